What follows belongs to an exercise in optimizing a design on an open flow for small area and a short achievable clock period; a production flow would make more cautious choices. Where RTL was checked, it was by simulation tests only, not by an equivalence proof against the original. Runs are listed by start time; runs that overlapped did not see each other's results, and the first one shown may already differ from the original design. Not every run is shown, and edits may drop behaviour that the tests do not exercise. No functional check of the RTL was part of runs 2 to 5, 7, 13, 14, 21 and 22. Power and IR drop assume default switching activity.

==> flow/design.v <==
module cla32(input [31:0]a, input [31:0]b,output [32:0]out);
wire [1:0]w[0:32], L1[0:31], L2[0:31], L3[0:31], L4[0:31],L5[0:31];
wire L6[31:0];
genvar q;
generate    for(q=0; q<=31; q=q+1) begin
                  current_status s(.a(a[q]),.b(b[q]),.t(w[q+1]));
            end
endgenerate
assign w[0] = 0;
generate    for(q=0;q<=30;q=q+1) begin
                  look_ahead l(.s(w[31-q]),.f(w[30-q]),.o(L1[q]));
            end
endgenerate
assign L1[31] = w[0];
generate    for(q=0;q<=29;q=q+1) begin
                  look_ahead l(.s(L1[q]),.f(L1[q+2]),.o(L2[q]));
            end
endgenerate
assign L2[30] = L1[30];
assign L2[31] = L1[31];
generate    for(q=0;q<=27;q=q+1) begin
                  look_ahead l(.s(L2[q]),.f(L2[q+4]),.o(L3[q]));
            end
endgenerate
assign {L3[28], L3[29], L3[30], L3[31]} = {L2[28], L2[29], L2[30], L2[31]};
generate    for(q=0;q<=23;q=q+1) begin
                  look_ahead l(.s(L3[q]),.f(L3[q+8]),.o(L4[q]));
            end
endgenerate
generate    for(q=24;q<=31;q=q+1) begin
                  assign L4[q] = L3[q];
            end
endgenerate
generate    for(q=0;q<=15;q=q+1) begin
                  look_ahead l(.s(L4[q]),.f(L4[q+16]),.o(L5[q]));
            end
endgenerate
generate    for(q=16;q<=31;q=q+1) begin
                  assign L5[q] = L4[q];
            end
endgenerate
generate    for(q=0;q<=31;q=q+1) begin
                  assign L6[q] = a[q] ^ b[q] ^ L5[31-q][0];
            end
endgenerate
generate    for(q=0;q<=31;q=q+1) begin
                  assign out[q] = L6[q];
            end
            assign out[32] = w[0];
endgenerate
endmodule
module current_status(input a,input b,output [1:0]t);
      assign {t[0],t[1]} = {a || b , a && b};
endmodule
module look_ahead(input [1:0]s, input [1:0]f,output [1:0]o);
      assign o[1] = (s[1] & s[0] & !f[1]) | (s[0] & f[1] & f[0]);
      assign o[0] = (s[1] & s[0] & !f[1] & !f[0]) | (f[0] & s[0]);
endmodule
module wallace_mul(input [15:0] a, input [15:0] b, output [32:0] out, input clk);
wire [30:0] m[0:15];
reg [30:0] m15_1,m15_2,m15_3;
reg [30:0] u[14:0];
reg [31:0] v[14:0];
reg [31:0] v10_1,v12_2,v12_1;
reg [31:0] temp;
reg [31:0] temp_v;
genvar q,k,i,j;
assign m[0] = b[0] == 0 ? 31'b0 : {15'b0,a};
assign m[1] = b[1] == 0 ? 31'b0 : {14'b0,a,1'b0};
assign m[2] = b[2] == 0 ? 31'b0 : {13'b0,a,2'b0};
assign m[3] = b[3] == 0 ? 31'b0 : {12'b0,a,3'b0};
assign m[4] = b[4] == 0 ? 31'b0 : {11'b0,a,4'b0};
assign m[5] = b[5] == 0 ? 31'b0 : {10'b0,a,5'b0};
assign m[6] = b[6] == 0 ? 31'b0 : {9'b0,a,6'b0};
assign m[7] = b[7] == 0 ? 31'b0 : {8'b0,a,7'b0};
assign m[8] = b[8] == 0 ? 31'b0 : {7'b0,a,8'b0};
assign m[9] = b[9] == 0 ? 31'b0 : {6'b0,a,9'b0};
assign m[10] = b[10] == 0 ? 31'b0 : {5'b0,a,10'b0};
assign m[11] = b[11] == 0 ? 31'b0 : {4'b0,a,11'b0};
assign m[12] = b[12] == 0 ? 31'b0 : {3'b0,a,12'b0};
assign m[13] = b[13] == 0 ? 31'b0 : {2'b0,a,13'b0};
assign m[14] = b[14] == 0 ? 31'b0 : {1'b0,a,14'b0};
assign m[15] = b[15] == 0 ? 31'b0 : {a,15'b0};
generate    for(q=0; q<=14; q=q+1) begin
                  always @ ( posedge clk )
                        v[q][0] <= 0;
            end
endgenerate
generate    for(k=0; k<=12; k=k+3) begin
                  for(q=0; q<=30; q=q+1) begin
                  always @ ( posedge clk ) begin
                        u[k][q] <= m[k][q] ^ m[k+1][q] ^ m[k+2][q];
                        v[k][q+1] <= m[k][q] && m[k+1][q] || m[k+2][q] && ( m[k][q] || m[k+1][q] );
                  end
                  end
            end
            always @ ( posedge clk )
                  m15_1 <= m[15];
            for(q=0; q<=30; q=q+1) begin
            always @ ( posedge clk ) begin
                        u[1][q] <= u[0][q] ^ v[0][q] ^ u[3][q];
                        v[1][q+1] <= u[0][q] && v[0][q] || u[3][q] && ( u[0][q] || v[0][q] );
            end
            end
            for(q=0; q<=30; q=q+1) begin
            always @ ( posedge clk ) begin
                        u[2][q] <= u[6][q] ^ v[6][q] ^ v[3][q];
                        v[2][q+1] <= u[6][q] && v[6][q] || v[3][q] && ( u[6][q] || v[6][q] );
            end
            end
            for(q=0; q<=30; q=q+1) begin
            always @ ( posedge clk ) begin
                  u[4][q] <= u[9][q] ^ v[9][q] ^ u[12][q];
                  v[4][q+1] <= u[9][q] && v[9][q] || u[12][q] && ( u[9][q] || v[9][q] );
            end
            end
            always @ ( posedge clk ) begin
                  m15_2 <= m15_1;
                  v12_1 <= v[12];
            end
            for(q=0; q<=30; q=q+1) begin
            always @ ( posedge clk ) begin
                  u[5][q] <= u[1][q] ^ v[1][q] ^ u[2][q];
                  v[5][q+1] <= u[1][q] && v[1][q] || u[2][q] && ( u[1][q] || v[1][q] );
            end
            end
            for(q=0; q<=30; q=q+1) begin
            always @ ( posedge clk ) begin
                  u[7][q] <= u[4][q] ^ v[4][q] ^ v[2][q];
                  v[7][q+1] <= u[4][q] && v[4][q] || v[2][q] && ( u[4][q] || v[4][q] );
            end
            end
            always @ ( posedge clk ) begin
                  m15_3 <= m15_2;
                  v12_2 <= v12_1;
            end
            for(q=0; q<=30; q=q+1) begin
            always @ ( posedge clk ) begin
                  u[8][q] <= u[5][q] ^ v[5][q] ^ u[7][q];
                  v[8][q+1] <= u[5][q] && v[5][q] || u[7][q] && ( u[5][q] || v[5][q] );
            end
            end
            for(q=0; q<=30; q=q+1) begin
            always @ ( posedge clk ) begin
                  u[10][q] <= m15_3[q] ^ v12_2[q] ^ v[7][q];
                  v[10][q+1] <= m15_3[q] && v12_2[q] || v[7][q] && ( m15_3[q] || v12_2[q] );
            end
            end
            for(q=0; q<=30; q=q+1) begin
            always @ ( posedge clk ) begin
                  u[11][q] <= u[8][q] ^ v[8][q] ^ u[10][q];
                  v[11][q+1] <= u[8][q] && v[8][q] || u[10][q] && ( u[8][q] || v[8][q] );
            end
            end
            always @ ( posedge clk )
                  v10_1 <= v[10];
            for(q=0; q<=30; q=q+1) begin
            always @ ( posedge clk ) begin
                  u[13][q] <= u[11][q] ^ v[11][q] ^ v10_1[q];
                  v[13][q+1] <= u[11][q] && v[11][q] || v10_1[q] && ( u[11][q] || v[11][q] );
            end
            end
endgenerate
always @ ( posedge clk ) begin
      temp <= {1'b0,u[13]};
      temp_v <= v[13];
end
cla32 object(.a(temp),.b(temp_v),.out(out));
endmodule
==> flow/run.sh <==
#!/bin/bash
# synth_recipe.tcl (not shown) runs the flow's synth.tcl, then flattens the netlist and writes it again
# the make line also repeats each setting of config.mk as NAME=value (left out here)
make -C /OpenROAD-flow-scripts/flow DESIGN_CONFIG=/design/flow/config.mk WORK_HOME=/design/flow/orfs CLKGATE_MAP_FILE= SYNTH_SCRIPT=/design/flow/synth_recipe.tcl finish
==> flow/config.mk <==
export PLATFORM = sky130hd
export DESIGN_NAME = wallace_mul
export DESIGN_NICKNAME = wallace_mul
export VERILOG_FILES = /design/flow/design.v
export SDC_FILE = /design/flow/constraint.sdc
export NUM_CORES = 4
export LEC_CHECK = 0
export CAP_MARGIN = 20
export CORE_MARGIN = 2
export CORE_UTILIZATION = 40
export PLACE_DENSITY = 0.6
export SLEW_MARGIN = 20
==> flow/constraint.sdc <==
create_clock -name core_clock -period 4.4 [get_ports {clk}]
set_input_delay 0.8800 -clock core_clock [delete_from_list [all_inputs] [get_ports {clk}]]
set_output_delay 0.8800 -clock core_clock [all_outputs]
set_load 0.01 [all_outputs]
==> impl_metrics.csv, run 1 <==
group,metric,value,unit
power_and_ir_drop,leakage,0.0117,uW
yosys,yosysWarnings,4,
global_route,grt_pass1_vias,12500,
power_and_ir_drop,sequential_power_share,46.2,%
final_layout,n_antenna_cell,0,
sta,post-route-worst-setup-slack,106,ps
run_status,status,"timing/DRC/antenna clean",
power_and_ir_drop,p_per_area,688,mW/mm2
detailed_routing,routed_wl,40900,um
critical_path,worstPathMaxFanout,6,
clock_tree,worst_skew_pair.late_latency,590,ps
critical_path,critical_path.cell_chain,"inv_1, ha_1, or2_0, a221o_1, a221oi_4, o21ai_0, xnor2_1, clkdlybuf4s50_1",
place,routability_congestion_estimate_from_global_placement,0.892,
yosys,synth_sequential_area_ratio,59.8,%
place,hpwlAfterDp,30300,um
clock_tree,cts_tree,"done",
yosys,synthDominantCellAreaShare,59.8,%
final_layout,finish.net_count,2125,
global_route,grt_max_degree,17,
clock_tree,ctsRootBufferMaster,"clkbuf_16",
power_and_ir_drop,irDropWorstVdd,0.000281,V
critical_path,required,3520,ps
floorplanning,placementRows,89,
sta,worst_slew_margin_rel,42.6,%
detailed_routing,drcViolationCount,0,
sta,totalNegativeSetupSlack,0,ps
yosys,async_s_r_ff_share_synth,0,%
yosys,dominantRegCellSynth,"dfxtp_1",
yosys,ys_top_cells_by_area,"dfxtp_1 60%, fa_1 17%, and2_1 6.8%, ha_1 5.8%, buf_4 1.0%",
clock_tree,clock_path_buffers,3,
place,placed_cell_area,0.0252,mm2
critical_path,cp-end-kind,"output port",
yosys,synthesized_area_per_cell,14.0,um2
critical_path,max_stage_delay,620,ps
detailed_routing,dr.pass1.iters,4,
sta,period_share,97.6,%
critical_path,timing_worst_setup_path_type,"reg -> out",
job,max_cap_violations,0,
critical_path,crit_path_top_delay_cell,"clkdlybuf4s50_1",
yosys,synthTopCellsByCount,"716 x dfxtp_1, 261 x and2_1, 200 x fa_1",
final_layout,post_route_cells_drive_above_1_share,9.01,%
clock_tree,cts.sink_count,716,
sta,setup_viol_count_final,0,
critical_path,crit_arrival,3410,ps
critical_path,timing.critical_path.max_delay_family,"compound AO/OA/AOI/OAI gates",
clock_tree,htreeDepth,3,
sta,timing.fmax,0.233,GHz
global_route,grt_usage,13.7,%
sta,tightest_slew,859,ps
sta,finalClockSkew,19.6,ps
detailed_routing,postRouteAntennaNets,0,
sta,grt_setup_unrepaired,"yes",
sta,finalWorstPathRequiredPeriod,4290,ps
yosys,yosys.area.top_type,"dfxtp_1",
place,port-buffer-count,64,
power_and_ir_drop,swShare,28.7,%
detailed_routing,vias,11500,
final_layout,areaGrowthSynthToFinish,15.3,%
critical_path,cp.buffers_inverters,2,
global_route,globalRoute.totalOverflow,0,
final_layout,instances_no_fill,2605,
floorplanning,core_area,0.0591,mm2
floorplanning,initial_utilization,40.5,%
place,place_inst,2480,
yosys,synthesis.instances,1714,
floorplanning,floorplan.io_pins,66,
clock_tree,number_of_cts_inserted_buffers,68,
floorplanning,die-height,249,um
floorplanning,area_enclosed_by_the_die_boundary,0.0619,mm2
global_route,grt_pass1_wl,67300,um
detailed_routing,post_drt_via_cell_ratio,4.41,
final_layout,finish.instance_area,0.0276,mm2
power_and_ir_drop,p_int,13600,uW
hold_path,timing.hold.worst.class,"reg -> reg",
global_route,grt_antenna_before_repair,0,
power_and_ir_drop,comb_power_share,23.5,%
critical_path,cp-start-kind,"flip-flop",
sta,finalHoldWorstSlack,312,ps
floorplanning,die_width,249,um
clock_tree,clk_pin_slew_worst_paths,60,ps
power_and_ir_drop,clkPwrFrac,30.3,%
detailed_routing,drt-initial-drc-count,448,
sta,timing_hold_violations_final,0,
yosys,ys_seq_elements,716,
yosys,count_of_flip_flops_with_a_built_in_enable_after_synthesis,0,
place,place_ws,390,ps
yosys,synth.distinct_cells,69,
clock_tree,hold_buffers,0,
power_and_ir_drop,net_switching_component_of_the_power,5450,uW
yosys,yosysMostFrequentCell,"dfxtp_1",
yosys,synth.cell_area,0.0240,mm2
sta,slew_violations,0,
detailed_routing,wl_per_cell,15.7,um
## flip-flops by register name, indices dropped and copies added, names as in the netlist
| register | cells |
|---|---|
| v12_1 | 16 |
| m15_1 | 16 |
| v12_2 | 16 |
| temp | 31 |
| v | 253 |
| v10_1 | 16 |
| m15_3 | 16 |
| m15_2 | 16 |
| temp_v | 25 |
| u | 311 |
## kinds of logic after synthesis
family | synth area share (%)
AOI/OAI and AO/OA | 3.75
xor gates and xnor gates | 0.840
adders and majority gates | 22.6
buffers and inverters | 2.56
DFF | 59.8
muxes | 0.392
other | 0.0156
and+or+nand+nor | 10.1
## what timing repair did
| item | 4_1_cts | 5_1_grt |
|---|---|---|
| setup buffers | 0 | 3 |
| pin swaps | 2 | 5 |
| setup endpoints to repair | 7 | 8 |
| hold endpoints to repair | 0 | 0 |
| resized for setup | 14 | 27 |
## layout by cell type (no fill, tap or decap), types with 14 or more instances in the layout
cell             synthesis  final
and2_1                 261    261
a21oi_1                 28     26
o21ai_0                 16     16
nor2b_1                 22     20
ha_1                   112    104
inv_1                   55     55
nor2_1                  35     33
dfxtp_1                716    716
clkdlybuf4s50_1          0     59
clkbuf_16                0     70
nand2b_1                29     29
fa_1                   200    200
xnor2_1                 14     14
clkbuf_8                 0     16
clkinv_2                 0     14
## cell type report
class	instances	area [um2]
Clock buffer	98	2020
Clock inverter	24	264
Fill cell	5124	31500
Inverter	55	206
Multi-Input combinational cell	872	9180
Sequential cell	716	14300
Tap cell	773	967
Timing Repair Buffer	67	672
## final timing paths
kind / cells past startpoint / startpoint / slack (ps) / endpoint
max: 8 / temp[12]$_DFF_P_ / 110 / out[13]
min: 0 / v[12][21]$_DFF_P_ / 310 / v12_1[21]$_DFF_P_
max reg2reg: 1 / v[1][12]$_DFF_P_ / 3400 / u[5][12]$_DFF_P_
min reg2reg: 0 / v[12][21]$_DFF_P_ / 310 / v12_1[21]$_DFF_P_
## power groups by stage
stage	registers (uW)	clock network, uW	logic [uW]
after floorplan	8740	0	2970
after global placement	8910	0	4350
after detailed placement	8960	0	4400
after CTS	8820	5910	4480
after global routing	8960	6190	5090
final	8780	5760	4470
## stage by stage
step	total power, uW	util [%]
floorplan	11700	-
global route	20200	46.7
CTS	19200	46.5
finish	19000	46.7
global placement	13300	42.6
detailed placement	13400	42.6
## per-layer routing
| layer | GRT usage (%) | vias up | part of all wire, % |
|---|---|---|---|
| met5 | 0 | - | 0 |
| li1 | - | 5582 | - |
| met1 | 18.4 | 5680 | 48 |
| met2 | 22.3 | 164 | 46 |
| met4 | 5.21 | 0 | 2.7 |
| met3 | 2.49 | 74 | 3.3 |
==> inputs of run 2 (changes only) <==
==> flow/design.v (replaced) <==
module cla32(input [31:0] a, input [31:0] b, output [32:0] out);
  assign out = a + b;
endmodule
module wallace_mul(input [15:0] a, input [15:0] b, output [32:0] out, input clk);
  reg [15:0] ra1, rb1;
  wire pp_0_0 = ra1[0] & rb1[0];
  wire pp_0_1 = ra1[0] & rb1[1];
  wire pp_0_2 = ra1[0] & rb1[2];
  wire pp_0_3 = ra1[0] & rb1[3];
  wire pp_0_4 = ra1[0] & rb1[4];
  wire pp_0_5 = ra1[0] & rb1[5];
  wire pp_0_6 = ra1[0] & rb1[6];
  wire pp_0_7 = ra1[0] & rb1[7];
  wire pp_0_8 = ra1[0] & rb1[8];
  wire pp_0_9 = ra1[0] & rb1[9];
  wire pp_0_10 = ra1[0] & rb1[10];
  wire pp_0_11 = ra1[0] & rb1[11];
  wire pp_0_12 = ra1[0] & rb1[12];
  wire pp_0_13 = ra1[0] & rb1[13];
  wire pp_0_14 = ra1[0] & rb1[14];
  wire pp_0_15 = ra1[0] & rb1[15];
  wire pp_1_0 = ra1[1] & rb1[0];
  wire pp_1_1 = ra1[1] & rb1[1];
  wire pp_1_2 = ra1[1] & rb1[2];
  wire pp_1_3 = ra1[1] & rb1[3];
  wire pp_1_4 = ra1[1] & rb1[4];
  wire pp_1_5 = ra1[1] & rb1[5];
  wire pp_1_6 = ra1[1] & rb1[6];
  wire pp_1_7 = ra1[1] & rb1[7];
  wire pp_1_8 = ra1[1] & rb1[8];
  wire pp_1_9 = ra1[1] & rb1[9];
  wire pp_1_10 = ra1[1] & rb1[10];
  wire pp_1_11 = ra1[1] & rb1[11];
  wire pp_1_12 = ra1[1] & rb1[12];
  wire pp_1_13 = ra1[1] & rb1[13];
  wire pp_1_14 = ra1[1] & rb1[14];
  wire pp_1_15 = ra1[1] & rb1[15];
  wire pp_2_0 = ra1[2] & rb1[0];
  wire pp_2_1 = ra1[2] & rb1[1];
  wire pp_2_2 = ra1[2] & rb1[2];
  wire pp_2_3 = ra1[2] & rb1[3];
  wire pp_2_4 = ra1[2] & rb1[4];
  wire pp_2_5 = ra1[2] & rb1[5];
  wire pp_2_6 = ra1[2] & rb1[6];
  wire pp_2_7 = ra1[2] & rb1[7];
  wire pp_2_8 = ra1[2] & rb1[8];
  wire pp_2_9 = ra1[2] & rb1[9];
  wire pp_2_10 = ra1[2] & rb1[10];
  wire pp_2_11 = ra1[2] & rb1[11];
  wire pp_2_12 = ra1[2] & rb1[12];
  wire pp_2_13 = ra1[2] & rb1[13];
  wire pp_2_14 = ra1[2] & rb1[14];
  wire pp_2_15 = ra1[2] & rb1[15];
  wire pp_3_0 = ra1[3] & rb1[0];
  wire pp_3_1 = ra1[3] & rb1[1];
  wire pp_3_2 = ra1[3] & rb1[2];
  wire pp_3_3 = ra1[3] & rb1[3];
  wire pp_3_4 = ra1[3] & rb1[4];
  wire pp_3_5 = ra1[3] & rb1[5];
  wire pp_3_6 = ra1[3] & rb1[6];
  wire pp_3_7 = ra1[3] & rb1[7];
  wire pp_3_8 = ra1[3] & rb1[8];
  wire pp_3_9 = ra1[3] & rb1[9];
  wire pp_3_10 = ra1[3] & rb1[10];
  wire pp_3_11 = ra1[3] & rb1[11];
  wire pp_3_12 = ra1[3] & rb1[12];
  wire pp_3_13 = ra1[3] & rb1[13];
  wire pp_3_14 = ra1[3] & rb1[14];
  wire pp_3_15 = ra1[3] & rb1[15];
  wire pp_4_0 = ra1[4] & rb1[0];
  wire pp_4_1 = ra1[4] & rb1[1];
  wire pp_4_2 = ra1[4] & rb1[2];
  wire pp_4_3 = ra1[4] & rb1[3];
  wire pp_4_4 = ra1[4] & rb1[4];
  wire pp_4_5 = ra1[4] & rb1[5];
  wire pp_4_6 = ra1[4] & rb1[6];
  wire pp_4_7 = ra1[4] & rb1[7];
  wire pp_4_8 = ra1[4] & rb1[8];
  wire pp_4_9 = ra1[4] & rb1[9];
  wire pp_4_10 = ra1[4] & rb1[10];
  wire pp_4_11 = ra1[4] & rb1[11];
  wire pp_4_12 = ra1[4] & rb1[12];
  wire pp_4_13 = ra1[4] & rb1[13];
  wire pp_4_14 = ra1[4] & rb1[14];
  wire pp_4_15 = ra1[4] & rb1[15];
  wire pp_5_0 = ra1[5] & rb1[0];
  wire pp_5_1 = ra1[5] & rb1[1];
  wire pp_5_2 = ra1[5] & rb1[2];
  wire pp_5_3 = ra1[5] & rb1[3];
  wire pp_5_4 = ra1[5] & rb1[4];
  wire pp_5_5 = ra1[5] & rb1[5];
  wire pp_5_6 = ra1[5] & rb1[6];
  wire pp_5_7 = ra1[5] & rb1[7];
  wire pp_5_8 = ra1[5] & rb1[8];
  wire pp_5_9 = ra1[5] & rb1[9];
  wire pp_5_10 = ra1[5] & rb1[10];
  wire pp_5_11 = ra1[5] & rb1[11];
  wire pp_5_12 = ra1[5] & rb1[12];
  wire pp_5_13 = ra1[5] & rb1[13];
  wire pp_5_14 = ra1[5] & rb1[14];
  wire pp_5_15 = ra1[5] & rb1[15];
  wire pp_6_0 = ra1[6] & rb1[0];
  wire pp_6_1 = ra1[6] & rb1[1];
  wire pp_6_2 = ra1[6] & rb1[2];
  wire pp_6_3 = ra1[6] & rb1[3];
  wire pp_6_4 = ra1[6] & rb1[4];
  wire pp_6_5 = ra1[6] & rb1[5];
  wire pp_6_6 = ra1[6] & rb1[6];
  wire pp_6_7 = ra1[6] & rb1[7];
  wire pp_6_8 = ra1[6] & rb1[8];
  wire pp_6_9 = ra1[6] & rb1[9];
  wire pp_6_10 = ra1[6] & rb1[10];
  wire pp_6_11 = ra1[6] & rb1[11];
  wire pp_6_12 = ra1[6] & rb1[12];
  wire pp_6_13 = ra1[6] & rb1[13];
  wire pp_6_14 = ra1[6] & rb1[14];
  wire pp_6_15 = ra1[6] & rb1[15];
  wire pp_7_0 = ra1[7] & rb1[0];
  wire pp_7_1 = ra1[7] & rb1[1];
  wire pp_7_2 = ra1[7] & rb1[2];
  wire pp_7_3 = ra1[7] & rb1[3];
  wire pp_7_4 = ra1[7] & rb1[4];
  wire pp_7_5 = ra1[7] & rb1[5];
  wire pp_7_6 = ra1[7] & rb1[6];
  wire pp_7_7 = ra1[7] & rb1[7];
  wire pp_7_8 = ra1[7] & rb1[8];
  wire pp_7_9 = ra1[7] & rb1[9];
  wire pp_7_10 = ra1[7] & rb1[10];
  wire pp_7_11 = ra1[7] & rb1[11];
  wire pp_7_12 = ra1[7] & rb1[12];
  wire pp_7_13 = ra1[7] & rb1[13];
  wire pp_7_14 = ra1[7] & rb1[14];
  wire pp_7_15 = ra1[7] & rb1[15];
  wire pp_8_0 = ra1[8] & rb1[0];
  wire pp_8_1 = ra1[8] & rb1[1];
  wire pp_8_2 = ra1[8] & rb1[2];
  wire pp_8_3 = ra1[8] & rb1[3];
  wire pp_8_4 = ra1[8] & rb1[4];
  wire pp_8_5 = ra1[8] & rb1[5];
  wire pp_8_6 = ra1[8] & rb1[6];
  wire pp_8_7 = ra1[8] & rb1[7];
  wire pp_8_8 = ra1[8] & rb1[8];
  wire pp_8_9 = ra1[8] & rb1[9];
  wire pp_8_10 = ra1[8] & rb1[10];
  wire pp_8_11 = ra1[8] & rb1[11];
  wire pp_8_12 = ra1[8] & rb1[12];
  wire pp_8_13 = ra1[8] & rb1[13];
  wire pp_8_14 = ra1[8] & rb1[14];
  wire pp_8_15 = ra1[8] & rb1[15];
  wire pp_9_0 = ra1[9] & rb1[0];
  wire pp_9_1 = ra1[9] & rb1[1];
  wire pp_9_2 = ra1[9] & rb1[2];
  wire pp_9_3 = ra1[9] & rb1[3];
  wire pp_9_4 = ra1[9] & rb1[4];
  wire pp_9_5 = ra1[9] & rb1[5];
  wire pp_9_6 = ra1[9] & rb1[6];
  wire pp_9_7 = ra1[9] & rb1[7];
  wire pp_9_8 = ra1[9] & rb1[8];
  wire pp_9_9 = ra1[9] & rb1[9];
  wire pp_9_10 = ra1[9] & rb1[10];
  wire pp_9_11 = ra1[9] & rb1[11];
  wire pp_9_12 = ra1[9] & rb1[12];
  wire pp_9_13 = ra1[9] & rb1[13];
  wire pp_9_14 = ra1[9] & rb1[14];
  wire pp_9_15 = ra1[9] & rb1[15];
  wire pp_10_0 = ra1[10] & rb1[0];
  wire pp_10_1 = ra1[10] & rb1[1];
  wire pp_10_2 = ra1[10] & rb1[2];
  wire pp_10_3 = ra1[10] & rb1[3];
  wire pp_10_4 = ra1[10] & rb1[4];
  wire pp_10_5 = ra1[10] & rb1[5];
  wire pp_10_6 = ra1[10] & rb1[6];
  wire pp_10_7 = ra1[10] & rb1[7];
  wire pp_10_8 = ra1[10] & rb1[8];
  wire pp_10_9 = ra1[10] & rb1[9];
  wire pp_10_10 = ra1[10] & rb1[10];
  wire pp_10_11 = ra1[10] & rb1[11];
  wire pp_10_12 = ra1[10] & rb1[12];
  wire pp_10_13 = ra1[10] & rb1[13];
  wire pp_10_14 = ra1[10] & rb1[14];
  wire pp_10_15 = ra1[10] & rb1[15];
  wire pp_11_0 = ra1[11] & rb1[0];
  wire pp_11_1 = ra1[11] & rb1[1];
  wire pp_11_2 = ra1[11] & rb1[2];
  wire pp_11_3 = ra1[11] & rb1[3];
  wire pp_11_4 = ra1[11] & rb1[4];
  wire pp_11_5 = ra1[11] & rb1[5];
  wire pp_11_6 = ra1[11] & rb1[6];
  wire pp_11_7 = ra1[11] & rb1[7];
  wire pp_11_8 = ra1[11] & rb1[8];
  wire pp_11_9 = ra1[11] & rb1[9];
  wire pp_11_10 = ra1[11] & rb1[10];
  wire pp_11_11 = ra1[11] & rb1[11];
  wire pp_11_12 = ra1[11] & rb1[12];
  wire pp_11_13 = ra1[11] & rb1[13];
  wire pp_11_14 = ra1[11] & rb1[14];
  wire pp_11_15 = ra1[11] & rb1[15];
  wire pp_12_0 = ra1[12] & rb1[0];
  wire pp_12_1 = ra1[12] & rb1[1];
  wire pp_12_2 = ra1[12] & rb1[2];
  wire pp_12_3 = ra1[12] & rb1[3];
  wire pp_12_4 = ra1[12] & rb1[4];
  wire pp_12_5 = ra1[12] & rb1[5];
  wire pp_12_6 = ra1[12] & rb1[6];
  wire pp_12_7 = ra1[12] & rb1[7];
  wire pp_12_8 = ra1[12] & rb1[8];
  wire pp_12_9 = ra1[12] & rb1[9];
  wire pp_12_10 = ra1[12] & rb1[10];
  wire pp_12_11 = ra1[12] & rb1[11];
  wire pp_12_12 = ra1[12] & rb1[12];
  wire pp_12_13 = ra1[12] & rb1[13];
  wire pp_12_14 = ra1[12] & rb1[14];
  wire pp_12_15 = ra1[12] & rb1[15];
  wire pp_13_0 = ra1[13] & rb1[0];
  wire pp_13_1 = ra1[13] & rb1[1];
  wire pp_13_2 = ra1[13] & rb1[2];
  wire pp_13_3 = ra1[13] & rb1[3];
  wire pp_13_4 = ra1[13] & rb1[4];
  wire pp_13_5 = ra1[13] & rb1[5];
  wire pp_13_6 = ra1[13] & rb1[6];
  wire pp_13_7 = ra1[13] & rb1[7];
  wire pp_13_8 = ra1[13] & rb1[8];
  wire pp_13_9 = ra1[13] & rb1[9];
  wire pp_13_10 = ra1[13] & rb1[10];
  wire pp_13_11 = ra1[13] & rb1[11];
  wire pp_13_12 = ra1[13] & rb1[12];
  wire pp_13_13 = ra1[13] & rb1[13];
  wire pp_13_14 = ra1[13] & rb1[14];
  wire pp_13_15 = ra1[13] & rb1[15];
  wire pp_14_0 = ra1[14] & rb1[0];
  wire pp_14_1 = ra1[14] & rb1[1];
  wire pp_14_2 = ra1[14] & rb1[2];
  wire pp_14_3 = ra1[14] & rb1[3];
  wire pp_14_4 = ra1[14] & rb1[4];
  wire pp_14_5 = ra1[14] & rb1[5];
  wire pp_14_6 = ra1[14] & rb1[6];
  wire pp_14_7 = ra1[14] & rb1[7];
  wire pp_14_8 = ra1[14] & rb1[8];
  wire pp_14_9 = ra1[14] & rb1[9];
  wire pp_14_10 = ra1[14] & rb1[10];
  wire pp_14_11 = ra1[14] & rb1[11];
  wire pp_14_12 = ra1[14] & rb1[12];
  wire pp_14_13 = ra1[14] & rb1[13];
  wire pp_14_14 = ra1[14] & rb1[14];
  wire pp_14_15 = ra1[14] & rb1[15];
  wire pp_15_0 = ra1[15] & rb1[0];
  wire pp_15_1 = ra1[15] & rb1[1];
  wire pp_15_2 = ra1[15] & rb1[2];
  wire pp_15_3 = ra1[15] & rb1[3];
  wire pp_15_4 = ra1[15] & rb1[4];
  wire pp_15_5 = ra1[15] & rb1[5];
  wire pp_15_6 = ra1[15] & rb1[6];
  wire pp_15_7 = ra1[15] & rb1[7];
  wire pp_15_8 = ra1[15] & rb1[8];
  wire pp_15_9 = ra1[15] & rb1[9];
  wire pp_15_10 = ra1[15] & rb1[10];
  wire pp_15_11 = ra1[15] & rb1[11];
  wire pp_15_12 = ra1[15] & rb1[12];
  wire pp_15_13 = ra1[15] & rb1[13];
  wire pp_15_14 = ra1[15] & rb1[14];
  wire pp_15_15 = ra1[15] & rb1[15];
  wire s1, c2;
  wire s3, c4;
  wire s5, c6;
  wire s7, c8;
  wire s9, c10;
  wire s11, c12;
  wire s13, c14;
  wire s15, c16;
  wire s17, c18;
  wire s19, c20;
  wire s21, c22;
  wire s23, c24;
  wire s25, c26;
  wire s27, c28;
  wire s29, c30;
  wire s31, c32;
  wire s33, c34;
  wire s35, c36;
  wire s37, c38;
  wire s39, c40;
  wire s41, c42;
  wire s43, c44;
  wire s45, c46;
  wire s47, c48;
  wire s49, c50;
  wire s51, c52;
  wire s53, c54;
  wire s55, c56;
  wire s57, c58;
  wire s59, c60;
  wire s61, c62;
  wire s63, c64;
  wire s65, c66;
  wire s67, c68;
  wire s69, c70;
  wire s71, c72;
  wire s73, c74;
  wire s75, c76;
  wire s77, c78;
  wire s79, c80;
  wire s81, c82;
  wire s83, c84;
  wire s85, c86;
  wire s87, c88;
  wire s89, c90;
  wire s91, c92;
  wire s93, c94;
  wire s95, c96;
  wire s97, c98;
  wire s99, c100;
  wire s101, c102;
  wire s103, c104;
  wire s105, c106;
  wire s107, c108;
  wire s109, c110;
  wire s111, c112;
  wire s113, c114;
  wire s115, c116;
  wire s117, c118;
  wire s119, c120;
  wire s121, c122;
  wire s123, c124;
  wire s125, c126;
  wire s127, c128;
  wire s129, c130;
  wire s131, c132;
  wire s133, c134;
  wire s135, c136;
  wire s137, c138;
  wire s139, c140;
  wire s141, c142;
  wire s143, c144;
  wire s145, c146;
  wire s147, c148;
  wire s149, c150;
  wire s151, c152;
  wire s153, c154;
  wire s155, c156;
  wire s157, c158;
  wire s159, c160;
  wire s161, c162;
  wire s163, c164;
  wire s165, c166;
  wire s167, c168;
  wire s169, c170;
  wire s171, c172;
  wire s173, c174;
  wire s175, c176;
  wire s177, c178;
  wire s179, c180;
  wire s181, c182;
  wire s183, c184;
  wire s185, c186;
  wire s187, c188;
  wire s189, c190;
  wire s191, c192;
  wire s193, c194;
  wire s195, c196;
  wire s197, c198;
  wire s199, c200;
  wire s201, c202;
  wire s203, c204;
  wire s205, c206;
  wire s207, c208;
  wire s209, c210;
  wire s211, c212;
  wire s213, c214;
  wire s215, c216;
  wire s217, c218;
  wire s219, c220;
  wire s221, c222;
  wire s223, c224;
  wire s225, c226;
  wire s227, c228;
  wire s229, c230;
  wire s231, c232;
  wire s233, c234;
  wire s235, c236;
  wire s237, c238;
  wire s239, c240;
  wire s241, c242;
  wire s243, c244;
  wire s245, c246;
  wire s247, c248;
  wire s249, c250;
  wire s251, c252;
  wire s253, c254;
  wire s255, c256;
  wire s257, c258;
  wire s259, c260;
  wire s261, c262;
  wire s263, c264;
  wire s265, c266;
  wire s267, c268;
  wire s269, c270;
  wire s271, c272;
  wire s273, c274;
  wire s275, c276;
  wire s277, c278;
  wire s279, c280;
  wire s281, c282;
  wire s283, c284;
  wire s285, c286;
  wire s287, c288;
  wire s289, c290;
  wire s291, c292;
  wire s293, c294;
  wire s295, c296;
  wire s297, c298;
  wire s299, c300;
  wire s301, c302;
  wire s303, c304;
  wire s305, c306;
  wire s307, c308;
  wire s309, c310;
  wire s311, c312;
  wire s313, c314;
  reg q2_pp_0_0;
  reg q2_pp_0_1;
  reg q2_pp_1_0;
  reg q2_s1;
  reg q2_s151;
  reg q2_s251;
  reg q2_c252;
  reg q2_c154;
  reg q2_s155;
  reg q2_s253;
  reg q2_pp_6_0;
  reg q2_c254;
  reg q2_s255;
  reg q2_c256;
  reg q2_s257;
  reg q2_s21;
  reg q2_s23;
  reg q2_c258;
  reg q2_s259;
  reg q2_pp_9_0;
  reg q2_c260;
  reg q2_s261;
  reg q2_s263;
  reg q2_c262;
  reg q2_c264;
  reg q2_s265;
  reg q2_s175;
  reg q2_s43;
  reg q2_c266;
  reg q2_s267;
  reg q2_s179;
  reg q2_s181;
  reg q2_c268;
  reg q2_s269;
  reg q2_s271;
  reg q2_pp_13_0;
  reg q2_c270;
  reg q2_c272;
  reg q2_s273;
  reg q2_s275;
  reg q2_c274;
  reg q2_c276;
  reg q2_s277;
  reg q2_s279;
  reg q2_s79;
  reg q2_pp_15_0;
  reg q2_c278;
  reg q2_c280;
  reg q2_s281;
  reg q2_s283;
  reg q2_s89;
  reg q2_c282;
  reg q2_c284;
  reg q2_s285;
  reg q2_s287;
  reg q2_pp_14_3;
  reg q2_pp_15_2;
  reg q2_c286;
  reg q2_c288;
  reg q2_s289;
  reg q2_s291;
  reg q2_c290;
  reg q2_c292;
  reg q2_s293;
  reg q2_s295;
  reg q2_s113;
  reg q2_c294;
  reg q2_c296;
  reg q2_s297;
  reg q2_s225;
  reg q2_s227;
  reg q2_c298;
  reg q2_s299;
  reg q2_s301;
  reg q2_c300;
  reg q2_c302;
  reg q2_s303;
  reg q2_s235;
  reg q2_c304;
  reg q2_s305;
  reg q2_s239;
  reg q2_pp_15_8;
  reg q2_c306;
  reg q2_s307;
  reg q2_s139;
  reg q2_pp_15_9;
  reg q2_c308;
  reg q2_s309;
  reg q2_c310;
  reg q2_s311;
  reg q2_pp_15_11;
  reg q2_c312;
  reg q2_c246;
  reg q2_s247;
  reg q2_s313;
  reg q2_c314;
  reg q2_s249;
  reg q2_c250;
  reg q2_pp_15_15;
  wire s315, c316;
  wire s317, c318;
  wire s319, c320;
  wire s321, c322;
  wire s323, c324;
  wire s325, c326;
  wire s327, c328;
  wire s329, c330;
  wire s331, c332;
  wire s333, c334;
  wire s335, c336;
  wire s337, c338;
  wire s339, c340;
  wire s341, c342;
  wire s343, c344;
  wire s345, c346;
  wire s347, c348;
  wire s349, c350;
  wire s351, c352;
  wire s353, c354;
  wire s355, c356;
  wire s357, c358;
  wire s359, c360;
  wire s361, c362;
  wire s363, c364;
  wire s365, c366;
  wire s367, c368;
  wire s369, c370;
  wire s371, c372;
  wire s373, c374;
  wire s375, c376;
  wire s377, c378;
  wire s379, c380;
  wire s381, c382;
  wire s383, c384;
  wire s385, c386;
  wire s387, c388;
  wire s389, c390;
  wire s391, c392;
  wire s393, c394;
  wire s395, c396;
  wire s397, c398;
  wire s399, c400;
  wire s401, c402;
  wire s403, c404;
  wire s405, c406;
  wire s407, c408;
  wire s409, c410;
  wire s411, c412;
  wire s413, c414;
  wire s415, c416;
  wire s417, c418;
  wire s419, c420;
  reg q3_q2_pp_0_0;
  reg q3_q2_pp_0_1;
  reg q3_q2_pp_1_0;
  reg q3_q2_s1;
  reg q3_q2_s151;
  reg q3_q2_s251;
  reg q3_s315;
  reg q3_s361;
  reg q3_s391;
  reg q3_c392;
  reg q3_s393;
  reg q3_c394;
  reg q3_s395;
  reg q3_c396;
  reg q3_s397;
  reg q3_c398;
  reg q3_s399;
  reg q3_c400;
  reg q3_s401;
  reg q3_c402;
  reg q3_s403;
  reg q3_c404;
  reg q3_s405;
  reg q3_c406;
  reg q3_s407;
  reg q3_c408;
  reg q3_s409;
  reg q3_c410;
  reg q3_s411;
  reg q3_c412;
  reg q3_s413;
  reg q3_c414;
  reg q3_s415;
  reg q3_c416;
  reg q3_s417;
  reg q3_c418;
  reg q3_s419;
  reg q3_c420;
  reg q3_s383;
  reg q3_c384;
  reg q3_s385;
  reg q3_c386;
  reg q3_s387;
  reg q3_c388;
  reg q3_s389;
  reg q3_c390;
  reg q3_s357;
  reg q3_c358;
  reg q3_s359;
  reg q3_c360;
  reg q3_q2_s313;
  reg q3_q2_c314;
  reg q3_q2_s249;
  reg q3_q2_c250;
  reg q3_q2_pp_15_15;
  wire [31:0] fx = {1'b0, q3_q2_c250, q3_q2_c314, q3_c360, q3_c358, q3_c390, q3_c388, q3_c386, q3_c384, q3_c420, q3_c418, q3_c416, q3_c414, q3_c412, q3_c410, q3_c408, q3_c406, q3_c404, q3_c402, q3_c400, q3_c398, q3_c396, q3_c394, q3_c392, q3_s391, q3_s361, q3_s315, q3_q2_s251, q3_q2_s151, q3_q2_s1, q3_q2_pp_0_1, q3_q2_pp_0_0};
  wire [31:0] fy = {1'b0, q3_q2_pp_15_15, q3_q2_s249, q3_q2_s313, q3_s359, q3_s357, q3_s389, q3_s387, q3_s385, q3_s383, q3_s419, q3_s417, q3_s415, q3_s413, q3_s411, q3_s409, q3_s407, q3_s405, q3_s403, q3_s401, q3_s399, q3_s397, q3_s395, q3_s393, 1'b0, 1'b0, 1'b0, 1'b0, 1'b0, 1'b0, q3_q2_pp_1_0, 1'b0};
  wire [32:0] fs;
  reg [31:0] p4;
  reg [31:0] p5;
  reg [31:0] p6;
  reg [31:0] p7;
  always @(posedge clk) begin ra1 <= a; rb1 <= b; end
  assign s1 = pp_0_2 ^ pp_1_1 ^ pp_2_0;
  assign c2 = (pp_0_2 & pp_1_1) | (pp_0_2 & pp_2_0) | (pp_1_1 & pp_2_0);
  assign s3 = pp_0_3 ^ pp_1_2 ^ pp_2_1;
  assign c4 = (pp_0_3 & pp_1_2) | (pp_0_3 & pp_2_1) | (pp_1_2 & pp_2_1);
  assign s5 = pp_0_4 ^ pp_1_3 ^ pp_2_2;
  assign c6 = (pp_0_4 & pp_1_3) | (pp_0_4 & pp_2_2) | (pp_1_3 & pp_2_2);
  assign s7 = pp_0_5 ^ pp_1_4 ^ pp_2_3;
  assign c8 = (pp_0_5 & pp_1_4) | (pp_0_5 & pp_2_3) | (pp_1_4 & pp_2_3);
  assign s9 = pp_3_2 ^ pp_4_1 ^ pp_5_0;
  assign c10 = (pp_3_2 & pp_4_1) | (pp_3_2 & pp_5_0) | (pp_4_1 & pp_5_0);
  assign s11 = pp_0_6 ^ pp_1_5 ^ pp_2_4;
  assign c12 = (pp_0_6 & pp_1_5) | (pp_0_6 & pp_2_4) | (pp_1_5 & pp_2_4);
  assign s13 = pp_3_3 ^ pp_4_2 ^ pp_5_1;
  assign c14 = (pp_3_3 & pp_4_2) | (pp_3_3 & pp_5_1) | (pp_4_2 & pp_5_1);
  assign s15 = pp_0_7 ^ pp_1_6 ^ pp_2_5;
  assign c16 = (pp_0_7 & pp_1_6) | (pp_0_7 & pp_2_5) | (pp_1_6 & pp_2_5);
  assign s17 = pp_3_4 ^ pp_4_3 ^ pp_5_2;
  assign c18 = (pp_3_4 & pp_4_3) | (pp_3_4 & pp_5_2) | (pp_4_3 & pp_5_2);
  assign s19 = pp_0_8 ^ pp_1_7 ^ pp_2_6;
  assign c20 = (pp_0_8 & pp_1_7) | (pp_0_8 & pp_2_6) | (pp_1_7 & pp_2_6);
  assign s21 = pp_3_5 ^ pp_4_4 ^ pp_5_3;
  assign c22 = (pp_3_5 & pp_4_4) | (pp_3_5 & pp_5_3) | (pp_4_4 & pp_5_3);
  assign s23 = pp_6_2 ^ pp_7_1 ^ pp_8_0;
  assign c24 = (pp_6_2 & pp_7_1) | (pp_6_2 & pp_8_0) | (pp_7_1 & pp_8_0);
  assign s25 = pp_0_9 ^ pp_1_8 ^ pp_2_7;
  assign c26 = (pp_0_9 & pp_1_8) | (pp_0_9 & pp_2_7) | (pp_1_8 & pp_2_7);
  assign s27 = pp_3_6 ^ pp_4_5 ^ pp_5_4;
  assign c28 = (pp_3_6 & pp_4_5) | (pp_3_6 & pp_5_4) | (pp_4_5 & pp_5_4);
  assign s29 = pp_6_3 ^ pp_7_2 ^ pp_8_1;
  assign c30 = (pp_6_3 & pp_7_2) | (pp_6_3 & pp_8_1) | (pp_7_2 & pp_8_1);
  assign s31 = pp_0_10 ^ pp_1_9 ^ pp_2_8;
  assign c32 = (pp_0_10 & pp_1_9) | (pp_0_10 & pp_2_8) | (pp_1_9 & pp_2_8);
  assign s33 = pp_3_7 ^ pp_4_6 ^ pp_5_5;
  assign c34 = (pp_3_7 & pp_4_6) | (pp_3_7 & pp_5_5) | (pp_4_6 & pp_5_5);
  assign s35 = pp_6_4 ^ pp_7_3 ^ pp_8_2;
  assign c36 = (pp_6_4 & pp_7_3) | (pp_6_4 & pp_8_2) | (pp_7_3 & pp_8_2);
  assign s37 = pp_0_11 ^ pp_1_10 ^ pp_2_9;
  assign c38 = (pp_0_11 & pp_1_10) | (pp_0_11 & pp_2_9) | (pp_1_10 & pp_2_9);
  assign s39 = pp_3_8 ^ pp_4_7 ^ pp_5_6;
  assign c40 = (pp_3_8 & pp_4_7) | (pp_3_8 & pp_5_6) | (pp_4_7 & pp_5_6);
  assign s41 = pp_6_5 ^ pp_7_4 ^ pp_8_3;
  assign c42 = (pp_6_5 & pp_7_4) | (pp_6_5 & pp_8_3) | (pp_7_4 & pp_8_3);
  assign s43 = pp_9_2 ^ pp_10_1 ^ pp_11_0;
  assign c44 = (pp_9_2 & pp_10_1) | (pp_9_2 & pp_11_0) | (pp_10_1 & pp_11_0);
  assign s45 = pp_0_12 ^ pp_1_11 ^ pp_2_10;
  assign c46 = (pp_0_12 & pp_1_11) | (pp_0_12 & pp_2_10) | (pp_1_11 & pp_2_10);
  assign s47 = pp_3_9 ^ pp_4_8 ^ pp_5_7;
  assign c48 = (pp_3_9 & pp_4_8) | (pp_3_9 & pp_5_7) | (pp_4_8 & pp_5_7);
  assign s49 = pp_6_6 ^ pp_7_5 ^ pp_8_4;
  assign c50 = (pp_6_6 & pp_7_5) | (pp_6_6 & pp_8_4) | (pp_7_5 & pp_8_4);
  assign s51 = pp_9_3 ^ pp_10_2 ^ pp_11_1;
  assign c52 = (pp_9_3 & pp_10_2) | (pp_9_3 & pp_11_1) | (pp_10_2 & pp_11_1);
  assign s53 = pp_0_13 ^ pp_1_12 ^ pp_2_11;
  assign c54 = (pp_0_13 & pp_1_12) | (pp_0_13 & pp_2_11) | (pp_1_12 & pp_2_11);
  assign s55 = pp_3_10 ^ pp_4_9 ^ pp_5_8;
  assign c56 = (pp_3_10 & pp_4_9) | (pp_3_10 & pp_5_8) | (pp_4_9 & pp_5_8);
  assign s57 = pp_6_7 ^ pp_7_6 ^ pp_8_5;
  assign c58 = (pp_6_7 & pp_7_6) | (pp_6_7 & pp_8_5) | (pp_7_6 & pp_8_5);
  assign s59 = pp_9_4 ^ pp_10_3 ^ pp_11_2;
  assign c60 = (pp_9_4 & pp_10_3) | (pp_9_4 & pp_11_2) | (pp_10_3 & pp_11_2);
  assign s61 = pp_0_14 ^ pp_1_13 ^ pp_2_12;
  assign c62 = (pp_0_14 & pp_1_13) | (pp_0_14 & pp_2_12) | (pp_1_13 & pp_2_12);
  assign s63 = pp_3_11 ^ pp_4_10 ^ pp_5_9;
  assign c64 = (pp_3_11 & pp_4_10) | (pp_3_11 & pp_5_9) | (pp_4_10 & pp_5_9);
  assign s65 = pp_6_8 ^ pp_7_7 ^ pp_8_6;
  assign c66 = (pp_6_8 & pp_7_7) | (pp_6_8 & pp_8_6) | (pp_7_7 & pp_8_6);
  assign s67 = pp_9_5 ^ pp_10_4 ^ pp_11_3;
  assign c68 = (pp_9_5 & pp_10_4) | (pp_9_5 & pp_11_3) | (pp_10_4 & pp_11_3);
  assign s69 = pp_12_2 ^ pp_13_1 ^ pp_14_0;
  assign c70 = (pp_12_2 & pp_13_1) | (pp_12_2 & pp_14_0) | (pp_13_1 & pp_14_0);
  assign s71 = pp_0_15 ^ pp_1_14 ^ pp_2_13;
  assign c72 = (pp_0_15 & pp_1_14) | (pp_0_15 & pp_2_13) | (pp_1_14 & pp_2_13);
  assign s73 = pp_3_12 ^ pp_4_11 ^ pp_5_10;
  assign c74 = (pp_3_12 & pp_4_11) | (pp_3_12 & pp_5_10) | (pp_4_11 & pp_5_10);
  assign s75 = pp_6_9 ^ pp_7_8 ^ pp_8_7;
  assign c76 = (pp_6_9 & pp_7_8) | (pp_6_9 & pp_8_7) | (pp_7_8 & pp_8_7);
  assign s77 = pp_9_6 ^ pp_10_5 ^ pp_11_4;
  assign c78 = (pp_9_6 & pp_10_5) | (pp_9_6 & pp_11_4) | (pp_10_5 & pp_11_4);
  assign s79 = pp_12_3 ^ pp_13_2 ^ pp_14_1;
  assign c80 = (pp_12_3 & pp_13_2) | (pp_12_3 & pp_14_1) | (pp_13_2 & pp_14_1);
  assign s81 = pp_1_15 ^ pp_2_14 ^ pp_3_13;
  assign c82 = (pp_1_15 & pp_2_14) | (pp_1_15 & pp_3_13) | (pp_2_14 & pp_3_13);
  assign s83 = pp_4_12 ^ pp_5_11 ^ pp_6_10;
  assign c84 = (pp_4_12 & pp_5_11) | (pp_4_12 & pp_6_10) | (pp_5_11 & pp_6_10);
  assign s85 = pp_7_9 ^ pp_8_8 ^ pp_9_7;
  assign c86 = (pp_7_9 & pp_8_8) | (pp_7_9 & pp_9_7) | (pp_8_8 & pp_9_7);
  assign s87 = pp_10_6 ^ pp_11_5 ^ pp_12_4;
  assign c88 = (pp_10_6 & pp_11_5) | (pp_10_6 & pp_12_4) | (pp_11_5 & pp_12_4);
  assign s89 = pp_13_3 ^ pp_14_2 ^ pp_15_1;
  assign c90 = (pp_13_3 & pp_14_2) | (pp_13_3 & pp_15_1) | (pp_14_2 & pp_15_1);
  assign s91 = pp_2_15 ^ pp_3_14 ^ pp_4_13;
  assign c92 = (pp_2_15 & pp_3_14) | (pp_2_15 & pp_4_13) | (pp_3_14 & pp_4_13);
  assign s93 = pp_5_12 ^ pp_6_11 ^ pp_7_10;
  assign c94 = (pp_5_12 & pp_6_11) | (pp_5_12 & pp_7_10) | (pp_6_11 & pp_7_10);
  assign s95 = pp_8_9 ^ pp_9_8 ^ pp_10_7;
  assign c96 = (pp_8_9 & pp_9_8) | (pp_8_9 & pp_10_7) | (pp_9_8 & pp_10_7);
  assign s97 = pp_11_6 ^ pp_12_5 ^ pp_13_4;
  assign c98 = (pp_11_6 & pp_12_5) | (pp_11_6 & pp_13_4) | (pp_12_5 & pp_13_4);
  assign s99 = pp_3_15 ^ pp_4_14 ^ pp_5_13;
  assign c100 = (pp_3_15 & pp_4_14) | (pp_3_15 & pp_5_13) | (pp_4_14 & pp_5_13);
  assign s101 = pp_6_12 ^ pp_7_11 ^ pp_8_10;
  assign c102 = (pp_6_12 & pp_7_11) | (pp_6_12 & pp_8_10) | (pp_7_11 & pp_8_10);
  assign s103 = pp_9_9 ^ pp_10_8 ^ pp_11_7;
  assign c104 = (pp_9_9 & pp_10_8) | (pp_9_9 & pp_11_7) | (pp_10_8 & pp_11_7);
  assign s105 = pp_12_6 ^ pp_13_5 ^ pp_14_4;
  assign c106 = (pp_12_6 & pp_13_5) | (pp_12_6 & pp_14_4) | (pp_13_5 & pp_14_4);
  assign s107 = pp_4_15 ^ pp_5_14 ^ pp_6_13;
  assign c108 = (pp_4_15 & pp_5_14) | (pp_4_15 & pp_6_13) | (pp_5_14 & pp_6_13);
  assign s109 = pp_7_12 ^ pp_8_11 ^ pp_9_10;
  assign c110 = (pp_7_12 & pp_8_11) | (pp_7_12 & pp_9_10) | (pp_8_11 & pp_9_10);
  assign s111 = pp_10_9 ^ pp_11_8 ^ pp_12_7;
  assign c112 = (pp_10_9 & pp_11_8) | (pp_10_9 & pp_12_7) | (pp_11_8 & pp_12_7);
  assign s113 = pp_13_6 ^ pp_14_5 ^ pp_15_4;
  assign c114 = (pp_13_6 & pp_14_5) | (pp_13_6 & pp_15_4) | (pp_14_5 & pp_15_4);
  assign s115 = pp_5_15 ^ pp_6_14 ^ pp_7_13;
  assign c116 = (pp_5_15 & pp_6_14) | (pp_5_15 & pp_7_13) | (pp_6_14 & pp_7_13);
  assign s117 = pp_8_12 ^ pp_9_11 ^ pp_10_10;
  assign c118 = (pp_8_12 & pp_9_11) | (pp_8_12 & pp_10_10) | (pp_9_11 & pp_10_10);
  assign s119 = pp_11_9 ^ pp_12_8 ^ pp_13_7;
  assign c120 = (pp_11_9 & pp_12_8) | (pp_11_9 & pp_13_7) | (pp_12_8 & pp_13_7);
  assign s121 = pp_6_15 ^ pp_7_14 ^ pp_8_13;
  assign c122 = (pp_6_15 & pp_7_14) | (pp_6_15 & pp_8_13) | (pp_7_14 & pp_8_13);
  assign s123 = pp_9_12 ^ pp_10_11 ^ pp_11_10;
  assign c124 = (pp_9_12 & pp_10_11) | (pp_9_12 & pp_11_10) | (pp_10_11 & pp_11_10);
  assign s125 = pp_12_9 ^ pp_13_8 ^ pp_14_7;
  assign c126 = (pp_12_9 & pp_13_8) | (pp_12_9 & pp_14_7) | (pp_13_8 & pp_14_7);
  assign s127 = pp_7_15 ^ pp_8_14 ^ pp_9_13;
  assign c128 = (pp_7_15 & pp_8_14) | (pp_7_15 & pp_9_13) | (pp_8_14 & pp_9_13);
  assign s129 = pp_10_12 ^ pp_11_11 ^ pp_12_10;
  assign c130 = (pp_10_12 & pp_11_11) | (pp_10_12 & pp_12_10) | (pp_11_11 & pp_12_10);
  assign s131 = pp_13_9 ^ pp_14_8 ^ pp_15_7;
  assign c132 = (pp_13_9 & pp_14_8) | (pp_13_9 & pp_15_7) | (pp_14_8 & pp_15_7);
  assign s133 = pp_8_15 ^ pp_9_14 ^ pp_10_13;
  assign c134 = (pp_8_15 & pp_9_14) | (pp_8_15 & pp_10_13) | (pp_9_14 & pp_10_13);
  assign s135 = pp_11_12 ^ pp_12_11 ^ pp_13_10;
  assign c136 = (pp_11_12 & pp_12_11) | (pp_11_12 & pp_13_10) | (pp_12_11 & pp_13_10);
  assign s137 = pp_9_15 ^ pp_10_14 ^ pp_11_13;
  assign c138 = (pp_9_15 & pp_10_14) | (pp_9_15 & pp_11_13) | (pp_10_14 & pp_11_13);
  assign s139 = pp_12_12 ^ pp_13_11 ^ pp_14_10;
  assign c140 = (pp_12_12 & pp_13_11) | (pp_12_12 & pp_14_10) | (pp_13_11 & pp_14_10);
  assign s141 = pp_10_15 ^ pp_11_14 ^ pp_12_13;
  assign c142 = (pp_10_15 & pp_11_14) | (pp_10_15 & pp_12_13) | (pp_11_14 & pp_12_13);
  assign s143 = pp_13_12 ^ pp_14_11 ^ pp_15_10;
  assign c144 = (pp_13_12 & pp_14_11) | (pp_13_12 & pp_15_10) | (pp_14_11 & pp_15_10);
  assign s145 = pp_11_15 ^ pp_12_14 ^ pp_13_13;
  assign c146 = (pp_11_15 & pp_12_14) | (pp_11_15 & pp_13_13) | (pp_12_14 & pp_13_13);
  assign s147 = pp_12_15 ^ pp_13_14 ^ pp_14_13;
  assign c148 = (pp_12_15 & pp_13_14) | (pp_12_15 & pp_14_13) | (pp_13_14 & pp_14_13);
  assign s149 = pp_13_15 ^ pp_14_14 ^ pp_15_13;
  assign c150 = (pp_13_15 & pp_14_14) | (pp_13_15 & pp_15_13) | (pp_14_14 & pp_15_13);
  assign s151 = c2 ^ s3 ^ pp_3_0;
  assign c152 = (c2 & s3) | (c2 & pp_3_0) | (s3 & pp_3_0);
  assign s153 = c4 ^ s5 ^ pp_3_1;
  assign c154 = (c4 & s5) | (c4 & pp_3_1) | (s5 & pp_3_1);
  assign s155 = c6 ^ s7 ^ s9;
  assign c156 = (c6 & s7) | (c6 & s9) | (s7 & s9);
  assign s157 = c8 ^ c10 ^ s11;
  assign c158 = (c8 & c10) | (c8 & s11) | (c10 & s11);
  assign s159 = c12 ^ c14 ^ s15;
  assign c160 = (c12 & c14) | (c12 & s15) | (c14 & s15);
  assign s161 = s17 ^ pp_6_1 ^ pp_7_0;
  assign c162 = (s17 & pp_6_1) | (s17 & pp_7_0) | (pp_6_1 & pp_7_0);
  assign s163 = c16 ^ c18 ^ s19;
  assign c164 = (c16 & c18) | (c16 & s19) | (c18 & s19);
  assign s165 = c20 ^ c22 ^ c24;
  assign c166 = (c20 & c22) | (c20 & c24) | (c22 & c24);
  assign s167 = s25 ^ s27 ^ s29;
  assign c168 = (s25 & s27) | (s25 & s29) | (s27 & s29);
  assign s169 = c26 ^ c28 ^ c30;
  assign c170 = (c26 & c28) | (c26 & c30) | (c28 & c30);
  assign s171 = s31 ^ s33 ^ s35;
  assign c172 = (s31 & s33) | (s31 & s35) | (s33 & s35);
  assign s173 = c32 ^ c34 ^ c36;
  assign c174 = (c32 & c34) | (c32 & c36) | (c34 & c36);
  assign s175 = s37 ^ s39 ^ s41;
  assign c176 = (s37 & s39) | (s37 & s41) | (s39 & s41);
  assign s177 = c38 ^ c40 ^ c42;
  assign c178 = (c38 & c40) | (c38 & c42) | (c40 & c42);
  assign s179 = c44 ^ s45 ^ s47;
  assign c180 = (c44 & s45) | (c44 & s47) | (s45 & s47);
  assign s181 = s49 ^ s51 ^ pp_12_0;
  assign c182 = (s49 & s51) | (s49 & pp_12_0) | (s51 & pp_12_0);
  assign s183 = c46 ^ c48 ^ c50;
  assign c184 = (c46 & c48) | (c46 & c50) | (c48 & c50);
  assign s185 = c52 ^ s53 ^ s55;
  assign c186 = (c52 & s53) | (c52 & s55) | (s53 & s55);
  assign s187 = s57 ^ s59 ^ pp_12_1;
  assign c188 = (s57 & s59) | (s57 & pp_12_1) | (s59 & pp_12_1);
  assign s189 = c54 ^ c56 ^ c58;
  assign c190 = (c54 & c56) | (c54 & c58) | (c56 & c58);
  assign s191 = c60 ^ s61 ^ s63;
  assign c192 = (c60 & s61) | (c60 & s63) | (s61 & s63);
  assign s193 = s65 ^ s67 ^ s69;
  assign c194 = (s65 & s67) | (s65 & s69) | (s67 & s69);
  assign s195 = c62 ^ c64 ^ c66;
  assign c196 = (c62 & c64) | (c62 & c66) | (c64 & c66);
  assign s197 = c68 ^ c70 ^ s71;
  assign c198 = (c68 & c70) | (c68 & s71) | (c70 & s71);
  assign s199 = s73 ^ s75 ^ s77;
  assign c200 = (s73 & s75) | (s73 & s77) | (s75 & s77);
  assign s201 = c72 ^ c74 ^ c76;
  assign c202 = (c72 & c74) | (c72 & c76) | (c74 & c76);
  assign s203 = c78 ^ c80 ^ s81;
  assign c204 = (c78 & c80) | (c78 & s81) | (c80 & s81);
  assign s205 = s83 ^ s85 ^ s87;
  assign c206 = (s83 & s85) | (s83 & s87) | (s85 & s87);
  assign s207 = c82 ^ c84 ^ c86;
  assign c208 = (c82 & c84) | (c82 & c86) | (c84 & c86);
  assign s209 = c88 ^ c90 ^ s91;
  assign c210 = (c88 & c90) | (c88 & s91) | (c90 & s91);
  assign s211 = s93 ^ s95 ^ s97;
  assign c212 = (s93 & s95) | (s93 & s97) | (s95 & s97);
  assign s213 = c92 ^ c94 ^ c96;
  assign c214 = (c92 & c94) | (c92 & c96) | (c94 & c96);
  assign s215 = c98 ^ s99 ^ s101;
  assign c216 = (c98 & s99) | (c98 & s101) | (s99 & s101);
  assign s217 = s103 ^ s105 ^ pp_15_3;
  assign c218 = (s103 & s105) | (s103 & pp_15_3) | (s105 & pp_15_3);
  assign s219 = c100 ^ c102 ^ c104;
  assign c220 = (c100 & c102) | (c100 & c104) | (c102 & c104);
  assign s221 = c106 ^ s107 ^ s109;
  assign c222 = (c106 & s107) | (c106 & s109) | (s107 & s109);
  assign s223 = c108 ^ c110 ^ c112;
  assign c224 = (c108 & c110) | (c108 & c112) | (c110 & c112);
  assign s225 = c114 ^ s115 ^ s117;
  assign c226 = (c114 & s115) | (c114 & s117) | (s115 & s117);
  assign s227 = s119 ^ pp_14_6 ^ pp_15_5;
  assign c228 = (s119 & pp_14_6) | (s119 & pp_15_5) | (pp_14_6 & pp_15_5);
  assign s229 = c116 ^ c118 ^ c120;
  assign c230 = (c116 & c118) | (c116 & c120) | (c118 & c120);
  assign s231 = s121 ^ s123 ^ s125;
  assign c232 = (s121 & s123) | (s121 & s125) | (s123 & s125);
  assign s233 = c122 ^ c124 ^ c126;
  assign c234 = (c122 & c124) | (c122 & c126) | (c124 & c126);
  assign s235 = s127 ^ s129 ^ s131;
  assign c236 = (s127 & s129) | (s127 & s131) | (s129 & s131);
  assign s237 = c128 ^ c130 ^ c132;
  assign c238 = (c128 & c130) | (c128 & c132) | (c130 & c132);
  assign s239 = s133 ^ s135 ^ pp_14_9;
  assign c240 = (s133 & s135) | (s133 & pp_14_9) | (s135 & pp_14_9);
  assign s241 = c134 ^ c136 ^ s137;
  assign c242 = (c134 & c136) | (c134 & s137) | (c136 & s137);
  assign s243 = c138 ^ c140 ^ s141;
  assign c244 = (c138 & c140) | (c138 & s141) | (c140 & s141);
  assign s245 = c142 ^ c144 ^ s145;
  assign c246 = (c142 & c144) | (c142 & s145) | (c144 & s145);
  assign s247 = c146 ^ s147 ^ pp_15_12;
  assign c248 = (c146 & s147) | (c146 & pp_15_12) | (s147 & pp_15_12);
  assign s249 = c150 ^ pp_14_15 ^ pp_15_14;
  assign c250 = (c150 & pp_14_15) | (c150 & pp_15_14) | (pp_14_15 & pp_15_14);
  assign s251 = c152 ^ s153 ^ pp_4_0;
  assign c252 = (c152 & s153) | (c152 & pp_4_0) | (s153 & pp_4_0);
  assign s253 = c156 ^ s157 ^ s13;
  assign c254 = (c156 & s157) | (c156 & s13) | (s157 & s13);
  assign s255 = c158 ^ s159 ^ s161;
  assign c256 = (c158 & s159) | (c158 & s161) | (s159 & s161);
  assign s257 = c160 ^ c162 ^ s163;
  assign c258 = (c160 & c162) | (c160 & s163) | (c162 & s163);
  assign s259 = c164 ^ s165 ^ s167;
  assign c260 = (c164 & s165) | (c164 & s167) | (s165 & s167);
  assign s261 = c166 ^ c168 ^ s169;
  assign c262 = (c166 & c168) | (c166 & s169) | (c168 & s169);
  assign s263 = s171 ^ pp_9_1 ^ pp_10_0;
  assign c264 = (s171 & pp_9_1) | (s171 & pp_10_0) | (pp_9_1 & pp_10_0);
  assign s265 = c170 ^ c172 ^ s173;
  assign c266 = (c170 & c172) | (c170 & s173) | (c172 & s173);
  assign s267 = c174 ^ c176 ^ s177;
  assign c268 = (c174 & c176) | (c174 & s177) | (c176 & s177);
  assign s269 = c178 ^ c180 ^ c182;
  assign c270 = (c178 & c180) | (c178 & c182) | (c180 & c182);
  assign s271 = s183 ^ s185 ^ s187;
  assign c272 = (s183 & s185) | (s183 & s187) | (s185 & s187);
  assign s273 = c184 ^ c186 ^ c188;
  assign c274 = (c184 & c186) | (c184 & c188) | (c186 & c188);
  assign s275 = s189 ^ s191 ^ s193;
  assign c276 = (s189 & s191) | (s189 & s193) | (s191 & s193);
  assign s277 = c190 ^ c192 ^ c194;
  assign c278 = (c190 & c192) | (c190 & c194) | (c192 & c194);
  assign s279 = s195 ^ s197 ^ s199;
  assign c280 = (s195 & s197) | (s195 & s199) | (s197 & s199);
  assign s281 = c196 ^ c198 ^ c200;
  assign c282 = (c196 & c198) | (c196 & c200) | (c198 & c200);
  assign s283 = s201 ^ s203 ^ s205;
  assign c284 = (s201 & s203) | (s201 & s205) | (s203 & s205);
  assign s285 = c202 ^ c204 ^ c206;
  assign c286 = (c202 & c204) | (c202 & c206) | (c204 & c206);
  assign s287 = s207 ^ s209 ^ s211;
  assign c288 = (s207 & s209) | (s207 & s211) | (s209 & s211);
  assign s289 = c208 ^ c210 ^ c212;
  assign c290 = (c208 & c210) | (c208 & c212) | (c210 & c212);
  assign s291 = s213 ^ s215 ^ s217;
  assign c292 = (s213 & s215) | (s213 & s217) | (s215 & s217);
  assign s293 = c214 ^ c216 ^ c218;
  assign c294 = (c214 & c216) | (c214 & c218) | (c216 & c218);
  assign s295 = s219 ^ s221 ^ s111;
  assign c296 = (s219 & s221) | (s219 & s111) | (s221 & s111);
  assign s297 = c220 ^ c222 ^ s223;
  assign c298 = (c220 & c222) | (c220 & s223) | (c222 & s223);
  assign s299 = c224 ^ c226 ^ c228;
  assign c300 = (c224 & c226) | (c224 & c228) | (c226 & c228);
  assign s301 = s229 ^ s231 ^ pp_15_6;
  assign c302 = (s229 & s231) | (s229 & pp_15_6) | (s231 & pp_15_6);
  assign s303 = c230 ^ c232 ^ s233;
  assign c304 = (c230 & c232) | (c230 & s233) | (c232 & s233);
  assign s305 = c234 ^ c236 ^ s237;
  assign c306 = (c234 & c236) | (c234 & s237) | (c236 & s237);
  assign s307 = c238 ^ c240 ^ s241;
  assign c308 = (c238 & c240) | (c238 & s241) | (c240 & s241);
  assign s309 = c242 ^ s243 ^ s143;
  assign c310 = (c242 & s243) | (c242 & s143) | (s243 & s143);
  assign s311 = c244 ^ s245 ^ pp_14_12;
  assign c312 = (c244 & s245) | (c244 & pp_14_12) | (s245 & pp_14_12);
  assign s313 = c248 ^ c148 ^ s149;
  assign c314 = (c248 & c148) | (c248 & s149) | (c148 & s149);
  always @(posedge clk) q2_pp_0_0 <= pp_0_0;
  always @(posedge clk) q2_pp_0_1 <= pp_0_1;
  always @(posedge clk) q2_pp_1_0 <= pp_1_0;
  always @(posedge clk) q2_s1 <= s1;
  always @(posedge clk) q2_s151 <= s151;
  always @(posedge clk) q2_s251 <= s251;
  always @(posedge clk) q2_c252 <= c252;
  always @(posedge clk) q2_c154 <= c154;
  always @(posedge clk) q2_s155 <= s155;
  always @(posedge clk) q2_s253 <= s253;
  always @(posedge clk) q2_pp_6_0 <= pp_6_0;
  always @(posedge clk) q2_c254 <= c254;
  always @(posedge clk) q2_s255 <= s255;
  always @(posedge clk) q2_c256 <= c256;
  always @(posedge clk) q2_s257 <= s257;
  always @(posedge clk) q2_s21 <= s21;
  always @(posedge clk) q2_s23 <= s23;
  always @(posedge clk) q2_c258 <= c258;
  always @(posedge clk) q2_s259 <= s259;
  always @(posedge clk) q2_pp_9_0 <= pp_9_0;
  always @(posedge clk) q2_c260 <= c260;
  always @(posedge clk) q2_s261 <= s261;
  always @(posedge clk) q2_s263 <= s263;
  always @(posedge clk) q2_c262 <= c262;
  always @(posedge clk) q2_c264 <= c264;
  always @(posedge clk) q2_s265 <= s265;
  always @(posedge clk) q2_s175 <= s175;
  always @(posedge clk) q2_s43 <= s43;
  always @(posedge clk) q2_c266 <= c266;
  always @(posedge clk) q2_s267 <= s267;
  always @(posedge clk) q2_s179 <= s179;
  always @(posedge clk) q2_s181 <= s181;
  always @(posedge clk) q2_c268 <= c268;
  always @(posedge clk) q2_s269 <= s269;
  always @(posedge clk) q2_s271 <= s271;
  always @(posedge clk) q2_pp_13_0 <= pp_13_0;
  always @(posedge clk) q2_c270 <= c270;
  always @(posedge clk) q2_c272 <= c272;
  always @(posedge clk) q2_s273 <= s273;
  always @(posedge clk) q2_s275 <= s275;
  always @(posedge clk) q2_c274 <= c274;
  always @(posedge clk) q2_c276 <= c276;
  always @(posedge clk) q2_s277 <= s277;
  always @(posedge clk) q2_s279 <= s279;
  always @(posedge clk) q2_s79 <= s79;
  always @(posedge clk) q2_pp_15_0 <= pp_15_0;
  always @(posedge clk) q2_c278 <= c278;
  always @(posedge clk) q2_c280 <= c280;
  always @(posedge clk) q2_s281 <= s281;
  always @(posedge clk) q2_s283 <= s283;
  always @(posedge clk) q2_s89 <= s89;
  always @(posedge clk) q2_c282 <= c282;
  always @(posedge clk) q2_c284 <= c284;
  always @(posedge clk) q2_s285 <= s285;
  always @(posedge clk) q2_s287 <= s287;
  always @(posedge clk) q2_pp_14_3 <= pp_14_3;
  always @(posedge clk) q2_pp_15_2 <= pp_15_2;
  always @(posedge clk) q2_c286 <= c286;
  always @(posedge clk) q2_c288 <= c288;
  always @(posedge clk) q2_s289 <= s289;
  always @(posedge clk) q2_s291 <= s291;
  always @(posedge clk) q2_c290 <= c290;
  always @(posedge clk) q2_c292 <= c292;
  always @(posedge clk) q2_s293 <= s293;
  always @(posedge clk) q2_s295 <= s295;
  always @(posedge clk) q2_s113 <= s113;
  always @(posedge clk) q2_c294 <= c294;
  always @(posedge clk) q2_c296 <= c296;
  always @(posedge clk) q2_s297 <= s297;
  always @(posedge clk) q2_s225 <= s225;
  always @(posedge clk) q2_s227 <= s227;
  always @(posedge clk) q2_c298 <= c298;
  always @(posedge clk) q2_s299 <= s299;
  always @(posedge clk) q2_s301 <= s301;
  always @(posedge clk) q2_c300 <= c300;
  always @(posedge clk) q2_c302 <= c302;
  always @(posedge clk) q2_s303 <= s303;
  always @(posedge clk) q2_s235 <= s235;
  always @(posedge clk) q2_c304 <= c304;
  always @(posedge clk) q2_s305 <= s305;
  always @(posedge clk) q2_s239 <= s239;
  always @(posedge clk) q2_pp_15_8 <= pp_15_8;
  always @(posedge clk) q2_c306 <= c306;
  always @(posedge clk) q2_s307 <= s307;
  always @(posedge clk) q2_s139 <= s139;
  always @(posedge clk) q2_pp_15_9 <= pp_15_9;
  always @(posedge clk) q2_c308 <= c308;
  always @(posedge clk) q2_s309 <= s309;
  always @(posedge clk) q2_c310 <= c310;
  always @(posedge clk) q2_s311 <= s311;
  always @(posedge clk) q2_pp_15_11 <= pp_15_11;
  always @(posedge clk) q2_c312 <= c312;
  always @(posedge clk) q2_c246 <= c246;
  always @(posedge clk) q2_s247 <= s247;
  always @(posedge clk) q2_s313 <= s313;
  always @(posedge clk) q2_c314 <= c314;
  always @(posedge clk) q2_s249 <= s249;
  always @(posedge clk) q2_c250 <= c250;
  always @(posedge clk) q2_pp_15_15 <= pp_15_15;
  assign s315 = q2_c252 ^ q2_c154 ^ q2_s155;
  assign c316 = (q2_c252 & q2_c154) | (q2_c252 & q2_s155) | (q2_c154 & q2_s155);
  assign s317 = q2_c256 ^ q2_s257 ^ q2_s21;
  assign c318 = (q2_c256 & q2_s257) | (q2_c256 & q2_s21) | (q2_s257 & q2_s21);
  assign s319 = q2_c258 ^ q2_s259 ^ q2_pp_9_0;
  assign c320 = (q2_c258 & q2_s259) | (q2_c258 & q2_pp_9_0) | (q2_s259 & q2_pp_9_0);
  assign s321 = q2_c260 ^ q2_s261 ^ q2_s263;
  assign c322 = (q2_c260 & q2_s261) | (q2_c260 & q2_s263) | (q2_s261 & q2_s263);
  assign s323 = q2_c262 ^ q2_c264 ^ q2_s265;
  assign c324 = (q2_c262 & q2_c264) | (q2_c262 & q2_s265) | (q2_c264 & q2_s265);
  assign s325 = q2_c266 ^ q2_s267 ^ q2_s179;
  assign c326 = (q2_c266 & q2_s267) | (q2_c266 & q2_s179) | (q2_s267 & q2_s179);
  assign s327 = q2_c268 ^ q2_s269 ^ q2_s271;
  assign c328 = (q2_c268 & q2_s269) | (q2_c268 & q2_s271) | (q2_s269 & q2_s271);
  assign s329 = q2_c270 ^ q2_c272 ^ q2_s273;
  assign c330 = (q2_c270 & q2_c272) | (q2_c270 & q2_s273) | (q2_c272 & q2_s273);
  assign s331 = q2_c274 ^ q2_c276 ^ q2_s277;
  assign c332 = (q2_c274 & q2_c276) | (q2_c274 & q2_s277) | (q2_c276 & q2_s277);
  assign s333 = q2_s279 ^ q2_s79 ^ q2_pp_15_0;
  assign c334 = (q2_s279 & q2_s79) | (q2_s279 & q2_pp_15_0) | (q2_s79 & q2_pp_15_0);
  assign s335 = q2_c278 ^ q2_c280 ^ q2_s281;
  assign c336 = (q2_c278 & q2_c280) | (q2_c278 & q2_s281) | (q2_c280 & q2_s281);
  assign s337 = q2_s283 ^ q2_s89;
  assign c338 = q2_s283 & q2_s89;
  assign s339 = q2_c282 ^ q2_c284 ^ q2_s285;
  assign c340 = (q2_c282 & q2_c284) | (q2_c282 & q2_s285) | (q2_c284 & q2_s285);
  assign s341 = q2_s287 ^ q2_pp_14_3 ^ q2_pp_15_2;
  assign c342 = (q2_s287 & q2_pp_14_3) | (q2_s287 & q2_pp_15_2) | (q2_pp_14_3 & q2_pp_15_2);
  assign s343 = q2_c286 ^ q2_c288 ^ q2_s289;
  assign c344 = (q2_c286 & q2_c288) | (q2_c286 & q2_s289) | (q2_c288 & q2_s289);
  assign s345 = q2_c290 ^ q2_c292 ^ q2_s293;
  assign c346 = (q2_c290 & q2_c292) | (q2_c290 & q2_s293) | (q2_c292 & q2_s293);
  assign s347 = q2_c294 ^ q2_c296 ^ q2_s297;
  assign c348 = (q2_c294 & q2_c296) | (q2_c294 & q2_s297) | (q2_c296 & q2_s297);
  assign s349 = q2_c298 ^ q2_s299 ^ q2_s301;
  assign c350 = (q2_c298 & q2_s299) | (q2_c298 & q2_s301) | (q2_s299 & q2_s301);
  assign s351 = q2_c300 ^ q2_c302 ^ q2_s303;
  assign c352 = (q2_c300 & q2_c302) | (q2_c300 & q2_s303) | (q2_c302 & q2_s303);
  assign s353 = q2_c304 ^ q2_s305 ^ q2_s239;
  assign c354 = (q2_c304 & q2_s305) | (q2_c304 & q2_s239) | (q2_s305 & q2_s239);
  assign s355 = q2_c306 ^ q2_s307 ^ q2_s139;
  assign c356 = (q2_c306 & q2_s307) | (q2_c306 & q2_s139) | (q2_s307 & q2_s139);
  assign s357 = q2_c310 ^ q2_s311 ^ q2_pp_15_11;
  assign c358 = (q2_c310 & q2_s311) | (q2_c310 & q2_pp_15_11) | (q2_s311 & q2_pp_15_11);
  assign s359 = q2_c312 ^ q2_c246 ^ q2_s247;
  assign c360 = (q2_c312 & q2_c246) | (q2_c312 & q2_s247) | (q2_c246 & q2_s247);
  assign s361 = c316 ^ q2_s253 ^ q2_pp_6_0;
  assign c362 = (c316 & q2_s253) | (c316 & q2_pp_6_0) | (q2_s253 & q2_pp_6_0);
  assign s363 = c322 ^ s323 ^ q2_s175;
  assign c364 = (c322 & s323) | (c322 & q2_s175) | (s323 & q2_s175);
  assign s365 = c324 ^ s325 ^ q2_s181;
  assign c366 = (c324 & s325) | (c324 & q2_s181) | (s325 & q2_s181);
  assign s367 = c326 ^ s327 ^ q2_pp_13_0;
  assign c368 = (c326 & s327) | (c326 & q2_pp_13_0) | (s327 & q2_pp_13_0);
  assign s369 = c328 ^ s329 ^ q2_s275;
  assign c370 = (c328 & s329) | (c328 & q2_s275) | (s329 & q2_s275);
  assign s371 = c330 ^ s331 ^ s333;
  assign c372 = (c330 & s331) | (c330 & s333) | (s331 & s333);
  assign s373 = c332 ^ c334 ^ s335;
  assign c374 = (c332 & c334) | (c332 & s335) | (c334 & s335);
  assign s375 = c336 ^ c338 ^ s339;
  assign c376 = (c336 & c338) | (c336 & s339) | (c338 & s339);
  assign s377 = c340 ^ c342 ^ s343;
  assign c378 = (c340 & c342) | (c340 & s343) | (c342 & s343);
  assign s379 = c344 ^ s345 ^ q2_s295;
  assign c380 = (c344 & s345) | (c344 & q2_s295) | (s345 & q2_s295);
  assign s381 = c346 ^ s347 ^ q2_s225;
  assign c382 = (c346 & s347) | (c346 & q2_s225) | (s347 & q2_s225);
  assign s383 = c350 ^ s351 ^ q2_s235;
  assign c384 = (c350 & s351) | (c350 & q2_s235) | (s351 & q2_s235);
  assign s385 = c352 ^ s353 ^ q2_pp_15_8;
  assign c386 = (c352 & s353) | (c352 & q2_pp_15_8) | (s353 & q2_pp_15_8);
  assign s387 = c354 ^ s355 ^ q2_pp_15_9;
  assign c388 = (c354 & s355) | (c354 & q2_pp_15_9) | (s355 & q2_pp_15_9);
  assign s389 = c356 ^ q2_c308 ^ q2_s309;
  assign c390 = (c356 & q2_c308) | (c356 & q2_s309) | (q2_c308 & q2_s309);
  assign s391 = c362 ^ q2_c254 ^ q2_s255;
  assign c392 = (c362 & q2_c254) | (c362 & q2_s255) | (q2_c254 & q2_s255);
  assign s393 = s317 ^ q2_s23;
  assign c394 = s317 & q2_s23;
  assign s395 = c318 ^ s319;
  assign c396 = c318 & s319;
  assign s397 = c320 ^ s321;
  assign c398 = c320 & s321;
  assign s399 = s363 ^ q2_s43;
  assign c400 = s363 & q2_s43;
  assign s401 = c364 ^ s365;
  assign c402 = c364 & s365;
  assign s403 = c366 ^ s367;
  assign c404 = c366 & s367;
  assign s405 = c368 ^ s369;
  assign c406 = c368 & s369;
  assign s407 = c370 ^ s371;
  assign c408 = c370 & s371;
  assign s409 = c372 ^ s373 ^ s337;
  assign c410 = (c372 & s373) | (c372 & s337) | (s373 & s337);
  assign s411 = c374 ^ s375 ^ s341;
  assign c412 = (c374 & s375) | (c374 & s341) | (s375 & s341);
  assign s413 = c376 ^ s377 ^ q2_s291;
  assign c414 = (c376 & s377) | (c376 & q2_s291) | (s377 & q2_s291);
  assign s415 = c378 ^ s379 ^ q2_s113;
  assign c416 = (c378 & s379) | (c378 & q2_s113) | (s379 & q2_s113);
  assign s417 = c380 ^ s381 ^ q2_s227;
  assign c418 = (c380 & s381) | (c380 & q2_s227) | (s381 & q2_s227);
  assign s419 = c382 ^ c348 ^ s349;
  assign c420 = (c382 & c348) | (c382 & s349) | (c348 & s349);
  always @(posedge clk) q3_q2_pp_0_0 <= q2_pp_0_0;
  always @(posedge clk) q3_q2_pp_0_1 <= q2_pp_0_1;
  always @(posedge clk) q3_q2_pp_1_0 <= q2_pp_1_0;
  always @(posedge clk) q3_q2_s1 <= q2_s1;
  always @(posedge clk) q3_q2_s151 <= q2_s151;
  always @(posedge clk) q3_q2_s251 <= q2_s251;
  always @(posedge clk) q3_s315 <= s315;
  always @(posedge clk) q3_s361 <= s361;
  always @(posedge clk) q3_s391 <= s391;
  always @(posedge clk) q3_c392 <= c392;
  always @(posedge clk) q3_s393 <= s393;
  always @(posedge clk) q3_c394 <= c394;
  always @(posedge clk) q3_s395 <= s395;
  always @(posedge clk) q3_c396 <= c396;
  always @(posedge clk) q3_s397 <= s397;
  always @(posedge clk) q3_c398 <= c398;
  always @(posedge clk) q3_s399 <= s399;
  always @(posedge clk) q3_c400 <= c400;
  always @(posedge clk) q3_s401 <= s401;
  always @(posedge clk) q3_c402 <= c402;
  always @(posedge clk) q3_s403 <= s403;
  always @(posedge clk) q3_c404 <= c404;
  always @(posedge clk) q3_s405 <= s405;
  always @(posedge clk) q3_c406 <= c406;
  always @(posedge clk) q3_s407 <= s407;
  always @(posedge clk) q3_c408 <= c408;
  always @(posedge clk) q3_s409 <= s409;
  always @(posedge clk) q3_c410 <= c410;
  always @(posedge clk) q3_s411 <= s411;
  always @(posedge clk) q3_c412 <= c412;
  always @(posedge clk) q3_s413 <= s413;
  always @(posedge clk) q3_c414 <= c414;
  always @(posedge clk) q3_s415 <= s415;
  always @(posedge clk) q3_c416 <= c416;
  always @(posedge clk) q3_s417 <= s417;
  always @(posedge clk) q3_c418 <= c418;
  always @(posedge clk) q3_s419 <= s419;
  always @(posedge clk) q3_c420 <= c420;
  always @(posedge clk) q3_s383 <= s383;
  always @(posedge clk) q3_c384 <= c384;
  always @(posedge clk) q3_s385 <= s385;
  always @(posedge clk) q3_c386 <= c386;
  always @(posedge clk) q3_s387 <= s387;
  always @(posedge clk) q3_c388 <= c388;
  always @(posedge clk) q3_s389 <= s389;
  always @(posedge clk) q3_c390 <= c390;
  always @(posedge clk) q3_s357 <= s357;
  always @(posedge clk) q3_c358 <= c358;
  always @(posedge clk) q3_s359 <= s359;
  always @(posedge clk) q3_c360 <= c360;
  always @(posedge clk) q3_q2_s313 <= q2_s313;
  always @(posedge clk) q3_q2_c314 <= q2_c314;
  always @(posedge clk) q3_q2_s249 <= q2_s249;
  always @(posedge clk) q3_q2_c250 <= q2_c250;
  always @(posedge clk) q3_q2_pp_15_15 <= q2_pp_15_15;
  cla32 u_cla(.a(fx), .b(fy), .out(fs));
  always @(posedge clk) p4 <= fs[31:0];
  always @(posedge clk) p5 <= p4;
  always @(posedge clk) p6 <= p5;
  always @(posedge clk) p7 <= p6;
  assign out = {1'b0, p7};
endmodule
==> run 2 against run 1 <==
- clock power decreased by 49%
- area after synthesis fell by 43%
- maximum frequency rose by 59%
- sequential power is about 50% lower
- sequential cell count decreased by 402
- clock-buffer cell count fell by 50
- combinational power is 26% lower
- die area is 42% lower
- cell count down 35%
- setup slack gained 1600 ps
- register-to-register slack got worse by 1700 ps
- non-clock buffer count shrank 3
- critical path type is now reg -> reg
==> impl_metrics.csv, run 2 <==
group,metric,value,unit
detailed_routing,routed_wl,25500,um
floorplanning,initial_utilization,40.8,%
sta,post-route-worst-setup-slack,1710,ps
critical_path,cp-start-kind,"flip-flop",
yosys,yosys.area.top_type,"dfxtp_1",
critical_path,worst_r2r_endpoint,"q2_s279$_DFF_P_",
yosys,synthesis.instances,1155,
final_layout,n_antenna_cell,0,
clock_tree,post_cts_resized,0,
critical_path,crit_arrival,3080,ps
yosys,synth_sequential_area_ratio,45.7,%
detailed_routing,wl_per_cell,15.1,um
detailed_routing,vias,7396,
yosys,count_of_flip_flops_with_a_built_in_enable_after_synthesis,0,
clock_tree,ctsRootBufferMaster,"clkbuf_16",
sta,totalNegativeSetupSlack,0,ps
clock_tree,clock_path_buffers,3,
global_route,grt_pass1_vias,7998,
power_and_ir_drop,p_int,7310,uW
critical_path,cp-end-kind,"flip-flop",
critical_path,timing.critical_path.max_delay_family,"adder cells",
clock_tree,hold_buffers,0,
final_layout,layout.cells.most_common,"dfxtp_1",
yosys,yosysMostFrequentCell,"dfxtp_1",
critical_path,max_stage_delay,870,ps
clock_tree,cts.sink_count,314,
final_layout,areaGrowthSynthToFinish,16.3,%
critical_path,required,4780,ps
final_layout,ff_latch_area,0.00629,mm2
power_and_ir_drop,comb_power_share,31.2,%
critical_path,timing.critical_path.mode_cell,"fa_1",
critical_path,ff2ff_path_depth,6,
global_route,grt_usage,14.8,%
detailed_routing,dr.pass1.iters,4,
clock_tree,number_of_cts_inserted_buffers,35,
place,place_ws,1670,ps
critical_path,worstSetupStartpoint,"ra1[8]$_DFF_P_",
critical_path,critical_path.cell_chain,"and2_1, fa_1, inv_1, fa_1, inv_1, fa_1",
floorplanning,placementRows,67,
place,hpwlAfterDp,17700,um
power_and_ir_drop,p_per_area,663,mW/mm2
sta,timing_hold_violations_final,0,
global_route,grt_pass1_wl,41700,um
power_and_ir_drop,irDropWorstVdd,0.000288,V
clock_tree,htreeDepth,2,
critical_path,rr_startpoint,"ra1[8]$_DFF_P_",
power_and_ir_drop,leakage,0.00733,uW
detailed_routing,drcViolationCount,0,
sta,tightest_slew,856,ps
global_route,grt_max_degree,17,
power_and_ir_drop,swShare,31.1,%
yosys,async_s_r_ff_share_synth,0,%
floorplanning,floorplan.io_pins,66,
final_layout,post_route_cells_drive_above_1_share,5.53,%
detailed_routing,drt-initial-drc-count,308,
final_layout,multiInputGateArea,0.00673,mm2
sta,finalWorstPathRequiredPeriod,2690,ps
critical_path,total_stage_count_of_the_critical_path,6,
global_route,globalRoute.totalOverflow,0,
place,port-buffer-count,64,
critical_path,reg2reg_slack,1710,ps
critical_path,cp.buffers_inverters,2,
run_status,status,"timing/DRC/antenna clean",
detailed_routing,postRouteAntennaNets,0,
floorplanning,die_width,189,um
power_and_ir_drop,clkPwrFrac,27.6,%
floorplanning,area_enclosed_by_the_die_boundary,0.0359,mm2
yosys,yosysWarnings,1,
yosys,synthesized_area_per_cell,11.9,um2
sta,slew_violations,0,
floorplanning,core_area,0.0337,mm2
power_and_ir_drop,net_switching_component_of_the_power,3300,uW
sta,grt_setup_unrepaired,"no",
final_layout,mostFrequentLayoutCells,"314 x dfxtp_1, 201 x fa_1, 159 x inv_1",
job,max_cap_violations,0,
sta,worst_slew_margin_rel,42.9,%
power_and_ir_drop,sequential_power_share,41.2,%
yosys,synth.cell_area,0.0137,mm2
final_layout,nFillCells,3061,
sta,setup_viol_count_final,0,
clock_tree,cts_setup_buffers,0,
critical_path,setup.worst_path.end,"q2_s279$_DFF_P_",
sta,timing.fmax,0.371,GHz
yosys,synthDominantCellAreaShare,45.7,%
hold_path,timing.hold.worst.class,"reg -> reg",
clock_tree,cts_tree,"done",
yosys,synth.distinct_cells,45,
floorplanning,die-height,189,um
final_layout,finish.net_count,1488,
global_route,grt_antenna_before_repair,1,
detailed_routing,post_drt_via_cell_ratio,4.36,
clock_tree,worst_skew_pair.late_latency,510,ps
yosys,ys_top_cells_by_area,"dfxtp_1 46%, fa_1 29%, and2_1 5.9%, inv_1 4.3%, nand2_1 4.1%",
critical_path,worstPathMaxFanout,16,
yosys,dominantRegCellSynth,"dfxtp_1",
critical_path,crit_path_top_delay_cell,"dfxtp_1",
yosys,ys_seq_elements,314,
clock_tree,clk_pin_slew_worst_paths,60,ps
yosys,synthTopCellsByCount,"314 x dfxtp_1, 201 x fa_1, 159 x inv_1",
sta,period_share,61.2,%
sta,finalClockSkew,13.4,ps
place,routability_congestion_estimate_from_global_placement,0.812,
critical_path,timing_worst_setup_path_type,"reg -> reg",
==> run 2: cell types whose count changed after synthesis, sizes merged, moves of 29 or more <==
cell    change
inv       +104
and2      -131
nand2b     -29
buf        -34
dfxtp     -402
nand2     +143
ha         -78
==> run 2: worst register-to-register path, delay by kind of cell, from the launching register on <==
kind | cells | cell delay, ps
simple gates | 1 | 250
flops | 1 | 870
fa+ha+maj | 3 | 1270
buf+inv | 2 | 190
==> run 2: area by class of cell <==
class | instances | share of cell area (%)
Tap cell | 448 | 3.50
Clock buffer | 48 | 6.23
Sequential cell | 314 | 39.3
Clock inverter | 16 | 1.17
Inverter | 159 | 3.73
Multi-Input combinational cell | 646 | 42.1
Timing Repair Buffer | 64 | 4.01
==> run 2: worst min path at each step <==
| stage | slack [ps] | from | cells past startpoint | endpoint |
|---|---|---|---|---|
| after floorplan | 310 | q3_q2_pp_0_0$_DFF_P_ | 0 | p4[0]$_DFF_P_ |
| after global placement | 310 | p6[1]$_DFF_P_ | 0 | p7[1]$_DFF_P_ |
| after detailed placement | 310 | p4[12]$_DFF_P_ | 0 | p5[12]$_DFF_P_ |
| after CTS | 300 | q2_pp_15_15$_DFF_P_ | 0 | q3_q2_pp_15_15$_DFF_P_ |
| after global routing | 320 | q2_s313$_DFF_P_ | 0 | q3_q2_s313$_DFF_P_ |
| final | 310 | q2_pp_15_15$_DFF_P_ | 0 | q3_q2_pp_15_15$_DFF_P_ |
==> run 2: logic make-up (layout without fill, tap and decap cells) <==
| group | after synthesis | count (layout) | share of synthesized area (%) |
|---|---|---|---|
| flip-flops | 314 | 314 | 45.7 |
| other | 1 | 1 | 0.0273 |
| buffers and inverters | 195 | 287 | 5.35 |
| AO/OA/AOI/OAI | 66 | 66 | 3.29 |
| AND/OR/NAND/NOR | 319 | 319 | 11.6 |
| multiplexers | 1 | 1 | 0.0819 |
| adder cells (fa/ha/maj) | 235 | 235 | 32.4 |
| XOR/XNOR | 24 | 24 | 1.53 |
==> run 2: per-stage QoR <==
stage | power, uW | util, % | instance area, um2 | cells | hold slack [ps]
after floorplan | 6670 | - | 13700 | 1155 | 310
after global placement | 7710 | 44.0 | 14800 | 1631 | 310
after detailed placement | 7800 | 44.0 | 14800 | 1631 | 312
after CTS | 10800 | 47.5 | 16000 | 1695 | 303
after global routing | 11500 | 47.5 | 16000 | 1695 | 319
final | 10600 | 47.5 | 16000 | 1695 | 315
==> run 2: metal layers <==
metal	up-vias	track usage (%)	share of wire, %
met5	-	0	0
met4	0	5.28	2.7
met3	55	2.58	5.8
met2	201	23.4	44
met1	3550	20.6	48
li1	3590	-	-
==> run 2: power by group through the flow <==
stage | registers [uW] | logic [uW] | clock network, uW
3_5_place_dp | 4440 | 3360 | 0
5_1_grt | 4470 | 3850 | 3140
2_1_floorplan | 4350 | 2320 | 0
4_1_cts | 4380 | 3370 | 3020
3_3_place_gp | 4430 | 3280 | 0
6_report | 4370 | 3310 | 2930
==> inputs of run 3 (changes only) <==
==> flow/design.v (replaced) <==
module cla32(input [31:0] a, input [31:0] b, output [32:0] out);
  assign out = a + b;
endmodule
module wallace_mul(input [15:0] a, input [15:0] b, output [32:0] out, input clk);
  reg [15:0] ra1;
  wire [17:0] bx = {2'b00, b};
  wire [16:0] bl = {b, 1'b0};
  wire [7:0] e_neg, e_one, e_two;
  reg [7:0] rneg1;
  reg [7:0] rone1;
  reg [7:0] rtwo1;
  reg rb15_1;
  wire [17:0] ax = {1'b0, ra1, 1'b0};
  wire pp_0_0 = ((rone1[0] & ax[1]) | (rtwo1[0] & ax[0])) ^ rneg1[0];
  wire pp_0_1 = ((rone1[0] & ax[2]) | (rtwo1[0] & ax[1])) ^ rneg1[0];
  wire pp_0_2 = ((rone1[0] & ax[3]) | (rtwo1[0] & ax[2])) ^ rneg1[0];
  wire pp_0_3 = ((rone1[0] & ax[4]) | (rtwo1[0] & ax[3])) ^ rneg1[0];
  wire pp_0_4 = ((rone1[0] & ax[5]) | (rtwo1[0] & ax[4])) ^ rneg1[0];
  wire pp_0_5 = ((rone1[0] & ax[6]) | (rtwo1[0] & ax[5])) ^ rneg1[0];
  wire pp_0_6 = ((rone1[0] & ax[7]) | (rtwo1[0] & ax[6])) ^ rneg1[0];
  wire pp_0_7 = ((rone1[0] & ax[8]) | (rtwo1[0] & ax[7])) ^ rneg1[0];
  wire pp_0_8 = ((rone1[0] & ax[9]) | (rtwo1[0] & ax[8])) ^ rneg1[0];
  wire pp_0_9 = ((rone1[0] & ax[10]) | (rtwo1[0] & ax[9])) ^ rneg1[0];
  wire pp_0_10 = ((rone1[0] & ax[11]) | (rtwo1[0] & ax[10])) ^ rneg1[0];
  wire pp_0_11 = ((rone1[0] & ax[12]) | (rtwo1[0] & ax[11])) ^ rneg1[0];
  wire pp_0_12 = ((rone1[0] & ax[13]) | (rtwo1[0] & ax[12])) ^ rneg1[0];
  wire pp_0_13 = ((rone1[0] & ax[14]) | (rtwo1[0] & ax[13])) ^ rneg1[0];
  wire pp_0_14 = ((rone1[0] & ax[15]) | (rtwo1[0] & ax[14])) ^ rneg1[0];
  wire pp_0_15 = ((rone1[0] & ax[16]) | (rtwo1[0] & ax[15])) ^ rneg1[0];
  wire pp_0_16 = ((rone1[0] & ax[17]) | (rtwo1[0] & ax[16])) ^ rneg1[0];
  wire pp_1_0 = ((rone1[1] & ax[1]) | (rtwo1[1] & ax[0])) ^ rneg1[1];
  wire pp_1_1 = ((rone1[1] & ax[2]) | (rtwo1[1] & ax[1])) ^ rneg1[1];
  wire pp_1_2 = ((rone1[1] & ax[3]) | (rtwo1[1] & ax[2])) ^ rneg1[1];
  wire pp_1_3 = ((rone1[1] & ax[4]) | (rtwo1[1] & ax[3])) ^ rneg1[1];
  wire pp_1_4 = ((rone1[1] & ax[5]) | (rtwo1[1] & ax[4])) ^ rneg1[1];
  wire pp_1_5 = ((rone1[1] & ax[6]) | (rtwo1[1] & ax[5])) ^ rneg1[1];
  wire pp_1_6 = ((rone1[1] & ax[7]) | (rtwo1[1] & ax[6])) ^ rneg1[1];
  wire pp_1_7 = ((rone1[1] & ax[8]) | (rtwo1[1] & ax[7])) ^ rneg1[1];
  wire pp_1_8 = ((rone1[1] & ax[9]) | (rtwo1[1] & ax[8])) ^ rneg1[1];
  wire pp_1_9 = ((rone1[1] & ax[10]) | (rtwo1[1] & ax[9])) ^ rneg1[1];
  wire pp_1_10 = ((rone1[1] & ax[11]) | (rtwo1[1] & ax[10])) ^ rneg1[1];
  wire pp_1_11 = ((rone1[1] & ax[12]) | (rtwo1[1] & ax[11])) ^ rneg1[1];
  wire pp_1_12 = ((rone1[1] & ax[13]) | (rtwo1[1] & ax[12])) ^ rneg1[1];
  wire pp_1_13 = ((rone1[1] & ax[14]) | (rtwo1[1] & ax[13])) ^ rneg1[1];
  wire pp_1_14 = ((rone1[1] & ax[15]) | (rtwo1[1] & ax[14])) ^ rneg1[1];
  wire pp_1_15 = ((rone1[1] & ax[16]) | (rtwo1[1] & ax[15])) ^ rneg1[1];
  wire pp_1_16 = ((rone1[1] & ax[17]) | (rtwo1[1] & ax[16])) ^ rneg1[1];
  wire pp_2_0 = ((rone1[2] & ax[1]) | (rtwo1[2] & ax[0])) ^ rneg1[2];
  wire pp_2_1 = ((rone1[2] & ax[2]) | (rtwo1[2] & ax[1])) ^ rneg1[2];
  wire pp_2_2 = ((rone1[2] & ax[3]) | (rtwo1[2] & ax[2])) ^ rneg1[2];
  wire pp_2_3 = ((rone1[2] & ax[4]) | (rtwo1[2] & ax[3])) ^ rneg1[2];
  wire pp_2_4 = ((rone1[2] & ax[5]) | (rtwo1[2] & ax[4])) ^ rneg1[2];
  wire pp_2_5 = ((rone1[2] & ax[6]) | (rtwo1[2] & ax[5])) ^ rneg1[2];
  wire pp_2_6 = ((rone1[2] & ax[7]) | (rtwo1[2] & ax[6])) ^ rneg1[2];
  wire pp_2_7 = ((rone1[2] & ax[8]) | (rtwo1[2] & ax[7])) ^ rneg1[2];
  wire pp_2_8 = ((rone1[2] & ax[9]) | (rtwo1[2] & ax[8])) ^ rneg1[2];
  wire pp_2_9 = ((rone1[2] & ax[10]) | (rtwo1[2] & ax[9])) ^ rneg1[2];
  wire pp_2_10 = ((rone1[2] & ax[11]) | (rtwo1[2] & ax[10])) ^ rneg1[2];
  wire pp_2_11 = ((rone1[2] & ax[12]) | (rtwo1[2] & ax[11])) ^ rneg1[2];
  wire pp_2_12 = ((rone1[2] & ax[13]) | (rtwo1[2] & ax[12])) ^ rneg1[2];
  wire pp_2_13 = ((rone1[2] & ax[14]) | (rtwo1[2] & ax[13])) ^ rneg1[2];
  wire pp_2_14 = ((rone1[2] & ax[15]) | (rtwo1[2] & ax[14])) ^ rneg1[2];
  wire pp_2_15 = ((rone1[2] & ax[16]) | (rtwo1[2] & ax[15])) ^ rneg1[2];
  wire pp_2_16 = ((rone1[2] & ax[17]) | (rtwo1[2] & ax[16])) ^ rneg1[2];
  wire pp_3_0 = ((rone1[3] & ax[1]) | (rtwo1[3] & ax[0])) ^ rneg1[3];
  wire pp_3_1 = ((rone1[3] & ax[2]) | (rtwo1[3] & ax[1])) ^ rneg1[3];
  wire pp_3_2 = ((rone1[3] & ax[3]) | (rtwo1[3] & ax[2])) ^ rneg1[3];
  wire pp_3_3 = ((rone1[3] & ax[4]) | (rtwo1[3] & ax[3])) ^ rneg1[3];
  wire pp_3_4 = ((rone1[3] & ax[5]) | (rtwo1[3] & ax[4])) ^ rneg1[3];
  wire pp_3_5 = ((rone1[3] & ax[6]) | (rtwo1[3] & ax[5])) ^ rneg1[3];
  wire pp_3_6 = ((rone1[3] & ax[7]) | (rtwo1[3] & ax[6])) ^ rneg1[3];
  wire pp_3_7 = ((rone1[3] & ax[8]) | (rtwo1[3] & ax[7])) ^ rneg1[3];
  wire pp_3_8 = ((rone1[3] & ax[9]) | (rtwo1[3] & ax[8])) ^ rneg1[3];
  wire pp_3_9 = ((rone1[3] & ax[10]) | (rtwo1[3] & ax[9])) ^ rneg1[3];
  wire pp_3_10 = ((rone1[3] & ax[11]) | (rtwo1[3] & ax[10])) ^ rneg1[3];
  wire pp_3_11 = ((rone1[3] & ax[12]) | (rtwo1[3] & ax[11])) ^ rneg1[3];
  wire pp_3_12 = ((rone1[3] & ax[13]) | (rtwo1[3] & ax[12])) ^ rneg1[3];
  wire pp_3_13 = ((rone1[3] & ax[14]) | (rtwo1[3] & ax[13])) ^ rneg1[3];
  wire pp_3_14 = ((rone1[3] & ax[15]) | (rtwo1[3] & ax[14])) ^ rneg1[3];
  wire pp_3_15 = ((rone1[3] & ax[16]) | (rtwo1[3] & ax[15])) ^ rneg1[3];
  wire pp_3_16 = ((rone1[3] & ax[17]) | (rtwo1[3] & ax[16])) ^ rneg1[3];
  wire pp_4_0 = ((rone1[4] & ax[1]) | (rtwo1[4] & ax[0])) ^ rneg1[4];
  wire pp_4_1 = ((rone1[4] & ax[2]) | (rtwo1[4] & ax[1])) ^ rneg1[4];
  wire pp_4_2 = ((rone1[4] & ax[3]) | (rtwo1[4] & ax[2])) ^ rneg1[4];
  wire pp_4_3 = ((rone1[4] & ax[4]) | (rtwo1[4] & ax[3])) ^ rneg1[4];
  wire pp_4_4 = ((rone1[4] & ax[5]) | (rtwo1[4] & ax[4])) ^ rneg1[4];
  wire pp_4_5 = ((rone1[4] & ax[6]) | (rtwo1[4] & ax[5])) ^ rneg1[4];
  wire pp_4_6 = ((rone1[4] & ax[7]) | (rtwo1[4] & ax[6])) ^ rneg1[4];
  wire pp_4_7 = ((rone1[4] & ax[8]) | (rtwo1[4] & ax[7])) ^ rneg1[4];
  wire pp_4_8 = ((rone1[4] & ax[9]) | (rtwo1[4] & ax[8])) ^ rneg1[4];
  wire pp_4_9 = ((rone1[4] & ax[10]) | (rtwo1[4] & ax[9])) ^ rneg1[4];
  wire pp_4_10 = ((rone1[4] & ax[11]) | (rtwo1[4] & ax[10])) ^ rneg1[4];
  wire pp_4_11 = ((rone1[4] & ax[12]) | (rtwo1[4] & ax[11])) ^ rneg1[4];
  wire pp_4_12 = ((rone1[4] & ax[13]) | (rtwo1[4] & ax[12])) ^ rneg1[4];
  wire pp_4_13 = ((rone1[4] & ax[14]) | (rtwo1[4] & ax[13])) ^ rneg1[4];
  wire pp_4_14 = ((rone1[4] & ax[15]) | (rtwo1[4] & ax[14])) ^ rneg1[4];
  wire pp_4_15 = ((rone1[4] & ax[16]) | (rtwo1[4] & ax[15])) ^ rneg1[4];
  wire pp_4_16 = ((rone1[4] & ax[17]) | (rtwo1[4] & ax[16])) ^ rneg1[4];
  wire pp_5_0 = ((rone1[5] & ax[1]) | (rtwo1[5] & ax[0])) ^ rneg1[5];
  wire pp_5_1 = ((rone1[5] & ax[2]) | (rtwo1[5] & ax[1])) ^ rneg1[5];
  wire pp_5_2 = ((rone1[5] & ax[3]) | (rtwo1[5] & ax[2])) ^ rneg1[5];
  wire pp_5_3 = ((rone1[5] & ax[4]) | (rtwo1[5] & ax[3])) ^ rneg1[5];
  wire pp_5_4 = ((rone1[5] & ax[5]) | (rtwo1[5] & ax[4])) ^ rneg1[5];
  wire pp_5_5 = ((rone1[5] & ax[6]) | (rtwo1[5] & ax[5])) ^ rneg1[5];
  wire pp_5_6 = ((rone1[5] & ax[7]) | (rtwo1[5] & ax[6])) ^ rneg1[5];
  wire pp_5_7 = ((rone1[5] & ax[8]) | (rtwo1[5] & ax[7])) ^ rneg1[5];
  wire pp_5_8 = ((rone1[5] & ax[9]) | (rtwo1[5] & ax[8])) ^ rneg1[5];
  wire pp_5_9 = ((rone1[5] & ax[10]) | (rtwo1[5] & ax[9])) ^ rneg1[5];
  wire pp_5_10 = ((rone1[5] & ax[11]) | (rtwo1[5] & ax[10])) ^ rneg1[5];
  wire pp_5_11 = ((rone1[5] & ax[12]) | (rtwo1[5] & ax[11])) ^ rneg1[5];
  wire pp_5_12 = ((rone1[5] & ax[13]) | (rtwo1[5] & ax[12])) ^ rneg1[5];
  wire pp_5_13 = ((rone1[5] & ax[14]) | (rtwo1[5] & ax[13])) ^ rneg1[5];
  wire pp_5_14 = ((rone1[5] & ax[15]) | (rtwo1[5] & ax[14])) ^ rneg1[5];
  wire pp_5_15 = ((rone1[5] & ax[16]) | (rtwo1[5] & ax[15])) ^ rneg1[5];
  wire pp_5_16 = ((rone1[5] & ax[17]) | (rtwo1[5] & ax[16])) ^ rneg1[5];
  wire pp_6_0 = ((rone1[6] & ax[1]) | (rtwo1[6] & ax[0])) ^ rneg1[6];
  wire pp_6_1 = ((rone1[6] & ax[2]) | (rtwo1[6] & ax[1])) ^ rneg1[6];
  wire pp_6_2 = ((rone1[6] & ax[3]) | (rtwo1[6] & ax[2])) ^ rneg1[6];
  wire pp_6_3 = ((rone1[6] & ax[4]) | (rtwo1[6] & ax[3])) ^ rneg1[6];
  wire pp_6_4 = ((rone1[6] & ax[5]) | (rtwo1[6] & ax[4])) ^ rneg1[6];
  wire pp_6_5 = ((rone1[6] & ax[6]) | (rtwo1[6] & ax[5])) ^ rneg1[6];
  wire pp_6_6 = ((rone1[6] & ax[7]) | (rtwo1[6] & ax[6])) ^ rneg1[6];
  wire pp_6_7 = ((rone1[6] & ax[8]) | (rtwo1[6] & ax[7])) ^ rneg1[6];
  wire pp_6_8 = ((rone1[6] & ax[9]) | (rtwo1[6] & ax[8])) ^ rneg1[6];
  wire pp_6_9 = ((rone1[6] & ax[10]) | (rtwo1[6] & ax[9])) ^ rneg1[6];
  wire pp_6_10 = ((rone1[6] & ax[11]) | (rtwo1[6] & ax[10])) ^ rneg1[6];
  wire pp_6_11 = ((rone1[6] & ax[12]) | (rtwo1[6] & ax[11])) ^ rneg1[6];
  wire pp_6_12 = ((rone1[6] & ax[13]) | (rtwo1[6] & ax[12])) ^ rneg1[6];
  wire pp_6_13 = ((rone1[6] & ax[14]) | (rtwo1[6] & ax[13])) ^ rneg1[6];
  wire pp_6_14 = ((rone1[6] & ax[15]) | (rtwo1[6] & ax[14])) ^ rneg1[6];
  wire pp_6_15 = ((rone1[6] & ax[16]) | (rtwo1[6] & ax[15])) ^ rneg1[6];
  wire pp_6_16 = ((rone1[6] & ax[17]) | (rtwo1[6] & ax[16])) ^ rneg1[6];
  wire pp_7_0 = ((rone1[7] & ax[1]) | (rtwo1[7] & ax[0])) ^ rneg1[7];
  wire pp_7_1 = ((rone1[7] & ax[2]) | (rtwo1[7] & ax[1])) ^ rneg1[7];
  wire pp_7_2 = ((rone1[7] & ax[3]) | (rtwo1[7] & ax[2])) ^ rneg1[7];
  wire pp_7_3 = ((rone1[7] & ax[4]) | (rtwo1[7] & ax[3])) ^ rneg1[7];
  wire pp_7_4 = ((rone1[7] & ax[5]) | (rtwo1[7] & ax[4])) ^ rneg1[7];
  wire pp_7_5 = ((rone1[7] & ax[6]) | (rtwo1[7] & ax[5])) ^ rneg1[7];
  wire pp_7_6 = ((rone1[7] & ax[7]) | (rtwo1[7] & ax[6])) ^ rneg1[7];
  wire pp_7_7 = ((rone1[7] & ax[8]) | (rtwo1[7] & ax[7])) ^ rneg1[7];
  wire pp_7_8 = ((rone1[7] & ax[9]) | (rtwo1[7] & ax[8])) ^ rneg1[7];
  wire pp_7_9 = ((rone1[7] & ax[10]) | (rtwo1[7] & ax[9])) ^ rneg1[7];
  wire pp_7_10 = ((rone1[7] & ax[11]) | (rtwo1[7] & ax[10])) ^ rneg1[7];
  wire pp_7_11 = ((rone1[7] & ax[12]) | (rtwo1[7] & ax[11])) ^ rneg1[7];
  wire pp_7_12 = ((rone1[7] & ax[13]) | (rtwo1[7] & ax[12])) ^ rneg1[7];
  wire pp_7_13 = ((rone1[7] & ax[14]) | (rtwo1[7] & ax[13])) ^ rneg1[7];
  wire pp_7_14 = ((rone1[7] & ax[15]) | (rtwo1[7] & ax[14])) ^ rneg1[7];
  wire pp_7_15 = ((rone1[7] & ax[16]) | (rtwo1[7] & ax[15])) ^ rneg1[7];
  wire pp_7_16 = ((rone1[7] & ax[17]) | (rtwo1[7] & ax[16])) ^ rneg1[7];
  wire pp_8_0 = ra1[0] & rb15_1;
  wire pp_8_1 = ra1[1] & rb15_1;
  wire pp_8_2 = ra1[2] & rb15_1;
  wire pp_8_3 = ra1[3] & rb15_1;
  wire pp_8_4 = ra1[4] & rb15_1;
  wire pp_8_5 = ra1[5] & rb15_1;
  wire pp_8_6 = ra1[6] & rb15_1;
  wire pp_8_7 = ra1[7] & rb15_1;
  wire pp_8_8 = ra1[8] & rb15_1;
  wire pp_8_9 = ra1[9] & rb15_1;
  wire pp_8_10 = ra1[10] & rb15_1;
  wire pp_8_11 = ra1[11] & rb15_1;
  wire pp_8_12 = ra1[12] & rb15_1;
  wire pp_8_13 = ra1[13] & rb15_1;
  wire pp_8_14 = ra1[14] & rb15_1;
  wire pp_8_15 = ra1[15] & rb15_1;
  wire s1, c1;
  wire s2, c2;
  wire s3, c3;
  wire s4, c4;
  wire s5, c5;
  wire s6, c6;
  wire s7, c7;
  wire s8, c8;
  wire s9, c9;
  wire s10, c10;
  wire s11, c11;
  wire s12, c12;
  wire s13, c13;
  wire s14, c14;
  wire s15, c15;
  wire s16, c16;
  wire s17, c17;
  wire s18, c18;
  wire s19, c19;
  wire s20, c20;
  wire s21, c21;
  wire s22, c22;
  wire s23, c23;
  wire s24, c24;
  wire s25, c25;
  wire s26, c26;
  wire s27, c27;
  wire s28, c28;
  wire s29, c29;
  wire s30, c30;
  wire s31, c31;
  wire s32, c32;
  wire s33, c33;
  wire s34, c34;
  wire s35, c35;
  wire s36, c36;
  wire s37, c37;
  wire s38, c38;
  wire s39, c39;
  wire s40, c40;
  wire s41, c41;
  wire s42, c42;
  wire s43, c43;
  wire s44, c44;
  wire s45, c45;
  wire s46, c46;
  wire s47, c47;
  wire s48, c48;
  wire s49, c49;
  wire s50, c50;
  wire s51, c51;
  wire s52, c52;
  wire s53, c53;
  wire s54, c54;
  wire s55, c55;
  wire s56, c56;
  wire s57, c57;
  wire s58, c58;
  wire s59, c59;
  wire s60, c60;
  wire s61, c61;
  wire s62, c62;
  wire s63, c63;
  wire s64, c64;
  wire s65, c65;
  wire s66, c66;
  wire s67, c67;
  wire s68, c68;
  wire s69, c69;
  wire s70, c70;
  wire s71, c71;
  wire s72, c72;
  wire s73, c73;
  wire s74, c74;
  wire s75, c75;
  wire s76, c76;
  wire s77, c77;
  wire s78, c78;
  wire s79, c79;
  wire s80, c80;
  wire s81, c81;
  wire s82, c82;
  wire s83, c83;
  wire s84, c84;
  wire s85, c85;
  wire s86, c86;
  wire s87, c87;
  reg q2_pp_0_0;
  reg q2_rneg1_0;
  reg q2_pp_0_1;
  reg q2_s1;
  reg q2_s52;
  reg q2_c52;
  reg q2_s2;
  reg q2_rneg1_2;
  reg q2_c2;
  reg q2_s3;
  reg q2_s53;
  reg q2_rneg1_3;
  reg q2_c53;
  reg q2_s54;
  reg q2_c54;
  reg q2_s55;
  reg q2_c55;
  reg q2_s56;
  reg q2_pp_3_3;
  reg q2_pp_4_1;
  reg q2_c56;
  reg q2_s57;
  reg q2_rneg1_5;
  reg q2_c57;
  reg q2_s58;
  reg q2_s12;
  reg q2_c58;
  reg q2_s59;
  reg q2_s60;
  reg q2_c59;
  reg q2_c60;
  reg q2_s61;
  reg q2_s62;
  reg q2_c61;
  reg q2_c62;
  reg q2_s63;
  reg q2_s64;
  reg q2_c63;
  reg q2_c64;
  reg q2_s65;
  reg q2_s66;
  reg q2_c65;
  reg q2_c66;
  reg q2_s67;
  reg q2_s68;
  reg q2_c67;
  reg q2_c68;
  reg q2_s69;
  reg q2_s70;
  reg q2_c69;
  reg q2_c70;
  reg q2_s71;
  reg q2_s72;
  reg q2_c71;
  reg q2_c72;
  reg q2_s73;
  reg q2_s74;
  reg q2_c73;
  reg q2_c74;
  reg q2_s75;
  reg q2_s76;
  reg q2_c75;
  reg q2_c76;
  reg q2_s77;
  reg q2_s78;
  reg q2_c77;
  reg q2_c78;
  reg q2_s79;
  reg q2_s80;
  reg q2_c79;
  reg q2_c80;
  reg q2_s81;
  reg q2_s43;
  reg q2_c81;
  reg q2_s82;
  reg q2_s45;
  reg q2_c82;
  reg q2_s83;
  reg q2_pp_7_11;
  reg q2_pp_8_9;
  reg q2_c83;
  reg q2_s84;
  reg q2_pp_8_10;
  reg q2_c84;
  reg q2_s85;
  reg q2_c85;
  reg q2_s86;
  reg q2_c86;
  reg q2_c49;
  reg q2_s50;
  reg q2_c50;
  reg q2_s51;
  reg q2_s87;
  wire s88, c88;
  wire s89, c89;
  wire s90, c90;
  wire s91, c91;
  wire s92, c92;
  wire s93, c93;
  wire s94, c94;
  wire s95, c95;
  wire s96, c96;
  wire s97, c97;
  wire s98, c98;
  wire s99, c99;
  wire s100, c100;
  wire s101, c101;
  wire s102, c102;
  wire s103, c103;
  wire s104, c104;
  wire s105, c105;
  wire s106, c106;
  wire s107, c107;
  wire s108, c108;
  wire s109, c109;
  wire s110, c110;
  wire s111, c111;
  wire s112, c112;
  wire s113, c113;
  wire s114, c114;
  wire s115, c115;
  wire s116, c116;
  wire s117, c117;
  wire s118, c118;
  wire s119, c119;
  wire s120, c120;
  wire s121, c121;
  wire s122, c122;
  wire s123, c123;
  wire s124, c124;
  wire s125, c125;
  wire s126, c126;
  wire s127, c127;
  wire s128, c128;
  wire s129, c129;
  wire s130, c130;
  wire s131, c131;
  wire s132, c132;
  reg q3_q2_pp_0_0;
  reg q3_q2_rneg1_0;
  reg q3_q2_pp_0_1;
  reg q3_q2_s1;
  reg q3_q2_s52;
  reg q3_s88;
  reg q3_s108;
  reg q3_c108;
  reg q3_s109;
  reg q3_c109;
  reg q3_s110;
  reg q3_c110;
  reg q3_s111;
  reg q3_c111;
  reg q3_s112;
  reg q3_c112;
  reg q3_s113;
  reg q3_c113;
  reg q3_s114;
  reg q3_c114;
  reg q3_s115;
  reg q3_c115;
  reg q3_s116;
  reg q3_c116;
  reg q3_s117;
  reg q3_c117;
  reg q3_s118;
  reg q3_c118;
  reg q3_s119;
  reg q3_c119;
  reg q3_s120;
  reg q3_c120;
  reg q3_s121;
  reg q3_c121;
  reg q3_s122;
  reg q3_c122;
  reg q3_s123;
  reg q3_c123;
  reg q3_s124;
  reg q3_c124;
  reg q3_s125;
  reg q3_c125;
  reg q3_s126;
  reg q3_c126;
  reg q3_s127;
  reg q3_c127;
  reg q3_s128;
  reg q3_c128;
  reg q3_s129;
  reg q3_c129;
  reg q3_s130;
  reg q3_c130;
  reg q3_s131;
  reg q3_c131;
  reg q3_s107;
  reg q3_s132;
  reg q3_c132;
  reg q3_q2_s87;
  wire [31:0] fx = {q3_c132, q3_s132, q3_c131, q3_c130, q3_c129, q3_c128, q3_c127, q3_c126, q3_c125, q3_c124, q3_c123, q3_c122, q3_c121, q3_c120, q3_c119, q3_c118, q3_c117, q3_c116, q3_c115, q3_c114, q3_c113, q3_c112, q3_c111, q3_c110, q3_c109, q3_c108, q3_s108, q3_s88, q3_q2_s52, q3_q2_s1, q3_q2_pp_0_1, q3_q2_pp_0_0};
  wire [31:0] fy = {q3_q2_s87, 1'b0, q3_s107, q3_s131, q3_s130, q3_s129, q3_s128, q3_s127, q3_s126, q3_s125, q3_s124, q3_s123, q3_s122, q3_s121, q3_s120, q3_s119, q3_s118, q3_s117, q3_s116, q3_s115, q3_s114, q3_s113, q3_s112, q3_s111, q3_s110, q3_s109, 1'b0, 1'b0, 1'b0, 1'b0, 1'b0, q3_q2_rneg1_0};
  wire [32:0] fs;
  reg [31:0] p4;
  reg [31:0] p5;
  reg [31:0] p6;
  reg [31:0] p7;
  always @(posedge clk) ra1 <= a;
  assign e_neg[0] = bx[1];
  assign e_one[0] = bx[0] ^ bl[0];
  assign e_two[0] = (bx[1] & ~bx[0] & ~bl[0]) | (~bx[1] & bx[0] & bl[0]);
  assign e_neg[1] = bx[3];
  assign e_one[1] = bx[2] ^ bl[2];
  assign e_two[1] = (bx[3] & ~bx[2] & ~bl[2]) | (~bx[3] & bx[2] & bl[2]);
  assign e_neg[2] = bx[5];
  assign e_one[2] = bx[4] ^ bl[4];
  assign e_two[2] = (bx[5] & ~bx[4] & ~bl[4]) | (~bx[5] & bx[4] & bl[4]);
  assign e_neg[3] = bx[7];
  assign e_one[3] = bx[6] ^ bl[6];
  assign e_two[3] = (bx[7] & ~bx[6] & ~bl[6]) | (~bx[7] & bx[6] & bl[6]);
  assign e_neg[4] = bx[9];
  assign e_one[4] = bx[8] ^ bl[8];
  assign e_two[4] = (bx[9] & ~bx[8] & ~bl[8]) | (~bx[9] & bx[8] & bl[8]);
  assign e_neg[5] = bx[11];
  assign e_one[5] = bx[10] ^ bl[10];
  assign e_two[5] = (bx[11] & ~bx[10] & ~bl[10]) | (~bx[11] & bx[10] & bl[10]);
  assign e_neg[6] = bx[13];
  assign e_one[6] = bx[12] ^ bl[12];
  assign e_two[6] = (bx[13] & ~bx[12] & ~bl[12]) | (~bx[13] & bx[12] & bl[12]);
  assign e_neg[7] = bx[15];
  assign e_one[7] = bx[14] ^ bl[14];
  assign e_two[7] = (bx[15] & ~bx[14] & ~bl[14]) | (~bx[15] & bx[14] & bl[14]);
  always @(posedge clk) rneg1 <= e_neg;
  always @(posedge clk) rone1 <= e_one;
  always @(posedge clk) rtwo1 <= e_two;
  always @(posedge clk) rb15_1 <= b[15];
  csa_fa u_s1(.x(pp_0_2), .y(pp_1_0), .z(rneg1[1]), .s(s1), .c(c1));
  csa_fa u_s2(.x(pp_0_4), .y(pp_1_2), .z(pp_2_0), .s(s2), .c(c2));
  csa_fa u_s3(.x(pp_0_5), .y(pp_1_3), .z(pp_2_1), .s(s3), .c(c3));
  csa_fa u_s4(.x(pp_0_6), .y(pp_1_4), .z(pp_2_2), .s(s4), .c(c4));
  csa_fa u_s5(.x(pp_0_7), .y(pp_1_5), .z(pp_2_3), .s(s5), .c(c5));
  csa_fa u_s6(.x(pp_0_8), .y(pp_1_6), .z(pp_2_4), .s(s6), .c(c6));
  csa_fa u_s7(.x(pp_3_2), .y(pp_4_0), .z(rneg1[4]), .s(s7), .c(c7));
  csa_fa u_s8(.x(pp_0_9), .y(pp_1_7), .z(pp_2_5), .s(s8), .c(c8));
  csa_fa u_s9(.x(pp_0_10), .y(pp_1_8), .z(pp_2_6), .s(s9), .c(c9));
  csa_fa u_s10(.x(pp_3_4), .y(pp_4_2), .z(pp_5_0), .s(s10), .c(c10));
  csa_fa u_s11(.x(pp_0_11), .y(pp_1_9), .z(pp_2_7), .s(s11), .c(c11));
  csa_fa u_s12(.x(pp_3_5), .y(pp_4_3), .z(pp_5_1), .s(s12), .c(c12));
  csa_fa u_s13(.x(pp_0_12), .y(pp_1_10), .z(pp_2_8), .s(s13), .c(c13));
  csa_fa u_s14(.x(pp_3_6), .y(pp_4_4), .z(pp_5_2), .s(s14), .c(c14));
  csa_fa u_s15(.x(pp_0_13), .y(pp_1_11), .z(pp_2_9), .s(s15), .c(c15));
  csa_fa u_s16(.x(pp_3_7), .y(pp_4_5), .z(pp_5_3), .s(s16), .c(c16));
  csa_fa u_s17(.x(pp_0_14), .y(pp_1_12), .z(pp_2_10), .s(s17), .c(c17));
  csa_fa u_s18(.x(pp_3_8), .y(pp_4_6), .z(pp_5_4), .s(s18), .c(c18));
  csa_fa u_s19(.x(pp_6_2), .y(pp_7_0), .z(rneg1[7]), .s(s19), .c(c19));
  csa_fa u_s20(.x(pp_0_15), .y(pp_1_13), .z(pp_2_11), .s(s20), .c(c20));
  csa_fa u_s21(.x(pp_3_9), .y(pp_4_7), .z(pp_5_5), .s(s21), .c(c21));
  csa_ha u_s22(.x(pp_6_3), .y(pp_7_1), .s(s22), .c(c22));
  csa_fa u_s23(.x(pp_0_16), .y(pp_1_14), .z(pp_2_12), .s(s23), .c(c23));
  csa_fa u_s24(.x(pp_3_10), .y(pp_4_8), .z(pp_5_6), .s(s24), .c(c24));
  csa_fa u_s25(.x(pp_6_4), .y(pp_7_2), .z(pp_8_0), .s(s25), .c(c25));
  csa_fa u_s26(.x(rneg1[0]), .y(pp_1_15), .z(pp_2_13), .s(s26), .c(c26));
  csa_fa u_s27(.x(pp_3_11), .y(pp_4_9), .z(pp_5_7), .s(s27), .c(c27));
  csa_fa u_s28(.x(pp_6_5), .y(pp_7_3), .z(pp_8_1), .s(s28), .c(c28));
  csa_fa u_s29(.x(rneg1[0]), .y(pp_1_16), .z(pp_2_14), .s(s29), .c(c29));
  csa_fa u_s30(.x(pp_3_12), .y(pp_4_10), .z(pp_5_8), .s(s30), .c(c30));
  csa_fa u_s31(.x(pp_6_6), .y(pp_7_4), .z(pp_8_2), .s(s31), .c(c31));
  csa_fa u_s32(.x(~rneg1[0]), .y(~rneg1[1]), .z(pp_2_15), .s(s32), .c(c32));
  csa_fa u_s33(.x(pp_3_13), .y(pp_4_11), .z(pp_5_9), .s(s33), .c(c33));
  csa_fa u_s34(.x(pp_6_7), .y(pp_7_5), .z(pp_8_3), .s(s34), .c(c34));
  assign s35 = ~(pp_2_16 ^ pp_3_14);
  assign c35 = pp_2_16 | pp_3_14;
  csa_fa u_s36(.x(pp_4_12), .y(pp_5_10), .z(pp_6_8), .s(s36), .c(c36));
  csa_ha u_s37(.x(pp_7_6), .y(pp_8_4), .s(s37), .c(c37));
  csa_fa u_s38(.x(~rneg1[2]), .y(pp_3_15), .z(pp_4_13), .s(s38), .c(c38));
  csa_fa u_s39(.x(pp_5_11), .y(pp_6_9), .z(pp_7_7), .s(s39), .c(c39));
  assign s40 = ~(pp_3_16 ^ pp_4_14);
  assign c40 = pp_3_16 | pp_4_14;
  csa_fa u_s41(.x(pp_5_12), .y(pp_6_10), .z(pp_7_8), .s(s41), .c(c41));
  csa_fa u_s42(.x(~rneg1[3]), .y(pp_4_15), .z(pp_5_13), .s(s42), .c(c42));
  csa_fa u_s43(.x(pp_6_11), .y(pp_7_9), .z(pp_8_7), .s(s43), .c(c43));
  assign s44 = ~(pp_4_16 ^ pp_5_14);
  assign c44 = pp_4_16 | pp_5_14;
  csa_fa u_s45(.x(pp_6_12), .y(pp_7_10), .z(pp_8_8), .s(s45), .c(c45));
  csa_fa u_s46(.x(~rneg1[4]), .y(pp_5_15), .z(pp_6_13), .s(s46), .c(c46));
  assign s47 = ~(pp_5_16 ^ pp_6_14);
  assign c47 = pp_5_16 | pp_6_14;
  csa_fa u_s48(.x(~rneg1[5]), .y(pp_6_15), .z(pp_7_13), .s(s48), .c(c48));
  assign s49 = ~(pp_6_16 ^ pp_7_14);
  assign c49 = pp_6_16 | pp_7_14;
  csa_fa u_s50(.x(~rneg1[6]), .y(pp_7_15), .z(pp_8_13), .s(s50), .c(c50));
  assign s51 = ~(pp_7_16 ^ pp_8_14);
  assign c51 = pp_7_16 | pp_8_14;
  csa_fa u_s52(.x(c1), .y(pp_0_3), .z(pp_1_1), .s(s52), .c(c52));
  csa_fa u_s53(.x(c3), .y(s4), .z(pp_3_0), .s(s53), .c(c53));
  csa_fa u_s54(.x(c4), .y(s5), .z(pp_3_1), .s(s54), .c(c54));
  csa_fa u_s55(.x(c5), .y(s6), .z(s7), .s(s55), .c(c55));
  csa_fa u_s56(.x(c6), .y(c7), .z(s8), .s(s56), .c(c56));
  csa_fa u_s57(.x(c8), .y(s9), .z(s10), .s(s57), .c(c57));
  csa_fa u_s58(.x(c9), .y(c10), .z(s11), .s(s58), .c(c58));
  csa_fa u_s59(.x(c11), .y(c12), .z(s13), .s(s59), .c(c59));
  csa_fa u_s60(.x(s14), .y(pp_6_0), .z(rneg1[6]), .s(s60), .c(c60));
  csa_fa u_s61(.x(c13), .y(c14), .z(s15), .s(s61), .c(c61));
  csa_ha u_s62(.x(s16), .y(pp_6_1), .s(s62), .c(c62));
  csa_fa u_s63(.x(c15), .y(c16), .z(s17), .s(s63), .c(c63));
  csa_ha u_s64(.x(s18), .y(s19), .s(s64), .c(c64));
  csa_fa u_s65(.x(c17), .y(c18), .z(c19), .s(s65), .c(c65));
  csa_fa u_s66(.x(s20), .y(s21), .z(s22), .s(s66), .c(c66));
  csa_fa u_s67(.x(c20), .y(c21), .z(c22), .s(s67), .c(c67));
  csa_fa u_s68(.x(s23), .y(s24), .z(s25), .s(s68), .c(c68));
  csa_fa u_s69(.x(c23), .y(c24), .z(c25), .s(s69), .c(c69));
  csa_fa u_s70(.x(s26), .y(s27), .z(s28), .s(s70), .c(c70));
  csa_fa u_s71(.x(c26), .y(c27), .z(c28), .s(s71), .c(c71));
  csa_fa u_s72(.x(s29), .y(s30), .z(s31), .s(s72), .c(c72));
  csa_fa u_s73(.x(c29), .y(c30), .z(c31), .s(s73), .c(c73));
  csa_fa u_s74(.x(s32), .y(s33), .z(s34), .s(s74), .c(c74));
  csa_fa u_s75(.x(c32), .y(c33), .z(c34), .s(s75), .c(c75));
  csa_fa u_s76(.x(s35), .y(s36), .z(s37), .s(s76), .c(c76));
  csa_fa u_s77(.x(c35), .y(c36), .z(c37), .s(s77), .c(c77));
  csa_fa u_s78(.x(s38), .y(s39), .z(pp_8_5), .s(s78), .c(c78));
  csa_fa u_s79(.x(c38), .y(c39), .z(s40), .s(s79), .c(c79));
  csa_ha u_s80(.x(s41), .y(pp_8_6), .s(s80), .c(c80));
  csa_fa u_s81(.x(c40), .y(c41), .z(s42), .s(s81), .c(c81));
  csa_fa u_s82(.x(c42), .y(c43), .z(s44), .s(s82), .c(c82));
  csa_fa u_s83(.x(c44), .y(c45), .z(s46), .s(s83), .c(c83));
  csa_fa u_s84(.x(c46), .y(s47), .z(pp_7_12), .s(s84), .c(c84));
  csa_fa u_s85(.x(c47), .y(s48), .z(pp_8_11), .s(s85), .c(c85));
  csa_fa u_s86(.x(c48), .y(s49), .z(pp_8_12), .s(s86), .c(c86));
  csa_fa u_s87(.x(c51), .y(~rneg1[7]), .z(pp_8_15), .s(s87), .c(c87));
  always @(posedge clk) q2_pp_0_0 <= pp_0_0;
  always @(posedge clk) q2_rneg1_0 <= rneg1[0];
  always @(posedge clk) q2_pp_0_1 <= pp_0_1;
  always @(posedge clk) q2_s1 <= s1;
  always @(posedge clk) q2_s52 <= s52;
  always @(posedge clk) q2_c52 <= c52;
  always @(posedge clk) q2_s2 <= s2;
  always @(posedge clk) q2_rneg1_2 <= rneg1[2];
  always @(posedge clk) q2_c2 <= c2;
  always @(posedge clk) q2_s3 <= s3;
  always @(posedge clk) q2_s53 <= s53;
  always @(posedge clk) q2_rneg1_3 <= rneg1[3];
  always @(posedge clk) q2_c53 <= c53;
  always @(posedge clk) q2_s54 <= s54;
  always @(posedge clk) q2_c54 <= c54;
  always @(posedge clk) q2_s55 <= s55;
  always @(posedge clk) q2_c55 <= c55;
  always @(posedge clk) q2_s56 <= s56;
  always @(posedge clk) q2_pp_3_3 <= pp_3_3;
  always @(posedge clk) q2_pp_4_1 <= pp_4_1;
  always @(posedge clk) q2_c56 <= c56;
  always @(posedge clk) q2_s57 <= s57;
  always @(posedge clk) q2_rneg1_5 <= rneg1[5];
  always @(posedge clk) q2_c57 <= c57;
  always @(posedge clk) q2_s58 <= s58;
  always @(posedge clk) q2_s12 <= s12;
  always @(posedge clk) q2_c58 <= c58;
  always @(posedge clk) q2_s59 <= s59;
  always @(posedge clk) q2_s60 <= s60;
  always @(posedge clk) q2_c59 <= c59;
  always @(posedge clk) q2_c60 <= c60;
  always @(posedge clk) q2_s61 <= s61;
  always @(posedge clk) q2_s62 <= s62;
  always @(posedge clk) q2_c61 <= c61;
  always @(posedge clk) q2_c62 <= c62;
  always @(posedge clk) q2_s63 <= s63;
  always @(posedge clk) q2_s64 <= s64;
  always @(posedge clk) q2_c63 <= c63;
  always @(posedge clk) q2_c64 <= c64;
  always @(posedge clk) q2_s65 <= s65;
  always @(posedge clk) q2_s66 <= s66;
  always @(posedge clk) q2_c65 <= c65;
  always @(posedge clk) q2_c66 <= c66;
  always @(posedge clk) q2_s67 <= s67;
  always @(posedge clk) q2_s68 <= s68;
  always @(posedge clk) q2_c67 <= c67;
  always @(posedge clk) q2_c68 <= c68;
  always @(posedge clk) q2_s69 <= s69;
  always @(posedge clk) q2_s70 <= s70;
  always @(posedge clk) q2_c69 <= c69;
  always @(posedge clk) q2_c70 <= c70;
  always @(posedge clk) q2_s71 <= s71;
  always @(posedge clk) q2_s72 <= s72;
  always @(posedge clk) q2_c71 <= c71;
  always @(posedge clk) q2_c72 <= c72;
  always @(posedge clk) q2_s73 <= s73;
  always @(posedge clk) q2_s74 <= s74;
  always @(posedge clk) q2_c73 <= c73;
  always @(posedge clk) q2_c74 <= c74;
  always @(posedge clk) q2_s75 <= s75;
  always @(posedge clk) q2_s76 <= s76;
  always @(posedge clk) q2_c75 <= c75;
  always @(posedge clk) q2_c76 <= c76;
  always @(posedge clk) q2_s77 <= s77;
  always @(posedge clk) q2_s78 <= s78;
  always @(posedge clk) q2_c77 <= c77;
  always @(posedge clk) q2_c78 <= c78;
  always @(posedge clk) q2_s79 <= s79;
  always @(posedge clk) q2_s80 <= s80;
  always @(posedge clk) q2_c79 <= c79;
  always @(posedge clk) q2_c80 <= c80;
  always @(posedge clk) q2_s81 <= s81;
  always @(posedge clk) q2_s43 <= s43;
  always @(posedge clk) q2_c81 <= c81;
  always @(posedge clk) q2_s82 <= s82;
  always @(posedge clk) q2_s45 <= s45;
  always @(posedge clk) q2_c82 <= c82;
  always @(posedge clk) q2_s83 <= s83;
  always @(posedge clk) q2_pp_7_11 <= pp_7_11;
  always @(posedge clk) q2_pp_8_9 <= pp_8_9;
  always @(posedge clk) q2_c83 <= c83;
  always @(posedge clk) q2_s84 <= s84;
  always @(posedge clk) q2_pp_8_10 <= pp_8_10;
  always @(posedge clk) q2_c84 <= c84;
  always @(posedge clk) q2_s85 <= s85;
  always @(posedge clk) q2_c85 <= c85;
  always @(posedge clk) q2_s86 <= s86;
  always @(posedge clk) q2_c86 <= c86;
  always @(posedge clk) q2_c49 <= c49;
  always @(posedge clk) q2_s50 <= s50;
  always @(posedge clk) q2_c50 <= c50;
  always @(posedge clk) q2_s51 <= s51;
  always @(posedge clk) q2_s87 <= s87;
  csa_fa u_s88(.x(q2_c52), .y(q2_s2), .z(q2_rneg1_2), .s(s88), .c(c88));
  csa_fa u_s89(.x(q2_c55), .y(q2_s56), .z(q2_pp_3_3), .s(s89), .c(c89));
  csa_fa u_s90(.x(q2_c56), .y(q2_s57), .z(q2_rneg1_5), .s(s90), .c(c90));
  csa_fa u_s91(.x(q2_c57), .y(q2_s58), .z(q2_s12), .s(s91), .c(c91));
  csa_fa u_s92(.x(q2_c58), .y(q2_s59), .z(q2_s60), .s(s92), .c(c92));
  csa_fa u_s93(.x(q2_c59), .y(q2_c60), .z(q2_s61), .s(s93), .c(c93));
  csa_fa u_s94(.x(q2_c61), .y(q2_c62), .z(q2_s63), .s(s94), .c(c94));
  csa_fa u_s95(.x(q2_c63), .y(q2_c64), .z(q2_s65), .s(s95), .c(c95));
  csa_fa u_s96(.x(q2_c65), .y(q2_c66), .z(q2_s67), .s(s96), .c(c96));
  csa_fa u_s97(.x(q2_c67), .y(q2_c68), .z(q2_s69), .s(s97), .c(c97));
  csa_fa u_s98(.x(q2_c69), .y(q2_c70), .z(q2_s71), .s(s98), .c(c98));
  csa_fa u_s99(.x(q2_c71), .y(q2_c72), .z(q2_s73), .s(s99), .c(c99));
  csa_fa u_s100(.x(q2_c73), .y(q2_c74), .z(q2_s75), .s(s100), .c(c100));
  csa_fa u_s101(.x(q2_c75), .y(q2_c76), .z(q2_s77), .s(s101), .c(c101));
  csa_fa u_s102(.x(q2_c77), .y(q2_c78), .z(q2_s79), .s(s102), .c(c102));
  csa_fa u_s103(.x(q2_c79), .y(q2_c80), .z(q2_s81), .s(s103), .c(c103));
  csa_fa u_s104(.x(q2_c81), .y(q2_s82), .z(q2_s45), .s(s104), .c(c104));
  csa_fa u_s105(.x(q2_c82), .y(q2_s83), .z(q2_pp_7_11), .s(s105), .c(c105));
  csa_fa u_s106(.x(q2_c83), .y(q2_s84), .z(q2_pp_8_10), .s(s106), .c(c106));
  csa_fa u_s107(.x(q2_c86), .y(q2_c49), .z(q2_s50), .s(s107), .c(c107));
  csa_fa u_s108(.x(c88), .y(q2_c2), .z(q2_s3), .s(s108), .c(c108));
  csa_ha u_s109(.x(q2_s53), .y(q2_rneg1_3), .s(s109), .c(c109));
  csa_ha u_s110(.x(q2_c53), .y(q2_s54), .s(s110), .c(c110));
  csa_ha u_s111(.x(q2_c54), .y(q2_s55), .s(s111), .c(c111));
  csa_ha u_s112(.x(s89), .y(q2_pp_4_1), .s(s112), .c(c112));
  csa_ha u_s113(.x(c89), .y(s90), .s(s113), .c(c113));
  csa_ha u_s114(.x(c90), .y(s91), .s(s114), .c(c114));
  csa_ha u_s115(.x(c91), .y(s92), .s(s115), .c(c115));
  csa_fa u_s116(.x(c92), .y(s93), .z(q2_s62), .s(s116), .c(c116));
  csa_fa u_s117(.x(c93), .y(s94), .z(q2_s64), .s(s117), .c(c117));
  csa_fa u_s118(.x(c94), .y(s95), .z(q2_s66), .s(s118), .c(c118));
  csa_fa u_s119(.x(c95), .y(s96), .z(q2_s68), .s(s119), .c(c119));
  csa_fa u_s120(.x(c96), .y(s97), .z(q2_s70), .s(s120), .c(c120));
  csa_fa u_s121(.x(c97), .y(s98), .z(q2_s72), .s(s121), .c(c121));
  csa_fa u_s122(.x(c98), .y(s99), .z(q2_s74), .s(s122), .c(c122));
  csa_fa u_s123(.x(c99), .y(s100), .z(q2_s76), .s(s123), .c(c123));
  csa_fa u_s124(.x(c100), .y(s101), .z(q2_s78), .s(s124), .c(c124));
  csa_fa u_s125(.x(c101), .y(s102), .z(q2_s80), .s(s125), .c(c125));
  csa_fa u_s126(.x(c102), .y(s103), .z(q2_s43), .s(s126), .c(c126));
  csa_ha u_s127(.x(c103), .y(s104), .s(s127), .c(c127));
  csa_fa u_s128(.x(c104), .y(s105), .z(q2_pp_8_9), .s(s128), .c(c128));
  csa_ha u_s129(.x(c105), .y(s106), .s(s129), .c(c129));
  csa_fa u_s130(.x(c106), .y(q2_c84), .z(q2_s85), .s(s130), .c(c130));
  csa_ha u_s131(.x(q2_c85), .y(q2_s86), .s(s131), .c(c131));
  csa_fa u_s132(.x(c107), .y(q2_c50), .z(q2_s51), .s(s132), .c(c132));
  always @(posedge clk) q3_q2_pp_0_0 <= q2_pp_0_0;
  always @(posedge clk) q3_q2_rneg1_0 <= q2_rneg1_0;
  always @(posedge clk) q3_q2_pp_0_1 <= q2_pp_0_1;
  always @(posedge clk) q3_q2_s1 <= q2_s1;
  always @(posedge clk) q3_q2_s52 <= q2_s52;
  always @(posedge clk) q3_s88 <= s88;
  always @(posedge clk) q3_s108 <= s108;
  always @(posedge clk) q3_c108 <= c108;
  always @(posedge clk) q3_s109 <= s109;
  always @(posedge clk) q3_c109 <= c109;
  always @(posedge clk) q3_s110 <= s110;
  always @(posedge clk) q3_c110 <= c110;
  always @(posedge clk) q3_s111 <= s111;
  always @(posedge clk) q3_c111 <= c111;
  always @(posedge clk) q3_s112 <= s112;
  always @(posedge clk) q3_c112 <= c112;
  always @(posedge clk) q3_s113 <= s113;
  always @(posedge clk) q3_c113 <= c113;
  always @(posedge clk) q3_s114 <= s114;
  always @(posedge clk) q3_c114 <= c114;
  always @(posedge clk) q3_s115 <= s115;
  always @(posedge clk) q3_c115 <= c115;
  always @(posedge clk) q3_s116 <= s116;
  always @(posedge clk) q3_c116 <= c116;
  always @(posedge clk) q3_s117 <= s117;
  always @(posedge clk) q3_c117 <= c117;
  always @(posedge clk) q3_s118 <= s118;
  always @(posedge clk) q3_c118 <= c118;
  always @(posedge clk) q3_s119 <= s119;
  always @(posedge clk) q3_c119 <= c119;
  always @(posedge clk) q3_s120 <= s120;
  always @(posedge clk) q3_c120 <= c120;
  always @(posedge clk) q3_s121 <= s121;
  always @(posedge clk) q3_c121 <= c121;
  always @(posedge clk) q3_s122 <= s122;
  always @(posedge clk) q3_c122 <= c122;
  always @(posedge clk) q3_s123 <= s123;
  always @(posedge clk) q3_c123 <= c123;
  always @(posedge clk) q3_s124 <= s124;
  always @(posedge clk) q3_c124 <= c124;
  always @(posedge clk) q3_s125 <= s125;
  always @(posedge clk) q3_c125 <= c125;
  always @(posedge clk) q3_s126 <= s126;
  always @(posedge clk) q3_c126 <= c126;
  always @(posedge clk) q3_s127 <= s127;
  always @(posedge clk) q3_c127 <= c127;
  always @(posedge clk) q3_s128 <= s128;
  always @(posedge clk) q3_c128 <= c128;
  always @(posedge clk) q3_s129 <= s129;
  always @(posedge clk) q3_c129 <= c129;
  always @(posedge clk) q3_s130 <= s130;
  always @(posedge clk) q3_c130 <= c130;
  always @(posedge clk) q3_s131 <= s131;
  always @(posedge clk) q3_c131 <= c131;
  always @(posedge clk) q3_s107 <= s107;
  always @(posedge clk) q3_s132 <= s132;
  always @(posedge clk) q3_c132 <= c132;
  always @(posedge clk) q3_q2_s87 <= q2_s87;
  cla32 u_cla(.a(fx), .b(fy), .out(fs));
  always @(posedge clk) p4 <= fs[31:0];
  always @(posedge clk) p5 <= p4;
  always @(posedge clk) p6 <= p5;
  always @(posedge clk) p7 <= p6;
  assign out = {1'b0, p7};
endmodule
module csa_fa(input x, input y, input z, output s, output c);
  assign s = x ^ y ^ z;
  assign c = (x & y) | (x & z) | (y & z);
endmodule
module csa_ha(input x, input y, output s, output c);
  assign s = x ^ y;
  assign c = x & y;
endmodule
--- a/flow/config.mk
+++ b/flow/config.mk
@@ -10,3 +10,5 @@
 export CORE_UTILIZATION = 40
 export PLACE_DENSITY = 0.6
 export SLEW_MARGIN = 20
+export SYNTH_HIERARCHICAL = 1
+export SYNTH_MINIMUM_KEEP_SIZE = 0
==> run 3 against run 2 <==
- still clean
- die area increased by 6.2%
- combinational power increased by 27%
- clock-buffer cell count decreased by 2
- area after synthesis increased by 6.3%
- sequential cell count increased by 5
- cell count decreased by 3.7%
- synthesized cell count decreased by 2.9%
- wire length increased by 12%
- critical path type unchanged
==> impl_metrics.csv, run 3 <==
group,metric,value,unit
run_status,status,"timing/DRC/antenna clean",
final_layout,layout.cells.most_common,"dfxtp_1",
critical_path,required,4790,ps
critical_path,cp-start-kind,"flip-flop",
final_layout,finish.instance_area,0.0162,mm2
place,routability_congestion_estimate_from_global_placement,0.858,
final_layout,mostFrequentLayoutCells,"314 x dfxtp_1, 150 x xnor2_1, 120 x a22oi_2",
sta,slew_violations,0,
clock_tree,worst_skew_pair.late_latency,520,ps
sta,finalClockSkew,14.5,ps
power_and_ir_drop,comb_power_share,34.7,%
detailed_routing,post_drt_via_cell_ratio,4.80,
critical_path,crit_path_top_delay_cell,"dfxtp_1",
floorplanning,floorplan.io_pins,66,
clock_tree,post_cts_resized,0,
critical_path,max_stage_delay,1070,ps
clock_tree,hold_buffers,0,
power_and_ir_drop,swShare,32.6,%
power_and_ir_drop,net_switching_component_of_the_power,3940,uW
clock_tree,ctsRootBufferMaster,"clkbuf_16",
final_layout,n_antenna_cell,0,
yosys,synthesis.instances,1122,
power_and_ir_drop,p_per_area,744,mW/mm2
yosys,synth.cell_area,0.0146,mm2
floorplanning,die_width,195,um
power_and_ir_drop,p_int,8130,uW
sta,finalWorstPathRequiredPeriod,2730,ps
clock_tree,clock_path_buffers,3,
final_layout,finish.net_count,1340,
global_route,grt_pass1_wl,46100,um
clock_tree,cts.sink_count,319,
critical_path,cp-end-kind,"flip-flop",
detailed_routing,postRouteAntennaNets,0,
detailed_routing,dr.pass1.iters,5,
yosys,yosysWarnings,7,
global_route,grt_usage,15.3,%
sta,timing.fmax,0.366,GHz
sta,tightest_slew,1190,ps
power_and_ir_drop,leakage,0.00622,uW
sta,grt_setup_unrepaired,"no",
critical_path,crit_arrival,3120,ps
sta,setup_viol_count_final,0,
place,port-buffer-count,64,
final_layout,areaGrowthSynthToFinish,11.0,%
place,hpwlAfterDp,19600,um
place,place_ws,1720,ps
final_layout,post_route_cells_drive_above_1_share,16.7,%
clock_tree,number_of_cts_inserted_buffers,35,
global_route,grt_antenna_before_repair,0,
clock_tree,cts_tree,"done",
detailed_routing,drcViolationCount,0,
power_and_ir_drop,clkPwrFrac,25.5,%
floorplanning,area_enclosed_by_the_die_boundary,0.0381,mm2
floorplanning,initial_utilization,40.3,%
critical_path,worstPathMaxFanout,16,
detailed_routing,wl_per_cell,17.5,um
hold_path,timing.hold.worst.class,"reg -> reg",
clock_tree,clk_pin_slew_worst_paths,60,ps
hold_path,min_delay_path_depth,0,
critical_path,critical_path.cell_chain,"a22oi_2, xnor2_1, fa_1, fa_1",
clock_tree,htreeDepth,2,
critical_path,timing_worst_setup_path_type,"reg -> reg",
global_route,grt_pass1_vias,8256,
job,max_cap_violations,0,
power_and_ir_drop,sequential_power_share,39.8,%
floorplanning,die-height,195,um
detailed_routing,drt-initial-drc-count,483,
floorplanning,placementRows,70,
critical_path,ff2ff_path_depth,4,
sta,post-route-worst-setup-slack,1670,ps
place,placed_cell_area,0.0150,mm2
sta,period_share,62.1,%
global_route,grt_max_degree,34,
critical_path,timing.critical_path.mode_cell,"fa_1",
floorplanning,core_area,0.0363,mm2
power_and_ir_drop,irDropWorstVdd,0.000283,V
sta,worst_slew_margin_rel,20.8,%
global_route,globalRoute.totalOverflow,0,
sta,totalNegativeSetupSlack,0,ps
yosys,synthesized_area_per_cell,13.0,um2
sta,timing_hold_violations_final,0,
clock_tree,cts_setup_buffers,0,
detailed_routing,vias,7839,
detailed_routing,routed_wl,28500,um
==> run 3: changes by cell type in the layout (fill, tap and decap cells not counted), moves of 11 or more <==
cell / change
nand2_1: -110
fa_1: -89
inv_1: -130
a22oi_2: +120
and2_1: -113
xor2_1: +11
o21ai_0: +11
a21oi_1: +16
xnor2_1: +133
ha_1: +19
==> run 3: worst max-delay path, delay by kind of cell (launching register included) <==
kind	cells	cell delay, ps
AOI/OAI and AO/OA	1	190
adders and majority gates	2	1000
xor gates and xnor gates	1	340
DFF	1	1070
==> run 3: cell type report <==
class | instances | area (um2)
inverters | 29 | 109
clock buffers | 46 | 1020
repair buffers | 66 | 656
flip-flops and latches | 319 | 6390
well taps | 468 | 586
fillers | 3340 | 20000
multi-input cells | 691 | 7250
clock inverters | 14 | 211
==> run 3: per-stage QoR <==
step                utilization [%]  cells  hold slack (ps)  total power (uW)
detailed placement             41.3   1573              312              9090
CTS                            44.7   1633              313             12200
floorplan                         -   1129              310              7770
global placement               41.3   1573              310              8970
finish                         44.8   1633              323             12100
global route                   44.8   1633              328             13100
==> run 3: final timing paths <==
path | to | from | slack, ps
setup / recovery | q2_s72$_DFF_P_ | rone1[3]$_DFF_P_ | 1670
hold / removal | p6[25]$_DFF_P_ | p5[25]$_DFF_P_ | 320
setup reg to reg | q2_s72$_DFF_P_ | rone1[3]$_DFF_P_ | 1670
hold reg to reg | p6[25]$_DFF_P_ | p5[25]$_DFF_P_ | 320
==> run 3: power by group through the flow <==
stage / clock [uW] / sequential, uW / combinational (uW)
2_1_floorplan: 0 / 4640 / 3130
3_3_place_gp: 0 / 4870 / 4110
3_5_place_dp: 0 / 4880 / 4210
4_1_cts: 3170 / 4830 / 4230
5_1_grt: 3310 / 4940 / 4820
6_report: 3080 / 4810 / 4190
==> run 3: routing by layer <==
layer / part of all wire [%] / GRT usage [%] / routed length, um
met1: 48 / 21.6 / 13600
met2: 43 / 22.9 / 12400
met3: 6.2 / 3.66 / 1770
met4: 2.8 / 5.57 / 806
met5: 0 / 0 / 0
==> inputs of run 4 (changes only) <==
--- a/flow/config.mk
+++ b/flow/config.mk
@@ -9,6 +9,7 @@
 export CORE_MARGIN = 2
 export CORE_UTILIZATION = 40
 export PLACE_DENSITY = 0.6
+export SETUP_SLACK_MARGIN = 2.5
 export SLEW_MARGIN = 20
 export SYNTH_HIERARCHICAL = 1
 export SYNTH_MINIMUM_KEEP_SIZE = 0
==> run 4 against run 3 <==
- critical path type unchanged
- still clean on timing, DRC and antenna
- global-route usage increased by 1.6 points
- die area unchanged
- highest routed layer unchanged
- largest power group is now combinational cells
- cell count increased by 10%
- clock skew decreased by 4.7 ps
==> impl_metrics.csv, run 4 <==
group,metric,value,unit
run_status,status,"timing/DRC/antenna clean",
detailed_routing,met3WireLength,1770,um
final_layout,nFillCells,3034,
critical_path,crit_arrival,2720,ps
clock_tree,cts_tree,"done",
detailed_routing,wl_per_cell,18.0,um
global_route,grt_antenna_before_repair,0,
yosys,synthesized_area_per_cell,13.0,um2
global_route,grt_max_degree,34,
sta,finalWorstPathRequiredPeriod,2330,ps
place,placed_cell_area,0.0150,mm2
critical_path,total_stage_count_of_the_critical_path,9,
critical_path,worst_r2r_endpoint,"p4[26]$_DFF_P_",
sta,worst_slew_margin_rel,63.3,%
final_layout,finish.instance_area,0.0191,mm2
global_route,grt_usage,17.0,%
sta,finalClockSkew,9.77,ps
critical_path,ff2ff_path_depth,9,
critical_path,critical_path.cell_chain,"ha_4, fa_2, a211oi_2, o211ai_1, nand4_1, a21oi_2, o32a_1, buf_4, xor2_1",
critical_path,cp-start-kind,"flip-flop",
final_layout,areaGrowthSynthToFinish,30.7,%
detailed_routing,wl_met1,14500,um
detailed_routing,drt-initial-drc-count,428,
sta,setup_viol_count_final,0,
critical_path,reg2reg_slack,2070,ps
power_and_ir_drop,comb_power_share,40.9,%
clock_tree,ctsRootBufferMaster,"clkbuf_16",
final_layout,finish.net_count,1506,
power_and_ir_drop,swShare,33.2,%
power_and_ir_drop,leakage,0.00762,uW
critical_path,worstSetupStartpoint,"q3_q2_pp_0_0$_DFF_P_",
clock_tree,hold_buffers,0,
floorplanning,core_area,0.0363,mm2
global_route,globalRoute.totalOverflow,0,
sta,slew_violations,0,
critical_path,rr_startpoint,"q3_q2_pp_0_0$_DFF_P_",
detailed_routing,routed.top_layer,"met4",
detailed_routing,routed_wl,32300,um
critical_path,max_stage_delay,350,ps
floorplanning,die_width,195,um
sta,period_share,53.0,%
final_layout,mostFrequentLayoutCells,"278 x dfxtp_1, 120 x a22oi_2, 100 x xnor2_1",
clock_tree,worst_skew_pair.late_latency,510,ps
sta,timing_hold_violations_final,0,
hold_path,timing.hold.worst.class,"reg -> reg",
floorplanning,initial_utilization,40.3,%
place,routability_congestion_estimate_from_global_placement,0.853,
detailed_routing,dr.pass1.iters,5,
clock_tree,number_of_cts_inserted_buffers,35,
critical_path,setup.worst_path.end,"p4[26]$_DFF_P_",
power_and_ir_drop,clkPwrFrac,23.4,%
clock_tree,clock_path_buffers,3,
sta,timing.fmax,0.429,GHz
sta,tightest_slew,551,ps
critical_path,timing_worst_setup_path_type,"reg -> reg",
critical_path,cp-end-kind,"flip-flop",
floorplanning,placementRows,70,
final_layout,layout.cells.most_common,"dfxtp_1",
clock_tree,cts.sink_count,319,
detailed_routing,vias,8681,
floorplanning,floorplan.io_pins,66,
floorplanning,die-height,195,um
final_layout,post_route_cells_drive_above_1_share,43.4,%
power_and_ir_drop,p_per_area,691,mW/mm2
detailed_routing,postRouteAntennaNets,0,
power_and_ir_drop,net_switching_component_of_the_power,4380,uW
power_and_ir_drop,sequential_power_share,35.7,%
detailed_routing,wl_met2,14900,um
global_route,grt_pass1_wl,50500,um
power_and_ir_drop,p_int,8820,uW
power_and_ir_drop,irDropWorstVdd,0.000316,V
yosys,synthesis.instances,1122,
sta,totalNegativeSetupSlack,0,ps
floorplanning,area_enclosed_by_the_die_boundary,0.0381,mm2
place,hpwlAfterDp,19200,um
place,port-buffer-count,64,
detailed_routing,post_drt_via_cell_ratio,4.83,
critical_path,required,4780,ps
critical_path,crit_path_top_delay_cell,"fa_2",
job,max_cap_violations,0,
yosys,synth.cell_area,0.0146,mm2
critical_path,timing.critical_path.max_delay_family,"compound AO/OA/AOI/OAI gates",
sta,grt_setup_unrepaired,"yes",
clock_tree,clk_pin_slew_worst_paths,60,ps
critical_path,cp.buffers_inverters,1,
final_layout,n_antenna_cell,0,
global_route,grt_pass1_vias,9210,
yosys,yosysWarnings,7,
clock_tree,htreeDepth,2,
detailed_routing,drcViolationCount,0,
critical_path,worstPathMaxFanout,2,
==> run 4: cell count changes in the layout (fill, tap and decap cells not counted), moves of 36 or more <==
cell     delta
fa_1       -44
buf_4      +93
dfxtp_1    -36
xnor2_2    +50
buf_12     +49
dfxtp_4    +39
xnor2_1    -50
fa_2       +44
==> run 4: per-layer routing <==
| metal | up-vias | global-route usage [%] |
|---|---|---|
| met4 | 0 | 7.46 |
| met1 | 4197 | 22.0 |
| li1 | 4143 | - |
| met2 | 272 | 27.6 |
| met5 | - | 0 |
| met3 | 69 | 3.23 |
==> run 4: final cells by class <==
type | count | area, um2 | area share, %
Sequential cell | 319 | 6540 | 34.2
Clock inverter | 15 | 249 | 1.30
Multi-Input combinational cell | 691 | 8170 | 42.7
Tap cell | 468 | 586 | 3.06
Inverter | 29 | 109 | 0.570
Timing Repair Buffer | 232 | 2480 | 13.0
Clock buffer | 43 | 987 | 5.17
==> run 4: how the worst min path moves through the flow <==
stage,from,end,slack (ps),cells past startpoint
CTS,p5[19]$_DFF_P_,p6[19]$_DFF_P_,320,0
finish,p5[11]$_DFF_P_,p6[11]$_DFF_P_,320,0
floorplan,p4[0]$_DFF_P_,p5[0]$_DFF_P_,310,0
global route,p5[19]$_DFF_P_,p6[19]$_DFF_P_,320,0
detailed placement,p4[2]$_DFF_P_,p5[2]$_DFF_P_,310,0
global placement,q2_rneg1_0$_DFF_P_,q3_q2_rneg1_0$_DFF_P_,310,0
==> run 4: metrics by stage <==
| stage | power, uW | instances | hold WS [ps] | util, % | setup WS, ps |
|---|---|---|---|---|---|
| after floorplan | 7820 | 1129 | 310 | - | 2480 |
| after global placement | 9000 | 1573 | 310 | 41.4 | 1670 |
| after detailed placement | 9100 | 1573 | 312 | 41.4 | 1710 |
| after CTS | 13100 | 1773 | 321 | 50.8 | 2010 |
| after global routing | 14200 | 1797 | 323 | 52.7 | 2010 |
| final | 13200 | 1797 | 322 | 52.7 | 2070 |
==> run 4: worst reg2reg max path, cell delays in order, from the launching register on <==
cell,delay [ps]
dfxtp_2,330
ha_4,160
fa_2,350
a211oi_2,250
o211ai_1,190
nand4_1,240
a21oi_2,90
o32a_1,320
buf_4,140
xor2_1,130
==> run 4: power groups by stage <==
stage	clock network (uW)	registers, uW	logic [uW]
after CTS	3180	4740	5130
final	3090	4710	5400
after detailed placement	0	4880	4220
after global placement	0	4870	4130
after global routing	3300	4840	6040
after floorplan	0	4640	3170
==> run 4: what timing repair did <==
| action | 4_1_cts | 5_1_grt |
|---|---|---|
| gates cloned | 1 | 0 |
| pin swaps | 83 | 96 |
| endpoints found under the setup margin | 133 | 80 |
| buffers inserted | 141 | 24 |
| resized for setup | 314 | 93 |
==> inputs of run 5 (changes only) <==
--- a/flow/design.v
+++ b/flow/design.v
@@ -388,33 +388,10 @@
   wire s130, c130;
   wire s131, c131;
   wire s132, c132;
-  reg q3_q2_pp_0_0;
-  reg q3_q2_rneg1_0;
-  reg q3_q2_pp_0_1;
-  reg q3_q2_s1;
-  reg q3_q2_s52;
-  reg q3_s88;
-  reg q3_s108;
-  reg q3_c108;
-  reg q3_s109;
-  reg q3_c109;
-  reg q3_s110;
-  reg q3_c110;
-  reg q3_s111;
-  reg q3_c111;
-  reg q3_s112;
-  reg q3_c112;
-  reg q3_s113;
-  reg q3_c113;
-  reg q3_s114;
-  reg q3_c114;
-  reg q3_s115;
-  reg q3_c115;
-  reg q3_s116;
-  reg q3_c116;
-  reg q3_s117;
-  reg q3_c117;
-  reg q3_s118;
+  wire [15:0] lx = {c117, c116, c115, c114, c113, c112, c111, c110, c109, c108, s108, s88, q2_s52, q2_s1, q2_pp_0_1, q2_pp_0_0};
+  wire [15:0] ly = {s118, s117, s116, s115, s114, s113, s112, s111, s110, s109, 1'b0, 1'b0, 1'b0, 1'b0, 1'b0, q2_rneg1_0};
+  wire [16:0] lsum = lx + ly;
+  reg [16:0] lo3;
   reg q3_c118;
   reg q3_s119;
   reg q3_c119;
@@ -446,9 +423,10 @@
   reg q3_s132;
   reg q3_c132;
   reg q3_q2_s87;
-  wire [31:0] fx = {q3_c132, q3_s132, q3_c131, q3_c130, q3_c129, q3_c128, q3_c127, q3_c126, q3_c125, q3_c124, q3_c123, q3_c122, q3_c121, q3_c120, q3_c119, q3_c118, q3_c117, q3_c116, q3_c115, q3_c114, q3_c113, q3_c112, q3_c111, q3_c110, q3_c109, q3_c108, q3_s108, q3_s88, q3_q2_s52, q3_q2_s1, q3_q2_pp_0_1, q3_q2_pp_0_0};
-  wire [31:0] fy = {q3_q2_s87, 1'b0, q3_s107, q3_s131, q3_s130, q3_s129, q3_s128, q3_s127, q3_s126, q3_s125, q3_s124, q3_s123, q3_s122, q3_s121, q3_s120, q3_s119, q3_s118, q3_s117, q3_s116, q3_s115, q3_s114, q3_s113, q3_s112, q3_s111, q3_s110, q3_s109, 1'b0, 1'b0, 1'b0, 1'b0, 1'b0, q3_q2_rneg1_0};
-  wire [32:0] fs;
+  wire [15:0] hx = {q3_c132, q3_s132, q3_c131, q3_c130, q3_c129, q3_c128, q3_c127, q3_c126, q3_c125, q3_c124, q3_c123, q3_c122, q3_c121, q3_c120, q3_c119, q3_c118};
+  wire [15:0] hy = {q3_q2_s87, 1'b0, q3_s107, q3_s131, q3_s130, q3_s129, q3_s128, q3_s127, q3_s126, q3_s125, q3_s124, q3_s123, q3_s122, q3_s121, q3_s120, q3_s119};
+  wire [15:0] hsum = hx + hy + lo3[16];
+  wire [32:0] fs = {1'b0, hsum, lo3[15:0]};
   reg [31:0] p4;
   reg [31:0] p5;
   reg [31:0] p6;
@@ -713,33 +691,7 @@
   csa_fa u_s130(.x(c106), .y(q2_c84), .z(q2_s85), .s(s130), .c(c130));
   csa_ha u_s131(.x(q2_c85), .y(q2_s86), .s(s131), .c(c131));
   csa_fa u_s132(.x(c107), .y(q2_c50), .z(q2_s51), .s(s132), .c(c132));
-  always @(posedge clk) q3_q2_pp_0_0 <= q2_pp_0_0;
-  always @(posedge clk) q3_q2_rneg1_0 <= q2_rneg1_0;
-  always @(posedge clk) q3_q2_pp_0_1 <= q2_pp_0_1;
-  always @(posedge clk) q3_q2_s1 <= q2_s1;
-  always @(posedge clk) q3_q2_s52 <= q2_s52;
-  always @(posedge clk) q3_s88 <= s88;
-  always @(posedge clk) q3_s108 <= s108;
-  always @(posedge clk) q3_c108 <= c108;
-  always @(posedge clk) q3_s109 <= s109;
-  always @(posedge clk) q3_c109 <= c109;
-  always @(posedge clk) q3_s110 <= s110;
-  always @(posedge clk) q3_c110 <= c110;
-  always @(posedge clk) q3_s111 <= s111;
-  always @(posedge clk) q3_c111 <= c111;
-  always @(posedge clk) q3_s112 <= s112;
-  always @(posedge clk) q3_c112 <= c112;
-  always @(posedge clk) q3_s113 <= s113;
-  always @(posedge clk) q3_c113 <= c113;
-  always @(posedge clk) q3_s114 <= s114;
-  always @(posedge clk) q3_c114 <= c114;
-  always @(posedge clk) q3_s115 <= s115;
-  always @(posedge clk) q3_c115 <= c115;
-  always @(posedge clk) q3_s116 <= s116;
-  always @(posedge clk) q3_c116 <= c116;
-  always @(posedge clk) q3_s117 <= s117;
-  always @(posedge clk) q3_c117 <= c117;
-  always @(posedge clk) q3_s118 <= s118;
+  always @(posedge clk) lo3 <= lsum;
   always @(posedge clk) q3_c118 <= c118;
   always @(posedge clk) q3_s119 <= s119;
   always @(posedge clk) q3_c119 <= c119;
@@ -771,7 +723,6 @@
   always @(posedge clk) q3_s132 <= s132;
   always @(posedge clk) q3_c132 <= c132;
   always @(posedge clk) q3_q2_s87 <= q2_s87;
-  cla32 u_cla(.a(fx), .b(fy), .out(fs));
   always @(posedge clk) p4 <= fs[31:0];
   always @(posedge clk) p5 <= p4;
   always @(posedge clk) p6 <= p5;
--- a/flow/config.mk
+++ b/flow/config.mk
@@ -9,7 +9,7 @@
 export CORE_MARGIN = 2
 export CORE_UTILIZATION = 40
 export PLACE_DENSITY = 0.6
-export SETUP_SLACK_MARGIN = 2.5
+export SETUP_SLACK_MARGIN = 2.3
 export SLEW_MARGIN = 20
 export SYNTH_HIERARCHICAL = 1
 export SYNTH_MINIMUM_KEEP_SIZE = 0
==> run 5 against run 4 <==
- still clean
- cell count fell by 17%
- combinational power decreased by 0.7%
- sequential power shrank 2%
- wire length fell by 26%
- setup slack worse by 270 ps
- clock-buffer cell count up 7
- worst hold slack worse by 2.5 ps
- area after synthesis is 12% lower
- via count fell by 15%
- highest routed layer unchanged
==> impl_metrics.csv, run 5 <==
group,metric,value,unit
yosys,dominantRegCellSynth,"dfxtp_1",
sta,grt_setup_unrepaired,"yes",
critical_path,crit_arrival,3000,ps
sta,timing_hold_violations_final,0,
final_layout,mostFrequentLayoutCells,"266 x dfxtp_1, 152 x xnor2_1, 120 x a22oi_1",
global_route,grt_usage,14.9,%
sta,slew_violations,0,
clock_tree,number_of_cts_inserted_buffers,34,
power_and_ir_drop,p_per_area,832,mW/mm2
power_and_ir_drop,p_int,8440,uW
global_route,globalRoute.totalOverflow,0,
yosys,synthesis.instances,1041,
final_layout,nFillCells,2794,
floorplanning,die_width,183,um
clock_tree,htreeDepth,2,
final_layout,layout.cells.most_common,"dfxtp_1",
detailed_routing,drt-initial-drc-count,574,
global_route,grt_max_degree,22,
sta,finalClockSkew,14.2,ps
power_and_ir_drop,comb_power_share,42.3,%
sta,period_share,59.1,%
clock_tree,hold_buffers,0,
yosys,async_s_r_ff_share_synth,0,%
run_status,status,"timing/DRC/antenna clean",
hold_path,timing.hold.worst.class,"reg -> reg",
power_and_ir_drop,swShare,33.5,%
final_layout,post_route_cells_drive_above_1_share,13.9,%
place,hpwlAfterDp,16300,um
floorplanning,floorplan.io_pins,66,
critical_path,worstSetupStartpoint,"q2_c55$_DFF_P_",
clock_tree,worst_skew_pair.late_latency,500,ps
critical_path,timing.critical_path.max_delay_family,"compound AO/OA/AOI/OAI gates",
final_layout,final_core_util,48.2,%
yosys,synthTopCellsByCount,"309 x dfxtp_1, 154 x xnor2_1, 120 x a22oi_1",
detailed_routing,dr.pass1.iters,5,
detailed_routing,post_drt_via_cell_ratio,4.93,
place,routability_congestion_estimate_from_global_placement,0.831,
final_layout,areaGrowthSynthToFinish,18.6,%
yosys,synth.cell_area,0.0129,mm2
sta,totalNegativeSetupSlack,0,ps
yosys,count_of_flip_flops_with_a_built_in_enable_after_synthesis,0,
critical_path,cp-start-kind,"flip-flop",
power_and_ir_drop,sequential_power_share,36.2,%
power_and_ir_drop,irDropWorstVdd,0.000552,V
detailed_routing,routed_wl,24100,um
critical_path,max_stage_delay,580,ps
global_route,grt_antenna_before_repair,0,
floorplanning,die-height,183,um
yosys,synthDominantCellAreaShare,48.1,%
floorplanning,area_enclosed_by_the_die_boundary,0.0336,mm2
hold_path,worstHoldStart,"p4[24]$_DFF_P_",
critical_path,cp.buffers_inverters,0,
floorplanning,initial_utilization,40.7,%
job,max_cap_violations,0,
detailed_routing,wl_met2,10100,um
yosys,synth_sequential_area_ratio,48.1,%
power_and_ir_drop,clkPwrFrac,21.5,%
floorplanning,core_area,0.0316,mm2
clock_tree,cts_tree,"done",
yosys,ys_seq_elements,309,
sta,finalWorstPathRequiredPeriod,2600,ps
power_and_ir_drop,net_switching_component_of_the_power,4250,uW
critical_path,worstPathMaxFanout,4,
clock_tree,ctsRootBufferMaster,"clkbuf_16",
yosys,yosys.area.top_type,"dfxtp_1",
detailed_routing,met3WireLength,1730,um
detailed_routing,wl_per_cell,16.1,um
yosys,ys_top_cells_by_area,"dfxtp_1 48%, fa_1 18%, xnor2_1 10%, a22oi_1 7.0%, ha_1 4.5%",
final_layout,ff_latch_area,0.00633,mm2
final_layout,finish.net_count,1262,
detailed_routing,vias,7369,
detailed_routing,postRouteAntennaNets,0,
final_layout,multiInputGateArea,0.00650,mm2
critical_path,rr_startpoint,"q2_c55$_DFF_P_",
final_layout,n_antenna_cell,0,
power_and_ir_drop,leakage,0.00595,uW
global_route,grt_pass1_vias,7392,
clock_tree,clock_path_buffers,3,
clock_tree,clk_pin_slew_worst_paths,60,ps
detailed_routing,drcViolationCount,0,
detailed_routing,routed.top_layer,"met4",
place,port-buffer-count,64,
critical_path,required,4800,ps
critical_path,cp-end-kind,"flip-flop",
sta,timing.fmax,0.385,GHz
critical_path,critical_path.cell_chain,"fa_1, ha_4, ha_4, a2111oi_4, o21ai_2, a221oi_2, o21ai_1, a21o_1",
critical_path,timing_worst_setup_path_type,"reg -> reg",
yosys,yosysWarnings,7,
clock_tree,cts.sink_count,309,
sta,setup_viol_count_final,0,
critical_path,timing.critical_path.mode_cell,"ha_4",
yosys,synth.distinct_cells,46,
yosys,yosysMostFrequentCell,"dfxtp_1",
floorplanning,placementRows,65,
detailed_routing,wl_met1,11700,um
yosys,synthesized_area_per_cell,12.4,um2
global_route,grt_pass1_wl,39900,um
critical_path,crit_path_top_delay_cell,"fa_1",
## run 5: timing repair
action                     in CTS  in global routing
setup endpoints to repair     112                 54
setup buffers                   9                  2
resized for setup             106                 47
pin swaps                      17                 10
## run 5: cells by family after synthesis
kind of cell	Yosys count	synth area share, %
AND/OR/NAND/NOR	101	4.16
XOR/XNOR	168	11.4
buffers and inverters	111	3.33
flip-flops	309	48.1
adder cells (fa/ha/maj)	159	22.1
other	1	0.0292
AO/OA/AOI/OAI	190	10.7
multiplexers	2	0.156
## run 5: path summary, 6_finish.rpt
check             cells past startpoint  slack [ps]         endpoint
setup / recovery                      8        1800  lo3[16]$_DFF_P_
hold / removal                        0         320   p5[24]$_DFF_P_
setup reg to reg                      8        1800  lo3[16]$_DFF_P_
hold reg to reg                       0         320   p5[24]$_DFF_P_
## run 5: Yosys stat by module (local to each module, per instance)
module / copies in the design / flip-flops and latches / area (um2) / cells
wallace_mul: 1 / 309 / 10500 / 915
csa_fa: 111 / 0 / 20.0 / 1
csa_ha: 15 / 0 / 12.5 / 1
## run 5: layout make-up
class	instances	share of cell area, %
clock buffer	50	6.62
inverter	27	0.664
sequential	309	41.5
timing repair buffer	77	4.67
clock inverter	9	0.648
tap	402	3.30
multi-input combinational	621	42.6
## run 5: worst register-to-register path, cell delays in order (launching register included)
cell and delay (ps):
dfxtp_2 320, fa_1 580, ha_4 230, ha_4 270
a2111oi_4 330, o21ai_2 140, a221oi_2 340, o21ai_1 140
a21o_1 170
## run 5: power by group through the flow
stage / Sequential [uW] / Clock, uW / Combinational [uW]
6_report: 4600 / 2730 / 5360
5_1_grt: 4740 / 2940 / 6000
4_1_cts: 4620 / 2830 / 5020
3_5_place_dp: 4670 / 0 / 4550
3_3_place_gp: 4650 / 0 / 4480
2_1_floorplan: 4510 / 0 / 3420
## run 5: per-layer routing
layer / up-vias / global-route usage [%]
li1: 3534 / -
met1: 3524 / 22.1
met2: 271 / 21.8
met3: 40 / 2.90
met4: 0 / 4.54
met5: - / 0
## run 5: per-stage QoR
step	total power, uW	instance area (um2)	hold WS, ps	cells	setup slack, ps
6_report	12700	15300	320	1495	1800
4_1_cts	12500	15100	319	1493	1970
3_5_place_dp	9220	13800	312	1425	1850
3_3_place_gp	9130	13800	311	1425	1860
5_1_grt	13700	15300	330	1495	1740
2_1_floorplan	7930	13000	310	1041	1990
==> inputs of run 6 (changes only) <==
--- a/flow/design.v
+++ b/flow/design.v
@@ -214,6 +214,133 @@
   wire s49, c49;
   wire s50, c50;
   wire s51, c51;
+  reg q2_pp_0_0;
+  reg q2_rneg1_0;
+  reg q2_pp_0_1;
+  reg q2_s1;
+  reg q2_c1;
+  reg q2_pp_0_3;
+  reg q2_pp_1_1;
+  reg q2_s2;
+  reg q2_rneg1_2;
+  reg q2_c2;
+  reg q2_s3;
+  reg q2_c3;
+  reg q2_s4;
+  reg q2_pp_3_0;
+  reg q2_rneg1_3;
+  reg q2_c4;
+  reg q2_s5;
+  reg q2_pp_3_1;
+  reg q2_c5;
+  reg q2_s6;
+  reg q2_s7;
+  reg q2_c6;
+  reg q2_c7;
+  reg q2_s8;
+  reg q2_pp_3_3;
+  reg q2_pp_4_1;
+  reg q2_c8;
+  reg q2_s9;
+  reg q2_s10;
+  reg q2_rneg1_5;
+  reg q2_c9;
+  reg q2_c10;
+  reg q2_s11;
+  reg q2_s12;
+  reg q2_c11;
+  reg q2_c12;
+  reg q2_s13;
+  reg q2_s14;
+  reg q2_pp_6_0;
+  reg q2_rneg1_6;
+  reg q2_c13;
+  reg q2_c14;
+  reg q2_s15;
+  reg q2_s16;
+  reg q2_pp_6_1;
+  reg q2_c15;
+  reg q2_c16;
+  reg q2_s17;
+  reg q2_s18;
+  reg q2_s19;
+  reg q2_c17;
+  reg q2_c18;
+  reg q2_c19;
+  reg q2_s20;
+  reg q2_s21;
+  reg q2_s22;
+  reg q2_c20;
+  reg q2_c21;
+  reg q2_c22;
+  reg q2_s23;
+  reg q2_s24;
+  reg q2_s25;
+  reg q2_c23;
+  reg q2_c24;
+  reg q2_c25;
+  reg q2_s26;
+  reg q2_s27;
+  reg q2_s28;
+  reg q2_c26;
+  reg q2_c27;
+  reg q2_c28;
+  reg q2_s29;
+  reg q2_s30;
+  reg q2_s31;
+  reg q2_c29;
+  reg q2_c30;
+  reg q2_c31;
+  reg q2_s32;
+  reg q2_s33;
+  reg q2_s34;
+  reg q2_c32;
+  reg q2_c33;
+  reg q2_c34;
+  reg q2_s35;
+  reg q2_s36;
+  reg q2_s37;
+  reg q2_c35;
+  reg q2_c36;
+  reg q2_c37;
+  reg q2_s38;
+  reg q2_s39;
+  reg q2_pp_8_5;
+  reg q2_c38;
+  reg q2_c39;
+  reg q2_s40;
+  reg q2_s41;
+  reg q2_pp_8_6;
+  reg q2_c40;
+  reg q2_c41;
+  reg q2_s42;
+  reg q2_s43;
+  reg q2_c42;
+  reg q2_c43;
+  reg q2_s44;
+  reg q2_s45;
+  reg q2_c44;
+  reg q2_c45;
+  reg q2_s46;
+  reg q2_pp_7_11;
+  reg q2_pp_8_9;
+  reg q2_c46;
+  reg q2_s47;
+  reg q2_pp_7_12;
+  reg q2_pp_8_10;
+  reg q2_c47;
+  reg q2_s48;
+  reg q2_pp_8_11;
+  reg q2_c48;
+  reg q2_s49;
+  reg q2_pp_8_12;
+  reg q2_c49;
+  reg q2_s50;
+  reg q2_c50;
+  reg q2_s51;
+  reg q2_c51;
+  reg q2_nrneg1_7;
+  reg q2_pp_8_15;
   wire s52, c52;
   wire s53, c53;
   wire s54, c54;
@@ -250,99 +377,6 @@
   wire s85, c85;
   wire s86, c86;
   wire s87, c87;
-  reg q2_pp_0_0;
-  reg q2_rneg1_0;
-  reg q2_pp_0_1;
-  reg q2_s1;
-  reg q2_s52;
-  reg q2_c52;
-  reg q2_s2;
-  reg q2_rneg1_2;
-  reg q2_c2;
-  reg q2_s3;
-  reg q2_s53;
-  reg q2_rneg1_3;
-  reg q2_c53;
-  reg q2_s54;
-  reg q2_c54;
-  reg q2_s55;
-  reg q2_c55;
-  reg q2_s56;
-  reg q2_pp_3_3;
-  reg q2_pp_4_1;
-  reg q2_c56;
-  reg q2_s57;
-  reg q2_rneg1_5;
-  reg q2_c57;
-  reg q2_s58;
-  reg q2_s12;
-  reg q2_c58;
-  reg q2_s59;
-  reg q2_s60;
-  reg q2_c59;
-  reg q2_c60;
-  reg q2_s61;
-  reg q2_s62;
-  reg q2_c61;
-  reg q2_c62;
-  reg q2_s63;
-  reg q2_s64;
-  reg q2_c63;
-  reg q2_c64;
-  reg q2_s65;
-  reg q2_s66;
-  reg q2_c65;
-  reg q2_c66;
-  reg q2_s67;
-  reg q2_s68;
-  reg q2_c67;
-  reg q2_c68;
-  reg q2_s69;
-  reg q2_s70;
-  reg q2_c69;
-  reg q2_c70;
-  reg q2_s71;
-  reg q2_s72;
-  reg q2_c71;
-  reg q2_c72;
-  reg q2_s73;
-  reg q2_s74;
-  reg q2_c73;
-  reg q2_c74;
-  reg q2_s75;
-  reg q2_s76;
-  reg q2_c75;
-  reg q2_c76;
-  reg q2_s77;
-  reg q2_s78;
-  reg q2_c77;
-  reg q2_c78;
-  reg q2_s79;
-  reg q2_s80;
-  reg q2_c79;
-  reg q2_c80;
-  reg q2_s81;
-  reg q2_s43;
-  reg q2_c81;
-  reg q2_s82;
-  reg q2_s45;
-  reg q2_c82;
-  reg q2_s83;
-  reg q2_pp_7_11;
-  reg q2_pp_8_9;
-  reg q2_c83;
-  reg q2_s84;
-  reg q2_pp_8_10;
-  reg q2_c84;
-  reg q2_s85;
-  reg q2_c85;
-  reg q2_s86;
-  reg q2_c86;
-  reg q2_c49;
-  reg q2_s50;
-  reg q2_c50;
-  reg q2_s51;
-  reg q2_s87;
   wire s88, c88;
   wire s89, c89;
   wire s90, c90;
@@ -363,6 +397,79 @@
   wire s105, c105;
   wire s106, c106;
   wire s107, c107;
+  reg q3_q2_pp_0_0;
+  reg q3_q2_rneg1_0;
+  reg q3_q2_pp_0_1;
+  reg q3_q2_s1;
+  reg q3_s52;
+  reg q3_s88;
+  reg q3_c88;
+  reg q3_q2_c2;
+  reg q3_q2_s3;
+  reg q3_s53;
+  reg q3_q2_rneg1_3;
+  reg q3_c53;
+  reg q3_s54;
+  reg q3_c54;
+  reg q3_s55;
+  reg q3_s89;
+  reg q3_q2_pp_4_1;
+  reg q3_c89;
+  reg q3_s90;
+  reg q3_c90;
+  reg q3_s91;
+  reg q3_c91;
+  reg q3_s92;
+  reg q3_c92;
+  reg q3_s93;
+  reg q3_s62;
+  reg q3_c93;
+  reg q3_s94;
+  reg q3_s64;
+  reg q3_c94;
+  reg q3_s95;
+  reg q3_s66;
+  reg q3_c95;
+  reg q3_s96;
+  reg q3_s68;
+  reg q3_c96;
+  reg q3_s97;
+  reg q3_s70;
+  reg q3_c97;
+  reg q3_s98;
+  reg q3_s72;
+  reg q3_c98;
+  reg q3_s99;
+  reg q3_s74;
+  reg q3_c99;
+  reg q3_s100;
+  reg q3_s76;
+  reg q3_c100;
+  reg q3_s101;
+  reg q3_s78;
+  reg q3_c101;
+  reg q3_s102;
+  reg q3_s80;
+  reg q3_c102;
+  reg q3_s103;
+  reg q3_q2_s43;
+  reg q3_c103;
+  reg q3_s104;
+  reg q3_c104;
+  reg q3_s105;
+  reg q3_q2_pp_8_9;
+  reg q3_c105;
+  reg q3_s106;
+  reg q3_c106;
+  reg q3_c84;
+  reg q3_s85;
+  reg q3_c85;
+  reg q3_s86;
+  reg q3_s107;
+  reg q3_c107;
+  reg q3_q2_c50;
+  reg q3_q2_s51;
+  reg q3_s87;
   wire s108, c108;
   wire s109, c109;
   wire s110, c110;
@@ -388,46 +495,53 @@
   wire s130, c130;
   wire s131, c131;
   wire s132, c132;
-  wire [15:0] lx = {c117, c116, c115, c114, c113, c112, c111, c110, c109, c108, s108, s88, q2_s52, q2_s1, q2_pp_0_1, q2_pp_0_0};
-  wire [15:0] ly = {s118, s117, s116, s115, s114, s113, s112, s111, s110, s109, 1'b0, 1'b0, 1'b0, 1'b0, 1'b0, q2_rneg1_0};
-  wire [16:0] lsum = lx + ly;
-  reg [16:0] lo3;
-  reg q3_c118;
-  reg q3_s119;
-  reg q3_c119;
-  reg q3_s120;
-  reg q3_c120;
-  reg q3_s121;
-  reg q3_c121;
-  reg q3_s122;
-  reg q3_c122;
-  reg q3_s123;
-  reg q3_c123;
-  reg q3_s124;
-  reg q3_c124;
-  reg q3_s125;
-  reg q3_c125;
-  reg q3_s126;
-  reg q3_c126;
-  reg q3_s127;
-  reg q3_c127;
-  reg q3_s128;
-  reg q3_c128;
-  reg q3_s129;
-  reg q3_c129;
-  reg q3_s130;
-  reg q3_c130;
-  reg q3_s131;
-  reg q3_c131;
-  reg q3_s107;
-  reg q3_s132;
-  reg q3_c132;
-  reg q3_q2_s87;
-  wire [15:0] hx = {q3_c132, q3_s132, q3_c131, q3_c130, q3_c129, q3_c128, q3_c127, q3_c126, q3_c125, q3_c124, q3_c123, q3_c122, q3_c121, q3_c120, q3_c119, q3_c118};
-  wire [15:0] hy = {q3_q2_s87, 1'b0, q3_s107, q3_s131, q3_s130, q3_s129, q3_s128, q3_s127, q3_s126, q3_s125, q3_s124, q3_s123, q3_s122, q3_s121, q3_s120, q3_s119};
-  wire [15:0] hsum = hx + hy + lo3[16];
-  wire [32:0] fs = {1'b0, hsum, lo3[15:0]};
-  reg [31:0] p4;
+  wire [11:0] lx = {c113, c112, c111, c110, c109, c108, s108, q3_s88, q3_s52, q3_q2_s1, q3_q2_pp_0_1, q3_q2_pp_0_0};
+  wire [11:0] ly = {s114, s113, s112, s111, s110, s109, 1'b0, 1'b0, 1'b0, 1'b0, 1'b0, q3_q2_rneg1_0};
+  wire [12:0] lsum = lx + ly;
+  reg [12:0] lo4;
+  reg q4_c114;
+  reg q4_s115;
+  reg q4_c115;
+  reg q4_s116;
+  reg q4_c116;
+  reg q4_s117;
+  reg q4_c117;
+  reg q4_s118;
+  reg q4_c118;
+  reg q4_s119;
+  reg q4_c119;
+  reg q4_s120;
+  reg q4_c120;
+  reg q4_s121;
+  reg q4_c121;
+  reg q4_s122;
+  reg q4_c122;
+  reg q4_s123;
+  reg q4_c123;
+  reg q4_s124;
+  reg q4_c124;
+  reg q4_s125;
+  reg q4_c125;
+  reg q4_s126;
+  reg q4_c126;
+  reg q4_s127;
+  reg q4_c127;
+  reg q4_s128;
+  reg q4_c128;
+  reg q4_s129;
+  reg q4_c129;
+  reg q4_s130;
+  reg q4_c130;
+  reg q4_s131;
+  reg q4_c131;
+  reg q4_q3_s107;
+  reg q4_s132;
+  reg q4_c132;
+  reg q4_q3_s87;
+  wire [19:0] hx = {q4_c132, q4_s132, q4_c131, q4_c130, q4_c129, q4_c128, q4_c127, q4_c126, q4_c125, q4_c124, q4_c123, q4_c122, q4_c121, q4_c120, q4_c119, q4_c118, q4_c117, q4_c116, q4_c115, q4_c114};
+  wire [19:0] hy = {q4_q3_s87, 1'b0, q4_q3_s107, q4_s131, q4_s130, q4_s129, q4_s128, q4_s127, q4_s126, q4_s125, q4_s124, q4_s123, q4_s122, q4_s121, q4_s120, q4_s119, q4_s118, q4_s117, q4_s116, q4_s115};
+  wire [20:0] hsum = {hx, lo4[12]} + {hy, lo4[12]};
+  wire [32:0] fs = {1'b0, hsum[20:1], lo4[11:0]};
   reg [31:0] p5;
   reg [31:0] p6;
   reg [31:0] p7;
@@ -517,214 +631,328 @@
   csa_fa u_s50(.x(~rneg1[6]), .y(pp_7_15), .z(pp_8_13), .s(s50), .c(c50));
   assign s51 = ~(pp_7_16 ^ pp_8_14);
   assign c51 = pp_7_16 | pp_8_14;
-  csa_fa u_s52(.x(c1), .y(pp_0_3), .z(pp_1_1), .s(s52), .c(c52));
-  csa_fa u_s53(.x(c3), .y(s4), .z(pp_3_0), .s(s53), .c(c53));
-  csa_fa u_s54(.x(c4), .y(s5), .z(pp_3_1), .s(s54), .c(c54));
-  csa_fa u_s55(.x(c5), .y(s6), .z(s7), .s(s55), .c(c55));
-  csa_fa u_s56(.x(c6), .y(c7), .z(s8), .s(s56), .c(c56));
-  csa_fa u_s57(.x(c8), .y(s9), .z(s10), .s(s57), .c(c57));
-  csa_fa u_s58(.x(c9), .y(c10), .z(s11), .s(s58), .c(c58));
-  csa_fa u_s59(.x(c11), .y(c12), .z(s13), .s(s59), .c(c59));
-  csa_fa u_s60(.x(s14), .y(pp_6_0), .z(rneg1[6]), .s(s60), .c(c60));
-  csa_fa u_s61(.x(c13), .y(c14), .z(s15), .s(s61), .c(c61));
-  csa_ha u_s62(.x(s16), .y(pp_6_1), .s(s62), .c(c62));
-  csa_fa u_s63(.x(c15), .y(c16), .z(s17), .s(s63), .c(c63));
-  csa_ha u_s64(.x(s18), .y(s19), .s(s64), .c(c64));
-  csa_fa u_s65(.x(c17), .y(c18), .z(c19), .s(s65), .c(c65));
-  csa_fa u_s66(.x(s20), .y(s21), .z(s22), .s(s66), .c(c66));
-  csa_fa u_s67(.x(c20), .y(c21), .z(c22), .s(s67), .c(c67));
-  csa_fa u_s68(.x(s23), .y(s24), .z(s25), .s(s68), .c(c68));
-  csa_fa u_s69(.x(c23), .y(c24), .z(c25), .s(s69), .c(c69));
-  csa_fa u_s70(.x(s26), .y(s27), .z(s28), .s(s70), .c(c70));
-  csa_fa u_s71(.x(c26), .y(c27), .z(c28), .s(s71), .c(c71));
-  csa_fa u_s72(.x(s29), .y(s30), .z(s31), .s(s72), .c(c72));
-  csa_fa u_s73(.x(c29), .y(c30), .z(c31), .s(s73), .c(c73));
-  csa_fa u_s74(.x(s32), .y(s33), .z(s34), .s(s74), .c(c74));
-  csa_fa u_s75(.x(c32), .y(c33), .z(c34), .s(s75), .c(c75));
-  csa_fa u_s76(.x(s35), .y(s36), .z(s37), .s(s76), .c(c76));
-  csa_fa u_s77(.x(c35), .y(c36), .z(c37), .s(s77), .c(c77));
-  csa_fa u_s78(.x(s38), .y(s39), .z(pp_8_5), .s(s78), .c(c78));
-  csa_fa u_s79(.x(c38), .y(c39), .z(s40), .s(s79), .c(c79));
-  csa_ha u_s80(.x(s41), .y(pp_8_6), .s(s80), .c(c80));
-  csa_fa u_s81(.x(c40), .y(c41), .z(s42), .s(s81), .c(c81));
-  csa_fa u_s82(.x(c42), .y(c43), .z(s44), .s(s82), .c(c82));
-  csa_fa u_s83(.x(c44), .y(c45), .z(s46), .s(s83), .c(c83));
-  csa_fa u_s84(.x(c46), .y(s47), .z(pp_7_12), .s(s84), .c(c84));
-  csa_fa u_s85(.x(c47), .y(s48), .z(pp_8_11), .s(s85), .c(c85));
-  csa_fa u_s86(.x(c48), .y(s49), .z(pp_8_12), .s(s86), .c(c86));
-  csa_fa u_s87(.x(c51), .y(~rneg1[7]), .z(pp_8_15), .s(s87), .c(c87));
   always @(posedge clk) q2_pp_0_0 <= pp_0_0;
   always @(posedge clk) q2_rneg1_0 <= rneg1[0];
   always @(posedge clk) q2_pp_0_1 <= pp_0_1;
   always @(posedge clk) q2_s1 <= s1;
-  always @(posedge clk) q2_s52 <= s52;
-  always @(posedge clk) q2_c52 <= c52;
+  always @(posedge clk) q2_c1 <= c1;
+  always @(posedge clk) q2_pp_0_3 <= pp_0_3;
+  always @(posedge clk) q2_pp_1_1 <= pp_1_1;
   always @(posedge clk) q2_s2 <= s2;
   always @(posedge clk) q2_rneg1_2 <= rneg1[2];
   always @(posedge clk) q2_c2 <= c2;
   always @(posedge clk) q2_s3 <= s3;
-  always @(posedge clk) q2_s53 <= s53;
+  always @(posedge clk) q2_c3 <= c3;
+  always @(posedge clk) q2_s4 <= s4;
+  always @(posedge clk) q2_pp_3_0 <= pp_3_0;
   always @(posedge clk) q2_rneg1_3 <= rneg1[3];
-  always @(posedge clk) q2_c53 <= c53;
-  always @(posedge clk) q2_s54 <= s54;
-  always @(posedge clk) q2_c54 <= c54;
-  always @(posedge clk) q2_s55 <= s55;
-  always @(posedge clk) q2_c55 <= c55;
-  always @(posedge clk) q2_s56 <= s56;
+  always @(posedge clk) q2_c4 <= c4;
+  always @(posedge clk) q2_s5 <= s5;
+  always @(posedge clk) q2_pp_3_1 <= pp_3_1;
+  always @(posedge clk) q2_c5 <= c5;
+  always @(posedge clk) q2_s6 <= s6;
+  always @(posedge clk) q2_s7 <= s7;
+  always @(posedge clk) q2_c6 <= c6;
+  always @(posedge clk) q2_c7 <= c7;
+  always @(posedge clk) q2_s8 <= s8;
   always @(posedge clk) q2_pp_3_3 <= pp_3_3;
   always @(posedge clk) q2_pp_4_1 <= pp_4_1;
-  always @(posedge clk) q2_c56 <= c56;
-  always @(posedge clk) q2_s57 <= s57;
+  always @(posedge clk) q2_c8 <= c8;
+  always @(posedge clk) q2_s9 <= s9;
+  always @(posedge clk) q2_s10 <= s10;
   always @(posedge clk) q2_rneg1_5 <= rneg1[5];
-  always @(posedge clk) q2_c57 <= c57;
-  always @(posedge clk) q2_s58 <= s58;
+  always @(posedge clk) q2_c9 <= c9;
+  always @(posedge clk) q2_c10 <= c10;
+  always @(posedge clk) q2_s11 <= s11;
   always @(posedge clk) q2_s12 <= s12;
-  always @(posedge clk) q2_c58 <= c58;
-  always @(posedge clk) q2_s59 <= s59;
-  always @(posedge clk) q2_s60 <= s60;
-  always @(posedge clk) q2_c59 <= c59;
-  always @(posedge clk) q2_c60 <= c60;
-  always @(posedge clk) q2_s61 <= s61;
-  always @(posedge clk) q2_s62 <= s62;
-  always @(posedge clk) q2_c61 <= c61;
-  always @(posedge clk) q2_c62 <= c62;
-  always @(posedge clk) q2_s63 <= s63;
-  always @(posedge clk) q2_s64 <= s64;
-  always @(posedge clk) q2_c63 <= c63;
-  always @(posedge clk) q2_c64 <= c64;
-  always @(posedge clk) q2_s65 <= s65;
-  always @(posedge clk) q2_s66 <= s66;
-  always @(posedge clk) q2_c65 <= c65;
-  always @(posedge clk) q2_c66 <= c66;
-  always @(posedge clk) q2_s67 <= s67;
-  always @(posedge clk) q2_s68 <= s68;
-  always @(posedge clk) q2_c67 <= c67;
-  always @(posedge clk) q2_c68 <= c68;
-  always @(posedge clk) q2_s69 <= s69;
-  always @(posedge clk) q2_s70 <= s70;
-  always @(posedge clk) q2_c69 <= c69;
-  always @(posedge clk) q2_c70 <= c70;
-  always @(posedge clk) q2_s71 <= s71;
-  always @(posedge clk) q2_s72 <= s72;
-  always @(posedge clk) q2_c71 <= c71;
-  always @(posedge clk) q2_c72 <= c72;
-  always @(posedge clk) q2_s73 <= s73;
-  always @(posedge clk) q2_s74 <= s74;
-  always @(posedge clk) q2_c73 <= c73;
-  always @(posedge clk) q2_c74 <= c74;
-  always @(posedge clk) q2_s75 <= s75;
-  always @(posedge clk) q2_s76 <= s76;
-  always @(posedge clk) q2_c75 <= c75;
-  always @(posedge clk) q2_c76 <= c76;
-  always @(posedge clk) q2_s77 <= s77;
-  always @(posedge clk) q2_s78 <= s78;
-  always @(posedge clk) q2_c77 <= c77;
-  always @(posedge clk) q2_c78 <= c78;
-  always @(posedge clk) q2_s79 <= s79;
-  always @(posedge clk) q2_s80 <= s80;
-  always @(posedge clk) q2_c79 <= c79;
-  always @(posedge clk) q2_c80 <= c80;
-  always @(posedge clk) q2_s81 <= s81;
+  always @(posedge clk) q2_c11 <= c11;
+  always @(posedge clk) q2_c12 <= c12;
+  always @(posedge clk) q2_s13 <= s13;
+  always @(posedge clk) q2_s14 <= s14;
+  always @(posedge clk) q2_pp_6_0 <= pp_6_0;
+  always @(posedge clk) q2_rneg1_6 <= rneg1[6];
+  always @(posedge clk) q2_c13 <= c13;
+  always @(posedge clk) q2_c14 <= c14;
+  always @(posedge clk) q2_s15 <= s15;
+  always @(posedge clk) q2_s16 <= s16;
+  always @(posedge clk) q2_pp_6_1 <= pp_6_1;
+  always @(posedge clk) q2_c15 <= c15;
+  always @(posedge clk) q2_c16 <= c16;
+  always @(posedge clk) q2_s17 <= s17;
+  always @(posedge clk) q2_s18 <= s18;
+  always @(posedge clk) q2_s19 <= s19;
+  always @(posedge clk) q2_c17 <= c17;
+  always @(posedge clk) q2_c18 <= c18;
+  always @(posedge clk) q2_c19 <= c19;
+  always @(posedge clk) q2_s20 <= s20;
+  always @(posedge clk) q2_s21 <= s21;
+  always @(posedge clk) q2_s22 <= s22;
+  always @(posedge clk) q2_c20 <= c20;
+  always @(posedge clk) q2_c21 <= c21;
+  always @(posedge clk) q2_c22 <= c22;
+  always @(posedge clk) q2_s23 <= s23;
+  always @(posedge clk) q2_s24 <= s24;
+  always @(posedge clk) q2_s25 <= s25;
+  always @(posedge clk) q2_c23 <= c23;
+  always @(posedge clk) q2_c24 <= c24;
+  always @(posedge clk) q2_c25 <= c25;
+  always @(posedge clk) q2_s26 <= s26;
+  always @(posedge clk) q2_s27 <= s27;
+  always @(posedge clk) q2_s28 <= s28;
+  always @(posedge clk) q2_c26 <= c26;
+  always @(posedge clk) q2_c27 <= c27;
+  always @(posedge clk) q2_c28 <= c28;
+  always @(posedge clk) q2_s29 <= s29;
+  always @(posedge clk) q2_s30 <= s30;
+  always @(posedge clk) q2_s31 <= s31;
+  always @(posedge clk) q2_c29 <= c29;
+  always @(posedge clk) q2_c30 <= c30;
+  always @(posedge clk) q2_c31 <= c31;
+  always @(posedge clk) q2_s32 <= s32;
+  always @(posedge clk) q2_s33 <= s33;
+  always @(posedge clk) q2_s34 <= s34;
+  always @(posedge clk) q2_c32 <= c32;
+  always @(posedge clk) q2_c33 <= c33;
+  always @(posedge clk) q2_c34 <= c34;
+  always @(posedge clk) q2_s35 <= s35;
+  always @(posedge clk) q2_s36 <= s36;
+  always @(posedge clk) q2_s37 <= s37;
+  always @(posedge clk) q2_c35 <= c35;
+  always @(posedge clk) q2_c36 <= c36;
+  always @(posedge clk) q2_c37 <= c37;
+  always @(posedge clk) q2_s38 <= s38;
+  always @(posedge clk) q2_s39 <= s39;
+  always @(posedge clk) q2_pp_8_5 <= pp_8_5;
+  always @(posedge clk) q2_c38 <= c38;
+  always @(posedge clk) q2_c39 <= c39;
+  always @(posedge clk) q2_s40 <= s40;
+  always @(posedge clk) q2_s41 <= s41;
+  always @(posedge clk) q2_pp_8_6 <= pp_8_6;
+  always @(posedge clk) q2_c40 <= c40;
+  always @(posedge clk) q2_c41 <= c41;
+  always @(posedge clk) q2_s42 <= s42;
   always @(posedge clk) q2_s43 <= s43;
-  always @(posedge clk) q2_c81 <= c81;
-  always @(posedge clk) q2_s82 <= s82;
+  always @(posedge clk) q2_c42 <= c42;
+  always @(posedge clk) q2_c43 <= c43;
+  always @(posedge clk) q2_s44 <= s44;
   always @(posedge clk) q2_s45 <= s45;
-  always @(posedge clk) q2_c82 <= c82;
-  always @(posedge clk) q2_s83 <= s83;
+  always @(posedge clk) q2_c44 <= c44;
+  always @(posedge clk) q2_c45 <= c45;
+  always @(posedge clk) q2_s46 <= s46;
   always @(posedge clk) q2_pp_7_11 <= pp_7_11;
   always @(posedge clk) q2_pp_8_9 <= pp_8_9;
-  always @(posedge clk) q2_c83 <= c83;
-  always @(posedge clk) q2_s84 <= s84;
+  always @(posedge clk) q2_c46 <= c46;
+  always @(posedge clk) q2_s47 <= s47;
+  always @(posedge clk) q2_pp_7_12 <= pp_7_12;
   always @(posedge clk) q2_pp_8_10 <= pp_8_10;
-  always @(posedge clk) q2_c84 <= c84;
-  always @(posedge clk) q2_s85 <= s85;
-  always @(posedge clk) q2_c85 <= c85;
-  always @(posedge clk) q2_s86 <= s86;
-  always @(posedge clk) q2_c86 <= c86;
+  always @(posedge clk) q2_c47 <= c47;
+  always @(posedge clk) q2_s48 <= s48;
+  always @(posedge clk) q2_pp_8_11 <= pp_8_11;
+  always @(posedge clk) q2_c48 <= c48;
+  always @(posedge clk) q2_s49 <= s49;
+  always @(posedge clk) q2_pp_8_12 <= pp_8_12;
   always @(posedge clk) q2_c49 <= c49;
   always @(posedge clk) q2_s50 <= s50;
   always @(posedge clk) q2_c50 <= c50;
   always @(posedge clk) q2_s51 <= s51;
-  always @(posedge clk) q2_s87 <= s87;
-  csa_fa u_s88(.x(q2_c52), .y(q2_s2), .z(q2_rneg1_2), .s(s88), .c(c88));
-  csa_fa u_s89(.x(q2_c55), .y(q2_s56), .z(q2_pp_3_3), .s(s89), .c(c89));
-  csa_fa u_s90(.x(q2_c56), .y(q2_s57), .z(q2_rneg1_5), .s(s90), .c(c90));
-  csa_fa u_s91(.x(q2_c57), .y(q2_s58), .z(q2_s12), .s(s91), .c(c91));
-  csa_fa u_s92(.x(q2_c58), .y(q2_s59), .z(q2_s60), .s(s92), .c(c92));
-  csa_fa u_s93(.x(q2_c59), .y(q2_c60), .z(q2_s61), .s(s93), .c(c93));
-  csa_fa u_s94(.x(q2_c61), .y(q2_c62), .z(q2_s63), .s(s94), .c(c94));
-  csa_fa u_s95(.x(q2_c63), .y(q2_c64), .z(q2_s65), .s(s95), .c(c95));
-  csa_fa u_s96(.x(q2_c65), .y(q2_c66), .z(q2_s67), .s(s96), .c(c96));
-  csa_fa u_s97(.x(q2_c67), .y(q2_c68), .z(q2_s69), .s(s97), .c(c97));
-  csa_fa u_s98(.x(q2_c69), .y(q2_c70), .z(q2_s71), .s(s98), .c(c98));
-  csa_fa u_s99(.x(q2_c71), .y(q2_c72), .z(q2_s73), .s(s99), .c(c99));
-  csa_fa u_s100(.x(q2_c73), .y(q2_c74), .z(q2_s75), .s(s100), .c(c100));
-  csa_fa u_s101(.x(q2_c75), .y(q2_c76), .z(q2_s77), .s(s101), .c(c101));
-  csa_fa u_s102(.x(q2_c77), .y(q2_c78), .z(q2_s79), .s(s102), .c(c102));
-  csa_fa u_s103(.x(q2_c79), .y(q2_c80), .z(q2_s81), .s(s103), .c(c103));
-  csa_fa u_s104(.x(q2_c81), .y(q2_s82), .z(q2_s45), .s(s104), .c(c104));
-  csa_fa u_s105(.x(q2_c82), .y(q2_s83), .z(q2_pp_7_11), .s(s105), .c(c105));
-  csa_fa u_s106(.x(q2_c83), .y(q2_s84), .z(q2_pp_8_10), .s(s106), .c(c106));
-  csa_fa u_s107(.x(q2_c86), .y(q2_c49), .z(q2_s50), .s(s107), .c(c107));
-  csa_fa u_s108(.x(c88), .y(q2_c2), .z(q2_s3), .s(s108), .c(c108));
-  csa_ha u_s109(.x(q2_s53), .y(q2_rneg1_3), .s(s109), .c(c109));
-  csa_ha u_s110(.x(q2_c53), .y(q2_s54), .s(s110), .c(c110));
-  csa_ha u_s111(.x(q2_c54), .y(q2_s55), .s(s111), .c(c111));
-  csa_ha u_s112(.x(s89), .y(q2_pp_4_1), .s(s112), .c(c112));
-  csa_ha u_s113(.x(c89), .y(s90), .s(s113), .c(c113));
-  csa_ha u_s114(.x(c90), .y(s91), .s(s114), .c(c114));
-  csa_ha u_s115(.x(c91), .y(s92), .s(s115), .c(c115));
-  csa_fa u_s116(.x(c92), .y(s93), .z(q2_s62), .s(s116), .c(c116));
-  csa_fa u_s117(.x(c93), .y(s94), .z(q2_s64), .s(s117), .c(c117));
-  csa_fa u_s118(.x(c94), .y(s95), .z(q2_s66), .s(s118), .c(c118));
-  csa_fa u_s119(.x(c95), .y(s96), .z(q2_s68), .s(s119), .c(c119));
-  csa_fa u_s120(.x(c96), .y(s97), .z(q2_s70), .s(s120), .c(c120));
-  csa_fa u_s121(.x(c97), .y(s98), .z(q2_s72), .s(s121), .c(c121));
-  csa_fa u_s122(.x(c98), .y(s99), .z(q2_s74), .s(s122), .c(c122));
-  csa_fa u_s123(.x(c99), .y(s100), .z(q2_s76), .s(s123), .c(c123));
-  csa_fa u_s124(.x(c100), .y(s101), .z(q2_s78), .s(s124), .c(c124));
-  csa_fa u_s125(.x(c101), .y(s102), .z(q2_s80), .s(s125), .c(c125));
-  csa_fa u_s126(.x(c102), .y(s103), .z(q2_s43), .s(s126), .c(c126));
-  csa_ha u_s127(.x(c103), .y(s104), .s(s127), .c(c127));
-  csa_fa u_s128(.x(c104), .y(s105), .z(q2_pp_8_9), .s(s128), .c(c128));
-  csa_ha u_s129(.x(c105), .y(s106), .s(s129), .c(c129));
-  csa_fa u_s130(.x(c106), .y(q2_c84), .z(q2_s85), .s(s130), .c(c130));
-  csa_ha u_s131(.x(q2_c85), .y(q2_s86), .s(s131), .c(c131));
-  csa_fa u_s132(.x(c107), .y(q2_c50), .z(q2_s51), .s(s132), .c(c132));
-  always @(posedge clk) lo3 <= lsum;
-  always @(posedge clk) q3_c118 <= c118;
-  always @(posedge clk) q3_s119 <= s119;
-  always @(posedge clk) q3_c119 <= c119;
-  always @(posedge clk) q3_s120 <= s120;
-  always @(posedge clk) q3_c120 <= c120;
-  always @(posedge clk) q3_s121 <= s121;
-  always @(posedge clk) q3_c121 <= c121;
-  always @(posedge clk) q3_s122 <= s122;
-  always @(posedge clk) q3_c122 <= c122;
-  always @(posedge clk) q3_s123 <= s123;
-  always @(posedge clk) q3_c123 <= c123;
-  always @(posedge clk) q3_s124 <= s124;
-  always @(posedge clk) q3_c124 <= c124;
-  always @(posedge clk) q3_s125 <= s125;
-  always @(posedge clk) q3_c125 <= c125;
-  always @(posedge clk) q3_s126 <= s126;
-  always @(posedge clk) q3_c126 <= c126;
-  always @(posedge clk) q3_s127 <= s127;
-  always @(posedge clk) q3_c127 <= c127;
-  always @(posedge clk) q3_s128 <= s128;
-  always @(posedge clk) q3_c128 <= c128;
-  always @(posedge clk) q3_s129 <= s129;
-  always @(posedge clk) q3_c129 <= c129;
-  always @(posedge clk) q3_s130 <= s130;
-  always @(posedge clk) q3_c130 <= c130;
-  always @(posedge clk) q3_s131 <= s131;
-  always @(posedge clk) q3_c131 <= c131;
+  always @(posedge clk) q2_c51 <= c51;
+  always @(posedge clk) q2_nrneg1_7 <= ~rneg1[7];
+  always @(posedge clk) q2_pp_8_15 <= pp_8_15;
+  csa_fa u_s52(.x(q2_c1), .y(q2_pp_0_3), .z(q2_pp_1_1), .s(s52), .c(c52));
+  csa_fa u_s53(.x(q2_c3), .y(q2_s4), .z(q2_pp_3_0), .s(s53), .c(c53));
+  csa_fa u_s54(.x(q2_c4), .y(q2_s5), .z(q2_pp_3_1), .s(s54), .c(c54));
+  csa_fa u_s55(.x(q2_c5), .y(q2_s6), .z(q2_s7), .s(s55), .c(c55));
+  csa_fa u_s56(.x(q2_c6), .y(q2_c7), .z(q2_s8), .s(s56), .c(c56));
+  csa_fa u_s57(.x(q2_c8), .y(q2_s9), .z(q2_s10), .s(s57), .c(c57));
+  csa_fa u_s58(.x(q2_c9), .y(q2_c10), .z(q2_s11), .s(s58), .c(c58));
+  csa_fa u_s59(.x(q2_c11), .y(q2_c12), .z(q2_s13), .s(s59), .c(c59));
+  csa_fa u_s60(.x(q2_s14), .y(q2_pp_6_0), .z(q2_rneg1_6), .s(s60), .c(c60));
+  csa_fa u_s61(.x(q2_c13), .y(q2_c14), .z(q2_s15), .s(s61), .c(c61));
+  csa_ha u_s62(.x(q2_s16), .y(q2_pp_6_1), .s(s62), .c(c62));
+  csa_fa u_s63(.x(q2_c15), .y(q2_c16), .z(q2_s17), .s(s63), .c(c63));
+  csa_ha u_s64(.x(q2_s18), .y(q2_s19), .s(s64), .c(c64));
+  csa_fa u_s65(.x(q2_c17), .y(q2_c18), .z(q2_c19), .s(s65), .c(c65));
+  csa_fa u_s66(.x(q2_s20), .y(q2_s21), .z(q2_s22), .s(s66), .c(c66));
+  csa_fa u_s67(.x(q2_c20), .y(q2_c21), .z(q2_c22), .s(s67), .c(c67));
+  csa_fa u_s68(.x(q2_s23), .y(q2_s24), .z(q2_s25), .s(s68), .c(c68));
+  csa_fa u_s69(.x(q2_c23), .y(q2_c24), .z(q2_c25), .s(s69), .c(c69));
+  csa_fa u_s70(.x(q2_s26), .y(q2_s27), .z(q2_s28), .s(s70), .c(c70));
+  csa_fa u_s71(.x(q2_c26), .y(q2_c27), .z(q2_c28), .s(s71), .c(c71));
+  csa_fa u_s72(.x(q2_s29), .y(q2_s30), .z(q2_s31), .s(s72), .c(c72));
+  csa_fa u_s73(.x(q2_c29), .y(q2_c30), .z(q2_c31), .s(s73), .c(c73));
+  csa_fa u_s74(.x(q2_s32), .y(q2_s33), .z(q2_s34), .s(s74), .c(c74));
+  csa_fa u_s75(.x(q2_c32), .y(q2_c33), .z(q2_c34), .s(s75), .c(c75));
+  csa_fa u_s76(.x(q2_s35), .y(q2_s36), .z(q2_s37), .s(s76), .c(c76));
+  csa_fa u_s77(.x(q2_c35), .y(q2_c36), .z(q2_c37), .s(s77), .c(c77));
+  csa_fa u_s78(.x(q2_s38), .y(q2_s39), .z(q2_pp_8_5), .s(s78), .c(c78));
+  csa_fa u_s79(.x(q2_c38), .y(q2_c39), .z(q2_s40), .s(s79), .c(c79));
+  csa_ha u_s80(.x(q2_s41), .y(q2_pp_8_6), .s(s80), .c(c80));
+  csa_fa u_s81(.x(q2_c40), .y(q2_c41), .z(q2_s42), .s(s81), .c(c81));
+  csa_fa u_s82(.x(q2_c42), .y(q2_c43), .z(q2_s44), .s(s82), .c(c82));
+  csa_fa u_s83(.x(q2_c44), .y(q2_c45), .z(q2_s46), .s(s83), .c(c83));
+  csa_fa u_s84(.x(q2_c46), .y(q2_s47), .z(q2_pp_7_12), .s(s84), .c(c84));
+  csa_fa u_s85(.x(q2_c47), .y(q2_s48), .z(q2_pp_8_11), .s(s85), .c(c85));
+  csa_fa u_s86(.x(q2_c48), .y(q2_s49), .z(q2_pp_8_12), .s(s86), .c(c86));
+  csa_fa u_s87(.x(q2_c51), .y(q2_nrneg1_7), .z(q2_pp_8_15), .s(s87), .c(c87));
+  csa_fa u_s88(.x(c52), .y(q2_s2), .z(q2_rneg1_2), .s(s88), .c(c88));
+  csa_fa u_s89(.x(c55), .y(s56), .z(q2_pp_3_3), .s(s89), .c(c89));
+  csa_fa u_s90(.x(c56), .y(s57), .z(q2_rneg1_5), .s(s90), .c(c90));
+  csa_fa u_s91(.x(c57), .y(s58), .z(q2_s12), .s(s91), .c(c91));
+  csa_fa u_s92(.x(c58), .y(s59), .z(s60), .s(s92), .c(c92));
+  csa_fa u_s93(.x(c59), .y(c60), .z(s61), .s(s93), .c(c93));
+  csa_fa u_s94(.x(c61), .y(c62), .z(s63), .s(s94), .c(c94));
+  csa_fa u_s95(.x(c63), .y(c64), .z(s65), .s(s95), .c(c95));
+  csa_fa u_s96(.x(c65), .y(c66), .z(s67), .s(s96), .c(c96));
+  csa_fa u_s97(.x(c67), .y(c68), .z(s69), .s(s97), .c(c97));
+  csa_fa u_s98(.x(c69), .y(c70), .z(s71), .s(s98), .c(c98));
+  csa_fa u_s99(.x(c71), .y(c72), .z(s73), .s(s99), .c(c99));
+  csa_fa u_s100(.x(c73), .y(c74), .z(s75), .s(s100), .c(c100));
+  csa_fa u_s101(.x(c75), .y(c76), .z(s77), .s(s101), .c(c101));
+  csa_fa u_s102(.x(c77), .y(c78), .z(s79), .s(s102), .c(c102));
+  csa_fa u_s103(.x(c79), .y(c80), .z(s81), .s(s103), .c(c103));
+  csa_fa u_s104(.x(c81), .y(s82), .z(q2_s45), .s(s104), .c(c104));
+  csa_fa u_s105(.x(c82), .y(s83), .z(q2_pp_7_11), .s(s105), .c(c105));
+  csa_fa u_s106(.x(c83), .y(s84), .z(q2_pp_8_10), .s(s106), .c(c106));
+  csa_fa u_s107(.x(c86), .y(q2_c49), .z(q2_s50), .s(s107), .c(c107));
+  always @(posedge clk) q3_q2_pp_0_0 <= q2_pp_0_0;
+  always @(posedge clk) q3_q2_rneg1_0 <= q2_rneg1_0;
+  always @(posedge clk) q3_q2_pp_0_1 <= q2_pp_0_1;
+  always @(posedge clk) q3_q2_s1 <= q2_s1;
+  always @(posedge clk) q3_s52 <= s52;
+  always @(posedge clk) q3_s88 <= s88;
+  always @(posedge clk) q3_c88 <= c88;
+  always @(posedge clk) q3_q2_c2 <= q2_c2;
+  always @(posedge clk) q3_q2_s3 <= q2_s3;
+  always @(posedge clk) q3_s53 <= s53;
+  always @(posedge clk) q3_q2_rneg1_3 <= q2_rneg1_3;
+  always @(posedge clk) q3_c53 <= c53;
+  always @(posedge clk) q3_s54 <= s54;
+  always @(posedge clk) q3_c54 <= c54;
+  always @(posedge clk) q3_s55 <= s55;
+  always @(posedge clk) q3_s89 <= s89;
+  always @(posedge clk) q3_q2_pp_4_1 <= q2_pp_4_1;
+  always @(posedge clk) q3_c89 <= c89;
+  always @(posedge clk) q3_s90 <= s90;
+  always @(posedge clk) q3_c90 <= c90;
+  always @(posedge clk) q3_s91 <= s91;
+  always @(posedge clk) q3_c91 <= c91;
+  always @(posedge clk) q3_s92 <= s92;
+  always @(posedge clk) q3_c92 <= c92;
+  always @(posedge clk) q3_s93 <= s93;
+  always @(posedge clk) q3_s62 <= s62;
+  always @(posedge clk) q3_c93 <= c93;
+  always @(posedge clk) q3_s94 <= s94;
+  always @(posedge clk) q3_s64 <= s64;
+  always @(posedge clk) q3_c94 <= c94;
+  always @(posedge clk) q3_s95 <= s95;
+  always @(posedge clk) q3_s66 <= s66;
+  always @(posedge clk) q3_c95 <= c95;
+  always @(posedge clk) q3_s96 <= s96;
+  always @(posedge clk) q3_s68 <= s68;
+  always @(posedge clk) q3_c96 <= c96;
+  always @(posedge clk) q3_s97 <= s97;
+  always @(posedge clk) q3_s70 <= s70;
+  always @(posedge clk) q3_c97 <= c97;
+  always @(posedge clk) q3_s98 <= s98;
+  always @(posedge clk) q3_s72 <= s72;
+  always @(posedge clk) q3_c98 <= c98;
+  always @(posedge clk) q3_s99 <= s99;
+  always @(posedge clk) q3_s74 <= s74;
+  always @(posedge clk) q3_c99 <= c99;
+  always @(posedge clk) q3_s100 <= s100;
+  always @(posedge clk) q3_s76 <= s76;
+  always @(posedge clk) q3_c100 <= c100;
+  always @(posedge clk) q3_s101 <= s101;
+  always @(posedge clk) q3_s78 <= s78;
+  always @(posedge clk) q3_c101 <= c101;
+  always @(posedge clk) q3_s102 <= s102;
+  always @(posedge clk) q3_s80 <= s80;
+  always @(posedge clk) q3_c102 <= c102;
+  always @(posedge clk) q3_s103 <= s103;
+  always @(posedge clk) q3_q2_s43 <= q2_s43;
+  always @(posedge clk) q3_c103 <= c103;
+  always @(posedge clk) q3_s104 <= s104;
+  always @(posedge clk) q3_c104 <= c104;
+  always @(posedge clk) q3_s105 <= s105;
+  always @(posedge clk) q3_q2_pp_8_9 <= q2_pp_8_9;
+  always @(posedge clk) q3_c105 <= c105;
+  always @(posedge clk) q3_s106 <= s106;
+  always @(posedge clk) q3_c106 <= c106;
+  always @(posedge clk) q3_c84 <= c84;
+  always @(posedge clk) q3_s85 <= s85;
+  always @(posedge clk) q3_c85 <= c85;
+  always @(posedge clk) q3_s86 <= s86;
   always @(posedge clk) q3_s107 <= s107;
-  always @(posedge clk) q3_s132 <= s132;
-  always @(posedge clk) q3_c132 <= c132;
-  always @(posedge clk) q3_q2_s87 <= q2_s87;
-  always @(posedge clk) p4 <= fs[31:0];
-  always @(posedge clk) p5 <= p4;
+  always @(posedge clk) q3_c107 <= c107;
+  always @(posedge clk) q3_q2_c50 <= q2_c50;
+  always @(posedge clk) q3_q2_s51 <= q2_s51;
+  always @(posedge clk) q3_s87 <= s87;
+  csa_fa u_s108(.x(q3_c88), .y(q3_q2_c2), .z(q3_q2_s3), .s(s108), .c(c108));
+  csa_ha u_s109(.x(q3_s53), .y(q3_q2_rneg1_3), .s(s109), .c(c109));
+  csa_ha u_s110(.x(q3_c53), .y(q3_s54), .s(s110), .c(c110));
+  csa_ha u_s111(.x(q3_c54), .y(q3_s55), .s(s111), .c(c111));
+  csa_ha u_s112(.x(q3_s89), .y(q3_q2_pp_4_1), .s(s112), .c(c112));
+  csa_ha u_s113(.x(q3_c89), .y(q3_s90), .s(s113), .c(c113));
+  csa_ha u_s114(.x(q3_c90), .y(q3_s91), .s(s114), .c(c114));
+  csa_ha u_s115(.x(q3_c91), .y(q3_s92), .s(s115), .c(c115));
+  csa_fa u_s116(.x(q3_c92), .y(q3_s93), .z(q3_s62), .s(s116), .c(c116));
+  csa_fa u_s117(.x(q3_c93), .y(q3_s94), .z(q3_s64), .s(s117), .c(c117));
+  csa_fa u_s118(.x(q3_c94), .y(q3_s95), .z(q3_s66), .s(s118), .c(c118));
+  csa_fa u_s119(.x(q3_c95), .y(q3_s96), .z(q3_s68), .s(s119), .c(c119));
+  csa_fa u_s120(.x(q3_c96), .y(q3_s97), .z(q3_s70), .s(s120), .c(c120));
+  csa_fa u_s121(.x(q3_c97), .y(q3_s98), .z(q3_s72), .s(s121), .c(c121));
+  csa_fa u_s122(.x(q3_c98), .y(q3_s99), .z(q3_s74), .s(s122), .c(c122));
+  csa_fa u_s123(.x(q3_c99), .y(q3_s100), .z(q3_s76), .s(s123), .c(c123));
+  csa_fa u_s124(.x(q3_c100), .y(q3_s101), .z(q3_s78), .s(s124), .c(c124));
+  csa_fa u_s125(.x(q3_c101), .y(q3_s102), .z(q3_s80), .s(s125), .c(c125));
+  csa_fa u_s126(.x(q3_c102), .y(q3_s103), .z(q3_q2_s43), .s(s126), .c(c126));
+  csa_ha u_s127(.x(q3_c103), .y(q3_s104), .s(s127), .c(c127));
+  csa_fa u_s128(.x(q3_c104), .y(q3_s105), .z(q3_q2_pp_8_9), .s(s128), .c(c128));
+  csa_ha u_s129(.x(q3_c105), .y(q3_s106), .s(s129), .c(c129));
+  csa_fa u_s130(.x(q3_c106), .y(q3_c84), .z(q3_s85), .s(s130), .c(c130));
+  csa_ha u_s131(.x(q3_c85), .y(q3_s86), .s(s131), .c(c131));
+  csa_fa u_s132(.x(q3_c107), .y(q3_q2_c50), .z(q3_q2_s51), .s(s132), .c(c132));
+  always @(posedge clk) lo4 <= lsum;
+  always @(posedge clk) q4_c114 <= c114;
+  always @(posedge clk) q4_s115 <= s115;
+  always @(posedge clk) q4_c115 <= c115;
+  always @(posedge clk) q4_s116 <= s116;
+  always @(posedge clk) q4_c116 <= c116;
+  always @(posedge clk) q4_s117 <= s117;
+  always @(posedge clk) q4_c117 <= c117;
+  always @(posedge clk) q4_s118 <= s118;
+  always @(posedge clk) q4_c118 <= c118;
+  always @(posedge clk) q4_s119 <= s119;
+  always @(posedge clk) q4_c119 <= c119;
+  always @(posedge clk) q4_s120 <= s120;
+  always @(posedge clk) q4_c120 <= c120;
+  always @(posedge clk) q4_s121 <= s121;
+  always @(posedge clk) q4_c121 <= c121;
+  always @(posedge clk) q4_s122 <= s122;
+  always @(posedge clk) q4_c122 <= c122;
+  always @(posedge clk) q4_s123 <= s123;
+  always @(posedge clk) q4_c123 <= c123;
+  always @(posedge clk) q4_s124 <= s124;
+  always @(posedge clk) q4_c124 <= c124;
+  always @(posedge clk) q4_s125 <= s125;
+  always @(posedge clk) q4_c125 <= c125;
+  always @(posedge clk) q4_s126 <= s126;
+  always @(posedge clk) q4_c126 <= c126;
+  always @(posedge clk) q4_s127 <= s127;
+  always @(posedge clk) q4_c127 <= c127;
+  always @(posedge clk) q4_s128 <= s128;
+  always @(posedge clk) q4_c128 <= c128;
+  always @(posedge clk) q4_s129 <= s129;
+  always @(posedge clk) q4_c129 <= c129;
+  always @(posedge clk) q4_s130 <= s130;
+  always @(posedge clk) q4_c130 <= c130;
+  always @(posedge clk) q4_s131 <= s131;
+  always @(posedge clk) q4_c131 <= c131;
+  always @(posedge clk) q4_q3_s107 <= q3_s107;
+  always @(posedge clk) q4_s132 <= s132;
+  always @(posedge clk) q4_c132 <= c132;
+  always @(posedge clk) q4_q3_s87 <= q3_s87;
+  always @(posedge clk) p5 <= fs[31:0];
   always @(posedge clk) p6 <= p5;
   always @(posedge clk) p7 <= p6;
   assign out = {1'b0, p7};
--- a/flow/config.mk
+++ b/flow/config.mk
@@ -9,7 +9,7 @@
 export CORE_MARGIN = 2
 export CORE_UTILIZATION = 40
 export PLACE_DENSITY = 0.6
-export SETUP_SLACK_MARGIN = 2.3
+export SETUP_SLACK_MARGIN = 2.5
 export SLEW_MARGIN = 20
 export SYNTH_HIERARCHICAL = 1
 export SYNTH_MINIMUM_KEEP_SIZE = 0
==> run 6 against run 5 <==
- total power up 2.3%
- largest power group is now sequential cells
- cell count rose by 9.6%
- clock skew barely moved
- synthesized cell count increased by 7.7%
- sequential power grew 22%
- wire length grew 14%
- combinational power shrank 31%
- still clean on timing, DRC and antenna
- utilization decreased by 0.85 points
==> impl_metrics.csv, run 6 <==
group,metric,value,unit
global_route,grt_usage,14.6,%
yosys,count_of_flip_flops_with_a_built_in_enable_after_synthesis,0,
floorplanning,initial_utilization,40.5,%
yosys,ys_top_cells_by_area,"dfxtp_1 54%, fa_1 16%, xnor2_1 9.5%, a22oi_1 6.3%, ha_1 4.1%",
detailed_routing,post_drt_via_cell_ratio,4.86,
critical_path,timing_worst_setup_path_type,"reg -> reg",
critical_path,critical_path.cell_chain,"ha_1, a21o_1, and4_2, o21ba_2, nor2_2, o211ai_1, xor2_1",
final_layout,areaGrowthSynthToFinish,17.0,%
final_layout,mostFrequentLayoutCells,"345 x dfxtp_1, 156 x xnor2_1, 120 x a22oi_1",
yosys,synth.distinct_cells,47,
detailed_routing,drt-initial-drc-count,608,
detailed_routing,routed_wl,27400,um
floorplanning,core_area,0.0356,mm2
global_route,grt_antenna_before_repair,0,
critical_path,max_stage_delay,330,ps
power_and_ir_drop,irDropWorstVdd,0.000328,V
sta,timing.fmax,0.530,GHz
final_layout,top_regs,"p5: 32 flops, p6: 32 flops, p7: 32 flops",
floorplanning,floorplan.io_pins,66,
yosys,synthDominantCellAreaShare,53.9,%
hold_path,timing.hold.worst.class,"reg -> reg",
yosys,synth_sequential_area_ratio,53.9,%
clock_tree,number_of_cts_inserted_buffers,40,
yosys,async_s_r_ff_share_synth,0,%
floorplanning,die_width,194,um
final_layout,layout.cells.most_common,"dfxtp_1",
job,max_cap_violations,0,
place,port-buffer-count,64,
sta,grt_setup_unrepaired,"yes",
final_layout,finish.net_count,1337,
run_status,status,"timing/DRC/antenna clean",
yosys,yosysWarnings,7,
sta,setup_viol_count_final,0,
critical_path,worstPathMaxFanout,3,
floorplanning,die-height,194,um
power_and_ir_drop,leakage,0.00665,uW
final_layout,nFillCells,3200,
yosys,yosysMostFrequentCell,"dfxtp_1",
sta,finalClockSkew,14.1,ps
critical_path,cp-start-kind,"flip-flop",
clock_tree,cts.sink_count,388,
place,placed_cell_area,0.0153,mm2
critical_path,cp-end-kind,"flip-flop",
sta,post-route-worst-setup-slack,2510,ps
global_route,grt_pass1_vias,8196,
yosys,synthTopCellsByCount,"388 x dfxtp_1, 156 x xnor2_1, 120 x a22oi_1",
global_route,globalRoute.totalOverflow,0,
yosys,ys_seq_elements,388,
final_layout,finish.instance_area,0.0169,mm2
clock_tree,clock_path_buffers,3,
clock_tree,cts_tree,"done",
sta,totalNegativeSetupSlack,0,ps
sta,slew_violations,0,
yosys,synthesis.instances,1121,
detailed_routing,vias,7967,
final_layout,instances_no_fill,1638,
sta,finalWorstPathRequiredPeriod,1890,ps
sta,tightest_slew,782,ps
final_layout,post_route_cells_drive_above_1_share,15.7,%
floorplanning,area_enclosed_by_the_die_boundary,0.0376,mm2
detailed_routing,wl_per_cell,16.7,um
power_and_ir_drop,p_per_area,770,mW/mm2
floorplanning,placementRows,69,
clock_tree,worst_skew_pair.late_latency,540,ps
final_layout,n_antenna_cell,0,
detailed_routing,postRouteAntennaNets,0,
place,place_ws,2340,ps
clock_tree,ctsRootBufferMaster,"clkbuf_16",
sta,period_share,42.9,%
global_route,grt_max_degree,34,
yosys,dominantRegCellSynth,"dfxtp_1",
critical_path,required,4820,ps
detailed_routing,dr.pass1.iters,5,
critical_path,crit_path_top_delay_cell,"dfxtp_2",
yosys,synthesized_area_per_cell,12.9,um2
place,hpwlAfterDp,18400,um
final_layout,final_core_util,47.4,%
yosys,yosys.area.top_type,"dfxtp_1",
clock_tree,htreeDepth,2,
sta,timing_hold_violations_final,0,
place,place_inst,1560,
yosys,synth.cell_area,0.0144,mm2
detailed_routing,drcViolationCount,0,
clock_tree,hold_buffers,0,
clock_tree,clk_pin_slew_worst_paths,60,ps
sta,worst_slew_margin_rel,47.8,%
global_route,grt_pass1_wl,44100,um
critical_path,crit_arrival,2310,ps
place,routability_congestion_estimate_from_global_placement,0.780,
==> run 6: cell count changes after synthesis, moves of 3 or more <==
cell | before | now
buf_2 | 6 | 9
nor3_1 | 4 | 1
xor2_1 | 14 | 17
a21o_1 | 9 | 4
nand2_1 | 31 | 35
a2111oi_0 | 3 | 0
nor2_1 | 12 | 15
nand2b_1 | 12 | 7
a31oi_1 | 0 | 4
dfxtp_1 | 309 | 388
==> run 6: cells by family (layout without fill, tap and decap cells) <==
| family | count (synthesis) | count (layout) | share of synthesized area (%) |
|---|---|---|---|
| xor+xnor | 173 | 173 | 10.5 |
| buf+inv | 113 | 169 | 3.07 |
| compound gates | 188 | 188 | 9.32 |
| flops | 388 | 388 | 53.9 |
| fa+ha+maj | 159 | 159 | 19.6 |
| simple gates | 99 | 99 | 3.53 |
| other cells | 1 | 1 | 0.0260 |
==> run 6: final timing paths <==
| kind | from | end | slack, ps | cells past startpoint |
|---|---|---|---|---|
| min | q3_s87$_DFF_P_ | q4_q3_s87$_DFF_P_ | 320 | 0 |
| max | q4_c114$_DFF_P_ | p5[30]$_DFF_P_ | 2510 | 7 |
| min reg2reg | q3_s87$_DFF_P_ | q4_q3_s87$_DFF_P_ | 320 | 0 |
| max reg2reg | q4_c114$_DFF_P_ | p5[30]$_DFF_P_ | 2510 | 7 |
==> run 6: power by group <==
| group | total [uW] | internal [uW] | switching [uW] |
|---|---|---|---|
| clock network | 3680 | 2310 | 1370 |
| registers | 5620 | 4940 | 679 |
| logic | 3680 | 1780 | 1900 |
| total | 13000 | 9030 | 3950 |
==> run 6: per-module statistics from Yosys, one instance, submodules excluded <==
| module | cells | flip-flops and latches |
|---|---|---|
| csa_fa | 1 | 0 |
| csa_ha | 1 | 0 |
| wallace_mul | 995 | 388 |
==> run 6: timing repair <==
item / 4_1_cts / 5_1_grt
setup endpoints to repair: 91 / 62
setup buffers: 3 / 1
resized for setup: 159 / 48
pin swaps: 9 / 11
==> run 6: metrics by stage <==
step / total power, uW / hold WS (ps)
floorplan: 7950 / 310
global placement: 9160 / 310
detailed placement: 9260 / 312
CTS: 13000 / 315
global route: 13900 / 328
finish: 13000 / 323
==> run 6: metal layers <==
metal	routed length, um	GRT usage, %
met5	0	0
met4	600	5.11
met2	11700	21.7
met3	1660	2.94
met1	13500	21.0
==> run 6: worst max-delay path, delay by kind of cell, from the launching register on <==
family	cells	cell delay, ps
xor+xnor	1	160
fa+ha+maj	1	290
compound gates	3	550
simple gates	2	460
flops	1	330
==> run 6: cell type report <==
| type | count | area, um2 | area share (%) |
|---|---|---|---|
| Clock buffer | 52 | 1140 | 6.74 |
| Clock inverter | 22 | 349 | 2.07 |
| Inverter | 25 | 93.8 | 0.557 |
| Multi-Input combinational cell | 620 | 6350 | 37.7 |
| Sequential cell | 388 | 7820 | 46.4 |
| Tap cell | 461 | 577 | 3.42 |
| Timing Repair Buffer | 70 | 526 | 3.12 |
==> inputs of run 7 (changes only) <==
--- a/flow/design.v
+++ b/flow/design.v
@@ -495,18 +495,10 @@
   wire s130, c130;
   wire s131, c131;
   wire s132, c132;
-  wire [11:0] lx = {c113, c112, c111, c110, c109, c108, s108, q3_s88, q3_s52, q3_q2_s1, q3_q2_pp_0_1, q3_q2_pp_0_0};
-  wire [11:0] ly = {s114, s113, s112, s111, s110, s109, 1'b0, 1'b0, 1'b0, 1'b0, 1'b0, q3_q2_rneg1_0};
-  wire [12:0] lsum = lx + ly;
-  reg [12:0] lo4;
-  reg q4_c114;
-  reg q4_s115;
-  reg q4_c115;
-  reg q4_s116;
-  reg q4_c116;
-  reg q4_s117;
-  reg q4_c117;
-  reg q4_s118;
+  wire [15:0] lx = {c117, c116, c115, c114, c113, c112, c111, c110, c109, c108, s108, q3_s88, q3_s52, q3_q2_s1, q3_q2_pp_0_1, q3_q2_pp_0_0};
+  wire [15:0] ly = {s118, s117, s116, s115, s114, s113, s112, s111, s110, s109, 1'b0, 1'b0, 1'b0, 1'b0, 1'b0, q3_q2_rneg1_0};
+  wire [16:0] lsum = lx + ly;
+  reg [16:0] lo4;
   reg q4_c118;
   reg q4_s119;
   reg q4_c119;
@@ -538,10 +530,10 @@
   reg q4_s132;
   reg q4_c132;
   reg q4_q3_s87;
-  wire [19:0] hx = {q4_c132, q4_s132, q4_c131, q4_c130, q4_c129, q4_c128, q4_c127, q4_c126, q4_c125, q4_c124, q4_c123, q4_c122, q4_c121, q4_c120, q4_c119, q4_c118, q4_c117, q4_c116, q4_c115, q4_c114};
-  wire [19:0] hy = {q4_q3_s87, 1'b0, q4_q3_s107, q4_s131, q4_s130, q4_s129, q4_s128, q4_s127, q4_s126, q4_s125, q4_s124, q4_s123, q4_s122, q4_s121, q4_s120, q4_s119, q4_s118, q4_s117, q4_s116, q4_s115};
-  wire [20:0] hsum = {hx, lo4[12]} + {hy, lo4[12]};
-  wire [32:0] fs = {1'b0, hsum[20:1], lo4[11:0]};
+  wire [15:0] hx = {q4_c132, q4_s132, q4_c131, q4_c130, q4_c129, q4_c128, q4_c127, q4_c126, q4_c125, q4_c124, q4_c123, q4_c122, q4_c121, q4_c120, q4_c119, q4_c118};
+  wire [15:0] hy = {q4_q3_s87, 1'b0, q4_q3_s107, q4_s131, q4_s130, q4_s129, q4_s128, q4_s127, q4_s126, q4_s125, q4_s124, q4_s123, q4_s122, q4_s121, q4_s120, q4_s119};
+  wire [16:0] hsum = {hx, lo4[16]} + {hy, lo4[16]};
+  wire [32:0] fs = {1'b0, hsum[16:1], lo4[15:0]};
   reg [31:0] p5;
   reg [31:0] p6;
   reg [31:0] p7;
@@ -913,14 +905,6 @@
   csa_ha u_s131(.x(q3_c85), .y(q3_s86), .s(s131), .c(c131));
   csa_fa u_s132(.x(q3_c107), .y(q3_q2_c50), .z(q3_q2_s51), .s(s132), .c(c132));
   always @(posedge clk) lo4 <= lsum;
-  always @(posedge clk) q4_c114 <= c114;
-  always @(posedge clk) q4_s115 <= s115;
-  always @(posedge clk) q4_c115 <= c115;
-  always @(posedge clk) q4_s116 <= s116;
-  always @(posedge clk) q4_c116 <= c116;
-  always @(posedge clk) q4_s117 <= s117;
-  always @(posedge clk) q4_c117 <= c117;
-  always @(posedge clk) q4_s118 <= s118;
   always @(posedge clk) q4_c118 <= c118;
   always @(posedge clk) q4_s119 <= s119;
   always @(posedge clk) q4_c119 <= c119;
--- a/flow/config.mk
+++ b/flow/config.mk
@@ -8,6 +8,9 @@
 export CAP_MARGIN = 20
 export CORE_MARGIN = 2
 export CORE_UTILIZATION = 40
+export CTS_BUF_LIST = sky130_fd_sc_hd__clkbuf_8
+export CTS_CLUSTER_DIAMETER = 60
+export CTS_CLUSTER_SIZE = 20
 export PLACE_DENSITY = 0.6
 export SETUP_SLACK_MARGIN = 2.5
 export SLEW_MARGIN = 20
==> run 7 against run 6 <==
- total power fell by 9.9%
- final area fell by 4.2%
- worst hold slack got worse by 1.1 ps
- critical path depth did not move
- cell count fell by 0.98%
- combinational power rose by 13%
- global-route usage fell by 0.30 points
- non-clock buffer count rose by 5
- area after synthesis fell by 0.12%
- clock-buffer cell count fell by 20
==> impl_metrics.csv, run 7 <==
group,metric,value,unit
final_layout,final_core_util,45.5,%
global_route,globalRoute.totalOverflow,0,
clock_tree,clk_pin_slew_worst_paths,110,ps
detailed_routing,post_drt_via_cell_ratio,4.81,
global_route,grt_pass1_wl,43800,um
clock_tree,number_of_cts_inserted_buffers,30,
run_status,status,"timing/DRC/antenna clean",
yosys,synthesized_area_per_cell,12.9,um2
power_and_ir_drop,p_per_area,724,mW/mm2
clock_tree,cts_tree,"done",
floorplanning,initial_utilization,40.6,%
critical_path,worstSetupStartpoint,"q3_q2_c2$_DFF_P_",
yosys,ys_top_cells_by_area,"dfxtp_1 53%, fa_1 16%, xnor2_1 9.5%, a22oi_1 6.3%, ha_1 4.1%",
place,routability_congestion_estimate_from_global_placement,0.813,
final_layout,instances_no_fill,1622,
final_layout,top_regs,"p5: 32 flops, p6: 32 flops, p7: 32 flops",
place,place_ws,2180,ps
final_layout,ff_latch_area,0.00775,mm2
hold_path,worstHoldStart,"p5[18]$_DFF_P_",
floorplanning,area_enclosed_by_the_die_boundary,0.0375,mm2
yosys,synthDominantCellAreaShare,53.4,%
critical_path,cp-end-kind,"flip-flop",
final_layout,nFillCells,3221,
final_layout,finish.net_count,1330,
floorplanning,placementRows,69,
final_layout,post_route_cells_drive_above_1_share,15.1,%
yosys,ys_seq_elements,384,
clock_tree,htreeDepth,1,
detailed_routing,met3WireLength,1330,um
sta,worst_slew_margin_rel,54.6,%
detailed_routing,wl_met2,11800,um
sta,totalNegativeSetupSlack,0,ps
yosys,yosysWarnings,7,
yosys,yosys.area.top_type,"dfxtp_1",
detailed_routing,wl_met1,13200,um
hold_path,timing.hold.worst.class,"reg -> reg",
yosys,yosysMostFrequentCell,"dfxtp_1",
clock_tree,hold_buffers,0,
sta,timing.fmax,0.473,GHz
detailed_routing,dr.pass1.iters,6,
final_layout,layout.cells.most_common,"dfxtp_1",
detailed_routing,postRouteAntennaNets,0,
yosys,async_s_r_ff_share_synth,0,%
clock_tree,worst_skew_pair.late_latency,610,ps
sta,grt_setup_unrepaired,"yes",
global_route,grt_pass1_vias,8336,
sta,period_share,48.0,%
final_layout,mostFrequentLayoutCells,"333 x dfxtp_1, 156 x xnor2_1, 120 x a22oi_1",
clock_tree,ctsRootBufferMaster,"clkbuf_8",
critical_path,cp-start-kind,"flip-flop",
global_route,grt_antenna_before_repair,0,
job,max_cap_violations,0,
power_and_ir_drop,post-layout-total-power,11700,uW
sta,finalWorstPathRequiredPeriod,2110,ps
power_and_ir_drop,irDropWorstVdd,0.000265,V
floorplanning,floorplan.io_pins,66,
sta,setup_viol_count_final,0,
detailed_routing,vias,7807,
power_and_ir_drop,leakage,0.00633,uW
sta,timing_hold_violations_final,0,
sta,tightest_slew,680,ps
critical_path,worstPathMaxFanout,3,
detailed_routing,drcViolationCount,0,
floorplanning,die-height,194,um
yosys,synthTopCellsByCount,"384 x dfxtp_1, 156 x xnor2_1, 120 x a22oi_1",
critical_path,crit_arrival,2620,ps
yosys,synth.distinct_cells,54,
detailed_routing,routed.top_layer,"met4",
yosys,synth.cell_area,0.0144,mm2
clock_tree,clock_path_buffers,3,
sta,post-route-worst-setup-slack,2290,ps
final_layout,n_antenna_cell,0,
detailed_routing,wl_per_cell,16.5,um
clock_tree,cts.sink_count,384,
critical_path,timing_worst_setup_path_type,"reg -> reg",
place,port-buffer-count,64,
yosys,dominantRegCellSynth,"dfxtp_1",
final_layout,multiInputGateArea,0.00642,mm2
yosys,synthesis.instances,1118,
sta,slew_violations,0,
floorplanning,core_area,0.0355,mm2
critical_path,rr_startpoint,"q3_q2_c2$_DFF_P_",
yosys,synth_sequential_area_ratio,53.4,%
sta,finalClockSkew,31.6,ps
global_route,grt_max_degree,24,
final_layout,areaGrowthSynthToFinish,12.2,%
place,hpwlAfterDp,18200,um
detailed_routing,routed_wl,26800,um
critical_path,required,4910,ps
global_route,grt_usage,14.3,%
floorplanning,die_width,194,um
yosys,count_of_flip_flops_with_a_built_in_enable_after_synthesis,0,
detailed_routing,drt-initial-drc-count,403,
place,place_inst,1559,
run 7: changes by cell type in the layout (fill, tap and decap cells not counted), sizes merged, moves of 4 or more:
| cell | previous run | this run |
|---|---|---|
| a21o | 4 | 11 |
| buf | 38 | 43 |
| bufinv | 8 | 0 |
| clkbuf | 52 | 32 |
| dfxtp | 388 | 384 |
| inv | 28 | 36 |
| nand2 | 35 | 30 |
| nor2 | 15 | 9 |
| nor3 | 1 | 5 |
| o21ai | 20 | 16 |
run 7: path summary, 6_finish.rpt:
| check | end | slack, ps | cells past startpoint |
|---|---|---|---|
| min reg2reg | p6[18]$_DFF_P_ | 320 | 0 |
| max | lo4[12]$_DFF_P_ | 2290 | 7 |
| max reg2reg | lo4[12]$_DFF_P_ | 2290 | 7 |
| min | p6[18]$_DFF_P_ | 320 | 0 |
run 7: repair_timing:
| action | 4_1_cts | 5_1_grt |
|---|---|---|
| gates resized for setup | 159 | 61 |
| pin swaps | 18 | 5 |
| buffers inserted | 6 | 2 |
| setup endpoints to repair | 88 | 96 |
run 7: report_power, final:
part / switching [uW] / internal, uW / leakage [uW]
Clock: 1250 / 753 / 0.000345
Sequential: 659 / 4880 / 0.00324
Combinational: 2090 / 2080 / 0.00275
run 7: kinds of logic (layout without fill, tap and decap cells):
| family | count (synthesis) | after routing | synth area share, % |
|---|---|---|---|
| XOR/XNOR | 170 | 170 | 10.3 |
| AND/OR/NAND/NOR | 96 | 96 | 3.53 |
| buffers and inverters | 112 | 155 | 3.02 |
| AO/OA/AOI/OAI | 196 | 196 | 10.0 |
| adder cells (fa/ha/maj) | 159 | 159 | 19.7 |
| other | 1 | 1 | 0.0261 |
| flip-flops | 384 | 384 | 53.4 |
run 7: through the flow:
step	area (um2)	hold WS (ps)
5_1_grt	16200	318
6_report	16200	322
3_3_place_gp	15300	311
4_1_cts	16000	321
2_1_floorplan	14400	310
3_5_place_dp	15300	312
run 7: layout make-up:
type	count	share of cell area, %
Inverter	25	0.581
Clock inverter	23	1.35
Multi-Input combinational cell	622	39.8
Sequential cell	384	48.0
Clock buffer	32	2.73
Timing Repair Buffer	75	4.04
Tap cell	461	3.57
run 7: layer usage:
metal,GRT usage [%],up-vias
met4,3.87,0
met3,1.95,39
li1,-,3761
met2,22.5,191
met5,0,-
met1,20.6,3816
run 7: per-module statistics from Yosys (local to each module, per instance):
module / flip-flops and latches / cells inside / cell area (um2)
csa_ha: 0 / 1 / 12.5
wallace_mul: 384 / 992 / 12000
csa_fa: 0 / 1 / 20.0
run 7: worst max-delay path, cell delays in order, from the launching register on:
cell	delay [ps]
dfxtp_2	340
fa_2	410
ha_4	180
a2111o_1	400
a41oi_4	260
o21bai_2	120
a21oi_2	170
xnor2_1	150
==> inputs of run 8 (changes only) <==
==> flow/design.v: back to that of run 6 <==
--- a/flow/config.mk
+++ b/flow/config.mk
@@ -9,8 +9,8 @@
 export CORE_MARGIN = 2
 export CORE_UTILIZATION = 40
 export CTS_BUF_LIST = sky130_fd_sc_hd__clkbuf_8
-export CTS_CLUSTER_DIAMETER = 60
-export CTS_CLUSTER_SIZE = 20
+export CTS_CLUSTER_DIAMETER = 50
+export CTS_CLUSTER_SIZE = 16
 export PLACE_DENSITY = 0.6
 export SETUP_SLACK_MARGIN = 2.5
 export SLEW_MARGIN = 20
==> run 8 against run 7 <==
- via count grew 0.15%
- sequential cell count up 4
- non-clock buffer count down 5
- sequential share of layout area increased by 0.32 points
==> impl_metrics.csv, run 8 <==
group,metric,value,unit
critical_path,reg2reg_slack,2520,ps
yosys,yosysWarnings,7,
critical_path,required,4880,ps
sta,finalClockSkew,24.2,ps
critical_path,timing_worst_setup_path_type,"reg -> reg",
sta,worst_slew_margin_rel,50.0,%
yosys,synthDominantCellAreaShare,53.9,%
final_layout,n_antenna_cell,0,
clock_tree,cts_tree,"done",
power_and_ir_drop,irDropWorstVdd,0.000349,V
clock_tree,cts.sink_count,388,
sta,finalWorstPathRequiredPeriod,1880,ps
critical_path,crit_arrival,2360,ps
sta,setup_viol_count_final,0,
detailed_routing,post_drt_via_cell_ratio,4.83,
power_and_ir_drop,post-layout-total-power,11600,uW
global_route,grt_usage,14.4,%
global_route,grt_pass1_wl,43800,um
yosys,synthesis.instances,1121,
yosys,dominantRegCellSynth,"dfxtp_1",
yosys,yosys.area.top_type,"dfxtp_1",
floorplanning,area_enclosed_by_the_die_boundary,0.0376,mm2
floorplanning,die_width,194,um
detailed_routing,vias,7819,
clock_tree,hold_buffers,0,
hold_path,hold_end,"q3_q2_pp_0_0$_DFF_P_",
place,routability_congestion_estimate_from_global_placement,0.780,
sta,period_share,42.8,%
yosys,synthTopCellsByCount,"388 x dfxtp_1, 156 x xnor2_1, 120 x a22oi_1",
floorplanning,floorplan.io_pins,66,
global_route,grt_antenna_before_repair,0,
floorplanning,die-height,194,um
final_layout,mostFrequentLayoutCells,"338 x dfxtp_1, 156 x xnor2_1, 120 x a22oi_1",
hold_path,timing.hold.worst.class,"reg -> reg",
yosys,synthesized_area_per_cell,12.9,um2
sta,timing_hold_violations_final,0,
clock_tree,clock_path_buffers,3,
final_layout,post_route_cells_drive_above_1_share,15.4,%
yosys,synth_sequential_area_ratio,53.9,%
sta,tightest_slew,750,ps
clock_tree,clk_pin_slew_worst_paths,90,ps
hold_path,min_delay_path_depth,0,
detailed_routing,routed_wl,27200,um
detailed_routing,dr.pass1.iters,5,
sta,timing.fmax,0.531,GHz
clock_tree,worst_skew_pair.late_latency,570,ps
final_layout,top_regs,"p5: 32 flops, p6: 32 flops, p7: 32 flops",
global_route,grt_pass1_vias,8143,
global_route,grt_max_degree,34,
critical_path,cp-end-kind,"flip-flop",
sta,grt_setup_unrepaired,"yes",
critical_path,cp-start-kind,"flip-flop",
yosys,ys_top_cells_by_area,"dfxtp_1 54%, fa_1 16%, xnor2_1 9.5%, a22oi_1 6.3%, ha_1 4.1%",
yosys,synth.distinct_cells,47,
hold_path,worstHoldStart,"q2_pp_0_0$_DFF_P_",
floorplanning,core_area,0.0356,mm2
critical_path,worstPathMaxFanout,3,
critical_path,ff2ff_path_depth,7,
power_and_ir_drop,leakage,0.00629,uW
sta,totalNegativeSetupSlack,0,ps
critical_path,rr_startpoint,"q3_c88$_DFF_P_",
clock_tree,htreeDepth,2,
job,max_cap_violations,0,
place,port-buffer-count,64,
detailed_routing,drcViolationCount,0,
sta,slew_violations,0,
yosys,ys_seq_elements,388,
final_layout,final_core_util,45.6,%
run_status,status,"timing/DRC/antenna clean",
detailed_routing,postRouteAntennaNets,0,
detailed_routing,wl_per_cell,16.8,um
critical_path,worst_r2r_endpoint,"lo4[11]$_DFF_P_",
final_layout,areaGrowthSynthToFinish,12.5,%
yosys,async_s_r_ff_share_synth,0,%
place,hpwlAfterDp,18400,um
power_and_ir_drop,p_per_area,718,mW/mm2
final_layout,layout.cells.most_common,"dfxtp_1",
yosys,count_of_flip_flops_with_a_built_in_enable_after_synthesis,0,
floorplanning,initial_utilization,40.5,%
final_layout,nFillCells,3256,
global_route,globalRoute.totalOverflow,0,
detailed_routing,drt-initial-drc-count,542,
yosys,synth.cell_area,0.0144,mm2
floorplanning,placementRows,69,
clock_tree,number_of_cts_inserted_buffers,35,
final_layout,finish.net_count,1332,
yosys,yosysMostFrequentCell,"dfxtp_1",
clock_tree,ctsRootBufferMaster,"clkbuf_8",
-- run 8: Yosys stat by module (local to each module, per instance) --
module	cells inside	flops+latches	cell area [um2]	copies in the design
wallace_mul	995	388	12000	1
csa_ha	1	0	12.5	15
csa_fa	1	0	20.0	111
-- run 8: logic make-up (layout without fill, tap and decap cells) --
logic type,count (synthesis),count (layout),synth area share (%)
flip-flops,388,388,53.9
other,1,1,0.0260
AO/OA/AOI/OAI,188,188,9.32
buffers and inverters,113,151,3.07
AND/OR/NAND/NOR,99,99,3.53
adder cells (fa/ha/maj),159,159,19.6
XOR/XNOR,173,173,10.5
-- run 8: metrics by stage --
step	worst slack (ps)	cell area (um2)	std cells	hold slack, ps
2_1_floorplan	2500	14400	1121	310
6_report	2520	16200	1620	323
3_5_place_dp	2340	15300	1560	312
4_1_cts	2360	16000	1619	315
5_1_grt	2420	16200	1620	325
3_3_place_gp	2380	15300	1560	310
-- run 8: per-layer routing --
metal  GRT usage, %  share of wire (%)  wire length, um
met2           21.5                 42            11500
met3           2.68                6.1             1660
met5              0                  0                0
met4           5.44                2.5              675
met1           20.9                 49            13400
-- run 8: area by class of cell --
type                    count  area (um2)  area share (%)
flip-flops and latches    388        7830            48.3
multi-input cells         620        6380            39.3
repair buffers             70         588            3.63
well taps                 461         577            3.56
clock buffers              37         509            3.14
clock inverters            19         236            1.46
inverters                  25        93.8           0.579
-- run 8: what timing repair did --
action                     in CTS  in global routing
gates resized for setup       165                 65
hold endpoints to repair        0                  0
pin swaps                      10                 13
setup buffers                   3                  1
setup endpoints to repair      99                 93
-- run 8: where the power goes --
part,switching (uW),internal (uW)
Clock,1190,1040
Combinational,1910,1860
Sequential,695,4940
-- run 8: worst max-delay path by stage --
stage | start | cells after the start | endpoint | slack (ps)
floorplan | q3_q2_c2$_DFF_P_ | 7 | lo4[10]$_DFF_P_ | 2500
detailed placement | q4_c114$_DFF_P_ | 7 | p5[24]$_DFF_P_ | 2340
CTS | p7[30]$_DFF_P_ | 1 | out[30] | 2360
global placement | q4_c114$_DFF_P_ | 7 | p5[24]$_DFF_P_ | 2380
finish | q3_c88$_DFF_P_ | 7 | lo4[11]$_DFF_P_ | 2520
global route | q3_c88$_DFF_P_ | 7 | lo4[11]$_DFF_P_ | 2420
-- run 8: critical path: stages (launching register included) --
cell and delay (ps):
dfxtp_2 330, fa_2 410, ha_4 240, a41o_1 270, a21oi_2 160, o21ai_1 80, a21oi_1 170, xnor2_1 140
==> inputs of run 9 (changes only) <==
--- a/flow/config.mk
+++ b/flow/config.mk
@@ -8,9 +8,9 @@
 export CAP_MARGIN = 20
 export CORE_MARGIN = 2
 export CORE_UTILIZATION = 40
-export CTS_BUF_LIST = sky130_fd_sc_hd__clkbuf_8
-export CTS_CLUSTER_DIAMETER = 50
-export CTS_CLUSTER_SIZE = 16
+export CTS_BUF_LIST = sky130_fd_sc_hd__clkbuf_16
+export CTS_CLUSTER_DIAMETER = 80
+export CTS_CLUSTER_SIZE = 30
 export PLACE_DENSITY = 0.6
 export SETUP_SLACK_MARGIN = 2.5
 export SLEW_MARGIN = 20
==> run 9 against run 8 <==
- non-clock buffer count grew 2
- via count shrank 2.5%
- global-route usage shrank 0.29 points
- setup slack is essentially flat
- first-iteration DRC count grew 1.7%
- maximum frequency is essentially flat
- die area is the same
- clock skew grew 20 ps
- synthesized cell count is the same
- register-to-register slack is essentially flat
- total power shrank 3.4%
- sequential power is essentially flat
- highest routed layer unchanged
==> impl_metrics.csv, run 9 <==
group,metric,value,unit
critical_path,reg2reg_slack,2520,ps
hold_path,timing.hold.worst.class,"reg -> reg",
final_layout,nFillCells,3273,
sta,totalNegativeSetupSlack,0,ps
hold_path,min_delay_path_depth,0,
detailed_routing,wl_per_cell,16.9,um
job,max_cap_violations,0,
critical_path,worstPathMaxFanout,3,
critical_path,rr_startpoint,"q4_c114$_DFF_P_",
global_route,grt_pass1_wl,43300,um
detailed_routing,dr.pass1.iters,5,
yosys,yosys.area.top_type,"dfxtp_1",
power_and_ir_drop,irDropWorstVdd,0.000323,V
yosys,synth.distinct_cells,47,
floorplanning,area_enclosed_by_the_die_boundary,0.0376,mm2
floorplanning,core_area,0.0356,mm2
floorplanning,floorplan.io_pins,66,
detailed_routing,routed_wl,26800,um
critical_path,required,4830,ps
yosys,synthDominantCellAreaShare,53.9,%
sta,worst_slew_margin_rel,54.9,%
detailed_routing,wl_met1,13400,um
sta,period_share,42.8,%
clock_tree,clock_path_buffers,3,
clock_tree,cts_tree,"done",
detailed_routing,routed.top_layer,"met4",
detailed_routing,drt-initial-drc-count,551,
global_route,grt_pass1_vias,7948,
final_layout,ff_latch_area,0.00783,mm2
global_route,globalRoute.totalOverflow,0,
detailed_routing,met3WireLength,1480,um
clock_tree,ctsRootBufferMaster,"clkbuf_16",
detailed_routing,vias,7623,
final_layout,mostFrequentLayoutCells,"337 x dfxtp_1, 156 x xnor2_1, 120 x a22oi_1",
final_layout,post_route_cells_drive_above_1_share,13.3,%
yosys,dominantRegCellSynth,"dfxtp_1",
global_route,grt_antenna_before_repair,0,
yosys,synthTopCellsByCount,"388 x dfxtp_1, 156 x xnor2_1, 120 x a22oi_1",
yosys,ys_seq_elements,388,
detailed_routing,post_drt_via_cell_ratio,4.79,
final_layout,finish.instance_area,0.0160,mm2
critical_path,cp-end-kind,"flip-flop",
sta,timing_hold_violations_final,0,
critical_path,worst_r2r_endpoint,"p5[30]$_DFF_P_",
place,port-buffer-count,64,
global_route,grt_usage,14.2,%
place,placed_cell_area,0.0153,mm2
place,hpwlAfterDp,18400,um
final_layout,n_antenna_cell,0,
final_layout,multiInputGateArea,0.00634,mm2
hold_path,worstHoldStart,"p6[6]$_DFF_P_",
final_layout,top_regs,"p5: 32 flops, p6: 32 flops, p7: 32 flops",
clock_tree,worst_skew_pair.late_latency,550,ps
clock_tree,number_of_cts_inserted_buffers,18,
final_layout,areaGrowthSynthToFinish,10.8,%
floorplanning,die_width,194,um
detailed_routing,postRouteAntennaNets,0,
sta,tightest_slew,676,ps
yosys,synth_sequential_area_ratio,53.9,%
critical_path,crit_arrival,2310,ps
power_and_ir_drop,leakage,0.00620,uW
sta,grt_setup_unrepaired,"yes",
clock_tree,htreeDepth,1,
run_status,status,"timing/DRC/antenna clean",
floorplanning,placementRows,69,
yosys,count_of_flip_flops_with_a_built_in_enable_after_synthesis,0,
hold_path,hold_end,"p7[6]$_DFF_P_",
yosys,ys_top_cells_by_area,"dfxtp_1 54%, fa_1 16%, xnor2_1 9.5%, a22oi_1 6.3%, ha_1 4.1%",
yosys,yosysWarnings,7,
sta,timing.fmax,0.531,GHz
critical_path,ff2ff_path_depth,7,
yosys,yosysMostFrequentCell,"dfxtp_1",
clock_tree,clk_pin_slew_worst_paths,110,ps
global_route,grt_max_degree,34,
critical_path,timing_worst_setup_path_type,"reg -> reg",
sta,finalWorstPathRequiredPeriod,1880,ps
final_layout,finish.net_count,1317,
yosys,async_s_r_ff_share_synth,0,%
detailed_routing,wl_met2,11500,um
yosys,synthesized_area_per_cell,12.9,um2
sta,finalClockSkew,44.6,ps
sta,setup_viol_count_final,0,
clock_tree,cts.sink_count,388,
sta,slew_violations,0,
power_and_ir_drop,p_per_area,704,mW/mm2
floorplanning,die-height,194,um
yosys,synthesis.instances,1121,
final_layout,layout.cells.most_common,"dfxtp_1",
critical_path,cp-start-kind,"flip-flop",
yosys,synth.cell_area,0.0144,mm2
place,routability_congestion_estimate_from_global_placement,0.780,
detailed_routing,drcViolationCount,0,
floorplanning,initial_utilization,40.5,%
run 9: cell counts after synthesis:
Identical to the previous run, type by type.
run 9: area by class of cell:
| cell class | count | share of cell area [%] |
|---|---|---|
| multi-input cells | 620 | 39.7 |
| flip-flops and latches | 388 | 49.1 |
| clock buffers | 18 | 2.82 |
| inverters | 25 | 0.588 |
| clock inverters | 9 | 0.627 |
| repair buffers | 72 | 3.58 |
| well taps | 461 | 3.61 |
run 9: cell families (layout without fill, tap and decap cells):
| kind of cell | count (synthesis) | after routing | share of synthesized area [%] |
|---|---|---|---|
| adder cells (fa/ha/maj) | 159 | 159 | 19.6 |
| AO/OA/AOI/OAI | 188 | 188 | 9.32 |
| flip-flops | 388 | 388 | 53.9 |
| buffers and inverters | 113 | 124 | 3.07 |
| other | 1 | 1 | 0.0260 |
| AND/OR/NAND/NOR | 99 | 99 | 3.53 |
| XOR/XNOR | 173 | 173 | 10.5 |
run 9: routing by layer:
metal / track usage (%) / up-vias
li1: - / 3692
met1: 21.2 / 3685
met2: 21.6 / 211
met3: 1.81 / 35
met4: 3.82 / 0
met5: 0 / -
run 9: what timing repair did:
action | CTS | global route
setup buffers | 3 | 3
pin swaps | 8 | 16
resized for setup | 156 | 62
hold buffers | 0 | 0
setup endpoints to repair | 99 | 76
run 9: worst max path at each step:
stage / start / to / slack [ps]
floorplan: q3_q2_c2$_DFF_P_ / lo4[10]$_DFF_P_ / 2500
global placement: q4_c114$_DFF_P_ / p5[24]$_DFF_P_ / 2380
detailed placement: q4_c114$_DFF_P_ / p5[24]$_DFF_P_ / 2340
CTS: lo4[12]$_DFF_P_ / p5[27]$_DFF_P_ / 2450
global route: q3_c88$_DFF_P_ / lo4[11]$_DFF_P_ / 2420
finish: q4_c114$_DFF_P_ / p5[30]$_DFF_P_ / 2520
run 9: Yosys stat by module, one instance, submodules excluded:
module       area [um2]  copies in the design  cells
wallace_mul       12000                     1    995
csa_fa             20.0                   111      1
csa_ha             12.5                    15      1
run 9: power breakdown:
group          total [uW]  switching, uW  internal, uW
Clock                1910           1120           788
Combinational        3720           1900          1820
Sequential           5620            687          4930
Total               11200           3700          7540
run 9: worst max-delay path: stages, from the launching register on:
cell and delay, ps:
dfxtp_2 350, ha_1 290, a21o_1 170, and4_2 270, o21ba_2 230, nor2_2 190, o211ai_1 150, xor2_1 160
run 9: stage by stage:
| stage | instances | setup slack, ps | total power, uW | hold slack, ps | utilization [%] |
|---|---|---|---|---|---|
| global placement | 1560 | 2380 | 9160 | 310 | 43.0 |
| detailed placement | 1560 | 2340 | 9260 | 312 | 43.0 |
| CTS | 1590 | 2450 | 11200 | 326 | 44.4 |
| floorplan | 1121 | 2500 | 7950 | 310 | - |
| global route | 1593 | 2420 | 12100 | 339 | 44.9 |
| finish | 1593 | 2520 | 11200 | 322 | 44.9 |
==> inputs of run 10 (changes only) <==
--- a/flow/config.mk
+++ b/flow/config.mk
@@ -7,11 +7,11 @@
 export LEC_CHECK = 0
 export CAP_MARGIN = 20
 export CORE_MARGIN = 2
-export CORE_UTILIZATION = 40
+export CORE_UTILIZATION = 60
 export CTS_BUF_LIST = sky130_fd_sc_hd__clkbuf_16
 export CTS_CLUSTER_DIAMETER = 80
 export CTS_CLUSTER_SIZE = 30
-export PLACE_DENSITY = 0.6
+export PLACE_DENSITY = 0.8
 export SETUP_SLACK_MARGIN = 2.5
 export SLEW_MARGIN = 20
 export SYNTH_HIERARCHICAL = 1
==> run 10 against run 9 <==
- still clean on timing, DRC and antenna
- cell count is 9.1% lower
- critical path depth is the same
- sequential power hardly changed
- clock skew shrank 30 ps
- largest power group unchanged
- utilization up 22 points
- worst hold slack better by 10 ps
- combinational power rose by 4%
- largest cell class unchanged
- global-route usage up 6.1 points
- non-clock buffer count increased by 1
- synthesized cell count unchanged
- register-to-register slack got worse by 50 ps
==> impl_metrics.csv, run 10 <==
group,metric,value,unit
run_status,status,"timing/DRC/antenna clean",
yosys,async_s_r_ff_share_synth,0,%
place,routability_congestion_estimate_from_global_placement,0.852,
floorplanning,placementRows,56,
global_route,grt_pass1_wl,41400,um
power_and_ir_drop,leakage,0.00617,uW
sta,timing.fmax,0.517,GHz
power_and_ir_drop,p_per_area,715,mW/mm2
yosys,ys_seq_elements,388,
clock_tree,clk_pin_slew_worst_paths,110,ps
final_layout,top_regs,"p5: 32 flops, p6: 32 flops, p7: 32 flops",
sta,setup_viol_count_final,0,
detailed_routing,postRouteAntennaNets,0,
sta,grt_setup_unrepaired,"yes",
yosys,synthTopCellsByCount,"388 x dfxtp_1, 156 x xnor2_1, 120 x a22oi_1",
clock_tree,clock_path_buffers,3,
detailed_routing,drcViolationCount,0,
sta,finalHoldWorstSlack,332,ps
place,place_inst,1418,
yosys,ys_top_cells_by_area,"dfxtp_1 54%, fa_1 16%, xnor2_1 9.5%, a22oi_1 6.3%, ha_1 4.1%",
clock_tree,cts.sink_count,388,
critical_path,required,4790,ps
sta,totalNegativeSetupSlack,0,ps
global_route,globalRoute.totalOverflow,0,
detailed_routing,dr.pass1.iters,6,
power_and_ir_drop,irDropWorstVdd,0.000371,V
hold_path,worstHoldStart,"p6[0]$_DFF_P_",
detailed_routing,routed_wl,26100,um
sta,worst_slew_margin_rel,48.6,%
yosys,dominantRegCellSynth,"dfxtp_1",
yosys,yosysMostFrequentCell,"dfxtp_1",
yosys,synth_sequential_area_ratio,53.9,%
detailed_routing,vias,7860,
sta,timing_hold_violations_final,0,
sta,finalClockSkew,14.4,ps
yosys,synthesized_area_per_cell,12.9,um2
global_route,grt_pass1_vias,8189,
yosys,synth.distinct_cells,47,
detailed_routing,drt-initial-drc-count,739,
detailed_routing,routed.top_layer,"met4",
final_layout,nFillCells,1700,
detailed_routing,post_drt_via_cell_ratio,5.43,
place,placed_cell_area,0.0151,mm2
critical_path,cp-start-kind,"flip-flop",
hold_path,hold_end,"p7[0]$_DFF_P_",
final_layout,finish.net_count,1317,
final_layout,mostFrequentLayoutCells,"342 x dfxtp_1, 156 x xnor2_1, 120 x a22oi_1",
place,port-buffer-count,64,
yosys,synth.cell_area,0.0144,mm2
hold_path,min_delay_path_depth,0,
critical_path,crit_arrival,2320,ps
yosys,yosys.area.top_type,"dfxtp_1",
final_layout,areaGrowthSynthToFinish,9.52,%
floorplanning,floorplan.io_pins,66,
critical_path,rr_startpoint,"q4_s127$_DFF_P_",
floorplanning,initial_utilization,61.2,%
sta,finalWorstPathRequiredPeriod,1930,ps
yosys,count_of_flip_flops_with_a_built_in_enable_after_synthesis,0,
critical_path,ff2ff_path_depth,7,
clock_tree,cts_tree,"done",
final_layout,n_antenna_cell,0,
global_route,grt_max_degree,31,
critical_path,cp-end-kind,"flip-flop",
global_route,grt_usage,20.2,%
detailed_routing,wl_met2,12300,um
yosys,synthDominantCellAreaShare,53.9,%
final_layout,finish.instance_area,0.0158,mm2
floorplanning,die-height,159,um
critical_path,worst_r2r_endpoint,"p5[30]$_DFF_P_",
clock_tree,number_of_cts_inserted_buffers,17,
hold_path,timing.hold.worst.class,"reg -> reg",
global_route,grt_antenna_before_repair,0,
place,hpwlAfterDp,16800,um
final_layout,instances_no_fill,1448,
clock_tree,worst_skew_pair.late_latency,510,ps
yosys,yosysWarnings,7,
clock_tree,ctsRootBufferMaster,"clkbuf_16",
clock_tree,hold_buffers,0,
detailed_routing,met3WireLength,2130,um
job,max_cap_violations,0,
critical_path,worstPathMaxFanout,8,
critical_path,reg2reg_slack,2470,ps
floorplanning,core_area,0.0235,mm2
floorplanning,area_enclosed_by_the_die_boundary,0.0253,mm2
clock_tree,htreeDepth,1,
yosys,synthesis.instances,1121,
sta,tightest_slew,770,ps
sta,period_share,43.9,%
floorplanning,die_width,159,um
detailed_routing,wl_per_cell,18.0,um
final_layout,post_route_cells_drive_above_1_share,13.2,%
critical_path,timing_worst_setup_path_type,"reg -> reg",
sta,slew_violations,0,
final_layout,layout.cells.most_common,"dfxtp_1",
critical_path,worstSetupStartpoint,"q4_s127$_DFF_P_",
detailed_routing,wl_met1,11200,um
run 10: cell count changes in the layout (fill, tap and decap cells not counted), sizes merged:
cell / previous run / this run
clkinv: 6 / 3
bufinv: 0 / 1
clkinvlp: 1 / 0
run 10: worst max-delay path, stage by stage, from the launching register on:
cell and delay [ps]:
dfxtp_1 340, ha_4 280, o21ai_0 270, o21ai_1 170, a211o_1 330, o2111ai_1 100
o211ai_1 170, xor2_1 170
run 10: where the power goes:
| part | switching [uW] | leakage (uW) | internal (uW) | total (uW) |
|---|---|---|---|---|
| Sequential | 692 | 0.00327 | 4930 | 5620 |
| Combinational | 1950 | 0.00266 | 1920 | 3870 |
| Clock | 1020 | 0.000241 | 778 | 1800 |
run 10: per-stage QoR:
stage	total power [uW]	utilization, %	setup slack (ps)
floorplan	7950	-	2500
global placement	9030	64.3	2380
detailed placement	9210	64.3	2320
CTS	11000	66.1	2390
global route	12100	67.0	2400
finish	11300	67.0	2470
run 10: modules after synthesis (local to each module, per instance):
| module | copies in the design | cells inside | flops+latches | cell area, um2 |
|---|---|---|---|---|
| wallace_mul | 1 | 995 | 388 | 12000 |
| csa_fa | 111 | 1 | 0 | 20.0 |
| csa_ha | 15 | 1 | 0 | 12.5 |
run 10: worst max path at each step:
stage / to / slack, ps / cells past startpoint
after floorplan: lo4[10]$_DFF_P_ / 2500 / 7
after global placement: q2_s41$_DFF_P_ / 2380 / 3
after detailed placement: q2_s41$_DFF_P_ / 2320 / 3
after CTS: out[20] / 2390 / 1
after global routing: p5[30]$_DFF_P_ / 2400 / 7
final: p5[30]$_DFF_P_ / 2470 / 7
run 10: cells by family after synthesis:
| group | after synthesis | synth area share, % |
|---|---|---|
| AO/OA/AOI/OAI | 188 | 9.32 |
| XOR/XNOR | 173 | 10.5 |
| adder cells (fa/ha/maj) | 159 | 19.6 |
| buffers and inverters | 113 | 3.07 |
| flip-flops | 388 | 53.9 |
| other | 1 | 0.0260 |
| AND/OR/NAND/NOR | 99 | 3.53 |
run 10: repair_timing:
action | 4_1_cts | 5_1_grt
gates resized for setup | 153 | 68
pin swaps | 8 | 19
buffers inserted | 2 | 5
endpoints found under the setup margin | 105 | 74
run 10: area by class of cell:
class / count / area, um2 / share of cell area [%]
clock buffers: 17 / 425 / 2.69
clock inverters: 6 / 66.3 / 0.420
inverters: 25 / 93.8 / 0.594
multi-input cells: 620 / 6430 / 40.7
flip-flops and latches: 388 / 7830 / 49.6
well taps: 319 / 399 / 2.53
repair buffers: 73 / 548 / 3.47
run 10: metal layers:
| metal | GRT usage [%] | vias up |
|---|---|---|
| li1 | - | 3692 |
| met1 | 27.5 | 3805 |
| met2 | 33.3 | 316 |
| met3 | 3.80 | 47 |
| met4 | 6.24 | 0 |
| met5 | 0 | - |
==> inputs of run 11 (changes only) <==
--- a/flow/config.mk
+++ b/flow/config.mk
@@ -7,12 +7,12 @@
 export LEC_CHECK = 0
 export CAP_MARGIN = 20
 export CORE_MARGIN = 2
-export CORE_UTILIZATION = 60
+export CORE_UTILIZATION = 40
 export CTS_BUF_LIST = sky130_fd_sc_hd__clkbuf_16
 export CTS_CLUSTER_DIAMETER = 80
 export CTS_CLUSTER_SIZE = 30
-export PLACE_DENSITY = 0.8
-export SETUP_SLACK_MARGIN = 2.5
+export PLACE_DENSITY = 0.6
+export SETUP_SLACK_MARGIN = 2.65
 export SLEW_MARGIN = 20
 export SYNTH_HIERARCHICAL = 1
 export SYNTH_MINIMUM_KEEP_SIZE = 0
==> run 11 against run 10 <==
- final area grew 3.9%
- highest routed layer unchanged
- non-clock buffer count is 11 higher
- critical path depth unchanged
- cell count up 11%
- clock-buffer cell count up 2
- setup slack improved by 27 ps
- sequential power up 0.9%
- area after synthesis unchanged
- worst hold slack worse by 11 ps
- largest cell class unchanged
- clock power is 7% higher
- synthesized cell count did not move
- sequential share of layout area down 1.7 points
==> impl_metrics.csv, run 11 <==
group,metric,value,unit
run_status,status,"timing/DRC/antenna clean",
final_layout,post_route_cells_drive_above_1_share,17.6,%
detailed_routing,routed_wl,27200,um
detailed_routing,postRouteAntennaNets,0,
sta,tightest_slew,624,ps
final_layout,nFillCells,3231,
job,max_cap_violations,0,
clock_tree,worst_skew_pair.late_latency,540,ps
global_route,grt_antenna_before_repair,0,
detailed_routing,post_drt_via_cell_ratio,4.87,
yosys,synthTopCellsByCount,"388 x dfxtp_1, 156 x xnor2_1, 120 x a22oi_1",
sta,timing_hold_violations_final,0,
yosys,yosys.area.top_type,"dfxtp_1",
final_layout,ff_latch_area,0.00785,mm2
hold_path,hold_end,"p7[4]$_DFF_P_",
clock_tree,clock_path_buffers,3,
critical_path,cp-end-kind,"flip-flop",
final_layout,multiInputGateArea,0.00662,mm2
critical_path,ff2ff_path_depth,7,
place,routability_congestion_estimate_from_global_placement,0.826,
place,hpwlAfterDp,18400,um
power_and_ir_drop,leakage,0.00632,uW
critical_path,worstPathMaxFanout,3,
critical_path,cp-start-kind,"flip-flop",
global_route,grt_usage,14.3,%
hold_path,min_delay_path_depth,0,
final_layout,areaGrowthSynthToFinish,13.8,%
clock_tree,number_of_cts_inserted_buffers,18,
critical_path,worstSetupStartpoint,"q3_c88$_DFF_P_",
critical_path,rr_startpoint,"q3_c88$_DFF_P_",
global_route,grt_pass1_vias,7991,
power_and_ir_drop,irDropWorstVdd,0.000332,V
place,place_inst,1559,
final_layout,instances_no_fill,1604,
final_layout,mostFrequentLayoutCells,"323 x dfxtp_1, 155 x xnor2_1, 120 x a22oi_1",
floorplanning,die_width,194,um
yosys,ys_top_cells_by_area,"dfxtp_1 54%, fa_1 16%, xnor2_1 9.5%, a22oi_1 6.3%, ha_1 4.1%",
detailed_routing,vias,7816,
sta,setup_viol_count_final,0,
yosys,dominantRegCellSynth,"dfxtp_1",
sta,period_share,43.3,%
power_and_ir_drop,post-layout-total-power,12000,uW
yosys,synth.distinct_cells,47,
sta,slew_violations,0,
clock_tree,clk_pin_slew_worst_paths,100,ps
hold_path,worstHoldStart,"p6[4]$_DFF_P_",
sta,worst_slew_margin_rel,58.4,%
detailed_routing,dr.pass1.iters,5,
floorplanning,die-height,194,um
floorplanning,placementRows,69,
yosys,synthesis.instances,1121,
yosys,synthDominantCellAreaShare,53.9,%
clock_tree,cts_tree,"done",
detailed_routing,drcViolationCount,0,
critical_path,timing_worst_setup_path_type,"reg -> reg",
floorplanning,initial_utilization,40.5,%
final_layout,top_regs,"p5: 32 flops, p6: 32 flops, p7: 32 flops",
detailed_routing,wl_per_cell,17.0,um
global_route,grt_max_degree,31,
critical_path,worst_r2r_endpoint,"lo4[10]$_DFF_P_",
sta,grt_setup_unrepaired,"yes",
final_layout,layout.cells.most_common,"dfxtp_1",
global_route,globalRoute.totalOverflow,0,
sta,timing.fmax,0.525,GHz
clock_tree,ctsRootBufferMaster,"clkbuf_16",
power_and_ir_drop,p_per_area,730,mW/mm2
final_layout,finish.net_count,1329,
sta,finalHoldWorstSlack,321,ps
sta,totalNegativeSetupSlack,0,ps
clock_tree,hold_buffers,0,
clock_tree,htreeDepth,1,
hold_path,timing.hold.worst.class,"reg -> reg",
floorplanning,area_enclosed_by_the_die_boundary,0.0376,mm2
critical_path,crit_arrival,2350,ps
yosys,yosysWarnings,7,
floorplanning,floorplan.io_pins,66,
yosys,synth_sequential_area_ratio,53.9,%
yosys,synthesized_area_per_cell,12.9,um2
floorplanning,core_area,0.0356,mm2
sta,finalClockSkew,20.6,ps
place,port-buffer-count,64,
sta,finalWorstPathRequiredPeriod,1910,ps
yosys,async_s_r_ff_share_synth,0,%
clock_tree,cts.sink_count,388,
global_route,grt_pass1_wl,43900,um
yosys,yosysMostFrequentCell,"dfxtp_1",
critical_path,required,4850,ps
detailed_routing,drt-initial-drc-count,571,
yosys,count_of_flip_flops_with_a_built_in_enable_after_synthesis,0,
yosys,ys_seq_elements,388,
yosys,synth.cell_area,0.0144,mm2
critical_path,reg2reg_slack,2490,ps
final_layout,n_antenna_cell,0,
==> run 11: cell counts after synthesis <==
No cell type changed its count.
==> run 11: worst max-delay path by stage <==
stage                           end  slack (ps)  cells after the start
floorplan           lo4[10]$_DFF_P_        2610                      7
global placement     q2_s32$_DFF_P_        2380                      2
detailed placement   q2_s25$_DFF_P_        2360                      3
CTS                 lo4[10]$_DFF_P_        2480                      7
global route        lo4[11]$_DFF_P_        2390                      7
finish              lo4[10]$_DFF_P_        2490                      7
==> run 11: final cells by class <==
class	instances	share of cell area, %
clock buffers	19	2.90
flip-flops and latches	388	47.9
inverters	25	0.572
well taps	461	3.52
repair buffers	84	4.28
clock inverters	7	0.496
multi-input cells	620	40.4
==> run 11: per-module statistics from Yosys, one instance, submodules excluded <==
module	area (um2)	copies in the design
csa_fa	20.0	111
csa_ha	12.5	15
wallace_mul	12000	1
==> run 11: kinds of logic after synthesis <==
family | count (synthesis) | share of synthesized area (%)
other cells | 1 | 0.0260
xor+xnor | 173 | 10.5
simple gates | 99 | 3.53
compound gates | 188 | 9.32
flops | 388 | 53.9
buf+inv | 113 | 3.07
fa+ha+maj | 159 | 19.6
==> run 11: timing repair <==
item	4_1_cts	5_1_grt
pin swaps	30	33
buffers inserted	14	5
gates resized for setup	222	59
setup endpoints to repair	146	82
==> run 11: worst max-delay path, stage by stage (launching register included) <==
cell	delay (ps)
dfxtp_2	330
fa_2	400
ha_4	230
a31o_4	240
a21o_1	180
a21o_1	170
a21oi_2	150
xnor2_1	130
==> run 11: routing by layer <==
metal	GRT usage (%)	part of all wire, %	up-vias	routed length, um
li1	-	-	3720	-
met1	21.5	50	3843	13600
met2	21.2	42	209	11500
met3	2.49	6.1	44	1660
met5	0	0	-	0
met4	3.70	1.8	0	487
==> run 11: metrics by stage <==
step / setup WS, ps / util (%) / instance area [um2]
detailed placement: 2360 / 43.2 / 15400
finish: 2490 / 46.1 / 16400
global placement: 2380 / 43.2 / 15400
global route: 2390 / 46.1 / 16400
CTS: 2480 / 45.3 / 16100
floorplan: 2610 / - / 14500
==> run 11: power by group <==
part,leakage [uW],internal [uW],switching [uW]
registers,0.00327,4940,726
logic,0.00277,2250,2120
clock network,0.000271,818,1120
==> inputs of run 12 (changes only) <==
--- a/flow/config.mk
+++ b/flow/config.mk
@@ -5,6 +5,7 @@
 export SDC_FILE = /design/flow/constraint.sdc
 export NUM_CORES = 4
 export LEC_CHECK = 0
+export ABC_AREA = 1
 export CAP_MARGIN = 20
 export CORE_MARGIN = 2
 export CORE_UTILIZATION = 40
@@ -12,7 +13,7 @@
 export CTS_CLUSTER_DIAMETER = 80
 export CTS_CLUSTER_SIZE = 30
 export PLACE_DENSITY = 0.6
-export SETUP_SLACK_MARGIN = 2.65
+export SETUP_SLACK_MARGIN = 2.5
 export SLEW_MARGIN = 20
 export SYNTH_HIERARCHICAL = 1
 export SYNTH_MINIMUM_KEEP_SIZE = 0
==> run 12 against run 11 <==
- total power is 4.4% lower
- final area up 1.4%
- critical path depth down 6
- via count up 11%
- critical path type is now reg -> out
- largest power group unchanged
==> impl_metrics.csv, run 12 <==
group,metric,value,unit
detailed_routing,dr.pass1.iters,6,
yosys,synthesis.instances,1295,
yosys,ys_top_cells_by_area,"dfxtp_1 53%, fa_1 15%, xor2_1 8.8%, o22ai_1 5.1%, nand2_1 4.2%",
detailed_routing,routed_wl,29200,um
global_route,globalRoute.totalOverflow,0,
floorplanning,floorplan.io_pins,66,
floorplanning,die-height,196,um
sta,timing_hold_violations_final,0,
critical_path,timing.critical_path.max_delay_family,"flip-flops",
clock_tree,worst_skew_pair.late_latency,550,ps
clock_tree,clk_pin_slew_worst_paths,100,ps
sta,setup_viol_count_final,0,
clock_tree,cts.sink_count,388,
global_route,grt_antenna_before_repair,0,
yosys,synth_top_family_by_area,"adder cells",
power_and_ir_drop,clkPwrFrac,18.1,%
power_and_ir_drop,comb_power_share,34.3,%
floorplanning,core_area,0.0365,mm2
clock_tree,clock_path_buffers,3,
detailed_routing,wl_per_cell,16.0,um
detailed_routing,postRouteAntennaNets,0,
yosys,synth-compound-area-share,6.10,%
critical_path,required,3520,ps
final_layout,mostFrequentLayoutCells,"369 x dfxtp_1, 164 x nand2_1, 149 x xor2_1",
power_and_ir_drop,leakage,0.00739,uW
critical_path,cp-start-kind,"flip-flop",
place,port-buffer-count,64,
global_route,grt_max_degree,33,
sta,slew_violations,0,
critical_path,worst_r2r_endpoint,"q2_s25$_DFF_P_",
critical_path,crit_path_top_delay_cell,"dfxtp_1",
detailed_routing,drt-initial-drc-count,536,
final_layout,post_route_cells_drive_above_1_share,11.1,%
sta,post-route-worst-setup-slack,2540,ps
sta,totalNegativeSetupSlack,0,ps
final_layout,finish.instance_area,0.0166,mm2
sta,finalHoldWorstSlack,331,ps
critical_path,ff2ff_path_depth,4,
yosys,synthDominantCellAreaShare,52.5,%
global_route,grt_pass1_wl,46500,um
power_and_ir_drop,post-layout-total-power,11400,uW
critical_path,crit_arrival,980,ps
yosys,yosysWarnings,7,
yosys,count_of_flip_flops_with_a_built_in_enable_after_synthesis,0,
place,placed_cell_area,0.0158,mm2
detailed_routing,drcViolationCount,0,
final_layout,n_antenna_cell,0,
final_layout,finish.net_count,1537,
floorplanning,initial_utilization,40.5,%
sta,grt_setup_unrepaired,"yes",
critical_path,cp.buffers_inverters,1,
clock_tree,number_of_cts_inserted_buffers,19,
yosys,muxShareOfSynthArea,0.533,%
yosys,synth_sequential_area_ratio,52.5,%
power_and_ir_drop,p_per_area,688,mW/mm2
detailed_routing,vias,8667,
floorplanning,die_width,196,um
clock_tree,cts_tree,"done",
global_route,grt_pass1_vias,8714,
final_layout,top_regs,"p5: 32 flops, p6: 32 flops, p7: 32 flops",
yosys,synthesized_area_per_cell,11.4,um2
yosys,synth_simple_gate_area_share,7.70,%
sta,worst_slew_margin_rel,55.8,%
yosys,yosys.area.top_type,"dfxtp_1",
power_and_ir_drop,sequential_power_share,47.6,%
critical_path,rr_startpoint,"ra1[1]$_DFF_P_",
critical_path,worstPathMaxFanout,1,
yosys,synthTopCellsByCount,"388 x dfxtp_1, 164 x nand2_1, 149 x xor2_1",
place,hpwlAfterDp,21300,um
power_and_ir_drop,irDropWorstVdd,0.000290,V
clock_tree,htreeDepth,1,
yosys,post_synth_fa_ha_maj_area_fraction,19.1,%
sta,timing.fmax,0.539,GHz
final_layout,areaGrowthSynthToFinish,12.5,%
sta,tightest_slew,663,ps
yosys,synthesized_area_fraction_occupied_by_xor_and_xnor_cells,8.94,%
yosys,async_s_r_ff_share_synth,0,%
yosys,synth.distinct_cells,33,
floorplanning,placementRows,70,
job,max_cap_violations,0,
critical_path,reg2reg_slack,2570,ps
yosys,yosysMostFrequentCell,"dfxtp_1",
critical_path,max_stage_delay,330,ps
power_and_ir_drop,net_switching_component_of_the_power,4020,uW
place,routability_congestion_estimate_from_global_placement,0.856,
sta,finalWorstPathRequiredPeriod,1860,ps
critical_path,worstSetupStartpoint,"p7[11]$_DFF_P_",
critical_path,timing_worst_setup_path_type,"reg -> out",
detailed_routing,post_drt_via_cell_ratio,4.75,
place,place_ws,2310,ps
run_status,status,"timing/DRC/antenna clean",
clock_tree,ctsRootBufferMaster,"clkbuf_16",
sta,period_share,42.2,%
sta,finalClockSkew,30.1,ps
critical_path,total_stage_count_of_the_critical_path,1,
critical_path,setup.worst_path.end,"out[11]",
yosys,ys_seq_elements,388,
critical_path,cp-end-kind,"output port",
yosys,dominantRegCellSynth,"dfxtp_1",
floorplanning,area_enclosed_by_the_die_boundary,0.0385,mm2
power_and_ir_drop,p_int,7430,uW
yosys,synth.cell_area,0.0148,mm2
hold_path,timing.hold.worst.class,"reg -> reg",
final_layout,layout.cells.most_common,"dfxtp_1",
power_and_ir_drop,swShare,35.1,%
global_route,grt_usage,15.2,%
critical_path,critical_path.cell_chain,"clkbuf_2",
## run 12: changes by cell type after synthesis, moves of 16 or more
cell / previous run / this run
buf_2: 9 / 46
nand3_1: 6 / 24
xnor2_1: 156 / 2
a22oi_1: 120 / 0
o22ai_1: 0 / 120
xor2_1: 17 / 149
o21ai_0: 19 / 3
nor2_1: 15 / 41
clkbuf_1: 73 / 1
nand2_1: 35 / 164
inv_1: 25 / 129
## run 12: how the worst min path moves through the flow
| stage | start | to | slack (ps) | cells past startpoint |
|---|---|---|---|---|
| global route | p6[13]$_DFF_P_ | p7[13]$_DFF_P_ | 340 | 0 |
| CTS | p6[30]$_DFF_P_ | p7[30]$_DFF_P_ | 340 | 0 |
| floorplan | lo4[0]$_DFF_P_ | p5[0]$_DFF_P_ | 310 | 0 |
| finish | p6[30]$_DFF_P_ | p7[30]$_DFF_P_ | 330 | 0 |
| global placement | p5[22]$_DFF_P_ | p6[22]$_DFF_P_ | 310 | 0 |
| detailed placement | p6[12]$_DFF_P_ | p7[12]$_DFF_P_ | 310 | 0 |
## run 12: layout make-up
| type | count | area (um2) |
|---|---|---|
| Clock inverter | 13 | 150 |
| Tap cell | 468 | 586 |
| Sequential cell | 388 | 7790 |
| Fill cell | 3356 | 19900 |
| Clock buffer | 19 | 475 |
| Inverter | 132 | 543 |
| Timing Repair Buffer | 79 | 810 |
| Multi-Input combinational cell | 725 | 6280 |
## run 12: layer usage
| metal | vias to the layer above | share of wire [%] | track usage (%) |
|---|---|---|---|
| li1 | 4208 | - | - |
| met1 | 4199 | 46 | 21.1 |
| met2 | 224 | 47 | 24.8 |
| met3 | 36 | 5.4 | 2.41 |
| met4 | 0 | 1.8 | 3.84 |
| met5 | - | 0 | 0 |
## run 12: cells by family (layout without fill, tap and decap cells)
family | Yosys count | in the layout
DFF | 388 | 388
and+or+nand+nor | 262 | 262
buffers and inverters | 182 | 243
adders and majority gates | 159 | 159
xor gates and xnor gates | 151 | 151
AOI/OAI and AO/OA | 145 | 145
muxes | 7 | 7
other | 1 | 1
## run 12: stage by stage
step | util [%] | instances
final | 45.6 | 1824
after global routing | 45.6 | 1824
after CTS | 44.5 | 1810
after detailed placement | 43.2 | 1778
after global placement | 43.2 | 1778
after floorplan | - | 1295
## run 12: power groups by stage
stage | logic, uW | clock network (uW) | registers [uW]
floorplan | 2660 | 0 | 5410
global placement | 3900 | 0 | 5500
detailed placement | 3970 | 0 | 5540
CTS | 3870 | 2160 | 5450
global route | 4540 | 2290 | 5600
finish | 3930 | 2070 | 5450
## run 12: repair_timing
item                                    CTS  global route
hold buffers                              0             0
pin swaps                                 0             1
gates resized for setup                 134            40
endpoints found under the setup margin   67            67
setup buffers                             0            14
## run 12: modules after synthesis (local to each module, per instance)
module,copies in the design,area [um2],cells inside
wallace_mul,1,12400,1169
csa_fa,111,20.0,1
csa_ha,15,12.5,1
==> inputs of run 13 (changes only) <==
==> flow/design.v (replaced) <==
module cla32(input [31:0] a, input [31:0] b, output [32:0] out);
  assign out = a + b;
endmodule
module wallace_mul(input [15:0] a, input [15:0] b, output [32:0] out, input clk);
  reg [15:0] ra1;
  wire [17:0] bx = {2'b00, b};
  wire [16:0] bl = {b, 1'b0};
  wire [7:0] e_neg, e_one, e_two;
  reg [7:0] rneg1;
  reg [7:0] rone1;
  reg [7:0] rtwo1;
  reg rb15_1;
  wire [17:0] ax = {1'b0, ra1, 1'b0};
  wire pp_0_0 = ((rone1[0] & ax[1]) | (rtwo1[0] & ax[0])) ^ rneg1[0];
  wire pp_0_1 = ((rone1[0] & ax[2]) | (rtwo1[0] & ax[1])) ^ rneg1[0];
  wire pp_0_2 = ((rone1[0] & ax[3]) | (rtwo1[0] & ax[2])) ^ rneg1[0];
  wire pp_0_3 = ((rone1[0] & ax[4]) | (rtwo1[0] & ax[3])) ^ rneg1[0];
  wire pp_0_4 = ((rone1[0] & ax[5]) | (rtwo1[0] & ax[4])) ^ rneg1[0];
  wire pp_0_5 = ((rone1[0] & ax[6]) | (rtwo1[0] & ax[5])) ^ rneg1[0];
  wire pp_0_6 = ((rone1[0] & ax[7]) | (rtwo1[0] & ax[6])) ^ rneg1[0];
  wire pp_0_7 = ((rone1[0] & ax[8]) | (rtwo1[0] & ax[7])) ^ rneg1[0];
  wire pp_0_8 = ((rone1[0] & ax[9]) | (rtwo1[0] & ax[8])) ^ rneg1[0];
  wire pp_0_9 = ((rone1[0] & ax[10]) | (rtwo1[0] & ax[9])) ^ rneg1[0];
  wire pp_0_10 = ((rone1[0] & ax[11]) | (rtwo1[0] & ax[10])) ^ rneg1[0];
  wire pp_0_11 = ((rone1[0] & ax[12]) | (rtwo1[0] & ax[11])) ^ rneg1[0];
  wire pp_0_12 = ((rone1[0] & ax[13]) | (rtwo1[0] & ax[12])) ^ rneg1[0];
  wire pp_0_13 = ((rone1[0] & ax[14]) | (rtwo1[0] & ax[13])) ^ rneg1[0];
  wire pp_0_14 = ((rone1[0] & ax[15]) | (rtwo1[0] & ax[14])) ^ rneg1[0];
  wire pp_0_15 = ((rone1[0] & ax[16]) | (rtwo1[0] & ax[15])) ^ rneg1[0];
  wire pp_0_16 = ((rone1[0] & ax[17]) | (rtwo1[0] & ax[16])) ^ rneg1[0];
  wire pp_1_0 = ((rone1[1] & ax[1]) | (rtwo1[1] & ax[0])) ^ rneg1[1];
  wire pp_1_1 = ((rone1[1] & ax[2]) | (rtwo1[1] & ax[1])) ^ rneg1[1];
  wire pp_1_2 = ((rone1[1] & ax[3]) | (rtwo1[1] & ax[2])) ^ rneg1[1];
  wire pp_1_3 = ((rone1[1] & ax[4]) | (rtwo1[1] & ax[3])) ^ rneg1[1];
  wire pp_1_4 = ((rone1[1] & ax[5]) | (rtwo1[1] & ax[4])) ^ rneg1[1];
  wire pp_1_5 = ((rone1[1] & ax[6]) | (rtwo1[1] & ax[5])) ^ rneg1[1];
  wire pp_1_6 = ((rone1[1] & ax[7]) | (rtwo1[1] & ax[6])) ^ rneg1[1];
  wire pp_1_7 = ((rone1[1] & ax[8]) | (rtwo1[1] & ax[7])) ^ rneg1[1];
  wire pp_1_8 = ((rone1[1] & ax[9]) | (rtwo1[1] & ax[8])) ^ rneg1[1];
  wire pp_1_9 = ((rone1[1] & ax[10]) | (rtwo1[1] & ax[9])) ^ rneg1[1];
  wire pp_1_10 = ((rone1[1] & ax[11]) | (rtwo1[1] & ax[10])) ^ rneg1[1];
  wire pp_1_11 = ((rone1[1] & ax[12]) | (rtwo1[1] & ax[11])) ^ rneg1[1];
  wire pp_1_12 = ((rone1[1] & ax[13]) | (rtwo1[1] & ax[12])) ^ rneg1[1];
  wire pp_1_13 = ((rone1[1] & ax[14]) | (rtwo1[1] & ax[13])) ^ rneg1[1];
  wire pp_1_14 = ((rone1[1] & ax[15]) | (rtwo1[1] & ax[14])) ^ rneg1[1];
  wire pp_1_15 = ((rone1[1] & ax[16]) | (rtwo1[1] & ax[15])) ^ rneg1[1];
  wire pp_1_16 = ((rone1[1] & ax[17]) | (rtwo1[1] & ax[16])) ^ rneg1[1];
  wire pp_2_0 = ((rone1[2] & ax[1]) | (rtwo1[2] & ax[0])) ^ rneg1[2];
  wire pp_2_1 = ((rone1[2] & ax[2]) | (rtwo1[2] & ax[1])) ^ rneg1[2];
  wire pp_2_2 = ((rone1[2] & ax[3]) | (rtwo1[2] & ax[2])) ^ rneg1[2];
  wire pp_2_3 = ((rone1[2] & ax[4]) | (rtwo1[2] & ax[3])) ^ rneg1[2];
  wire pp_2_4 = ((rone1[2] & ax[5]) | (rtwo1[2] & ax[4])) ^ rneg1[2];
  wire pp_2_5 = ((rone1[2] & ax[6]) | (rtwo1[2] & ax[5])) ^ rneg1[2];
  wire pp_2_6 = ((rone1[2] & ax[7]) | (rtwo1[2] & ax[6])) ^ rneg1[2];
  wire pp_2_7 = ((rone1[2] & ax[8]) | (rtwo1[2] & ax[7])) ^ rneg1[2];
  wire pp_2_8 = ((rone1[2] & ax[9]) | (rtwo1[2] & ax[8])) ^ rneg1[2];
  wire pp_2_9 = ((rone1[2] & ax[10]) | (rtwo1[2] & ax[9])) ^ rneg1[2];
  wire pp_2_10 = ((rone1[2] & ax[11]) | (rtwo1[2] & ax[10])) ^ rneg1[2];
  wire pp_2_11 = ((rone1[2] & ax[12]) | (rtwo1[2] & ax[11])) ^ rneg1[2];
  wire pp_2_12 = ((rone1[2] & ax[13]) | (rtwo1[2] & ax[12])) ^ rneg1[2];
  wire pp_2_13 = ((rone1[2] & ax[14]) | (rtwo1[2] & ax[13])) ^ rneg1[2];
  wire pp_2_14 = ((rone1[2] & ax[15]) | (rtwo1[2] & ax[14])) ^ rneg1[2];
  wire pp_2_15 = ((rone1[2] & ax[16]) | (rtwo1[2] & ax[15])) ^ rneg1[2];
  wire pp_2_16 = ((rone1[2] & ax[17]) | (rtwo1[2] & ax[16])) ^ rneg1[2];
  wire pp_3_0 = ((rone1[3] & ax[1]) | (rtwo1[3] & ax[0])) ^ rneg1[3];
  wire pp_3_1 = ((rone1[3] & ax[2]) | (rtwo1[3] & ax[1])) ^ rneg1[3];
  wire pp_3_2 = ((rone1[3] & ax[3]) | (rtwo1[3] & ax[2])) ^ rneg1[3];
  wire pp_3_3 = ((rone1[3] & ax[4]) | (rtwo1[3] & ax[3])) ^ rneg1[3];
  wire pp_3_4 = ((rone1[3] & ax[5]) | (rtwo1[3] & ax[4])) ^ rneg1[3];
  wire pp_3_5 = ((rone1[3] & ax[6]) | (rtwo1[3] & ax[5])) ^ rneg1[3];
  wire pp_3_6 = ((rone1[3] & ax[7]) | (rtwo1[3] & ax[6])) ^ rneg1[3];
  wire pp_3_7 = ((rone1[3] & ax[8]) | (rtwo1[3] & ax[7])) ^ rneg1[3];
  wire pp_3_8 = ((rone1[3] & ax[9]) | (rtwo1[3] & ax[8])) ^ rneg1[3];
  wire pp_3_9 = ((rone1[3] & ax[10]) | (rtwo1[3] & ax[9])) ^ rneg1[3];
  wire pp_3_10 = ((rone1[3] & ax[11]) | (rtwo1[3] & ax[10])) ^ rneg1[3];
  wire pp_3_11 = ((rone1[3] & ax[12]) | (rtwo1[3] & ax[11])) ^ rneg1[3];
  wire pp_3_12 = ((rone1[3] & ax[13]) | (rtwo1[3] & ax[12])) ^ rneg1[3];
  wire pp_3_13 = ((rone1[3] & ax[14]) | (rtwo1[3] & ax[13])) ^ rneg1[3];
  wire pp_3_14 = ((rone1[3] & ax[15]) | (rtwo1[3] & ax[14])) ^ rneg1[3];
  wire pp_3_15 = ((rone1[3] & ax[16]) | (rtwo1[3] & ax[15])) ^ rneg1[3];
  wire pp_3_16 = ((rone1[3] & ax[17]) | (rtwo1[3] & ax[16])) ^ rneg1[3];
  wire pp_4_0 = ((rone1[4] & ax[1]) | (rtwo1[4] & ax[0])) ^ rneg1[4];
  wire pp_4_1 = ((rone1[4] & ax[2]) | (rtwo1[4] & ax[1])) ^ rneg1[4];
  wire pp_4_2 = ((rone1[4] & ax[3]) | (rtwo1[4] & ax[2])) ^ rneg1[4];
  wire pp_4_3 = ((rone1[4] & ax[4]) | (rtwo1[4] & ax[3])) ^ rneg1[4];
  wire pp_4_4 = ((rone1[4] & ax[5]) | (rtwo1[4] & ax[4])) ^ rneg1[4];
  wire pp_4_5 = ((rone1[4] & ax[6]) | (rtwo1[4] & ax[5])) ^ rneg1[4];
  wire pp_4_6 = ((rone1[4] & ax[7]) | (rtwo1[4] & ax[6])) ^ rneg1[4];
  wire pp_4_7 = ((rone1[4] & ax[8]) | (rtwo1[4] & ax[7])) ^ rneg1[4];
  wire pp_4_8 = ((rone1[4] & ax[9]) | (rtwo1[4] & ax[8])) ^ rneg1[4];
  wire pp_4_9 = ((rone1[4] & ax[10]) | (rtwo1[4] & ax[9])) ^ rneg1[4];
  wire pp_4_10 = ((rone1[4] & ax[11]) | (rtwo1[4] & ax[10])) ^ rneg1[4];
  wire pp_4_11 = ((rone1[4] & ax[12]) | (rtwo1[4] & ax[11])) ^ rneg1[4];
  wire pp_4_12 = ((rone1[4] & ax[13]) | (rtwo1[4] & ax[12])) ^ rneg1[4];
  wire pp_4_13 = ((rone1[4] & ax[14]) | (rtwo1[4] & ax[13])) ^ rneg1[4];
  wire pp_4_14 = ((rone1[4] & ax[15]) | (rtwo1[4] & ax[14])) ^ rneg1[4];
  wire pp_4_15 = ((rone1[4] & ax[16]) | (rtwo1[4] & ax[15])) ^ rneg1[4];
  wire pp_4_16 = ((rone1[4] & ax[17]) | (rtwo1[4] & ax[16])) ^ rneg1[4];
  wire pp_5_0 = ((rone1[5] & ax[1]) | (rtwo1[5] & ax[0])) ^ rneg1[5];
  wire pp_5_1 = ((rone1[5] & ax[2]) | (rtwo1[5] & ax[1])) ^ rneg1[5];
  wire pp_5_2 = ((rone1[5] & ax[3]) | (rtwo1[5] & ax[2])) ^ rneg1[5];
  wire pp_5_3 = ((rone1[5] & ax[4]) | (rtwo1[5] & ax[3])) ^ rneg1[5];
  wire pp_5_4 = ((rone1[5] & ax[5]) | (rtwo1[5] & ax[4])) ^ rneg1[5];
  wire pp_5_5 = ((rone1[5] & ax[6]) | (rtwo1[5] & ax[5])) ^ rneg1[5];
  wire pp_5_6 = ((rone1[5] & ax[7]) | (rtwo1[5] & ax[6])) ^ rneg1[5];
  wire pp_5_7 = ((rone1[5] & ax[8]) | (rtwo1[5] & ax[7])) ^ rneg1[5];
  wire pp_5_8 = ((rone1[5] & ax[9]) | (rtwo1[5] & ax[8])) ^ rneg1[5];
  wire pp_5_9 = ((rone1[5] & ax[10]) | (rtwo1[5] & ax[9])) ^ rneg1[5];
  wire pp_5_10 = ((rone1[5] & ax[11]) | (rtwo1[5] & ax[10])) ^ rneg1[5];
  wire pp_5_11 = ((rone1[5] & ax[12]) | (rtwo1[5] & ax[11])) ^ rneg1[5];
  wire pp_5_12 = ((rone1[5] & ax[13]) | (rtwo1[5] & ax[12])) ^ rneg1[5];
  wire pp_5_13 = ((rone1[5] & ax[14]) | (rtwo1[5] & ax[13])) ^ rneg1[5];
  wire pp_5_14 = ((rone1[5] & ax[15]) | (rtwo1[5] & ax[14])) ^ rneg1[5];
  wire pp_5_15 = ((rone1[5] & ax[16]) | (rtwo1[5] & ax[15])) ^ rneg1[5];
  wire pp_5_16 = ((rone1[5] & ax[17]) | (rtwo1[5] & ax[16])) ^ rneg1[5];
  wire pp_6_0 = ((rone1[6] & ax[1]) | (rtwo1[6] & ax[0])) ^ rneg1[6];
  wire pp_6_1 = ((rone1[6] & ax[2]) | (rtwo1[6] & ax[1])) ^ rneg1[6];
  wire pp_6_2 = ((rone1[6] & ax[3]) | (rtwo1[6] & ax[2])) ^ rneg1[6];
  wire pp_6_3 = ((rone1[6] & ax[4]) | (rtwo1[6] & ax[3])) ^ rneg1[6];
  wire pp_6_4 = ((rone1[6] & ax[5]) | (rtwo1[6] & ax[4])) ^ rneg1[6];
  wire pp_6_5 = ((rone1[6] & ax[6]) | (rtwo1[6] & ax[5])) ^ rneg1[6];
  wire pp_6_6 = ((rone1[6] & ax[7]) | (rtwo1[6] & ax[6])) ^ rneg1[6];
  wire pp_6_7 = ((rone1[6] & ax[8]) | (rtwo1[6] & ax[7])) ^ rneg1[6];
  wire pp_6_8 = ((rone1[6] & ax[9]) | (rtwo1[6] & ax[8])) ^ rneg1[6];
  wire pp_6_9 = ((rone1[6] & ax[10]) | (rtwo1[6] & ax[9])) ^ rneg1[6];
  wire pp_6_10 = ((rone1[6] & ax[11]) | (rtwo1[6] & ax[10])) ^ rneg1[6];
  wire pp_6_11 = ((rone1[6] & ax[12]) | (rtwo1[6] & ax[11])) ^ rneg1[6];
  wire pp_6_12 = ((rone1[6] & ax[13]) | (rtwo1[6] & ax[12])) ^ rneg1[6];
  wire pp_6_13 = ((rone1[6] & ax[14]) | (rtwo1[6] & ax[13])) ^ rneg1[6];
  wire pp_6_14 = ((rone1[6] & ax[15]) | (rtwo1[6] & ax[14])) ^ rneg1[6];
  wire pp_6_15 = ((rone1[6] & ax[16]) | (rtwo1[6] & ax[15])) ^ rneg1[6];
  wire pp_6_16 = ((rone1[6] & ax[17]) | (rtwo1[6] & ax[16])) ^ rneg1[6];
  wire pp_7_0 = ((rone1[7] & ax[1]) | (rtwo1[7] & ax[0])) ^ rneg1[7];
  wire pp_7_1 = ((rone1[7] & ax[2]) | (rtwo1[7] & ax[1])) ^ rneg1[7];
  wire pp_7_2 = ((rone1[7] & ax[3]) | (rtwo1[7] & ax[2])) ^ rneg1[7];
  wire pp_7_3 = ((rone1[7] & ax[4]) | (rtwo1[7] & ax[3])) ^ rneg1[7];
  wire pp_7_4 = ((rone1[7] & ax[5]) | (rtwo1[7] & ax[4])) ^ rneg1[7];
  wire pp_7_5 = ((rone1[7] & ax[6]) | (rtwo1[7] & ax[5])) ^ rneg1[7];
  wire pp_7_6 = ((rone1[7] & ax[7]) | (rtwo1[7] & ax[6])) ^ rneg1[7];
  wire pp_7_7 = ((rone1[7] & ax[8]) | (rtwo1[7] & ax[7])) ^ rneg1[7];
  wire pp_7_8 = ((rone1[7] & ax[9]) | (rtwo1[7] & ax[8])) ^ rneg1[7];
  wire pp_7_9 = ((rone1[7] & ax[10]) | (rtwo1[7] & ax[9])) ^ rneg1[7];
  wire pp_7_10 = ((rone1[7] & ax[11]) | (rtwo1[7] & ax[10])) ^ rneg1[7];
  wire pp_7_11 = ((rone1[7] & ax[12]) | (rtwo1[7] & ax[11])) ^ rneg1[7];
  wire pp_7_12 = ((rone1[7] & ax[13]) | (rtwo1[7] & ax[12])) ^ rneg1[7];
  wire pp_7_13 = ((rone1[7] & ax[14]) | (rtwo1[7] & ax[13])) ^ rneg1[7];
  wire pp_7_14 = ((rone1[7] & ax[15]) | (rtwo1[7] & ax[14])) ^ rneg1[7];
  wire pp_7_15 = ((rone1[7] & ax[16]) | (rtwo1[7] & ax[15])) ^ rneg1[7];
  wire pp_7_16 = ((rone1[7] & ax[17]) | (rtwo1[7] & ax[16])) ^ rneg1[7];
  wire pp_8_0 = ra1[0] & rb15_1;
  wire pp_8_1 = ra1[1] & rb15_1;
  wire pp_8_2 = ra1[2] & rb15_1;
  wire pp_8_3 = ra1[3] & rb15_1;
  wire pp_8_4 = ra1[4] & rb15_1;
  wire pp_8_5 = ra1[5] & rb15_1;
  wire pp_8_6 = ra1[6] & rb15_1;
  wire pp_8_7 = ra1[7] & rb15_1;
  wire pp_8_8 = ra1[8] & rb15_1;
  wire pp_8_9 = ra1[9] & rb15_1;
  wire pp_8_10 = ra1[10] & rb15_1;
  wire pp_8_11 = ra1[11] & rb15_1;
  wire pp_8_12 = ra1[12] & rb15_1;
  wire pp_8_13 = ra1[13] & rb15_1;
  wire pp_8_14 = ra1[14] & rb15_1;
  wire pp_8_15 = ra1[15] & rb15_1;
  wire s1, c1;
  wire s2, c2;
  wire s3, c3;
  wire s4, c4;
  wire s5, c5;
  wire s6, c6;
  wire s7, c7;
  wire s8, c8;
  wire s9, c9;
  wire s10, c10;
  wire s11, c11;
  wire s12, c12;
  wire s13, c13;
  wire s14, c14;
  wire s15, c15;
  wire s16, c16;
  wire s17, c17;
  wire s18, c18;
  wire s19, c19;
  wire s20, c20;
  wire s21, c21;
  wire s22, c22;
  wire s23, c23;
  wire s24, c24;
  wire s25, c25;
  wire s26, c26;
  wire s27, c27;
  wire s28, c28;
  wire s29, c29;
  wire s30, c30;
  wire s31, c31;
  wire s32, c32;
  wire s33, c33;
  wire s34, c34;
  wire s35, c35;
  wire s36, c36;
  wire s37, c37;
  wire s38, c38;
  wire s39, c39;
  wire s40, c40;
  wire s41, c41;
  wire s42, c42;
  wire s43, c43;
  wire s44, c44;
  wire s45, c45;
  wire s46, c46;
  wire s47, c47;
  wire s48, c48;
  wire s49, c49;
  wire s50, c50;
  wire s51, c51;
  wire s52, c52;
  wire s53, c53;
  wire s54, c54;
  wire s55, c55;
  wire s56, c56;
  wire s57, c57;
  wire s58, c58;
  wire s59, c59;
  wire s60, c60;
  wire s61, c61;
  wire s62, c62;
  wire s63, c63;
  wire s64, c64;
  wire s65, c65;
  wire s66, c66;
  wire s67, c67;
  wire s68, c68;
  wire s69, c69;
  wire s70, c70;
  wire s71, c71;
  wire s72, c72;
  wire s73, c73;
  wire s74, c74;
  wire s75, c75;
  wire s76, c76;
  wire s77, c77;
  wire s78, c78;
  wire s79, c79;
  wire s80, c80;
  wire s81, c81;
  wire s82, c82;
  wire s83, c83;
  wire s84, c84;
  wire s85, c85;
  wire s86, c86;
  wire s87, c87;
  reg q2_pp_0_0;
  reg q2_rneg1_0;
  reg q2_pp_0_1;
  reg q2_s1;
  reg q2_s52;
  reg q2_c52;
  reg q2_s2;
  reg q2_rneg1_2;
  reg q2_c2;
  reg q2_s3;
  reg q2_s53;
  reg q2_rneg1_3;
  reg q2_c53;
  reg q2_s54;
  reg q2_c54;
  reg q2_s55;
  reg q2_c55;
  reg q2_s56;
  reg q2_pp_3_3;
  reg q2_pp_4_1;
  reg q2_c56;
  reg q2_s57;
  reg q2_rneg1_5;
  reg q2_c57;
  reg q2_s58;
  reg q2_s12;
  reg q2_c58;
  reg q2_s59;
  reg q2_s60;
  reg q2_c59;
  reg q2_c60;
  reg q2_s61;
  reg q2_s62;
  reg q2_c61;
  reg q2_c62;
  reg q2_s63;
  reg q2_s64;
  reg q2_c63;
  reg q2_c64;
  reg q2_s65;
  reg q2_s66;
  reg q2_c65;
  reg q2_c66;
  reg q2_s67;
  reg q2_s68;
  reg q2_c67;
  reg q2_c68;
  reg q2_s69;
  reg q2_s70;
  reg q2_c69;
  reg q2_c70;
  reg q2_s71;
  reg q2_s72;
  reg q2_c71;
  reg q2_c72;
  reg q2_s73;
  reg q2_s74;
  reg q2_c73;
  reg q2_c74;
  reg q2_s75;
  reg q2_s76;
  reg q2_c75;
  reg q2_c76;
  reg q2_s77;
  reg q2_s78;
  reg q2_c77;
  reg q2_c78;
  reg q2_s79;
  reg q2_s80;
  reg q2_c79;
  reg q2_c80;
  reg q2_s81;
  reg q2_s43;
  reg q2_c81;
  reg q2_s82;
  reg q2_s45;
  reg q2_c82;
  reg q2_s83;
  reg q2_pp_7_11;
  reg q2_pp_8_9;
  reg q2_c83;
  reg q2_s84;
  reg q2_pp_8_10;
  reg q2_c84;
  reg q2_s85;
  reg q2_c85;
  reg q2_s86;
  reg q2_c86;
  reg q2_c49;
  reg q2_s50;
  reg q2_c50;
  reg q2_s51;
  reg q2_s87;
  wire s88, c88;
  wire s89, c89;
  wire s90, c90;
  wire s91, c91;
  wire s92, c92;
  wire s93, c93;
  wire s94, c94;
  wire s95, c95;
  wire s96, c96;
  wire s97, c97;
  wire s98, c98;
  wire s99, c99;
  wire s100, c100;
  wire s101, c101;
  wire s102, c102;
  wire s103, c103;
  wire s104, c104;
  wire s105, c105;
  wire s106, c106;
  wire s107, c107;
  wire s108, c108;
  wire s109, c109;
  wire s110, c110;
  wire s111, c111;
  wire s112, c112;
  wire s113, c113;
  wire s114, c114;
  wire s115, c115;
  wire s116, c116;
  wire s117, c117;
  wire s118, c118;
  wire s119, c119;
  wire s120, c120;
  wire s121, c121;
  wire s122, c122;
  wire s123, c123;
  wire s124, c124;
  wire s125, c125;
  wire s126, c126;
  wire s127, c127;
  wire s128, c128;
  wire s129, c129;
  wire s130, c130;
  wire s131, c131;
  wire s132, c132;
  reg q3_q2_pp_0_0;
  reg q3_q2_rneg1_0;
  reg q3_q2_pp_0_1;
  reg q3_q2_s1;
  reg q3_q2_s52;
  reg q3_s88;
  reg q3_s108;
  reg q3_c108;
  reg q3_s109;
  reg q3_c109;
  reg q3_s110;
  reg q3_c110;
  reg q3_s111;
  reg q3_c111;
  reg q3_s112;
  reg q3_c112;
  reg q3_s113;
  reg q3_c113;
  reg q3_s114;
  reg q3_c114;
  reg q3_s115;
  reg q3_c115;
  reg q3_s116;
  reg q3_c116;
  reg q3_s117;
  reg q3_c117;
  reg q3_s118;
  reg q3_c118;
  reg q3_s119;
  reg q3_c119;
  reg q3_s120;
  reg q3_c120;
  reg q3_s121;
  reg q3_c121;
  reg q3_s122;
  reg q3_c122;
  reg q3_s123;
  reg q3_c123;
  reg q3_s124;
  reg q3_c124;
  reg q3_s125;
  reg q3_c125;
  reg q3_s126;
  reg q3_c126;
  reg q3_s127;
  reg q3_c127;
  reg q3_s128;
  reg q3_c128;
  reg q3_s129;
  reg q3_c129;
  reg q3_s130;
  reg q3_c130;
  reg q3_s131;
  reg q3_c131;
  reg q3_s107;
  reg q3_s132;
  reg q3_c132;
  reg q3_q2_s87;
  wire [11:0] lx = {q3_c113, q3_c112, q3_c111, q3_c110, q3_c109, q3_c108, q3_s108, q3_s88, q3_q2_s52, q3_q2_s1, q3_q2_pp_0_1, q3_q2_pp_0_0};
  wire [11:0] ly = {q3_s114, q3_s113, q3_s112, q3_s111, q3_s110, q3_s109, 1'b0, 1'b0, 1'b0, 1'b0, 1'b0, q3_q2_rneg1_0};
  wire [12:0] lsum = lx + ly;
  reg [12:0] lo4;
  reg q4_q3_c114;
  reg q4_q3_s115;
  reg q4_q3_c115;
  reg q4_q3_s116;
  reg q4_q3_c116;
  reg q4_q3_s117;
  reg q4_q3_c117;
  reg q4_q3_s118;
  reg q4_q3_c118;
  reg q4_q3_s119;
  reg q4_q3_c119;
  reg q4_q3_s120;
  reg q4_q3_c120;
  reg q4_q3_s121;
  reg q4_q3_c121;
  reg q4_q3_s122;
  reg q4_q3_c122;
  reg q4_q3_s123;
  reg q4_q3_c123;
  reg q4_q3_s124;
  reg q4_q3_c124;
  reg q4_q3_s125;
  reg q4_q3_c125;
  reg q4_q3_s126;
  reg q4_q3_c126;
  reg q4_q3_s127;
  reg q4_q3_c127;
  reg q4_q3_s128;
  reg q4_q3_c128;
  reg q4_q3_s129;
  reg q4_q3_c129;
  reg q4_q3_s130;
  reg q4_q3_c130;
  reg q4_q3_s131;
  reg q4_q3_c131;
  reg q4_q3_s107;
  reg q4_q3_s132;
  reg q4_q3_c132;
  reg q4_q3_q2_s87;
  wire [19:0] hx = {q4_q3_c132, q4_q3_s132, q4_q3_c131, q4_q3_c130, q4_q3_c129, q4_q3_c128, q4_q3_c127, q4_q3_c126, q4_q3_c125, q4_q3_c124, q4_q3_c123, q4_q3_c122, q4_q3_c121, q4_q3_c120, q4_q3_c119, q4_q3_c118, q4_q3_c117, q4_q3_c116, q4_q3_c115, q4_q3_c114};
  wire [19:0] hy = {q4_q3_q2_s87, 1'b0, q4_q3_s107, q4_q3_s131, q4_q3_s130, q4_q3_s129, q4_q3_s128, q4_q3_s127, q4_q3_s126, q4_q3_s125, q4_q3_s124, q4_q3_s123, q4_q3_s122, q4_q3_s121, q4_q3_s120, q4_q3_s119, q4_q3_s118, q4_q3_s117, q4_q3_s116, q4_q3_s115};
  wire [20:0] hsum = {hx, lo4[12]} + {hy, lo4[12]};
  wire [32:0] fs = {1'b0, hsum[20:1], lo4[11:0]};
  reg [31:0] p5;
  reg [31:0] p6;
  reg [31:0] p7;
  always @(posedge clk) ra1 <= a;
  assign e_neg[0] = bx[1];
  assign e_one[0] = bx[0] ^ bl[0];
  assign e_two[0] = (bx[1] & ~bx[0] & ~bl[0]) | (~bx[1] & bx[0] & bl[0]);
  assign e_neg[1] = bx[3];
  assign e_one[1] = bx[2] ^ bl[2];
  assign e_two[1] = (bx[3] & ~bx[2] & ~bl[2]) | (~bx[3] & bx[2] & bl[2]);
  assign e_neg[2] = bx[5];
  assign e_one[2] = bx[4] ^ bl[4];
  assign e_two[2] = (bx[5] & ~bx[4] & ~bl[4]) | (~bx[5] & bx[4] & bl[4]);
  assign e_neg[3] = bx[7];
  assign e_one[3] = bx[6] ^ bl[6];
  assign e_two[3] = (bx[7] & ~bx[6] & ~bl[6]) | (~bx[7] & bx[6] & bl[6]);
  assign e_neg[4] = bx[9];
  assign e_one[4] = bx[8] ^ bl[8];
  assign e_two[4] = (bx[9] & ~bx[8] & ~bl[8]) | (~bx[9] & bx[8] & bl[8]);
  assign e_neg[5] = bx[11];
  assign e_one[5] = bx[10] ^ bl[10];
  assign e_two[5] = (bx[11] & ~bx[10] & ~bl[10]) | (~bx[11] & bx[10] & bl[10]);
  assign e_neg[6] = bx[13];
  assign e_one[6] = bx[12] ^ bl[12];
  assign e_two[6] = (bx[13] & ~bx[12] & ~bl[12]) | (~bx[13] & bx[12] & bl[12]);
  assign e_neg[7] = bx[15];
  assign e_one[7] = bx[14] ^ bl[14];
  assign e_two[7] = (bx[15] & ~bx[14] & ~bl[14]) | (~bx[15] & bx[14] & bl[14]);
  always @(posedge clk) rneg1 <= e_neg;
  always @(posedge clk) rone1 <= e_one;
  always @(posedge clk) rtwo1 <= e_two;
  always @(posedge clk) rb15_1 <= b[15];
  assign s1 = pp_0_2 ^ pp_1_0 ^ rneg1[1];
  assign c1 = pp_0_2 ? (pp_1_0 | rneg1[1]) : (pp_1_0 & rneg1[1]);
  assign s2 = pp_0_4 ^ pp_1_2 ^ pp_2_0;
  assign c2 = pp_0_4 ? (pp_1_2 | pp_2_0) : (pp_1_2 & pp_2_0);
  assign s3 = pp_0_5 ^ pp_1_3 ^ pp_2_1;
  assign c3 = pp_0_5 ? (pp_1_3 | pp_2_1) : (pp_1_3 & pp_2_1);
  assign s4 = pp_0_6 ^ pp_1_4 ^ pp_2_2;
  assign c4 = pp_0_6 ? (pp_1_4 | pp_2_2) : (pp_1_4 & pp_2_2);
  assign s5 = pp_0_7 ^ pp_1_5 ^ pp_2_3;
  assign c5 = pp_0_7 ? (pp_1_5 | pp_2_3) : (pp_1_5 & pp_2_3);
  assign s6 = pp_0_8 ^ pp_1_6 ^ pp_2_4;
  assign c6 = pp_0_8 ? (pp_1_6 | pp_2_4) : (pp_1_6 & pp_2_4);
  assign s7 = pp_3_2 ^ pp_4_0 ^ rneg1[4];
  assign c7 = pp_3_2 ? (pp_4_0 | rneg1[4]) : (pp_4_0 & rneg1[4]);
  assign s8 = pp_0_9 ^ pp_1_7 ^ pp_2_5;
  assign c8 = pp_0_9 ? (pp_1_7 | pp_2_5) : (pp_1_7 & pp_2_5);
  assign s9 = pp_0_10 ^ pp_1_8 ^ pp_2_6;
  assign c9 = pp_0_10 ? (pp_1_8 | pp_2_6) : (pp_1_8 & pp_2_6);
  assign s10 = pp_3_4 ^ pp_4_2 ^ pp_5_0;
  assign c10 = pp_3_4 ? (pp_4_2 | pp_5_0) : (pp_4_2 & pp_5_0);
  assign s11 = pp_0_11 ^ pp_1_9 ^ pp_2_7;
  assign c11 = pp_0_11 ? (pp_1_9 | pp_2_7) : (pp_1_9 & pp_2_7);
  assign s12 = pp_3_5 ^ pp_4_3 ^ pp_5_1;
  assign c12 = pp_3_5 ? (pp_4_3 | pp_5_1) : (pp_4_3 & pp_5_1);
  assign s13 = pp_0_12 ^ pp_1_10 ^ pp_2_8;
  assign c13 = pp_0_12 ? (pp_1_10 | pp_2_8) : (pp_1_10 & pp_2_8);
  assign s14 = pp_3_6 ^ pp_4_4 ^ pp_5_2;
  assign c14 = pp_3_6 ? (pp_4_4 | pp_5_2) : (pp_4_4 & pp_5_2);
  assign s15 = pp_0_13 ^ pp_1_11 ^ pp_2_9;
  assign c15 = pp_0_13 ? (pp_1_11 | pp_2_9) : (pp_1_11 & pp_2_9);
  assign s16 = pp_3_7 ^ pp_4_5 ^ pp_5_3;
  assign c16 = pp_3_7 ? (pp_4_5 | pp_5_3) : (pp_4_5 & pp_5_3);
  assign s17 = pp_0_14 ^ pp_1_12 ^ pp_2_10;
  assign c17 = pp_0_14 ? (pp_1_12 | pp_2_10) : (pp_1_12 & pp_2_10);
  assign s18 = pp_3_8 ^ pp_4_6 ^ pp_5_4;
  assign c18 = pp_3_8 ? (pp_4_6 | pp_5_4) : (pp_4_6 & pp_5_4);
  assign s19 = pp_6_2 ^ pp_7_0 ^ rneg1[7];
  assign c19 = pp_6_2 ? (pp_7_0 | rneg1[7]) : (pp_7_0 & rneg1[7]);
  assign s20 = pp_0_15 ^ pp_1_13 ^ pp_2_11;
  assign c20 = pp_0_15 ? (pp_1_13 | pp_2_11) : (pp_1_13 & pp_2_11);
  assign s21 = pp_3_9 ^ pp_4_7 ^ pp_5_5;
  assign c21 = pp_3_9 ? (pp_4_7 | pp_5_5) : (pp_4_7 & pp_5_5);
  csa_ha u_s22(.x(pp_6_3), .y(pp_7_1), .s(s22), .c(c22));
  assign s23 = pp_0_16 ^ pp_1_14 ^ pp_2_12;
  assign c23 = pp_0_16 ? (pp_1_14 | pp_2_12) : (pp_1_14 & pp_2_12);
  assign s24 = pp_3_10 ^ pp_4_8 ^ pp_5_6;
  assign c24 = pp_3_10 ? (pp_4_8 | pp_5_6) : (pp_4_8 & pp_5_6);
  assign s25 = pp_6_4 ^ pp_7_2 ^ pp_8_0;
  assign c25 = pp_6_4 ? (pp_7_2 | pp_8_0) : (pp_7_2 & pp_8_0);
  assign s26 = rneg1[0] ^ pp_1_15 ^ pp_2_13;
  assign c26 = rneg1[0] ? (pp_1_15 | pp_2_13) : (pp_1_15 & pp_2_13);
  assign s27 = pp_3_11 ^ pp_4_9 ^ pp_5_7;
  assign c27 = pp_3_11 ? (pp_4_9 | pp_5_7) : (pp_4_9 & pp_5_7);
  assign s28 = pp_6_5 ^ pp_7_3 ^ pp_8_1;
  assign c28 = pp_6_5 ? (pp_7_3 | pp_8_1) : (pp_7_3 & pp_8_1);
  assign s29 = rneg1[0] ^ pp_1_16 ^ pp_2_14;
  assign c29 = rneg1[0] ? (pp_1_16 | pp_2_14) : (pp_1_16 & pp_2_14);
  assign s30 = pp_3_12 ^ pp_4_10 ^ pp_5_8;
  assign c30 = pp_3_12 ? (pp_4_10 | pp_5_8) : (pp_4_10 & pp_5_8);
  assign s31 = pp_6_6 ^ pp_7_4 ^ pp_8_2;
  assign c31 = pp_6_6 ? (pp_7_4 | pp_8_2) : (pp_7_4 & pp_8_2);
  assign s32 = ~rneg1[0] ^ ~rneg1[1] ^ pp_2_15;
  assign c32 = ~rneg1[0] ? (~rneg1[1] | pp_2_15) : (~rneg1[1] & pp_2_15);
  assign s33 = pp_3_13 ^ pp_4_11 ^ pp_5_9;
  assign c33 = pp_3_13 ? (pp_4_11 | pp_5_9) : (pp_4_11 & pp_5_9);
  assign s34 = pp_6_7 ^ pp_7_5 ^ pp_8_3;
  assign c34 = pp_6_7 ? (pp_7_5 | pp_8_3) : (pp_7_5 & pp_8_3);
  assign s35 = ~(pp_2_16 ^ pp_3_14);
  assign c35 = pp_2_16 | pp_3_14;
  assign s36 = pp_4_12 ^ pp_5_10 ^ pp_6_8;
  assign c36 = pp_4_12 ? (pp_5_10 | pp_6_8) : (pp_5_10 & pp_6_8);
  csa_ha u_s37(.x(pp_7_6), .y(pp_8_4), .s(s37), .c(c37));
  assign s38 = ~rneg1[2] ^ pp_3_15 ^ pp_4_13;
  assign c38 = ~rneg1[2] ? (pp_3_15 | pp_4_13) : (pp_3_15 & pp_4_13);
  assign s39 = pp_5_11 ^ pp_6_9 ^ pp_7_7;
  assign c39 = pp_5_11 ? (pp_6_9 | pp_7_7) : (pp_6_9 & pp_7_7);
  assign s40 = ~(pp_3_16 ^ pp_4_14);
  assign c40 = pp_3_16 | pp_4_14;
  assign s41 = pp_5_12 ^ pp_6_10 ^ pp_7_8;
  assign c41 = pp_5_12 ? (pp_6_10 | pp_7_8) : (pp_6_10 & pp_7_8);
  assign s42 = ~rneg1[3] ^ pp_4_15 ^ pp_5_13;
  assign c42 = ~rneg1[3] ? (pp_4_15 | pp_5_13) : (pp_4_15 & pp_5_13);
  assign s43 = pp_6_11 ^ pp_7_9 ^ pp_8_7;
  assign c43 = pp_6_11 ? (pp_7_9 | pp_8_7) : (pp_7_9 & pp_8_7);
  assign s44 = ~(pp_4_16 ^ pp_5_14);
  assign c44 = pp_4_16 | pp_5_14;
  assign s45 = pp_6_12 ^ pp_7_10 ^ pp_8_8;
  assign c45 = pp_6_12 ? (pp_7_10 | pp_8_8) : (pp_7_10 & pp_8_8);
  assign s46 = ~rneg1[4] ^ pp_5_15 ^ pp_6_13;
  assign c46 = ~rneg1[4] ? (pp_5_15 | pp_6_13) : (pp_5_15 & pp_6_13);
  assign s47 = ~(pp_5_16 ^ pp_6_14);
  assign c47 = pp_5_16 | pp_6_14;
  assign s48 = ~rneg1[5] ^ pp_6_15 ^ pp_7_13;
  assign c48 = ~rneg1[5] ? (pp_6_15 | pp_7_13) : (pp_6_15 & pp_7_13);
  assign s49 = ~(pp_6_16 ^ pp_7_14);
  assign c49 = pp_6_16 | pp_7_14;
  assign s50 = ~rneg1[6] ^ pp_7_15 ^ pp_8_13;
  assign c50 = ~rneg1[6] ? (pp_7_15 | pp_8_13) : (pp_7_15 & pp_8_13);
  assign s51 = ~(pp_7_16 ^ pp_8_14);
  assign c51 = pp_7_16 | pp_8_14;
  csa_fa u_s52(.x(c1), .y(pp_0_3), .z(pp_1_1), .s(s52), .c(c52));
  csa_fa u_s53(.x(c3), .y(s4), .z(pp_3_0), .s(s53), .c(c53));
  csa_fa u_s54(.x(c4), .y(s5), .z(pp_3_1), .s(s54), .c(c54));
  csa_fa u_s55(.x(c5), .y(s6), .z(s7), .s(s55), .c(c55));
  csa_fa u_s56(.x(c6), .y(c7), .z(s8), .s(s56), .c(c56));
  csa_fa u_s57(.x(c8), .y(s9), .z(s10), .s(s57), .c(c57));
  csa_fa u_s58(.x(c9), .y(c10), .z(s11), .s(s58), .c(c58));
  csa_fa u_s59(.x(c11), .y(c12), .z(s13), .s(s59), .c(c59));
  csa_fa u_s60(.x(s14), .y(pp_6_0), .z(rneg1[6]), .s(s60), .c(c60));
  csa_fa u_s61(.x(c13), .y(c14), .z(s15), .s(s61), .c(c61));
  csa_ha u_s62(.x(s16), .y(pp_6_1), .s(s62), .c(c62));
  csa_fa u_s63(.x(c15), .y(c16), .z(s17), .s(s63), .c(c63));
  csa_ha u_s64(.x(s18), .y(s19), .s(s64), .c(c64));
  csa_fa u_s65(.x(c17), .y(c18), .z(c19), .s(s65), .c(c65));
  csa_fa u_s66(.x(s20), .y(s21), .z(s22), .s(s66), .c(c66));
  csa_fa u_s67(.x(c20), .y(c21), .z(c22), .s(s67), .c(c67));
  csa_fa u_s68(.x(s23), .y(s24), .z(s25), .s(s68), .c(c68));
  csa_fa u_s69(.x(c23), .y(c24), .z(c25), .s(s69), .c(c69));
  csa_fa u_s70(.x(s26), .y(s27), .z(s28), .s(s70), .c(c70));
  csa_fa u_s71(.x(c26), .y(c27), .z(c28), .s(s71), .c(c71));
  csa_fa u_s72(.x(s29), .y(s30), .z(s31), .s(s72), .c(c72));
  csa_fa u_s73(.x(c29), .y(c30), .z(c31), .s(s73), .c(c73));
  csa_fa u_s74(.x(s32), .y(s33), .z(s34), .s(s74), .c(c74));
  csa_fa u_s75(.x(c32), .y(c33), .z(c34), .s(s75), .c(c75));
  csa_fa u_s76(.x(s35), .y(s36), .z(s37), .s(s76), .c(c76));
  csa_fa u_s77(.x(c35), .y(c36), .z(c37), .s(s77), .c(c77));
  csa_fa u_s78(.x(s38), .y(s39), .z(pp_8_5), .s(s78), .c(c78));
  csa_fa u_s79(.x(c38), .y(c39), .z(s40), .s(s79), .c(c79));
  csa_ha u_s80(.x(s41), .y(pp_8_6), .s(s80), .c(c80));
  csa_fa u_s81(.x(c40), .y(c41), .z(s42), .s(s81), .c(c81));
  csa_fa u_s82(.x(c42), .y(c43), .z(s44), .s(s82), .c(c82));
  csa_fa u_s83(.x(c44), .y(c45), .z(s46), .s(s83), .c(c83));
  csa_fa u_s84(.x(c46), .y(s47), .z(pp_7_12), .s(s84), .c(c84));
  csa_fa u_s85(.x(c47), .y(s48), .z(pp_8_11), .s(s85), .c(c85));
  csa_fa u_s86(.x(c48), .y(s49), .z(pp_8_12), .s(s86), .c(c86));
  csa_fa u_s87(.x(c51), .y(~rneg1[7]), .z(pp_8_15), .s(s87), .c(c87));
  always @(posedge clk) q2_pp_0_0 <= pp_0_0;
  always @(posedge clk) q2_rneg1_0 <= rneg1[0];
  always @(posedge clk) q2_pp_0_1 <= pp_0_1;
  always @(posedge clk) q2_s1 <= s1;
  always @(posedge clk) q2_s52 <= s52;
  always @(posedge clk) q2_c52 <= c52;
  always @(posedge clk) q2_s2 <= s2;
  always @(posedge clk) q2_rneg1_2 <= rneg1[2];
  always @(posedge clk) q2_c2 <= c2;
  always @(posedge clk) q2_s3 <= s3;
  always @(posedge clk) q2_s53 <= s53;
  always @(posedge clk) q2_rneg1_3 <= rneg1[3];
  always @(posedge clk) q2_c53 <= c53;
  always @(posedge clk) q2_s54 <= s54;
  always @(posedge clk) q2_c54 <= c54;
  always @(posedge clk) q2_s55 <= s55;
  always @(posedge clk) q2_c55 <= c55;
  always @(posedge clk) q2_s56 <= s56;
  always @(posedge clk) q2_pp_3_3 <= pp_3_3;
  always @(posedge clk) q2_pp_4_1 <= pp_4_1;
  always @(posedge clk) q2_c56 <= c56;
  always @(posedge clk) q2_s57 <= s57;
  always @(posedge clk) q2_rneg1_5 <= rneg1[5];
  always @(posedge clk) q2_c57 <= c57;
  always @(posedge clk) q2_s58 <= s58;
  always @(posedge clk) q2_s12 <= s12;
  always @(posedge clk) q2_c58 <= c58;
  always @(posedge clk) q2_s59 <= s59;
  always @(posedge clk) q2_s60 <= s60;
  always @(posedge clk) q2_c59 <= c59;
  always @(posedge clk) q2_c60 <= c60;
  always @(posedge clk) q2_s61 <= s61;
  always @(posedge clk) q2_s62 <= s62;
  always @(posedge clk) q2_c61 <= c61;
  always @(posedge clk) q2_c62 <= c62;
  always @(posedge clk) q2_s63 <= s63;
  always @(posedge clk) q2_s64 <= s64;
  always @(posedge clk) q2_c63 <= c63;
  always @(posedge clk) q2_c64 <= c64;
  always @(posedge clk) q2_s65 <= s65;
  always @(posedge clk) q2_s66 <= s66;
  always @(posedge clk) q2_c65 <= c65;
  always @(posedge clk) q2_c66 <= c66;
  always @(posedge clk) q2_s67 <= s67;
  always @(posedge clk) q2_s68 <= s68;
  always @(posedge clk) q2_c67 <= c67;
  always @(posedge clk) q2_c68 <= c68;
  always @(posedge clk) q2_s69 <= s69;
  always @(posedge clk) q2_s70 <= s70;
  always @(posedge clk) q2_c69 <= c69;
  always @(posedge clk) q2_c70 <= c70;
  always @(posedge clk) q2_s71 <= s71;
  always @(posedge clk) q2_s72 <= s72;
  always @(posedge clk) q2_c71 <= c71;
  always @(posedge clk) q2_c72 <= c72;
  always @(posedge clk) q2_s73 <= s73;
  always @(posedge clk) q2_s74 <= s74;
  always @(posedge clk) q2_c73 <= c73;
  always @(posedge clk) q2_c74 <= c74;
  always @(posedge clk) q2_s75 <= s75;
  always @(posedge clk) q2_s76 <= s76;
  always @(posedge clk) q2_c75 <= c75;
  always @(posedge clk) q2_c76 <= c76;
  always @(posedge clk) q2_s77 <= s77;
  always @(posedge clk) q2_s78 <= s78;
  always @(posedge clk) q2_c77 <= c77;
  always @(posedge clk) q2_c78 <= c78;
  always @(posedge clk) q2_s79 <= s79;
  always @(posedge clk) q2_s80 <= s80;
  always @(posedge clk) q2_c79 <= c79;
  always @(posedge clk) q2_c80 <= c80;
  always @(posedge clk) q2_s81 <= s81;
  always @(posedge clk) q2_s43 <= s43;
  always @(posedge clk) q2_c81 <= c81;
  always @(posedge clk) q2_s82 <= s82;
  always @(posedge clk) q2_s45 <= s45;
  always @(posedge clk) q2_c82 <= c82;
  always @(posedge clk) q2_s83 <= s83;
  always @(posedge clk) q2_pp_7_11 <= pp_7_11;
  always @(posedge clk) q2_pp_8_9 <= pp_8_9;
  always @(posedge clk) q2_c83 <= c83;
  always @(posedge clk) q2_s84 <= s84;
  always @(posedge clk) q2_pp_8_10 <= pp_8_10;
  always @(posedge clk) q2_c84 <= c84;
  always @(posedge clk) q2_s85 <= s85;
  always @(posedge clk) q2_c85 <= c85;
  always @(posedge clk) q2_s86 <= s86;
  always @(posedge clk) q2_c86 <= c86;
  always @(posedge clk) q2_c49 <= c49;
  always @(posedge clk) q2_s50 <= s50;
  always @(posedge clk) q2_c50 <= c50;
  always @(posedge clk) q2_s51 <= s51;
  always @(posedge clk) q2_s87 <= s87;
  csa_fa u_s88(.x(q2_c52), .y(q2_s2), .z(q2_rneg1_2), .s(s88), .c(c88));
  csa_fa u_s89(.x(q2_c55), .y(q2_s56), .z(q2_pp_3_3), .s(s89), .c(c89));
  csa_fa u_s90(.x(q2_c56), .y(q2_s57), .z(q2_rneg1_5), .s(s90), .c(c90));
  csa_fa u_s91(.x(q2_c57), .y(q2_s58), .z(q2_s12), .s(s91), .c(c91));
  csa_fa u_s92(.x(q2_c58), .y(q2_s59), .z(q2_s60), .s(s92), .c(c92));
  csa_fa u_s93(.x(q2_c59), .y(q2_c60), .z(q2_s61), .s(s93), .c(c93));
  csa_fa u_s94(.x(q2_c61), .y(q2_c62), .z(q2_s63), .s(s94), .c(c94));
  csa_fa u_s95(.x(q2_c63), .y(q2_c64), .z(q2_s65), .s(s95), .c(c95));
  csa_fa u_s96(.x(q2_c65), .y(q2_c66), .z(q2_s67), .s(s96), .c(c96));
  csa_fa u_s97(.x(q2_c67), .y(q2_c68), .z(q2_s69), .s(s97), .c(c97));
  csa_fa u_s98(.x(q2_c69), .y(q2_c70), .z(q2_s71), .s(s98), .c(c98));
  csa_fa u_s99(.x(q2_c71), .y(q2_c72), .z(q2_s73), .s(s99), .c(c99));
  csa_fa u_s100(.x(q2_c73), .y(q2_c74), .z(q2_s75), .s(s100), .c(c100));
  csa_fa u_s101(.x(q2_c75), .y(q2_c76), .z(q2_s77), .s(s101), .c(c101));
  csa_fa u_s102(.x(q2_c77), .y(q2_c78), .z(q2_s79), .s(s102), .c(c102));
  csa_fa u_s103(.x(q2_c79), .y(q2_c80), .z(q2_s81), .s(s103), .c(c103));
  csa_fa u_s104(.x(q2_c81), .y(q2_s82), .z(q2_s45), .s(s104), .c(c104));
  csa_fa u_s105(.x(q2_c82), .y(q2_s83), .z(q2_pp_7_11), .s(s105), .c(c105));
  csa_fa u_s106(.x(q2_c83), .y(q2_s84), .z(q2_pp_8_10), .s(s106), .c(c106));
  csa_fa u_s107(.x(q2_c86), .y(q2_c49), .z(q2_s50), .s(s107), .c(c107));
  csa_fa u_s108(.x(c88), .y(q2_c2), .z(q2_s3), .s(s108), .c(c108));
  csa_ha u_s109(.x(q2_s53), .y(q2_rneg1_3), .s(s109), .c(c109));
  csa_ha u_s110(.x(q2_c53), .y(q2_s54), .s(s110), .c(c110));
  csa_ha u_s111(.x(q2_c54), .y(q2_s55), .s(s111), .c(c111));
  csa_ha u_s112(.x(s89), .y(q2_pp_4_1), .s(s112), .c(c112));
  csa_ha u_s113(.x(c89), .y(s90), .s(s113), .c(c113));
  csa_ha u_s114(.x(c90), .y(s91), .s(s114), .c(c114));
  csa_ha u_s115(.x(c91), .y(s92), .s(s115), .c(c115));
  csa_fa u_s116(.x(c92), .y(s93), .z(q2_s62), .s(s116), .c(c116));
  csa_fa u_s117(.x(c93), .y(s94), .z(q2_s64), .s(s117), .c(c117));
  csa_fa u_s118(.x(c94), .y(s95), .z(q2_s66), .s(s118), .c(c118));
  csa_fa u_s119(.x(c95), .y(s96), .z(q2_s68), .s(s119), .c(c119));
  csa_fa u_s120(.x(c96), .y(s97), .z(q2_s70), .s(s120), .c(c120));
  csa_fa u_s121(.x(c97), .y(s98), .z(q2_s72), .s(s121), .c(c121));
  csa_fa u_s122(.x(c98), .y(s99), .z(q2_s74), .s(s122), .c(c122));
  csa_fa u_s123(.x(c99), .y(s100), .z(q2_s76), .s(s123), .c(c123));
  csa_fa u_s124(.x(c100), .y(s101), .z(q2_s78), .s(s124), .c(c124));
  csa_fa u_s125(.x(c101), .y(s102), .z(q2_s80), .s(s125), .c(c125));
  csa_fa u_s126(.x(c102), .y(s103), .z(q2_s43), .s(s126), .c(c126));
  csa_ha u_s127(.x(c103), .y(s104), .s(s127), .c(c127));
  csa_fa u_s128(.x(c104), .y(s105), .z(q2_pp_8_9), .s(s128), .c(c128));
  csa_ha u_s129(.x(c105), .y(s106), .s(s129), .c(c129));
  csa_fa u_s130(.x(c106), .y(q2_c84), .z(q2_s85), .s(s130), .c(c130));
  csa_ha u_s131(.x(q2_c85), .y(q2_s86), .s(s131), .c(c131));
  csa_fa u_s132(.x(c107), .y(q2_c50), .z(q2_s51), .s(s132), .c(c132));
  always @(posedge clk) q3_q2_pp_0_0 <= q2_pp_0_0;
  always @(posedge clk) q3_q2_rneg1_0 <= q2_rneg1_0;
  always @(posedge clk) q3_q2_pp_0_1 <= q2_pp_0_1;
  always @(posedge clk) q3_q2_s1 <= q2_s1;
  always @(posedge clk) q3_q2_s52 <= q2_s52;
  always @(posedge clk) q3_s88 <= s88;
  always @(posedge clk) q3_s108 <= s108;
  always @(posedge clk) q3_c108 <= c108;
  always @(posedge clk) q3_s109 <= s109;
  always @(posedge clk) q3_c109 <= c109;
  always @(posedge clk) q3_s110 <= s110;
  always @(posedge clk) q3_c110 <= c110;
  always @(posedge clk) q3_s111 <= s111;
  always @(posedge clk) q3_c111 <= c111;
  always @(posedge clk) q3_s112 <= s112;
  always @(posedge clk) q3_c112 <= c112;
  always @(posedge clk) q3_s113 <= s113;
  always @(posedge clk) q3_c113 <= c113;
  always @(posedge clk) q3_s114 <= s114;
  always @(posedge clk) q3_c114 <= c114;
  always @(posedge clk) q3_s115 <= s115;
  always @(posedge clk) q3_c115 <= c115;
  always @(posedge clk) q3_s116 <= s116;
  always @(posedge clk) q3_c116 <= c116;
  always @(posedge clk) q3_s117 <= s117;
  always @(posedge clk) q3_c117 <= c117;
  always @(posedge clk) q3_s118 <= s118;
  always @(posedge clk) q3_c118 <= c118;
  always @(posedge clk) q3_s119 <= s119;
  always @(posedge clk) q3_c119 <= c119;
  always @(posedge clk) q3_s120 <= s120;
  always @(posedge clk) q3_c120 <= c120;
  always @(posedge clk) q3_s121 <= s121;
  always @(posedge clk) q3_c121 <= c121;
  always @(posedge clk) q3_s122 <= s122;
  always @(posedge clk) q3_c122 <= c122;
  always @(posedge clk) q3_s123 <= s123;
  always @(posedge clk) q3_c123 <= c123;
  always @(posedge clk) q3_s124 <= s124;
  always @(posedge clk) q3_c124 <= c124;
  always @(posedge clk) q3_s125 <= s125;
  always @(posedge clk) q3_c125 <= c125;
  always @(posedge clk) q3_s126 <= s126;
  always @(posedge clk) q3_c126 <= c126;
  always @(posedge clk) q3_s127 <= s127;
  always @(posedge clk) q3_c127 <= c127;
  always @(posedge clk) q3_s128 <= s128;
  always @(posedge clk) q3_c128 <= c128;
  always @(posedge clk) q3_s129 <= s129;
  always @(posedge clk) q3_c129 <= c129;
  always @(posedge clk) q3_s130 <= s130;
  always @(posedge clk) q3_c130 <= c130;
  always @(posedge clk) q3_s131 <= s131;
  always @(posedge clk) q3_c131 <= c131;
  always @(posedge clk) q3_s107 <= s107;
  always @(posedge clk) q3_s132 <= s132;
  always @(posedge clk) q3_c132 <= c132;
  always @(posedge clk) q3_q2_s87 <= q2_s87;
  always @(posedge clk) lo4 <= lsum;
  always @(posedge clk) q4_q3_c114 <= q3_c114;
  always @(posedge clk) q4_q3_s115 <= q3_s115;
  always @(posedge clk) q4_q3_c115 <= q3_c115;
  always @(posedge clk) q4_q3_s116 <= q3_s116;
  always @(posedge clk) q4_q3_c116 <= q3_c116;
  always @(posedge clk) q4_q3_s117 <= q3_s117;
  always @(posedge clk) q4_q3_c117 <= q3_c117;
  always @(posedge clk) q4_q3_s118 <= q3_s118;
  always @(posedge clk) q4_q3_c118 <= q3_c118;
  always @(posedge clk) q4_q3_s119 <= q3_s119;
  always @(posedge clk) q4_q3_c119 <= q3_c119;
  always @(posedge clk) q4_q3_s120 <= q3_s120;
  always @(posedge clk) q4_q3_c120 <= q3_c120;
  always @(posedge clk) q4_q3_s121 <= q3_s121;
  always @(posedge clk) q4_q3_c121 <= q3_c121;
  always @(posedge clk) q4_q3_s122 <= q3_s122;
  always @(posedge clk) q4_q3_c122 <= q3_c122;
  always @(posedge clk) q4_q3_s123 <= q3_s123;
  always @(posedge clk) q4_q3_c123 <= q3_c123;
  always @(posedge clk) q4_q3_s124 <= q3_s124;
  always @(posedge clk) q4_q3_c124 <= q3_c124;
  always @(posedge clk) q4_q3_s125 <= q3_s125;
  always @(posedge clk) q4_q3_c125 <= q3_c125;
  always @(posedge clk) q4_q3_s126 <= q3_s126;
  always @(posedge clk) q4_q3_c126 <= q3_c126;
  always @(posedge clk) q4_q3_s127 <= q3_s127;
  always @(posedge clk) q4_q3_c127 <= q3_c127;
  always @(posedge clk) q4_q3_s128 <= q3_s128;
  always @(posedge clk) q4_q3_c128 <= q3_c128;
  always @(posedge clk) q4_q3_s129 <= q3_s129;
  always @(posedge clk) q4_q3_c129 <= q3_c129;
  always @(posedge clk) q4_q3_s130 <= q3_s130;
  always @(posedge clk) q4_q3_c130 <= q3_c130;
  always @(posedge clk) q4_q3_s131 <= q3_s131;
  always @(posedge clk) q4_q3_c131 <= q3_c131;
  always @(posedge clk) q4_q3_s107 <= q3_s107;
  always @(posedge clk) q4_q3_s132 <= q3_s132;
  always @(posedge clk) q4_q3_c132 <= q3_c132;
  always @(posedge clk) q4_q3_q2_s87 <= q3_q2_s87;
  always @(posedge clk) p5 <= fs[31:0];
  always @(posedge clk) p6 <= p5;
  always @(posedge clk) p7 <= p6;
  assign out = {1'b0, p7};
endmodule
module csa_fa(input x, input y, input z, output s, output c);
  assign s = x ^ y ^ z;
  assign c = (x & y) | (x & z) | (y & z);
endmodule
module csa_ha(input x, input y, output s, output c);
  assign s = x ^ y;
  assign c = x & y;
endmodule
--- a/flow/config.mk
+++ b/flow/config.mk
@@ -5,7 +5,6 @@
 export SDC_FILE = /design/flow/constraint.sdc
 export NUM_CORES = 4
 export LEC_CHECK = 0
-export ABC_AREA = 1
 export CAP_MARGIN = 20
 export CORE_MARGIN = 2
 export CORE_UTILIZATION = 40
==> run 13 against run 12 <==
- synthesized cell count shrank 11%
- critical path depth grew 5
- clock power shrank 14%
- largest cell class is now multi-input gates
- largest power group unchanged
- final area grew 3.8%
- wire length grew 3.5%
- maximum frequency shrank 6.5%
- critical path type is now reg -> reg
- clock-buffer cell count shrank 2
- setup slack lost 130 ps
- first-iteration DRC count grew 15%
- sequential cell count shrank 49
- global-route usage shrank 0.10 points
==> impl_metrics.csv, run 13 <==
group,metric,value,unit
run_status,status,"timing/DRC/antenna clean",
yosys,dominantRegCellSynth,"dfxtp_1",
global_route,grt_max_degree,31,
clock_tree,cts_tree,"done",
global_route,globalRoute.totalOverflow,0,
sta,finalWorstPathRequiredPeriod,1980,ps
floorplanning,core_area,0.0337,mm2
sta,finalClockSkew,12.2,ps
place,routability_congestion_estimate_from_global_placement,0.814,
hold_path,timing.hold.worst.class,"reg -> reg",
yosys,synth.cell_area,0.0137,mm2
floorplanning,placementRows,67,
yosys,synth.distinct_cells,49,
critical_path,worst_r2r_endpoint,"q2_s61$_DFF_P_",
critical_path,cp-start-kind,"flip-flop",
final_layout,top_regs,"p5: 32 flops, p6: 32 flops, p7: 32 flops",
clock_tree,clk_pin_slew_worst_paths,100,ps
final_layout,layout.cells.most_common,"dfxtp_1",
clock_tree,clock_path_buffers,3,
critical_path,setup.worst_path.end,"q2_s61$_DFF_P_",
final_layout,finish.net_count,1450,
global_route,grt_antenna_before_repair,0,
yosys,yosysWarnings,7,
final_layout,mostFrequentLayoutCells,"292 x dfxtp_1, 207 x xnor2_1, 117 x buf_4",
yosys,synthesis.instances,1153,
floorplanning,die_width,189,um
detailed_routing,post_drt_via_cell_ratio,4.90,
detailed_routing,drcViolationCount,0,
critical_path,ff2ff_path_depth,6,
power_and_ir_drop,clkPwrFrac,16.0,%
clock_tree,ctsRootBufferMaster,"clkbuf_16",
power_and_ir_drop,sequential_power_share,45.4,%
clock_tree,number_of_cts_inserted_buffers,17,
final_layout,areaGrowthSynthToFinish,25.6,%
yosys,synthDominantCellAreaShare,49.4,%
sta,totalNegativeSetupSlack,0,ps
power_and_ir_drop,comb_power_share,38.6,%
power_and_ir_drop,net_switching_component_of_the_power,3720,uW
detailed_routing,drt-initial-drc-count,615,
detailed_routing,wl_per_cell,17.2,um
detailed_routing,vias,8597,
floorplanning,die-height,189,um
critical_path,timing_worst_setup_path_type,"reg -> reg",
yosys,synth_sequential_area_ratio,49.4,%
floorplanning,area_enclosed_by_the_die_boundary,0.0359,mm2
yosys,ys_top_cells_by_area,"dfxtp_1 49%, xnor2_1 15%, fa_1 10%, a22oi_1 6.6%, ha_1 4.3%",
sta,timing.fmax,0.504,GHz
power_and_ir_drop,p_per_area,640,mW/mm2
critical_path,required,4800,ps
sta,grt_setup_unrepaired,"yes",
global_route,grt_pass1_wl,43500,um
global_route,grt_pass1_vias,8016,
power_and_ir_drop,swShare,33.7,%
yosys,synthesized_area_per_cell,11.9,um2
critical_path,critical_path.cell_chain,"buf_4, a22oi_1, xnor2_1, xnor2_1, xnor2_1, fa_1",
power_and_ir_drop,p_int,7320,uW
clock_tree,cts.sink_count,339,
critical_path,crit_path_top_delay_cell,"fa_1",
critical_path,max_stage_delay,460,ps
yosys,yosys.area.top_type,"dfxtp_1",
floorplanning,initial_utilization,40.8,%
yosys,ys_seq_elements,339,
final_layout,n_antenna_cell,0,
critical_path,worstSetupStartpoint,"ra1[13]$_DFF_P_",
final_layout,finish.instance_area,0.0173,mm2
power_and_ir_drop,leakage,0.00675,uW
global_route,grt_usage,15.1,%
clock_tree,htreeDepth,1,
yosys,synthTopCellsByCount,"339 x dfxtp_1, 233 x xnor2_1, 120 x a22oi_1",
critical_path,reg2reg_slack,2420,ps
hold_path,min_delay_path_depth,0,
yosys,yosysMostFrequentCell,"dfxtp_1",
yosys,count_of_flip_flops_with_a_built_in_enable_after_synthesis,0,
place,placed_cell_area,0.0146,mm2
critical_path,cp-end-kind,"flip-flop",
clock_tree,worst_skew_pair.late_latency,510,ps
place,port-buffer-count,64,
detailed_routing,dr.pass1.iters,5,
detailed_routing,routed_wl,30200,um
job,max_cap_violations,0,
critical_path,timing.critical_path.mode_cell,"xnor2_1",
final_layout,post_route_cells_drive_above_1_share,29.5,%
detailed_routing,postRouteAntennaNets,0,
floorplanning,floorplan.io_pins,66,
sta,slew_violations,0,
critical_path,worstPathMaxFanout,7,
place,hpwlAfterDp,17800,um
yosys,async_s_r_ff_share_synth,0,%
sta,period_share,45.1,%
critical_path,rr_startpoint,"ra1[13]$_DFF_P_",
power_and_ir_drop,irDropWorstVdd,0.000323,V
final_layout,final_core_util,51.2,%
critical_path,crit_arrival,2390,ps
sta,timing_hold_violations_final,0,
sta,setup_viol_count_final,0,
[run 13: layout make-up]
class	count	area, um2
timing repair buffer	217	1970
fill	2916	16400
multi-input combinational	702	7160
tap	448	561
clock buffer	17	425
clock inverter	9	109
sequential	339	6950
inverter	24	90.1
[run 13: logic make-up (layout without fill, tap and decap cells)]
| family | after synthesis | after routing | share of synthesized area, % |
|---|---|---|---|
| XOR/XNOR | 253 | 253 | 16.1 |
| multiplexers | 3 | 3 | 0.246 |
| AND/OR/NAND/NOR | 101 | 101 | 3.74 |
| flip-flops | 339 | 339 | 49.4 |
| other | 1 | 1 | 0.0273 |
| AO/OA/AOI/OAI | 189 | 189 | 9.73 |
| buffers and inverters | 112 | 267 | 3.57 |
| adder cells (fa/ha/maj) | 155 | 155 | 17.2 |
[run 13: timing repair]
action                                  in CTS  in global routing
pin swaps                                    4                109
resized for setup                          224                155
setup buffers                               16                134
endpoints found under the setup margin     112                 52
hold buffers                                 0                  0
[run 13: power groups by stage]
stage               logic (uW)  registers (uW)  clock network (uW)
CTS                       3750            5030                1850
global route              4800            5150                1950
detailed placement        3740            5110                   0
finish                    4260            5020                1770
global placement          3630            5080                   0
floorplan                 2710            4900                   0
[run 13: metal layers]
metal	vias to the layer above	wire (um)	global-route usage, %
met3	53	2190	2.74
li1	4133	-	-
met1	4086	14000	21.6
met2	325	13300	23.1
met5	-	0	0
met4	0	673	4.74
[run 13: worst min path at each step]
stage	start	to	slack, ps
finish	q3_s119$_DFF_P_	q4_q3_s119$_DFF_P_	330
global placement	q3_s118$_DFF_P_	q4_q3_s118$_DFF_P_	310
CTS	p6[26]$_DFF_P_	p7[26]$_DFF_P_	330
detailed placement	lo4[5]$_DFF_P_	p5[5]$_DFF_P_	310
floorplan	lo4[0]$_DFF_P_	p5[0]$_DFF_P_	310
global route	p5[4]$_DFF_P_	p6[4]$_DFF_P_	340
[run 13: per-module statistics from Yosys (local to each module, per instance)]
module       area (um2)  cells  times used  flip-flops and latches
csa_fa             20.0      1          68                       0
csa_ha             12.5      1          15                       0
wallace_mul       12200   1070           1                     339
[run 13: worst max-delay path: cells and delay by family (launching register included)]
| family | cells | cell delay (ps) |
|---|---|---|
| AOI/OAI and AO/OA | 1 | 270 |
| xor gates and xnor gates | 3 | 600 |
| adders and majority gates | 1 | 460 |
| buffers and inverters | 1 | 150 |
| DFF | 1 | 390 |
[run 13: stage by stage]
step           instances  power (uW)  hold slack (ps)  setup slack (ps)
6_report            1756       11000              327              2420
5_1_grt             1756       11900              338              2370
4_1_cts             1622       10600              333              2490
3_5_place_dp        1580        8840              312              1900
3_3_place_gp        1580        8720              311              2000
2_1_floorplan       1153        7610              310              2510
==> inputs of run 14 (changes only) <==
==> flow/design.v (replaced) <==
module cla32(input [31:0] a, input [31:0] b, output [32:0] out);
  assign out = a + b;
endmodule
module wallace_mul(input [15:0] a, input [15:0] b, output [32:0] out, input clk);
  reg [15:0] ra1;
  wire [17:0] bx = {2'b00, b};
  wire [16:0] bl = {b, 1'b0};
  wire [7:0] e_neg, e_one, e_two;
  reg [7:0] rneg1;
  reg [7:0] rone1;
  reg [7:0] rtwo1;
  reg rb15_1;
  wire [17:0] ax = {1'b0, ra1, 1'b0};
  wire pp_0_0 = ((rone1[0] & ax[1]) | (rtwo1[0] & ax[0])) ^ rneg1[0];
  wire pp_0_1 = ((rone1[0] & ax[2]) | (rtwo1[0] & ax[1])) ^ rneg1[0];
  wire pp_0_2 = ((rone1[0] & ax[3]) | (rtwo1[0] & ax[2])) ^ rneg1[0];
  wire pp_0_3 = ((rone1[0] & ax[4]) | (rtwo1[0] & ax[3])) ^ rneg1[0];
  wire pp_0_4 = ((rone1[0] & ax[5]) | (rtwo1[0] & ax[4])) ^ rneg1[0];
  wire pp_0_5 = ((rone1[0] & ax[6]) | (rtwo1[0] & ax[5])) ^ rneg1[0];
  wire pp_0_6 = ((rone1[0] & ax[7]) | (rtwo1[0] & ax[6])) ^ rneg1[0];
  wire pp_0_7 = ((rone1[0] & ax[8]) | (rtwo1[0] & ax[7])) ^ rneg1[0];
  wire pp_0_8 = ((rone1[0] & ax[9]) | (rtwo1[0] & ax[8])) ^ rneg1[0];
  wire pp_0_9 = ((rone1[0] & ax[10]) | (rtwo1[0] & ax[9])) ^ rneg1[0];
  wire pp_0_10 = ((rone1[0] & ax[11]) | (rtwo1[0] & ax[10])) ^ rneg1[0];
  wire pp_0_11 = ((rone1[0] & ax[12]) | (rtwo1[0] & ax[11])) ^ rneg1[0];
  wire pp_0_12 = ((rone1[0] & ax[13]) | (rtwo1[0] & ax[12])) ^ rneg1[0];
  wire pp_0_13 = ((rone1[0] & ax[14]) | (rtwo1[0] & ax[13])) ^ rneg1[0];
  wire pp_0_14 = ((rone1[0] & ax[15]) | (rtwo1[0] & ax[14])) ^ rneg1[0];
  wire pp_0_15 = ((rone1[0] & ax[16]) | (rtwo1[0] & ax[15])) ^ rneg1[0];
  wire pp_0_16 = ((rone1[0] & ax[17]) | (rtwo1[0] & ax[16])) ^ rneg1[0];
  wire pp_1_0 = ((rone1[1] & ax[1]) | (rtwo1[1] & ax[0])) ^ rneg1[1];
  wire pp_1_1 = ((rone1[1] & ax[2]) | (rtwo1[1] & ax[1])) ^ rneg1[1];
  wire pp_1_2 = ((rone1[1] & ax[3]) | (rtwo1[1] & ax[2])) ^ rneg1[1];
  wire pp_1_3 = ((rone1[1] & ax[4]) | (rtwo1[1] & ax[3])) ^ rneg1[1];
  wire pp_1_4 = ((rone1[1] & ax[5]) | (rtwo1[1] & ax[4])) ^ rneg1[1];
  wire pp_1_5 = ((rone1[1] & ax[6]) | (rtwo1[1] & ax[5])) ^ rneg1[1];
  wire pp_1_6 = ((rone1[1] & ax[7]) | (rtwo1[1] & ax[6])) ^ rneg1[1];
  wire pp_1_7 = ((rone1[1] & ax[8]) | (rtwo1[1] & ax[7])) ^ rneg1[1];
  wire pp_1_8 = ((rone1[1] & ax[9]) | (rtwo1[1] & ax[8])) ^ rneg1[1];
  wire pp_1_9 = ((rone1[1] & ax[10]) | (rtwo1[1] & ax[9])) ^ rneg1[1];
  wire pp_1_10 = ((rone1[1] & ax[11]) | (rtwo1[1] & ax[10])) ^ rneg1[1];
  wire pp_1_11 = ((rone1[1] & ax[12]) | (rtwo1[1] & ax[11])) ^ rneg1[1];
  wire pp_1_12 = ((rone1[1] & ax[13]) | (rtwo1[1] & ax[12])) ^ rneg1[1];
  wire pp_1_13 = ((rone1[1] & ax[14]) | (rtwo1[1] & ax[13])) ^ rneg1[1];
  wire pp_1_14 = ((rone1[1] & ax[15]) | (rtwo1[1] & ax[14])) ^ rneg1[1];
  wire pp_1_15 = ((rone1[1] & ax[16]) | (rtwo1[1] & ax[15])) ^ rneg1[1];
  wire pp_1_16 = ((rone1[1] & ax[17]) | (rtwo1[1] & ax[16])) ^ rneg1[1];
  wire pp_2_0 = ((rone1[2] & ax[1]) | (rtwo1[2] & ax[0])) ^ rneg1[2];
  wire pp_2_1 = ((rone1[2] & ax[2]) | (rtwo1[2] & ax[1])) ^ rneg1[2];
  wire pp_2_2 = ((rone1[2] & ax[3]) | (rtwo1[2] & ax[2])) ^ rneg1[2];
  wire pp_2_3 = ((rone1[2] & ax[4]) | (rtwo1[2] & ax[3])) ^ rneg1[2];
  wire pp_2_4 = ((rone1[2] & ax[5]) | (rtwo1[2] & ax[4])) ^ rneg1[2];
  wire pp_2_5 = ((rone1[2] & ax[6]) | (rtwo1[2] & ax[5])) ^ rneg1[2];
  wire pp_2_6 = ((rone1[2] & ax[7]) | (rtwo1[2] & ax[6])) ^ rneg1[2];
  wire pp_2_7 = ((rone1[2] & ax[8]) | (rtwo1[2] & ax[7])) ^ rneg1[2];
  wire pp_2_8 = ((rone1[2] & ax[9]) | (rtwo1[2] & ax[8])) ^ rneg1[2];
  wire pp_2_9 = ((rone1[2] & ax[10]) | (rtwo1[2] & ax[9])) ^ rneg1[2];
  wire pp_2_10 = ((rone1[2] & ax[11]) | (rtwo1[2] & ax[10])) ^ rneg1[2];
  wire pp_2_11 = ((rone1[2] & ax[12]) | (rtwo1[2] & ax[11])) ^ rneg1[2];
  wire pp_2_12 = ((rone1[2] & ax[13]) | (rtwo1[2] & ax[12])) ^ rneg1[2];
  wire pp_2_13 = ((rone1[2] & ax[14]) | (rtwo1[2] & ax[13])) ^ rneg1[2];
  wire pp_2_14 = ((rone1[2] & ax[15]) | (rtwo1[2] & ax[14])) ^ rneg1[2];
  wire pp_2_15 = ((rone1[2] & ax[16]) | (rtwo1[2] & ax[15])) ^ rneg1[2];
  wire pp_2_16 = ((rone1[2] & ax[17]) | (rtwo1[2] & ax[16])) ^ rneg1[2];
  wire pp_3_0 = ((rone1[3] & ax[1]) | (rtwo1[3] & ax[0])) ^ rneg1[3];
  wire pp_3_1 = ((rone1[3] & ax[2]) | (rtwo1[3] & ax[1])) ^ rneg1[3];
  wire pp_3_2 = ((rone1[3] & ax[3]) | (rtwo1[3] & ax[2])) ^ rneg1[3];
  wire pp_3_3 = ((rone1[3] & ax[4]) | (rtwo1[3] & ax[3])) ^ rneg1[3];
  wire pp_3_4 = ((rone1[3] & ax[5]) | (rtwo1[3] & ax[4])) ^ rneg1[3];
  wire pp_3_5 = ((rone1[3] & ax[6]) | (rtwo1[3] & ax[5])) ^ rneg1[3];
  wire pp_3_6 = ((rone1[3] & ax[7]) | (rtwo1[3] & ax[6])) ^ rneg1[3];
  wire pp_3_7 = ((rone1[3] & ax[8]) | (rtwo1[3] & ax[7])) ^ rneg1[3];
  wire pp_3_8 = ((rone1[3] & ax[9]) | (rtwo1[3] & ax[8])) ^ rneg1[3];
  wire pp_3_9 = ((rone1[3] & ax[10]) | (rtwo1[3] & ax[9])) ^ rneg1[3];
  wire pp_3_10 = ((rone1[3] & ax[11]) | (rtwo1[3] & ax[10])) ^ rneg1[3];
  wire pp_3_11 = ((rone1[3] & ax[12]) | (rtwo1[3] & ax[11])) ^ rneg1[3];
  wire pp_3_12 = ((rone1[3] & ax[13]) | (rtwo1[3] & ax[12])) ^ rneg1[3];
  wire pp_3_13 = ((rone1[3] & ax[14]) | (rtwo1[3] & ax[13])) ^ rneg1[3];
  wire pp_3_14 = ((rone1[3] & ax[15]) | (rtwo1[3] & ax[14])) ^ rneg1[3];
  wire pp_3_15 = ((rone1[3] & ax[16]) | (rtwo1[3] & ax[15])) ^ rneg1[3];
  wire pp_3_16 = ((rone1[3] & ax[17]) | (rtwo1[3] & ax[16])) ^ rneg1[3];
  wire pp_4_0 = ((rone1[4] & ax[1]) | (rtwo1[4] & ax[0])) ^ rneg1[4];
  wire pp_4_1 = ((rone1[4] & ax[2]) | (rtwo1[4] & ax[1])) ^ rneg1[4];
  wire pp_4_2 = ((rone1[4] & ax[3]) | (rtwo1[4] & ax[2])) ^ rneg1[4];
  wire pp_4_3 = ((rone1[4] & ax[4]) | (rtwo1[4] & ax[3])) ^ rneg1[4];
  wire pp_4_4 = ((rone1[4] & ax[5]) | (rtwo1[4] & ax[4])) ^ rneg1[4];
  wire pp_4_5 = ((rone1[4] & ax[6]) | (rtwo1[4] & ax[5])) ^ rneg1[4];
  wire pp_4_6 = ((rone1[4] & ax[7]) | (rtwo1[4] & ax[6])) ^ rneg1[4];
  wire pp_4_7 = ((rone1[4] & ax[8]) | (rtwo1[4] & ax[7])) ^ rneg1[4];
  wire pp_4_8 = ((rone1[4] & ax[9]) | (rtwo1[4] & ax[8])) ^ rneg1[4];
  wire pp_4_9 = ((rone1[4] & ax[10]) | (rtwo1[4] & ax[9])) ^ rneg1[4];
  wire pp_4_10 = ((rone1[4] & ax[11]) | (rtwo1[4] & ax[10])) ^ rneg1[4];
  wire pp_4_11 = ((rone1[4] & ax[12]) | (rtwo1[4] & ax[11])) ^ rneg1[4];
  wire pp_4_12 = ((rone1[4] & ax[13]) | (rtwo1[4] & ax[12])) ^ rneg1[4];
  wire pp_4_13 = ((rone1[4] & ax[14]) | (rtwo1[4] & ax[13])) ^ rneg1[4];
  wire pp_4_14 = ((rone1[4] & ax[15]) | (rtwo1[4] & ax[14])) ^ rneg1[4];
  wire pp_4_15 = ((rone1[4] & ax[16]) | (rtwo1[4] & ax[15])) ^ rneg1[4];
  wire pp_4_16 = ((rone1[4] & ax[17]) | (rtwo1[4] & ax[16])) ^ rneg1[4];
  wire pp_5_0 = ((rone1[5] & ax[1]) | (rtwo1[5] & ax[0])) ^ rneg1[5];
  wire pp_5_1 = ((rone1[5] & ax[2]) | (rtwo1[5] & ax[1])) ^ rneg1[5];
  wire pp_5_2 = ((rone1[5] & ax[3]) | (rtwo1[5] & ax[2])) ^ rneg1[5];
  wire pp_5_3 = ((rone1[5] & ax[4]) | (rtwo1[5] & ax[3])) ^ rneg1[5];
  wire pp_5_4 = ((rone1[5] & ax[5]) | (rtwo1[5] & ax[4])) ^ rneg1[5];
  wire pp_5_5 = ((rone1[5] & ax[6]) | (rtwo1[5] & ax[5])) ^ rneg1[5];
  wire pp_5_6 = ((rone1[5] & ax[7]) | (rtwo1[5] & ax[6])) ^ rneg1[5];
  wire pp_5_7 = ((rone1[5] & ax[8]) | (rtwo1[5] & ax[7])) ^ rneg1[5];
  wire pp_5_8 = ((rone1[5] & ax[9]) | (rtwo1[5] & ax[8])) ^ rneg1[5];
  wire pp_5_9 = ((rone1[5] & ax[10]) | (rtwo1[5] & ax[9])) ^ rneg1[5];
  wire pp_5_10 = ((rone1[5] & ax[11]) | (rtwo1[5] & ax[10])) ^ rneg1[5];
  wire pp_5_11 = ((rone1[5] & ax[12]) | (rtwo1[5] & ax[11])) ^ rneg1[5];
  wire pp_5_12 = ((rone1[5] & ax[13]) | (rtwo1[5] & ax[12])) ^ rneg1[5];
  wire pp_5_13 = ((rone1[5] & ax[14]) | (rtwo1[5] & ax[13])) ^ rneg1[5];
  wire pp_5_14 = ((rone1[5] & ax[15]) | (rtwo1[5] & ax[14])) ^ rneg1[5];
  wire pp_5_15 = ((rone1[5] & ax[16]) | (rtwo1[5] & ax[15])) ^ rneg1[5];
  wire pp_5_16 = ((rone1[5] & ax[17]) | (rtwo1[5] & ax[16])) ^ rneg1[5];
  wire pp_6_0 = ((rone1[6] & ax[1]) | (rtwo1[6] & ax[0])) ^ rneg1[6];
  wire pp_6_1 = ((rone1[6] & ax[2]) | (rtwo1[6] & ax[1])) ^ rneg1[6];
  wire pp_6_2 = ((rone1[6] & ax[3]) | (rtwo1[6] & ax[2])) ^ rneg1[6];
  wire pp_6_3 = ((rone1[6] & ax[4]) | (rtwo1[6] & ax[3])) ^ rneg1[6];
  wire pp_6_4 = ((rone1[6] & ax[5]) | (rtwo1[6] & ax[4])) ^ rneg1[6];
  wire pp_6_5 = ((rone1[6] & ax[6]) | (rtwo1[6] & ax[5])) ^ rneg1[6];
  wire pp_6_6 = ((rone1[6] & ax[7]) | (rtwo1[6] & ax[6])) ^ rneg1[6];
  wire pp_6_7 = ((rone1[6] & ax[8]) | (rtwo1[6] & ax[7])) ^ rneg1[6];
  wire pp_6_8 = ((rone1[6] & ax[9]) | (rtwo1[6] & ax[8])) ^ rneg1[6];
  wire pp_6_9 = ((rone1[6] & ax[10]) | (rtwo1[6] & ax[9])) ^ rneg1[6];
  wire pp_6_10 = ((rone1[6] & ax[11]) | (rtwo1[6] & ax[10])) ^ rneg1[6];
  wire pp_6_11 = ((rone1[6] & ax[12]) | (rtwo1[6] & ax[11])) ^ rneg1[6];
  wire pp_6_12 = ((rone1[6] & ax[13]) | (rtwo1[6] & ax[12])) ^ rneg1[6];
  wire pp_6_13 = ((rone1[6] & ax[14]) | (rtwo1[6] & ax[13])) ^ rneg1[6];
  wire pp_6_14 = ((rone1[6] & ax[15]) | (rtwo1[6] & ax[14])) ^ rneg1[6];
  wire pp_6_15 = ((rone1[6] & ax[16]) | (rtwo1[6] & ax[15])) ^ rneg1[6];
  wire pp_6_16 = ((rone1[6] & ax[17]) | (rtwo1[6] & ax[16])) ^ rneg1[6];
  wire pp_7_0 = ((rone1[7] & ax[1]) | (rtwo1[7] & ax[0])) ^ rneg1[7];
  wire pp_7_1 = ((rone1[7] & ax[2]) | (rtwo1[7] & ax[1])) ^ rneg1[7];
  wire pp_7_2 = ((rone1[7] & ax[3]) | (rtwo1[7] & ax[2])) ^ rneg1[7];
  wire pp_7_3 = ((rone1[7] & ax[4]) | (rtwo1[7] & ax[3])) ^ rneg1[7];
  wire pp_7_4 = ((rone1[7] & ax[5]) | (rtwo1[7] & ax[4])) ^ rneg1[7];
  wire pp_7_5 = ((rone1[7] & ax[6]) | (rtwo1[7] & ax[5])) ^ rneg1[7];
  wire pp_7_6 = ((rone1[7] & ax[7]) | (rtwo1[7] & ax[6])) ^ rneg1[7];
  wire pp_7_7 = ((rone1[7] & ax[8]) | (rtwo1[7] & ax[7])) ^ rneg1[7];
  wire pp_7_8 = ((rone1[7] & ax[9]) | (rtwo1[7] & ax[8])) ^ rneg1[7];
  wire pp_7_9 = ((rone1[7] & ax[10]) | (rtwo1[7] & ax[9])) ^ rneg1[7];
  wire pp_7_10 = ((rone1[7] & ax[11]) | (rtwo1[7] & ax[10])) ^ rneg1[7];
  wire pp_7_11 = ((rone1[7] & ax[12]) | (rtwo1[7] & ax[11])) ^ rneg1[7];
  wire pp_7_12 = ((rone1[7] & ax[13]) | (rtwo1[7] & ax[12])) ^ rneg1[7];
  wire pp_7_13 = ((rone1[7] & ax[14]) | (rtwo1[7] & ax[13])) ^ rneg1[7];
  wire pp_7_14 = ((rone1[7] & ax[15]) | (rtwo1[7] & ax[14])) ^ rneg1[7];
  wire pp_7_15 = ((rone1[7] & ax[16]) | (rtwo1[7] & ax[15])) ^ rneg1[7];
  wire pp_7_16 = ((rone1[7] & ax[17]) | (rtwo1[7] & ax[16])) ^ rneg1[7];
  wire pp_8_0 = ra1[0] & rb15_1;
  wire pp_8_1 = ra1[1] & rb15_1;
  wire pp_8_2 = ra1[2] & rb15_1;
  wire pp_8_3 = ra1[3] & rb15_1;
  wire pp_8_4 = ra1[4] & rb15_1;
  wire pp_8_5 = ra1[5] & rb15_1;
  wire pp_8_6 = ra1[6] & rb15_1;
  wire pp_8_7 = ra1[7] & rb15_1;
  wire pp_8_8 = ra1[8] & rb15_1;
  wire pp_8_9 = ra1[9] & rb15_1;
  wire pp_8_10 = ra1[10] & rb15_1;
  wire pp_8_11 = ra1[11] & rb15_1;
  wire pp_8_12 = ra1[12] & rb15_1;
  wire pp_8_13 = ra1[13] & rb15_1;
  wire pp_8_14 = ra1[14] & rb15_1;
  wire pp_8_15 = ra1[15] & rb15_1;
  wire s1, c1;
  wire s2, c2;
  wire s3, c3;
  wire s4, c4;
  wire s5, c5;
  wire s6, c6;
  wire s7, c7;
  wire s8, c8;
  wire s9, c9;
  wire s10, c10;
  wire s11, c11;
  wire s12, c12;
  wire s13, c13;
  wire s14, c14;
  wire s15, c15;
  wire s16, c16;
  wire s17, c17;
  wire s18, c18;
  wire s19, c19;
  wire s20, c20;
  wire s21, c21;
  wire s22, c22;
  wire s23, c23;
  wire s24, c24;
  wire s25, c25;
  wire s26, c26;
  wire s27, c27;
  wire s28, c28;
  wire s29, c29;
  wire s30, c30;
  wire s31, c31;
  wire s32, c32;
  wire s33, c33;
  wire s34, c34;
  wire s35, c35;
  wire s36, c36;
  wire s37, c37;
  wire s38, c38;
  wire s39, c39;
  wire s40, c40;
  wire s41, c41;
  wire s42, c42;
  wire s43, c43;
  wire s44, c44;
  wire s45, c45;
  wire s46, c46;
  wire s47, c47;
  wire s48, c48;
  wire s49, c49;
  wire s50, c50;
  wire s51, c51;
  reg q2_pp_0_0;
  reg q2_rneg1_0;
  reg q2_pp_0_1;
  reg q2_s1;
  reg q2_c1;
  reg q2_pp_0_3;
  reg q2_pp_1_1;
  reg q2_s2;
  reg q2_rneg1_2;
  reg q2_c2;
  reg q2_s3;
  reg q2_c3;
  reg q2_s4;
  reg q2_pp_3_0;
  reg q2_rneg1_3;
  reg q2_c4;
  reg q2_s5;
  reg q2_pp_3_1;
  reg q2_c5;
  reg q2_s6;
  reg q2_s7;
  reg q2_c6;
  reg q2_c7;
  reg q2_s8;
  reg q2_pp_3_3;
  reg q2_pp_4_1;
  reg q2_c8;
  reg q2_s9;
  reg q2_s10;
  reg q2_rneg1_5;
  reg q2_c9;
  reg q2_c10;
  reg q2_s11;
  reg q2_s12;
  reg q2_c11;
  reg q2_c12;
  reg q2_s13;
  reg q2_s14;
  reg q2_pp_6_0;
  reg q2_rneg1_6;
  reg q2_c13;
  reg q2_c14;
  reg q2_s15;
  reg q2_s16;
  reg q2_pp_6_1;
  reg q2_c15;
  reg q2_c16;
  reg q2_s17;
  reg q2_s18;
  reg q2_s19;
  reg q2_c17;
  reg q2_c18;
  reg q2_c19;
  reg q2_s20;
  reg q2_s21;
  reg q2_s22;
  reg q2_c20;
  reg q2_c21;
  reg q2_c22;
  reg q2_s23;
  reg q2_s24;
  reg q2_s25;
  reg q2_c23;
  reg q2_c24;
  reg q2_c25;
  reg q2_s26;
  reg q2_s27;
  reg q2_s28;
  reg q2_c26;
  reg q2_c27;
  reg q2_c28;
  reg q2_s29;
  reg q2_s30;
  reg q2_s31;
  reg q2_c29;
  reg q2_c30;
  reg q2_c31;
  reg q2_s32;
  reg q2_s33;
  reg q2_s34;
  reg q2_c32;
  reg q2_c33;
  reg q2_c34;
  reg q2_s35;
  reg q2_s36;
  reg q2_s37;
  reg q2_c35;
  reg q2_c36;
  reg q2_c37;
  reg q2_s38;
  reg q2_s39;
  reg q2_pp_8_5;
  reg q2_c38;
  reg q2_c39;
  reg q2_s40;
  reg q2_s41;
  reg q2_pp_8_6;
  reg q2_c40;
  reg q2_c41;
  reg q2_s42;
  reg q2_s43;
  reg q2_c42;
  reg q2_c43;
  reg q2_s44;
  reg q2_s45;
  reg q2_c44;
  reg q2_c45;
  reg q2_s46;
  reg q2_pp_7_11;
  reg q2_pp_8_9;
  reg q2_c46;
  reg q2_s47;
  reg q2_pp_7_12;
  reg q2_pp_8_10;
  reg q2_c47;
  reg q2_s48;
  reg q2_pp_8_11;
  reg q2_c48;
  reg q2_s49;
  reg q2_pp_8_12;
  reg q2_c49;
  reg q2_s50;
  reg q2_c50;
  reg q2_s51;
  reg q2_c51;
  reg q2_nrneg1_7;
  reg q2_pp_8_15;
  wire s52, c52;
  wire s53, c53;
  wire s54, c54;
  wire s55, c55;
  wire s56, c56;
  wire s57, c57;
  wire s58, c58;
  wire s59, c59;
  wire s60, c60;
  wire s61, c61;
  wire s62, c62;
  wire s63, c63;
  wire s64, c64;
  wire s65, c65;
  wire s66, c66;
  wire s67, c67;
  wire s68, c68;
  wire s69, c69;
  wire s70, c70;
  wire s71, c71;
  wire s72, c72;
  wire s73, c73;
  wire s74, c74;
  wire s75, c75;
  wire s76, c76;
  wire s77, c77;
  wire s78, c78;
  wire s79, c79;
  wire s80, c80;
  wire s81, c81;
  wire s82, c82;
  wire s83, c83;
  wire s84, c84;
  wire s85, c85;
  wire s86, c86;
  wire s87, c87;
  wire s88, c88;
  wire s89, c89;
  wire s90, c90;
  wire s91, c91;
  wire s92, c92;
  wire s93, c93;
  wire s94, c94;
  wire s95, c95;
  wire s96, c96;
  wire s97, c97;
  wire s98, c98;
  wire s99, c99;
  wire s100, c100;
  wire s101, c101;
  wire s102, c102;
  wire s103, c103;
  wire s104, c104;
  wire s105, c105;
  wire s106, c106;
  wire s107, c107;
  reg q3_q2_pp_0_0;
  reg q3_q2_rneg1_0;
  reg q3_q2_pp_0_1;
  reg q3_q2_s1;
  reg q3_s52;
  reg q3_s88;
  reg q3_c88;
  reg q3_q2_c2;
  reg q3_q2_s3;
  reg q3_s53;
  reg q3_q2_rneg1_3;
  reg q3_c53;
  reg q3_s54;
  reg q3_c54;
  reg q3_s55;
  reg q3_s89;
  reg q3_q2_pp_4_1;
  reg q3_c89;
  reg q3_s90;
  reg q3_c90;
  reg q3_s91;
  reg q3_c91;
  reg q3_s92;
  reg q3_c92;
  reg q3_s93;
  reg q3_s62;
  reg q3_c93;
  reg q3_s94;
  reg q3_s64;
  reg q3_c94;
  reg q3_s95;
  reg q3_s66;
  reg q3_c95;
  reg q3_s96;
  reg q3_s68;
  reg q3_c96;
  reg q3_s97;
  reg q3_s70;
  reg q3_c97;
  reg q3_s98;
  reg q3_s72;
  reg q3_c98;
  reg q3_s99;
  reg q3_s74;
  reg q3_c99;
  reg q3_s100;
  reg q3_s76;
  reg q3_c100;
  reg q3_s101;
  reg q3_s78;
  reg q3_c101;
  reg q3_s102;
  reg q3_s80;
  reg q3_c102;
  reg q3_s103;
  reg q3_q2_s43;
  reg q3_c103;
  reg q3_s104;
  reg q3_c104;
  reg q3_s105;
  reg q3_q2_pp_8_9;
  reg q3_c105;
  reg q3_s106;
  reg q3_c106;
  reg q3_c84;
  reg q3_s85;
  reg q3_c85;
  reg q3_s86;
  reg q3_s107;
  reg q3_c107;
  reg q3_q2_c50;
  reg q3_q2_s51;
  reg q3_s87;
  wire s108, c108;
  wire s109, c109;
  wire s110, c110;
  wire s111, c111;
  wire s112, c112;
  wire s113, c113;
  wire s114, c114;
  wire s115, c115;
  wire s116, c116;
  wire s117, c117;
  wire s118, c118;
  wire s119, c119;
  wire s120, c120;
  wire s121, c121;
  wire s122, c122;
  wire s123, c123;
  wire s124, c124;
  wire s125, c125;
  wire s126, c126;
  wire s127, c127;
  wire s128, c128;
  wire s129, c129;
  wire s130, c130;
  wire s131, c131;
  wire s132, c132;
  wire [13:0] lx = {c115, c114, c113, c112, c111, c110, c109, c108, s108, q3_s88, q3_s52, q3_q2_s1, q3_q2_pp_0_1, q3_q2_pp_0_0};
  wire [13:0] ly = {s116, s115, s114, s113, s112, s111, s110, s109, 1'b0, 1'b0, 1'b0, 1'b0, 1'b0, q3_q2_rneg1_0};
  wire [14:0] lsum = lx + ly;
  reg [14:0] lo4;
  reg q4_c116;
  reg q4_s117;
  reg q4_c117;
  reg q4_s118;
  reg q4_c118;
  reg q4_s119;
  reg q4_c119;
  reg q4_s120;
  reg q4_c120;
  reg q4_s121;
  reg q4_c121;
  reg q4_s122;
  reg q4_c122;
  reg q4_s123;
  reg q4_c123;
  reg q4_s124;
  reg q4_c124;
  reg q4_s125;
  reg q4_c125;
  reg q4_s126;
  reg q4_c126;
  reg q4_s127;
  reg q4_c127;
  reg q4_s128;
  reg q4_c128;
  reg q4_s129;
  reg q4_c129;
  reg q4_s130;
  reg q4_c130;
  reg q4_s131;
  reg q4_c131;
  reg q4_q3_s107;
  reg q4_s132;
  reg q4_c132;
  reg q4_q3_s87;
  wire [17:0] hx = {q4_c132, q4_s132, q4_c131, q4_c130, q4_c129, q4_c128, q4_c127, q4_c126, q4_c125, q4_c124, q4_c123, q4_c122, q4_c121, q4_c120, q4_c119, q4_c118, q4_c117, q4_c116};
  wire [17:0] hy = {q4_q3_s87, 1'b0, q4_q3_s107, q4_s131, q4_s130, q4_s129, q4_s128, q4_s127, q4_s126, q4_s125, q4_s124, q4_s123, q4_s122, q4_s121, q4_s120, q4_s119, q4_s118, q4_s117};
  wire [18:0] hsum = {hx, lo4[14]} + {hy, lo4[14]};
  wire [32:0] fs = {1'b0, hsum[18:1], lo4[13:0]};
  reg [31:0] p5;
  reg [31:0] p6;
  reg [31:0] p7;
  always @(posedge clk) ra1 <= a;
  assign e_neg[0] = bx[1];
  assign e_one[0] = bx[0] ^ bl[0];
  assign e_two[0] = (bx[1] & ~bx[0] & ~bl[0]) | (~bx[1] & bx[0] & bl[0]);
  assign e_neg[1] = bx[3];
  assign e_one[1] = bx[2] ^ bl[2];
  assign e_two[1] = (bx[3] & ~bx[2] & ~bl[2]) | (~bx[3] & bx[2] & bl[2]);
  assign e_neg[2] = bx[5];
  assign e_one[2] = bx[4] ^ bl[4];
  assign e_two[2] = (bx[5] & ~bx[4] & ~bl[4]) | (~bx[5] & bx[4] & bl[4]);
  assign e_neg[3] = bx[7];
  assign e_one[3] = bx[6] ^ bl[6];
  assign e_two[3] = (bx[7] & ~bx[6] & ~bl[6]) | (~bx[7] & bx[6] & bl[6]);
  assign e_neg[4] = bx[9];
  assign e_one[4] = bx[8] ^ bl[8];
  assign e_two[4] = (bx[9] & ~bx[8] & ~bl[8]) | (~bx[9] & bx[8] & bl[8]);
  assign e_neg[5] = bx[11];
  assign e_one[5] = bx[10] ^ bl[10];
  assign e_two[5] = (bx[11] & ~bx[10] & ~bl[10]) | (~bx[11] & bx[10] & bl[10]);
  assign e_neg[6] = bx[13];
  assign e_one[6] = bx[12] ^ bl[12];
  assign e_two[6] = (bx[13] & ~bx[12] & ~bl[12]) | (~bx[13] & bx[12] & bl[12]);
  assign e_neg[7] = bx[15];
  assign e_one[7] = bx[14] ^ bl[14];
  assign e_two[7] = (bx[15] & ~bx[14] & ~bl[14]) | (~bx[15] & bx[14] & bl[14]);
  always @(posedge clk) rneg1 <= e_neg;
  always @(posedge clk) rone1 <= e_one;
  always @(posedge clk) rtwo1 <= e_two;
  always @(posedge clk) rb15_1 <= b[15];
  csa_fa u_s1(.x(pp_0_2), .y(pp_1_0), .z(rneg1[1]), .s(s1), .c(c1));
  csa_fa u_s2(.x(pp_0_4), .y(pp_1_2), .z(pp_2_0), .s(s2), .c(c2));
  csa_fa u_s3(.x(pp_0_5), .y(pp_1_3), .z(pp_2_1), .s(s3), .c(c3));
  csa_fa u_s4(.x(pp_0_6), .y(pp_1_4), .z(pp_2_2), .s(s4), .c(c4));
  csa_fa u_s5(.x(pp_0_7), .y(pp_1_5), .z(pp_2_3), .s(s5), .c(c5));
  csa_fa u_s6(.x(pp_0_8), .y(pp_1_6), .z(pp_2_4), .s(s6), .c(c6));
  csa_fa u_s7(.x(pp_3_2), .y(pp_4_0), .z(rneg1[4]), .s(s7), .c(c7));
  csa_fa u_s8(.x(pp_0_9), .y(pp_1_7), .z(pp_2_5), .s(s8), .c(c8));
  csa_fa u_s9(.x(pp_0_10), .y(pp_1_8), .z(pp_2_6), .s(s9), .c(c9));
  csa_fa u_s10(.x(pp_3_4), .y(pp_4_2), .z(pp_5_0), .s(s10), .c(c10));
  csa_fa u_s11(.x(pp_0_11), .y(pp_1_9), .z(pp_2_7), .s(s11), .c(c11));
  csa_fa u_s12(.x(pp_3_5), .y(pp_4_3), .z(pp_5_1), .s(s12), .c(c12));
  csa_fa u_s13(.x(pp_0_12), .y(pp_1_10), .z(pp_2_8), .s(s13), .c(c13));
  csa_fa u_s14(.x(pp_3_6), .y(pp_4_4), .z(pp_5_2), .s(s14), .c(c14));
  csa_fa u_s15(.x(pp_0_13), .y(pp_1_11), .z(pp_2_9), .s(s15), .c(c15));
  csa_fa u_s16(.x(pp_3_7), .y(pp_4_5), .z(pp_5_3), .s(s16), .c(c16));
  csa_fa u_s17(.x(pp_0_14), .y(pp_1_12), .z(pp_2_10), .s(s17), .c(c17));
  csa_fa u_s18(.x(pp_3_8), .y(pp_4_6), .z(pp_5_4), .s(s18), .c(c18));
  csa_fa u_s19(.x(pp_6_2), .y(pp_7_0), .z(rneg1[7]), .s(s19), .c(c19));
  csa_fa u_s20(.x(pp_0_15), .y(pp_1_13), .z(pp_2_11), .s(s20), .c(c20));
  csa_fa u_s21(.x(pp_3_9), .y(pp_4_7), .z(pp_5_5), .s(s21), .c(c21));
  csa_ha u_s22(.x(pp_6_3), .y(pp_7_1), .s(s22), .c(c22));
  csa_fa u_s23(.x(pp_0_16), .y(pp_1_14), .z(pp_2_12), .s(s23), .c(c23));
  csa_fa u_s24(.x(pp_3_10), .y(pp_4_8), .z(pp_5_6), .s(s24), .c(c24));
  csa_fa u_s25(.x(pp_6_4), .y(pp_7_2), .z(pp_8_0), .s(s25), .c(c25));
  csa_fa u_s26(.x(rneg1[0]), .y(pp_1_15), .z(pp_2_13), .s(s26), .c(c26));
  csa_fa u_s27(.x(pp_3_11), .y(pp_4_9), .z(pp_5_7), .s(s27), .c(c27));
  csa_fa u_s28(.x(pp_6_5), .y(pp_7_3), .z(pp_8_1), .s(s28), .c(c28));
  csa_fa u_s29(.x(rneg1[0]), .y(pp_1_16), .z(pp_2_14), .s(s29), .c(c29));
  csa_fa u_s30(.x(pp_3_12), .y(pp_4_10), .z(pp_5_8), .s(s30), .c(c30));
  csa_fa u_s31(.x(pp_6_6), .y(pp_7_4), .z(pp_8_2), .s(s31), .c(c31));
  csa_fa u_s32(.x(~rneg1[0]), .y(~rneg1[1]), .z(pp_2_15), .s(s32), .c(c32));
  csa_fa u_s33(.x(pp_3_13), .y(pp_4_11), .z(pp_5_9), .s(s33), .c(c33));
  csa_fa u_s34(.x(pp_6_7), .y(pp_7_5), .z(pp_8_3), .s(s34), .c(c34));
  assign s35 = ~(pp_2_16 ^ pp_3_14);
  assign c35 = pp_2_16 | pp_3_14;
  csa_fa u_s36(.x(pp_4_12), .y(pp_5_10), .z(pp_6_8), .s(s36), .c(c36));
  csa_ha u_s37(.x(pp_7_6), .y(pp_8_4), .s(s37), .c(c37));
  csa_fa u_s38(.x(~rneg1[2]), .y(pp_3_15), .z(pp_4_13), .s(s38), .c(c38));
  csa_fa u_s39(.x(pp_5_11), .y(pp_6_9), .z(pp_7_7), .s(s39), .c(c39));
  assign s40 = ~(pp_3_16 ^ pp_4_14);
  assign c40 = pp_3_16 | pp_4_14;
  csa_fa u_s41(.x(pp_5_12), .y(pp_6_10), .z(pp_7_8), .s(s41), .c(c41));
  csa_fa u_s42(.x(~rneg1[3]), .y(pp_4_15), .z(pp_5_13), .s(s42), .c(c42));
  csa_fa u_s43(.x(pp_6_11), .y(pp_7_9), .z(pp_8_7), .s(s43), .c(c43));
  assign s44 = ~(pp_4_16 ^ pp_5_14);
  assign c44 = pp_4_16 | pp_5_14;
  csa_fa u_s45(.x(pp_6_12), .y(pp_7_10), .z(pp_8_8), .s(s45), .c(c45));
  csa_fa u_s46(.x(~rneg1[4]), .y(pp_5_15), .z(pp_6_13), .s(s46), .c(c46));
  assign s47 = ~(pp_5_16 ^ pp_6_14);
  assign c47 = pp_5_16 | pp_6_14;
  csa_fa u_s48(.x(~rneg1[5]), .y(pp_6_15), .z(pp_7_13), .s(s48), .c(c48));
  assign s49 = ~(pp_6_16 ^ pp_7_14);
  assign c49 = pp_6_16 | pp_7_14;
  csa_fa u_s50(.x(~rneg1[6]), .y(pp_7_15), .z(pp_8_13), .s(s50), .c(c50));
  assign s51 = ~(pp_7_16 ^ pp_8_14);
  assign c51 = pp_7_16 | pp_8_14;
  always @(posedge clk) q2_pp_0_0 <= pp_0_0;
  always @(posedge clk) q2_rneg1_0 <= rneg1[0];
  always @(posedge clk) q2_pp_0_1 <= pp_0_1;
  always @(posedge clk) q2_s1 <= s1;
  always @(posedge clk) q2_c1 <= c1;
  always @(posedge clk) q2_pp_0_3 <= pp_0_3;
  always @(posedge clk) q2_pp_1_1 <= pp_1_1;
  always @(posedge clk) q2_s2 <= s2;
  always @(posedge clk) q2_rneg1_2 <= rneg1[2];
  always @(posedge clk) q2_c2 <= c2;
  always @(posedge clk) q2_s3 <= s3;
  always @(posedge clk) q2_c3 <= c3;
  always @(posedge clk) q2_s4 <= s4;
  always @(posedge clk) q2_pp_3_0 <= pp_3_0;
  always @(posedge clk) q2_rneg1_3 <= rneg1[3];
  always @(posedge clk) q2_c4 <= c4;
  always @(posedge clk) q2_s5 <= s5;
  always @(posedge clk) q2_pp_3_1 <= pp_3_1;
  always @(posedge clk) q2_c5 <= c5;
  always @(posedge clk) q2_s6 <= s6;
  always @(posedge clk) q2_s7 <= s7;
  always @(posedge clk) q2_c6 <= c6;
  always @(posedge clk) q2_c7 <= c7;
  always @(posedge clk) q2_s8 <= s8;
  always @(posedge clk) q2_pp_3_3 <= pp_3_3;
  always @(posedge clk) q2_pp_4_1 <= pp_4_1;
  always @(posedge clk) q2_c8 <= c8;
  always @(posedge clk) q2_s9 <= s9;
  always @(posedge clk) q2_s10 <= s10;
  always @(posedge clk) q2_rneg1_5 <= rneg1[5];
  always @(posedge clk) q2_c9 <= c9;
  always @(posedge clk) q2_c10 <= c10;
  always @(posedge clk) q2_s11 <= s11;
  always @(posedge clk) q2_s12 <= s12;
  always @(posedge clk) q2_c11 <= c11;
  always @(posedge clk) q2_c12 <= c12;
  always @(posedge clk) q2_s13 <= s13;
  always @(posedge clk) q2_s14 <= s14;
  always @(posedge clk) q2_pp_6_0 <= pp_6_0;
  always @(posedge clk) q2_rneg1_6 <= rneg1[6];
  always @(posedge clk) q2_c13 <= c13;
  always @(posedge clk) q2_c14 <= c14;
  always @(posedge clk) q2_s15 <= s15;
  always @(posedge clk) q2_s16 <= s16;
  always @(posedge clk) q2_pp_6_1 <= pp_6_1;
  always @(posedge clk) q2_c15 <= c15;
  always @(posedge clk) q2_c16 <= c16;
  always @(posedge clk) q2_s17 <= s17;
  always @(posedge clk) q2_s18 <= s18;
  always @(posedge clk) q2_s19 <= s19;
  always @(posedge clk) q2_c17 <= c17;
  always @(posedge clk) q2_c18 <= c18;
  always @(posedge clk) q2_c19 <= c19;
  always @(posedge clk) q2_s20 <= s20;
  always @(posedge clk) q2_s21 <= s21;
  always @(posedge clk) q2_s22 <= s22;
  always @(posedge clk) q2_c20 <= c20;
  always @(posedge clk) q2_c21 <= c21;
  always @(posedge clk) q2_c22 <= c22;
  always @(posedge clk) q2_s23 <= s23;
  always @(posedge clk) q2_s24 <= s24;
  always @(posedge clk) q2_s25 <= s25;
  always @(posedge clk) q2_c23 <= c23;
  always @(posedge clk) q2_c24 <= c24;
  always @(posedge clk) q2_c25 <= c25;
  always @(posedge clk) q2_s26 <= s26;
  always @(posedge clk) q2_s27 <= s27;
  always @(posedge clk) q2_s28 <= s28;
  always @(posedge clk) q2_c26 <= c26;
  always @(posedge clk) q2_c27 <= c27;
  always @(posedge clk) q2_c28 <= c28;
  always @(posedge clk) q2_s29 <= s29;
  always @(posedge clk) q2_s30 <= s30;
  always @(posedge clk) q2_s31 <= s31;
  always @(posedge clk) q2_c29 <= c29;
  always @(posedge clk) q2_c30 <= c30;
  always @(posedge clk) q2_c31 <= c31;
  always @(posedge clk) q2_s32 <= s32;
  always @(posedge clk) q2_s33 <= s33;
  always @(posedge clk) q2_s34 <= s34;
  always @(posedge clk) q2_c32 <= c32;
  always @(posedge clk) q2_c33 <= c33;
  always @(posedge clk) q2_c34 <= c34;
  always @(posedge clk) q2_s35 <= s35;
  always @(posedge clk) q2_s36 <= s36;
  always @(posedge clk) q2_s37 <= s37;
  always @(posedge clk) q2_c35 <= c35;
  always @(posedge clk) q2_c36 <= c36;
  always @(posedge clk) q2_c37 <= c37;
  always @(posedge clk) q2_s38 <= s38;
  always @(posedge clk) q2_s39 <= s39;
  always @(posedge clk) q2_pp_8_5 <= pp_8_5;
  always @(posedge clk) q2_c38 <= c38;
  always @(posedge clk) q2_c39 <= c39;
  always @(posedge clk) q2_s40 <= s40;
  always @(posedge clk) q2_s41 <= s41;
  always @(posedge clk) q2_pp_8_6 <= pp_8_6;
  always @(posedge clk) q2_c40 <= c40;
  always @(posedge clk) q2_c41 <= c41;
  always @(posedge clk) q2_s42 <= s42;
  always @(posedge clk) q2_s43 <= s43;
  always @(posedge clk) q2_c42 <= c42;
  always @(posedge clk) q2_c43 <= c43;
  always @(posedge clk) q2_s44 <= s44;
  always @(posedge clk) q2_s45 <= s45;
  always @(posedge clk) q2_c44 <= c44;
  always @(posedge clk) q2_c45 <= c45;
  always @(posedge clk) q2_s46 <= s46;
  always @(posedge clk) q2_pp_7_11 <= pp_7_11;
  always @(posedge clk) q2_pp_8_9 <= pp_8_9;
  always @(posedge clk) q2_c46 <= c46;
  always @(posedge clk) q2_s47 <= s47;
  always @(posedge clk) q2_pp_7_12 <= pp_7_12;
  always @(posedge clk) q2_pp_8_10 <= pp_8_10;
  always @(posedge clk) q2_c47 <= c47;
  always @(posedge clk) q2_s48 <= s48;
  always @(posedge clk) q2_pp_8_11 <= pp_8_11;
  always @(posedge clk) q2_c48 <= c48;
  always @(posedge clk) q2_s49 <= s49;
  always @(posedge clk) q2_pp_8_12 <= pp_8_12;
  always @(posedge clk) q2_c49 <= c49;
  always @(posedge clk) q2_s50 <= s50;
  always @(posedge clk) q2_c50 <= c50;
  always @(posedge clk) q2_s51 <= s51;
  always @(posedge clk) q2_c51 <= c51;
  always @(posedge clk) q2_nrneg1_7 <= ~rneg1[7];
  always @(posedge clk) q2_pp_8_15 <= pp_8_15;
  csa_fa u_s52(.x(q2_c1), .y(q2_pp_0_3), .z(q2_pp_1_1), .s(s52), .c(c52));
  csa_fa u_s53(.x(q2_c3), .y(q2_s4), .z(q2_pp_3_0), .s(s53), .c(c53));
  csa_fa u_s54(.x(q2_c4), .y(q2_s5), .z(q2_pp_3_1), .s(s54), .c(c54));
  csa_fa u_s55(.x(q2_c5), .y(q2_s6), .z(q2_s7), .s(s55), .c(c55));
  csa_fa u_s56(.x(q2_c6), .y(q2_c7), .z(q2_s8), .s(s56), .c(c56));
  csa_fa u_s57(.x(q2_c8), .y(q2_s9), .z(q2_s10), .s(s57), .c(c57));
  csa_fa u_s58(.x(q2_c9), .y(q2_c10), .z(q2_s11), .s(s58), .c(c58));
  csa_fa u_s59(.x(q2_c11), .y(q2_c12), .z(q2_s13), .s(s59), .c(c59));
  csa_fa u_s60(.x(q2_s14), .y(q2_pp_6_0), .z(q2_rneg1_6), .s(s60), .c(c60));
  csa_fa u_s61(.x(q2_c13), .y(q2_c14), .z(q2_s15), .s(s61), .c(c61));
  csa_ha u_s62(.x(q2_s16), .y(q2_pp_6_1), .s(s62), .c(c62));
  csa_fa u_s63(.x(q2_c15), .y(q2_c16), .z(q2_s17), .s(s63), .c(c63));
  csa_ha u_s64(.x(q2_s18), .y(q2_s19), .s(s64), .c(c64));
  csa_fa u_s65(.x(q2_c17), .y(q2_c18), .z(q2_c19), .s(s65), .c(c65));
  csa_fa u_s66(.x(q2_s20), .y(q2_s21), .z(q2_s22), .s(s66), .c(c66));
  csa_fa u_s67(.x(q2_c20), .y(q2_c21), .z(q2_c22), .s(s67), .c(c67));
  csa_fa u_s68(.x(q2_s23), .y(q2_s24), .z(q2_s25), .s(s68), .c(c68));
  csa_fa u_s69(.x(q2_c23), .y(q2_c24), .z(q2_c25), .s(s69), .c(c69));
  csa_fa u_s70(.x(q2_s26), .y(q2_s27), .z(q2_s28), .s(s70), .c(c70));
  csa_fa u_s71(.x(q2_c26), .y(q2_c27), .z(q2_c28), .s(s71), .c(c71));
  csa_fa u_s72(.x(q2_s29), .y(q2_s30), .z(q2_s31), .s(s72), .c(c72));
  csa_fa u_s73(.x(q2_c29), .y(q2_c30), .z(q2_c31), .s(s73), .c(c73));
  csa_fa u_s74(.x(q2_s32), .y(q2_s33), .z(q2_s34), .s(s74), .c(c74));
  csa_fa u_s75(.x(q2_c32), .y(q2_c33), .z(q2_c34), .s(s75), .c(c75));
  csa_fa u_s76(.x(q2_s35), .y(q2_s36), .z(q2_s37), .s(s76), .c(c76));
  csa_fa u_s77(.x(q2_c35), .y(q2_c36), .z(q2_c37), .s(s77), .c(c77));
  csa_fa u_s78(.x(q2_s38), .y(q2_s39), .z(q2_pp_8_5), .s(s78), .c(c78));
  csa_fa u_s79(.x(q2_c38), .y(q2_c39), .z(q2_s40), .s(s79), .c(c79));
  csa_ha u_s80(.x(q2_s41), .y(q2_pp_8_6), .s(s80), .c(c80));
  csa_fa u_s81(.x(q2_c40), .y(q2_c41), .z(q2_s42), .s(s81), .c(c81));
  csa_fa u_s82(.x(q2_c42), .y(q2_c43), .z(q2_s44), .s(s82), .c(c82));
  csa_fa u_s83(.x(q2_c44), .y(q2_c45), .z(q2_s46), .s(s83), .c(c83));
  csa_fa u_s84(.x(q2_c46), .y(q2_s47), .z(q2_pp_7_12), .s(s84), .c(c84));
  csa_fa u_s85(.x(q2_c47), .y(q2_s48), .z(q2_pp_8_11), .s(s85), .c(c85));
  csa_fa u_s86(.x(q2_c48), .y(q2_s49), .z(q2_pp_8_12), .s(s86), .c(c86));
  csa_fa u_s87(.x(q2_c51), .y(q2_nrneg1_7), .z(q2_pp_8_15), .s(s87), .c(c87));
  csa_fa u_s88(.x(c52), .y(q2_s2), .z(q2_rneg1_2), .s(s88), .c(c88));
  csa_fa u_s89(.x(c55), .y(s56), .z(q2_pp_3_3), .s(s89), .c(c89));
  csa_fa u_s90(.x(c56), .y(s57), .z(q2_rneg1_5), .s(s90), .c(c90));
  csa_fa u_s91(.x(c57), .y(s58), .z(q2_s12), .s(s91), .c(c91));
  csa_fa u_s92(.x(c58), .y(s59), .z(s60), .s(s92), .c(c92));
  csa_fa u_s93(.x(c59), .y(c60), .z(s61), .s(s93), .c(c93));
  csa_fa u_s94(.x(c61), .y(c62), .z(s63), .s(s94), .c(c94));
  csa_fa u_s95(.x(c63), .y(c64), .z(s65), .s(s95), .c(c95));
  csa_fa u_s96(.x(c65), .y(c66), .z(s67), .s(s96), .c(c96));
  csa_fa u_s97(.x(c67), .y(c68), .z(s69), .s(s97), .c(c97));
  csa_fa u_s98(.x(c69), .y(c70), .z(s71), .s(s98), .c(c98));
  csa_fa u_s99(.x(c71), .y(c72), .z(s73), .s(s99), .c(c99));
  csa_fa u_s100(.x(c73), .y(c74), .z(s75), .s(s100), .c(c100));
  csa_fa u_s101(.x(c75), .y(c76), .z(s77), .s(s101), .c(c101));
  csa_fa u_s102(.x(c77), .y(c78), .z(s79), .s(s102), .c(c102));
  csa_fa u_s103(.x(c79), .y(c80), .z(s81), .s(s103), .c(c103));
  csa_fa u_s104(.x(c81), .y(s82), .z(q2_s45), .s(s104), .c(c104));
  csa_fa u_s105(.x(c82), .y(s83), .z(q2_pp_7_11), .s(s105), .c(c105));
  csa_fa u_s106(.x(c83), .y(s84), .z(q2_pp_8_10), .s(s106), .c(c106));
  csa_fa u_s107(.x(c86), .y(q2_c49), .z(q2_s50), .s(s107), .c(c107));
  always @(posedge clk) q3_q2_pp_0_0 <= q2_pp_0_0;
  always @(posedge clk) q3_q2_rneg1_0 <= q2_rneg1_0;
  always @(posedge clk) q3_q2_pp_0_1 <= q2_pp_0_1;
  always @(posedge clk) q3_q2_s1 <= q2_s1;
  always @(posedge clk) q3_s52 <= s52;
  always @(posedge clk) q3_s88 <= s88;
  always @(posedge clk) q3_c88 <= c88;
  always @(posedge clk) q3_q2_c2 <= q2_c2;
  always @(posedge clk) q3_q2_s3 <= q2_s3;
  always @(posedge clk) q3_s53 <= s53;
  always @(posedge clk) q3_q2_rneg1_3 <= q2_rneg1_3;
  always @(posedge clk) q3_c53 <= c53;
  always @(posedge clk) q3_s54 <= s54;
  always @(posedge clk) q3_c54 <= c54;
  always @(posedge clk) q3_s55 <= s55;
  always @(posedge clk) q3_s89 <= s89;
  always @(posedge clk) q3_q2_pp_4_1 <= q2_pp_4_1;
  always @(posedge clk) q3_c89 <= c89;
  always @(posedge clk) q3_s90 <= s90;
  always @(posedge clk) q3_c90 <= c90;
  always @(posedge clk) q3_s91 <= s91;
  always @(posedge clk) q3_c91 <= c91;
  always @(posedge clk) q3_s92 <= s92;
  always @(posedge clk) q3_c92 <= c92;
  always @(posedge clk) q3_s93 <= s93;
  always @(posedge clk) q3_s62 <= s62;
  always @(posedge clk) q3_c93 <= c93;
  always @(posedge clk) q3_s94 <= s94;
  always @(posedge clk) q3_s64 <= s64;
  always @(posedge clk) q3_c94 <= c94;
  always @(posedge clk) q3_s95 <= s95;
  always @(posedge clk) q3_s66 <= s66;
  always @(posedge clk) q3_c95 <= c95;
  always @(posedge clk) q3_s96 <= s96;
  always @(posedge clk) q3_s68 <= s68;
  always @(posedge clk) q3_c96 <= c96;
  always @(posedge clk) q3_s97 <= s97;
  always @(posedge clk) q3_s70 <= s70;
  always @(posedge clk) q3_c97 <= c97;
  always @(posedge clk) q3_s98 <= s98;
  always @(posedge clk) q3_s72 <= s72;
  always @(posedge clk) q3_c98 <= c98;
  always @(posedge clk) q3_s99 <= s99;
  always @(posedge clk) q3_s74 <= s74;
  always @(posedge clk) q3_c99 <= c99;
  always @(posedge clk) q3_s100 <= s100;
  always @(posedge clk) q3_s76 <= s76;
  always @(posedge clk) q3_c100 <= c100;
  always @(posedge clk) q3_s101 <= s101;
  always @(posedge clk) q3_s78 <= s78;
  always @(posedge clk) q3_c101 <= c101;
  always @(posedge clk) q3_s102 <= s102;
  always @(posedge clk) q3_s80 <= s80;
  always @(posedge clk) q3_c102 <= c102;
  always @(posedge clk) q3_s103 <= s103;
  always @(posedge clk) q3_q2_s43 <= q2_s43;
  always @(posedge clk) q3_c103 <= c103;
  always @(posedge clk) q3_s104 <= s104;
  always @(posedge clk) q3_c104 <= c104;
  always @(posedge clk) q3_s105 <= s105;
  always @(posedge clk) q3_q2_pp_8_9 <= q2_pp_8_9;
  always @(posedge clk) q3_c105 <= c105;
  always @(posedge clk) q3_s106 <= s106;
  always @(posedge clk) q3_c106 <= c106;
  always @(posedge clk) q3_c84 <= c84;
  always @(posedge clk) q3_s85 <= s85;
  always @(posedge clk) q3_c85 <= c85;
  always @(posedge clk) q3_s86 <= s86;
  always @(posedge clk) q3_s107 <= s107;
  always @(posedge clk) q3_c107 <= c107;
  always @(posedge clk) q3_q2_c50 <= q2_c50;
  always @(posedge clk) q3_q2_s51 <= q2_s51;
  always @(posedge clk) q3_s87 <= s87;
  csa_fa u_s108(.x(q3_c88), .y(q3_q2_c2), .z(q3_q2_s3), .s(s108), .c(c108));
  csa_ha u_s109(.x(q3_s53), .y(q3_q2_rneg1_3), .s(s109), .c(c109));
  csa_ha u_s110(.x(q3_c53), .y(q3_s54), .s(s110), .c(c110));
  csa_ha u_s111(.x(q3_c54), .y(q3_s55), .s(s111), .c(c111));
  csa_ha u_s112(.x(q3_s89), .y(q3_q2_pp_4_1), .s(s112), .c(c112));
  csa_ha u_s113(.x(q3_c89), .y(q3_s90), .s(s113), .c(c113));
  csa_ha u_s114(.x(q3_c90), .y(q3_s91), .s(s114), .c(c114));
  csa_ha u_s115(.x(q3_c91), .y(q3_s92), .s(s115), .c(c115));
  csa_fa u_s116(.x(q3_c92), .y(q3_s93), .z(q3_s62), .s(s116), .c(c116));
  csa_fa u_s117(.x(q3_c93), .y(q3_s94), .z(q3_s64), .s(s117), .c(c117));
  csa_fa u_s118(.x(q3_c94), .y(q3_s95), .z(q3_s66), .s(s118), .c(c118));
  csa_fa u_s119(.x(q3_c95), .y(q3_s96), .z(q3_s68), .s(s119), .c(c119));
  csa_fa u_s120(.x(q3_c96), .y(q3_s97), .z(q3_s70), .s(s120), .c(c120));
  csa_fa u_s121(.x(q3_c97), .y(q3_s98), .z(q3_s72), .s(s121), .c(c121));
  csa_fa u_s122(.x(q3_c98), .y(q3_s99), .z(q3_s74), .s(s122), .c(c122));
  csa_fa u_s123(.x(q3_c99), .y(q3_s100), .z(q3_s76), .s(s123), .c(c123));
  csa_fa u_s124(.x(q3_c100), .y(q3_s101), .z(q3_s78), .s(s124), .c(c124));
  csa_fa u_s125(.x(q3_c101), .y(q3_s102), .z(q3_s80), .s(s125), .c(c125));
  csa_fa u_s126(.x(q3_c102), .y(q3_s103), .z(q3_q2_s43), .s(s126), .c(c126));
  csa_ha u_s127(.x(q3_c103), .y(q3_s104), .s(s127), .c(c127));
  csa_fa u_s128(.x(q3_c104), .y(q3_s105), .z(q3_q2_pp_8_9), .s(s128), .c(c128));
  csa_ha u_s129(.x(q3_c105), .y(q3_s106), .s(s129), .c(c129));
  csa_fa u_s130(.x(q3_c106), .y(q3_c84), .z(q3_s85), .s(s130), .c(c130));
  csa_ha u_s131(.x(q3_c85), .y(q3_s86), .s(s131), .c(c131));
  csa_fa u_s132(.x(q3_c107), .y(q3_q2_c50), .z(q3_q2_s51), .s(s132), .c(c132));
  always @(posedge clk) lo4 <= lsum;
  always @(posedge clk) q4_c116 <= c116;
  always @(posedge clk) q4_s117 <= s117;
  always @(posedge clk) q4_c117 <= c117;
  always @(posedge clk) q4_s118 <= s118;
  always @(posedge clk) q4_c118 <= c118;
  always @(posedge clk) q4_s119 <= s119;
  always @(posedge clk) q4_c119 <= c119;
  always @(posedge clk) q4_s120 <= s120;
  always @(posedge clk) q4_c120 <= c120;
  always @(posedge clk) q4_s121 <= s121;
  always @(posedge clk) q4_c121 <= c121;
  always @(posedge clk) q4_s122 <= s122;
  always @(posedge clk) q4_c122 <= c122;
  always @(posedge clk) q4_s123 <= s123;
  always @(posedge clk) q4_c123 <= c123;
  always @(posedge clk) q4_s124 <= s124;
  always @(posedge clk) q4_c124 <= c124;
  always @(posedge clk) q4_s125 <= s125;
  always @(posedge clk) q4_c125 <= c125;
  always @(posedge clk) q4_s126 <= s126;
  always @(posedge clk) q4_c126 <= c126;
  always @(posedge clk) q4_s127 <= s127;
  always @(posedge clk) q4_c127 <= c127;
  always @(posedge clk) q4_s128 <= s128;
  always @(posedge clk) q4_c128 <= c128;
  always @(posedge clk) q4_s129 <= s129;
  always @(posedge clk) q4_c129 <= c129;
  always @(posedge clk) q4_s130 <= s130;
  always @(posedge clk) q4_c130 <= c130;
  always @(posedge clk) q4_s131 <= s131;
  always @(posedge clk) q4_c131 <= c131;
  always @(posedge clk) q4_q3_s107 <= q3_s107;
  always @(posedge clk) q4_s132 <= s132;
  always @(posedge clk) q4_c132 <= c132;
  always @(posedge clk) q4_q3_s87 <= q3_s87;
  always @(posedge clk) p5 <= fs[31:0];
  always @(posedge clk) p6 <= p5;
  always @(posedge clk) p7 <= p6;
  assign out = {1'b0, p7};
endmodule
module csa_fa(input x, input y, input z, output s, output c);
  assign s = x ^ y ^ z;
  assign c = (x & y) | (x & z) | (y & z);
endmodule
module csa_ha(input x, input y, output s, output c);
  assign s = x ^ y;
  assign c = x & y;
endmodule
==> run 14 against run 13 <==
- still clean on timing, DRC and antenna
- sequential power is 11% higher
- clock-buffer cell count is 2 higher
- maximum frequency is 13% lower
- clock power is 9% higher
- register-to-register slack worse by 300 ps
- sequential cell count is 47 higher
- wire length is 12% lower
- worst hold slack hardly changed
==> impl_metrics.csv, run 14 <==
group,metric,value,unit
run_status,status,"timing/DRC/antenna clean",
final_layout,n_antenna_cell,0,
detailed_routing,dr.pass1.iters,5,
detailed_routing,vias,7712,
place,port-buffer-count,64,
sta,grt_setup_unrepaired,"yes",
global_route,grt_usage,14.0,%
yosys,synthDominantCellAreaShare,53.8,%
critical_path,cp-end-kind,"flip-flop",
final_layout,finish.instance_area,0.0161,mm2
yosys,yosys.area.top_type,"dfxtp_1",
final_layout,instances_no_fill,1593,
final_layout,layout.cells.most_common,"dfxtp_1",
yosys,synth_sequential_area_ratio,53.8,%
hold_path,hold_end,"p5[4]$_DFF_P_",
critical_path,timing.critical_path.max_delay_family,"compound AO/OA/AOI/OAI gates",
clock_tree,worst_skew_pair.late_latency,540,ps
place,hpwlAfterDp,17800,um
critical_path,ff2ff_path_depth,8,
yosys,ys_top_cells_by_area,"dfxtp_1 54%, fa_1 16%, xnor2_1 9.4%, a22oi_1 6.3%, ha_1 4.1%",
clock_tree,htreeDepth,1,
yosys,synthesis.instances,1109,
final_layout,nFillCells,3181,
detailed_routing,post_drt_via_cell_ratio,4.84,
critical_path,required,4820,ps
final_layout,finish.net_count,1315,
hold_path,timing.hold.worst.class,"reg -> reg",
power_and_ir_drop,leakage,0.00625,uW
clock_tree,cts_tree,"done",
floorplanning,placementRows,69,
clock_tree,clk_pin_slew_worst_paths,100,ps
sta,finalClockSkew,26.5,ps
critical_path,cp.buffers_inverters,0,
critical_path,worstPathMaxFanout,2,
global_route,globalRoute.totalOverflow,0,
clock_tree,cts.sink_count,386,
yosys,ys_seq_elements,386,
detailed_routing,postRouteAntennaNets,0,
clock_tree,number_of_cts_inserted_buffers,18,
critical_path,rr_startpoint,"q3_q2_c2$_DFF_P_",
yosys,synth.distinct_cells,48,
yosys,synthTopCellsByCount,"386 x dfxtp_1, 154 x xnor2_1, 120 x a22oi_1",
sta,totalNegativeSetupSlack,0,ps
sta,setup_viol_count_final,0,
critical_path,worstSetupStartpoint,"q3_q2_c2$_DFF_P_",
yosys,count_of_flip_flops_with_a_built_in_enable_after_synthesis,0,
clock_tree,hold_buffers,0,
critical_path,critical_path.cell_chain,"fa_2, ha_4, a21oi_4, o31ai_4, and4_1, a311o_1, o41a_1, xor2_1",
global_route,grt_pass1_wl,42600,um
yosys,async_s_r_ff_share_synth,0,%
critical_path,timing_worst_setup_path_type,"reg -> reg",
critical_path,max_stage_delay,410,ps
critical_path,cp-start-kind,"flip-flop",
place,routability_congestion_estimate_from_global_placement,0.799,
clock_tree,ctsRootBufferMaster,"clkbuf_16",
sta,slew_violations,0,
sta,worst_slew_margin_rel,50.8,%
global_route,grt_max_degree,34,
clock_tree,clock_path_buffers,3,
final_layout,top_regs,"p5: 32 flops, p6: 32 flops, p7: 32 flops",
floorplanning,initial_utilization,40.5,%
floorplanning,floorplan.io_pins,66,
sta,timing_hold_violations_final,0,
yosys,dominantRegCellSynth,"dfxtp_1",
floorplanning,core_area,0.0355,mm2
detailed_routing,routed_wl,26700,um
detailed_routing,drt-initial-drc-count,484,
job,max_cap_violations,0,
floorplanning,area_enclosed_by_the_die_boundary,0.0374,mm2
floorplanning,die_width,193,um
sta,finalWorstPathRequiredPeriod,2290,ps
place,place_inst,1550,
critical_path,worst_r2r_endpoint,"lo4[13]$_DFF_P_",
global_route,grt_pass1_vias,7821,
final_layout,mostFrequentLayoutCells,"339 x dfxtp_1, 154 x xnor2_1, 120 x a22oi_1",
sta,period_share,51.9,%
detailed_routing,drcViolationCount,0,
power_and_ir_drop,irDropWorstVdd,0.000254,V
final_layout,areaGrowthSynthToFinish,12.3,%
sta,tightest_slew,737,ps
yosys,yosysWarnings,7,
sta,timing.fmax,0.438,GHz
critical_path,reg2reg_slack,2110,ps
final_layout,final_core_util,45.4,%
final_layout,post_route_cells_drive_above_1_share,14.1,%
hold_path,min_delay_path_depth,0,
sta,finalHoldWorstSlack,328,ps
hold_path,worstHoldStart,"lo4[4]$_DFF_P_",
global_route,grt_antenna_before_repair,0,
power_and_ir_drop,p_per_area,715,mW/mm2
critical_path,crit_arrival,2710,ps
yosys,yosysMostFrequentCell,"dfxtp_1",
detailed_routing,wl_per_cell,16.7,um
floorplanning,die-height,193,um
place,placed_cell_area,0.0153,mm2
yosys,synth.cell_area,0.0144,mm2
yosys,synthesized_area_per_cell,12.9,um2
critical_path,crit_path_top_delay_cell,"fa_2",
-- run 14: worst reg2reg max path: stages, from the launching register on --
cell	delay, ps
dfxtp_2	340
fa_2	410
ha_4	190
a21oi_4	170
o31ai_4	100
and4_1	200
a311o_1	300
o41a_1	330
xor2_1	150
-- run 14: logic make-up (layout without fill, tap and decap cells) --
logic type | count (synthesis) | after routing | share of synthesized area [%]
AO/OA/AOI/OAI | 184 | 184 | 9.44
other | 1 | 1 | 0.0261
buffers and inverters | 109 | 132 | 2.92
adder cells (fa/ha/maj) | 159 | 159 | 19.7
flip-flops | 386 | 386 | 53.8
XOR/XNOR | 172 | 172 | 10.5
AND/OR/NAND/NOR | 98 | 98 | 3.60
-- run 14: worst max path at each step --
stage                            to  slack (ps)  cells after the start
finish              lo4[13]$_DFF_P_        2110                      8
global route        lo4[13]$_DFF_P_        2080                      8
CTS                 lo4[13]$_DFF_P_        2140                      8
detailed placement  lo4[13]$_DFF_P_        2140                      8
global placement    lo4[13]$_DFF_P_        2150                      8
floorplan           lo4[13]$_DFF_P_        2260                      8
-- run 14: metrics by stage --
step / setup slack [ps] / total power (uW)
final: 2110 / 11500
after global routing: 2080 / 12400
after CTS: 2140 / 11300
after detailed placement: 2140 / 9340
after global placement: 2150 / 9260
after floorplan: 2260 / 8030
-- run 14: timing repair --
action                                 CTS  global route
setup endpoints to repair              109            69
pin swaps                               14            23
endpoints found under the hold margin    0             0
gates resized for setup                161            60
buffers inserted                         2            12
-- run 14: power breakdown --
part	total, uW	switching (uW)	leakage [uW]	internal (uW)
sequential	5560	664	0.00326	4900
combinational	4040	2010	0.00271	2030
clock	1930	1110	0.000290	821
total	11500	3780	0.00625	7750
-- run 14: per-layer routing --
layer	global-route usage [%]	up-vias	wire length [um]
met2	20.5	213	11300
li1	-	3675	-
met1	20.9	3787	13200
met5	0	-	0
met3	2.68	37	1680
met4	3.85	0	470
-- run 14: Yosys stat by module, one instance, submodules excluded --
| module | copies in the design | cells inside | flops+latches |
|---|---|---|---|
| csa_ha | 15 | 1 | 0 |
| wallace_mul | 1 | 983 | 386 |
| csa_fa | 111 | 1 | 0 |
-- run 14: layout make-up --
class	instances	area (um2)	share of cell area, %
Multi-Input combinational cell	614	6450	40.0
Clock inverter	10	93.8	0.582
Sequential cell	386	7790	48.3
Timing Repair Buffer	79	649	4.03
Tap cell	461	577	3.58
Clock buffer	19	475	2.95
Inverter	24	90.1	0.559
==> inputs of run 15 (changes only) <==
--- a/flow/design.v
+++ b/flow/design.v
@@ -495,10 +495,14 @@
   wire s130, c130;
   wire s131, c131;
   wire s132, c132;
-  wire [13:0] lx = {c115, c114, c113, c112, c111, c110, c109, c108, s108, q3_s88, q3_s52, q3_q2_s1, q3_q2_pp_0_1, q3_q2_pp_0_0};
-  wire [13:0] ly = {s116, s115, s114, s113, s112, s111, s110, s109, 1'b0, 1'b0, 1'b0, 1'b0, 1'b0, q3_q2_rneg1_0};
-  wire [14:0] lsum = lx + ly;
-  reg [14:0] lo4;
+  wire [11:0] lx = {c113, c112, c111, c110, c109, c108, s108, q3_s88, q3_s52, q3_q2_s1, q3_q2_pp_0_1, q3_q2_pp_0_0};
+  wire [11:0] ly = {s114, s113, s112, s111, s110, s109, 1'b0, 1'b0, 1'b0, 1'b0, 1'b0, q3_q2_rneg1_0};
+  wire [12:0] lsum = lx + ly;
+  reg [12:0] lo4;
+  reg q4_c114;
+  reg q4_s115;
+  reg q4_c115;
+  reg q4_s116;
   reg q4_c116;
   reg q4_s117;
   reg q4_c117;
@@ -534,10 +538,10 @@
   reg q4_s132;
   reg q4_c132;
   reg q4_q3_s87;
-  wire [17:0] hx = {q4_c132, q4_s132, q4_c131, q4_c130, q4_c129, q4_c128, q4_c127, q4_c126, q4_c125, q4_c124, q4_c123, q4_c122, q4_c121, q4_c120, q4_c119, q4_c118, q4_c117, q4_c116};
-  wire [17:0] hy = {q4_q3_s87, 1'b0, q4_q3_s107, q4_s131, q4_s130, q4_s129, q4_s128, q4_s127, q4_s126, q4_s125, q4_s124, q4_s123, q4_s122, q4_s121, q4_s120, q4_s119, q4_s118, q4_s117};
-  wire [18:0] hsum = {hx, lo4[14]} + {hy, lo4[14]};
-  wire [32:0] fs = {1'b0, hsum[18:1], lo4[13:0]};
+  wire [19:0] hx = {q4_c132, q4_s132, q4_c131, q4_c130, q4_c129, q4_c128, q4_c127, q4_c126, q4_c125, q4_c124, q4_c123, q4_c122, q4_c121, q4_c120, q4_c119, q4_c118, q4_c117, q4_c116, q4_c115, q4_c114};
+  wire [19:0] hy = {q4_q3_s87, 1'b0, q4_q3_s107, q4_s131, q4_s130, q4_s129, q4_s128, q4_s127, q4_s126, q4_s125, q4_s124, q4_s123, q4_s122, q4_s121, q4_s120, q4_s119, q4_s118, q4_s117, q4_s116, q4_s115};
+  wire [20:0] hsum = {hx, lo4[12]} + {hy, lo4[12]};
+  wire [32:0] fs = {1'b0, hsum[20:1], lo4[11:0]};
   reg [31:0] p5;
   reg [31:0] p6;
   reg [31:0] p7;
@@ -909,6 +913,10 @@
   csa_ha u_s131(.x(q3_c85), .y(q3_s86), .s(s131), .c(c131));
   csa_fa u_s132(.x(q3_c107), .y(q3_q2_c50), .z(q3_q2_s51), .s(s132), .c(c132));
   always @(posedge clk) lo4 <= lsum;
+  always @(posedge clk) q4_c114 <= c114;
+  always @(posedge clk) q4_s115 <= s115;
+  always @(posedge clk) q4_c115 <= c115;
+  always @(posedge clk) q4_s116 <= s116;
   always @(posedge clk) q4_c116 <= c116;
   always @(posedge clk) q4_s117 <= s117;
   always @(posedge clk) q4_c117 <= c117;
--- a/flow/config.mk
+++ b/flow/config.mk
@@ -12,7 +12,7 @@
 export CTS_CLUSTER_DIAMETER = 80
 export CTS_CLUSTER_SIZE = 30
 export PLACE_DENSITY = 0.6
-export SETUP_SLACK_MARGIN = 2.5
+export SETUP_SLACK_MARGIN = 2.4
 export SLEW_MARGIN = 20
 export SYNTH_HIERARCHICAL = 1
 export SYNTH_MINIMUM_KEEP_SIZE = 0
==> run 15 against run 14 <==
- die area grew 0.37%
- first-iteration DRC count up 6.2%
- cell count hardly changed
- setup slack better by 320 ps
- wire length is 0.36% lower
- worst hold slack improved by 5.3 ps
- sequential share of layout area increased by 0.64 points
- critical path depth down 1
- maximum frequency rose by 16%
- register-to-register slack better by 320 ps
- largest power group unchanged
==> impl_metrics.csv, run 15 <==
group,metric,value,unit
clock_tree,number_of_cts_inserted_buffers,19,
detailed_routing,drcViolationCount,0,
sta,slew_violations,0,
final_layout,n_antenna_cell,0,
final_layout,layout.cells.most_common,"dfxtp_1",
global_route,top_usage_layer,"met2",
yosys,synthesized_area_per_cell,12.9,um2
global_route,grt_pass1_vias,7801,
yosys,synthesis.instances,1121,
yosys,yosysMostFrequentCell,"dfxtp_1",
floorplanning,core_area,0.0356,mm2
yosys,yosys.area.top_type,"dfxtp_1",
power_and_ir_drop,leakage,0.00621,uW
run_status,status,"timing/DRC/antenna clean",
global_route,grt_pass1_wl,43200,um
detailed_routing,post_drt_via_cell_ratio,4.81,
critical_path,worstPathMaxFanout,3,
final_layout,areaGrowthSynthToFinish,10.5,%
critical_path,crit_path_top_delay_cell,"fa_1",
sta,timing.fmax,0.509,GHz
floorplanning,area_enclosed_by_the_die_boundary,0.0376,mm2
floorplanning,floorplan.io_pins,66,
sta,finalWorstPathRequiredPeriod,1960,ps
sta,post-route-worst-setup-slack,2440,ps
final_layout,nFillCells,3293,
sta,finalHoldWorstSlack,333,ps
yosys,ys_seq_elements,388,
place,place_ws,2320,ps
global_route,grt_use_met1,20.9,%
sta,period_share,44.6,%
detailed_routing,dr.pass1.iters,5,
final_layout,ff_latch_area,0.00779,mm2
critical_path,cp-start-kind,"flip-flop",
critical_path,timing_worst_setup_path_type,"reg -> reg",
yosys,synth.cell_area,0.0144,mm2
yosys,count_of_flip_flops_with_a_built_in_enable_after_synthesis,0,
final_layout,multiInputGateArea,0.00630,mm2
yosys,ys_top_cells_by_area,"dfxtp_1 54%, fa_1 16%, xnor2_1 9.5%, a22oi_1 6.3%, ha_1 4.1%",
yosys,synthTopCellsByCount,"388 x dfxtp_1, 156 x xnor2_1, 120 x a22oi_1",
yosys,synth.distinct_cells,47,
clock_tree,ctsRootBufferMaster,"clkbuf_16",
hold_path,timing.hold.worst.class,"reg -> reg",
critical_path,cp-end-kind,"flip-flop",
critical_path,cp.buffers_inverters,0,
yosys,dominantRegCellSynth,"dfxtp_1",
power_and_ir_drop,irDropWorstVdd,0.000272,V
critical_path,crit_arrival,2420,ps
floorplanning,die-height,194,um
global_route,grt_antenna_before_repair,0,
clock_tree,clock_path_buffers,3,
yosys,synth_sequential_area_ratio,53.9,%
power_and_ir_drop,p_per_area,703,mW/mm2
place,port-buffer-count,64,
place,routability_congestion_estimate_from_global_placement,0.806,
clock_tree,cts.sink_count,388,
global_route,grt.met2_usage,21.5,%
clock_tree,cts_tree,"done",
place,hpwlAfterDp,17900,um
final_layout,finish.net_count,1313,
clock_tree,worst_skew_pair.late_latency,530,ps
yosys,async_s_r_ff_share_synth,0,%
place,place_inst,1559,
final_layout,post_route_cells_drive_above_1_share,8.93,%
detailed_routing,postRouteAntennaNets,0,
global_route,grt_usage,14.1,%
critical_path,required,4860,ps
global_route,globalRouteMet3Util,1.69,%
detailed_routing,drt-initial-drc-count,514,
critical_path,timing.critical_path.max_delay_family,"compound AO/OA/AOI/OAI gates",
sta,finalClockSkew,12.8,ps
clock_tree,clk_pin_slew_worst_paths,100,ps
sta,totalNegativeSetupSlack,0,ps
critical_path,reg2reg_slack,2440,ps
global_route,globalRoute.totalOverflow,0,
yosys,synthDominantCellAreaShare,53.9,%
final_layout,final_core_util,44.8,%
sta,tightest_slew,818,ps
floorplanning,die_width,194,um
detailed_routing,vias,7665,
detailed_routing,wl_per_cell,16.7,um
detailed_routing,routed_wl,26600,um
sta,timing_hold_violations_final,0,
floorplanning,placementRows,69,
floorplanning,initial_utilization,40.5,%
final_layout,mostFrequentLayoutCells,"366 x dfxtp_1, 156 x xnor2_1, 120 x a22oi_1",
critical_path,timing.critical_path.mode_cell,"a21o_1",
sta,setup_viol_count_final,0,
sta,grt_setup_unrepaired,"yes",
final_layout,top_regs,"p5: 32 flops, p6: 32 flops, p7: 32 flops",
global_route,grt_max_degree,34,
job,max_cap_violations,0,
critical_path,critical_path.cell_chain,"fa_1, and4_4, a31o_2, a21o_1, a21o_1, a21oi_2, xnor2_1",
sta,worst_slew_margin_rel,45.4,%
yosys,yosysWarnings,7,
final_layout,instances_no_fill,1592,
critical_path,max_stage_delay,510,ps
clock_tree,htreeDepth,1,
-- run 15: cell count changes after synthesis, sizes merged, moves of 3 or more --
cell	change
a21oi	+6
nand2	+8
nand4	+4
nor3	-4
o21ai	+3
o31ai	-3
-- run 15: metrics by stage --
step	power (uW)	cell area (um2)
after floorplan	7920	14400
after global placement	9170	15300
after detailed placement	9220	15300
after CTS	11200	15900
after global routing	12100	15900
final	11200	15900
-- run 15: cells by family after synthesis --
logic type               count (synthesis)  synth area share (%)
AO/OA/AOI/OAI                          188                  9.32
XOR/XNOR                               173                  10.5
adder cells (fa/ha/maj)                159                  19.6
buffers and inverters                  113                  3.07
flip-flops                             388                  53.9
other                                    1                0.0260
AND/OR/NAND/NOR                         99                  3.53
-- run 15: final cells by class --
cell class                 count  area share, %
sequential                   388           48.9
multi-input combinational    620           39.6
tap                          461           3.62
timing repair buffer          67           3.48
clock buffer                  19           2.99
clock inverter                12          0.825
inverter                      25          0.589
-- run 15: metal layers --
| layer | up-vias | routed length, um | part of all wire [%] |
|---|---|---|---|
| met5 | - | 0 | 0 |
| met4 | 0 | 574 | 2.2 |
| li1 | 3685 | - | - |
| met3 | 33 | 1380 | 5.2 |
| met2 | 199 | 11500 | 43 |
| met1 | 3748 | 13100 | 49 |
-- run 15: repair_timing --
action / in CTS / in global routing
setup endpoints to repair: 38 / 90
cloned: 0 / 0
resized for setup: 72 / 57
hold buffers: 0 / 0
setup buffers: 1 / 1
pin swaps: 7 / 9
-- run 15: modules after synthesis (local to each module, per instance) --
module	cell area, um2	flops+latches	cells inside
csa_fa	20.0	0	1
wallace_mul	12000	388	995
csa_ha	12.5	0	1
-- run 15: path summary, 6_finish.rpt --
kind                      to  cells after the start            from
max          lo4[10]$_DFF_P_                      7  q3_c88$_DFF_P_
min           p7[29]$_DFF_P_                      0  p6[29]$_DFF_P_
max reg2reg  lo4[10]$_DFF_P_                      7  q3_c88$_DFF_P_
min reg2reg   p7[29]$_DFF_P_                      0  p6[29]$_DFF_P_
-- run 15: where the power goes --
group	internal, uW	leakage [uW]	switching, uW
registers	4920	0.00327	651
clock network	849	0.000299	1160
logic	1740	0.00264	1890
-- run 15: worst reg2reg max path, delay by kind of cell (launching register included) --
kind                       cells  cell delay [ps]
AOI/OAI and AO/OA              4              730
xor gates and xnor gates       1              130
adders and majority gates      1              510
DFF                            1              340
and+or+nand+nor                1              180
==> inputs of run 16 (changes only) <==
--- a/flow/config.mk
+++ b/flow/config.mk
@@ -12,7 +12,8 @@
 export CTS_CLUSTER_DIAMETER = 80
 export CTS_CLUSTER_SIZE = 30
 export PLACE_DENSITY = 0.6
-export SETUP_SLACK_MARGIN = 2.4
+export SETUP_SLACK_MARGIN = 2.5
 export SLEW_MARGIN = 20
 export SYNTH_HIERARCHICAL = 1
 export SYNTH_MINIMUM_KEEP_SIZE = 0
+export TNS_END_PERCENT = 0
==> run 16 against run 15 <==
- via count fell by 0.46%
- wire length is 0.85% higher
- first-iteration DRC count increased by 18%
- sequential share of layout area down 0.22 points
- non-clock buffer count grew 2
- total power decreased by 0.46%
- setup slack better by 2.7 ps
- clock-buffer cell count shrank 1
- cell count decreased by 0.13%
- critical path depth shrank 4
- area after synthesis did not move
==> impl_metrics.csv, run 16 <==
group,metric,value,unit
clock_tree,worst_skew_pair.late_latency,550,ps
final_layout,top_regs,"p5: 32 flops, p6: 32 flops, p7: 32 flops",
clock_tree,clk_pin_slew_worst_paths,110,ps
critical_path,ff2ff_path_depth,3,
global_route,grt_antenna_before_repair,0,
yosys,ys_top_cells_by_area,"dfxtp_1 54%, fa_1 16%, xnor2_1 9.5%, a22oi_1 6.3%, ha_1 4.1%",
clock_tree,hold_buffers,0,
power_and_ir_drop,leakage,0.00619,uW
yosys,synthesized_area_fraction_occupied_by_xor_and_xnor_cells,10.5,%
yosys,synthDominantCellAreaShare,53.9,%
final_layout,post_route_cells_drive_above_1_share,7.79,%
detailed_routing,routed_wl,26800,um
clock_tree,number_of_cts_inserted_buffers,18,
sta,slew_violations,0,
sta,tightest_slew,1070,ps
critical_path,rr_startpoint,"ra1[9]$_DFF_P_",
job,max_cap_violations,0,
final_layout,mostFrequentLayoutCells,"375 x dfxtp_1, 156 x xnor2_1, 120 x a22oi_1",
yosys,yosysWarnings,7,
sta,grt_setup_unrepaired,"yes",
critical_path,reg2reg_slack,2440,ps
floorplanning,placementRows,69,
sta,timing.fmax,0.510,GHz
yosys,synth_top_family_by_area,"adder cells",
detailed_routing,postRouteAntennaNets,0,
critical_path,cp.buffers_inverters,0,
yosys,yosysMostFrequentCell,"dfxtp_1",
final_layout,finish.net_count,1314,
critical_path,crit_path_top_delay_cell,"dfxtp_1",
place,placed_cell_area,0.0153,mm2
clock_tree,cts.sink_count,388,
final_layout,nFillCells,3269,
sta,finalHoldWorstSlack,322,ps
yosys,synth.cell_area,0.0144,mm2
floorplanning,die-height,194,um
yosys,synthTopCellsByCount,"388 x dfxtp_1, 156 x xnor2_1, 120 x a22oi_1",
sta,period_share,44.6,%
critical_path,max_stage_delay,880,ps
place,port-buffer-count,64,
global_route,grt_pass1_vias,7897,
detailed_routing,vias,7630,
clock_tree,clock_path_buffers,3,
sta,setup_viol_count_final,0,
critical_path,worst_r2r_endpoint,"q2_c11$_DFF_P_",
yosys,muxShareOfSynthArea,0,%
yosys,dominantRegCellSynth,"dfxtp_1",
power_and_ir_drop,irDropWorstVdd,0.000306,V
critical_path,crit_arrival,2350,ps
yosys,count_of_flip_flops_with_a_built_in_enable_after_synthesis,0,
critical_path,timing_worst_setup_path_type,"reg -> reg",
critical_path,required,4790,ps
place,place_ws,2340,ps
critical_path,critical_path.cell_chain,"a22oi_1, xnor2_1, fa_1",
yosys,synthesized_area_per_cell,12.9,um2
detailed_routing,post_drt_via_cell_ratio,4.80,
critical_path,cp-end-kind,"flip-flop",
yosys,synth_simple_gate_area_share,3.53,%
global_route,globalRoute.totalOverflow,0,
sta,post-route-worst-setup-slack,2440,ps
floorplanning,area_enclosed_by_the_die_boundary,0.0376,mm2
yosys,ys_seq_elements,388,
run_status,status,"timing/DRC/antenna clean",
place,hpwlAfterDp,18400,um
yosys,synth.distinct_cells,47,
power_and_ir_drop,p_per_area,698,mW/mm2
global_route,grt_pass1_wl,43100,um
floorplanning,die_width,194,um
detailed_routing,drt-initial-drc-count,608,
final_layout,layout.cells.most_common,"dfxtp_1",
hold_path,timing.hold.worst.class,"reg -> reg",
final_layout,ff_latch_area,0.00778,mm2
sta,finalClockSkew,40.6,ps
sta,totalNegativeSetupSlack,0,ps
clock_tree,htreeDepth,1,
floorplanning,floorplan.io_pins,66,
yosys,synthesis.instances,1121,
yosys,post_synth_fa_ha_maj_area_fraction,19.6,%
final_layout,finish.instance_area,0.0160,mm2
hold_path,hold_end,"p7[6]$_DFF_P_",
floorplanning,initial_utilization,40.5,%
hold_path,worstHoldStart,"p6[6]$_DFF_P_",
sta,finalWorstPathRequiredPeriod,1960,ps
detailed_routing,drcViolationCount,0,
final_layout,areaGrowthSynthToFinish,10.9,%
final_layout,n_antenna_cell,0,
global_route,grt_usage,14.1,%
yosys,synth_sequential_area_ratio,53.9,%
critical_path,timing.critical_path.max_delay_family,"flip-flops",
sta,timing_hold_violations_final,0,
floorplanning,core_area,0.0356,mm2
yosys,yosys.area.top_type,"dfxtp_1",
yosys,synth-compound-area-share,9.32,%
place,routability_congestion_estimate_from_global_placement,0.780,
final_layout,multiInputGateArea,0.00629,mm2
clock_tree,ctsRootBufferMaster,"clkbuf_16",
yosys,async_s_r_ff_share_synth,0,%
power_and_ir_drop,post-layout-total-power,11200,uW
hold_path,min_delay_path_depth,0,
clock_tree,cts_tree,"done",
detailed_routing,dr.pass1.iters,5,
critical_path,cp-start-kind,"flip-flop",
global_route,grt_max_degree,34,
detailed_routing,wl_per_cell,16.9,um
sta,worst_slew_margin_rel,28.9,%
critical_path,worstPathMaxFanout,17,
-- run 16: changes by cell type in the layout (fill, tap and decap cells not counted), moves of 3 or more --
cell             before  now
o21ai_1               1    4
clkdlybuf4s15_2       1   15
clkdlybuf4s15_1       9   13
inv_1                28   25
dfxtp_1             366  375
clkbuf_2             21    3
dfxtp_2              22   13
-- run 16: repair_timing --
| item | 4_1_cts | 5_1_grt |
|---|---|---|
| buffers inserted | 1 | 2 |
| endpoints found under the setup margin | 99 | 140 |
| resized for setup | 86 | 30 |
| pin swaps | 1 | 9 |
-- run 16: per-module statistics from Yosys, one instance, submodules excluded --
module       area [um2]  flip-flops and latches  copies in the design  cells inside
csa_fa             20.0                       0                   111             1
csa_ha             12.5                       0                    15             1
wallace_mul       12000                     388                     1           995
-- run 16: area by class of cell --
type / instances / area share, %
sequential: 388 / 48.7
multi-input combinational: 620 / 39.4
timing repair buffer: 69 / 4.24
tap: 461 / 3.61
clock buffer: 18 / 2.82
clock inverter: 9 / 0.627
inverter: 25 / 0.587
-- run 16: how the worst max path moves through the flow --
stage,from,endpoint,slack (ps),cells after the start
4_1_cts,p7[16]$_DFF_P_,out[16],2410,1
6_report,ra1[9]$_DFF_P_,q2_c11$_DFF_P_,2440,3
5_1_grt,q4_c122$_DFF_P_,p5[29]$_DFF_P_,2370,7
2_1_floorplan,q3_q2_c2$_DFF_P_,lo4[10]$_DFF_P_,2500,7
3_3_place_gp,q4_c114$_DFF_P_,p5[24]$_DFF_P_,2380,7
3_5_place_dp,q4_c114$_DFF_P_,p5[24]$_DFF_P_,2340,7
-- run 16: kinds of logic (layout without fill, tap and decap cells) --
family          after synthesis  count (layout)
flops                       388             388
compound gates              188             188
xor+xnor                    173             173
fa+ha+maj                   159             159
buf+inv                     113             121
simple gates                 99              99
other cells                   1               1
-- run 16: report_power, final --
group          internal [uW]  switching [uW]  total, uW
Clock                    788            1110       1900
Combinational           1790            1870       3660
Sequential              4910             676       5590
-- run 16: layer usage --
layer | global-route usage, % | wire length (um)
met5 | 0 | 0
met4 | 3.70 | 464
met3 | 1.79 | 1460
met2 | 21.5 | 11500
met1 | 21.1 | 13400
-- run 16: worst register-to-register path: cells and delay by family, from the launching register on --
family                     cells  cell delay, ps
DFF                            1             880
adders and majority gates      1             520
AOI/OAI and AO/OA              1             240
xor gates and xnor gates       1             200
-- run 16: through the flow --
| stage | std cells | util, % |
|---|---|---|
| final | 1590 | 44.9 |
| after global routing | 1590 | 44.9 |
| after CTS | 1588 | 44.7 |
| after detailed placement | 1560 | 43.0 |
| after global placement | 1560 | 43.0 |
| after floorplan | 1121 | - |
==> inputs of run 17 (changes only) <==
--- a/flow/config.mk
+++ b/flow/config.mk
@@ -16,4 +16,4 @@
 export SLEW_MARGIN = 20
 export SYNTH_HIERARCHICAL = 1
 export SYNTH_MINIMUM_KEEP_SIZE = 0
-export TNS_END_PERCENT = 0
+export TNS_END_PERCENT = 10
==> run 17 against run 16 <==
- largest power group unchanged
- largest cell class unchanged
- setup slack improved by 0.99 ps
- area after synthesis unchanged
- still clean on timing, DRC and antenna
- clock power about the same
==> impl_metrics.csv, run 17 <==
group,metric,value,unit
yosys,synthDominantCellAreaShare,53.9,%
clock_tree,ctsRootBufferMaster,"clkbuf_16",
final_layout,n_antenna_cell,0,
yosys,ys_seq_elements,388,
power_and_ir_drop,leakage,0.00620,uW
sta,slew_violations,0,
run_status,status,"timing/DRC/antenna clean",
critical_path,cp-start-kind,"flip-flop",
clock_tree,number_of_cts_inserted_buffers,18,
floorplanning,area_enclosed_by_the_die_boundary,0.0376,mm2
sta,timing_hold_violations_final,0,
detailed_routing,routed_wl,26900,um
final_layout,mostFrequentLayoutCells,"360 x dfxtp_1, 156 x xnor2_1, 120 x a22oi_1",
sta,totalNegativeSetupSlack,0,ps
floorplanning,initial_utilization,40.5,%
final_layout,multiInputGateArea,0.00636,mm2
yosys,synthesized_area_per_cell,12.9,um2
yosys,yosysMostFrequentCell,"dfxtp_1",
job,max_cap_violations,0,
global_route,globalRoute.totalOverflow,0,
power_and_ir_drop,p_per_area,703,mW/mm2
yosys,synth_top_family_by_area,"adder cells",
floorplanning,floorplan.io_pins,66,
yosys,yosys.area.top_type,"dfxtp_1",
yosys,dominantRegCellSynth,"dfxtp_1",
floorplanning,die_width,194,um
hold_path,timing.hold.worst.class,"reg -> reg",
yosys,synthTopCellsByCount,"388 x dfxtp_1, 156 x xnor2_1, 120 x a22oi_1",
detailed_routing,post_drt_via_cell_ratio,4.85,
critical_path,required,3520,ps
yosys,synthesized_area_fraction_occupied_by_xor_and_xnor_cells,10.5,%
global_route,grt_usage,14.1,%
sta,period_share,44.6,%
sta,worst_slew_margin_rel,28.2,%
power_and_ir_drop,net_switching_component_of_the_power,3700,uW
detailed_routing,drcViolationCount,0,
yosys,muxShareOfSynthArea,0,%
clock_tree,cts_tree,"done",
power_and_ir_drop,sequential_power_share,49.9,%
clock_tree,clock_path_buffers,3,
floorplanning,die-height,194,um
critical_path,cp-end-kind,"output port",
power_and_ir_drop,p_int,7550,uW
final_layout,ff_latch_area,0.00780,mm2
sta,post-route-worst-setup-slack,2440,ps
power_and_ir_drop,comb_power_share,33.2,%
yosys,synth_simple_gate_area_share,3.53,%
sta,grt_setup_unrepaired,"yes",
floorplanning,placementRows,69,
critical_path,max_stage_delay,320,ps
place,hpwlAfterDp,18400,um
sta,timing.fmax,0.510,GHz
final_layout,post_route_cells_drive_above_1_share,9.82,%
power_and_ir_drop,irDropWorstVdd,0.000305,V
final_layout,layout.cells.most_common,"dfxtp_1",
place,place_ws,2340,ps
detailed_routing,drt-initial-drc-count,633,
yosys,synth.distinct_cells,47,
final_layout,finish.net_count,1315,
floorplanning,core_area,0.0356,mm2
yosys,synth_sequential_area_ratio,53.9,%
yosys,synth.cell_area,0.0144,mm2
global_route,grt_pass1_wl,43100,um
detailed_routing,vias,7709,
yosys,count_of_flip_flops_with_a_built_in_enable_after_synthesis,0,
critical_path,crit_arrival,1080,ps
sta,finalWorstPathRequiredPeriod,1960,ps
detailed_routing,dr.pass1.iters,5,
yosys,async_s_r_ff_share_synth,0,%
critical_path,timing_worst_setup_path_type,"reg -> out",
critical_path,cp.buffers_inverters,1,
yosys,ys_top_cells_by_area,"dfxtp_1 54%, fa_1 16%, xnor2_1 9.5%, a22oi_1 6.3%, ha_1 4.1%",
detailed_routing,wl_per_cell,16.9,um
final_layout,nFillCells,3280,
clock_tree,cts.sink_count,388,
clock_tree,worst_skew_pair.late_latency,550,ps
clock_tree,htreeDepth,1,
global_route,grt_antenna_before_repair,0,
place,port-buffer-count,64,
yosys,synth-compound-area-share,9.32,%
clock_tree,clk_pin_slew_worst_paths,110,ps
power_and_ir_drop,swShare,32.9,%
critical_path,crit_path_top_delay_cell,"dfxtp_1",
place,routability_congestion_estimate_from_global_placement,0.780,
sta,tightest_slew,1080,ps
critical_path,critical_path.cell_chain,"clkdlybuf4s15_1",
final_layout,top_regs,"p5: 32 flops, p6: 32 flops, p7: 32 flops",
critical_path,worstPathMaxFanout,1,
sta,setup_viol_count_final,0,
yosys,post_synth_fa_ha_maj_area_fraction,19.6,%
critical_path,timing.critical_path.max_delay_family,"flip-flops",
clock_tree,hold_buffers,0,
final_layout,areaGrowthSynthToFinish,11.1,%
global_route,grt_max_degree,34,
global_route,grt_pass1_vias,7897,
sta,finalClockSkew,42.0,ps
detailed_routing,postRouteAntennaNets,0,
power_and_ir_drop,clkPwrFrac,16.9,%
yosys,synthesis.instances,1121,
yosys,yosysWarnings,7,
## run 17: kinds of logic after synthesis
group / after synthesis
AO/OA/AOI/OAI: 188
buffers and inverters: 113
flip-flops: 388
AND/OR/NAND/NOR: 99
XOR/XNOR: 173
other: 1
adder cells (fa/ha/maj): 159
## run 17: per-layer routing
layer / global-route usage (%) / share of wire [%] / routed length, um
met5: 0 / 0 / 0
met1: 21.1 / 49 / 13200
met2: 21.5 / 43 / 11600
met4: 3.70 / 1.7 / 458
met3: 1.79 / 6.0 / 1620
## run 17: Yosys stat by module (local to each module, per instance)
module | cells | cell area (um2) | copies in the design
csa_fa | 1 | 20.0 | 111
wallace_mul | 995 | 12000 | 1
csa_ha | 1 | 12.5 | 15
## run 17: area by class of cell
type | instances | area share (%)
Clock buffer | 18 | 2.81
Timing Repair Buffer | 70 | 3.96
Multi-Input combinational cell | 620 | 39.7
Clock inverter | 9 | 0.625
Sequential cell | 388 | 48.7
Tap cell | 461 | 3.60
Inverter | 25 | 0.586
## run 17: power by group through the flow
stage / clock network [uW] / logic [uW] / registers [uW]
2_1_floorplan: 0 / 2500 / 5450
3_3_place_gp: 0 / 3530 / 5640
3_5_place_dp: 0 / 3600 / 5670
4_1_cts: 1980 / 3550 / 5590
5_1_grt: 2120 / 4240 / 5760
6_report: 1910 / 3740 / 5610
## run 17: path summary, 6_finish.rpt
check | from | end | slack (ps) | depth (start not counted)
max | p7[16]$_DFF_P_ | out[16] | 2440 | 1
min | p6[6]$_DFF_P_ | p7[6]$_DFF_P_ | 320 | 0
max reg2reg | rneg1[3]$_DFF_P_ | q2_s42$_DFF_P_ | 2440 | 2
min reg2reg | p6[6]$_DFF_P_ | p7[6]$_DFF_P_ | 320 | 0
## run 17: through the flow
step	hold WS, ps	cells	instance area [um2]	total power [uW]	util, %
3_5_place_dp	312	1560	15300	9260	43.0
4_1_cts	326	1588	15900	11100	44.6
5_1_grt	339	1591	16000	12100	45.0
3_3_place_gp	310	1560	15300	9160	43.0
2_1_floorplan	310	1121	14400	7950	-
6_report	322	1591	16000	11300	45.0
## run 17: timing repair
action / CTS / global route
resized for setup: 95 / 56
pin swaps: 1 / 14
setup buffers: 1 / 3
setup endpoints to repair: 99 / 136
==> inputs of run 18 (changes only) <==
--- a/flow/config.mk
+++ b/flow/config.mk
@@ -11,9 +11,8 @@
 export CTS_BUF_LIST = sky130_fd_sc_hd__clkbuf_16
 export CTS_CLUSTER_DIAMETER = 80
 export CTS_CLUSTER_SIZE = 30
-export PLACE_DENSITY = 0.6
+export PLACE_DENSITY = 0.7
 export SETUP_SLACK_MARGIN = 2.5
 export SLEW_MARGIN = 20
 export SYNTH_HIERARCHICAL = 1
 export SYNTH_MINIMUM_KEEP_SIZE = 0
-export TNS_END_PERCENT = 10
==> run 18 against run 17 <==
- clock-buffer cell count grew 3
- setup slack gained 53 ps
- highest routed layer unchanged
- critical endpoint is now lo4[11]$_DFF_P_
- critical path type is now reg -> reg
- utilization grew 0.65 points
- via count grew 1.8%
==> impl_metrics.csv, run 18 <==
group,metric,value,unit
sta,totalNegativeSetupSlack,0,ps
final_layout,post_route_cells_drive_above_1_share,14.7,%
final_layout,finish.net_count,1324,
sta,finalClockSkew,22.7,ps
clock_tree,worst_skew_pair.late_latency,540,ps
place,routability_congestion_estimate_from_global_placement,0.850,
yosys,count_of_flip_flops_with_a_built_in_enable_after_synthesis,0,
place,place_ws,2340,ps
power_and_ir_drop,leakage,0.00632,uW
yosys,ys_seq_elements,388,
critical_path,required,4810,ps
yosys,synth.distinct_cells,47,
yosys,synthesis.instances,1121,
floorplanning,area_enclosed_by_the_die_boundary,0.0376,mm2
detailed_routing,drt-initial-drc-count,520,
global_route,top_usage_layer,"met2",
floorplanning,die_width,194,um
yosys,ys_top_cells_by_area,"dfxtp_1 54%, fa_1 16%, xnor2_1 9.5%, a22oi_1 6.3%, ha_1 4.1%",
yosys,synth_sequential_area_ratio,53.9,%
yosys,yosys.area.top_type,"dfxtp_1",
run_status,status,"timing/DRC/antenna clean",
floorplanning,initial_utilization,40.5,%
clock_tree,number_of_cts_inserted_buffers,20,
final_layout,layout.cells.most_common,"dfxtp_1",
final_layout,final_core_util,45.7,%
critical_path,crit_arrival,2320,ps
sta,tightest_slew,748,ps
global_route,globalRouteMet3Util,2.26,%
global_route,grt_pass1_wl,43000,um
yosys,yosysWarnings,7,
floorplanning,floorplan.io_pins,66,
detailed_routing,postRouteAntennaNets,0,
clock_tree,cts.sink_count,388,
yosys,dominantRegCellSynth,"dfxtp_1",
detailed_routing,routed_wl,26600,um
power_and_ir_drop,irDropWorstVdd,0.000289,V
sta,setup_viol_count_final,0,
global_route,grt_antenna_before_repair,0,
place,port-buffer-count,64,
sta,slew_violations,0,
clock_tree,cts_tree,"done",
critical_path,timing_worst_setup_path_type,"reg -> reg",
floorplanning,core_area,0.0356,mm2
sta,grt_setup_unrepaired,"yes",
yosys,synthesized_area_per_cell,12.9,um2
place,hpwlAfterDp,18200,um
yosys,synthTopCellsByCount,"388 x dfxtp_1, 156 x xnor2_1, 120 x a22oi_1",
critical_path,cp-end-kind,"flip-flop",
final_layout,n_antenna_cell,0,
clock_tree,ctsRootBufferMaster,"clkbuf_16",
global_route,globalRoute.totalOverflow,0,
clock_tree,clock_path_buffers,3,
final_layout,top_regs,"p5: 32 flops, p6: 32 flops, p7: 32 flops",
final_layout,mostFrequentLayoutCells,"336 x dfxtp_1, 156 x xnor2_1, 120 x a22oi_1",
detailed_routing,wl_per_cell,16.6,um
global_route,grt.met2_usage,21.7,%
critical_path,worstPathMaxFanout,3,
clock_tree,htreeDepth,1,
detailed_routing,dr.pass1.iters,6,
yosys,synthDominantCellAreaShare,53.9,%
global_route,grt_max_degree,31,
critical_path,cp-start-kind,"flip-flop",
sta,worst_slew_margin_rel,50.0,%
sta,timing_hold_violations_final,0,
sta,post-route-worst-setup-slack,2490,ps
job,max_cap_violations,0,
final_layout,areaGrowthSynthToFinish,12.7,%
global_route,grt_usage,13.9,%
power_and_ir_drop,p_per_area,722,mW/mm2
yosys,yosysMostFrequentCell,"dfxtp_1",
detailed_routing,vias,7845,
sta,finalHoldWorstSlack,320,ps
detailed_routing,drcViolationCount,0,
sta,finalWorstPathRequiredPeriod,1910,ps
hold_path,timing.hold.worst.class,"reg -> reg",
yosys,synth.cell_area,0.0144,mm2
floorplanning,die-height,194,um
yosys,async_s_r_ff_share_synth,0,%
detailed_routing,post_drt_via_cell_ratio,4.89,
clock_tree,clk_pin_slew_worst_paths,100,ps
clock_tree,hold_buffers,0,
global_route,grt_pass1_vias,8110,
floorplanning,placementRows,69,
sta,period_share,43.4,%
global_route,grt_use_met1,20.0,%
sta,timing.fmax,0.524,GHz
==> run 18: cell counts after synthesis <==
No cell type changed its count.
==> run 18: path summary, 6_finish.rpt <==
check / startpoint / end / slack, ps / cells past startpoint
setup / recovery: q3_q2_c2$_DFF_P_ / lo4[11]$_DFF_P_ / 2490 / 7
hold / removal: p6[0]$_DFF_P_ / p7[0]$_DFF_P_ / 320 / 0
setup reg to reg: q3_q2_c2$_DFF_P_ / lo4[11]$_DFF_P_ / 2490 / 7
hold reg to reg: p6[0]$_DFF_P_ / p7[0]$_DFF_P_ / 320 / 0
==> run 18: metal layers <==
metal  routed length (um)  up-vias
li1                     -     3712
met1                12600     3844
met2                11800      241
met3                 1540       48
met4                  622        0
met5                    0        -
==> run 18: layout make-up <==
| class | count | area, um2 |
|---|---|---|
| timing repair buffer | 77 | 628 |
| clock inverter | 12 | 203 |
| tap | 461 | 577 |
| multi-input combinational | 620 | 6390 |
| clock buffer | 21 | 526 |
| inverter | 25 | 93.8 |
| fill | 3212 | 19300 |
| sequential | 388 | 7840 |
==> run 18: per-stage QoR <==
stage	instance area, um2	instances	total power, uW
after floorplan	14400	1121	7950
after global placement	15300	1559	9140
after detailed placement	15300	1559	9260
after CTS	16000	1596	11600
after global routing	16200	1604	12600
final	16200	1604	11700
==> run 18: timing repair <==
item	4_1_cts	5_1_grt
pin swaps	11	24
resized for setup	165	68
cloned	0	0
endpoints found under the setup margin	96	77
endpoints found under the hold margin	0	0
setup buffers	4	8
==> run 18: logic make-up after synthesis <==
| kind of cell | count (synthesis) | synth area share, % |
|---|---|---|
| xor gates and xnor gates | 173 | 10.5 |
| other | 1 | 0.0260 |
| DFF | 388 | 53.9 |
| AOI/OAI and AO/OA | 188 | 9.32 |
| adders and majority gates | 159 | 19.6 |
| buffers and inverters | 113 | 3.07 |
| and+or+nand+nor | 99 | 3.53 |
==> run 18: worst max-delay path, stage by stage (launching register included) <==
cell,delay [ps]
dfxtp_2,330
fa_2,570
and4_4,220
a41o_1,230
a21oi_2,70
o21ai_1,160
a21oi_1,100
xnor2_1,120
==> run 18: Yosys stat by module (local to each module, per instance) <==
module	flops+latches	copies in the design
csa_fa	0	111
wallace_mul	388	1
csa_ha	0	15
==> run 18: power breakdown <==
group          internal [uW]  leakage (uW)  switching, uW
Sequential              4930       0.00327            701
Combinational           1940       0.00269           1920
Clock                   1050      0.000351           1180
Total                   7920       0.00632           3810
## Run 19: large edit since run 18, in outline
flow/design.v: 967 -> 961 lines; modules unchanged: 3
  wallace_mul: edited, 956 -> 950 lines, shown in part
==> module wallace_mul, changes in run 19, first 33 of 1014 lines <==
@@ -8,7 +8,8 @@
   reg [7:0] rtwo1;
   reg rb15_1;
   wire [17:0] ax = {1'b0, ra1, 1'b0};
-  wire pp_0_0 = ((rone1[0] & ax[1]) | (rtwo1[0] & ax[0])) ^ rneg1[0];
+  wire pp_0_0 = rone1[0] & ax[1];
+  wire nc_0 = rneg1[0] & ~pp_0_0;
   wire pp_0_1 = ((rone1[0] & ax[2]) | (rtwo1[0] & ax[1])) ^ rneg1[0];
   wire pp_0_2 = ((rone1[0] & ax[3]) | (rtwo1[0] & ax[2])) ^ rneg1[0];
   wire pp_0_3 = ((rone1[0] & ax[4]) | (rtwo1[0] & ax[3])) ^ rneg1[0];
@@ -25,7 +26,8 @@
   wire pp_0_14 = ((rone1[0] & ax[15]) | (rtwo1[0] & ax[14])) ^ rneg1[0];
   wire pp_0_15 = ((rone1[0] & ax[16]) | (rtwo1[0] & ax[15])) ^ rneg1[0];
   wire pp_0_16 = ((rone1[0] & ax[17]) | (rtwo1[0] & ax[16])) ^ rneg1[0];
-  wire pp_1_0 = ((rone1[1] & ax[1]) | (rtwo1[1] & ax[0])) ^ rneg1[1];
+  wire pp_1_0 = rone1[1] & ax[1];
+  wire nc_1 = rneg1[1] & ~pp_1_0;
   wire pp_1_1 = ((rone1[1] & ax[2]) | (rtwo1[1] & ax[1])) ^ rneg1[1];
   wire pp_1_2 = ((rone1[1] & ax[3]) | (rtwo1[1] & ax[2])) ^ rneg1[1];
   wire pp_1_3 = ((rone1[1] & ax[4]) | (rtwo1[1] & ax[3])) ^ rneg1[1];
@@ -42,7 +44,8 @@
   wire pp_1_14 = ((rone1[1] & ax[15]) | (rtwo1[1] & ax[14])) ^ rneg1[1];
   wire pp_1_15 = ((rone1[1] & ax[16]) | (rtwo1[1] & ax[15])) ^ rneg1[1];
   wire pp_1_16 = ((rone1[1] & ax[17]) | (rtwo1[1] & ax[16])) ^ rneg1[1];
-  wire pp_2_0 = ((rone1[2] & ax[1]) | (rtwo1[2] & ax[0])) ^ rneg1[2];
+  wire pp_2_0 = rone1[2] & ax[1];
+  wire nc_2 = rneg1[2] & ~pp_2_0;
   wire pp_2_1 = ((rone1[2] & ax[2]) | (rtwo1[2] & ax[1])) ^ rneg1[2];
   wire pp_2_2 = ((rone1[2] & ax[3]) | (rtwo1[2] & ax[2])) ^ rneg1[2];
   wire pp_2_3 = ((rone1[2] & ax[4]) | (rtwo1[2] & ax[3])) ^ rneg1[2];
@@ -59,7 +62,8 @@
   wire pp_2_14 = ((rone1[2] & ax[15]) | (rtwo1[2] & ax[14])) ^ rneg1[2];
   wire pp_2_15 = ((rone1[2] & ax[16]) | (rtwo1[2] & ax[15])) ^ rneg1[2];
--- a/flow/config.mk
+++ b/flow/config.mk
@@ -11,7 +11,7 @@
 export CTS_BUF_LIST = sky130_fd_sc_hd__clkbuf_16
 export CTS_CLUSTER_DIAMETER = 80
 export CTS_CLUSTER_SIZE = 30
-export PLACE_DENSITY = 0.7
+export PLACE_DENSITY = 0.6
 export SETUP_SLACK_MARGIN = 2.5
 export SLEW_MARGIN = 20
 export SYNTH_HIERARCHICAL = 1
==> run 19 against run 18 <==
- still clean
- sequential share of layout area is 0.71 points higher
- clock power is 9% lower
- via count down 3.3%
- cell count is 1.5% lower
- area after synthesis shrank 0.95%
- worst hold slack gained 12 ps
- first-iteration DRC count is 11% lower
- maximum frequency up 3.0%
- setup slack better by 55 ps
- global-route usage rose by 1.3 points
- synthesized cell count shrank 1.2%
- critical path type unchanged
- critical endpoint is now p5[28]$_DFF_P_
- largest cell class unchanged
- highest routed layer unchanged
==> impl_metrics.csv, run 19 <==
group,metric,value,unit
run_status,status,"timing/DRC/antenna clean",
final_layout,nFillCells,3239,
detailed_routing,routed_wl,27600,um
final_layout,multiInputGateArea,0.00631,mm2
critical_path,ff2ff_path_depth,7,
yosys,synthesis.instances,1108,
final_layout,finish.net_count,1297,
sta,timing_hold_violations_final,0,
yosys,count_of_flip_flops_with_a_built_in_enable_after_synthesis,0,
clock_tree,worst_skew_pair.late_latency,530,ps
final_layout,mostFrequentLayoutCells,"347 x dfxtp_1, 147 x xnor2_1, 120 x a22oi_1",
sta,totalNegativeSetupSlack,0,ps
global_route,grt_pass1_vias,7844,
sta,period_share,42.1,%
sta,worst_slew_margin_rel,52.9,%
critical_path,timing_worst_setup_path_type,"reg -> reg",
detailed_routing,vias,7585,
clock_tree,cts_tree,"done",
final_layout,areaGrowthSynthToFinish,11.9,%
final_layout,post_route_cells_drive_above_1_share,13.1,%
floorplanning,placementRows,69,
critical_path,rr_startpoint,"q4_c107$_DFF_P_",
detailed_routing,dr.pass1.iters,5,
clock_tree,clock_path_buffers,3,
yosys,yosys.area.top_type,"dfxtp_1",
floorplanning,die-height,193,um
clock_tree,number_of_cts_inserted_buffers,19,
floorplanning,area_enclosed_by_the_die_boundary,0.0372,mm2
clock_tree,hold_buffers,0,
sta,grt_setup_unrepaired,"yes",
place,port-buffer-count,64,
yosys,synth_sequential_area_ratio,54.4,%
yosys,ys_top_cells_by_area,"dfxtp_1 54%, fa_1 16%, xnor2_1 9.0%, a22oi_1 6.3%, ha_1 3.2%",
critical_path,reg2reg_slack,2550,ps
yosys,synthDominantCellAreaShare,54.4,%
global_route,grt_antenna_before_repair,0,
sta,timing.fmax,0.540,GHz
final_layout,ff_latch_area,0.00782,mm2
job,max_cap_violations,0,
detailed_routing,wl_per_cell,17.4,um
hold_path,timing.hold.worst.class,"reg -> reg",
yosys,ys_seq_elements,388,
final_layout,n_antenna_cell,0,
yosys,synthesized_area_per_cell,12.9,um2
clock_tree,htreeDepth,1,
yosys,synthTopCellsByCount,"388 x dfxtp_1, 147 x xnor2_1, 120 x a22oi_1",
critical_path,cp-end-kind,"flip-flop",
final_layout,top_regs,"p5: 32 flops, p6: 32 flops, p7: 32 flops",
detailed_routing,postRouteAntennaNets,0,
place,hpwlAfterDp,18800,um
final_layout,finish.instance_area,0.0160,mm2
detailed_routing,post_drt_via_cell_ratio,4.80,
place,routability_congestion_estimate_from_global_placement,0.850,
detailed_routing,drcViolationCount,0,
yosys,yosysMostFrequentCell,"dfxtp_1",
global_route,globalRoute.totalOverflow,0,
yosys,dominantRegCellSynth,"dfxtp_1",
clock_tree,clk_pin_slew_worst_paths,100,ps
critical_path,setup.worst_path.end,"p5[28]$_DFF_P_",
detailed_routing,drt-initial-drc-count,464,
clock_tree,ctsRootBufferMaster,"clkbuf_16",
global_route,grt_usage,15.2,%
place,placed_cell_area,0.0152,mm2
floorplanning,core_area,0.0354,mm2
critical_path,cp-start-kind,"flip-flop",
critical_path,required,4810,ps
critical_path,worst_r2r_endpoint,"p5[28]$_DFF_P_",
sta,slew_violations,0,
sta,setup_viol_count_final,0,
global_route,grt_pass1_wl,43900,um
clock_tree,cts.sink_count,388,
critical_path,worstSetupStartpoint,"q4_c107$_DFF_P_",
critical_path,crit_arrival,2270,ps
yosys,synth.cell_area,0.0143,mm2
sta,finalClockSkew,15.9,ps
global_route,grt_max_degree,32,
yosys,yosysWarnings,7,
sta,finalWorstPathRequiredPeriod,1850,ps
sta,tightest_slew,705,ps
floorplanning,initial_utilization,40.3,%
yosys,synth.distinct_cells,47,
power_and_ir_drop,post-layout-total-power,11300,uW
power_and_ir_drop,p_per_area,708,mW/mm2
power_and_ir_drop,irDropWorstVdd,0.000307,V
power_and_ir_drop,leakage,0.00615,uW
final_layout,layout.cells.most_common,"dfxtp_1",
floorplanning,die_width,193,um
yosys,async_s_r_ff_share_synth,0,%
critical_path,worstPathMaxFanout,3,
floorplanning,floorplan.io_pins,66,
==> run 19: cell types whose count changed after synthesis, moves of 4 or more <==
cell     delta
and2_1      +8
xnor2_1     -9
a31oi_1     +4
nor2_1      +5
nand2_1     -4
ha_1       -10
a21oi_1     -5
==> run 19: report_power, final <==
group | internal [uW] | leakage, uW | switching, uW | total (uW)
Clock | 897 | 0.000291 | 1150 | 2040
Sequential | 4900 | 0.00327 | 664 | 5560
Combinational | 1810 | 0.00258 | 1900 | 3710
Total | 7610 | 0.00615 | 3700 | 11300
==> run 19: worst max-delay path, stage by stage, from the launching register on <==
cell and delay, ps:
dfxtp_2 350, ha_1 280, a21o_1 170, and4_2 280, o21ba_4 220, o21ai_2 160
o21ai_0 130, xor2_1 160
==> run 19: repair_timing <==
action                                  CTS  global route
gates resized for setup                 165            60
buffers inserted                          1             3
pin swaps                                 4            17
endpoints found under the setup margin   91            59
==> run 19: cells by family after synthesis <==
| family | count (synthesis) | share of synthesized area, % |
|---|---|---|
| AO/OA/AOI/OAI | 185 | 9.33 |
| XOR/XNOR | 164 | 10.1 |
| adder cells (fa/ha/maj) | 151 | 19.2 |
| buffers and inverters | 115 | 3.17 |
| flip-flops | 388 | 54.4 |
| other | 1 | 0.0263 |
| AND/OR/NAND/NOR | 104 | 3.78 |
==> run 19: layout make-up <==
type / instances / area share (%)
Sequential cell: 388 / 48.9
Multi-Input combinational cell: 605 / 39.5
Tap cell: 461 / 3.61
Timing Repair Buffer: 71 / 3.49
Clock buffer: 19 / 2.98
Clock inverter: 8 / 0.822
Inverter: 28 / 0.658
==> run 19: per-layer routing <==
layer / up-vias / wire, um / track usage [%]
li1: 3638 / - / -
met1: 3716 / 13100 / 21.7
met2: 198 / 12400 / 24.0
met3: 33 / 1610 / 2.56
met4: 0 / 517 / 3.90
met5: - / 0 / 0
==> run 19: worst min-delay path by stage <==
stage / from / to / slack [ps] / cells past startpoint
after detailed placement: p5[31]$_DFF_P_ / p6[31]$_DFF_P_ / 310 / 0
after global placement: p6[0]$_DFF_P_ / p7[0]$_DFF_P_ / 310 / 0
after CTS: q2_c1$_DFF_P_ / q3_q2_c1$_DFF_P_ / 330 / 0
after global routing: p6[9]$_DFF_P_ / p7[9]$_DFF_P_ / 340 / 0
after floorplan: q3_q2_pp_0_0$_DFF_P_ / lo4[0]$_DFF_P_ / 310 / 0
final: p6[1]$_DFF_P_ / p7[1]$_DFF_P_ / 330 / 0
==> run 19: stage by stage <==
stage               instances  hold slack [ps]  worst slack [ps]  utilization, %
finish                   1580              333              2550            45.1
global route             1580              335              2470            45.1
detailed placement       1549              312              2370            42.9
floorplan                1108              310              2580               -
global placement         1549              312              2390            42.9
CTS                      1577              333              2400            44.4
==> run 19: modules after synthesis (local to each module, per instance) <==
module | flops+latches | area (um2) | cells
wallace_mul | 388 | 11900 | 989
csa_fa | 0 | 20.0 | 1
csa_ha | 0 | 12.5 | 1
==> inputs of run 20 (changes only) <==
--- a/flow/config.mk
+++ b/flow/config.mk
@@ -9,8 +9,8 @@
 export CORE_MARGIN = 2
 export CORE_UTILIZATION = 40
 export CTS_BUF_LIST = sky130_fd_sc_hd__clkbuf_16
-export CTS_CLUSTER_DIAMETER = 80
-export CTS_CLUSTER_SIZE = 30
+export CTS_CLUSTER_DIAMETER = 60
+export CTS_CLUSTER_SIZE = 40
 export PLACE_DENSITY = 0.6
 export SETUP_SLACK_MARGIN = 2.5
 export SLEW_MARGIN = 20
==> run 20 against run 19 <==
- critical path depth is 6 lower
- non-clock buffer count is 1 lower
- setup slack worse by 39 ps
- maximum frequency is 2.1% lower
- global-route usage is 0.058 points higher
- clock power is 44% higher
- clock skew is 9.6 ps higher
- largest power group unchanged
- die area stayed put
- largest cell class unchanged
- register-to-register slack worse by 30 ps
- cell count is 1.4% higher
- sequential share of layout area is 1.2 points lower
==> impl_metrics.csv, run 20 <==
group,metric,value,unit
final_layout,finish.net_count,1304,
global_route,grt_max_degree,32,
critical_path,cp.buffers_inverters,1,
final_layout,nFillCells,3197,
yosys,yosys.area.top_type,"dfxtp_1",
yosys,yosysWarnings,7,
critical_path,max_stage_delay,320,ps
yosys,synth.cell_area,0.0143,mm2
detailed_routing,wl_per_cell,17.2,um
yosys,synthesized_area_per_cell,12.9,um2
yosys,dominantRegCellSynth,"dfxtp_1",
final_layout,layout.cells.most_common,"dfxtp_1",
sta,finalHoldWorstSlack,327,ps
clock_tree,clk_pin_slew_worst_paths,90,ps
floorplanning,floorplan.io_pins,66,
detailed_routing,routed_wl,27600,um
yosys,synth_sequential_area_ratio,54.4,%
yosys,async_s_r_ff_share_synth,0,%
critical_path,timing.critical_path.max_delay_family,"flip-flops",
place,placed_cell_area,0.0152,mm2
floorplanning,initial_utilization,40.3,%
global_route,globalRoute.totalOverflow,0,
hold_path,timing.hold.worst.class,"reg -> reg",
place,port-buffer-count,64,
critical_path,critical_path.cell_chain,"buf_2",
critical_path,required,3520,ps
clock_tree,hold_buffers,0,
clock_tree,ctsRootBufferMaster,"clkbuf_16",
clock_tree,number_of_cts_inserted_buffers,27,
clock_tree,worst_skew_pair.late_latency,570,ps
final_layout,areaGrowthSynthToFinish,14.8,%
sta,finalClockSkew,25.4,ps
sta,setup_viol_count_final,0,
global_route,grt.met2_usage,24.1,%
detailed_routing,vias,7691,
global_route,top_usage_layer,"met2",
critical_path,worstPathMaxFanout,1,
global_route,grt_antenna_before_repair,0,
yosys,synthDominantCellAreaShare,54.4,%
clock_tree,cts_tree,"done",
yosys,synth.distinct_cells,47,
critical_path,crit_arrival,1010,ps
power_and_ir_drop,p_per_area,736,mW/mm2
global_route,grt_usage,15.3,%
sta,totalNegativeSetupSlack,0,ps
global_route,globalRouteMet3Util,2.44,%
power_and_ir_drop,irDropWorstVdd,0.000423,V
critical_path,cp-end-kind,"output port",
sta,period_share,43.0,%
detailed_routing,drt-initial-drc-count,405,
final_layout,finish.instance_area,0.0164,mm2
detailed_routing,drcViolationCount,0,
sta,finalWorstPathRequiredPeriod,1890,ps
floorplanning,die-height,193,um
detailed_routing,post_drt_via_cell_ratio,4.80,
floorplanning,placementRows,69,
clock_tree,clock_path_buffers,3,
power_and_ir_drop,leakage,0.00637,uW
clock_tree,cts.sink_count,388,
sta,worst_slew_margin_rel,55.6,%
critical_path,crit_path_top_delay_cell,"dfxtp_1",
yosys,yosysMostFrequentCell,"dfxtp_1",
place,hpwlAfterDp,18800,um
floorplanning,core_area,0.0354,mm2
global_route,grt_pass1_vias,7896,
sta,tightest_slew,665,ps
job,max_cap_violations,0,
critical_path,reg2reg_slack,2520,ps
yosys,count_of_flip_flops_with_a_built_in_enable_after_synthesis,0,
floorplanning,area_enclosed_by_the_die_boundary,0.0372,mm2
critical_path,cp-start-kind,"flip-flop",
final_layout,top_regs,"p5: 32 flops, p6: 32 flops, p7: 32 flops",
place,routability_congestion_estimate_from_global_placement,0.850,
critical_path,timing_worst_setup_path_type,"reg -> out",
global_route,grt_pass1_wl,44100,um
clock_tree,htreeDepth,1,
sta,slew_violations,0,
final_layout,post_route_cells_drive_above_1_share,14.2,%
sta,grt_setup_unrepaired,"yes",
floorplanning,die_width,193,um
final_layout,mostFrequentLayoutCells,"350 x dfxtp_1, 147 x xnor2_1, 120 x a22oi_1",
global_route,grt_use_met1,21.9,%
yosys,ys_seq_elements,388,
detailed_routing,dr.pass1.iters,5,
sta,timing_hold_violations_final,0,
sta,timing.fmax,0.529,GHz
detailed_routing,postRouteAntennaNets,0,
yosys,synthTopCellsByCount,"388 x dfxtp_1, 147 x xnor2_1, 120 x a22oi_1",
final_layout,n_antenna_cell,0,
run_status,status,"timing/DRC/antenna clean",
yosys,synthesis.instances,1108,
yosys,ys_top_cells_by_area,"dfxtp_1 54%, fa_1 16%, xnor2_1 9.0%, a22oi_1 6.3%, ha_1 3.2%",
## run 20: cell counts after synthesis
No cell type changed its count.
## run 20: final timing paths
| path | from | to | cells after the start |
|---|---|---|---|
| max | p7[26]$_DFF_P_ | out[26] | 1 |
| min reg2reg | p5[18]$_DFF_P_ | p6[18]$_DFF_P_ | 0 |
| min | p5[18]$_DFF_P_ | p6[18]$_DFF_P_ | 0 |
| max reg2reg | q4_c107$_DFF_P_ | p5[30]$_DFF_P_ | 7 |
## run 20: per-layer routing
layer / up-vias / share of wire, % / wire length, um
li1: 3673 / - / -
met1: 3804 / 48 / 13200
met2: 175 / 45 / 12500
met3: 39 / 4.9 / 1340
met4: 0 / 1.9 / 511
met5: - / 0 / 0
## run 20: worst register-to-register path, cell delays in order, from the launching register on
cell and delay (ps):
dfxtp_2 340, ha_1 280, a21o_1 170, and4_2 270, o21ba_2 230, nor2_2 180
o211ai_1 150, xor2_1 160
## run 20: cells by family (layout without fill, tap and decap cells)
logic type | Yosys count | after routing | synth area share, %
xor+xnor | 164 | 164 | 10.1
flops | 388 | 388 | 54.4
buf+inv | 115 | 148 | 3.17
other cells | 1 | 1 | 0.0263
compound gates | 185 | 185 | 9.33
simple gates | 104 | 104 | 3.78
fa+ha+maj | 151 | 151 | 19.2
## run 20: power by group
group          leakage, uW  switching, uW  internal, uW
logic              0.00257           1870          1720
registers          0.00327            645          4900
clock network     0.000526           1470          1460
total              0.00637           3990          8080
## run 20: stage by stage
| stage | instances | power (uW) | utilization, % | setup slack [ps] |
|---|---|---|---|---|
| global placement | 1549 | 9040 | 42.9 | 2390 |
| global route | 1602 | 13000 | 46.3 | 2440 |
| floorplan | 1108 | 7770 | - | 2580 |
| finish | 1602 | 12100 | 46.3 | 2510 |
| CTS | 1600 | 12000 | 45.8 | 2460 |
| detailed placement | 1549 | 9120 | 42.9 | 2370 |
## run 20: what timing repair did
action,CTS,global route
cloned,0,0
endpoints found under the setup margin,93,76
resized for setup,165,46
setup buffers,1,2
pin swaps,4,13
## run 20: layout make-up
class | instances | area [um2] | area share, %
clock inverters | 23 | 428 | 2.61
inverters | 28 | 105 | 0.641
clock buffers | 27 | 676 | 4.12
repair buffers | 70 | 563 | 3.44
flip-flops and latches | 388 | 7820 | 47.7
multi-input cells | 605 | 6220 | 38.0
well taps | 461 | 577 | 3.52
## run 20: modules after synthesis (local to each module, per instance)
module / cells / flip-flops and latches / copies in the design
csa_ha: 1 / 0 / 7
csa_fa: 1 / 0 / 112
wallace_mul: 989 / 388 / 1
==> inputs of run 21 (changes only) <==
--- a/flow/design.v
+++ b/flow/design.v
@@ -496,12 +496,10 @@
   wire s123, c123;
   wire s124, c124;
   wire s125, c125;
-  wire [11:0] lx = {s107, c106, s106, q3_c86, q3_s86, q3_c51, q3_s51, q3_q2_c1, q3_q2_s1, q3_q2_pp_0_2, q3_q2_nc_0, q3_q2_pp_0_0};
-  wire [11:0] ly = {1'b0, q3_s88, 1'b0, q3_s87, 1'b0, q3_s52, 1'b0, q3_q2_s2, 1'b0, q3_q2_pp_1_0, q3_q2_pp_0_1, 1'b0};
-  wire [12:0] lsum = lx + ly;
-  reg [12:0] lo4;
-  reg q4_c107;
-  reg q4_s108;
+  wire [12:0] lx = {c107, s107, c106, s106, q3_c86, q3_s86, q3_c51, q3_s51, q3_q2_c1, q3_q2_s1, q3_q2_pp_0_2, q3_q2_nc_0, q3_q2_pp_0_0};
+  wire [12:0] ly = {s108, 1'b0, q3_s88, 1'b0, q3_s87, 1'b0, q3_s52, 1'b0, q3_q2_s2, 1'b0, q3_q2_pp_1_0, q3_q2_pp_0_1, 1'b0};
+  wire [13:0] lsum = lx + ly;
+  reg [13:0] lo4;
   reg q4_c108;
   reg q4_s109;
   reg q4_c109;
@@ -539,10 +537,10 @@
   reg q4_s125;
   reg q4_c125;
   reg q4_q3_s85;
-  wire [19:0] hx = {q4_c125, q4_s125, q4_c124, q4_c123, q4_c122, q4_c121, q4_c120, q4_c119, q4_c118, q4_c117, q4_c116, q4_c115, q4_c114, q4_c113, q4_c112, q4_c111, q4_c110, q4_c109, q4_c108, q4_c107};
-  wire [19:0] hy = {q4_q3_s85, 1'b0, q4_q3_s105, q4_s124, q4_s123, q4_s122, q4_s121, q4_s120, q4_s119, q4_s118, q4_s117, q4_s116, q4_s115, q4_s114, q4_s113, q4_s112, q4_s111, q4_s110, q4_s109, q4_s108};
-  wire [20:0] hsum = {hx, lo4[12]} + {hy, lo4[12]};
-  wire [32:0] fs = {1'b0, hsum[20:1], lo4[11:0]};
+  wire [18:0] hx = {q4_c125, q4_s125, q4_c124, q4_c123, q4_c122, q4_c121, q4_c120, q4_c119, q4_c118, q4_c117, q4_c116, q4_c115, q4_c114, q4_c113, q4_c112, q4_c111, q4_c110, q4_c109, q4_c108};
+  wire [18:0] hy = {q4_q3_s85, 1'b0, q4_q3_s105, q4_s124, q4_s123, q4_s122, q4_s121, q4_s120, q4_s119, q4_s118, q4_s117, q4_s116, q4_s115, q4_s114, q4_s113, q4_s112, q4_s111, q4_s110, q4_s109};
+  wire [19:0] hsum = {hx, lo4[13]} + {hy, lo4[13]};
+  wire [32:0] fs = {1'b0, hsum[19:1], lo4[12:0]};
   reg [31:0] p5;
   reg [31:0] p6;
   reg [31:0] p7;
@@ -907,8 +905,6 @@
   csa_ha u_s124(.x(q3_c83), .y(q3_s84), .s(s124), .c(c124));
   csa_fa u_s125(.x(q3_c105), .y(q3_q2_c49), .z(q3_q2_s50), .s(s125), .c(c125));
   always @(posedge clk) lo4 <= lsum;
-  always @(posedge clk) q4_c107 <= c107;
-  always @(posedge clk) q4_s108 <= s108;
   always @(posedge clk) q4_c108 <= c108;
   always @(posedge clk) q4_s109 <= s109;
   always @(posedge clk) q4_c109 <= c109;
--- a/flow/config.mk
+++ b/flow/config.mk
@@ -9,8 +9,8 @@
 export CORE_MARGIN = 2
 export CORE_UTILIZATION = 40
 export CTS_BUF_LIST = sky130_fd_sc_hd__clkbuf_16
-export CTS_CLUSTER_DIAMETER = 60
-export CTS_CLUSTER_SIZE = 40
+export CTS_CLUSTER_DIAMETER = 80
+export CTS_CLUSTER_SIZE = 30
 export PLACE_DENSITY = 0.6
 export SETUP_SLACK_MARGIN = 2.5
 export SLEW_MARGIN = 20
==> run 21 against run 20 <==
- clock skew shrank 1.5 ps
- still clean
- wire length shrank 0.36%
- clock power shrank 31%
- cell count shrank 0.25%
- via count grew 0.62%
- critical path type is now reg -> reg
- total power shrank 5.2%
- maximum frequency grew 1.6%
- non-clock buffer count grew 8
- sequential share of layout area grew 0.97 points
==> impl_metrics.csv, run 21 <==
group,metric,value,unit
power_and_ir_drop,p_per_area,713,mW/mm2
power_and_ir_drop,clkPwrFrac,17.7,%
critical_path,required,4780,ps
final_layout,n_antenna_cell,0,
sta,tightest_slew,689,ps
detailed_routing,dr.pass1.iters,5,
critical_path,crit_arrival,2240,ps
final_layout,mostFrequentLayoutCells,"335 x dfxtp_1, 145 x xnor2_1, 120 x a22oi_1",
yosys,synthesis.instances,1116,
floorplanning,area_enclosed_by_the_die_boundary,0.0373,mm2
detailed_routing,postRouteAntennaNets,0,
critical_path,reg2reg_slack,2540,ps
global_route,grt_usage,15.0,%
sta,timing_hold_violations_final,0,
clock_tree,clock_path_buffers,3,
detailed_routing,post_drt_via_cell_ratio,4.84,
clock_tree,htreeDepth,1,
clock_tree,cts.sink_count,387,
yosys,dominantRegCellSynth,"dfxtp_1",
power_and_ir_drop,comb_power_share,33.7,%
power_and_ir_drop,swShare,32.8,%
final_layout,finish.instance_area,0.0161,mm2
clock_tree,clk_pin_slew_worst_paths,110,ps
sta,finalWorstPathRequiredPeriod,1860,ps
yosys,synth.distinct_cells,47,
yosys,yosys.area.top_type,"dfxtp_1",
final_layout,post_route_cells_drive_above_1_share,14.5,%
yosys,synth.cell_area,0.0143,mm2
yosys,synthDominantCellAreaShare,54.2,%
yosys,synth_sequential_area_ratio,54.2,%
yosys,ys_top_cells_by_area,"dfxtp_1 54%, fa_1 16%, xnor2_1 8.9%, a22oi_1 6.3%, ha_1 3.2%",
sta,setup_viol_count_final,0,
critical_path,crit_path_top_delay_cell,"dfxtp_1",
power_and_ir_drop,sequential_power_share,48.6,%
place,port-buffer-count,64,
global_route,grt_max_degree,31,
place,routability_congestion_estimate_from_global_placement,0.847,
yosys,synthTopCellsByCount,"387 x dfxtp_1, 145 x xnor2_1, 120 x a22oi_1",
floorplanning,die-height,193,um
sta,worst_slew_margin_rel,54.0,%
yosys,count_of_flip_flops_with_a_built_in_enable_after_synthesis,0,
clock_tree,cts_tree,"done",
floorplanning,initial_utilization,40.4,%
power_and_ir_drop,irDropWorstVdd,0.000348,V
place,hpwlAfterDp,19100,um
sta,finalHoldWorstSlack,320,ps
final_layout,layout.cells.most_common,"dfxtp_1",
sta,finalClockSkew,23.9,ps
detailed_routing,drcViolationCount,0,
power_and_ir_drop,net_switching_component_of_the_power,3750,uW
critical_path,max_stage_delay,780,ps
yosys,ys_seq_elements,387,
floorplanning,floorplan.io_pins,66,
final_layout,areaGrowthSynthToFinish,12.2,%
sta,timing.fmax,0.537,GHz
run_status,status,"timing/DRC/antenna clean",
power_and_ir_drop,p_int,7690,uW
clock_tree,number_of_cts_inserted_buffers,19,
place,placed_cell_area,0.0152,mm2
final_layout,nFillCells,3219,
clock_tree,ctsRootBufferMaster,"clkbuf_16",
sta,slew_violations,0,
global_route,grt_pass1_wl,43500,um
critical_path,critical_path.cell_chain,"a22oi_1, xnor2_1, fa_1",
yosys,async_s_r_ff_share_synth,0,%
detailed_routing,vias,7739,
detailed_routing,wl_per_cell,17.2,um
critical_path,cp-start-kind,"flip-flop",
clock_tree,hold_buffers,0,
sta,grt_setup_unrepaired,"yes",
job,max_cap_violations,0,
floorplanning,core_area,0.0354,mm2
yosys,synthesized_area_per_cell,12.8,um2
power_and_ir_drop,leakage,0.00626,uW
final_layout,finish.net_count,1313,
sta,period_share,42.3,%
detailed_routing,routed_wl,27500,um
clock_tree,worst_skew_pair.late_latency,530,ps
critical_path,worstPathMaxFanout,16,
global_route,grt_antenna_before_repair,0,
hold_path,timing.hold.worst.class,"reg -> reg",
floorplanning,placementRows,69,
global_route,grt_pass1_vias,7929,
critical_path,cp-end-kind,"flip-flop",
yosys,yosysMostFrequentCell,"dfxtp_1",
critical_path,timing_worst_setup_path_type,"reg -> reg",
floorplanning,die_width,193,um
final_layout,top_regs,"p5: 32 flops, p6: 32 flops, p7: 32 flops",
global_route,globalRoute.totalOverflow,0,
yosys,yosysWarnings,7,
sta,totalNegativeSetupSlack,0,ps
detailed_routing,drt-initial-drc-count,514,
## run 21: cell count changes in the layout (fill, tap and decap cells not counted), sizes merged, moves of 6 or more
cell,before,now
a21o,3,12
buf,38,46
clkbuf,27,19
clkinv,8,2
nor2,20,14
nor3,1,7
## run 21: layout make-up
cell class,instances,area [um2],area share [%]
Timing Repair Buffer,78,611,3.80
Multi-Input combinational cell,613,6340,39.5
Sequential cell,387,7810,48.7
Clock inverter,10,133,0.826
Clock buffer,19,475,2.96
Inverter,30,113,0.701
Tap cell,461,577,3.59
## run 21: cell families after synthesis
family	after synthesis	share of synthesized area, %
flops	387	54.2
other cells	1	0.0262
xor+xnor	161	9.86
buf+inv	116	3.15
simple gates	106	3.97
compound gates	194	9.66
fa+ha+maj	151	19.2
## run 21: what timing repair did
action | 4_1_cts | 5_1_grt
gates cloned | 0 | 0
resized for setup | 168 | 58
pin swaps | 12 | 15
buffers inserted | 6 | 4
endpoints found under the setup margin | 83 | 66
## run 21: worst paths after layout
path / from / to / cells past startpoint
min: q2_pp_0_1$_DFF_P_ / q3_q2_pp_0_1$_DFF_P_ / 0
min reg2reg: q2_pp_0_1$_DFF_P_ / q3_q2_pp_0_1$_DFF_P_ / 0
max: rtwo1[3]$_DFF_P_ / q2_s14$_DFF_P_ / 3
max reg2reg: rtwo1[3]$_DFF_P_ / q2_s14$_DFF_P_ / 3
## run 21: layer usage
layer,GRT usage (%),wire length [um]
met3,2.95,1620
met4,4.69,643
met5,0,0
met2,23.1,12200
met1,21.3,13100
## run 21: metrics by stage
| stage | total power [uW] | cells | utilization, % | worst slack [ps] |
|---|---|---|---|---|
| after floorplan | 7860 | 1116 | - | 2500 |
| after global placement | 9120 | 1559 | 43.0 | 2360 |
| after detailed placement | 9190 | 1559 | 43.0 | 2310 |
| after CTS | 11300 | 1594 | 44.8 | 2420 |
| after global routing | 12300 | 1598 | 45.4 | 2450 |
| final | 11400 | 1598 | 45.4 | 2540 |
## run 21: power groups by stage
| stage | clock, uW | sequential (uW) | combinational [uW] |
|---|---|---|---|
| after floorplan | 0 | 5400 | 2460 |
| after global placement | 0 | 5580 | 3540 |
| after detailed placement | 0 | 5610 | 3590 |
| after CTS | 2120 | 5550 | 3620 |
| after global routing | 2240 | 5710 | 4370 |
| final | 2030 | 5560 | 3850 |
## run 21: critical path, delay by kind of cell (launching register included)
family                   cells  cell delay, ps
flip-flops                   1             780
adder cells (fa/ha/maj)      1             510
XOR/XNOR                     1             240
AO/OA/AOI/OAI                1             180
## run 21: Yosys stat by module (local to each module, per instance)
module / copies in the design / cell area [um2] / flops+latches / cells
wallace_mul: 1 / 12000 / 387 / 997
csa_fa: 112 / 20.0 / 0 / 1
csa_ha: 7 / 12.5 / 0 / 1
==> inputs of run 22 (changes only) <==
--- a/flow/design.v
+++ b/flow/design.v
@@ -496,10 +496,13 @@
   wire s123, c123;
   wire s124, c124;
   wire s125, c125;
-  wire [12:0] lx = {c107, s107, c106, s106, q3_c86, q3_s86, q3_c51, q3_s51, q3_q2_c1, q3_q2_s1, q3_q2_pp_0_2, q3_q2_nc_0, q3_q2_pp_0_0};
-  wire [12:0] ly = {s108, 1'b0, q3_s88, 1'b0, q3_s87, 1'b0, q3_s52, 1'b0, q3_q2_s2, 1'b0, q3_q2_pp_1_0, q3_q2_pp_0_1, 1'b0};
-  wire [13:0] lsum = lx + ly;
-  reg [13:0] lo4;
+  wire [10:0] lx = {c106, s106, q3_c86, q3_s86, q3_c51, q3_s51, q3_q2_c1, q3_q2_s1, q3_q2_pp_0_2, q3_q2_nc_0, q3_q2_pp_0_0};
+  wire [10:0] ly = {q3_s88, 1'b0, q3_s87, 1'b0, q3_s52, 1'b0, q3_q2_s2, 1'b0, q3_q2_pp_1_0, q3_q2_pp_0_1, 1'b0};
+  wire [11:0] lsum = lx + ly;
+  reg [11:0] lo4;
+  reg q4_s107;
+  reg q4_c107;
+  reg q4_s108;
   reg q4_c108;
   reg q4_s109;
   reg q4_c109;
@@ -537,10 +540,10 @@
   reg q4_s125;
   reg q4_c125;
   reg q4_q3_s85;
-  wire [18:0] hx = {q4_c125, q4_s125, q4_c124, q4_c123, q4_c122, q4_c121, q4_c120, q4_c119, q4_c118, q4_c117, q4_c116, q4_c115, q4_c114, q4_c113, q4_c112, q4_c111, q4_c110, q4_c109, q4_c108};
-  wire [18:0] hy = {q4_q3_s85, 1'b0, q4_q3_s105, q4_s124, q4_s123, q4_s122, q4_s121, q4_s120, q4_s119, q4_s118, q4_s117, q4_s116, q4_s115, q4_s114, q4_s113, q4_s112, q4_s111, q4_s110, q4_s109};
-  wire [19:0] hsum = {hx, lo4[13]} + {hy, lo4[13]};
-  wire [32:0] fs = {1'b0, hsum[19:1], lo4[12:0]};
+  wire [20:0] hx = {q4_c125, q4_s125, q4_c124, q4_c123, q4_c122, q4_c121, q4_c120, q4_c119, q4_c118, q4_c117, q4_c116, q4_c115, q4_c114, q4_c113, q4_c112, q4_c111, q4_c110, q4_c109, q4_c108, q4_c107, q4_s107};
+  wire [20:0] hy = {q4_q3_s85, 1'b0, q4_q3_s105, q4_s124, q4_s123, q4_s122, q4_s121, q4_s120, q4_s119, q4_s118, q4_s117, q4_s116, q4_s115, q4_s114, q4_s113, q4_s112, q4_s111, q4_s110, q4_s109, q4_s108, 1'b0};
+  wire [21:0] hsum = {hx, lo4[11]} + {hy, lo4[11]};
+  wire [32:0] fs = {1'b0, hsum[21:1], lo4[10:0]};
   reg [31:0] p5;
   reg [31:0] p6;
   reg [31:0] p7;
@@ -905,6 +908,9 @@
   csa_ha u_s124(.x(q3_c83), .y(q3_s84), .s(s124), .c(c124));
   csa_fa u_s125(.x(q3_c105), .y(q3_q2_c49), .z(q3_q2_s50), .s(s125), .c(c125));
   always @(posedge clk) lo4 <= lsum;
+  always @(posedge clk) q4_s107 <= s107;
+  always @(posedge clk) q4_c107 <= c107;
+  always @(posedge clk) q4_s108 <= s108;
   always @(posedge clk) q4_c108 <= c108;
   always @(posedge clk) q4_s109 <= s109;
   always @(posedge clk) q4_c109 <= c109;
==> run 22 against run 21 <==
- clock skew is 7.9 ps higher
- sequential power shrank 0.7%
- sequential cell count increased by 1
- utilization decreased by 0.48 points
- global-route usage shrank 0.39 points
- combinational power shrank 6.5%
- maximum frequency is 1.1% lower
- critical path depth rose by 4
- still clean on timing, DRC and antenna
- register-to-register slack got worse by 20 ps
- cell count decreased by 1.0%
==> impl_metrics.csv, run 22 <==
group,metric,value,unit
critical_path,reg2reg_slack,2520,ps
global_route,globalRoute.totalOverflow,0,
place,place_ws,2360,ps
place,routability_congestion_estimate_from_global_placement,0.841,
power_and_ir_drop,sequential_power_share,49.8,%
power_and_ir_drop,p_per_area,700,mW/mm2
global_route,grt_antenna_before_repair,1,
clock_tree,worst_skew_pair.late_latency,530,ps
final_layout,nFillCells,3196,
yosys,dominantRegCellSynth,"dfxtp_1",
yosys,synth.cell_area,0.0143,mm2
critical_path,cp-end-kind,"flip-flop",
yosys,ys_seq_elements,388,
yosys,count_of_flip_flops_with_a_built_in_enable_after_synthesis,0,
global_route,grt_max_degree,32,
global_route,grt_usage,14.6,%
yosys,synthDominantCellAreaShare,54.4,%
final_layout,areaGrowthSynthToFinish,11.1,%
final_layout,finish.net_count,1295,
final_layout,post_route_cells_drive_above_1_share,12.1,%
floorplanning,initial_utilization,40.4,%
detailed_routing,post_drt_via_cell_ratio,4.77,
global_route,grt_pass1_vias,7517,
final_layout,layout.cells.most_common,"dfxtp_1",
floorplanning,die_width,193,um
clock_tree,cts_tree,"done",
place,hpwlAfterDp,18500,um
sta,tightest_slew,717,ps
power_and_ir_drop,p_int,7460,uW
clock_tree,ctsRootBufferMaster,"clkbuf_16",
sta,slew_violations,0,
clock_tree,cts.sink_count,388,
clock_tree,clk_pin_slew_worst_paths,100,ps
power_and_ir_drop,comb_power_share,32.4,%
detailed_routing,drcViolationCount,0,
sta,totalNegativeSetupSlack,0,ps
sta,period_share,42.8,%
final_layout,top_regs,"p5: 32 flops, p6: 32 flops, p7: 32 flops",
sta,finalWorstPathRequiredPeriod,1880,ps
critical_path,timing_worst_setup_path_type,"reg -> reg",
power_and_ir_drop,irDropWorstVdd,0.000357,V
critical_path,crit_arrival,2340,ps
sta,timing.fmax,0.531,GHz
sta,finalClockSkew,31.8,ps
critical_path,required,4860,ps
clock_tree,hold_buffers,0,
critical_path,worstPathMaxFanout,3,
floorplanning,placementRows,69,
yosys,synth_sequential_area_ratio,54.4,%
sta,setup_viol_count_final,0,
detailed_routing,dr.pass1.iters,5,
power_and_ir_drop,leakage,0.00617,uW
yosys,synthesized_area_per_cell,12.9,um2
critical_path,cp-start-kind,"flip-flop",
power_and_ir_drop,clkPwrFrac,17.8,%
yosys,async_s_r_ff_share_synth,0,%
clock_tree,htreeDepth,1,
clock_tree,number_of_cts_inserted_buffers,19,
sta,grt_setup_unrepaired,"yes",
yosys,synthTopCellsByCount,"388 x dfxtp_1, 146 x xnor2_1, 120 x a22oi_1",
detailed_routing,drt-initial-drc-count,553,
yosys,yosysMostFrequentCell,"dfxtp_1",
clock_tree,clock_path_buffers,3,
detailed_routing,postRouteAntennaNets,0,
sta,timing_hold_violations_final,0,
floorplanning,area_enclosed_by_the_die_boundary,0.0372,mm2
yosys,yosysWarnings,7,
global_route,grt_pass1_wl,41700,um
sta,worst_slew_margin_rel,52.1,%
yosys,synthesis.instances,1103,
job,max_cap_violations,0,
place,place_inst,1547,
detailed_routing,vias,7545,
yosys,ys_top_cells_by_area,"dfxtp_1 54%, fa_1 16%, xnor2_1 9.0%, a22oi_1 6.3%, ha_1 3.3%",
floorplanning,floorplan.io_pins,66,
sta,post-route-worst-setup-slack,2520,ps
sta,finalHoldWorstSlack,326,ps
yosys,synth.distinct_cells,48,
power_and_ir_drop,swShare,32.7,%
final_layout,instances_no_fill,1582,
detailed_routing,wl_per_cell,17.0,um
final_layout,final_core_util,44.9,%
floorplanning,die-height,193,um
detailed_routing,routed_wl,27000,um
floorplanning,core_area,0.0353,mm2
hold_path,timing.hold.worst.class,"reg -> reg",
final_layout,mostFrequentLayoutCells,"351 x dfxtp_1, 146 x xnor2_1, 120 x a22oi_1",
run_status,status,"timing/DRC/antenna clean",
yosys,yosys.area.top_type,"dfxtp_1",
place,port-buffer-count,64,
power_and_ir_drop,net_switching_component_of_the_power,3630,uW
## run 22: per-module statistics from Yosys, one instance, submodules excluded
| module | flops+latches | cell area (um2) | times used | cells |
|---|---|---|---|---|
| wallace_mul | 388 | 11900 | 1 | 984 |
| csa_fa | 0 | 20.0 | 112 | 1 |
| csa_ha | 0 | 12.5 | 7 | 1 |
## run 22: layout make-up
class	instances	area, um2	area share, %
flip-flops and latches	388	7810	49.3
multi-input cells	607	6230	39.3
well taps	461	577	3.64
repair buffers	72	553	3.49
clock buffers	19	475	3.00
clock inverters	11	115	0.726
inverters	23	86.3	0.545
diodes	1	2.50	0.0158
## run 22: logic make-up (layout without fill, tap and decap cells)
kind of cell / Yosys count / count (layout) / share of synthesized area, %
flops: 388 / 388 / 54.4
mux: 3 / 3 / 0.228
xor+xnor: 161 / 161 / 9.88
buf+inv: 108 / 125 / 2.89
compound gates: 194 / 194 / 9.76
other cells: 1 / 2 / 0.0263
simple gates: 97 / 97 / 3.59
fa+ha+maj: 151 / 151 / 19.2
## run 22: layer usage
layer	wire length [um]	vias to the layer above	track usage (%)
li1	-	3642	-
met1	13100	3662	20.7
met2	11600	207	22.5
met3	1520	34	2.62
met4	667	0	4.96
met5	0	-	0
## run 22: final timing paths
kind	start	to	cells after the start
max	q4_c107$_DFF_P_	p5[28]$_DFF_P_	7
max reg2reg	q4_c107$_DFF_P_	p5[28]$_DFF_P_	7
min	p6[1]$_DFF_P_	p7[1]$_DFF_P_	0
min reg2reg	p6[1]$_DFF_P_	p7[1]$_DFF_P_	0
## run 22: stage by stage
step	instance area, um2	total power (uW)
detailed placement	15200	9130
global route	15800	11900
CTS	15700	11100
floorplan	14300	7800
global placement	15200	9060
finish	15800	11100
## run 22: power groups by stage
stage	clock [uW]	combinational, uW	sequential [uW]
floorplan	0	2390	5420
global placement	0	3490	5580
detailed placement	0	3510	5610
CTS	2070	3490	5530
global route	2210	4070	5670
finish	1980	3600	5520
## run 22: timing repair
item,in CTS,in global routing
pin swaps,3,12
buffers inserted,1,3
setup endpoints to repair,85,62
gates resized for setup,158,39
## run 22: worst max-delay path, cell delays in order, from the launching register on
cell and delay (ps):
dfxtp_1 330, ha_2 330, a21o_1 130, nand4_1 210
a21oi_4 260, o21ai_2 110, o31ai_2 260, xor2_1 190
==> inputs of run 23 (changes only) <==
--- a/flow/design.v
+++ b/flow/design.v
@@ -496,11 +496,10 @@
   wire s123, c123;
   wire s124, c124;
   wire s125, c125;
-  wire [10:0] lx = {c106, s106, q3_c86, q3_s86, q3_c51, q3_s51, q3_q2_c1, q3_q2_s1, q3_q2_pp_0_2, q3_q2_nc_0, q3_q2_pp_0_0};
-  wire [10:0] ly = {q3_s88, 1'b0, q3_s87, 1'b0, q3_s52, 1'b0, q3_q2_s2, 1'b0, q3_q2_pp_1_0, q3_q2_pp_0_1, 1'b0};
-  wire [11:0] lsum = lx + ly;
-  reg [11:0] lo4;
-  reg q4_s107;
+  wire [11:0] lx = {s107, c106, s106, q3_c86, q3_s86, q3_c51, q3_s51, q3_q2_c1, q3_q2_s1, q3_q2_pp_0_2, q3_q2_nc_0, q3_q2_pp_0_0};
+  wire [11:0] ly = {1'b0, q3_s88, 1'b0, q3_s87, 1'b0, q3_s52, 1'b0, q3_q2_s2, 1'b0, q3_q2_pp_1_0, q3_q2_pp_0_1, 1'b0};
+  wire [12:0] lsum = lx + ly;
+  reg [12:0] lo4;
   reg q4_c107;
   reg q4_s108;
   reg q4_c108;
@@ -540,10 +539,10 @@
   reg q4_s125;
   reg q4_c125;
   reg q4_q3_s85;
-  wire [20:0] hx = {q4_c125, q4_s125, q4_c124, q4_c123, q4_c122, q4_c121, q4_c120, q4_c119, q4_c118, q4_c117, q4_c116, q4_c115, q4_c114, q4_c113, q4_c112, q4_c111, q4_c110, q4_c109, q4_c108, q4_c107, q4_s107};
-  wire [20:0] hy = {q4_q3_s85, 1'b0, q4_q3_s105, q4_s124, q4_s123, q4_s122, q4_s121, q4_s120, q4_s119, q4_s118, q4_s117, q4_s116, q4_s115, q4_s114, q4_s113, q4_s112, q4_s111, q4_s110, q4_s109, q4_s108, 1'b0};
-  wire [21:0] hsum = {hx, lo4[11]} + {hy, lo4[11]};
-  wire [32:0] fs = {1'b0, hsum[21:1], lo4[10:0]};
+  wire [19:0] hx = {q4_c125, q4_s125, q4_c124, q4_c123, q4_c122, q4_c121, q4_c120, q4_c119, q4_c118, q4_c117, q4_c116, q4_c115, q4_c114, q4_c113, q4_c112, q4_c111, q4_c110, q4_c109, q4_c108, q4_c107};
+  wire [19:0] hy = {q4_q3_s85, 1'b0, q4_q3_s105, q4_s124, q4_s123, q4_s122, q4_s121, q4_s120, q4_s119, q4_s118, q4_s117, q4_s116, q4_s115, q4_s114, q4_s113, q4_s112, q4_s111, q4_s110, q4_s109, q4_s108};
+  wire [20:0] hsum = {hx, lo4[12]} + {hy, lo4[12]};
+  wire [32:0] fs = {1'b0, hsum[20:1], lo4[11:0]};
   reg [31:0] p5;
   reg [31:0] p6;
   reg [31:0] p7;
@@ -908,7 +907,6 @@
   csa_ha u_s124(.x(q3_c83), .y(q3_s84), .s(s124), .c(c124));
   csa_fa u_s125(.x(q3_c105), .y(q3_q2_c49), .z(q3_q2_s50), .s(s125), .c(c125));
   always @(posedge clk) lo4 <= lsum;
-  always @(posedge clk) q4_s107 <= s107;
   always @(posedge clk) q4_c107 <= c107;
   always @(posedge clk) q4_s108 <= s108;
   always @(posedge clk) q4_c108 <= c108;
--- a/flow/config.mk
+++ b/flow/config.mk
@@ -9,10 +9,10 @@
 export CORE_MARGIN = 2
 export CORE_UTILIZATION = 40
 export CTS_BUF_LIST = sky130_fd_sc_hd__clkbuf_16
-export CTS_CLUSTER_DIAMETER = 80
-export CTS_CLUSTER_SIZE = 30
+export CTS_CLUSTER_DIAMETER = 120
+export CTS_CLUSTER_SIZE = 28
 export PLACE_DENSITY = 0.6
-export SETUP_SLACK_MARGIN = 2.5
+export SETUP_SLACK_MARGIN = 2.6
 export SLEW_MARGIN = 20
 export SYNTH_HIERARCHICAL = 1
 export SYNTH_MINIMUM_KEEP_SIZE = 0
==> run 23 against run 22 <==
- worst hold slack gained 2.8 ps
- sequential power rose by 1%
- area after synthesis is essentially flat
- cell count grew 0.13%
- critical endpoint is now p5[31]$_DFF_P_
- via count rose by 1.6%
- maximum frequency increased by 2.2%
- utilization increased by 0.36 points
- critical path type unchanged
- final area grew 1.0%
==> impl_metrics.csv, run 23 <==
group,metric,value,unit
yosys,synthTopCellsByCount,"388 x dfxtp_1, 147 x xnor2_1, 120 x a22oi_1",
critical_path,rr_startpoint,"q4_s111$_DFF_P_",
floorplanning,die_width,193,um
sta,tightest_slew,568,ps
power_and_ir_drop,irDropWorstVdd,0.000277,V
clock_tree,hold_buffers,0,
yosys,synthDominantCellAreaShare,54.4,%
sta,finalWorstPathRequiredPeriod,1840,ps
power_and_ir_drop,post-layout-total-power,11300,uW
detailed_routing,vias,7663,
yosys,dominantRegCellSynth,"dfxtp_1",
detailed_routing,routed_wl,27400,um
hold_path,timing.hold.worst.class,"reg -> reg",
critical_path,worstSetupStartpoint,"q4_s111$_DFF_P_",
critical_path,critical_path.cell_chain,"ha_4, nand2_2, o211a_1, or3_4, a211oi_2, o21ai_1, xnor2_1",
yosys,synth_sequential_area_ratio,54.4,%
global_route,grt_pass1_wl,43300,um
floorplanning,core_area,0.0354,mm2
final_layout,layout.cells.most_common,"dfxtp_1",
clock_tree,ctsRootBufferMaster,"clkbuf_16",
detailed_routing,dr.pass1.iters,5,
clock_tree,cts_tree,"done",
yosys,yosys.area.top_type,"dfxtp_1",
global_route,grt_antenna_before_repair,1,
place,hpwlAfterDp,18700,um
detailed_routing,postRouteAntennaNets,0,
global_route,globalRoute.totalOverflow,0,
final_layout,mostFrequentLayoutCells,"329 x dfxtp_1, 147 x xnor2_1, 120 x a22oi_1",
hold_path,min_delay_path_depth,0,
sta,finalHoldWorstSlack,329,ps
critical_path,cp-end-kind,"flip-flop",
sta,grt_setup_unrepaired,"yes",
sta,slew_violations,0,
critical_path,worstPathMaxFanout,4,
critical_path,ff2ff_path_depth,7,
final_layout,nFillCells,3209,
power_and_ir_drop,leakage,0.00616,uW
critical_path,max_stage_delay,370,ps
place,place_ws,2380,ps
sta,post-route-worst-setup-slack,2560,ps
sta,setup_viol_count_final,0,
sta,timing.fmax,0.543,GHz
critical_path,required,4810,ps
sta,totalNegativeSetupSlack,0,ps
yosys,synthesis.instances,1108,
critical_path,timing.critical_path.max_delay_family,"compound AO/OA/AOI/OAI gates",
floorplanning,area_enclosed_by_the_die_boundary,0.0372,mm2
yosys,ys_seq_elements,388,
critical_path,cp-start-kind,"flip-flop",
yosys,count_of_flip_flops_with_a_built_in_enable_after_synthesis,0,
detailed_routing,drt-initial-drc-count,509,
critical_path,cp.buffers_inverters,0,
critical_path,setup.worst_path.end,"p5[31]$_DFF_P_",
global_route,grt_usage,15.0,%
sta,finalClockSkew,18.6,ps
floorplanning,die-height,193,um
sta,worst_slew_margin_rel,62.1,%
floorplanning,floorplan.io_pins,66,
yosys,ys_top_cells_by_area,"dfxtp_1 54%, fa_1 16%, xnor2_1 9.0%, a22oi_1 6.3%, ha_1 3.2%",
final_layout,post_route_cells_drive_above_1_share,15.9,%
critical_path,crit_arrival,2260,ps
critical_path,timing_worst_setup_path_type,"reg -> reg",
place,routability_congestion_estimate_from_global_placement,0.837,
global_route,grt_pass1_vias,7863,
global_route,grt_max_degree,32,
sta,timing_hold_violations_final,0,
critical_path,worst_r2r_endpoint,"p5[31]$_DFF_P_",
sta,period_share,41.9,%
clock_tree,cts.sink_count,388,
critical_path,reg2reg_slack,2560,ps
clock_tree,number_of_cts_inserted_buffers,17,
clock_tree,htreeDepth,1,
yosys,synthesized_area_per_cell,12.9,um2
yosys,synth.cell_area,0.0143,mm2
final_layout,areaGrowthSynthToFinish,12.2,%
floorplanning,placementRows,69,
detailed_routing,post_drt_via_cell_ratio,4.84,
job,max_cap_violations,0,
critical_path,total_stage_count_of_the_critical_path,7,
final_layout,top_regs,"p5: 32 flops, p6: 32 flops, p7: 32 flops",
yosys,synth.distinct_cells,47,
power_and_ir_drop,p_per_area,706,mW/mm2
run_status,status,"timing/DRC/antenna clean",
yosys,yosysWarnings,7,
yosys,yosysMostFrequentCell,"dfxtp_1",
clock_tree,clock_path_buffers,3,
critical_path,crit_path_top_delay_cell,"or3_4",
floorplanning,initial_utilization,40.3,%
clock_tree,worst_skew_pair.late_latency,530,ps
yosys,async_s_r_ff_share_synth,0,%
place,port-buffer-count,64,
final_layout,n_antenna_cell,0,
clock_tree,clk_pin_slew_worst_paths,100,ps
detailed_routing,drcViolationCount,0,
final_layout,finish.net_count,1307,
detailed_routing,wl_per_cell,17.3,um
-- run 23: how the worst min path moves through the flow --
stage | from | endpoint
final | p6[6]$_DFF_P_ | p7[6]$_DFF_P_
after global placement | q2_pp_0_1$_DFF_P_ | q3_q2_pp_0_1$_DFF_P_
after floorplan | q3_q2_pp_0_0$_DFF_P_ | lo4[0]$_DFF_P_
after detailed placement | p5[31]$_DFF_P_ | p6[31]$_DFF_P_
after global routing | p6[10]$_DFF_P_ | p7[10]$_DFF_P_
after CTS | p6[6]$_DFF_P_ | p7[6]$_DFF_P_
-- run 23: area by class of cell --
| cell class | instances | area, um2 | share of cell area [%] |
|---|---|---|---|
| clock buffer | 17 | 425 | 2.66 |
| clock inverter | 2 | 38.8 | 0.242 |
| inverter | 28 | 105 | 0.656 |
| multi-input combinational | 605 | 6350 | 39.6 |
| sequential | 388 | 7840 | 49.0 |
| tap | 461 | 577 | 3.60 |
| timing repair buffer | 83 | 679 | 4.24 |
-- run 23: kinds of logic (layout without fill, tap and decap cells) --
group	Yosys count	count (layout)	synth area share (%)
AO/OA/AOI/OAI	185	185	9.33
flip-flops	388	388	54.4
AND/OR/NAND/NOR	104	104	3.78
adder cells (fa/ha/maj)	151	151	19.2
buffers and inverters	115	130	3.17
XOR/XNOR	164	164	10.1
other	1	1	0.0263
-- run 23: metrics by stage --
step | utilization [%] | instances | instance area [um2]
5_1_grt | 45.2 | 1584 | 16000
6_report | 45.2 | 1584 | 16000
2_1_floorplan | - | 1108 | 14300
3_5_place_dp | 42.9 | 1550 | 15200
4_1_cts | 44.6 | 1577 | 15800
3_3_place_gp | 42.9 | 1550 | 15200
-- run 23: power by group --
| group | internal, uW | switching [uW] | leakage (uW) | total, uW |
|---|---|---|---|---|
| logic | 1990 | 1930 | 0.00266 | 3920 |
| clock network | 765 | 1030 | 0.000228 | 1790 |
| registers | 4910 | 679 | 0.00327 | 5590 |
| total | 7660 | 3640 | 0.00616 | 11300 |
-- run 23: timing repair --
item	4_1_cts	5_1_grt
resized for setup	204	51
setup endpoints to repair	132	84
pin swaps	18	25
buffers inserted	8	7
-- run 23: per-module statistics from Yosys (local to each module, per instance) --
module | area (um2) | cells inside | flip-flops and latches | times used
csa_fa | 20.0 | 1 | 0 | 112
csa_ha | 12.5 | 1 | 0 | 7
wallace_mul | 11900 | 989 | 388 | 1
-- run 23: routing by layer --
layer | share of wire [%] | track usage [%]
met4 | 2.3 | 4.40
met5 | 0 | 0
met2 | 45 | 24.1
met1 | 47 | 21.0
met3 | 5.6 | 2.49
==> inputs of run 24 (changes only) <==
--- a/flow/config.mk
+++ b/flow/config.mk
@@ -12,7 +12,7 @@
 export CTS_CLUSTER_DIAMETER = 120
 export CTS_CLUSTER_SIZE = 28
 export PLACE_DENSITY = 0.6
-export SETUP_SLACK_MARGIN = 2.6
+export SETUP_SLACK_MARGIN = 2.5
 export SLEW_MARGIN = 20
 export SYNTH_HIERARCHICAL = 1
 export SYNTH_MINIMUM_KEEP_SIZE = 0
==> run 24 against run 23 <==
- utilization is 0.68 points lower
- via count is 1.1% lower
- combinational power is 5.9% lower
- die area stayed put
- global-route usage is 0.16 points higher
- still clean
- clock power is 2% lower
- largest cell class unchanged
==> impl_metrics.csv, run 24 <==
group,metric,value,unit
critical_path,ff2ff_path_depth,7,
final_layout,post_route_cells_drive_above_1_share,12.2,%
hold_path,min_delay_path_depth,0,
detailed_routing,dr.pass1.iters,5,
sta,finalWorstPathRequiredPeriod,1860,ps
clock_tree,htreeDepth,1,
final_layout,mostFrequentLayoutCells,"348 x dfxtp_1, 147 x xnor2_1, 120 x a22oi_1",
critical_path,cp-start-kind,"flip-flop",
sta,worst_slew_margin_rel,55.8,%
critical_path,crit_arrival,2300,ps
yosys,async_s_r_ff_share_synth,0,%
sta,finalClockSkew,24.5,ps
power_and_ir_drop,leakage,0.00607,uW
floorplanning,initial_utilization,40.3,%
global_route,grt_antenna_before_repair,1,
clock_tree,clk_pin_slew_worst_paths,100,ps
critical_path,reg2reg_slack,2540,ps
critical_path,critical_path.cell_chain,"ha_4, nand2_1, o211a_1, or3_4, and3_1, o21ai_2, xor2_1",
clock_tree,ctsRootBufferMaster,"clkbuf_16",
detailed_routing,routed_wl,27300,um
detailed_routing,drt-initial-drc-count,442,
yosys,yosysMostFrequentCell,"dfxtp_1",
critical_path,worstSetupStartpoint,"q4_s110$_DFF_P_",
critical_path,timing_worst_setup_path_type,"reg -> reg",
hold_path,worstHoldStart,"q2_c1$_DFF_P_",
critical_path,cp.buffers_inverters,0,
yosys,ys_top_cells_by_area,"dfxtp_1 54%, fa_1 16%, xnor2_1 9.0%, a22oi_1 6.3%, ha_1 3.2%",
sta,timing_hold_violations_final,0,
critical_path,worst_r2r_endpoint,"p5[27]$_DFF_P_",
place,hpwlAfterDp,18800,um
final_layout,nFillCells,3264,
sta,grt_setup_unrepaired,"yes",
final_layout,finish.net_count,1294,
sta,totalNegativeSetupSlack,0,ps
power_and_ir_drop,p_per_area,697,mW/mm2
floorplanning,die-height,193,um
floorplanning,die_width,193,um
hold_path,hold_end,"q3_q2_c1$_DFF_P_",
yosys,dominantRegCellSynth,"dfxtp_1",
clock_tree,cts.sink_count,388,
job,max_cap_violations,0,
yosys,synthesis.instances,1108,
hold_path,timing.hold.worst.class,"reg -> reg",
detailed_routing,post_drt_via_cell_ratio,4.83,
final_layout,n_antenna_cell,0,
yosys,synthesized_area_per_cell,12.9,um2
clock_tree,cts_tree,"done",
global_route,grt_pass1_wl,43800,um
place,routability_congestion_estimate_from_global_placement,0.850,
yosys,synth.distinct_cells,47,
global_route,globalRoute.totalOverflow,0,
yosys,count_of_flip_flops_with_a_built_in_enable_after_synthesis,0,
final_layout,final_core_util,44.6,%
yosys,ys_seq_elements,388,
clock_tree,number_of_cts_inserted_buffers,17,
critical_path,cp-end-kind,"flip-flop",
critical_path,timing.critical_path.max_delay_family,"simple AND/OR/NAND/NOR gates",
place,place_ws,2370,ps
sta,post-route-worst-setup-slack,2540,ps
sta,setup_viol_count_final,0,
detailed_routing,vias,7580,
global_route,grt_usage,15.2,%
global_route,grt_pass1_vias,7874,
yosys,synth_sequential_area_ratio,54.4,%
floorplanning,area_enclosed_by_the_die_boundary,0.0372,mm2
yosys,synthTopCellsByCount,"388 x dfxtp_1, 147 x xnor2_1, 120 x a22oi_1",
place,place_inst,1549,
clock_tree,hold_buffers,0,
global_route,grt_max_degree,32,
floorplanning,placementRows,69,
critical_path,max_stage_delay,370,ps
sta,period_share,42.3,%
floorplanning,floorplan.io_pins,66,
critical_path,crit_path_top_delay_cell,"or3_4",
sta,timing.fmax,0.537,GHz
critical_path,rr_startpoint,"q4_s110$_DFF_P_",
final_layout,finish.instance_area,0.0158,mm2
place,port-buffer-count,64,
sta,slew_violations,0,
detailed_routing,wl_per_cell,17.4,um
power_and_ir_drop,irDropWorstVdd,0.000339,V
run_status,status,"timing/DRC/antenna clean",
clock_tree,worst_skew_pair.late_latency,520,ps
yosys,synthDominantCellAreaShare,54.4,%
final_layout,top_regs,"p5: 32 flops, p6: 32 flops, p7: 32 flops",
final_layout,instances_no_fill,1570,
detailed_routing,postRouteAntennaNets,0,
detailed_routing,drcViolationCount,0,
floorplanning,core_area,0.0354,mm2
yosys,yosysWarnings,7,
final_layout,layout.cells.most_common,"dfxtp_1",
final_layout,areaGrowthSynthToFinish,10.5,%
yosys,synth.cell_area,0.0143,mm2
critical_path,required,4840,ps
sta,tightest_slew,663,ps
critical_path,worstPathMaxFanout,5,
clock_tree,clock_path_buffers,3,
place,placed_cell_area,0.0152,mm2
yosys,yosys.area.top_type,"dfxtp_1",
==> run 24: cell types whose count changed in the layout (fill, tap and decap cells not counted), sizes merged <==
cell  previous run  this run
buf             51        38
inv             29        28
==> run 24: how the worst max path moves through the flow <==
stage / to / slack, ps / depth (start not counted)
after floorplan: p5[31]$_DFF_P_ / 2580 / 7
after global placement: q2_s13$_DFF_P_ / 2390 / 3
after detailed placement: q2_s13$_DFF_P_ / 2370 / 3
after CTS: out[0] / 2370 / 1
after global routing: p5[27]$_DFF_P_ / 2480 / 7
final: p5[27]$_DFF_P_ / 2540 / 7
==> run 24: final cells by class <==
cell class	count	area [um2]	area share (%)
repair buffers	70	526	3.33
clock inverters	1	30.0	0.190
well taps	461	577	3.66
flip-flops and latches	388	7820	49.6
clock buffers	17	425	2.70
inverters	28	105	0.666
multi-input cells	605	6300	39.9
==> run 24: stage by stage <==
stage | power (uW) | hold WS (ps)
after floorplan | 7770 | 310
after global placement | 9040 | 312
after detailed placement | 9120 | 312
after CTS | 10900 | 326
after global routing | 11900 | 333
final | 11000 | 325
==> run 24: per-module statistics from Yosys, one instance, submodules excluded <==
module,cells,copies in the design,area (um2),flops+latches
wallace_mul,989,1,11900,388
csa_ha,1,7,12.5,0
csa_fa,1,112,20.0,0
==> run 24: repair_timing <==
action,4_1_cts,5_1_grt
endpoints found under the hold margin,0,0
resized for setup,162,57
pin swaps,5,11
setup endpoints to repair,94,53
setup buffers,1,2
==> run 24: where the power goes <==
group	total, uW	internal, uW	switching [uW]
Combinational	3690	1780	1910
Sequential	5550	4900	653
Clock	1750	759	994
==> run 24: logic make-up after synthesis <==
| family | after synthesis | synth area share (%) |
|---|---|---|
| other cells | 1 | 0.0263 |
| flops | 388 | 54.4 |
| simple gates | 104 | 3.78 |
| buf+inv | 115 | 3.17 |
| xor+xnor | 164 | 10.1 |
| fa+ha+maj | 151 | 19.2 |
| compound gates | 185 | 9.33 |
==> run 24: worst reg2reg max path, cell delays in order, from the launching register on <==
cell and delay (ps):
dfxtp_1 340, ha_4 290, nand2_1 70, o211a_1 250, or3_4 370, and3_1 190, o21ai_2 130, xor2_1 140
==> run 24: layer usage <==
layer	vias up	wire [um]	GRT usage [%]
li1	3630	-	-
met5	-	13	0
met2	201	12200	23.8
met1	3706	12700	21.5
met4	2	551	4.11
met3	41	1760	3.00

re-timing with driven ports:
No port has a modelled driver above. Below, the same layouts with a new extraction and two added sets of constraints. Step 1 (the two cells are an assumption about what drives the block):
set clk [get_ports {clk}]
set_driving_cell -lib_cell sky130_fd_sc_hd__clkbuf_16 $clk
set_driving_cell -lib_cell sky130_fd_sc_hd__buf_2 [delete_from_list [all_inputs] $clk]
Step 2 adds t to the input delays and takes it off the output delays; t is the mean of the earliest and latest rising clock arrival at the registers after step 1. Input paths then give back, and output paths get back, about the clock's delay inside the block. Three values: ideal, step 1, step 2; two values: the first two.
| run | shift t [ns] | setup slack, ns | worst setup path after step 2 | latest minus earliest clock arrival (ns) | slew at the worst register clock pin (ns) |
|---|---|---|---|---|---|
| run 1 | 0.631 | 0.106 / 0.050 / 0.681 | register to output | 0.023 / 0.022 | 0.06 / 0.06 |
| run 2 | 0.555 | 1.706 / 1.706 / 1.706 | register to register | 0.016 / 0.017 | 0.06 / 0.06 |
| run 3 | 0.557 | 1.666 / 1.666 / 1.666 | register to register | 0.015 / 0.015 | 0.06 / 0.06 |
| run 4 | 0.558 | 2.067 / 2.067 / 2.067 | register to register | 0.010 / 0.011 | 0.06 / 0.06 |
| run 5 | 0.546 | 1.800 / 1.800 / 1.800 | register to register | 0.014 / 0.014 | 0.06 / 0.06 |
| run 6 | 0.581 | 2.513 / 2.506 / 2.513 | register to register | 0.016 / 0.016 | 0.06 / 0.06 |
| run 7 | 0.643 | 2.287 / 2.287 / 2.287 | register to register | 0.032 / 0.033 | 0.12 / 0.12 |
| run 8 | 0.599 | 2.518 / 2.480 / 2.518 | register to register | 0.031 / 0.030 | 0.10 / 0.10 |
| run 9 | 0.579 | 2.518 / 2.491 / 2.518 | register to register | 0.045 / 0.046 | 0.12 / 0.12 |
| run 10 | 0.552 | 2.467 / 2.467 / 2.467 | register to register | 0.015 / 0.015 | 0.11 / 0.11 |
| run 11 | 0.567 | 2.493 / 2.493 / 2.493 | register to register | 0.027 / 0.027 | 0.11 / 0.11 |
| run 12 | 0.581 | 2.544 / 2.494 / 2.483 | input to register | 0.030 / 0.030 | 0.11 / 0.11 |
| run 13 | 0.552 | 2.416 / 2.416 / 2.416 | register to register | 0.015 / 0.015 | 0.10 / 0.10 |
| run 14 | 0.574 | 2.115 / 2.115 / 2.115 | register to register | 0.031 / 0.031 | 0.12 / 0.12 |
| run 15 | 0.576 | 2.435 / 2.401 / 2.435 | register to register | 0.014 / 0.014 | 0.11 / 0.11 |
| run 16 | 0.579 | 2.438 / 2.390 / 2.438 | register to register | 0.042 / 0.042 | 0.12 / 0.12 |
| run 17 | 0.582 | 2.439 / 2.388 / 2.444 | register to register | 0.043 / 0.043 | 0.12 / 0.12 |
| run 18 | 0.570 | 2.492 / 2.492 / 2.492 | register to register | 0.024 / 0.024 | 0.11 / 0.11 |
| run 19 | 0.569 | 2.547 / 2.501 / 2.547 | register to register | 0.018 / 0.018 | 0.11 / 0.11 |
| run 20 | 0.603 | 2.508 / 2.459 / 2.523 | register to register | 0.031 / 0.031 | 0.10 / 0.10 |
| run 21 | 0.567 | 2.538 / 2.503 / 2.538 | register to register | 0.027 / 0.026 | 0.11 / 0.11 |
| run 22 | 0.571 | 2.517 / 2.499 / 2.517 | register to register | 0.036 / 0.036 | 0.11 / 0.11 |
| run 23 | 0.568 | 2.558 / 2.512 / 2.558 | register to register | 0.021 / 0.021 | 0.12 / 0.12 |
| run 24 | 0.557 | 2.539 / 2.505 / 2.539 | register to register | 0.028 / 0.028 | 0.11 / 0.11 |
After both steps setup and hold are still met in every run listed. The setup slack of run 12, which loses most, moves by -0.050 ns with the drivers and by -0.061 ns with both steps.
